This design comes from an exercise in tuning for small area, a short achievable clock period and few clock cycles on the open sky130 flow, not from production work.
At most, simulation tests tie the RTL to the original design; equivalence was not proved.
Runs are listed by start time; runs that overlapped did not see each other's results, and the first one shown may already differ from the original design.
Some runs may be left out. An edit can pass the tests and still lose a function that they never use.
No functional check of the RTL was part of run 12.
No activity file was given, so power comes from the tool's default toggle rates.

`design/flow/run.sh`:
```
#!/bin/bash
# synth_recipe.tcl (not shown) runs the flow's synth.tcl, then flattens the netlist and writes it again
# the make line also repeats each setting of config.mk as NAME=value (left out here)
make -C /OpenROAD-flow-scripts/flow DESIGN_CONFIG=/design/flow/config.mk WORK_HOME=/design/flow/orfs CLKGATE_MAP_FILE= SYNTH_SCRIPT=/design/flow/synth_recipe.tcl finish
```
`design/flow/config.mk`:
```
export PLATFORM = sky130hd
export DESIGN_NAME = Bicubic
export DESIGN_NICKNAME = Bicubic
export VERILOG_FILES = /design/flow/design.v
export SDC_FILE = /design/flow/constraint.sdc
export NUM_CORES = 4
export LEC_CHECK = 0
export CAP_MARGIN = 20
export CORE_MARGIN = 2
export CORE_UTILIZATION = 40
export SLEW_MARGIN = 20
```
`design/flow/constraint.sdc`:
```
create_clock -name core_clock -period 55.0 [get_ports {CLK}]
set_input_delay 11.0000 -clock core_clock [delete_from_list [all_inputs] [get_ports {CLK}]]
set_output_delay 11.0000 -clock core_clock [all_outputs]
set_load 0.01 [all_outputs]
```
`design/flow/design.v`:
```
module Bicubic #(parameter fraction_bits = 15) 
(
input CLK,
input RST,
input enable,
input [7:0] input_data,
output logic [13:0] iaddr,
output logic ird,
output logic we,
output logic [13:0] waddr,
output logic [7:0] output_data,
input [6:0] V0,
input [6:0] H0,
input [4:0] SW,
input [4:0] SH,
input [5:0] TW,
input [5:0] TH,
output logic DONE
);
localparam IDLE = 4'd0;
localparam UPDATE_Y = 4'd1;
localparam UPDATE_X = 4'd2;
localparam INIT_SELECT = 4'd3;
localparam SELECT = 4'd4;
localparam READ4 = 4'd5;
localparam READ16 = 4'd6;
localparam INTERPOLATE_V = 4'd7;
localparam INTERPOLATE_V2 = 4'd8;
localparam WRITE = 4'd9;
localparam FIHISH = 4'd10;
reg [3:0] currentState, nextState;
reg [5:0] cntx, cnty;
reg [fraction_bits - 1:0] new_x, new_y;
reg [6:0] ori_x, ori_y;
reg [6:0] new_x_integer, new_y_integer, last_y_integer;
reg [7:0] p_minus1, p_0, p_1, p_2, final_p;
reg [3:0] cnt;
reg [fraction_bits:0] point;
reg [7:0] pixelvalue [0:3];
reg [7:0] additional;
reg [7:0] temp [0:2];
reg [5:0] tw_minus1, th_minus1;
reg [4:0] sw_minus1, sh_minus1;
reg [5:0] denominator;
reg [fraction_bits + 9:0] numerator_x, numerator_y, numerator;
wire [fraction_bits + 4:0] motion;
wire x_flag, y_flag, shift_flag;
reg [2:0] times;
reg [13:0] addr;
integer i;
wire [fraction_bits + 10:0] dividend = {numerator[10:0], {fraction_bits{1'b0}}};
assign motion = dividend / denominator;
assign x_flag = new_x[fraction_bits - 1 : fraction_bits - 5] > 0;
assign y_flag = new_y[fraction_bits - 1 : fraction_bits - 5] > 0;
assign shift_flag = (last_y_integer != new_y_integer);
reg inter_enable;
wire valid;
wire [7:0] p_value;
cubic_interpolation #(.fraction_bits(fraction_bits + 1)) u_cubic_interpolation(.CLK(CLK), .RST(RST), .enable(inter_enable), .p_minus1(p_minus1), .p_0(p_0), .p_1(p_1), .p_2(p_2), .point(point), .valid(valid), .p(p_value));
always @(posedge CLK or posedge RST) begin
    if (RST) begin
        currentState <= IDLE;
    end
    else begin
        currentState <= nextState;
    end
end
always @(*) begin
    case (currentState)
        IDLE: nextState = (enable)? UPDATE_Y : IDLE;
        UPDATE_Y: nextState = UPDATE_X;
        UPDATE_X: nextState = (cnty == 0)? INIT_SELECT : SELECT;
        INIT_SELECT: nextState = (x_flag)? READ16 : READ4;
        SELECT: begin
            case ({x_flag, y_flag})
                2'b00: nextState = WRITE;
                2'b01: nextState = INTERPOLATE_V;
                2'b10: nextState = WRITE;
                2'b11: nextState = INTERPOLATE_V2;
            endcase
        end
        READ4: nextState = (cnt == 5)? WRITE : READ4;
        READ16: nextState = (valid && (times == 0))? WRITE : READ16;
        INTERPOLATE_V: nextState = (valid)? WRITE : INTERPOLATE_V;
        INTERPOLATE_V2: nextState = (cnt == 7)? WRITE : INTERPOLATE_V2;
        WRITE: nextState = ((cntx == (tw_minus1)) && (cnty == (th_minus1)))? FIHISH : UPDATE_Y;
        FIHISH: nextState = FIHISH;
        default: nextState = IDLE;
    endcase
end
always @(posedge CLK or posedge RST) begin
    if (RST) begin
        iaddr <= 0;
        ird <= 0;
        we <= 0;
        waddr <= 0;
        output_data <= 0;
        DONE <= 0;
        cntx <= 0;
        cnty <= 0;
        ori_x <= 0;
        ori_y <= 0;
        new_x <= 0;
        new_y <= 0;
        p_minus1 <= 0; 
        p_0 <= 0;
        p_1 <= 0;
        p_2 <= 0;
        cnt <= 0;
        final_p <= 0;
        point <= 0;
        new_x_integer <= 0;
        new_y_integer <= 0;
        numerator_x <= 0;
        numerator_y <= 0;
        tw_minus1 <= 0;
        th_minus1 <= 0;
        sw_minus1 <= 0;
        sh_minus1 <= 0;
        last_y_integer <= 0;
        inter_enable <= 0;
        numerator <= 0;
        denominator <= 0;
        times <= 0;
        addr <= 0;
        additional <= 0;
        for (i = 0; i < 4; i = i + 1) begin
            pixelvalue[i] <= 0;
        end
        for (i = 0; i < 3; i = i + 1) begin
            temp[i] <= 0;
        end
    end
    else begin
        case (currentState)
            IDLE: begin
                ori_x <= H0;
                ori_y <= V0;
                tw_minus1 <= TW - 1;
                th_minus1 <= TH - 1;
                sw_minus1 <= SW - 1;
                sh_minus1 <= SH - 1;
                DONE <= 0;
                cntx <= 0;
                cnty <= 0;
                numerator <= 0;
                denominator <= TH - 1;
            end
            UPDATE_Y: begin
                we <= 0;
                numerator <= numerator_x;
                denominator <= tw_minus1;
                new_y <= motion[fraction_bits - 1:0];
                new_y_integer <= ori_y + motion[fraction_bits + 4:fraction_bits];
                inter_enable <= 0;
                additional <= (valid)? p_value : input_data;
            end
            UPDATE_X: begin
                new_x <= motion[fraction_bits - 1:0];
                new_x_integer <= ori_x + motion[fraction_bits + 4:fraction_bits];
                if (shift_flag) begin
                    pixelvalue[0] <= pixelvalue[1];
                    pixelvalue[1] <= pixelvalue[2];
                    pixelvalue[2] <= pixelvalue[3];
                    pixelvalue[3] <= additional;
                end
            end
            INIT_SELECT: begin
                times <= 4;
            end
            SELECT: begin
                if (y_flag) begin
                    inter_enable <= 1;
                    p_minus1 <= pixelvalue[0];
                    p_0 <= pixelvalue[1];
                    p_1 <= pixelvalue[2];
                    p_2 <= pixelvalue[3];
                    point <= {new_y[fraction_bits - 1:0], 1'b0};
                end
                else begin
                    final_p <= pixelvalue[1];
                end
                if (x_flag) begin
                    iaddr <= (new_x_integer - 1) * 100 + (new_y_integer + 3);
                end
                else begin
                    iaddr <= new_x_integer * 100 + (new_y_integer + 3);
                end
            end
            WRITE: begin
                addr <= (cnty == th_minus1)? 0 : addr + TW;
                last_y_integer <= new_y_integer;
                we <= 1;
                waddr <= cntx + addr;
                output_data <= final_p;
                cntx <= (cnty == th_minus1)? cntx + 1 : cntx;
                cnty <= (cnty == th_minus1)? 0 : cnty + 1;
                numerator_y <= (cnty == th_minus1)? 0 : numerator_y + (sh_minus1);
                numerator_x <= (cnty == th_minus1)? numerator_x + (sw_minus1) : numerator_x;
                numerator <= (cnty == th_minus1)? 0 : numerator_y + (sh_minus1);
                denominator <= th_minus1;
                cnt <= 0;
            end
            READ4: begin
                ird <= 1;
                cnt <= cnt + 1;
                case (cnt)
                    0: iaddr <= new_x_integer * 100 + (new_y_integer - 1); 
                    1: iaddr <= new_x_integer * 100 + new_y_integer;
                    2: iaddr <= new_x_integer * 100 + (new_y_integer + 1);
                    3: iaddr <= new_x_integer * 100 + (new_y_integer + 2);
                endcase
                case (cnt)
                    2: pixelvalue[0] <= input_data; 
                    3: pixelvalue[1] <= input_data;
                    4: pixelvalue[2] <= input_data;
                    5: pixelvalue[3] <= input_data;
                endcase
                final_p <= pixelvalue[1];
            end
            READ16: begin
                ird <= 1;
                point <= {new_x[fraction_bits - 1:0], 1'b0};
                cnt <= (cnt == 6)? 0 : cnt + 1;
                case (cnt)
                    0: iaddr <= (new_x_integer - 1) * 100 + ((new_y_integer + 3) - times); 
                    1: iaddr <= new_x_integer * 100 + ((new_y_integer + 3) - times);
                    2: iaddr <= (new_x_integer + 1) * 100 + ((new_y_integer + 3) - times);
                    3: iaddr <= (new_x_integer + 2) * 100 + ((new_y_integer + 3) - times);
                endcase
                case (cnt)
                    2: p_minus1 <= input_data; 
                    3: p_0 <= input_data;
                    4: p_1 <= input_data;
                    5: p_2 <= input_data;
                endcase
                if (cnt == 4) begin
                    inter_enable <= 1;
                    times <= times - 1;
                end
                if (valid) begin
                    inter_enable <= 0;
                    pixelvalue[3 - times] <= p_value;
                end
                final_p <= pixelvalue[1];
            end
            INTERPOLATE_V: begin
                inter_enable <= (valid)? 0 : 1;
                final_p <= p_value;
            end
            INTERPOLATE_V2: begin
                cnt <= cnt + 1;
                case (cnt)
                    0: iaddr <= new_x_integer * 100 + (new_y_integer + 3);
                    1: iaddr <= (new_x_integer + 1) * 100 + (new_y_integer + 3);
                    2: iaddr <= (new_x_integer + 2) * 100 + (new_y_integer + 3);
                endcase
                case (cnt)
                    1: temp[0] <= input_data;
                    2: temp[1] <= input_data;
                    3: temp[2] <= input_data;
                endcase
                if (valid) begin
                    final_p <= p_value;
                    p_minus1 <= temp[0];
                    p_0 <= temp[1];
                    p_1 <= temp[2];
                    p_2 <= input_data;
                    point <= {new_x[fraction_bits - 1:0], 1'b0};
                end
            end
            FIHISH: begin
                DONE <= 1;
            end 
        endcase
    end
end
endmodule
module cubic_interpolation #(parameter fraction_bits = 16)
(
input CLK,
input RST,
input enable,
input [7:0] p_minus1,
input [7:0] p_0,
input [7:0] p_1,
input [7:0] p_2,
input [fraction_bits - 1:0] point,
output reg valid,
output reg [7:0] p
);
localparam CAL = 2'b01;
localparam FINISH = 2'b10;
reg [1:0] currentState, nextState;
wire signed [fraction_bits + 9:0] a, b, c, d;
wire signed [fraction_bits + 27:0] constx;
reg [1:0] inter_cnt;
reg signed [fraction_bits + 27:0] temp_p;
reg signed [fraction_bits + 9:0] const_temp;
reg flag;
wire [fraction_bits - 1:0] x_temp;
multiply u_multiply(.CLK(CLK), .RST(RST), .a(x_temp), .b(point), .ans(x_temp), .flag(flag));
signed_multiply u_signed_multiply(.CLK(CLK), .RST(RST), .a(const_temp), .b({1'b0, x_temp}), .ans(constx));
assign a = ((-p_minus1 + ({p_0, 1'b0} + p_0)) + (p_2 - ({p_1, 1'b0} + p_1))) << (fraction_bits - 1);
assign b = (({p_minus1, 1'b0} - ({p_0, 2'b0} + p_0)) + ({p_1, 2'b0} - p_2)) << (fraction_bits - 1);
assign c = (-p_minus1 + p_1) << (fraction_bits - 1);
assign d = {p_0, 1'b0} << (fraction_bits - 1);
always @(posedge CLK or posedge RST) begin
    if (RST) begin
        currentState <= CAL;
    end
    else begin
        currentState <= nextState;
    end
end
always @(*) begin
    case (currentState)
        CAL: nextState = (inter_cnt == 3)? FINISH : CAL;
        FINISH: nextState = CAL;
        default: nextState = CAL;
    endcase
end
always @(*) begin
    case (inter_cnt)
        0: const_temp = c;
        1: const_temp = b;
        default: const_temp = a;
    endcase
end
always @(posedge CLK or posedge RST) begin
    if (RST) begin
        inter_cnt <= 0;
        temp_p <= 0;
        flag <= 1;
    end
    else begin
        case (currentState)
            CAL: begin
                if (enable) begin
                    inter_cnt <= inter_cnt + 1;
                    flag <= 0;
                end
                temp_p <= (inter_cnt == 0)? d : temp_p + constx;
            end
            FINISH: begin
                flag <= 1;
            end 
        endcase
    end
end
wire [8:0] rounded = temp_p[fraction_bits+7:fraction_bits] + temp_p[fraction_bits - 1];
wire overflow = (|temp_p[fraction_bits + 26:fraction_bits + 8]) | rounded[8];
always @(*) begin
    valid = (currentState == FINISH);
    p = (temp_p[fraction_bits + 27])? 0 : (overflow)? 8'd255 : rounded[7:0];
end
endmodule
module multiply #(parameter MUL_WIDTH = 16, parameter MUL_RESULT = 32)
(
input                        CLK,
input                        RST,
input  [MUL_WIDTH-1:0]         a,
input  [MUL_WIDTH-1:0]         b,
input                       flag,
output [MUL_WIDTH-1:0]       ans
);
reg [MUL_RESULT-1:0]         add;
wire [MUL_WIDTH-1:0]   mul_a_reg;
wire [MUL_WIDTH-1:0]   mul_b_reg;
wire [16:0]   stored0, stored2, stored4, stored6, stored8, stored10, stored12, stored14;
wire [16:0]   stored1, stored3, stored5, stored7, stored9, stored11, stored13, stored15;
assign mul_a_reg = a ;
assign mul_b_reg = b ;
assign stored0 = mul_b_reg[0]? mul_a_reg : 0;
assign stored1 = mul_b_reg[1]? mul_a_reg : 0;
assign stored2 = mul_b_reg[2]? mul_a_reg : 0;
assign stored3 = mul_b_reg[3]? mul_a_reg : 0;
assign stored4 = mul_b_reg[4]? mul_a_reg : 0;
assign stored5 = mul_b_reg[5]? mul_a_reg : 0;
assign stored6 = mul_b_reg[6]? mul_a_reg : 0;
assign stored7 = mul_b_reg[7]? mul_a_reg : 0;
assign stored8 = mul_b_reg[8]? mul_a_reg : 0;
assign stored9 = mul_b_reg[9]? mul_a_reg : 0;
assign stored10 = mul_b_reg[10]? mul_a_reg : 0;
assign stored11 = mul_b_reg[11]? mul_a_reg : 0;
assign stored12 = mul_b_reg[12]? mul_a_reg : 0;
assign stored13 = mul_b_reg[13]? mul_a_reg : 0;
assign stored14 = mul_b_reg[14]? mul_a_reg : 0;
assign stored15 = mul_b_reg[15]? mul_a_reg : 0;
always @(posedge CLK or posedge RST) begin
	if (RST) begin		
		add <= 0;	
	end
	else begin
        add <= (((({stored1, 1'b0} + stored0) + {({stored3, 1'b0} + stored2), 2'b0}) + 
               {(({stored5, 1'b0} + stored4) + {({stored7, 1'b0} + stored6),2'b0}), 4'b0}) +
               {((({stored9, 1'b0} + stored8) + {({stored11, 1'b0} + stored10), 2'b0}) + 
               {(({stored13, 1'b0} + stored12) + {({stored15, 1'b0} + stored14),2'b0}), 4'b0}), 8'b0});
	end
end
assign ans = (flag)? b : add[31:16];
endmodule
module signed_multiply #(parameter MUL_WIDTH = 26, parameter MUL_RESULT = 43)
(
input                    CLK,
input                    RST,
input  [MUL_WIDTH-1:0]     a,
input  [16:0]              b,
output [MUL_RESULT:0]    ans
);
reg                             msb;
reg [MUL_RESULT-1:0]            add;
wire [MUL_WIDTH-2:0]      mul_a_reg;
wire [16:0]               mul_b_reg;
wire [MUL_WIDTH-2:0]          inv_a;
wire [MUL_RESULT-1:0]       inv_add;
wire [25:0]   stored0, stored2, stored4, stored6, stored8, stored10, stored12, stored14;
wire [25:0]   stored1, stored3, stored5, stored7, stored9, stored11, stored13, stored15;
assign inv_a = ~a[24:0] + 1;
assign mul_a_reg = (a[25] == 0)? a[24:0] : inv_a;
assign mul_b_reg = b;
assign stored0 = mul_b_reg[0]? mul_a_reg : 0;
assign stored1 = mul_b_reg[1]? mul_a_reg : 0;
assign stored2 = mul_b_reg[2]? mul_a_reg : 0;
assign stored3 = mul_b_reg[3]? mul_a_reg : 0;
assign stored4 = mul_b_reg[4]? mul_a_reg : 0;
assign stored5 = mul_b_reg[5]? mul_a_reg : 0;
assign stored6 = mul_b_reg[6]? mul_a_reg : 0;
assign stored7 = mul_b_reg[7]? mul_a_reg : 0;
assign stored8 = mul_b_reg[8]? mul_a_reg : 0;
assign stored9 = mul_b_reg[9]? mul_a_reg : 0;
assign stored10 = mul_b_reg[10]? mul_a_reg : 0;
assign stored11 = mul_b_reg[11]? mul_a_reg : 0;
assign stored12 = mul_b_reg[12]? mul_a_reg : 0;
assign stored13 = mul_b_reg[13]? mul_a_reg : 0;
assign stored14 = mul_b_reg[14]? mul_a_reg : 0;
assign stored15 = mul_b_reg[15]? mul_a_reg : 0;
always @(posedge CLK or posedge RST) begin
	if (RST) begin		
		msb<=0;
		add<=0;	
	end
	else begin
		msb <= a[25];
        if (a != 0) begin
            add <= (((({stored1, 1'b0} + stored0) + {({stored3, 1'b0} + stored2), 2'b0}) + 
                    {(({stored5, 1'b0} + stored4) + {({stored7, 1'b0} + stored6),2'b0}), 4'b0}) +
                    {((({stored9, 1'b0} + stored8) + {({stored11, 1'b0} + stored10), 2'b0}) + 
                    {(({stored13, 1'b0} + stored12) + {({stored15, 1'b0} + stored14),2'b0}), 4'b0}), 8'b0}) >> 16;
        end
        else begin
            add <= 0;
        end
	end
end
assign ans = (msb)? -add : add;
endmodule
```
==> metrics.csv, run 1 <==
metric,value,unit
cpPeakStageDelay,0.59,ns
final_core_util,44.6,%
timing.critical_path.to_type,flop,
crit_slowest_cell,sky130_fd_sc_hd__or4_4,
post_synth_num_cell_types,139,
number_of_antenna_violations_at_the_first_check_in_global_routing,5,
critPathKind,reg2reg,
critical_path_peak_fanout,17,
top_level_ports,86,
final_cell_mix,"sky130_fd_sc_hd__ha_1, sky130_fd_sc_hd__a21oi_1, sky130_fd_sc_hd__nor2_1, sky130_fd_sc_hd__nand2_1, sky130_fd_sc_hd__inv_1",
clk_root_buffer_cell,sky130_fd_sc_hd__clkbuf_16,
area.growth.synth_to_final,10.5,%
worstPathRequired,55.52,ns
die_h,387,µm
gr-total-overflow,0,
finalHoldViolCount,0,
synth_top_flop_cell,sky130_fd_sc_hd__dfrtp_1,
globalRouteTotalUtil,22.6,%
tightestPinTransition,1.10,ns
ys_ff_latch,414,
port_buffers,85,
grt_start_max_net_pins,94,
arrival_time_of_the_worst_setup_path,51.92,ns
period_needed,51.39,ns
detail_route.first_pass.iterations,6,
share_of_flip_flops_with_an_asynchronous_set_or_reset_after_synthesis,100,%
setup_viol,0,
routed_via_density,5.72,
drt.antenna.violating_nets,0,
wl_per_cell,18.9,µm
floorplan.core_area,146000,µm²
drt_iter0_drc,3532,
cp_num_buf_inv,11,
achievable-frequency,19.5,MHz
synth_enable_flop_cells,0,
routed_wirelength,175000,µm
placed_wire_length_estimate,135000,µm
detailroute.via_count,52900,
holdCritPathClass,reg2reg,
startpoint_type,flop,
wire_length_of_the_first_global_routing_pass,281000,µm
status,finished clean,
floorplan.initialDensity,40.4,%
synthesis.yosys.warnings,6,
worst_clock_skew_on_the_final_layout,0.0311,ns
synth.yosys.seq_area_share,17.6,%
globalplace.congestion,0.923,
clk-insertion-delay-late,0.66,ns
power_per_cell_area,17.9,nW/µm²
maxCapViolCount,0,
final_cycle_share,93.4,%
layout.filler_cells,14500,
peakVddDrop,27.3,µV
first_global_vias,51800,
slew_headroom,26.2,%
syn_area,58800,µm²
critical-path-top-cell-by-count,sky130_fd_sc_hd__ha_1,
timing.final.max_slew_violations,0,
cts.clk_slew.worst_paths,0.06,ns
cts-buffers-inserted,51,
core.rowCount,140,
synth_area_per_cell,8.18,µm²
power_leakage,31.7,nW
fp.dieArea,150000,µm²
tritoncts_clock_tree,yes,
layout-drive-gt1-share,8.04,%
post-route-drc-count,0,
netlist_instances,7192,
layout_commonest_cell,sky130_fd_sc_hd__ha_1,
ctsLongestPathBuffers,3,
critical_path.top_delay_family,compound AO/OA/AOI/OAI gates,
clk_sink_count,414,
h-tree-depth,2,
die_width,387,µm
finalNetCount,8294,
setup_tns,0,ns
[Yosys cell counts, types with 17 or more instances]
cell type	count	area [µm²]
sky130_fd_sc_hd__a31oi_1	30	188
sky130_fd_sc_hd__xor2_1	192	1680
sky130_fd_sc_hd__nor4_1	31	194
sky130_fd_sc_hd__ha_1	736	9210
sky130_fd_sc_hd__or2_2	29	181
sky130_fd_sc_hd__nand2_1	551	2070
sky130_fd_sc_hd__o21ai_0	356	1780
sky130_fd_sc_hd__nor3_1	139	696
sky130_fd_sc_hd__mux2_2	57	642
sky130_fd_sc_hd__a22o_1	35	307
sky130_fd_sc_hd__nor2_1	608	2280
sky130_fd_sc_hd__o31ai_1	55	413
sky130_fd_sc_hd__a21oi_1	631	3160
sky130_fd_sc_hd__buf_1	20	75.1
sky130_fd_sc_hd__and4_1	17	149
sky130_fd_sc_hd__and2_1	66	413
sky130_fd_sc_hd__fa_1	221	4420
sky130_fd_sc_hd__nand4_1	53	332
sky130_fd_sc_hd__or3_1	43	269
sky130_fd_sc_hd__mux2i_1	80	801
sky130_fd_sc_hd__a211oi_1	38	285
sky130_fd_sc_hd__a221oi_1	47	412
sky130_fd_sc_hd__nand2b_1	93	582
sky130_fd_sc_hd__o21bai_1	170	1280
sky130_fd_sc_hd__o211ai_1	46	345
sky130_fd_sc_hd__nor2b_1	266	1660
sky130_fd_sc_hd__inv_1	490	1840
sky130_fd_sc_hd__o22ai_1	42	263
sky130_fd_sc_hd__buf_2	26	130
sky130_fd_sc_hd__clkbuf_1	211	792
sky130_fd_sc_hd__xnor2_1	461	4040
sky130_fd_sc_hd__a22oi_1	22	165
sky130_fd_sc_hd__o41ai_1	29	254
sky130_fd_sc_hd__o21a_1	113	848
sky130_fd_sc_hd__o21ai_1	33	165
sky130_fd_sc_hd__a21o_1	196	1470
sky130_fd_sc_hd__dfrtp_1	412	10300
sky130_fd_sc_hd__and3_1	57	357
sky130_fd_sc_hd__nand3_1	114	571
[what timing repair did]
action | CTS | global route
buffers inserted | 2 | 51
cloned | 0 | 3
pin swaps | 1 | 23
setup endpoints to repair | 2 | 6
gates resized for setup | 6 | 77
hold buffers | 0 | 0
[worst paths after layout]
kind                       depth (start not counted)  slack [ns]               to            start
max                                              257        3.61         new_y[0]   denominator[2]
min                                                1        0.47  numerator_x[10]  numerator_x[10]
max reg2reg                                      257        3.61         new_y[0]   denominator[2]
min reg2reg                                        1        0.47  numerator_x[10]  numerator_x[10]
max in group asynchronous                          4       41.84         new_x[7]              RST
min in group asynchronous                          2       10.88         iaddr[8]              RST
[layer usage]
metal / part of all wire [%] / up-vias / wire length (µm) / global-route usage (%)
li1: - / 25800 / - / -
met1: 47 / 25700 / 81800 / 31.8
met2: 46 / 1229 / 80600 / 37.3
met3: 4.9 / 232 / 8510 / 2.06
met4: 2.2 / 2 / 3860 / 5.38
met5: 0.0051 / - / 9 / 0
[flip-flops by register name, summed over array words and instances (netlist names), 15 cells and up]
signal and flops:
new_x 15, point 15, pixelvalue 32, temp 24, u_cubic_interpolation.u_signed_multiply.add 26, new_y 15, u_cubic_interpolation.temp_p 44, u_cubic_interpolation.u_multiply.add 16
[report_power, final]
group | internal (mW) | total [mW] | leakage, nW | switching, mW
registers | 0.332 | 0.359 | 4.97 | 0.0263
logic | 0.207 | 0.449 | 25.9 | 0.242
clock network | 0.203 | 0.358 | 0.845 | 0.154
[through the flow]
| step | instance area, µm² | power (mW) | instances | worst slack [ns] | hold slack [ns] |
|---|---|---|---|---|---|
| 4_1_cts | 64200 | 1.18 | 9193 | 0.0371 | 0.475 |
| 6_report | 65000 | 1.16 | 9250 | 3.61 | 0.470 |
| 3_3_place_gp | 62400 | 0.808 | 9098 | 0.439 | 0.462 |
| 5_1_grt | 64900 | 1.26 | 9247 | -0.362 | 0.502 |
| 2_1_floorplan | 58800 | 0.705 | 7192 | 0.00758 | 0.439 |
| 3_5_place_dp | 62400 | 0.816 | 9098 | -0.891 | 0.457 |
[cells by family (layout without fill, tap and decap cells)]
kind of cell,count (synthesis),after routing,synth area share (%)
buffers and inverters,762,897,5.00
DFF,414,414,17.6
muxes,142,142,2.56
xor gates and xnor gates,655,655,9.79
other,0,3,0
adders and majority gates,957,957,23.2
AOI/OAI and AO/OA,2082,2083,23.5
and+or+nand+nor,2180,2182,18.4
[cell type report]
class                   count  area [µm²]  share of cell area, %
multi-input cells        6019       46000                   70.9
flip-flops and latches    414       10400                   16.0
repair buffers            309        2540                   3.91
well taps                1917        2400                   3.69
inverters                 495        1870                   2.87
clock buffers              65        1380                   2.12
clock inverters            28         360                  0.555
diodes                      3        7.51                 0.0116
Testbench counts, summed over its fixed seeds: cycles 647,935.
==> run 2: changes to the inputs <==
==> design/flow/design.v (replaced) <==
module Bicubic #(parameter fraction_bits = 15)
(
input CLK,
input RST,
input enable,
input [7:0] input_data,
output logic [13:0] iaddr,
output logic ird,
output logic we,
output logic [13:0] waddr,
output logic [7:0] output_data,
input [6:0] V0,
input [6:0] H0,
input [4:0] SW,
input [4:0] SH,
input [5:0] TW,
input [5:0] TH,
output logic DONE
);
localparam JS_IDLE = 2'd0, JS_DIV = 2'd1, JS_RUN = 2'd2, JS_END = 2'd3;
reg [1:0] js;
reg [3:0] dcnt;
reg [5:0] rTW, rTW1, rTH1, rRows;    
reg [6:0] rH0, rV0m1;
reg [6:0] remx, remy;
reg [15:0] qx, qy;
wire eqS = qy[15];                   
wire [6:0] dvx = (dcnt == 0) ? remx : {remx[5:0], 1'b0};
wire [6:0] dvy = (dcnt == 0) ? remy : {remy[5:0], 1'b0};
wire [7:0] dsx = {1'b0, dvx} - {2'b0, rTW1};
wire [7:0] dsy = {1'b0, dvy} - {2'b0, rTH1};
wire start_run = (js == JS_DIV) && (dcnt == 4'd15);
always @(posedge CLK or posedge RST) begin
    if (RST) begin
        js <= JS_IDLE;
        dcnt <= 0;
    end else begin
        case (js)
            JS_IDLE: if (enable) begin js <= JS_DIV; dcnt <= 0; end
            JS_DIV: begin
                dcnt <= dcnt + 1'b1;
                if (dcnt == 4'd15) js <= JS_RUN;
            end
            default: ;
        endcase
    end
end
always @(posedge CLK) begin
    if (js == JS_IDLE) begin
        rTW <= TW;
        rTW1 <= TW - 1'b1;
        rTH1 <= TH - 1'b1;
        rRows <= {1'b0, SH} + 6'd2;
        rH0 <= H0;
        rV0m1 <= V0 - 1'b1;
        remx <= {2'b0, SW - 1'b1};
        remy <= {2'b0, SH - 1'b1};
    end else if (js == JS_DIV) begin
        if (!dsx[7]) begin remx <= dsx[6:0]; qx <= {qx[14:0], 1'b1}; end
        else begin remx <= dvx; qx <= {qx[14:0], 1'b0}; end
        if (!dsy[7]) begin remy <= dsy[6:0]; qy <= {qy[14:0], 1'b1}; end
        else begin remy <= dvy; qy <= {qy[14:0], 1'b0}; end
    end
end
reg tu_busy, tu_own;                 
reg [15:0] tu_tmp;
reg [14:0] tu_f;
wire pr_req, cs_req;
wire [14:0] pr_f, cs_f;
wire tu_gpr = !tu_busy && pr_req;
wire tu_gcs = !tu_busy && !pr_req && cs_req;
wire [14:0] tu_fin = tu_gpr ? pr_f : cs_f;
wire [15:0] tu_ma = tu_busy ? tu_tmp : {1'b0, tu_fin};
wire [14:0] tu_mb = tu_busy ? tu_f : tu_fin;
wire [30:0] tu_p = tu_ma * tu_mb;
wire [15:0] tu_t3 = tu_p[30:15];
always @(posedge CLK or posedge RST) begin
    if (RST) tu_busy <= 0;
    else tu_busy <= tu_gpr || tu_gcs;
end
always @(posedge CLK) begin
    if (!tu_busy) begin
        tu_tmp <= tu_p[29:14];
        tu_f <= tu_fin;
        tu_own <= tu_gcs;
    end
end
reg [6:0]  bX  [0:1][0:1];
reg        bxf [0:1][0:1];
reg        bval[0:1][0:1];
reg [14:0] bf  [0:1][0:1];
reg [15:0] bt2 [0:1][0:1];
reg [15:0] bt3 [0:1][0:1];
reg [13:0] brow[0:1];
reg [1:0]  bfull;
reg [19:0] QX; reg [5:0] RX;
wire [6:0] rxs = {1'b0, RX} + {1'b0, remx[5:0]};
wire [7:0] rxd = {1'b0, rxs} - {2'b0, rTW1};
wire       rxc = !rxd[7];
wire [19:0] QXn = QX + {4'b0, qx} + rxc;
wire [5:0] RXn = rxc ? rxd[5:0] : rxs[5:0];
localparam CS_OFF = 2'd0, CS_COL = 2'd1, CS_WT = 2'd2, CS_FIN = 2'd3;
reg [1:0] cs_st;
reg cs_b, cs_c;
reg [5:0] cs_i;
wire cs_valid = cs_i < rTW;
wire cs_xf = |QX[14:10];
assign cs_req = (cs_st == CS_COL) && !bfull[cs_b] && cs_valid && cs_xf;
assign cs_f = QX[14:0];
wire cs_colgo = (cs_st == CS_COL) && !bfull[cs_b] && (!(cs_valid && cs_xf) || tu_gcs);
wire cs_coldone = cs_colgo && !(cs_valid && cs_xf) || (cs_st == CS_WT);
wire fe_freebank;                    
wire fe_fb_cur;
always @(posedge CLK or posedge RST) begin
    if (RST) begin
        cs_st <= CS_OFF;
        bfull <= 2'b00;
    end else begin
        if (start_run) begin
            cs_st <= CS_COL;
            bfull <= 2'b00;
        end else begin
            case (cs_st)
                CS_COL: if (cs_colgo && cs_valid && cs_xf) cs_st <= CS_WT;
                        else if (cs_colgo && cs_c) cs_st <= CS_FIN;
                CS_WT:  cs_st <= cs_c ? CS_FIN : CS_COL;
                CS_FIN: cs_st <= cs_valid ? CS_COL : CS_OFF;
                default: ;
            endcase
            if (cs_st == CS_FIN) bfull[cs_b] <= 1'b1;
            if (fe_freebank) bfull[fe_fb_cur] <= 1'b0;
        end
    end
end
always @(posedge CLK) begin
    if (start_run) begin
        cs_b <= 0; cs_c <= 0; cs_i <= 0;
        QX <= 0; RX <= 0;
    end else begin
        if (cs_st == CS_COL && cs_colgo) begin
            bX[cs_b][cs_c] <= rH0 + {2'b0, QX[19:15]};
            bxf[cs_b][cs_c] <= cs_xf;
            bval[cs_b][cs_c] <= cs_valid;
            bf[cs_b][cs_c] <= cs_xf ? QX[14:0] : 15'd0;
            if (!(cs_valid && cs_xf)) begin
                bt2[cs_b][cs_c] <= 0;
                bt3[cs_b][cs_c] <= 0;
            end
        end
        if (tu_busy && tu_own) begin
            bt2[cs_b][cs_c] <= tu_tmp;
            bt3[cs_b][cs_c] <= tu_t3;
        end
        if (cs_coldone) begin
            QX <= QXn; RX <= RXn;
            cs_i <= cs_i + 1'b1;
            cs_c <= ~cs_c;
        end
        if (cs_st == CS_FIN) begin
            brow[cs_b] <= ({7'b0, bX[cs_b][0]} * 14'd100) - 14'd100 + {7'b0, rV0m1};
            cs_b <= ~cs_b;
        end
    end
end
localparam FE_OFF = 2'd0, FE_GRP = 2'd1, FE_ROW = 2'd2;
reg [1:0] fe_st;
reg fb;
reg [2:0] slot;
reg [5:0] rr;
reg [13:0] rowaddr, rdaddr;
reg [1:0] pend;
wire oe_pop;
assign fe_fb_cur = tg2_bank;
wire col1v = bval[fb][1];
wire samex = bX[fb][1] == bX[fb][0];
wire row_start = (fe_st == FE_ROW) && (slot == 0) && ((pend != 2'd2) || oe_pop);
wire slot_act = (fe_st == FE_ROW) && ((slot != 0) || row_start);
wire last_slot = slot_act && ((slot == 3'd4) || (slot == 3'd3 && !col1v));
wire s_read = slot_act && !(slot == 3'd4 && samex);
wire s_fire = slot_act && (slot == 3'd3 || slot == 3'd4);
wire lastrow = (rr == rRows);
reg tg1_sh, tg1_fire, tg1_c, tg1_alt, tg1_last, tg1_free, tg1_bank;
reg tg2_sh, tg2_fire, tg2_c, tg2_alt, tg2_last, tg2_free, tg2_bank;
always @(posedge CLK or posedge RST) begin
    if (RST) begin
        fe_st <= FE_OFF;
        pend <= 0;
        ird <= 0;
        tg1_sh <= 0; tg1_fire <= 0; tg2_sh <= 0; tg2_fire <= 0;
    end else begin
        if (start_run) begin
            fe_st <= FE_GRP;
            pend <= 0;
        end else begin
            case (fe_st)
                FE_GRP: if (bfull[fb]) fe_st <= FE_ROW;
                FE_ROW: if (last_slot && lastrow) fe_st <= FE_GRP;
                default: ;
            endcase
            pend <= pend + row_start - oe_pop;
        end
        ird <= s_read;
        tg1_sh <= s_read;
        tg1_fire <= s_fire;
        tg2_sh <= tg1_sh;
        tg2_fire <= tg1_fire;
    end
end
always @(posedge CLK) begin
    if (start_run) fb <= 0;
    if (fe_st == FE_GRP && bfull[fb]) begin
        rowaddr <= brow[fb];
        rr <= 0;
        slot <= 0;
    end
    if (slot_act) begin
        if (s_read) begin
            iaddr <= (slot == 0) ? rowaddr : rdaddr;
            rdaddr <= ((slot == 0) ? rowaddr : rdaddr) + 14'd100;
        end
        slot <= last_slot ? 3'd0 : slot + 1'b1;
        if (last_slot) begin
            rowaddr <= rowaddr + 1'b1;
            rr <= rr + 1'b1;
            if (lastrow) fb <= ~fb;
        end
    end
    tg1_c <= (slot == 3'd4);
    tg1_alt <= eqS && (rr == 6'd4);
    tg1_last <= last_slot;
    tg1_free <= last_slot && lastrow;
    tg1_bank <= fb;
    tg2_c <= tg1_c; tg2_alt <= tg1_alt; tg2_last <= tg1_last;
    tg2_free <= tg1_free; tg2_bank <= tg1_bank;
end
reg [7:0] sr [0:3];
wire [7:0] hp0 = tg2_sh ? sr[1] : sr[0];
wire [7:0] hp1 = tg2_sh ? sr[2] : sr[1];
wire [7:0] hp2 = tg2_sh ? sr[3] : sr[2];
wire [7:0] hp3 = tg2_sh ? input_data : sr[3];
always @(posedge CLK) begin
    if (tg2_sh) begin
        sr[0] <= sr[1]; sr[1] <= sr[2]; sr[2] <= sr[3]; sr[3] <= input_data;
    end
end
wire fire = tg2_fire;
assign fe_freebank = fire && tg2_free;
reg [19:0] QY; reg [5:0] RY;
reg [5:0] jp;
wire [6:0] rys = {1'b0, RY} + {1'b0, remy[5:0]};
wire [7:0] ryd = {1'b0, rys} - {2'b0, rTH1};
wire       ryc = !ryd[7];
wire [19:0] QYn = QY + {4'b0, qy} + ryc;
wire [5:0] RYn = ryc ? ryd[5:0] : rys[5:0];
reg pr_on, pr_wait, pvalid;
reg [14:0] pf; reg [15:0] pt2, pt3;
reg pstep, plast, pj0;
wire oe_load;
wire pr_free = !pvalid || oe_load;
wire pr_yf = |QY[14:10];
assign pr_req = pr_on && !pr_wait && pr_free && pr_yf;
assign pr_f = QY[14:0];
wire pr_go = pr_on && !pr_wait && pr_free && (!pr_yf || tu_gpr);
always @(posedge CLK or posedge RST) begin
    if (RST) begin
        pr_on <= 0; pr_wait <= 0; pvalid <= 0;
    end else begin
        if (start_run) begin
            pr_on <= 1; pr_wait <= 0; pvalid <= 0;
        end else begin
            if (pr_go) pr_wait <= pr_yf;
            else if (pr_wait) pr_wait <= 0;
            if (pr_go) pvalid <= !pr_yf;
            else if (pr_wait) pvalid <= 1;
            else if (oe_load) pvalid <= 0;
        end
    end
end
wire plast_n = (jp == rTH1);
always @(posedge CLK) begin
    if (start_run) begin
        QY <= 0; RY <= 0; jp <= 0;
    end else if (pr_go) begin
        pf <= pr_yf ? QY[14:0] : 15'd0;
        if (!pr_yf) begin pt2 <= 0; pt3 <= 0; end
        pstep <= !plast_n && (QYn[19:15] != QY[19:15]);
        plast <= plast_n;
        pj0 <= (jp == 0);
        if (plast_n) begin QY <= 0; RY <= 0; jp <= 0; end
        else begin QY <= QYn; RY <= RYn; jp <= jp + 1'b1; end
    end
    if (tu_busy && !tu_own) begin
        pt2 <= tu_tmp;
        pt3 <= tu_t3;
    end
end
reg [7:0] nH [0:1][0:1];             
reg [7:0] nA [0:1][0:1];
reg       nX [0:1][0:1];
reg [1:0] nvalid;
reg wptr, rptr;
reg [7:0] W [0:1][0:3];              
reg oe_on, rv, need_pop, oc;
reg [2:0] initcnt;
reg [5:0] oi0;
reg [11:0] rowbase;
reg [14:0] rf; reg [15:0] rt2, rt3;
reg rstep, rlast, rj0;
reg d1, d2;
wire olastc = ({1'b0, oi0} + 7'd1) < {1'b0, rTW};
wire issue = oe_on && rv && !fire;
wire last_issue = issue && (oc == olastc);
wire grp_end = last_issue && rlast;
wire all_end = grp_end && (({1'b0, oi0} + 7'd2) >= {1'b0, rTW});
wire head_v = nvalid[rptr];
wire step_now = last_issue && rstep;
wire pop_step = head_v && (need_pop || step_now);
wire pop_init = oe_on && head_v && (initcnt != 0) && !rv;
assign oe_pop = pop_step || pop_init;
wire need_pop_after = (need_pop || step_now) && !pop_step;
wire [2:0] initcnt_after = grp_end ? (all_end ? 3'd0 : 3'd4) : (initcnt - pop_init);
assign oe_load = oe_on && pvalid && (!rv || last_issue) && !need_pop_after &&
                 (initcnt_after == 0) && !grp_end;
wire ryf = |rf[14:10];
always @(posedge CLK or posedge RST) begin
    if (RST) begin
        oe_on <= 0; rv <= 0; need_pop <= 0; initcnt <= 0;
        nvalid <= 0; wptr <= 0; rptr <= 0;
        d1 <= 0; d2 <= 0; DONE <= 0;
    end else begin
        if (start_run) begin
            oe_on <= 1; rv <= 0; need_pop <= 0; initcnt <= 3'd4;
            nvalid <= 0; wptr <= 0; rptr <= 0;
        end else begin
            if (all_end) oe_on <= 0;
            initcnt <= initcnt_after;
            need_pop <= need_pop_after;
            if (oe_load) rv <= 1;
            else if (last_issue) rv <= 0;
            if (oe_pop) begin
                nvalid[rptr] <= 1'b0;
                rptr <= ~rptr;
            end
            if (kh && klast) begin
                nvalid[wptr] <= 1'b1;
                wptr <= ~wptr;
            end
        end
        d1 <= all_end;
        d2 <= d1;
        if (d2) DONE <= 1'b1;
    end
end
integer c;
always @(posedge CLK) begin
    if (start_run) begin
        oi0 <= 0; rowbase <= 0; oc <= 0;
    end
    if (issue) oc <= last_issue ? 1'b0 : ~oc;
    if (last_issue) begin
        if (rlast) begin
            oi0 <= oi0 + 6'd2;
            rowbase <= 0;
        end else
            rowbase <= rowbase + {6'b0, rTW};
    end
    if (oe_load) begin
        rf <= pf; rt2 <= pt2; rt3 <= pt3;
        rstep <= pstep; rlast <= plast; rj0 <= pj0;
    end
    if (oe_pop) begin
        for (c = 0; c < 2; c = c + 1) begin
            W[c][0] <= W[c][1];
            W[c][1] <= W[c][2];
            W[c][2] <= W[c][3];
            if (pop_init)
                W[c][3] <= nH[rptr][c];
            else if (nX[rptr][c])
                W[c][3] <= ryf ? nH[rptr][c] : nA[rptr][c];
            else
                W[c][3] <= rj0 ? W[c][3] : nH[rptr][c];
        end
    end
end
reg kv, kh;
reg kc, klast, kxf;
reg [7:0] kalt;
reg [11:0] kwa;
reg [7:0] kp0, kp1, kp2, kp3;
reg [14:0] kf; reg [15:0] kt2, kt3;
always @(posedge CLK or posedge RST) begin
    if (RST) begin
        kv <= 0; kh <= 0; we <= 0;
    end else begin
        kv <= issue;
        kh <= fire;
        we <= kv;
    end
end
always @(posedge CLK) begin
    if (fire) begin
        kp0 <= hp0; kp1 <= hp1; kp2 <= hp2; kp3 <= hp3;
        kf <= bf[tg2_bank][tg2_c];
        kt2 <= bt2[tg2_bank][tg2_c];
        kt3 <= bt3[tg2_bank][tg2_c];
        kc <= tg2_c;
        klast <= tg2_last;
        kxf <= bxf[tg2_bank][tg2_c];
        kalt <= tg2_alt ? hp2 : hp0;
    end else if (issue) begin
        kp0 <= W[oc][0]; kp1 <= W[oc][1]; kp2 <= W[oc][2]; kp3 <= W[oc][3];
        kf <= rf; kt2 <= rt2; kt3 <= rt3;
        kwa <= rowbase + {6'b0, oi0} + {11'b0, oc};
    end
end
wire [7:0] kres;
cubic_kernel u_kernel(.pm1(kp0), .p0(kp1), .p1(kp2), .p2(kp3), .f(kf), .t2(kt2), .t3(kt3), .q(kres));
always @(posedge CLK) begin
    if (kv) begin
        output_data <= kres;
        waddr <= {2'b0, kwa};
    end
    if (kh) begin
        nH[wptr][kc] <= kres;
        nA[wptr][kc] <= kalt;
        nX[wptr][kc] <= kxf;
    end
end
endmodule
module cubic_kernel (
input [7:0] pm1, p0, p1, p2,
input [14:0] f,
input [15:0] t2, t3,
output [7:0] q
);
wire signed [9:0] sm1 = {2'b0, pm1};
wire signed [9:0] s0 = {2'b0, p0};
wire signed [9:0] s1 = {2'b0, p1};
wire signed [9:0] s2 = {2'b0, p2};
wire signed [15:0] sf = {1'b0, f};
wire signed [16:0] st2 = {1'b0, t2};
wire signed [16:0] st3 = {1'b0, t3};
wire signed [9:0] c = s1 - sm1;
wire [10:0] kbw = {2'b0, pm1, 1'b0} - ({1'b0, p0, 2'b0} + {3'b0, p0}) + {1'b0, p1, 2'b0} - {3'b0, p2};
wire signed [10:0] kb = (kbw == 11'h400) ? 11'd0 : kbw;
wire signed [11:0] ka = s2 - sm1 + 12'sd3 * (s0 - s1);
wire signed [27:0] prb = kb * st2;
wire signed [28:0] pra = ka * st3;
wire signed [27:0] prb1 = prb + prb[27];
wire signed [28:0] pra1 = pra + pra[28];
wire signed [26:0] tb = prb1[27:1];
wire signed [27:0] ta = pra1[28:1];
wire signed [25:0] pc = c * sf;
wire signed [29:0] sp0 = {6'b0, p0, 16'b0};
wire signed [29:0] S = sp0 + pc + tb + ta;
wire [8:0] rnd = {1'b0, S[23:16]} + S[15];
assign q = S[29] ? 8'd0 : ((|S[28:24]) | rnd[8]) ? 8'd255 : rnd[7:0];
endmodule
==> metrics.csv, run 2 <==
metric,value,unit
synth_top_flop_cell,sky130_fd_sc_hd__edfxtp_1,
routed_wirelength,165000,µm
synth.area.top_cells,"sky130_fd_sc_hd__edfxtp_1, sky130_fd_sc_hd__fa_1, sky130_fd_sc_hd__ha_1",
final_cycle_share,28.7,%
floorplan.core_area,174000,µm²
achievable-frequency,63.4,MHz
setup_tns,0,ns
maxCapViolCount,0,
post-route-drc-count,0,
drt.antenna.violating_nets,0,
wire_length_of_the_first_global_routing_pass,264000,µm
cpPeakStageDelay,0.77,ns
slew_headroom,24.8,%
layout-drive-gt1-share,7.41,%
critical_path_peak_fanout,18,
core.rowCount,153,
globalRouteTotalUtil,18.7,%
tritoncts_clock_tree,yes,
tightestPinTransition,1.13,ns
setup_viol,0,
synth.yosys.seq_area_share,37.7,%
synth_enable_flop_cells,744,
arrival_time_of_the_worst_setup_path,16.11,ns
fp.dieArea,178000,µm²
multi_input_area,39100,µm²
clk-insertion-delay-late,0.73,ns
number_of_antenna_violations_at_the_first_check_in_global_routing,4,
finalHoldViolCount,0,
port_buffers,83,
grt_setup_unrepaired,no,
placed_wire_length_estimate,126000,µm
globalplace.congestion,0.883,
syn_area,69900,µm²
post_synth_num_cell_types,86,
ys_ff_latch,933,
holdCritPathClass,reg2reg,
cts_resized,0,
seq_area,26300,µm²
worst_clock_skew_on_the_final_layout,0.0743,ns
routed_via_density,5.11,
layout_commonest_cell,sky130_fd_sc_hd__inv_1,
layout.filler_cells,16200,
die_width,422,µm
yosysMostFrequentCell,sky130_fd_sc_hd__inv_1,
h-tree-depth,3,
clk_root_buffer_cell,sky130_fd_sc_hd__clkbuf_16,
post-synth-top-area-fraction,32.0,%
reg.largest.list,"W x64, bt2 x64, bt3 x64",
finalNetCount,7665,
share_of_flip_flops_with_an_asynchronous_set_or_reset_after_synthesis,4.07,%
netlist.top_cell.by_area,sky130_fd_sc_hd__edfxtp_1,
netlist_instances,6376,
grt_start_max_net_pins,79,
period_needed,15.76,ns
synth.cells.most_frequent,"sky130_fd_sc_hd__inv_1, sky130_fd_sc_hd__edfxtp_1, sky130_fd_sc_hd__fa_1, sky130_fd_sc_hd__nand2_1, sky130_fd_sc_hd__ha_1",
ctsHoldBuffers,0,
timing.final.max_slew_violations,0,
die_h,422,µm
cts-buffers-inserted,96,
final_cell_mix,"sky130_fd_sc_hd__inv_1, sky130_fd_sc_hd__edfxtp_1, sky130_fd_sc_hd__fa_1, sky130_fd_sc_hd__nand2_1, sky130_fd_sc_hd__ha_1",
first_global_vias,47100,
critPathKind,reg2reg,
floorplan.initialDensity,40.2,%
detail_route.first_pass.iterations,6,
timing.critical_path.to_type,flop,
wl_per_cell,18.6,µm
synthesis.yosys.warnings,3,
detailroute.via_count,45200,
clk_sink_count,933,
drt_iter0_drc,2825,
crit_slowest_cell,sky130_fd_sc_hd__a211oi_2,
top_level_ports,86,
startpoint_type,flop,
cts_setup_buffers,0,
worstPathRequired,55.34,ns
cts.clk_slew.worst_paths,0.07,ns
gr-total-overflow,0,
ctsLongestPathBuffers,3,
area.growth.synth_to_final,9.99,%
synth_area_per_cell,11.0,µm²
status,finished clean,
==> run 2: final timing paths <==
path | to | start | cells after the start | slack, ns
worst max-delay path | output_data[6] | kp1[0] | 61 | 39.24
worst min-delay path | tg2_bank | tg1_bank | 0 | 0.33
worst max register to register | output_data[6] | kp1[0] | 61 | 39.24
worst min register to register | tg2_bank | tg1_bank | 0 | 0.33
max in group asynchronous | js[0] | RST | 3 | 43.84
min in group asynchronous | kv | RST | 2 | 10.63
==> run 2: layout make-up <==
cell class,count,area share [%]
Timing Repair Buffer,159,1.84
Multi-Input combinational cell,4226,50.9
Clock buffer,119,3.41
Sequential cell,933,34.3
Inverter,1005,4.91
Tap cell,2325,3.79
Clock inverter,63,0.918
Antenna cell,1,0.00326
==> run 2: cell families (layout without fill, tap and decap cells) <==
group / count (synthesis) / in the layout / synth area share [%]
AND/OR/NAND/NOR: 1676 / 1676 / 11.4
buffers and inverters: 1218 / 1346 / 6.58
adder cells (fa/ha/maj): 1197 / 1197 / 28.1
flip-flops: 933 / 933 / 37.7
AO/OA/AOI/OAI: 740 / 740 / 6.74
XOR/XNOR: 350 / 350 / 4.41
multiplexers: 261 / 261 / 5.08
other: 1 / 3 / 0.00537
==> run 2: per-stage QoR <==
step                      area, µm²  setup slack, ns  std cells  util (%)  hold slack [ns]
after detailed placement      73500            38.98       8647      42.3            0.312
after global placement        73500            39.26       8646      42.3            0.311
after CTS                     76800            38.92       8829      44.2            0.327
after global routing          76900            38.27       8831      44.3            0.332
final                         76900            39.24       8831      44.3            0.326
after floorplan               69900            40.73       6377         -            0.310
==> run 2: worst max-delay path, delay by kind of cell, from the launching register on <==
kind,cells,cell delay [ns]
buffers and inverters,9,0.73
AO/OA/AOI/OAI,24,5.85
AND/OR/NAND/NOR,10,2.19
adder cells (fa/ha/maj),14,5.51
flip-flops,1,0.42
XOR/XNOR,4,0.69
==> run 2: layer usage <==
| layer | wire length, µm | up-vias | global-route usage, % |
|---|---|---|---|
| met3 | 6810 | 190 | 1.99 |
| li1 | - | 21300 | - |
| met4 | 2970 | 0 | 4.02 |
| met5 | 0 | - | 0 |
| met1 | 75300 | 22800 | 26.0 |
| met2 | 79600 | 937 | 31.4 |
Testbench counts for the RTL of run 2, summed over its fixed seeds: cycles 91,141.
Power of run 2 is not shown: default switching activity piles up to over one toggle a cycle in this logic, so the estimate is an artifact.
--- run 3: outline of the changes from run 2 ---
design/flow/design.v: 458 -> 1851 lines; modules unchanged: 0
  Bicubic: edited, 429 -> 409 lines
  cubic_kernel: edited, 29 -> 989 lines, shown in part
  tmul: new, 445 lines
  kfa: new, 4 lines
  kha: new, 4 lines
==> module Bicubic, changes in run 3 <==
@@ -74,3 +74,4 @@
 wire [14:0] tu_mb = tu_busy ? tu_f : tu_fin;
-wire [30:0] tu_p = tu_ma * tu_mb;
+wire [30:0] tu_p;
+tmul u_tmul(.a(tu_ma), .b(tu_mb), .p(tu_p));
 wire [15:0] tu_t3 = tu_p[30:15];
@@ -87,9 +88,8 @@
 end
-reg [6:0]  bX  [0:1][0:1];
-reg        bxf [0:1][0:1];
-reg        bval[0:1][0:1];
-reg [14:0] bf  [0:1][0:1];
+reg [6:0]  bX0 [0:1];                
+reg        bdx [0:1];                
+reg        bv1 [0:1];                
+reg [14:0] bf  [0:1][0:1];           
 reg [15:0] bt2 [0:1][0:1];
 reg [15:0] bt3 [0:1][0:1];
-reg [13:0] brow[0:1];
 reg [1:0]  bfull;
@@ -107,2 +107,3 @@
 wire cs_xf = |QX[14:10];
+wire [6:0] cs_X = rH0 + {2'b0, QX[19:15]};
 assign cs_req = (cs_st == CS_COL) && !bfull[cs_b] && cs_valid && cs_xf;
@@ -140,5 +141,7 @@
         if (cs_st == CS_COL && cs_colgo) begin
-            bX[cs_b][cs_c] <= rH0 + {2'b0, QX[19:15]};
-            bxf[cs_b][cs_c] <= cs_xf;
-            bval[cs_b][cs_c] <= cs_valid;
+            if (!cs_c) bX0[cs_b] <= cs_X;
+            else begin
+                bdx[cs_b] <= cs_X != bX0[cs_b];
+                bv1[cs_b] <= cs_valid;
+            end
             bf[cs_b][cs_c] <= cs_xf ? QX[14:0] : 15'd0;
@@ -158,6 +161,3 @@
         end
-        if (cs_st == CS_FIN) begin
-            brow[cs_b] <= ({7'b0, bX[cs_b][0]} * 14'd100) - 14'd100 + {7'b0, rV0m1};
-            cs_b <= ~cs_b;
-        end
+        if (cs_st == CS_FIN) cs_b <= ~cs_b;
     end
@@ -172,5 +172,6 @@
 wire oe_pop;
-assign fe_fb_cur = tg2_bank;
-wire col1v = bval[fb][1];
-wire samex = bX[fb][1] == bX[fb][0];
+assign fe_fb_cur = tg3_bank;
+wire col1v = bv1[fb];
+wire samex = !bdx[fb];
+wire [13:0] grprow = ({7'b0, bX0[fb]} * 14'd100) - 14'd100 + {7'b0, rV0m1};
 wire row_start = (fe_st == FE_ROW) && (slot == 0) && ((pend != 2'd2) || oe_pop);
@@ -183,2 +184,3 @@
 reg tg2_sh, tg2_fire, tg2_c, tg2_alt, tg2_last, tg2_free, tg2_bank;
+reg tg3_fire, tg3_c, tg3_alt, tg3_last, tg3_free, tg3_bank;
 always @(posedge CLK or posedge RST) begin
@@ -188,3 +190,3 @@
         ird <= 0;
-        tg1_sh <= 0; tg1_fire <= 0; tg2_sh <= 0; tg2_fire <= 0;
+        tg1_sh <= 0; tg1_fire <= 0; tg2_sh <= 0; tg2_fire <= 0; tg3_fire <= 0;
     end else begin
@@ -206,2 +208,3 @@
         tg2_fire <= tg1_fire;
+        tg3_fire <= tg2_fire;
     end
@@ -211,3 +214,3 @@
     if (fe_st == FE_GRP && bfull[fb]) begin
-        rowaddr <= brow[fb];
+        rowaddr <= grprow;
         rr <= 0;
@@ -234,8 +237,6 @@
     tg2_free <= tg1_free; tg2_bank <= tg1_bank;
+    tg3_c <= tg2_c; tg3_alt <= tg2_alt; tg3_last <= tg2_last;
+    tg3_free <= tg2_free; tg3_bank <= tg2_bank;
 end
 reg [7:0] sr [0:3];
-wire [7:0] hp0 = tg2_sh ? sr[1] : sr[0];
-wire [7:0] hp1 = tg2_sh ? sr[2] : sr[1];
-wire [7:0] hp2 = tg2_sh ? sr[3] : sr[2];
-wire [7:0] hp3 = tg2_sh ? input_data : sr[3];
 always @(posedge CLK) begin
@@ -245,4 +246,4 @@
 end
-wire fire = tg2_fire;
-assign fe_freebank = fire && tg2_free;
+wire fire = tg3_fire;
+assign fe_freebank = fire && tg3_free;
 reg [19:0] QY; reg [5:0] RY;
@@ -308,3 +309,3 @@
 reg rstep, rlast, rj0;
-reg d1, d2;
+reg d1;
 wire olastc = ({1'b0, oi0} + 7'd1) < {1'b0, rTW};
@@ -328,3 +329,3 @@
         nvalid <= 0; wptr <= 0; rptr <= 0;
-        d1 <= 0; d2 <= 0; DONE <= 0;
+        d1 <= 0; DONE <= 0;
     end else begin
@@ -343,3 +344,3 @@
             end
-            if (kh && klast) begin
+            if (fire && tg3_last) begin
                 nvalid[wptr] <= 1'b1;
@@ -349,4 +350,3 @@
         d1 <= all_end;
-        d2 <= d1;
-        if (d2) DONE <= 1'b1;
+        if (d1) DONE <= 1'b1;
     end
@@ -384,44 +384,24 @@
 end
-reg kv, kh;
-reg kc, klast, kxf;
-reg [7:0] kalt;
-reg [11:0] kwa;
-reg [7:0] kp0, kp1, kp2, kp3;
-reg [14:0] kf; reg [15:0] kt2, kt3;
-always @(posedge CLK or posedge RST) begin
-    if (RST) begin
-        kv <= 0; kh <= 0; we <= 0;
-    end else begin
-        kv <= issue;
-        kh <= fire;
-        we <= kv;
-    end
-end
-always @(posedge CLK) begin
-    if (fire) begin
-        kp0 <= hp0; kp1 <= hp1; kp2 <= hp2; kp3 <= hp3;
-        kf <= bf[tg2_bank][tg2_c];
-        kt2 <= bt2[tg2_bank][tg2_c];
-        kt3 <= bt3[tg2_bank][tg2_c];
-        kc <= tg2_c;
-        klast <= tg2_last;
-        kxf <= bxf[tg2_bank][tg2_c];
-        kalt <= tg2_alt ? hp2 : hp0;
-    end else if (issue) begin
-        kp0 <= W[oc][0]; kp1 <= W[oc][1]; kp2 <= W[oc][2]; kp3 <= W[oc][3];
-        kf <= rf; kt2 <= rt2; kt3 <= rt3;
-        kwa <= rowbase + {6'b0, oi0} + {11'b0, oc};
-    end
-end
+wire [7:0] kp0 = fire ? sr[0] : W[oc][0];
+wire [7:0] kp1 = fire ? sr[1] : W[oc][1];
+wire [7:0] kp2 = fire ? sr[2] : W[oc][2];
+wire [7:0] kp3 = fire ? sr[3] : W[oc][3];
+wire [14:0] kf = fire ? bf[tg3_bank][tg3_c] : rf;
+wire [15:0] kt2 = fire ? bt2[tg3_bank][tg3_c] : rt2;
+wire [15:0] kt3 = fire ? bt3[tg3_bank][tg3_c] : rt3;
 wire [7:0] kres;
 cubic_kernel u_kernel(.pm1(kp0), .p0(kp1), .p1(kp2), .p2(kp3), .f(kf), .t2(kt2), .t3(kt3), .q(kres));
+always @(posedge CLK or posedge RST) begin
+    if (RST) we <= 0;
+    else we <= issue;
+end
 always @(posedge CLK) begin
-    if (kv) begin
+    if (issue) begin
         output_data <= kres;
-        waddr <= {2'b0, kwa};
+        waddr <= {2'b0, rowbase + {6'b0, oi0} + {11'b0, oc}};
     end
-    if (kh) begin
-        nH[wptr][kc] <= kres;
-        nA[wptr][kc] <= kalt;
-        nX[wptr][kc] <= kxf;
+    if (fire) begin
+        nH[wptr][tg3_c] <= kres;
+        nA[wptr][tg3_c] <= tg3_alt ? sr[2] : sr[0];
+        nX[wptr][tg3_c] <= |kf[14:10];
     end
==> module cubic_kernel, changes in run 3, first 50 of 1006 lines <==
@@ -6,24 +6,984 @@
 );
-wire signed [9:0] sm1 = {2'b0, pm1};
-wire signed [9:0] s0 = {2'b0, p0};
-wire signed [9:0] s1 = {2'b0, p1};
-wire signed [9:0] s2 = {2'b0, p2};
-wire signed [15:0] sf = {1'b0, f};
-wire signed [16:0] st2 = {1'b0, t2};
-wire signed [16:0] st3 = {1'b0, t3};
-wire signed [9:0] c = s1 - sm1;
+wire [8:0] c = {1'b0, p1} - {1'b0, pm1};
 wire [10:0] kbw = {2'b0, pm1, 1'b0} - ({1'b0, p0, 2'b0} + {3'b0, p0}) + {1'b0, p1, 2'b0} - {3'b0, p2};
-wire signed [10:0] kb = (kbw == 11'h400) ? 11'd0 : kbw;
-wire signed [11:0] ka = s2 - sm1 + 12'sd3 * (s0 - s1);
-wire signed [27:0] prb = kb * st2;
-wire signed [28:0] pra = ka * st3;
-wire signed [27:0] prb1 = prb + prb[27];
-wire signed [28:0] pra1 = pra + pra[28];
-wire signed [26:0] tb = prb1[27:1];
-wire signed [27:0] ta = pra1[28:1];
-wire signed [25:0] pc = c * sf;
-wire signed [29:0] sp0 = {6'b0, p0, 16'b0};
-wire signed [29:0] S = sp0 + pc + tb + ta;
-wire [8:0] rnd = {1'b0, S[23:16]} + S[15];
-assign q = S[29] ? 8'd0 : ((|S[28:24]) | rnd[8]) ? 8'd255 : rnd[7:0];
+wire [10:0] kb = (kbw == 11'h400) ? 11'd0 : kbw;
+wire [10:0] ka = {3'b0, p2} - {3'b0, pm1} + {2'b0, p0, 1'b0} + {3'b0, p0} - {2'b0, p1, 1'b0} - {3'b0, p1};
+wire ob = kb[0] & t2[0];
+wire oa = ka[0] & t3[0];
+wire pp0 = c[0] & f[0];
+wire pp1 = c[0] & f[1];
+wire pp2 = c[0] & f[2];
+wire pp3 = c[0] & f[3];
+wire pp4 = c[0] & f[4];
+wire pp5 = c[0] & f[5];
+wire pp6 = c[0] & f[6];
+wire pp7 = c[0] & f[7];
+wire pp8 = c[0] & f[8];
+wire pp9 = c[0] & f[9];
+wire pp10 = c[0] & f[10];
+wire pp11 = c[0] & f[11];
+wire pp12 = c[0] & f[12];
+wire pp13 = c[0] & f[13];
+wire pp14 = c[0] & f[14];
+wire pp15 = c[1] & f[0];
+wire pp16 = c[1] & f[1];
+wire pp17 = c[1] & f[2];
+wire pp18 = c[1] & f[3];
+wire pp19 = c[1] & f[4];
+wire pp20 = c[1] & f[5];
==> module tmul as of run 3 <==
module tmul (
input [15:0] a,
input [14:0] b,
output [30:0] p
);
wire pp0 = a[0] & b[0];
wire pp1 = a[0] & b[1];
wire pp2 = a[0] & b[2];
wire pp3 = a[0] & b[3];
wire pp4 = a[0] & b[4];
wire pp5 = a[0] & b[5];
wire pp6 = a[0] & b[6];
wire pp7 = a[0] & b[7];
wire pp8 = a[0] & b[8];
wire pp9 = a[0] & b[9];
wire pp10 = a[0] & b[10];
wire pp11 = a[0] & b[11];
wire pp12 = a[0] & b[12];
wire pp13 = a[0] & b[13];
wire pp14 = a[0] & b[14];
wire pp15 = a[1] & b[0];
wire pp16 = a[1] & b[1];
wire pp17 = a[1] & b[2];
wire pp18 = a[1] & b[3];
wire pp19 = a[1] & b[4];
wire pp20 = a[1] & b[5];
wire pp21 = a[1] & b[6];
wire pp22 = a[1] & b[7];
wire pp23 = a[1] & b[8];
wire pp24 = a[1] & b[9];
wire pp25 = a[1] & b[10];
wire pp26 = a[1] & b[11];
wire pp27 = a[1] & b[12];
wire pp28 = a[1] & b[13];
wire pp29 = a[1] & b[14];
wire pp30 = a[2] & b[0];
wire pp31 = a[2] & b[1];
wire pp32 = a[2] & b[2];
wire pp33 = a[2] & b[3];
wire pp34 = a[2] & b[4];
wire pp35 = a[2] & b[5];
wire pp36 = a[2] & b[6];
wire pp37 = a[2] & b[7];
wire pp38 = a[2] & b[8];
wire pp39 = a[2] & b[9];
wire pp40 = a[2] & b[10];
wire pp41 = a[2] & b[11];
wire pp42 = a[2] & b[12];
wire pp43 = a[2] & b[13];
wire pp44 = a[2] & b[14];
wire pp45 = a[3] & b[0];
wire pp46 = a[3] & b[1];
wire pp47 = a[3] & b[2];
wire pp48 = a[3] & b[3];
wire pp49 = a[3] & b[4];
wire pp50 = a[3] & b[5];
wire pp51 = a[3] & b[6];
wire pp52 = a[3] & b[7];
wire pp53 = a[3] & b[8];
wire pp54 = a[3] & b[9];
wire pp55 = a[3] & b[10];
wire pp56 = a[3] & b[11];
wire pp57 = a[3] & b[12];
wire pp58 = a[3] & b[13];
wire pp59 = a[3] & b[14];
wire pp60 = a[4] & b[0];
wire pp61 = a[4] & b[1];
wire pp62 = a[4] & b[2];
wire pp63 = a[4] & b[3];
wire pp64 = a[4] & b[4];
wire pp65 = a[4] & b[5];
wire pp66 = a[4] & b[6];
wire pp67 = a[4] & b[7];
wire pp68 = a[4] & b[8];
wire pp69 = a[4] & b[9];
wire pp70 = a[4] & b[10];
wire pp71 = a[4] & b[11];
wire pp72 = a[4] & b[12];
wire pp73 = a[4] & b[13];
wire pp74 = a[4] & b[14];
wire pp75 = a[5] & b[0];
wire pp76 = a[5] & b[1];
wire pp77 = a[5] & b[2];
wire pp78 = a[5] & b[3];
wire pp79 = a[5] & b[4];
wire pp80 = a[5] & b[5];
wire pp81 = a[5] & b[6];
wire pp82 = a[5] & b[7];
wire pp83 = a[5] & b[8];
wire pp84 = a[5] & b[9];
wire pp85 = a[5] & b[10];
wire pp86 = a[5] & b[11];
wire pp87 = a[5] & b[12];
wire pp88 = a[5] & b[13];
wire pp89 = a[5] & b[14];
wire pp90 = a[6] & b[0];
wire pp91 = a[6] & b[1];
wire pp92 = a[6] & b[2];
wire pp93 = a[6] & b[3];
wire pp94 = a[6] & b[4];
wire pp95 = a[6] & b[5];
wire pp96 = a[6] & b[6];
wire pp97 = a[6] & b[7];
wire pp98 = a[6] & b[8];
wire pp99 = a[6] & b[9];
wire pp100 = a[6] & b[10];
wire pp101 = a[6] & b[11];
wire pp102 = a[6] & b[12];
wire pp103 = a[6] & b[13];
wire pp104 = a[6] & b[14];
wire pp105 = a[7] & b[0];
wire pp106 = a[7] & b[1];
wire pp107 = a[7] & b[2];
wire pp108 = a[7] & b[3];
wire pp109 = a[7] & b[4];
wire pp110 = a[7] & b[5];
wire pp111 = a[7] & b[6];
wire pp112 = a[7] & b[7];
wire pp113 = a[7] & b[8];
wire pp114 = a[7] & b[9];
wire pp115 = a[7] & b[10];
wire pp116 = a[7] & b[11];
wire pp117 = a[7] & b[12];
wire pp118 = a[7] & b[13];
wire pp119 = a[7] & b[14];
wire pp120 = a[8] & b[0];
wire pp121 = a[8] & b[1];
wire pp122 = a[8] & b[2];
wire pp123 = a[8] & b[3];
wire pp124 = a[8] & b[4];
wire pp125 = a[8] & b[5];
wire pp126 = a[8] & b[6];
wire pp127 = a[8] & b[7];
wire pp128 = a[8] & b[8];
wire pp129 = a[8] & b[9];
wire pp130 = a[8] & b[10];
wire pp131 = a[8] & b[11];
wire pp132 = a[8] & b[12];
wire pp133 = a[8] & b[13];
wire pp134 = a[8] & b[14];
wire pp135 = a[9] & b[0];
wire pp136 = a[9] & b[1];
wire pp137 = a[9] & b[2];
wire pp138 = a[9] & b[3];
wire pp139 = a[9] & b[4];
wire pp140 = a[9] & b[5];
wire pp141 = a[9] & b[6];
wire pp142 = a[9] & b[7];
wire pp143 = a[9] & b[8];
wire pp144 = a[9] & b[9];
wire pp145 = a[9] & b[10];
wire pp146 = a[9] & b[11];
wire pp147 = a[9] & b[12];
wire pp148 = a[9] & b[13];
wire pp149 = a[9] & b[14];
wire pp150 = a[10] & b[0];
wire pp151 = a[10] & b[1];
wire pp152 = a[10] & b[2];
wire pp153 = a[10] & b[3];
wire pp154 = a[10] & b[4];
wire pp155 = a[10] & b[5];
wire pp156 = a[10] & b[6];
wire pp157 = a[10] & b[7];
wire pp158 = a[10] & b[8];
wire pp159 = a[10] & b[9];
wire pp160 = a[10] & b[10];
wire pp161 = a[10] & b[11];
wire pp162 = a[10] & b[12];
wire pp163 = a[10] & b[13];
wire pp164 = a[10] & b[14];
wire pp165 = a[11] & b[0];
wire pp166 = a[11] & b[1];
wire pp167 = a[11] & b[2];
wire pp168 = a[11] & b[3];
wire pp169 = a[11] & b[4];
wire pp170 = a[11] & b[5];
wire pp171 = a[11] & b[6];
wire pp172 = a[11] & b[7];
wire pp173 = a[11] & b[8];
wire pp174 = a[11] & b[9];
wire pp175 = a[11] & b[10];
wire pp176 = a[11] & b[11];
wire pp177 = a[11] & b[12];
wire pp178 = a[11] & b[13];
wire pp179 = a[11] & b[14];
wire pp180 = a[12] & b[0];
wire pp181 = a[12] & b[1];
wire pp182 = a[12] & b[2];
wire pp183 = a[12] & b[3];
wire pp184 = a[12] & b[4];
wire pp185 = a[12] & b[5];
wire pp186 = a[12] & b[6];
wire pp187 = a[12] & b[7];
wire pp188 = a[12] & b[8];
wire pp189 = a[12] & b[9];
wire pp190 = a[12] & b[10];
wire pp191 = a[12] & b[11];
wire pp192 = a[12] & b[12];
wire pp193 = a[12] & b[13];
wire pp194 = a[12] & b[14];
wire pp195 = a[13] & b[0];
wire pp196 = a[13] & b[1];
wire pp197 = a[13] & b[2];
wire pp198 = a[13] & b[3];
wire pp199 = a[13] & b[4];
wire pp200 = a[13] & b[5];
wire pp201 = a[13] & b[6];
wire pp202 = a[13] & b[7];
wire pp203 = a[13] & b[8];
wire pp204 = a[13] & b[9];
wire pp205 = a[13] & b[10];
wire pp206 = a[13] & b[11];
wire pp207 = a[13] & b[12];
wire pp208 = a[13] & b[13];
wire pp209 = a[13] & b[14];
wire pp210 = a[14] & b[0];
wire pp211 = a[14] & b[1];
wire pp212 = a[14] & b[2];
wire pp213 = a[14] & b[3];
wire pp214 = a[14] & b[4];
wire pp215 = a[14] & b[5];
wire pp216 = a[14] & b[6];
wire pp217 = a[14] & b[7];
wire pp218 = a[14] & b[8];
wire pp219 = a[14] & b[9];
wire pp220 = a[14] & b[10];
wire pp221 = a[14] & b[11];
wire pp222 = a[14] & b[12];
wire pp223 = a[14] & b[13];
wire pp224 = a[14] & b[14];
wire pp225 = a[15] & b[0];
wire pp226 = a[15] & b[1];
wire pp227 = a[15] & b[2];
wire pp228 = a[15] & b[3];
wire pp229 = a[15] & b[4];
wire pp230 = a[15] & b[5];
wire pp231 = a[15] & b[6];
wire pp232 = a[15] & b[7];
wire pp233 = a[15] & b[8];
wire pp234 = a[15] & b[9];
wire pp235 = a[15] & b[10];
wire pp236 = a[15] & b[11];
wire pp237 = a[15] & b[12];
wire pp238 = a[15] & b[13];
wire pp239 = a[15] & b[14];
wire s1, k2, s3, k4, s5, k6, s7, k8, s9, k10, s11, k12, s13, k14, s15, k16, s17, k18, s19, k20, s21, k22, s23, k24, s25, k26, s27, k28, s29, k30, s31, k32, s33, k34, s35, k36, s37, k38, s39, k40, s41, k42, s43, k44, s45, k46, s47, k48, s49, k50, s51, k52, s53, k54, s55, k56, s57, k58, s59, k60, s61, k62, s63, k64, s65, k66, s67, k68, s69, k70, s71, k72, s73, k74, s75, k76, s77, k78, s79, k80, s81, k82, s83, k84, s85, k86, s87, k88, s89, k90, s91, k92, s93, k94, s95, k96, s97, k98, s99, k100, s101, k102, s103, k104, s105, k106, s107, k108, s109, k110, s111, k112, s113, k114, s115, k116, s117, k118, s119, k120, s121, k122, s123, k124, s125, k126, s127, k128, s129, k130, s131, k132, s133, k134, s135, k136, s137, k138, s139, k140, s141, k142, s143, k144, s145, k146, s147, k148, s149, k150, s151, k152, s153, k154, s155, k156, s157, k158, s159, k160, s161, k162, s163, k164, s165, k166, s167, k168, s169, k170, s171, k172, s173, k174, s175, k176, s177, k178, s179, k180, s181, k182, s183, k184, s185, k186, s187, k188, s189, k190, s191, k192, s193, k194, s195, k196, s197, k198, s199, k200, s201, k202, s203, k204, s205, k206, s207, k208, s209, k210, s211, k212, s213, k214, s215, k216, s217, k218, s219, k220, s221, k222, s223, k224, s225, k226, s227, k228, s229, k230, s231, k232, s233, k234, s235, k236, s237, k238, s239, k240, s241, k242, s243, k244, s245, k246, s247, k248, s249, k250, s251, k252, s253, k254, s255, k256, s257, k258, s259, k260, s261, k262, s263, k264, s265, k266, s267, k268, s269, k270, s271, k272, s273, k274, s275, k276, s277, k278, s279, k280, s281, k282, s283, k284, s285, k286, s287, k288, s289, k290, s291, k292, s293, k294, s295, k296, s297, k298, s299, k300, s301, k302, s303, k304, s305, k306, s307, k308, s309, k310, s311, k312, s313, k314, s315, k316, s317, k318, s319, k320, s321, k322, s323, k324, s325, k326, s327, k328, s329, k330, s331, k332, s333, k334, s335, k336, s337, k338, s339, k340, s341, k342, s343, k344, s345, k346, s347, k348, s349, k350, s351, k352, s353, k354, s355, k356, s357, k358, s359, k360, s361, k362, s363, k364, s365, k366, s367, k368, s369, k370, s371, k372, s373, k374, s375, k376, s377, k378, s379, k380, s381, k382, s383, k384, s385, k386, s387, k388, s389, k390;
kha us1(.a(pp13), .b(pp27), .s(s1), .co(k2));
kfa us3(.a(pp14), .b(pp28), .c(pp42), .s(s3), .co(k4));
kha us5(.a(pp56), .b(pp70), .s(s5), .co(k6));
kfa us7(.a(pp29), .b(pp43), .c(pp57), .s(s7), .co(k8));
kfa us9(.a(pp71), .b(pp85), .c(pp99), .s(s9), .co(k10));
kfa us11(.a(pp44), .b(pp58), .c(pp72), .s(s11), .co(k12));
kha us13(.a(pp86), .b(pp100), .s(s13), .co(k14));
kfa us15(.a(pp59), .b(pp73), .c(pp87), .s(s15), .co(k16));
kha us17(.a(pp9), .b(pp23), .s(s17), .co(k18));
kfa us19(.a(pp10), .b(pp24), .c(pp38), .s(s19), .co(k20));
kha us21(.a(pp52), .b(pp66), .s(s21), .co(k22));
kfa us23(.a(pp11), .b(pp25), .c(pp39), .s(s23), .co(k24));
kfa us25(.a(pp53), .b(pp67), .c(pp81), .s(s25), .co(k26));
kha us27(.a(pp95), .b(pp109), .s(s27), .co(k28));
kfa us29(.a(pp12), .b(pp26), .c(pp40), .s(s29), .co(k30));
kfa us31(.a(pp54), .b(pp68), .c(pp82), .s(s31), .co(k32));
kfa us33(.a(pp96), .b(pp110), .c(pp124), .s(s33), .co(k34));
kha us35(.a(pp138), .b(pp152), .s(s35), .co(k36));
kfa us37(.a(s1), .b(pp41), .c(pp55), .s(s37), .co(k38));
kfa us39(.a(pp69), .b(pp83), .c(pp97), .s(s39), .co(k40));
kfa us41(.a(pp111), .b(pp125), .c(pp139), .s(s41), .co(k42));
kfa us43(.a(pp153), .b(pp167), .c(pp181), .s(s43), .co(k44));
kfa us45(.a(k2), .b(s3), .c(s5), .s(s45), .co(k46));
kfa us47(.a(pp84), .b(pp98), .c(pp112), .s(s47), .co(k48));
kfa us49(.a(pp126), .b(pp140), .c(pp154), .s(s49), .co(k50));
kfa us51(.a(pp168), .b(pp182), .c(pp196), .s(s51), .co(k52));
kfa us53(.a(k4), .b(k6), .c(s7), .s(s53), .co(k54));
kfa us55(.a(s9), .b(pp113), .c(pp127), .s(s55), .co(k56));
kfa us57(.a(pp141), .b(pp155), .c(pp169), .s(s57), .co(k58));
kfa us59(.a(pp183), .b(pp197), .c(pp211), .s(s59), .co(k60));
kfa us61(.a(k8), .b(k10), .c(s11), .s(s61), .co(k62));
kfa us63(.a(s13), .b(pp114), .c(pp128), .s(s63), .co(k64));
kfa us65(.a(pp142), .b(pp156), .c(pp170), .s(s65), .co(k66));
kfa us67(.a(pp184), .b(pp198), .c(pp212), .s(s67), .co(k68));
kfa us69(.a(k12), .b(k14), .c(s15), .s(s69), .co(k70));
kfa us71(.a(pp101), .b(pp115), .c(pp129), .s(s71), .co(k72));
kfa us73(.a(pp143), .b(pp157), .c(pp171), .s(s73), .co(k74));
kfa us75(.a(pp185), .b(pp199), .c(pp213), .s(s75), .co(k76));
kfa us77(.a(k16), .b(pp74), .c(pp88), .s(s77), .co(k78));
kfa us79(.a(pp102), .b(pp116), .c(pp130), .s(s79), .co(k80));
kfa us81(.a(pp144), .b(pp158), .c(pp172), .s(s81), .co(k82));
kfa us83(.a(pp186), .b(pp200), .c(pp214), .s(s83), .co(k84));
kfa us85(.a(pp89), .b(pp103), .c(pp117), .s(s85), .co(k86));
kfa us87(.a(pp131), .b(pp145), .c(pp159), .s(s87), .co(k88));
kfa us89(.a(pp173), .b(pp187), .c(pp201), .s(s89), .co(k90));
kfa us91(.a(pp104), .b(pp118), .c(pp132), .s(s91), .co(k92));
kfa us93(.a(pp146), .b(pp160), .c(pp174), .s(s93), .co(k94));
kfa us95(.a(pp119), .b(pp133), .c(pp147), .s(s95), .co(k96));
kha us97(.a(pp6), .b(pp20), .s(s97), .co(k98));
kfa us99(.a(pp7), .b(pp21), .c(pp35), .s(s99), .co(k100));
kha us101(.a(pp49), .b(pp63), .s(s101), .co(k102));
kfa us103(.a(pp8), .b(pp22), .c(pp36), .s(s103), .co(k104));
kfa us105(.a(pp50), .b(pp64), .c(pp78), .s(s105), .co(k106));
kha us107(.a(pp92), .b(pp106), .s(s107), .co(k108));
kfa us109(.a(s17), .b(pp37), .c(pp51), .s(s109), .co(k110));
kfa us111(.a(pp65), .b(pp79), .c(pp93), .s(s111), .co(k112));
kfa us113(.a(pp107), .b(pp121), .c(pp135), .s(s113), .co(k114));
kfa us115(.a(k18), .b(s19), .c(s21), .s(s115), .co(k116));
kfa us117(.a(pp80), .b(pp94), .c(pp108), .s(s117), .co(k118));
kfa us119(.a(pp122), .b(pp136), .c(pp150), .s(s119), .co(k120));
kfa us121(.a(k20), .b(k22), .c(s23), .s(s121), .co(k122));
kfa us123(.a(s25), .b(s27), .c(pp123), .s(s123), .co(k124));
kfa us125(.a(pp137), .b(pp151), .c(pp165), .s(s125), .co(k126));
kfa us127(.a(k24), .b(k26), .c(k28), .s(s127), .co(k128));
kfa us129(.a(s29), .b(s31), .c(s33), .s(s129), .co(k130));
kfa us131(.a(s35), .b(pp166), .c(pp180), .s(s131), .co(k132));
kfa us133(.a(k30), .b(k32), .c(k34), .s(s133), .co(k134));
kfa us135(.a(k36), .b(s37), .c(s39), .s(s135), .co(k136));
kfa us137(.a(s41), .b(s43), .c(pp195), .s(s137), .co(k138));
kfa us139(.a(k38), .b(k40), .c(k42), .s(s139), .co(k140));
kfa us141(.a(k44), .b(s45), .c(s47), .s(s141), .co(k142));
kfa us143(.a(s49), .b(s51), .c(pp210), .s(s143), .co(k144));
kfa us145(.a(k46), .b(k48), .c(k50), .s(s145), .co(k146));
kfa us147(.a(k52), .b(s53), .c(s55), .s(s147), .co(k148));
kfa us149(.a(s57), .b(s59), .c(pp225), .s(s149), .co(k150));
kfa us151(.a(k54), .b(k56), .c(k58), .s(s151), .co(k152));
kfa us153(.a(k60), .b(s61), .c(s63), .s(s153), .co(k154));
kfa us155(.a(s65), .b(s67), .c(pp226), .s(s155), .co(k156));
kfa us157(.a(k62), .b(k64), .c(k66), .s(s157), .co(k158));
kfa us159(.a(k68), .b(s69), .c(s71), .s(s159), .co(k160));
kfa us161(.a(s73), .b(s75), .c(pp227), .s(s161), .co(k162));
kfa us163(.a(k70), .b(k72), .c(k74), .s(s163), .co(k164));
kfa us165(.a(k76), .b(s77), .c(s79), .s(s165), .co(k166));
kfa us167(.a(s81), .b(s83), .c(pp228), .s(s167), .co(k168));
kfa us169(.a(k78), .b(k80), .c(k82), .s(s169), .co(k170));
kfa us171(.a(k84), .b(s85), .c(s87), .s(s171), .co(k172));
kfa us173(.a(s89), .b(pp215), .c(pp229), .s(s173), .co(k174));
kfa us175(.a(k86), .b(k88), .c(k90), .s(s175), .co(k176));
kfa us177(.a(s91), .b(s93), .c(pp188), .s(s177), .co(k178));
kfa us179(.a(pp202), .b(pp216), .c(pp230), .s(s179), .co(k180));
kfa us181(.a(k92), .b(k94), .c(s95), .s(s181), .co(k182));
kfa us183(.a(pp161), .b(pp175), .c(pp189), .s(s183), .co(k184));
kfa us185(.a(pp203), .b(pp217), .c(pp231), .s(s185), .co(k186));
kfa us187(.a(k96), .b(pp134), .c(pp148), .s(s187), .co(k188));
kfa us189(.a(pp162), .b(pp176), .c(pp190), .s(s189), .co(k190));
kfa us191(.a(pp204), .b(pp218), .c(pp232), .s(s191), .co(k192));
kfa us193(.a(pp149), .b(pp163), .c(pp177), .s(s193), .co(k194));
kfa us195(.a(pp191), .b(pp205), .c(pp219), .s(s195), .co(k196));
kfa us197(.a(pp164), .b(pp178), .c(pp192), .s(s197), .co(k198));
kha us199(.a(pp4), .b(pp18), .s(s199), .co(k200));
kfa us201(.a(pp5), .b(pp19), .c(pp33), .s(s201), .co(k202));
kha us203(.a(pp47), .b(pp61), .s(s203), .co(k204));
kfa us205(.a(s97), .b(pp34), .c(pp48), .s(s205), .co(k206));
kfa us207(.a(pp62), .b(pp76), .c(pp90), .s(s207), .co(k208));
kfa us209(.a(k98), .b(s99), .c(s101), .s(s209), .co(k210));
kfa us211(.a(pp77), .b(pp91), .c(pp105), .s(s211), .co(k212));
kfa us213(.a(k100), .b(k102), .c(s103), .s(s213), .co(k214));
kfa us215(.a(s105), .b(s107), .c(pp120), .s(s215), .co(k216));
kfa us217(.a(k104), .b(k106), .c(k108), .s(s217), .co(k218));
kfa us219(.a(s109), .b(s111), .c(s113), .s(s219), .co(k220));
kfa us221(.a(k110), .b(k112), .c(k114), .s(s221), .co(k222));
kfa us223(.a(s115), .b(s117), .c(s119), .s(s223), .co(k224));
kfa us225(.a(k116), .b(k118), .c(k120), .s(s225), .co(k226));
kfa us227(.a(s121), .b(s123), .c(s125), .s(s227), .co(k228));
kfa us229(.a(k122), .b(k124), .c(k126), .s(s229), .co(k230));
kfa us231(.a(s127), .b(s129), .c(s131), .s(s231), .co(k232));
kfa us233(.a(k128), .b(k130), .c(k132), .s(s233), .co(k234));
kfa us235(.a(s133), .b(s135), .c(s137), .s(s235), .co(k236));
kfa us237(.a(k134), .b(k136), .c(k138), .s(s237), .co(k238));
kfa us239(.a(s139), .b(s141), .c(s143), .s(s239), .co(k240));
kfa us241(.a(k140), .b(k142), .c(k144), .s(s241), .co(k242));
kfa us243(.a(s145), .b(s147), .c(s149), .s(s243), .co(k244));
kfa us245(.a(k146), .b(k148), .c(k150), .s(s245), .co(k246));
kfa us247(.a(s151), .b(s153), .c(s155), .s(s247), .co(k248));
kfa us249(.a(k152), .b(k154), .c(k156), .s(s249), .co(k250));
kfa us251(.a(s157), .b(s159), .c(s161), .s(s251), .co(k252));
kfa us253(.a(k158), .b(k160), .c(k162), .s(s253), .co(k254));
kfa us255(.a(s163), .b(s165), .c(s167), .s(s255), .co(k256));
kfa us257(.a(k164), .b(k166), .c(k168), .s(s257), .co(k258));
kfa us259(.a(s169), .b(s171), .c(s173), .s(s259), .co(k260));
kfa us261(.a(k170), .b(k172), .c(k174), .s(s261), .co(k262));
kfa us263(.a(s175), .b(s177), .c(s179), .s(s263), .co(k264));
kfa us265(.a(k176), .b(k178), .c(k180), .s(s265), .co(k266));
kfa us267(.a(s181), .b(s183), .c(s185), .s(s267), .co(k268));
kfa us269(.a(k182), .b(k184), .c(k186), .s(s269), .co(k270));
kfa us271(.a(s187), .b(s189), .c(s191), .s(s271), .co(k272));
kfa us273(.a(k188), .b(k190), .c(k192), .s(s273), .co(k274));
kfa us275(.a(s193), .b(s195), .c(pp233), .s(s275), .co(k276));
kfa us277(.a(k194), .b(k196), .c(s197), .s(s277), .co(k278));
kfa us279(.a(pp206), .b(pp220), .c(pp234), .s(s279), .co(k280));
kfa us281(.a(k198), .b(pp179), .c(pp193), .s(s281), .co(k282));
kfa us283(.a(pp207), .b(pp221), .c(pp235), .s(s283), .co(k284));
kfa us285(.a(pp194), .b(pp208), .c(pp222), .s(s285), .co(k286));
kha us287(.a(pp3), .b(pp17), .s(s287), .co(k288));
kfa us289(.a(s199), .b(pp32), .c(pp46), .s(s289), .co(k290));
kfa us291(.a(k200), .b(s201), .c(s203), .s(s291), .co(k292));
kfa us293(.a(k202), .b(k204), .c(s205), .s(s293), .co(k294));
kfa us295(.a(k206), .b(k208), .c(s209), .s(s295), .co(k296));
kfa us297(.a(k210), .b(k212), .c(s213), .s(s297), .co(k298));
kfa us299(.a(k214), .b(k216), .c(s217), .s(s299), .co(k300));
kfa us301(.a(k218), .b(k220), .c(s221), .s(s301), .co(k302));
kfa us303(.a(k222), .b(k224), .c(s225), .s(s303), .co(k304));
kfa us305(.a(k226), .b(k228), .c(s229), .s(s305), .co(k306));
kfa us307(.a(k230), .b(k232), .c(s233), .s(s307), .co(k308));
kfa us309(.a(k234), .b(k236), .c(s237), .s(s309), .co(k310));
kfa us311(.a(k238), .b(k240), .c(s241), .s(s311), .co(k312));
kfa us313(.a(k242), .b(k244), .c(s245), .s(s313), .co(k314));
kfa us315(.a(k246), .b(k248), .c(s249), .s(s315), .co(k316));
kfa us317(.a(k250), .b(k252), .c(s253), .s(s317), .co(k318));
kfa us319(.a(k254), .b(k256), .c(s257), .s(s319), .co(k320));
kfa us321(.a(k258), .b(k260), .c(s261), .s(s321), .co(k322));
kfa us323(.a(k262), .b(k264), .c(s265), .s(s323), .co(k324));
kfa us325(.a(k266), .b(k268), .c(s269), .s(s325), .co(k326));
kfa us327(.a(k270), .b(k272), .c(s273), .s(s327), .co(k328));
kfa us329(.a(k274), .b(k276), .c(s277), .s(s329), .co(k330));
kfa us331(.a(k278), .b(k280), .c(s281), .s(s331), .co(k332));
kfa us333(.a(k282), .b(k284), .c(s285), .s(s333), .co(k334));
kfa us335(.a(k286), .b(pp209), .c(pp223), .s(s335), .co(k336));
kha us337(.a(pp2), .b(pp16), .s(s337), .co(k338));
kfa us339(.a(s287), .b(pp31), .c(pp45), .s(s339), .co(k340));
kfa us341(.a(k288), .b(s289), .c(pp60), .s(s341), .co(k342));
kfa us343(.a(k290), .b(s291), .c(pp75), .s(s343), .co(k344));
kfa us345(.a(k292), .b(s293), .c(s207), .s(s345), .co(k346));
kfa us347(.a(k294), .b(s295), .c(s211), .s(s347), .co(k348));
kfa us349(.a(k296), .b(s297), .c(s215), .s(s349), .co(k350));
kfa us351(.a(k298), .b(s299), .c(s219), .s(s351), .co(k352));
kfa us353(.a(k300), .b(s301), .c(s223), .s(s353), .co(k354));
kfa us355(.a(k302), .b(s303), .c(s227), .s(s355), .co(k356));
kfa us357(.a(k304), .b(s305), .c(s231), .s(s357), .co(k358));
kfa us359(.a(k306), .b(s307), .c(s235), .s(s359), .co(k360));
kfa us361(.a(k308), .b(s309), .c(s239), .s(s361), .co(k362));
kfa us363(.a(k310), .b(s311), .c(s243), .s(s363), .co(k364));
kfa us365(.a(k312), .b(s313), .c(s247), .s(s365), .co(k366));
kfa us367(.a(k314), .b(s315), .c(s251), .s(s367), .co(k368));
kfa us369(.a(k316), .b(s317), .c(s255), .s(s369), .co(k370));
kfa us371(.a(k318), .b(s319), .c(s259), .s(s371), .co(k372));
kfa us373(.a(k320), .b(s321), .c(s263), .s(s373), .co(k374));
kfa us375(.a(k322), .b(s323), .c(s267), .s(s375), .co(k376));
kfa us377(.a(k324), .b(s325), .c(s271), .s(s377), .co(k378));
kfa us379(.a(k326), .b(s327), .c(s275), .s(s379), .co(k380));
kfa us381(.a(k328), .b(s329), .c(s279), .s(s381), .co(k382));
kfa us383(.a(k330), .b(s331), .c(s283), .s(s383), .co(k384));
kfa us385(.a(k332), .b(s333), .c(pp236), .s(s385), .co(k386));
kfa us387(.a(k334), .b(s335), .c(pp237), .s(s387), .co(k388));
kfa us389(.a(k336), .b(pp224), .c(pp238), .s(s389), .co(k390));
wire [30:0] ra = {1'b0, k390, k388, k386, k384, k382, k380, k378, k376, k374, k372, k370, k368, k366, k364, k362, k360, k358, k356, k354, k352, k350, k348, k346, k344, k342, k340, k338, s337, pp1, pp0};
wire [30:0] rb = {1'b0, pp239, s389, s387, s385, s383, s381, s379, s377, s375, s373, s371, s369, s367, s365, s363, s361, s359, s357, s355, s353, s351, s349, s347, s345, s343, s341, s339, pp30, pp15, 1'b0};
assign p = ra + rb;
endmodule
==> module kfa as of run 3 <==
module kfa (input a, input b, input c, output s, output co);
assign s = a ^ b ^ c;
assign co = (a & b) | (c & (a ^ b));
endmodule
==> module kha as of run 3 <==
module kha (input a, input b, output s, output co);
assign s = a ^ b;
assign co = a & b;
endmodule
--- a/design/flow/config.mk
+++ b/design/flow/config.mk
@@ -11 +11,3 @@
 export SLEW_MARGIN = 20
+export SYNTH_HIERARCHICAL = 1
+export SYNTH_MINIMUM_KEEP_SIZE = 0
==> metrics.csv, run 3 <==
metric,value,unit
critical_path.cell_chain,clkdlybuf4s50_1,
h-tree-depth,3,
critPathKind,reg2out,
clk_root_buffer_cell,sky130_fd_sc_hd__clkbuf_16,
detailroute.via_count,37100,
synth_area_per_cell,12.3,µm²
maxCapViolCount,0,
holdPathStages,0,
die_width,389,µm
clk-insertion-delay-late,0.67,ns
die_h,389,µm
layout.filler_cells,13400,
final_cell_area,65500,µm²
finalHoldViolCount,0,
placedCellCount,6732,
tightestPinTransition,1.05,ns
placed_wire_length_estimate,113000,µm
worst_r2r_endpoint,nH[1][3],
reg2reg_slack,42.67,ns
final_core_util,44.4,%
setup_tns,0,ns
drt.antenna.violating_nets,0,
gr-total-overflow,0,
worstReg2RegStart,oc,
clk_sink_count,790,
post-route-drc-count,0,
layout-drive-gt1-share,9.79,%
setup_viol,0,
critical_path_peak_fanout,1,
routed_wirelength,151000,µm
number_of_antenna_violations_at_the_first_check_in_global_routing,4,
post_dp_cell_area,62700,µm²
tritoncts_clock_tree,yes,
cts_resized,0,
cpPeakStageDelay,0.59,ns
grt_setup_unrepaired,no,
port_buffers,83,
netlist_instances,4822,
status,finished clean,
finalNetCount,5934,
worst_clock_skew_on_the_final_layout,0.0334,ns
area.growth.synth_to_final,10.4,%
cp_num_buf_inv,1,
wire_length_of_the_first_global_routing_pass,235000,µm
arrival_time_of_the_worst_setup_path,1.70,ns
detail_route.first_pass.iterations,5,
setup.worst_path.start,iaddr[3],
globalRouteTotalUtil,20.2,%
holdCritPathClass,reg2reg,
final_cell_mix,"sky130_fd_sc_hd__fa_1, sky130_fd_sc_hd__and2_1, sky130_fd_sc_hd__edfxtp_1, sky130_fd_sc_hd__ha_1, sky130_fd_sc_hd__inv_1",
startpoint_type,flop,
fp.dieArea,151000,µm²
syn_area,59400,µm²
final_cycle_share,23.1,%
critical_path.top_delay_family,buffers and inverters,
slew_headroom,29.3,%
floorplan.initialDensity,40.2,%
drt_iter0_drc,2657,
reg.largest.list,"W x64, bt2 x64, bt3 x64",
floorplan.core_area,147000,µm²
cts_setup_buffers,0,
timing.final.max_slew_violations,0,
synthesis.yosys.warnings,9,
achievable-frequency,78.8,MHz
ctsHoldBuffers,0,
worst-r2r-cell-count,38,
layout_commonest_cell,sky130_fd_sc_hd__fa_1,
wl_per_cell,22.0,µm
finish.cell_count_without_fillers,6896,
first_global_vias,39500,
globalplace.congestion,0.889,
worst_hold_path.endpoint,tg2_last,
cts.clk_slew.worst_paths,0.06,ns
core.rowCount,141,
period_needed,12.70,ns
worstPathRequired,44.00,ns
grt_start_max_net_pins,74,
hp-start,tg1_last,
cts-buffers-inserted,86,
ctsLongestPathBuffers,3,
timing.critical_path.to_type,primary output,
top_level_ports,86,
crit_slowest_cell,sky130_fd_sc_hd__clkdlybuf4s50_1,
routed_via_density,5.37,
==> run 3: stage by stage <==
step,worst slack [ns],hold WS [ns]
floorplan,43.09,0.310
global route,42.05,0.335
CTS,42.21,0.326
global placement,42.45,0.311
detailed placement,42.48,0.313
finish,42.30,0.324
==> run 3: metal layers <==
metal	track usage (%)	share of wire [%]	vias to the layer above
met1	28.1	45	19100
met5	0	0	-
met2	32.8	47	960
li1	-	-	16700
met3	3.67	5.9	200
met4	4.86	2.3	0
==> run 3: final cells by class <==
class | instances | area, µm² | area share, %
clock inverters | 55 | 517 | 0.788
well taps | 1930 | 2410 | 3.68
diodes | 3 | 7.51 | 0.0115
repair buffers | 178 | 1540 | 2.36
inverters | 266 | 998 | 1.52
clock buffers | 106 | 2310 | 3.52
flip-flops and latches | 790 | 22300 | 34.0
multi-input cells | 3568 | 35400 | 54.1
==> run 3: worst max-delay path by stage <==
stage	endpoint	depth (start not counted)
floorplan	rTH1[5]	3
global placement	remy[3]	8
detailed placement	remy[3]	8
CTS	iaddr[1]	1
global route	nH[0][4]	39
finish	iaddr[3]	1
Testbench counts for the RTL of run 3, summed over its fixed seeds: cycles 90,839.
Power of run 3 is left out for the same reason.
==> run 4: changes to the inputs <==
--- a/design/flow/design.v
+++ b/design/flow/design.v
@@ -19,3 +19,3 @@
 );
-localparam JS_IDLE = 2'd0, JS_DIV = 2'd1, JS_RUN = 2'd2, JS_END = 2'd3;
+localparam JS_IDLE = 2'd0, JS_DIV = 2'd1, JS_RUN = 2'd2;
 reg [1:0] js;
@@ -64,14 +64,24 @@
 end
+reg [19:0] QX; reg [5:0] RX;
+wire [6:0] rxs = {1'b0, RX} + {1'b0, remx[5:0]};
+wire [7:0] rxd = {1'b0, rxs} - {2'b0, rTW1};
+wire       rxc = !rxd[7];
+wire [19:0] QXn = QX + {4'b0, qx} + rxc;
+wire [5:0] RXn = rxc ? rxd[5:0] : rxs[5:0];
+reg [19:0] QY; reg [5:0] RY;
+reg [5:0] jp;
+wire [6:0] rys = {1'b0, RY} + {1'b0, remy[5:0]};
+wire [7:0] ryd = {1'b0, rys} - {2'b0, rTH1};
+wire       ryc = !ryd[7];
+wire [19:0] QYn = QY + {4'b0, qy} + ryc;
+wire [5:0] RYn = ryc ? ryd[5:0] : rys[5:0];
 reg tu_busy, tu_own;                 
 reg [15:0] tu_tmp;
-reg [14:0] tu_f;
-wire pr_req, cs_req;
-wire [14:0] pr_f, cs_f;
-wire tu_gpr = !tu_busy && pr_req;
-wire tu_gcs = !tu_busy && !pr_req && cs_req;
-wire [14:0] tu_fin = tu_gpr ? pr_f : cs_f;
-wire [15:0] tu_ma = tu_busy ? tu_tmp : {1'b0, tu_fin};
-wire [14:0] tu_mb = tu_busy ? tu_f : tu_fin;
+wire cs_req, pr_req, tu_rel;
+wire tu_gcs = !tu_busy && cs_req;
+wire tu_gpr = !tu_busy && !cs_req && pr_req;
+wire [14:0] tu_fr = (tu_busy ? tu_own : tu_gcs) ? QX[14:0] : QY[14:0];
+wire [15:0] tu_ma = tu_busy ? tu_tmp : {1'b0, tu_fr};
 wire [30:0] tu_p;
-tmul u_tmul(.a(tu_ma), .b(tu_mb), .p(tu_p));
+tmul u_tmul(.a(tu_ma), .b(tu_fr), .p(tu_p));
 wire [15:0] tu_t3 = tu_p[30:15];
@@ -79,8 +89,8 @@
     if (RST) tu_busy <= 0;
-    else tu_busy <= tu_gpr || tu_gcs;
+    else if (tu_gcs || tu_gpr) tu_busy <= 1;
+    else if (tu_busy && (tu_own || tu_rel)) tu_busy <= 0;
 end
 always @(posedge CLK) begin
-    if (!tu_busy) begin
+    if (tu_gcs || tu_gpr) begin
         tu_tmp <= tu_p[29:14];
-        tu_f <= tu_fin;
         tu_own <= tu_gcs;
@@ -95,8 +105,2 @@
 reg [1:0]  bfull;
-reg [19:0] QX; reg [5:0] RX;
-wire [6:0] rxs = {1'b0, RX} + {1'b0, remx[5:0]};
-wire [7:0] rxd = {1'b0, rxs} - {2'b0, rTW1};
-wire       rxc = !rxd[7];
-wire [19:0] QXn = QX + {4'b0, qx} + rxc;
-wire [5:0] RXn = rxc ? rxd[5:0] : rxs[5:0];
 localparam CS_OFF = 2'd0, CS_COL = 2'd1, CS_WT = 2'd2, CS_FIN = 2'd3;
@@ -109,3 +113,2 @@
 assign cs_req = (cs_st == CS_COL) && !bfull[cs_b] && cs_valid && cs_xf;
-assign cs_f = QX[14:0];
 wire cs_colgo = (cs_st == CS_COL) && !bfull[cs_b] && (!(cs_valid && cs_xf) || tu_gcs);
@@ -152,3 +155,3 @@
         end
-        if (tu_busy && tu_own) begin
+        if (cs_st == CS_WT) begin
             bt2[cs_b][cs_c] <= tu_tmp;
@@ -169,4 +172,4 @@
 reg [5:0] rr;
-reg [13:0] rowaddr, rdaddr;
-reg [1:0] pend;
+reg [13:0] rowaddr;
+reg [2:0] pend;
 wire oe_pop;
@@ -176,3 +179,3 @@
 wire [13:0] grprow = ({7'b0, bX0[fb]} * 14'd100) - 14'd100 + {7'b0, rV0m1};
-wire row_start = (fe_st == FE_ROW) && (slot == 0) && ((pend != 2'd2) || oe_pop);
+wire row_start = (fe_st == FE_ROW) && (slot == 0) && (!pend[2] || oe_pop);
 wire slot_act = (fe_st == FE_ROW) && ((slot != 0) || row_start);
@@ -219,6 +222,3 @@
     if (slot_act) begin
-        if (s_read) begin
-            iaddr <= (slot == 0) ? rowaddr : rdaddr;
-            rdaddr <= ((slot == 0) ? rowaddr : rdaddr) + 14'd100;
-        end
+        if (s_read) iaddr <= ((slot == 0) ? rowaddr : iaddr + 14'd100);
         slot <= last_slot ? 3'd0 : slot + 1'b1;
@@ -248,61 +248,11 @@
 assign fe_freebank = fire && tg3_free;
-reg [19:0] QY; reg [5:0] RY;
-reg [5:0] jp;
-wire [6:0] rys = {1'b0, RY} + {1'b0, remy[5:0]};
-wire [7:0] ryd = {1'b0, rys} - {2'b0, rTH1};
-wire       ryc = !ryd[7];
-wire [19:0] QYn = QY + {4'b0, qy} + ryc;
-wire [5:0] RYn = ryc ? ryd[5:0] : rys[5:0];
-reg pr_on, pr_wait, pvalid;
-reg [14:0] pf; reg [15:0] pt2, pt3;
-reg pstep, plast, pj0;
-wire oe_load;
-wire pr_free = !pvalid || oe_load;
-wire pr_yf = |QY[14:10];
-assign pr_req = pr_on && !pr_wait && pr_free && pr_yf;
-assign pr_f = QY[14:0];
-wire pr_go = pr_on && !pr_wait && pr_free && (!pr_yf || tu_gpr);
-always @(posedge CLK or posedge RST) begin
-    if (RST) begin
-        pr_on <= 0; pr_wait <= 0; pvalid <= 0;
-    end else begin
-        if (start_run) begin
-            pr_on <= 1; pr_wait <= 0; pvalid <= 0;
-        end else begin
-            if (pr_go) pr_wait <= pr_yf;
-            else if (pr_wait) pr_wait <= 0;
-            if (pr_go) pvalid <= !pr_yf;
-            else if (pr_wait) pvalid <= 1;
-            else if (oe_load) pvalid <= 0;
-        end
-    end
-end
-wire plast_n = (jp == rTH1);
-always @(posedge CLK) begin
-    if (start_run) begin
-        QY <= 0; RY <= 0; jp <= 0;
-    end else if (pr_go) begin
-        pf <= pr_yf ? QY[14:0] : 15'd0;
-        if (!pr_yf) begin pt2 <= 0; pt3 <= 0; end
-        pstep <= !plast_n && (QYn[19:15] != QY[19:15]);
-        plast <= plast_n;
-        pj0 <= (jp == 0);
-        if (plast_n) begin QY <= 0; RY <= 0; jp <= 0; end
-        else begin QY <= QYn; RY <= RYn; jp <= jp + 1'b1; end
-    end
-    if (tu_busy && !tu_own) begin
-        pt2 <= tu_tmp;
-        pt3 <= tu_t3;
-    end
-end
-reg [7:0] nH [0:1][0:1];             
-reg [7:0] nA [0:1][0:1];
-reg       nX [0:1][0:1];
-reg [1:0] nvalid;
-reg wptr, rptr;
+reg [7:0] nH [0:3][0:1];             
+reg [7:0] nA [0:3][0:1];
+reg       nX [0:3][0:1];
+reg [3:0] nvalid;
+reg [1:0] wptr, rptr;
 reg [7:0] W [0:1][0:3];              
-reg oe_on, rv, need_pop, oc;
+reg oe_on, pr_on, rv, need_pop, oc, gfirst;
 reg [2:0] initcnt;
 reg [5:0] oi0;
-reg [11:0] rowbase;
 reg [14:0] rf; reg [15:0] rt2, rt3;
@@ -310,4 +260,13 @@
 reg d1;
+wire g_yf = |QY[14:10];
+wire g_last = (jp == rTH1);
+wire g_step = !g_last && (QYn[19:15] != QY[19:15]);
+wire g_tready = tu_busy && !tu_own;
+assign pr_req = pr_on && g_yf && !tu_busy;
+wire pvalid = pr_on && (!g_yf || g_tready);
 wire olastc = ({1'b0, oi0} + 7'd1) < {1'b0, rTW};
-wire issue = oe_on && rv && !fire;
+wire ryf = |rf[14:10];
+wire fxf = |bf[tg3_bank][tg3_c][14:10];
+wire fire_k = fire && fxf;           
+wire issue = oe_on && rv && !(fire_k && ryf);
 wire last_issue = issue && (oc == olastc);
@@ -322,8 +281,8 @@
 wire [2:0] initcnt_after = grp_end ? (all_end ? 3'd0 : 3'd4) : (initcnt - pop_init);
-assign oe_load = oe_on && pvalid && (!rv || last_issue) && !need_pop_after &&
-                 (initcnt_after == 0) && !grp_end;
-wire ryf = |rf[14:10];
+wire oe_load = oe_on && pvalid && (!rv || last_issue) && !need_pop_after &&
+               (initcnt_after == 0) && !grp_end;
+assign tu_rel = oe_load || cs_req;
 always @(posedge CLK or posedge RST) begin
     if (RST) begin
-        oe_on <= 0; rv <= 0; need_pop <= 0; initcnt <= 0;
+        oe_on <= 0; pr_on <= 0; rv <= 0; need_pop <= 0; initcnt <= 0;
         nvalid <= 0; wptr <= 0; rptr <= 0;
@@ -332,6 +291,6 @@
         if (start_run) begin
-            oe_on <= 1; rv <= 0; need_pop <= 0; initcnt <= 3'd4;
+            oe_on <= 1; pr_on <= 1; rv <= 0; need_pop <= 0; initcnt <= 3'd4;
             nvalid <= 0; wptr <= 0; rptr <= 0;
         end else begin
-            if (all_end) oe_on <= 0;
+            if (all_end) begin oe_on <= 0; pr_on <= 0; end
             initcnt <= initcnt_after;
@@ -342,3 +301,3 @@
                 nvalid[rptr] <= 1'b0;
-                rptr <= ~rptr;
+                rptr <= rptr + 1'b1;
             end
@@ -346,3 +305,3 @@
                 nvalid[wptr] <= 1'b1;
-                wptr <= ~wptr;
+                wptr <= wptr + 1'b1;
             end
@@ -356,15 +315,20 @@
     if (start_run) begin
-        oi0 <= 0; rowbase <= 0; oc <= 0;
+        oi0 <= 0; oc <= 0; gfirst <= 1;
+        QY <= 0; RY <= 0; jp <= 0;
     end
-    if (issue) oc <= last_issue ? 1'b0 : ~oc;
-    if (last_issue) begin
-        if (rlast) begin
-            oi0 <= oi0 + 6'd2;
-            rowbase <= 0;
-        end else
-            rowbase <= rowbase + {6'b0, rTW};
+    if (issue) begin
+        oc <= last_issue ? 1'b0 : ~oc;
+        gfirst <= 0;
+    end
+    if (grp_end) begin
+        oi0 <= oi0 + 6'd2;
+        gfirst <= 1;
     end
     if (oe_load) begin
-        rf <= pf; rt2 <= pt2; rt3 <= pt3;
-        rstep <= pstep; rlast <= plast; rj0 <= pj0;
+        rf <= g_yf ? QY[14:0] : 15'd0;
+        rt2 <= g_yf ? tu_tmp : 16'd0;
+        rt3 <= g_yf ? tu_t3 : 16'd0;
+        rstep <= g_step; rlast <= g_last; rj0 <= (jp == 0);
+        if (g_last) begin QY <= 0; RY <= 0; jp <= 0; end
+        else begin QY <= QYn; RY <= RYn; jp <= jp + 1'b1; end
     end
@@ -384,9 +348,9 @@
 end
-wire [7:0] kp0 = fire ? sr[0] : W[oc][0];
-wire [7:0] kp1 = fire ? sr[1] : W[oc][1];
-wire [7:0] kp2 = fire ? sr[2] : W[oc][2];
-wire [7:0] kp3 = fire ? sr[3] : W[oc][3];
-wire [14:0] kf = fire ? bf[tg3_bank][tg3_c] : rf;
-wire [15:0] kt2 = fire ? bt2[tg3_bank][tg3_c] : rt2;
-wire [15:0] kt3 = fire ? bt3[tg3_bank][tg3_c] : rt3;
+wire [7:0] kp0 = fire_k ? sr[0] : W[oc][0];
+wire [7:0] kp1 = fire_k ? sr[1] : W[oc][1];
+wire [7:0] kp2 = fire_k ? sr[2] : W[oc][2];
+wire [7:0] kp3 = fire_k ? sr[3] : W[oc][3];
+wire [14:0] kf = fire_k ? bf[tg3_bank][tg3_c] : rf;
+wire [15:0] kt2 = fire_k ? bt2[tg3_bank][tg3_c] : rt2;
+wire [15:0] kt3 = fire_k ? bt3[tg3_bank][tg3_c] : rt3;
 wire [7:0] kres;
@@ -399,9 +363,11 @@
     if (issue) begin
-        output_data <= kres;
-        waddr <= {2'b0, rowbase + {6'b0, oi0} + {11'b0, oc}};
+        output_data <= ryf ? kres : W[oc][1];
+        waddr <= gfirst ? {8'b0, oi0} :
+                 oc ? waddr + 1'b1 :
+                 waddr + {8'b0, rTW} - {13'b0, olastc};
     end
     if (fire) begin
-        nH[wptr][tg3_c] <= kres;
+        nH[wptr][tg3_c] <= fxf ? kres : sr[1];
         nA[wptr][tg3_c] <= tg3_alt ? sr[2] : sr[0];
-        nX[wptr][tg3_c] <= |kf[14:10];
+        nX[wptr][tg3_c] <= fxf;
     end
==> metrics.csv, run 4 <==
metric,value,unit
status,finished clean,
ctsLongestPathBuffers,3,
syn_area,60300,µm²
wire_length_of_the_first_global_routing_pass,239000,µm
clk_sink_count,773,
detailroute.via_count,37700,
tightestPinTransition,1.18,ns
layout_commonest_cell,sky130_fd_sc_hd__and2_1,
number_of_antenna_violations_at_the_first_check_in_global_routing,9,
met2_length,72300,µm
finalHoldViolCount,0,
die_width,392,µm
final_cell_mix,"sky130_fd_sc_hd__and2_1, sky130_fd_sc_hd__fa_1, sky130_fd_sc_hd__edfxtp_1, sky130_fd_sc_hd__ha_1, sky130_fd_sc_hd__nand2_1",
h-tree-depth,3,
startpoint_type,flop,
met3_length,8670,µm
cts-buffers-inserted,79,
post-route-drc-count,0,
highest-signal-layer,met5,
routed_via_density,5.37,
layout-drive-gt1-share,9.17,%
slew_headroom,21.0,%
setup_viol,0,
critical_path_peak_fanout,65,
synth_area_per_cell,12.3,µm²
achievable-frequency,69.0,MHz
worstPathRequired,55.37,ns
wl_per_cell,22.3,µm
critical-path-top-cell-by-count,sky130_fd_sc_hd__fa_1,
port_buffers,85,
detail_route.first_pass.iterations,5,
fp.dieArea,154000,µm²
floorplan.core_area,150000,µm²
ctsHoldBuffers,0,
cts_resized,0,
first_global_vias,39600,
clk_root_buffer_cell,sky130_fd_sc_hd__clkbuf_16,
cpPeakStageDelay,0.67,ns
grt_setup_unrepaired,no,
cts_setup_buffers,0,
holdCritPathClass,reg2reg,
layout.filler_cells,13600,
tritoncts_clock_tree,yes,
drt_iter0_drc,2651,
timing.critical_path.to_type,flop,
maxCapViolCount,0,
floorplan.initialDensity,40.3,%
final_cell_area,66200,µm²
routed_wirelength,156000,µm
critPathKind,reg2reg,
globalRouteTotalUtil,20.4,%
arrival_time_of_the_worst_setup_path,14.85,ns
period_needed,14.48,ns
gr-total-overflow,0,
worst_clock_skew_on_the_final_layout,0.0288,ns
final_cycle_share,26.3,%
globalplace.congestion,0.902,
crit_slowest_cell,sky130_fd_sc_hd__a21oi_1,
clk-insertion-delay-late,0.67,ns
grt_start_max_net_pins,66,
worst-r2r-cell-count,43,
top_level_ports,86,
placed_wire_length_estimate,117000,µm
holdPathStages,0,
core.rowCount,142,
cts.clk_slew.worst_paths,0.06,ns
area.growth.synth_to_final,9.74,%
die_h,392,µm
drt.antenna.violating_nets,0,
met1_length,71100,µm
finalNetCount,6005,
netlist_instances,4901,
post_dp_cell_area,63500,µm²
setup_tns,0,ns
synthesis.yosys.warnings,9,
final.hold.worst_slack,0.319,ns
timing.final.max_slew_violations,0,
## run 4: area by class of cell
cell class                 count  area, µm²  share of cell area, %
antenna                        3       7.51                 0.0113
clock buffer                 101       2200                   3.33
clock inverter                45        398                  0.601
inverter                     256        961                   1.45
multi-input combinational   3672      36400                   55.0
sequential                   773      22300                   33.6
tap                         2016       2520                   3.81
timing repair buffer         156       1400                   2.12
## run 4: metal layers
| layer | track usage [%] | vias to the layer above |
|---|---|---|
| met1 | 28.9 | 19500 |
| met5 | 0 | - |
| met3 | 2.96 | 220 |
| met2 | 32.7 | 969 |
| li1 | - | 17000 |
| met4 | 6.03 | 2 |
## run 4: final timing paths
kind,from,endpoint,slack [ns]
min,tg2_bank,tg3_bank,0.32
max reg2reg,tg3_c,nH[2][4],40.52
min in group asynchronous,RST,ird,10.83
max in group asynchronous,RST,rptr[0],43.70
max,tg3_c,nH[2][4],40.52
min reg2reg,tg2_bank,tg3_bank,0.32
## run 4: through the flow
step	setup slack (ns)	cells	utilization [%]
5_1_grt	39.44	7019	44.2
2_1_floorplan	42.80	4912	-
4_1_cts	40.40	7018	44.2
3_5_place_dp	40.45	6872	42.4
6_report	40.52	7022	44.2
3_3_place_gp	40.59	6872	42.4
## run 4: worst max-delay path, delay by kind of cell (launching register included)
| family | cells | cell delay (ns) |
|---|---|---|
| compound gates | 11 | 2.74 |
| xor+xnor | 3 | 0.70 |
| fa+ha+maj | 14 | 5.92 |
| buf+inv | 4 | 1.08 |
| flops | 1 | 0.60 |
| mux | 2 | 0.98 |
| simple gates | 9 | 2.01 |
Testbench counts for the RTL of run 4, summed over its fixed seeds: cycles 87,406.
Power of run 4 is left out for the same reason.
==> run 5: changes to the inputs <==
--- a/design/flow/config.mk
+++ b/design/flow/config.mk
@@ -9,3 +9,3 @@
 export CORE_MARGIN = 2
-export CORE_UTILIZATION = 40
+export CORE_UTILIZATION = 65
 export SLEW_MARGIN = 20
==> metrics.csv, run 5 <==
metric,value,unit
tritoncts_clock_tree,yes,
routed_wirelength,149000,µm
startpoint_type,flop,
final_cell_mix,"sky130_fd_sc_hd__and2_1, sky130_fd_sc_hd__fa_1, sky130_fd_sc_hd__edfxtp_1, sky130_fd_sc_hd__ha_1, sky130_fd_sc_hd__nand2_1",
detail_route.first_pass.iterations,7,
layout_commonest_cell,sky130_fd_sc_hd__and2_1,
finalHoldViolCount,0,
worstReg2RegStart,tg3_bank,
placed_wire_length_estimate,113000,µm
netlist_instances,4901,
fp.dieArea,95300,µm²
clk_root_buffer_cell,sky130_fd_sc_hd__clkbuf_16,
die_h,309,µm
critPathKind,reg2reg,
syn_area,60300,µm²
top_level_ports,86,
worstPathRequired,55.33,ns
achievable-frequency,68.6,MHz
ctsLongestPathBuffers,3,
timing.critical_path.to_type,flop,
port_buffers,85,
floorplan.core_area,91800,µm²
area.growth.synth_to_final,8.02,%
grt_setup_unrepaired,no,
critical-path-top-cell-by-count,sky130_fd_sc_hd__fa_1,
holdCritPathClass,reg2reg,
cts-buffers-inserted,80,
drt_iter0_drc,3656,
maxCapViolCount,0,
floorplan.initialDensity,65.7,%
critical_path_peak_fanout,72,
seq_area,22300,µm²
finalNetCount,6008,
clk_sink_count,773,
reg2reg_slack,40.42,ns
worst_hold_path.endpoint,tg3_free,
globalplace.congestion,0.963,
number_of_antenna_violations_at_the_first_check_in_global_routing,1,
detailroute.via_count,37900,
tightestPinTransition,1.06,ns
synth_area_per_cell,12.3,µm²
core.rowCount,111,
wl_per_cell,23.8,µm
cts_resized,0,
ctsHoldBuffers,0,
arrival_time_of_the_worst_setup_path,14.92,ns
worst_clock_skew_on_the_final_layout,0.0528,ns
post-route-drc-count,0,
grt_start_max_net_pins,73,
cts.clk_slew.worst_paths,0.06,ns
slew_headroom,29.1,%
status,finished clean,
crit_slowest_cell,sky130_fd_sc_hd__a21oi_1,
period_needed,14.58,ns
drt.antenna.violating_nets,0,
gr-total-overflow,0,
worst_r2r_endpoint,nH[6][6],
globalRouteTotalUtil,32.0,%
h-tree-depth,3,
final_cycle_share,26.5,%
layout.filler_cells,6547,
layout-drive-gt1-share,8.99,%
timing.final.max_slew_violations,0,
setup_tns,0,ns
die_width,309,µm
multi_input_area,36400,µm²
hp-start,tg2_free,
wire_length_of_the_first_global_routing_pass,230000,µm
setup_viol,0,
routed_via_density,6.07,
cpPeakStageDelay,0.84,ns
holdPathStages,0,
first_global_vias,39200,
worst-r2r-cell-count,43,
cts_setup_buffers,0,
clk-insertion-delay-late,0.67,ns
synthesis.yosys.warnings,9,
-- run 5: how the worst max path moves through the flow --
| stage | from | end | slack (ns) |
|---|---|---|---|
| after global routing | tg3_bank | nH[3][6] | 39.57 |
| after floorplan | tg3_c | nH[0][4] | 42.80 |
| after detailed placement | tg3_bank | nH[1][6] | 40.46 |
| final | tg3_bank | nH[6][6] | 40.42 |
| after global placement | tg3_bank | nH[1][6] | 40.72 |
| after CTS | tg3_bank | nH[6][6] | 40.38 |
-- run 5: cell type report --
cell class	instances	area share (%)
Tap cell	1243	2.39
Sequential cell	773	34.2
Multi-Input combinational cell	3672	55.9
Clock buffer	119	3.44
Timing Repair Buffer	158	2.15
Clock inverter	26	0.503
Inverter	256	1.47
Antenna cell	1	0.00384
-- run 5: through the flow --
step	utilization [%]	hold WS (ns)	instances	instance area [µm²]	setup slack [ns]
finish	71.0	0.328	6248	65200	40.42
global route	71.0	0.334	6247	65200	39.57
CTS	71.0	0.326	6247	65200	40.38
detailed placement	68.2	0.312	6102	62600	40.46
global placement	68.2	0.313	6102	62600	40.72
floorplan	-	0.310	4912	60400	42.80
-- run 5: per-layer routing --
| metal | vias to the layer above | wire [µm] | global-route usage [%] |
|---|---|---|---|
| li1 | 17000 | - | - |
| met1 | 19500 | 66100 | 47.9 |
| met2 | 1263 | 69000 | 50.2 |
| met3 | 181 | 10300 | 4.16 |
| met4 | 0 | 3290 | 7.92 |
| met5 | - | 0 | 0 |
-- run 5: worst max-delay path, delay by kind of cell, from the launching register on --
family | cells | cell delay (ns)
buf+inv | 5 | 1.76
compound gates | 11 | 2.96
mux | 2 | 0.83
simple gates | 9 | 1.93
flops | 1 | 0.31
xor+xnor | 3 | 0.68
fa+ha+maj | 13 | 5.72
Power of run 5 is left out for the same reason.
==> run 6: changes to the inputs <==
--- a/design/flow/design.v
+++ b/design/flow/design.v
@@ -187,3 +187,3 @@
 reg tg2_sh, tg2_fire, tg2_c, tg2_alt, tg2_last, tg2_free, tg2_bank;
-reg tg3_fire, tg3_c, tg3_alt, tg3_last, tg3_free, tg3_bank;
+reg tg3_fire, tg3_c, tg3_alt, tg3_last, tg3_free, tg3_bank, tg3_xf;
 always @(posedge CLK or posedge RST) begin
@@ -239,2 +239,3 @@
     tg3_free <= tg2_free; tg3_bank <= tg2_bank;
+    tg3_xf <= |bf[tg2_bank][tg2_c][14:10];
 end
@@ -267,4 +268,4 @@
 wire olastc = ({1'b0, oi0} + 7'd1) < {1'b0, rTW};
-wire ryf = |rf[14:10];
-wire fxf = |bf[tg3_bank][tg3_c][14:10];
+reg ryf;                             
+wire fxf = tg3_xf;
 wire fire_k = fire && fxf;           
@@ -328,2 +329,3 @@
         rf <= g_yf ? QY[14:0] : 15'd0;
+        ryf <= g_yf;
         rt2 <= g_yf ? tu_tmp : 16'd0;
--- a/design/flow/config.mk
+++ b/design/flow/config.mk
@@ -9,3 +9,3 @@
 export CORE_MARGIN = 2
-export CORE_UTILIZATION = 65
+export CORE_UTILIZATION = 40
 export SLEW_MARGIN = 20
==> metrics.csv, run 6 <==
metric,value,unit
critPathKind,reg2reg,
final_cell_mix,"sky130_fd_sc_hd__and2_1, sky130_fd_sc_hd__fa_1, sky130_fd_sc_hd__edfxtp_1, sky130_fd_sc_hd__ha_1, sky130_fd_sc_hd__inv_1",
ctsHoldBuffers,0,
layout-drive-gt1-share,10.2,%
achievable-frequency,76.1,MHz
reg2reg_slack,41.86,ns
cts_resized,0,
globalRouteTotalUtil,20.3,%
core.rowCount,142,
post-route-drc-count,0,
slew_headroom,27.2,%
ctsLongestPathBuffers,3,
floorplan.initialDensity,40.3,%
wl_per_cell,22.0,µm
timing.final.max_slew_violations,0,
holdCritPathClass,reg2reg,
finalNetCount,6013,
synthesis.yosys.warnings,9,
cts_setup_buffers,0,
area.growth.synth_to_final,9.60,%
floorplan.core_area,150000,µm²
arrival_time_of_the_worst_setup_path,13.49,ns
worstReg2RegStart,oc,
final_cycle_share,23.9,%
timing.critical_path.to_type,flop,
syn_area,60500,µm²
cpPeakStageDelay,0.71,ns
cts.clk_slew.worst_paths,0.06,ns
cp_num_buf_inv,5,
cts-buffers-inserted,78,
h-tree-depth,3,
grt_start_max_net_pins,58,
fp.dieArea,154000,µm²
grt_setup_unrepaired,no,
routed_via_density,5.39,
detail_route.first_pass.iterations,5,
placed_wire_length_estimate,116000,µm
tightestPinTransition,1.09,ns
setup_tns,0,ns
critical_path_peak_fanout,31,
finalHoldViolCount,0,
number_of_antenna_violations_at_the_first_check_in_global_routing,7,
worst_clock_skew_on_the_final_layout,0.0294,ns
drt_iter0_drc,2873,
die_h,393,µm
critical-path-top-cell-by-count,sky130_fd_sc_hd__fa_1,
tritoncts_clock_tree,yes,
drt.antenna.violating_nets,0,
period_needed,13.14,ns
startpoint_type,flop,
netlist_instances,4903,
worst_hold_path.endpoint,tg3_last,
maxCapViolCount,0,
wire_length_of_the_first_global_routing_pass,240000,µm
status,finished clean,
crit_slowest_cell,sky130_fd_sc_hd__xnor2_1,
die_width,393,µm
met2_length,73100,µm
worstPathRequired,55.35,ns
clk-insertion-delay-late,0.66,ns
clk_root_buffer_cell,sky130_fd_sc_hd__clkbuf_16,
critical_path.top_delay_family,adder cells,
layout_commonest_cell,sky130_fd_sc_hd__and2_1,
highest-signal-layer,met4,
hp-start,tg2_last,
worst-r2r-cell-count,40,
synth_area_per_cell,12.3,µm²
globalplace.congestion,0.889,
setup_viol,0,
setup.worst_path.start,oc,
routed_wirelength,154000,µm
holdPathStages,0,
top_level_ports,86,
met1_length,70000,µm
port_buffers,85,
gr-total-overflow,0,
clk_sink_count,775,
first_global_vias,40100,
detailroute.via_count,37900,
met3_length,8200,µm
worst_r2r_endpoint,nH[5][6],
[run 6: per-layer routing]
| layer | vias up | track usage, % |
|---|---|---|
| li1 | 17100 | - |
| met1 | 19700 | 28.8 |
| met2 | 947 | 33.4 |
| met3 | 183 | 2.41 |
| met4 | 0 | 4.36 |
| met5 | - | 0 |
[run 6: stage by stage]
stage / hold WS (ns) / utilization (%) / setup slack (ns) / std cells / area [µm²]
floorplan: 0.310 / - / 42.93 / 4914 / 60500
global placement: 0.313 / 42.5 / 42.14 / 6882 / 63700
detailed placement: 0.315 / 42.5 / 41.97 / 6882 / 63800
CTS: 0.329 / 44.2 / 41.92 / 7023 / 66300
global route: 0.334 / 44.2 / 41.14 / 7023 / 66300
finish: 0.326 / 44.2 / 41.86 / 7025 / 66300
[run 6: worst max path at each step]
stage	endpoint	cells past startpoint	slack, ns
global route	nH[5][6]	46	41.14
floorplan	remy[3]	7	42.93
global placement	nH[0][6]	40	42.14
detailed placement	nH[0][6]	40	41.97
CTS	nH[1][6]	40	41.92
finish	nH[5][6]	40	41.86
[run 6: final cells by class]
| cell class | instances | area [µm²] |
|---|---|---|
| antenna | 2 | 5.00 |
| fill | 13800 | 83700 |
| timing repair buffer | 161 | 1420 |
| clock buffer | 98 | 2100 |
| tap | 2016 | 2520 |
| inverter | 260 | 976 |
| sequential | 775 | 22300 |
| multi-input combinational | 3670 | 36500 |
| clock inverter | 43 | 447 |
Testbench counts for the RTL of run 6, summed over its fixed seeds: cycles 87,406.
Power of run 6 is left out for the same reason.
==> run 7: changes to the inputs <==
--- a/design/flow/design.v
+++ b/design/flow/design.v
@@ -385,3 +385,4 @@
 wire [10:0] kbw = {2'b0, pm1, 1'b0} - ({1'b0, p0, 2'b0} + {3'b0, p0}) + {1'b0, p1, 2'b0} - {3'b0, p2};
-wire [10:0] kb = (kbw == 11'h400) ? 11'd0 : kbw;
+wire [10:0] kb = kbw;
+wire kz = (kbw == 11'h400);          
 wire [10:0] ka = {3'b0, p2} - {3'b0, pm1} + {2'b0, p0, 1'b0} + {3'b0, p0} - {2'b0, p1, 1'b0} - {3'b0, p1};
@@ -876,15 +877,31 @@
 wire pp486 = ~(ka[10] & t3[15]);
-wire pp487 = p0[0];
-wire pp488 = p0[1];
-wire pp489 = p0[2];
-wire pp490 = p0[3];
-wire pp491 = p0[4];
-wire pp492 = p0[5];
-wire pp493 = p0[6];
-wire pp494 = p0[7];
-wire pp495 = ob & kb[10];
-wire pp496 = ~(ob);
-wire pp497 = oa & ka[10];
-wire pp498 = ~(oa);
-wire s1, k2, s3, k4, s5, k6, s7, k8, s9, k10, s11, k12, s13, k14, s15, k16, s17, k18, s19, k20, s21, k22, s23, k24, s25, k26, s27, k28, s29, k30, s31, k32, s33, k34, s35, k36, s37, k38, s39, k40, s41, k42, s43, k44, s45, k46, s47, k48, s49, k50, s51, k52, s53, k54, s55, k56, s57, k58, s59, k60, s61, k62, s63, k64, s65, k66, s67, k68, s69, k70, s71, k72, s73, k74, s75, k76, s77, k78, s79, k80, s81, k82, s83, k84, s85, k86, s87, k88, s89, k90, s91, k92, s93, k94, s95, k96, s97, k98, s99, k100, s101, k102, s103, k104, s105, k106, s107, k108, s109, k110, s111, k112, s113, k114, s115, k116, s117, k118, s119, k120, s121, k122, s123, k124, s125, k126, s127, k128, s129, k130, s131, k132, s133, k134, s135, k136, s137, k138, s139, k140, s141, k142, s143, k144, s145, k146, s147, k148, s149, k150, s151, k152, s153, k154, s155, k156, s157, k158, s159, k160, s161, k162, s163, k164, s165, k166, s167, k168, s169, k170, s171, k172, s173, k174, s175, k176, s177, k178, s179, k180, s181, k182, s183, k184, s185, k186, s187, k188, s189, k190, s191, k192, s193, k194, s195, k196, s197, k198, s199, k200, s201, k202, s203, k204, s205, k206, s207, k208, s209, k210, s211, k212, s213, k214, s215, k216, s217, k218, s219, k220, s221, k222, s223, k224, s225, k226, s227, k228, s229, k230, s231, k232, s233, k234, s235, k236, s237, k238, s239, k240, s241, k242, s243, k244, s245, k246, s247, k248, s249, k250, s251, k252, s253, k254, s255, k256, s257, k258, s259, k260, s261, k262, s263, k264, s265, k266, s267, k268, s269, k270, s271, k272, s273, k274, s275, k276, s277, k278, s279, k280, s281, k282, s283, k284, s285, k286, s287, k288, s289, k290, s291, k292, s293, k294, s295, k296, s297, k298, s299, k300, s301, k302, s303, k304, s305, k306, s307, k308, s309, k310, s311, k312, s313, k314, s315, k316, s317, k318, s319, k320, s321, k322, s323, k324, s325, k326, s327, k328, s329, k330, s331, k332, s333, k334, s335, k336, s337, k338, s339, k340, s341, k342, s343, k344, s345, k346, s347, k348, s349, k350, s351, k352, s353, k354, s355, k356, s357, k358, s359, k360, s361, k362, s363, k364, s365, k366, s367, k368, s369, k370, s371, k372, s373, k374, s375, k376, s377, k378, s379, k380, s381, k382, s383, k384, s385, k386, s387, k388, s389, k390, s391, k392, s393, k394, s395, k396, s397, k398, s399, k400, s401, k402, s403, k404, s405, k406, s407, k408, s409, k410, s411, k412, s413, k414, s415, k416, s417, k418, s419, k420, s421, k422, s423, k424, s425, k426, s427, k428, s429, k430, s431, k432, s433, k434, s435, k436, s437, k438, s439, k440, s441, k442, s443, k444, s445, k446, s447, k448, s449, k450, s451, k452, s453, k454, s455, k456, s457, k458, s459, k460, s461, k462, s463, k464, s465, k466, s467, k468, s469, k470, s471, k472, s473, k474, s475, k476, s477, k478, s479, k480, s481, k482, s483, k484, s485, k486, s487, k488, s489, k490, s491, k492, s493, k494, s495, k496, s497, k498, s499, k500, s501, k502, s503, k504, s505, k506, s507, k508, s509, k510, s511, k512, s513, k514, s515, k516, s517, k518, s519, k520, s521, k522, s523, k524, s525, k526, s527, k528, s529, k530, s531, k532, s533, k534, s535, k536, s537, k538, s539, k540, s541, k542, s543, k544, s545, k546, s547, k548, s549, k550, s551, k552, s553, k554, s555, k556, s557, k558, s559, k560, s561, k562, s563, k564, s565, k566, s567, k568, s569, k570, s571, k572, s573, k574, s575, k576, s577, k578, s579, k580, s581, k582, s583, k584, s585, k586, s587, k588, s589, k590, s591, k592, s593, k594, s595, k596, s597, k598, s599, k600, s601, k602, s603, k604, s605, k606, s607, k608, s609, k610, s611, k612, s613, k614, s615, k616, s617, k618, s619, k620, s621, k622, s623, k624, s625, k626, s627, k628, s629, k630, s631, k632, s633, k634, s635, k636, s637, k638, s639, k640, s641, k642, s643, k644, s645, k646, s647, k648, s649, k650, s651, k652, s653, k654, s655, k656, s657, k658, s659, k660, s661, k662, s663, k664, s665, k666, s667, k668, s669, k670, s671, k672, s673, k674, s675, k676, s677, k678, s679, k680, s681, k682, s683, k684, s685, k686, s687, k688, s689, k690, s691, k692, s693, k694, s695, k696, s697, k698, s699, k700, s701, k702, s703, k704, s705, k706, s707, k708, s709, k710, s711, k712, s713, k714, s715, k716, s717, k718, s719, k720, s721, k722, s723, k724, s725, k726, s727, k728, s729, k730, s731, k732, s733, k734, s735, k736, s737, k738, s739, k740, s741, k742, s743, k744, s745, k746, s747, k748, s749, k750, s751, k752, s753, k754, s755, k756, s757, k758, s759, k760, s761, k762, s763, k764, s765, k766, s767, k768, s769, k770, s771, k772, s773, k774, s775, k776, s777, k778, s779, k780, s781, k782, s783, k784, s785, k786, s787, k788, s789, k790, s791, k792, s793, k794, s795, k796, s797, k798, s799, k800, s801, k802, s803, k804, s805, k806, s807, k808, s809, k810, s811, k812, s813, k814, s815, k816, s817, k818, s819, k820, s821, k822, s823, k824, s825, k826, s827, k828, s829, k830, s831, k832, s833, k834, s835, k836, s837, k838, s839, k840, s841, k842, s843, k844, s845, k846, s847, k848, s849, k850, s851, k852, s853, k854, s855, k856, s857, k858, s859, k860, s861, k862, s863, k864, s865, k866, s867, k868, s869, k870, s871, k872, s873, k874, s875, k876, s877, k878, s879, k880, s881, k882, s883, k884, s885, k886, s887, k888, s889, k890, s891, k892, s893, k894, s895, k896, s897, k898, s899, k900, s901, k902, s903, k904, s905, k906, s907, k908, s909, k910, s911, k912, s913, k914, s915, k916, s917, k918, s919, k920, s921, k922, s923, k924, s925, k926, s927, k928, s929, k930, s931, k932, s933, k934, s935, k936, s937, k938, s939, k940, s941, k942;
+wire pp487 = kz & t2[0];
+wire pp488 = kz & t2[1];
+wire pp489 = kz & t2[2];
+wire pp490 = kz & t2[3];
+wire pp491 = kz & t2[4];
+wire pp492 = kz & t2[5];
+wire pp493 = kz & t2[6];
+wire pp494 = kz & t2[7];
+wire pp495 = kz & t2[8];
+wire pp496 = kz & t2[9];
+wire pp497 = kz & t2[10];
+wire pp498 = kz & t2[11];
+wire pp499 = kz & t2[12];
+wire pp500 = kz & t2[13];
+wire pp501 = kz & t2[14];
+wire pp502 = kz & t2[15];
+wire pp503 = p0[0];
+wire pp504 = p0[1];
+wire pp505 = p0[2];
+wire pp506 = p0[3];
+wire pp507 = p0[4];
+wire pp508 = p0[5];
+wire pp509 = p0[6];
+wire pp510 = p0[7];
+wire pp511 = ob & kb[10];
+wire pp512 = ~(ob);
+wire pp513 = oa & ka[10];
+wire pp514 = ~(oa);
+wire s1, k2, s3, k4, s5, k6, s7, k8, s9, k10, s11, k12, s13, k14, s15, k16, s17, k18, s19, k20, s21, k22, s23, k24, s25, k26, s27, k28, s29, k30, s31, k32, s33, k34, s35, k36, s37, k38, s39, k40, s41, k42, s43, k44, s45, k46, s47, k48, s49, k50, s51, k52, s53, k54, s55, k56, s57, k58, s59, k60, s61, k62, s63, k64, s65, k66, s67, k68, s69, k70, s71, k72, s73, k74, s75, k76, s77, k78, s79, k80, s81, k82, s83, k84, s85, k86, s87, k88, s89, k90, s91, k92, s93, k94, s95, k96, s97, k98, s99, k100, s101, k102, s103, k104, s105, k106, s107, k108, s109, k110, s111, k112, s113, k114, s115, k116, s117, k118, s119, k120, s121, k122, s123, k124, s125, k126, s127, k128, s129, k130, s131, k132, s133, k134, s135, k136, s137, k138, s139, k140, s141, k142, s143, k144, s145, k146, s147, k148, s149, k150, s151, k152, s153, k154, s155, k156, s157, k158, s159, k160, s161, k162, s163, k164, s165, k166, s167, k168, s169, k170, s171, k172, s173, k174, s175, k176, s177, k178, s179, k180, s181, k182, s183, k184, s185, k186, s187, k188, s189, k190, s191, k192, s193, k194, s195, k196, s197, k198, s199, k200, s201, k202, s203, k204, s205, k206, s207, k208, s209, k210, s211, k212, s213, k214, s215, k216, s217, k218, s219, k220, s221, k222, s223, k224, s225, k226, s227, k228, s229, k230, s231, k232, s233, k234, s235, k236, s237, k238, s239, k240, s241, k242, s243, k244, s245, k246, s247, k248, s249, k250, s251, k252, s253, k254, s255, k256, s257, k258, s259, k260, s261, k262, s263, k264, s265, k266, s267, k268, s269, k270, s271, k272, s273, k274, s275, k276, s277, k278, s279, k280, s281, k282, s283, k284, s285, k286, s287, k288, s289, k290, s291, k292, s293, k294, s295, k296, s297, k298, s299, k300, s301, k302, s303, k304, s305, k306, s307, k308, s309, k310, s311, k312, s313, k314, s315, k316, s317, k318, s319, k320, s321, k322, s323, k324, s325, k326, s327, k328, s329, k330, s331, k332, s333, k334, s335, k336, s337, k338, s339, k340, s341, k342, s343, k344, s345, k346, s347, k348, s349, k350, s351, k352, s353, k354, s355, k356, s357, k358, s359, k360, s361, k362, s363, k364, s365, k366, s367, k368, s369, k370, s371, k372, s373, k374, s375, k376, s377, k378, s379, k380, s381, k382, s383, k384, s385, k386, s387, k388, s389, k390, s391, k392, s393, k394, s395, k396, s397, k398, s399, k400, s401, k402, s403, k404, s405, k406, s407, k408, s409, k410, s411, k412, s413, k414, s415, k416, s417, k418, s419, k420, s421, k422, s423, k424, s425, k426, s427, k428, s429, k430, s431, k432, s433, k434, s435, k436, s437, k438, s439, k440, s441, k442, s443, k444, s445, k446, s447, k448, s449, k450, s451, k452, s453, k454, s455, k456, s457, k458, s459, k460, s461, k462, s463, k464, s465, k466, s467, k468, s469, k470, s471, k472, s473, k474, s475, k476, s477, k478, s479, k480, s481, k482, s483, k484, s485, k486, s487, k488, s489, k490, s491, k492, s493, k494, s495, k496, s497, k498, s499, k500, s501, k502, s503, k504, s505, k506, s507, k508, s509, k510, s511, k512, s513, k514, s515, k516, s517, k518, s519, k520, s521, k522, s523, k524, s525, k526, s527, k528, s529, k530, s531, k532, s533, k534, s535, k536, s537, k538, s539, k540, s541, k542, s543, k544, s545, k546, s547, k548, s549, k550, s551, k552, s553, k554, s555, k556, s557, k558, s559, k560, s561, k562, s563, k564, s565, k566, s567, k568, s569, k570, s571, k572, s573, k574, s575, k576, s577, k578, s579, k580, s581, k582, s583, k584, s585, k586, s587, k588, s589, k590, s591, k592, s593, k594, s595, k596, s597, k598, s599, k600, s601, k602, s603, k604, s605, k606, s607, k608, s609, k610, s611, k612, s613, k614, s615, k616, s617, k618, s619, k620, s621, k622, s623, k624, s625, k626, s627, k628, s629, k630, s631, k632, s633, k634, s635, k636, s637, k638, s639, k640, s641, k642, s643, k644, s645, k646, s647, k648, s649, k650, s651, k652, s653, k654, s655, k656, s657, k658, s659, k660, s661, k662, s663, k664, s665, k666, s667, k668, s669, k670, s671, k672, s673, k674, s675, k676, s677, k678, s679, k680, s681, k682, s683, k684, s685, k686, s687, k688, s689, k690, s691, k692, s693, k694, s695, k696, s697, k698, s699, k700, s701, k702, s703, k704, s705, k706, s707, k708, s709, k710, s711, k712, s713, k714, s715, k716, s717, k718, s719, k720, s721, k722, s723, k724, s725, k726, s727, k728, s729, k730, s731, k732, s733, k734, s735, k736, s737, k738, s739, k740, s741, k742, s743, k744, s745, k746, s747, k748, s749, k750, s751, k752, s753, k754, s755, k756, s757, k758, s759, k760, s761, k762, s763, k764, s765, k766, s767, k768, s769, k770, s771, k772, s773, k774, s775, k776, s777, k778, s779, k780, s781, k782, s783, k784, s785, k786, s787, k788, s789, k790, s791, k792, s793, k794, s795, k796, s797, k798, s799, k800, s801, k802, s803, k804, s805, k806, s807, k808, s809, k810, s811, k812, s813, k814, s815, k816, s817, k818, s819, k820, s821, k822, s823, k824, s825, k826, s827, k828, s829, k830, s831, k832, s833, k834, s835, k836, s837, k838, s839, k840, s841, k842, s843, k844, s845, k846, s847, k848, s849, k850, s851, k852, s853, k854, s855, k856, s857, k858, s859, k860, s861, k862, s863, k864, s865, k866, s867, k868, s869, k870, s871, k872, s873, k874, s875, k876, s877, k878, s879, k880, s881, k882, s883, k884, s885, k886, s887, k888, s889, k890, s891, k892, s893, k894, s895, k896, s897, k898, s899, k900, s901, k902, s903, k904, s905, k906, s907, k908, s909, k910, s911, k912, s913, k914, s915, k916, s917, k918, s919, k920, s921, k922, s923, k924, s925, k926, s927, k928, s929, k930, s931, k932, s933, k934, s935, k936, s937, k938, s939, k940, s941, k942, s943, k944, s945, k946, s947, k948, s949, k950, s951, k952, s953, k954, s955, k956, s957, k958, s959, k960, s961, k962, s963, k964, s965, k966, s967, k968, s969, k970, s971, k972, s973, k974;
 kha us1(.a(pp8), .b(pp22), .s(s1), .co(k2));
@@ -892,475 +909,490 @@
 kfa us5(.a(pp51), .b(pp65), .c(pp79), .s(s5), .co(k6));
-kfa us7(.a(pp10), .b(pp24), .c(pp38), .s(s7), .co(k8));
-kfa us9(.a(pp52), .b(pp66), .c(pp80), .s(s9), .co(k10));
-kfa us11(.a(pp94), .b(pp108), .c(pp122), .s(s11), .co(k12));
-kfa us13(.a(pp11), .b(pp25), .c(pp39), .s(s13), .co(k14));
-kfa us15(.a(pp53), .b(pp67), .c(pp81), .s(s15), .co(k16));
-kfa us17(.a(pp95), .b(pp109), .c(pp123), .s(s17), .co(k18));
-kfa us19(.a(pp12), .b(pp26), .c(pp40), .s(s19), .co(k20));
-kfa us21(.a(pp54), .b(pp68), .c(pp82), .s(s21), .co(k22));
-kfa us23(.a(pp96), .b(pp110), .c(pp124), .s(s23), .co(k24));
-kfa us25(.a(pp13), .b(pp27), .c(pp41), .s(s25), .co(k26));
-kfa us27(.a(pp55), .b(pp69), .c(pp83), .s(s27), .co(k28));
-kfa us29(.a(pp97), .b(pp111), .c(pp125), .s(s29), .co(k30));
-kfa us31(.a(pp14), .b(pp28), .c(pp42), .s(s31), .co(k32));
-kfa us33(.a(pp56), .b(pp70), .c(pp84), .s(s33), .co(k34));
-kfa us35(.a(pp98), .b(pp112), .c(pp126), .s(s35), .co(k36));
-kfa us37(.a(pp29), .b(pp43), .c(pp57), .s(s37), .co(k38));
-kha us39(.a(pp71), .b(pp85), .s(s39), .co(k40));
-kfa us41(.a(pp5), .b(pp19), .c(pp33), .s(s41), .co(k42));
-kfa us43(.a(pp6), .b(pp20), .c(pp34), .s(s43), .co(k44));
-kfa us45(.a(pp48), .b(pp62), .c(pp76), .s(s45), .co(k46));
-kfa us47(.a(pp90), .b(pp142), .c(pp157), .s(s47), .co(k48));
-kfa us49(.a(pp7), .b(pp21), .c(pp35), .s(s49), .co(k50));
-kfa us51(.a(pp49), .b(pp63), .c(pp77), .s(s51), .co(k52));
-kfa us53(.a(pp91), .b(pp105), .c(pp143), .s(s53), .co(k54));
-kfa us55(.a(pp158), .b(pp173), .c(pp188), .s(s55), .co(k56));
-kfa us57(.a(pp203), .b(pp218), .c(pp233), .s(s57), .co(k58));
-kha us59(.a(pp248), .b(pp263), .s(s59), .co(k60));
-kfa us61(.a(s1), .b(pp36), .c(pp50), .s(s61), .co(k62));
-kfa us63(.a(pp64), .b(pp78), .c(pp92), .s(s63), .co(k64));
-kfa us65(.a(pp106), .b(pp120), .c(pp144), .s(s65), .co(k66));
-kfa us67(.a(pp159), .b(pp174), .c(pp189), .s(s67), .co(k68));
-kfa us69(.a(pp204), .b(pp219), .c(pp234), .s(s69), .co(k70));
-kfa us71(.a(pp249), .b(pp264), .c(pp279), .s(s71), .co(k72));
-kfa us73(.a(pp320), .b(pp335), .c(pp350), .s(s73), .co(k74));
-kha us75(.a(pp365), .b(pp380), .s(s75), .co(k76));
-kfa us77(.a(k2), .b(s3), .c(s5), .s(s77), .co(k78));
-kfa us79(.a(pp93), .b(pp107), .c(pp121), .s(s79), .co(k80));
-kfa us81(.a(pp145), .b(pp160), .c(pp175), .s(s81), .co(k82));
-kfa us83(.a(pp190), .b(pp205), .c(pp220), .s(s83), .co(k84));
-kfa us85(.a(pp235), .b(pp250), .c(pp265), .s(s85), .co(k86));
-kfa us87(.a(pp280), .b(pp295), .c(pp321), .s(s87), .co(k88));
-kfa us89(.a(pp336), .b(pp351), .c(pp366), .s(s89), .co(k90));
-kfa us91(.a(pp381), .b(pp396), .c(pp411), .s(s91), .co(k92));
-kha us93(.a(pp426), .b(pp441), .s(s93), .co(k94));
-kfa us95(.a(k4), .b(k6), .c(s7), .s(s95), .co(k96));
-kfa us97(.a(s9), .b(s11), .c(pp146), .s(s97), .co(k98));
-kfa us99(.a(pp161), .b(pp176), .c(pp191), .s(s99), .co(k100));
-kfa us101(.a(pp206), .b(pp221), .c(pp236), .s(s101), .co(k102));
-kfa us103(.a(pp251), .b(pp266), .c(pp281), .s(s103), .co(k104));
-kfa us105(.a(pp296), .b(pp322), .c(pp337), .s(s105), .co(k106));
-kfa us107(.a(pp352), .b(pp367), .c(pp382), .s(s107), .co(k108));
-kfa us109(.a(pp397), .b(pp412), .c(pp427), .s(s109), .co(k110));
-kfa us111(.a(pp442), .b(pp457), .c(pp472), .s(s111), .co(k112));
-kfa us113(.a(k8), .b(k10), .c(k12), .s(s113), .co(k114));
-kfa us115(.a(s13), .b(s15), .c(s17), .s(s115), .co(k116));
-kfa us117(.a(pp147), .b(pp162), .c(pp177), .s(s117), .co(k118));
-kfa us119(.a(pp192), .b(pp207), .c(pp222), .s(s119), .co(k120));
-kfa us121(.a(pp237), .b(pp252), .c(pp267), .s(s121), .co(k122));
-kfa us123(.a(pp282), .b(pp297), .c(pp323), .s(s123), .co(k124));
-kfa us125(.a(pp338), .b(pp353), .c(pp368), .s(s125), .co(k126));
-kfa us127(.a(pp383), .b(pp398), .c(pp413), .s(s127), .co(k128));
-kfa us129(.a(pp428), .b(pp443), .c(pp458), .s(s129), .co(k130));
-kfa us131(.a(k14), .b(k16), .c(k18), .s(s131), .co(k132));
-kfa us133(.a(s19), .b(s21), .c(s23), .s(s133), .co(k134));
-kfa us135(.a(pp148), .b(pp163), .c(pp178), .s(s135), .co(k136));
-kfa us137(.a(pp193), .b(pp208), .c(pp223), .s(s137), .co(k138));
-kfa us139(.a(pp238), .b(pp253), .c(pp268), .s(s139), .co(k140));
-kfa us141(.a(pp283), .b(pp298), .c(pp324), .s(s141), .co(k142));
-kfa us143(.a(pp339), .b(pp354), .c(pp369), .s(s143), .co(k144));
-kfa us145(.a(pp384), .b(pp399), .c(pp414), .s(s145), .co(k146));
-kfa us147(.a(pp429), .b(pp444), .c(pp459), .s(s147), .co(k148));
-kfa us149(.a(k20), .b(k22), .c(k24), .s(s149), .co(k150));
-kfa us151(.a(s25), .b(s27), .c(s29), .s(s151), .co(k152));
-kfa us153(.a(pp149), .b(pp164), .c(pp179), .s(s153), .co(k154));
-kfa us155(.a(pp194), .b(pp209), .c(pp224), .s(s155), .co(k156));
-kfa us157(.a(pp239), .b(pp254), .c(pp269), .s(s157), .co(k158));
-kfa us159(.a(pp284), .b(pp299), .c(pp325), .s(s159), .co(k160));
-kfa us161(.a(pp340), .b(pp355), .c(pp370), .s(s161), .co(k162));
-kfa us163(.a(pp385), .b(pp400), .c(pp415), .s(s163), .co(k164));
-kfa us165(.a(pp430), .b(pp445), .c(pp460), .s(s165), .co(k166));
-kfa us167(.a(k26), .b(k28), .c(k30), .s(s167), .co(k168));
-kfa us169(.a(s31), .b(s33), .c(s35), .s(s169), .co(k170));
-kfa us171(.a(pp150), .b(pp165), .c(pp180), .s(s171), .co(k172));
-kfa us173(.a(pp195), .b(pp210), .c(pp225), .s(s173), .co(k174));
-kfa us175(.a(pp240), .b(pp255), .c(pp270), .s(s175), .co(k176));
-kfa us177(.a(pp285), .b(pp300), .c(pp326), .s(s177), .co(k178));
-kfa us179(.a(pp341), .b(pp356), .c(pp371), .s(s179), .co(k180));
-kfa us181(.a(pp386), .b(pp401), .c(pp416), .s(s181), .co(k182));
-kfa us183(.a(pp431), .b(pp446), .c(pp461), .s(s183), .co(k184));
-kfa us185(.a(k32), .b(k34), .c(k36), .s(s185), .co(k186));
-kfa us187(.a(s37), .b(s39), .c(pp99), .s(s187), .co(k188));
-kfa us189(.a(pp113), .b(pp127), .c(pp166), .s(s189), .co(k190));
-kfa us191(.a(pp181), .b(pp196), .c(pp211), .s(s191), .co(k192));
-kfa us193(.a(pp226), .b(pp241), .c(pp256), .s(s193), .co(k194));
-kfa us195(.a(pp271), .b(pp286), .c(pp301), .s(s195), .co(k196));
-kfa us197(.a(pp342), .b(pp357), .c(pp372), .s(s197), .co(k198));
-kfa us199(.a(pp387), .b(pp402), .c(pp417), .s(s199), .co(k200));
-kfa us201(.a(pp432), .b(pp447), .c(pp462), .s(s201), .co(k202));
-kfa us203(.a(k38), .b(k40), .c(pp44), .s(s203), .co(k204));
-kfa us205(.a(pp58), .b(pp72), .c(pp86), .s(s205), .co(k206));
-kfa us207(.a(pp100), .b(pp114), .c(pp128), .s(s207), .co(k208));
-kfa us209(.a(pp182), .b(pp197), .c(pp212), .s(s209), .co(k210));
-kfa us211(.a(pp227), .b(pp242), .c(pp257), .s(s211), .co(k212));
-kfa us213(.a(pp272), .b(pp287), .c(pp302), .s(s213), .co(k214));
-kfa us215(.a(pp358), .b(pp373), .c(pp388), .s(s215), .co(k216));
-kfa us217(.a(pp403), .b(pp418), .c(pp433), .s(s217), .co(k218));
-kfa us219(.a(pp448), .b(pp463), .c(pp478), .s(s219), .co(k220));
-kfa us221(.a(pp59), .b(pp73), .c(pp87), .s(s221), .co(k222));
-kfa us223(.a(pp101), .b(pp115), .c(pp129), .s(s223), .co(k224));
-kfa us225(.a(pp198), .b(pp213), .c(pp228), .s(s225), .co(k226));
-kfa us227(.a(pp243), .b(pp258), .c(pp273), .s(s227), .co(k228));
-kfa us229(.a(pp288), .b(pp303), .c(pp374), .s(s229), .co(k230));
-kfa us231(.a(pp389), .b(pp404), .c(pp419), .s(s231), .co(k232));
-kha us233(.a(pp434), .b(pp449), .s(s233), .co(k234));
-kfa us235(.a(pp74), .b(pp88), .c(pp102), .s(s235), .co(k236));
-kfa us237(.a(pp116), .b(pp130), .c(pp214), .s(s237), .co(k238));
-kfa us239(.a(pp229), .b(pp244), .c(pp259), .s(s239), .co(k240));
-kfa us241(.a(pp274), .b(pp289), .c(pp304), .s(s241), .co(k242));
-kfa us243(.a(pp89), .b(pp103), .c(pp117), .s(s243), .co(k244));
-kfa us245(.a(pp3), .b(pp17), .c(pp31), .s(s245), .co(k246));
-kfa us247(.a(pp4), .b(pp18), .c(pp32), .s(s247), .co(k248));
-kfa us249(.a(pp46), .b(pp60), .c(pp140), .s(s249), .co(k250));
-kfa us251(.a(pp155), .b(pp170), .c(pp185), .s(s251), .co(k252));
-kfa us253(.a(s41), .b(pp47), .c(pp61), .s(s253), .co(k254));
-kfa us255(.a(pp75), .b(pp141), .c(pp156), .s(s255), .co(k256));
-kfa us257(.a(pp171), .b(pp186), .c(pp201), .s(s257), .co(k258));
-kfa us259(.a(pp216), .b(pp231), .c(pp317), .s(s259), .co(k260));
-kha us261(.a(pp332), .b(pp347), .s(s261), .co(k262));
-kfa us263(.a(k42), .b(s43), .c(s45), .s(s263), .co(k264));
-kfa us265(.a(s47), .b(pp172), .c(pp187), .s(s265), .co(k266));
-kfa us267(.a(pp202), .b(pp217), .c(pp232), .s(s267), .co(k268));
-kfa us269(.a(pp247), .b(pp318), .c(pp333), .s(s269), .co(k270));
-kfa us271(.a(pp348), .b(pp363), .c(pp378), .s(s271), .co(k272));
-kha us273(.a(pp393), .b(pp408), .s(s273), .co(k274));
-kfa us275(.a(k44), .b(k46), .c(k48), .s(s275), .co(k276));
-kfa us277(.a(s49), .b(s51), .c(s53), .s(s277), .co(k278));
-kfa us279(.a(s55), .b(s57), .c(s59), .s(s279), .co(k280));
-kfa us281(.a(pp319), .b(pp334), .c(pp349), .s(s281), .co(k282));
-kfa us283(.a(pp364), .b(pp379), .c(pp394), .s(s283), .co(k284));
-kfa us285(.a(pp409), .b(pp424), .c(pp439), .s(s285), .co(k286));
-kfa us287(.a(k50), .b(k52), .c(k54), .s(s287), .co(k288));
-kfa us289(.a(k56), .b(k58), .c(k60), .s(s289), .co(k290));
-kfa us291(.a(s61), .b(s63), .c(s65), .s(s291), .co(k292));
-kfa us293(.a(s67), .b(s69), .c(s71), .s(s293), .co(k294));
-kfa us295(.a(s73), .b(s75), .c(pp395), .s(s295), .co(k296));
-kfa us297(.a(pp410), .b(pp425), .c(pp440), .s(s297), .co(k298));
-kfa us299(.a(k62), .b(k64), .c(k66), .s(s299), .co(k300));
-kfa us301(.a(k68), .b(k70), .c(k72), .s(s301), .co(k302));
-kfa us303(.a(k74), .b(k76), .c(s77), .s(s303), .co(k304));
-kfa us305(.a(s79), .b(s81), .c(s83), .s(s305), .co(k306));
-kfa us307(.a(s85), .b(s87), .c(s89), .s(s307), .co(k308));
-kfa us309(.a(s91), .b(s93), .c(pp456), .s(s309), .co(k310));
-kfa us311(.a(k78), .b(k80), .c(k82), .s(s311), .co(k312));
-kfa us313(.a(k84), .b(k86), .c(k88), .s(s313), .co(k314));
-kfa us315(.a(k90), .b(k92), .c(k94), .s(s315), .co(k316));
-kfa us317(.a(s95), .b(s97), .c(s99), .s(s317), .co(k318));
-kfa us319(.a(s101), .b(s103), .c(s105), .s(s319), .co(k320));
-kfa us321(.a(s107), .b(s109), .c(s111), .s(s321), .co(k322));
-kfa us323(.a(k96), .b(k98), .c(k100), .s(s323), .co(k324));
-kfa us325(.a(k102), .b(k104), .c(k106), .s(s325), .co(k326));
-kfa us327(.a(k108), .b(k110), .c(k112), .s(s327), .co(k328));
-kfa us329(.a(s113), .b(s115), .c(s117), .s(s329), .co(k330));
-kfa us331(.a(s119), .b(s121), .c(s123), .s(s331), .co(k332));
-kfa us333(.a(s125), .b(s127), .c(s129), .s(s333), .co(k334));
-kfa us335(.a(k114), .b(k116), .c(k118), .s(s335), .co(k336));
-kfa us337(.a(k120), .b(k122), .c(k124), .s(s337), .co(k338));
-kfa us339(.a(k126), .b(k128), .c(k130), .s(s339), .co(k340));
-kfa us341(.a(s131), .b(s133), .c(s135), .s(s341), .co(k342));
-kfa us343(.a(s137), .b(s139), .c(s141), .s(s343), .co(k344));
-kfa us345(.a(s143), .b(s145), .c(s147), .s(s345), .co(k346));
-kfa us347(.a(k132), .b(k134), .c(k136), .s(s347), .co(k348));
-kfa us349(.a(k138), .b(k140), .c(k142), .s(s349), .co(k350));
-kfa us351(.a(k144), .b(k146), .c(k148), .s(s351), .co(k352));
-kfa us353(.a(s149), .b(s151), .c(s153), .s(s353), .co(k354));
-kfa us355(.a(s155), .b(s157), .c(s159), .s(s355), .co(k356));
-kfa us357(.a(s161), .b(s163), .c(s165), .s(s357), .co(k358));
-kfa us359(.a(k150), .b(k152), .c(k154), .s(s359), .co(k360));
-kfa us361(.a(k156), .b(k158), .c(k160), .s(s361), .co(k362));
-kfa us363(.a(k162), .b(k164), .c(k166), .s(s363), .co(k364));
-kfa us365(.a(s167), .b(s169), .c(s171), .s(s365), .co(k366));
-kfa us367(.a(s173), .b(s175), .c(s177), .s(s367), .co(k368));
-kfa us369(.a(s179), .b(s181), .c(s183), .s(s369), .co(k370));
-kfa us371(.a(k168), .b(k170), .c(k172), .s(s371), .co(k372));
-kfa us373(.a(k174), .b(k176), .c(k178), .s(s373), .co(k374));
-kfa us375(.a(k180), .b(k182), .c(k184), .s(s375), .co(k376));
-kfa us377(.a(s185), .b(s187), .c(s189), .s(s377), .co(k378));
-kfa us379(.a(s191), .b(s193), .c(s195), .s(s379), .co(k380));
-kfa us381(.a(s197), .b(s199), .c(s201), .s(s381), .co(k382));
-kfa us383(.a(k186), .b(k188), .c(k190), .s(s383), .co(k384));
-kfa us385(.a(k192), .b(k194), .c(k196), .s(s385), .co(k386));
-kfa us387(.a(k198), .b(k200), .c(k202), .s(s387), .co(k388));
-kfa us389(.a(s203), .b(s205), .c(s207), .s(s389), .co(k390));
-kfa us391(.a(s209), .b(s211), .c(s213), .s(s391), .co(k392));
-kfa us393(.a(s215), .b(s217), .c(s219), .s(s393), .co(k394));
-kfa us395(.a(k204), .b(k206), .c(k208), .s(s395), .co(k396));
-kfa us397(.a(k210), .b(k212), .c(k214), .s(s397), .co(k398));
-kfa us399(.a(k216), .b(k218), .c(k220), .s(s399), .co(k400));
-kfa us401(.a(s221), .b(s223), .c(s225), .s(s401), .co(k402));
-kfa us403(.a(s227), .b(s229), .c(s231), .s(s403), .co(k404));
-kfa us405(.a(s233), .b(pp464), .c(pp479), .s(s405), .co(k406));
-kfa us407(.a(k222), .b(k224), .c(k226), .s(s407), .co(k408));
-kfa us409(.a(k228), .b(k230), .c(k232), .s(s409), .co(k410));
-kfa us411(.a(k234), .b(s235), .c(s237), .s(s411), .co(k412));
-kfa us413(.a(s239), .b(s241), .c(pp390), .s(s413), .co(k414));
-kfa us415(.a(pp405), .b(pp420), .c(pp435), .s(s415), .co(k416));
-kfa us417(.a(pp450), .b(pp465), .c(pp480), .s(s417), .co(k418));
-kfa us419(.a(k236), .b(k238), .c(k240), .s(s419), .co(k420));
-kfa us421(.a(k242), .b(s243), .c(pp131), .s(s421), .co(k422));
-kfa us423(.a(pp230), .b(pp245), .c(pp260), .s(s423), .co(k424));
-kfa us425(.a(pp275), .b(pp290), .c(pp305), .s(s425), .co(k426));
-kfa us427(.a(pp406), .b(pp421), .c(pp436), .s(s427), .co(k428));
-kfa us429(.a(pp451), .b(pp466), .c(pp481), .s(s429), .co(k430));
-kfa us431(.a(k244), .b(pp104), .c(pp118), .s(s431), .co(k432));
-kfa us433(.a(pp132), .b(pp246), .c(pp261), .s(s433), .co(k434));
-kfa us435(.a(pp276), .b(pp291), .c(pp306), .s(s435), .co(k436));
-kfa us437(.a(pp422), .b(pp437), .c(pp452), .s(s437), .co(k438));
-kfa us439(.a(pp119), .b(pp133), .c(pp262), .s(s439), .co(k440));
-kfa us441(.a(pp2), .b(pp16), .c(pp30), .s(s441), .co(k442));
-kha us443(.a(pp138), .b(pp153), .s(s443), .co(k444));
-kfa us445(.a(s245), .b(pp45), .c(pp139), .s(s445), .co(k446));
-kfa us447(.a(pp154), .b(pp169), .c(pp184), .s(s447), .co(k448));
-kfa us449(.a(pp199), .b(pp315), .c(pp330), .s(s449), .co(k450));
-kfa us451(.a(k246), .b(s247), .c(s249), .s(s451), .co(k452));
-kfa us453(.a(s251), .b(pp200), .c(pp215), .s(s453), .co(k454));
-kfa us455(.a(pp316), .b(pp331), .c(pp346), .s(s455), .co(k456));
-kha us457(.a(pp361), .b(pp376), .s(s457), .co(k458));
-kfa us459(.a(k248), .b(k250), .c(k252), .s(s459), .co(k460));
-kfa us461(.a(s253), .b(s255), .c(s257), .s(s461), .co(k462));
-kfa us463(.a(s259), .b(s261), .c(pp362), .s(s463), .co(k464));
-kfa us465(.a(pp377), .b(pp392), .c(pp407), .s(s465), .co(k466));
-kfa us467(.a(k254), .b(k256), .c(k258), .s(s467), .co(k468));
-kfa us469(.a(k260), .b(k262), .c(s263), .s(s469), .co(k470));
-kfa us471(.a(s265), .b(s267), .c(s269), .s(s471), .co(k472));
-kfa us473(.a(s271), .b(s273), .c(pp423), .s(s473), .co(k474));
-kfa us475(.a(k264), .b(k266), .c(k268), .s(s475), .co(k476));
-kfa us477(.a(k270), .b(k272), .c(k274), .s(s477), .co(k478));
-kfa us479(.a(s275), .b(s277), .c(s279), .s(s479), .co(k480));
-kfa us481(.a(s281), .b(s283), .c(s285), .s(s481), .co(k482));
-kfa us483(.a(k276), .b(k278), .c(k280), .s(s483), .co(k484));
-kfa us485(.a(k282), .b(k284), .c(k286), .s(s485), .co(k486));
-kfa us487(.a(s287), .b(s289), .c(s291), .s(s487), .co(k488));
-kfa us489(.a(s293), .b(s295), .c(s297), .s(s489), .co(k490));
-kfa us491(.a(k288), .b(k290), .c(k292), .s(s491), .co(k492));
-kfa us493(.a(k294), .b(k296), .c(k298), .s(s493), .co(k494));
-kfa us495(.a(s299), .b(s301), .c(s303), .s(s495), .co(k496));
-kfa us497(.a(s305), .b(s307), .c(s309), .s(s497), .co(k498));
-kfa us499(.a(k300), .b(k302), .c(k304), .s(s499), .co(k500));
-kfa us501(.a(k306), .b(k308), .c(k310), .s(s501), .co(k502));
-kfa us503(.a(s311), .b(s313), .c(s315), .s(s503), .co(k504));
-kfa us505(.a(s317), .b(s319), .c(s321), .s(s505), .co(k506));
-kfa us507(.a(k312), .b(k314), .c(k316), .s(s507), .co(k508));
-kfa us509(.a(k318), .b(k320), .c(k322), .s(s509), .co(k510));
-kfa us511(.a(s323), .b(s325), .c(s327), .s(s511), .co(k512));
-kfa us513(.a(s329), .b(s331), .c(s333), .s(s513), .co(k514));
-kfa us515(.a(k324), .b(k326), .c(k328), .s(s515), .co(k516));
-kfa us517(.a(k330), .b(k332), .c(k334), .s(s517), .co(k518));
-kfa us519(.a(s335), .b(s337), .c(s339), .s(s519), .co(k520));
-kfa us521(.a(s341), .b(s343), .c(s345), .s(s521), .co(k522));
-kfa us523(.a(k336), .b(k338), .c(k340), .s(s523), .co(k524));
-kfa us525(.a(k342), .b(k344), .c(k346), .s(s525), .co(k526));
-kfa us527(.a(s347), .b(s349), .c(s351), .s(s527), .co(k528));
-kfa us529(.a(s353), .b(s355), .c(s357), .s(s529), .co(k530));
-kfa us531(.a(k348), .b(k350), .c(k352), .s(s531), .co(k532));
-kfa us533(.a(k354), .b(k356), .c(k358), .s(s533), .co(k534));
-kfa us535(.a(s359), .b(s361), .c(s363), .s(s535), .co(k536));
-kfa us537(.a(s365), .b(s367), .c(s369), .s(s537), .co(k538));
-kfa us539(.a(k360), .b(k362), .c(k364), .s(s539), .co(k540));
-kfa us541(.a(k366), .b(k368), .c(k370), .s(s541), .co(k542));
-kfa us543(.a(s371), .b(s373), .c(s375), .s(s543), .co(k544));
-kfa us545(.a(s377), .b(s379), .c(s381), .s(s545), .co(k546));
-kfa us547(.a(k372), .b(k374), .c(k376), .s(s547), .co(k548));
-kfa us549(.a(k378), .b(k380), .c(k382), .s(s549), .co(k550));
-kfa us551(.a(s383), .b(s385), .c(s387), .s(s551), .co(k552));
-kfa us553(.a(s389), .b(s391), .c(s393), .s(s553), .co(k554));
-kfa us555(.a(k384), .b(k386), .c(k388), .s(s555), .co(k556));
-kfa us557(.a(k390), .b(k392), .c(k394), .s(s557), .co(k558));
-kfa us559(.a(s395), .b(s397), .c(s399), .s(s559), .co(k560));
-kfa us561(.a(s401), .b(s403), .c(s405), .s(s561), .co(k562));
-kfa us563(.a(k396), .b(k398), .c(k400), .s(s563), .co(k564));
-kfa us565(.a(k402), .b(k404), .c(k406), .s(s565), .co(k566));
-kfa us567(.a(s407), .b(s409), .c(s411), .s(s567), .co(k568));
-kfa us569(.a(s413), .b(s415), .c(s417), .s(s569), .co(k570));
-kfa us571(.a(k408), .b(k410), .c(k412), .s(s571), .co(k572));
-kfa us573(.a(k414), .b(k416), .c(k418), .s(s573), .co(k574));
-kfa us575(.a(s419), .b(s421), .c(s423), .s(s575), .co(k576));
-kfa us577(.a(s425), .b(s427), .c(s429), .s(s577), .co(k578));
-kfa us579(.a(k420), .b(k422), .c(k424), .s(s579), .co(k580));
-kfa us581(.a(k426), .b(k428), .c(k430), .s(s581), .co(k582));
-kfa us583(.a(s431), .b(s433), .c(s435), .s(s583), .co(k584));
-kfa us585(.a(s437), .b(pp467), .c(pp482), .s(s585), .co(k586));
-kfa us587(.a(k432), .b(k434), .c(k436), .s(s587), .co(k588));
-kfa us589(.a(k438), .b(s439), .c(pp277), .s(s589), .co(k590));
-kfa us591(.a(pp292), .b(pp307), .c(pp438), .s(s591), .co(k592));
-kfa us593(.a(pp453), .b(pp468), .c(pp483), .s(s593), .co(k594));
-kfa us595(.a(k440), .b(pp134), .c(pp278), .s(s595), .co(k596));
-kfa us597(.a(pp293), .b(pp308), .c(pp454), .s(s597), .co(k598));
-kfa us599(.a(pp0), .b(pp136), .c(pp151), .s(s599), .co(k600));
-kfa us601(.a(pp1), .b(pp15), .c(pp137), .s(s601), .co(k602));
-kfa us603(.a(pp152), .b(pp167), .c(pp313), .s(s603), .co(k604));
-kfa us605(.a(s441), .b(s443), .c(pp168), .s(s605), .co(k606));
-kfa us607(.a(pp183), .b(pp314), .c(pp329), .s(s607), .co(k608));
-kha us609(.a(pp344), .b(pp359), .s(s609), .co(k610));
-kfa us611(.a(k442), .b(k444), .c(s445), .s(s611), .co(k612));
-kfa us613(.a(s447), .b(s449), .c(pp345), .s(s613), .co(k614));
-kfa us615(.a(pp360), .b(pp375), .c(1'b1), .s(s615), .co(k616));
-kfa us617(.a(k446), .b(k448), .c(k450), .s(s617), .co(k618));
-kfa us619(.a(s451), .b(s453), .c(s455), .s(s619), .co(k620));
-kfa us621(.a(s457), .b(pp391), .c(1'b1), .s(s621), .co(k622));
-kfa us623(.a(k452), .b(k454), .c(k456), .s(s623), .co(k624));
-kfa us625(.a(k458), .b(s459), .c(s461), .s(s625), .co(k626));
-kfa us627(.a(s463), .b(s465), .c(1'b1), .s(s627), .co(k628));
-kfa us629(.a(k460), .b(k462), .c(k464), .s(s629), .co(k630));
-kfa us631(.a(k466), .b(s467), .c(s469), .s(s631), .co(k632));
-kfa us633(.a(s471), .b(s473), .c(1'b1), .s(s633), .co(k634));
-kfa us635(.a(k468), .b(k470), .c(k472), .s(s635), .co(k636));
-kfa us637(.a(k474), .b(s475), .c(s477), .s(s637), .co(k638));
-kfa us639(.a(s479), .b(s481), .c(1'b1), .s(s639), .co(k640));
-kfa us641(.a(k476), .b(k478), .c(k480), .s(s641), .co(k642));
-kfa us643(.a(k482), .b(s483), .c(s485), .s(s643), .co(k644));
-kfa us645(.a(s487), .b(s489), .c(pp455), .s(s645), .co(k646));
-kfa us647(.a(k484), .b(k486), .c(k488), .s(s647), .co(k648));
-kfa us649(.a(k490), .b(s491), .c(s493), .s(s649), .co(k650));
-kfa us651(.a(s495), .b(s497), .c(pp471), .s(s651), .co(k652));
-kfa us653(.a(k492), .b(k494), .c(k496), .s(s653), .co(k654));
-kfa us655(.a(k498), .b(s499), .c(s501), .s(s655), .co(k656));
-kfa us657(.a(s503), .b(s505), .c(1'b1), .s(s657), .co(k658));
-kfa us659(.a(k500), .b(k502), .c(k504), .s(s659), .co(k660));
-kfa us661(.a(k506), .b(s507), .c(s509), .s(s661), .co(k662));
-kfa us663(.a(s511), .b(s513), .c(pp473), .s(s663), .co(k664));
-kfa us665(.a(k508), .b(k510), .c(k512), .s(s665), .co(k666));
-kfa us667(.a(k514), .b(s515), .c(s517), .s(s667), .co(k668));
-kfa us669(.a(s519), .b(s521), .c(pp474), .s(s669), .co(k670));
-kfa us671(.a(k516), .b(k518), .c(k520), .s(s671), .co(k672));
-kfa us673(.a(k522), .b(s523), .c(s525), .s(s673), .co(k674));
-kfa us675(.a(s527), .b(s529), .c(pp475), .s(s675), .co(k676));
-kfa us677(.a(k524), .b(k526), .c(k528), .s(s677), .co(k678));
-kfa us679(.a(k530), .b(s531), .c(s533), .s(s679), .co(k680));
-kfa us681(.a(s535), .b(s537), .c(pp476), .s(s681), .co(k682));
-kfa us683(.a(k532), .b(k534), .c(k536), .s(s683), .co(k684));
-kfa us685(.a(k538), .b(s539), .c(s541), .s(s685), .co(k686));
-kfa us687(.a(s543), .b(s545), .c(pp477), .s(s687), .co(k688));
-kfa us689(.a(k540), .b(k542), .c(k544), .s(s689), .co(k690));
-kfa us691(.a(k546), .b(s547), .c(s549), .s(s691), .co(k692));
-kfa us693(.a(s551), .b(s553), .c(pp487), .s(s693), .co(k694));
-kfa us695(.a(k548), .b(k550), .c(k552), .s(s695), .co(k696));
-kfa us697(.a(k554), .b(s555), .c(s557), .s(s697), .co(k698));
-kfa us699(.a(s559), .b(s561), .c(pp488), .s(s699), .co(k700));
-kfa us701(.a(k556), .b(k558), .c(k560), .s(s701), .co(k702));
-kfa us703(.a(k562), .b(s563), .c(s565), .s(s703), .co(k704));
-kfa us705(.a(s567), .b(s569), .c(pp489), .s(s705), .co(k706));
-kfa us707(.a(k564), .b(k566), .c(k568), .s(s707), .co(k708));
-kfa us709(.a(k570), .b(s571), .c(s573), .s(s709), .co(k710));
-kfa us711(.a(s575), .b(s577), .c(pp490), .s(s711), .co(k712));
-kfa us713(.a(k572), .b(k574), .c(k576), .s(s713), .co(k714));
-kfa us715(.a(k578), .b(s579), .c(s581), .s(s715), .co(k716));
-kfa us717(.a(s583), .b(s585), .c(pp491), .s(s717), .co(k718));
-kfa us719(.a(k580), .b(k582), .c(k584), .s(s719), .co(k720));
-kfa us721(.a(k586), .b(s587), .c(s589), .s(s721), .co(k722));
-kfa us723(.a(s591), .b(s593), .c(pp492), .s(s723), .co(k724));
-kfa us725(.a(k588), .b(k590), .c(k592), .s(s725), .co(k726));
-kfa us727(.a(k594), .b(s595), .c(s597), .s(s727), .co(k728));
-kfa us729(.a(pp469), .b(pp484), .c(pp493), .s(s729), .co(k730));
-kfa us731(.a(k596), .b(k598), .c(pp294), .s(s731), .co(k732));
-kfa us733(.a(pp309), .b(pp470), .c(pp485), .s(s733), .co(k734));
-kha us735(.a(pp494), .b(1'b1), .s(s735), .co(k736));
-kfa us737(.a(s599), .b(pp312), .c(pp327), .s(s737), .co(k738));
-kfa us739(.a(k600), .b(s601), .c(s603), .s(s739), .co(k740));
-kha us741(.a(pp328), .b(pp343), .s(s741), .co(k742));
-kfa us743(.a(k602), .b(k604), .c(s605), .s(s743), .co(k744));
-kfa us745(.a(s607), .b(s609), .c(1'b1), .s(s745), .co(k746));
-kfa us747(.a(k606), .b(k608), .c(k610), .s(s747), .co(k748));
-kfa us749(.a(s611), .b(s613), .c(s615), .s(s749), .co(k750));
-kfa us751(.a(k612), .b(k614), .c(k616), .s(s751), .co(k752));
-kfa us753(.a(s617), .b(s619), .c(s621), .s(s753), .co(k754));
-kfa us755(.a(k618), .b(k620), .c(k622), .s(s755), .co(k756));
-kfa us757(.a(s623), .b(s625), .c(s627), .s(s757), .co(k758));
-kfa us759(.a(k624), .b(k626), .c(k628), .s(s759), .co(k760));
-kfa us761(.a(s629), .b(s631), .c(s633), .s(s761), .co(k762));
-kfa us763(.a(k630), .b(k632), .c(k634), .s(s763), .co(k764));
-kfa us765(.a(s635), .b(s637), .c(s639), .s(s765), .co(k766));
-kfa us767(.a(k636), .b(k638), .c(k640), .s(s767), .co(k768));
-kfa us769(.a(s641), .b(s643), .c(s645), .s(s769), .co(k770));
-kfa us771(.a(k642), .b(k644), .c(k646), .s(s771), .co(k772));
-kfa us773(.a(s647), .b(s649), .c(s651), .s(s773), .co(k774));
-kfa us775(.a(k648), .b(k650), .c(k652), .s(s775), .co(k776));
-kfa us777(.a(s653), .b(s655), .c(s657), .s(s777), .co(k778));
-kfa us779(.a(k654), .b(k656), .c(k658), .s(s779), .co(k780));
-kfa us781(.a(s659), .b(s661), .c(s663), .s(s781), .co(k782));
-kfa us783(.a(k660), .b(k662), .c(k664), .s(s783), .co(k784));
-kfa us785(.a(s665), .b(s667), .c(s669), .s(s785), .co(k786));
-kfa us787(.a(k666), .b(k668), .c(k670), .s(s787), .co(k788));
-kfa us789(.a(s671), .b(s673), .c(s675), .s(s789), .co(k790));
-kfa us791(.a(k672), .b(k674), .c(k676), .s(s791), .co(k792));
-kfa us793(.a(s677), .b(s679), .c(s681), .s(s793), .co(k794));
-kfa us795(.a(k678), .b(k680), .c(k682), .s(s795), .co(k796));
-kfa us797(.a(s683), .b(s685), .c(s687), .s(s797), .co(k798));
-kfa us799(.a(k684), .b(k686), .c(k688), .s(s799), .co(k800));
-kfa us801(.a(s689), .b(s691), .c(s693), .s(s801), .co(k802));
-kfa us803(.a(k690), .b(k692), .c(k694), .s(s803), .co(k804));
-kfa us805(.a(s695), .b(s697), .c(s699), .s(s805), .co(k806));
-kfa us807(.a(k696), .b(k698), .c(k700), .s(s807), .co(k808));
-kfa us809(.a(s701), .b(s703), .c(s705), .s(s809), .co(k810));
-kfa us811(.a(k702), .b(k704), .c(k706), .s(s811), .co(k812));
-kfa us813(.a(s707), .b(s709), .c(s711), .s(s813), .co(k814));
-kfa us815(.a(k708), .b(k710), .c(k712), .s(s815), .co(k816));
-kfa us817(.a(s713), .b(s715), .c(s717), .s(s817), .co(k818));
-kfa us819(.a(k714), .b(k716), .c(k718), .s(s819), .co(k820));
-kfa us821(.a(s719), .b(s721), .c(s723), .s(s821), .co(k822));
-kfa us823(.a(k720), .b(k722), .c(k724), .s(s823), .co(k824));
-kfa us825(.a(s725), .b(s727), .c(s729), .s(s825), .co(k826));
-kfa us827(.a(k726), .b(k728), .c(k730), .s(s827), .co(k828));
-kfa us829(.a(s731), .b(s733), .c(s735), .s(s829), .co(k830));
-kfa us831(.a(k732), .b(k734), .c(k736), .s(s831), .co(k832));
-kfa us833(.a(pp310), .b(pp486), .c(1'b1), .s(s833), .co(k834));
-kha us835(.a(pp135), .b(pp311), .s(s835), .co(k836));
-kfa us837(.a(s737), .b(pp495), .c(pp497), .s(s837), .co(k838));
-kfa us839(.a(k738), .b(s739), .c(s741), .s(s839), .co(k840));
-kfa us841(.a(k740), .b(k742), .c(s743), .s(s841), .co(k842));
-kfa us843(.a(k744), .b(k746), .c(s747), .s(s843), .co(k844));
-kfa us845(.a(k748), .b(k750), .c(s751), .s(s845), .co(k846));
-kfa us847(.a(k752), .b(k754), .c(s755), .s(s847), .co(k848));
-kfa us849(.a(k756), .b(k758), .c(s759), .s(s849), .co(k850));
-kfa us851(.a(k760), .b(k762), .c(s763), .s(s851), .co(k852));
-kfa us853(.a(k764), .b(k766), .c(s767), .s(s853), .co(k854));
-kfa us855(.a(k768), .b(k770), .c(s771), .s(s855), .co(k856));
-kfa us857(.a(k772), .b(k774), .c(s775), .s(s857), .co(k858));
-kfa us859(.a(k776), .b(k778), .c(s779), .s(s859), .co(k860));
-kfa us861(.a(k780), .b(k782), .c(s783), .s(s861), .co(k862));
-kfa us863(.a(k784), .b(k786), .c(s787), .s(s863), .co(k864));
-kfa us865(.a(k788), .b(k790), .c(s791), .s(s865), .co(k866));
-kfa us867(.a(k792), .b(k794), .c(s795), .s(s867), .co(k868));
-kfa us869(.a(k796), .b(k798), .c(s799), .s(s869), .co(k870));
-kfa us871(.a(k800), .b(k802), .c(s803), .s(s871), .co(k872));
-kfa us873(.a(k804), .b(k806), .c(s807), .s(s873), .co(k874));
-kfa us875(.a(k808), .b(k810), .c(s811), .s(s875), .co(k876));
-kfa us877(.a(k812), .b(k814), .c(s815), .s(s877), .co(k878));
-kfa us879(.a(k816), .b(k818), .c(s819), .s(s879), .co(k880));
-kfa us881(.a(k820), .b(k822), .c(s823), .s(s881), .co(k882));
-kfa us883(.a(k824), .b(k826), .c(s827), .s(s883), .co(k884));
-kfa us885(.a(k828), .b(k830), .c(s831), .s(s885), .co(k886));
-kha us887(.a(k832), .b(k834), .s(s887), .co(k888));
-kha us889(.a(s835), .b(pp496), .s(s889), .co(k890));
-kfa us891(.a(k836), .b(s837), .c(1'b1), .s(s891), .co(k892));
-kfa us893(.a(k838), .b(s839), .c(1'b1), .s(s893), .co(k894));
-kfa us895(.a(k840), .b(s841), .c(s745), .s(s895), .co(k896));
-kfa us897(.a(k842), .b(s843), .c(s749), .s(s897), .co(k898));
-kfa us899(.a(k844), .b(s845), .c(s753), .s(s899), .co(k900));
-kfa us901(.a(k846), .b(s847), .c(s757), .s(s901), .co(k902));
-kfa us903(.a(k848), .b(s849), .c(s761), .s(s903), .co(k904));
-kfa us905(.a(k850), .b(s851), .c(s765), .s(s905), .co(k906));
-kfa us907(.a(k852), .b(s853), .c(s769), .s(s907), .co(k908));
-kfa us909(.a(k854), .b(s855), .c(s773), .s(s909), .co(k910));
-kfa us911(.a(k856), .b(s857), .c(s777), .s(s911), .co(k912));
-kfa us913(.a(k858), .b(s859), .c(s781), .s(s913), .co(k914));
-kfa us915(.a(k860), .b(s861), .c(s785), .s(s915), .co(k916));
-kfa us917(.a(k862), .b(s863), .c(s789), .s(s917), .co(k918));
-kfa us919(.a(k864), .b(s865), .c(s793), .s(s919), .co(k920));
-kfa us921(.a(k866), .b(s867), .c(s797), .s(s921), .co(k922));
-kfa us923(.a(k868), .b(s869), .c(s801), .s(s923), .co(k924));
-kfa us925(.a(k870), .b(s871), .c(s805), .s(s925), .co(k926));
-kfa us927(.a(k872), .b(s873), .c(s809), .s(s927), .co(k928));
-kfa us929(.a(k874), .b(s875), .c(s813), .s(s929), .co(k930));
-kfa us931(.a(k876), .b(s877), .c(s817), .s(s931), .co(k932));
-kfa us933(.a(k878), .b(s879), .c(s821), .s(s933), .co(k934));
-kfa us935(.a(k880), .b(s881), .c(s825), .s(s935), .co(k936));
-kfa us937(.a(k882), .b(s883), .c(s829), .s(s937), .co(k938));
-kfa us939(.a(k884), .b(s885), .c(s833), .s(s939), .co(k940));
-kfa us941(.a(k886), .b(s887), .c(1'b1), .s(s941), .co(k942));
-wire [29:0] ra = {1'b1, 1'b1, k942, k940, k938, k936, k934, k932, k930, k928, k926, k924, k922, k920, k918, k916, k914, k912, k910, k908, k906, k904, k902, k900, k898, k896, k894, k892, k890, s889};
-wire [29:0] rb = {1'b0, 1'b0, k888, s941, s939, s937, s935, s933, s931, s929, s927, s925, s923, s921, s919, s917, s915, s913, s911, s909, s907, s905, s903, s901, s899, s897, s895, s893, s891, pp498};
+kha us7(.a(pp93), .b(pp107), .s(s7), .co(k8));
+kfa us9(.a(pp10), .b(pp24), .c(pp38), .s(s9), .co(k10));
+kfa us11(.a(pp52), .b(pp66), .c(pp80), .s(s11), .co(k12));
+kfa us13(.a(pp94), .b(pp108), .c(pp122), .s(s13), .co(k14));
+kfa us15(.a(pp146), .b(pp161), .c(pp176), .s(s15), .co(k16));
+kfa us17(.a(pp11), .b(pp25), .c(pp39), .s(s17), .co(k18));
+kfa us19(.a(pp53), .b(pp67), .c(pp81), .s(s19), .co(k20));
+kfa us21(.a(pp95), .b(pp109), .c(pp123), .s(s21), .co(k22));
+kfa us23(.a(pp147), .b(pp162), .c(pp177), .s(s23), .co(k24));
+kfa us25(.a(pp12), .b(pp26), .c(pp40), .s(s25), .co(k26));
+kfa us27(.a(pp54), .b(pp68), .c(pp82), .s(s27), .co(k28));
+kfa us29(.a(pp96), .b(pp110), .c(pp124), .s(s29), .co(k30));
+kfa us31(.a(pp148), .b(pp163), .c(pp178), .s(s31), .co(k32));
+kfa us33(.a(pp13), .b(pp27), .c(pp41), .s(s33), .co(k34));
+kfa us35(.a(pp55), .b(pp69), .c(pp83), .s(s35), .co(k36));
+kfa us37(.a(pp97), .b(pp111), .c(pp125), .s(s37), .co(k38));
+kfa us39(.a(pp149), .b(pp164), .c(pp179), .s(s39), .co(k40));
+kfa us41(.a(pp14), .b(pp28), .c(pp42), .s(s41), .co(k42));
+kfa us43(.a(pp56), .b(pp70), .c(pp84), .s(s43), .co(k44));
+kfa us45(.a(pp98), .b(pp112), .c(pp126), .s(s45), .co(k46));
+kfa us47(.a(pp150), .b(pp165), .c(pp180), .s(s47), .co(k48));
+kfa us49(.a(pp29), .b(pp43), .c(pp57), .s(s49), .co(k50));
+kfa us51(.a(pp71), .b(pp85), .c(pp99), .s(s51), .co(k52));
+kfa us53(.a(pp113), .b(pp127), .c(pp166), .s(s53), .co(k54));
+kfa us55(.a(pp44), .b(pp58), .c(pp72), .s(s55), .co(k56));
+kfa us57(.a(pp5), .b(pp19), .c(pp33), .s(s57), .co(k58));
+kfa us59(.a(pp6), .b(pp20), .c(pp34), .s(s59), .co(k60));
+kfa us61(.a(pp48), .b(pp62), .c(pp76), .s(s61), .co(k62));
+kfa us63(.a(pp90), .b(pp142), .c(pp157), .s(s63), .co(k64));
+kfa us65(.a(pp7), .b(pp21), .c(pp35), .s(s65), .co(k66));
+kfa us67(.a(pp49), .b(pp63), .c(pp77), .s(s67), .co(k68));
+kfa us69(.a(pp91), .b(pp105), .c(pp143), .s(s69), .co(k70));
+kfa us71(.a(pp158), .b(pp173), .c(pp188), .s(s71), .co(k72));
+kfa us73(.a(pp203), .b(pp218), .c(pp233), .s(s73), .co(k74));
+kha us75(.a(pp248), .b(pp263), .s(s75), .co(k76));
+kfa us77(.a(s1), .b(pp36), .c(pp50), .s(s77), .co(k78));
+kfa us79(.a(pp64), .b(pp78), .c(pp92), .s(s79), .co(k80));
+kfa us81(.a(pp106), .b(pp120), .c(pp144), .s(s81), .co(k82));
+kfa us83(.a(pp159), .b(pp174), .c(pp189), .s(s83), .co(k84));
+kfa us85(.a(pp204), .b(pp219), .c(pp234), .s(s85), .co(k86));
+kfa us87(.a(pp249), .b(pp264), .c(pp279), .s(s87), .co(k88));
+kfa us89(.a(pp320), .b(pp335), .c(pp350), .s(s89), .co(k90));
+kha us91(.a(pp365), .b(pp380), .s(s91), .co(k92));
+kfa us93(.a(k2), .b(s3), .c(s5), .s(s93), .co(k94));
+kfa us95(.a(s7), .b(pp121), .c(pp145), .s(s95), .co(k96));
+kfa us97(.a(pp160), .b(pp175), .c(pp190), .s(s97), .co(k98));
+kfa us99(.a(pp205), .b(pp220), .c(pp235), .s(s99), .co(k100));
+kfa us101(.a(pp250), .b(pp265), .c(pp280), .s(s101), .co(k102));
+kfa us103(.a(pp295), .b(pp321), .c(pp336), .s(s103), .co(k104));
+kfa us105(.a(pp351), .b(pp366), .c(pp381), .s(s105), .co(k106));
+kfa us107(.a(pp396), .b(pp411), .c(pp426), .s(s107), .co(k108));
+kha us109(.a(pp441), .b(pp456), .s(s109), .co(k110));
+kfa us111(.a(k4), .b(k6), .c(k8), .s(s111), .co(k112));
+kfa us113(.a(s9), .b(s11), .c(s13), .s(s113), .co(k114));
+kfa us115(.a(s15), .b(pp191), .c(pp206), .s(s115), .co(k116));
+kfa us117(.a(pp221), .b(pp236), .c(pp251), .s(s117), .co(k118));
+kfa us119(.a(pp266), .b(pp281), .c(pp296), .s(s119), .co(k120));
+kfa us121(.a(pp322), .b(pp337), .c(pp352), .s(s121), .co(k122));
+kfa us123(.a(pp367), .b(pp382), .c(pp397), .s(s123), .co(k124));
+kfa us125(.a(pp412), .b(pp427), .c(pp442), .s(s125), .co(k126));
+kfa us127(.a(pp457), .b(pp472), .c(pp488), .s(s127), .co(k128));
+kfa us129(.a(k10), .b(k12), .c(k14), .s(s129), .co(k130));
+kfa us131(.a(k16), .b(s17), .c(s19), .s(s131), .co(k132));
+kfa us133(.a(s21), .b(s23), .c(pp192), .s(s133), .co(k134));
+kfa us135(.a(pp207), .b(pp222), .c(pp237), .s(s135), .co(k136));
+kfa us137(.a(pp252), .b(pp267), .c(pp282), .s(s137), .co(k138));
+kfa us139(.a(pp297), .b(pp323), .c(pp338), .s(s139), .co(k140));
+kfa us141(.a(pp353), .b(pp368), .c(pp383), .s(s141), .co(k142));
+kfa us143(.a(pp398), .b(pp413), .c(pp428), .s(s143), .co(k144));
+kfa us145(.a(pp443), .b(pp458), .c(pp473), .s(s145), .co(k146));
+kfa us147(.a(k18), .b(k20), .c(k22), .s(s147), .co(k148));
+kfa us149(.a(k24), .b(s25), .c(s27), .s(s149), .co(k150));
+kfa us151(.a(s29), .b(s31), .c(pp193), .s(s151), .co(k152));
+kfa us153(.a(pp208), .b(pp223), .c(pp238), .s(s153), .co(k154));
+kfa us155(.a(pp253), .b(pp268), .c(pp283), .s(s155), .co(k156));
+kfa us157(.a(pp298), .b(pp324), .c(pp339), .s(s157), .co(k158));
+kfa us159(.a(pp354), .b(pp369), .c(pp384), .s(s159), .co(k160));
+kfa us161(.a(pp399), .b(pp414), .c(pp429), .s(s161), .co(k162));
+kfa us163(.a(pp444), .b(pp459), .c(pp474), .s(s163), .co(k164));
+kfa us165(.a(k26), .b(k28), .c(k30), .s(s165), .co(k166));
+kfa us167(.a(k32), .b(s33), .c(s35), .s(s167), .co(k168));
+kfa us169(.a(s37), .b(s39), .c(pp194), .s(s169), .co(k170));
+kfa us171(.a(pp209), .b(pp224), .c(pp239), .s(s171), .co(k172));
+kfa us173(.a(pp254), .b(pp269), .c(pp284), .s(s173), .co(k174));
+kfa us175(.a(pp299), .b(pp325), .c(pp340), .s(s175), .co(k176));
+kfa us177(.a(pp355), .b(pp370), .c(pp385), .s(s177), .co(k178));
+kfa us179(.a(pp400), .b(pp415), .c(pp430), .s(s179), .co(k180));
+kfa us181(.a(pp445), .b(pp460), .c(pp475), .s(s181), .co(k182));
+kfa us183(.a(k34), .b(k36), .c(k38), .s(s183), .co(k184));
+kfa us185(.a(k40), .b(s41), .c(s43), .s(s185), .co(k186));
+kfa us187(.a(s45), .b(s47), .c(pp195), .s(s187), .co(k188));
+kfa us189(.a(pp210), .b(pp225), .c(pp240), .s(s189), .co(k190));
+kfa us191(.a(pp255), .b(pp270), .c(pp285), .s(s191), .co(k192));
+kfa us193(.a(pp300), .b(pp326), .c(pp341), .s(s193), .co(k194));
+kfa us195(.a(pp356), .b(pp371), .c(pp386), .s(s195), .co(k196));
+kfa us197(.a(pp401), .b(pp416), .c(pp431), .s(s197), .co(k198));
+kfa us199(.a(pp446), .b(pp461), .c(pp476), .s(s199), .co(k200));
+kfa us201(.a(k42), .b(k44), .c(k46), .s(s201), .co(k202));
+kfa us203(.a(k48), .b(s49), .c(s51), .s(s203), .co(k204));
+kfa us205(.a(s53), .b(pp181), .c(pp196), .s(s205), .co(k206));
+kfa us207(.a(pp211), .b(pp226), .c(pp241), .s(s207), .co(k208));
+kfa us209(.a(pp256), .b(pp271), .c(pp286), .s(s209), .co(k210));
+kfa us211(.a(pp301), .b(pp342), .c(pp357), .s(s211), .co(k212));
+kfa us213(.a(pp372), .b(pp387), .c(pp402), .s(s213), .co(k214));
+kfa us215(.a(pp417), .b(pp432), .c(pp447), .s(s215), .co(k216));
+kfa us217(.a(pp462), .b(pp477), .c(pp493), .s(s217), .co(k218));
+kfa us219(.a(k50), .b(k52), .c(k54), .s(s219), .co(k220));
+kfa us221(.a(s55), .b(pp86), .c(pp100), .s(s221), .co(k222));
+kfa us223(.a(pp114), .b(pp128), .c(pp182), .s(s223), .co(k224));
+kfa us225(.a(pp197), .b(pp212), .c(pp227), .s(s225), .co(k226));
+kfa us227(.a(pp242), .b(pp257), .c(pp272), .s(s227), .co(k228));
+kfa us229(.a(pp287), .b(pp302), .c(pp358), .s(s229), .co(k230));
+kfa us231(.a(pp373), .b(pp388), .c(pp403), .s(s231), .co(k232));
+kfa us233(.a(pp418), .b(pp433), .c(pp448), .s(s233), .co(k234));
+kfa us235(.a(pp463), .b(pp478), .c(pp494), .s(s235), .co(k236));
+kfa us237(.a(k56), .b(pp59), .c(pp73), .s(s237), .co(k238));
+kfa us239(.a(pp87), .b(pp101), .c(pp115), .s(s239), .co(k240));
+kfa us241(.a(pp129), .b(pp198), .c(pp213), .s(s241), .co(k242));
+kfa us243(.a(pp228), .b(pp243), .c(pp258), .s(s243), .co(k244));
+kfa us245(.a(pp273), .b(pp288), .c(pp303), .s(s245), .co(k246));
+kfa us247(.a(pp374), .b(pp389), .c(pp404), .s(s247), .co(k248));
+kfa us249(.a(pp419), .b(pp434), .c(pp449), .s(s249), .co(k250));
+kha us251(.a(pp464), .b(pp479), .s(s251), .co(k252));
+kfa us253(.a(pp74), .b(pp88), .c(pp102), .s(s253), .co(k254));
+kfa us255(.a(pp116), .b(pp130), .c(pp214), .s(s255), .co(k256));
+kfa us257(.a(pp229), .b(pp244), .c(pp259), .s(s257), .co(k258));
+kfa us259(.a(pp274), .b(pp289), .c(pp304), .s(s259), .co(k260));
+kfa us261(.a(pp390), .b(pp405), .c(pp420), .s(s261), .co(k262));
+kfa us263(.a(pp89), .b(pp103), .c(pp117), .s(s263), .co(k264));
+kfa us265(.a(pp131), .b(pp230), .c(pp245), .s(s265), .co(k266));
+kfa us267(.a(pp3), .b(pp17), .c(pp31), .s(s267), .co(k268));
+kfa us269(.a(pp4), .b(pp18), .c(pp32), .s(s269), .co(k270));
+kfa us271(.a(pp46), .b(pp60), .c(pp140), .s(s271), .co(k272));
+kfa us273(.a(pp155), .b(pp170), .c(pp185), .s(s273), .co(k274));
+kfa us275(.a(s57), .b(pp47), .c(pp61), .s(s275), .co(k276));
+kfa us277(.a(pp75), .b(pp141), .c(pp156), .s(s277), .co(k278));
+kfa us279(.a(pp171), .b(pp186), .c(pp201), .s(s279), .co(k280));
+kfa us281(.a(pp216), .b(pp231), .c(pp317), .s(s281), .co(k282));
+kha us283(.a(pp332), .b(pp347), .s(s283), .co(k284));
+kfa us285(.a(k58), .b(s59), .c(s61), .s(s285), .co(k286));
+kfa us287(.a(s63), .b(pp172), .c(pp187), .s(s287), .co(k288));
+kfa us289(.a(pp202), .b(pp217), .c(pp232), .s(s289), .co(k290));
+kfa us291(.a(pp247), .b(pp318), .c(pp333), .s(s291), .co(k292));
+kfa us293(.a(pp348), .b(pp363), .c(pp378), .s(s293), .co(k294));
+kha us295(.a(pp393), .b(pp408), .s(s295), .co(k296));
+kfa us297(.a(k60), .b(k62), .c(k64), .s(s297), .co(k298));
+kfa us299(.a(s65), .b(s67), .c(s69), .s(s299), .co(k300));
+kfa us301(.a(s71), .b(s73), .c(s75), .s(s301), .co(k302));
+kfa us303(.a(pp319), .b(pp334), .c(pp349), .s(s303), .co(k304));
+kfa us305(.a(pp364), .b(pp379), .c(pp394), .s(s305), .co(k306));
+kfa us307(.a(pp409), .b(pp424), .c(pp439), .s(s307), .co(k308));
+kfa us309(.a(k66), .b(k68), .c(k70), .s(s309), .co(k310));
+kfa us311(.a(k72), .b(k74), .c(k76), .s(s311), .co(k312));
+kfa us313(.a(s77), .b(s79), .c(s81), .s(s313), .co(k314));
+kfa us315(.a(s83), .b(s85), .c(s87), .s(s315), .co(k316));
+kfa us317(.a(s89), .b(s91), .c(pp395), .s(s317), .co(k318));
+kfa us319(.a(pp410), .b(pp425), .c(pp440), .s(s319), .co(k320));
+kfa us321(.a(k78), .b(k80), .c(k82), .s(s321), .co(k322));
+kfa us323(.a(k84), .b(k86), .c(k88), .s(s323), .co(k324));
+kfa us325(.a(k90), .b(k92), .c(s93), .s(s325), .co(k326));
+kfa us327(.a(s95), .b(s97), .c(s99), .s(s327), .co(k328));
+kfa us329(.a(s101), .b(s103), .c(s105), .s(s329), .co(k330));
+kfa us331(.a(s107), .b(s109), .c(pp471), .s(s331), .co(k332));
+kfa us333(.a(k94), .b(k96), .c(k98), .s(s333), .co(k334));
+kfa us335(.a(k100), .b(k102), .c(k104), .s(s335), .co(k336));
+kfa us337(.a(k106), .b(k108), .c(k110), .s(s337), .co(k338));
+kfa us339(.a(s111), .b(s113), .c(s115), .s(s339), .co(k340));
+kfa us341(.a(s117), .b(s119), .c(s121), .s(s341), .co(k342));
+kfa us343(.a(s123), .b(s125), .c(s127), .s(s343), .co(k344));
+kfa us345(.a(k112), .b(k114), .c(k116), .s(s345), .co(k346));
+kfa us347(.a(k118), .b(k120), .c(k122), .s(s347), .co(k348));
+kfa us349(.a(k124), .b(k126), .c(k128), .s(s349), .co(k350));
+kfa us351(.a(s129), .b(s131), .c(s133), .s(s351), .co(k352));
+kfa us353(.a(s135), .b(s137), .c(s139), .s(s353), .co(k354));
+kfa us355(.a(s141), .b(s143), .c(s145), .s(s355), .co(k356));
+kfa us357(.a(k130), .b(k132), .c(k134), .s(s357), .co(k358));
+kfa us359(.a(k136), .b(k138), .c(k140), .s(s359), .co(k360));
+kfa us361(.a(k142), .b(k144), .c(k146), .s(s361), .co(k362));
+kfa us363(.a(s147), .b(s149), .c(s151), .s(s363), .co(k364));
+kfa us365(.a(s153), .b(s155), .c(s157), .s(s365), .co(k366));
+kfa us367(.a(s159), .b(s161), .c(s163), .s(s367), .co(k368));
+kfa us369(.a(k148), .b(k150), .c(k152), .s(s369), .co(k370));
+kfa us371(.a(k154), .b(k156), .c(k158), .s(s371), .co(k372));
+kfa us373(.a(k160), .b(k162), .c(k164), .s(s373), .co(k374));
+kfa us375(.a(s165), .b(s167), .c(s169), .s(s375), .co(k376));
+kfa us377(.a(s171), .b(s173), .c(s175), .s(s377), .co(k378));
+kfa us379(.a(s177), .b(s179), .c(s181), .s(s379), .co(k380));
+kfa us381(.a(k166), .b(k168), .c(k170), .s(s381), .co(k382));
+kfa us383(.a(k172), .b(k174), .c(k176), .s(s383), .co(k384));
+kfa us385(.a(k178), .b(k180), .c(k182), .s(s385), .co(k386));
+kfa us387(.a(s183), .b(s185), .c(s187), .s(s387), .co(k388));
+kfa us389(.a(s189), .b(s191), .c(s193), .s(s389), .co(k390));
+kfa us391(.a(s195), .b(s197), .c(s199), .s(s391), .co(k392));
+kfa us393(.a(k184), .b(k186), .c(k188), .s(s393), .co(k394));
+kfa us395(.a(k190), .b(k192), .c(k194), .s(s395), .co(k396));
+kfa us397(.a(k196), .b(k198), .c(k200), .s(s397), .co(k398));
+kfa us399(.a(s201), .b(s203), .c(s205), .s(s399), .co(k400));
+kfa us401(.a(s207), .b(s209), .c(s211), .s(s401), .co(k402));
+kfa us403(.a(s213), .b(s215), .c(s217), .s(s403), .co(k404));
+kfa us405(.a(k202), .b(k204), .c(k206), .s(s405), .co(k406));
+kfa us407(.a(k208), .b(k210), .c(k212), .s(s407), .co(k408));
+kfa us409(.a(k214), .b(k216), .c(k218), .s(s409), .co(k410));
+kfa us411(.a(s219), .b(s221), .c(s223), .s(s411), .co(k412));
+kfa us413(.a(s225), .b(s227), .c(s229), .s(s413), .co(k414));
+kfa us415(.a(s231), .b(s233), .c(s235), .s(s415), .co(k416));
+kfa us417(.a(k220), .b(k222), .c(k224), .s(s417), .co(k418));
+kfa us419(.a(k226), .b(k228), .c(k230), .s(s419), .co(k420));
+kfa us421(.a(k232), .b(k234), .c(k236), .s(s421), .co(k422));
+kfa us423(.a(s237), .b(s239), .c(s241), .s(s423), .co(k424));
+kfa us425(.a(s243), .b(s245), .c(s247), .s(s425), .co(k426));
+kfa us427(.a(s249), .b(s251), .c(pp495), .s(s427), .co(k428));
+kfa us429(.a(k238), .b(k240), .c(k242), .s(s429), .co(k430));
+kfa us431(.a(k244), .b(k246), .c(k248), .s(s431), .co(k432));
+kfa us433(.a(k250), .b(k252), .c(s253), .s(s433), .co(k434));
+kfa us435(.a(s255), .b(s257), .c(s259), .s(s435), .co(k436));
+kfa us437(.a(s261), .b(pp435), .c(pp450), .s(s437), .co(k438));
+kfa us439(.a(pp465), .b(pp480), .c(pp496), .s(s439), .co(k440));
+kfa us441(.a(k254), .b(k256), .c(k258), .s(s441), .co(k442));
+kfa us443(.a(k260), .b(k262), .c(s263), .s(s443), .co(k444));
+kfa us445(.a(s265), .b(pp260), .c(pp275), .s(s445), .co(k446));
+kfa us447(.a(pp290), .b(pp305), .c(pp406), .s(s447), .co(k448));
+kfa us449(.a(pp421), .b(pp436), .c(pp451), .s(s449), .co(k450));
+kfa us451(.a(pp466), .b(pp481), .c(pp497), .s(s451), .co(k452));
+kfa us453(.a(k264), .b(k266), .c(pp104), .s(s453), .co(k454));
+kfa us455(.a(pp118), .b(pp132), .c(pp246), .s(s455), .co(k456));
+kfa us457(.a(pp261), .b(pp276), .c(pp291), .s(s457), .co(k458));
+kfa us459(.a(pp306), .b(pp422), .c(pp437), .s(s459), .co(k460));
+kfa us461(.a(pp452), .b(pp467), .c(pp482), .s(s461), .co(k462));
+kfa us463(.a(pp119), .b(pp133), .c(pp262), .s(s463), .co(k464));
+kfa us465(.a(pp277), .b(pp292), .c(pp307), .s(s465), .co(k466));
+kfa us467(.a(pp2), .b(pp16), .c(pp30), .s(s467), .co(k468));
+kha us469(.a(pp138), .b(pp153), .s(s469), .co(k470));
+kfa us471(.a(s267), .b(pp45), .c(pp139), .s(s471), .co(k472));
+kfa us473(.a(pp154), .b(pp169), .c(pp184), .s(s473), .co(k474));
+kfa us475(.a(pp199), .b(pp315), .c(pp330), .s(s475), .co(k476));
+kfa us477(.a(k268), .b(s269), .c(s271), .s(s477), .co(k478));
+kfa us479(.a(s273), .b(pp200), .c(pp215), .s(s479), .co(k480));
+kfa us481(.a(pp316), .b(pp331), .c(pp346), .s(s481), .co(k482));
+kha us483(.a(pp361), .b(pp376), .s(s483), .co(k484));
+kfa us485(.a(k270), .b(k272), .c(k274), .s(s485), .co(k486));
+kfa us487(.a(s275), .b(s277), .c(s279), .s(s487), .co(k488));
+kfa us489(.a(s281), .b(s283), .c(pp362), .s(s489), .co(k490));
+kfa us491(.a(pp377), .b(pp392), .c(pp407), .s(s491), .co(k492));
+kfa us493(.a(k276), .b(k278), .c(k280), .s(s493), .co(k494));
+kfa us495(.a(k282), .b(k284), .c(s285), .s(s495), .co(k496));
+kfa us497(.a(s287), .b(s289), .c(s291), .s(s497), .co(k498));
+kfa us499(.a(s293), .b(s295), .c(pp423), .s(s499), .co(k500));
+kfa us501(.a(k286), .b(k288), .c(k290), .s(s501), .co(k502));
+kfa us503(.a(k292), .b(k294), .c(k296), .s(s503), .co(k504));
+kfa us505(.a(s297), .b(s299), .c(s301), .s(s505), .co(k506));
+kfa us507(.a(s303), .b(s305), .c(s307), .s(s507), .co(k508));
+kfa us509(.a(k298), .b(k300), .c(k302), .s(s509), .co(k510));
+kfa us511(.a(k304), .b(k306), .c(k308), .s(s511), .co(k512));
+kfa us513(.a(s309), .b(s311), .c(s313), .s(s513), .co(k514));
+kfa us515(.a(s315), .b(s317), .c(s319), .s(s515), .co(k516));
+kfa us517(.a(k310), .b(k312), .c(k314), .s(s517), .co(k518));
+kfa us519(.a(k316), .b(k318), .c(k320), .s(s519), .co(k520));
+kfa us521(.a(s321), .b(s323), .c(s325), .s(s521), .co(k522));
+kfa us523(.a(s327), .b(s329), .c(s331), .s(s523), .co(k524));
+kfa us525(.a(k322), .b(k324), .c(k326), .s(s525), .co(k526));
+kfa us527(.a(k328), .b(k330), .c(k332), .s(s527), .co(k528));
+kfa us529(.a(s333), .b(s335), .c(s337), .s(s529), .co(k530));
+kfa us531(.a(s339), .b(s341), .c(s343), .s(s531), .co(k532));
+kfa us533(.a(k334), .b(k336), .c(k338), .s(s533), .co(k534));
+kfa us535(.a(k340), .b(k342), .c(k344), .s(s535), .co(k536));
+kfa us537(.a(s345), .b(s347), .c(s349), .s(s537), .co(k538));
+kfa us539(.a(s351), .b(s353), .c(s355), .s(s539), .co(k540));
+kfa us541(.a(k346), .b(k348), .c(k350), .s(s541), .co(k542));
+kfa us543(.a(k352), .b(k354), .c(k356), .s(s543), .co(k544));
+kfa us545(.a(s357), .b(s359), .c(s361), .s(s545), .co(k546));
+kfa us547(.a(s363), .b(s365), .c(s367), .s(s547), .co(k548));
+kfa us549(.a(k358), .b(k360), .c(k362), .s(s549), .co(k550));
+kfa us551(.a(k364), .b(k366), .c(k368), .s(s551), .co(k552));
+kfa us553(.a(s369), .b(s371), .c(s373), .s(s553), .co(k554));
+kfa us555(.a(s375), .b(s377), .c(s379), .s(s555), .co(k556));
+kfa us557(.a(k370), .b(k372), .c(k374), .s(s557), .co(k558));
+kfa us559(.a(k376), .b(k378), .c(k380), .s(s559), .co(k560));
+kfa us561(.a(s381), .b(s383), .c(s385), .s(s561), .co(k562));
+kfa us563(.a(s387), .b(s389), .c(s391), .s(s563), .co(k564));
+kfa us565(.a(k382), .b(k384), .c(k386), .s(s565), .co(k566));
+kfa us567(.a(k388), .b(k390), .c(k392), .s(s567), .co(k568));
+kfa us569(.a(s393), .b(s395), .c(s397), .s(s569), .co(k570));
+kfa us571(.a(s399), .b(s401), .c(s403), .s(s571), .co(k572));
+kfa us573(.a(k394), .b(k396), .c(k398), .s(s573), .co(k574));
+kfa us575(.a(k400), .b(k402), .c(k404), .s(s575), .co(k576));
+kfa us577(.a(s405), .b(s407), .c(s409), .s(s577), .co(k578));
+kfa us579(.a(s411), .b(s413), .c(s415), .s(s579), .co(k580));
+kfa us581(.a(k406), .b(k408), .c(k410), .s(s581), .co(k582));
+kfa us583(.a(k412), .b(k414), .c(k416), .s(s583), .co(k584));
+kfa us585(.a(s417), .b(s419), .c(s421), .s(s585), .co(k586));
+kfa us587(.a(s423), .b(s425), .c(s427), .s(s587), .co(k588));
+kfa us589(.a(k418), .b(k420), .c(k422), .s(s589), .co(k590));
+kfa us591(.a(k424), .b(k426), .c(k428), .s(s591), .co(k592));
+kfa us593(.a(s429), .b(s431), .c(s433), .s(s593), .co(k594));
+kfa us595(.a(s435), .b(s437), .c(s439), .s(s595), .co(k596));
+kfa us597(.a(k430), .b(k432), .c(k434), .s(s597), .co(k598));
+kfa us599(.a(k436), .b(k438), .c(k440), .s(s599), .co(k600));
+kfa us601(.a(s441), .b(s443), .c(s445), .s(s601), .co(k602));
+kfa us603(.a(s447), .b(s449), .c(s451), .s(s603), .co(k604));
+kfa us605(.a(k442), .b(k444), .c(k446), .s(s605), .co(k606));
+kfa us607(.a(k448), .b(k450), .c(k452), .s(s607), .co(k608));
+kfa us609(.a(s453), .b(s455), .c(s457), .s(s609), .co(k610));
+kfa us611(.a(s459), .b(s461), .c(pp498), .s(s611), .co(k612));
+kfa us613(.a(k454), .b(k456), .c(k458), .s(s613), .co(k614));
+kfa us615(.a(k460), .b(k462), .c(s463), .s(s615), .co(k616));
+kfa us617(.a(s465), .b(pp438), .c(pp453), .s(s617), .co(k618));
+kfa us619(.a(pp468), .b(pp483), .c(pp499), .s(s619), .co(k620));
+kfa us621(.a(k464), .b(k466), .c(pp134), .s(s621), .co(k622));
+kfa us623(.a(pp278), .b(pp293), .c(pp308), .s(s623), .co(k624));
+kfa us625(.a(pp454), .b(pp469), .c(pp484), .s(s625), .co(k626));
+kha us627(.a(pp294), .b(pp309), .s(s627), .co(k628));
+kfa us629(.a(pp0), .b(pp136), .c(pp151), .s(s629), .co(k630));
+kfa us631(.a(pp1), .b(pp15), .c(pp137), .s(s631), .co(k632));
+kfa us633(.a(pp152), .b(pp167), .c(pp313), .s(s633), .co(k634));
+kfa us635(.a(s467), .b(s469), .c(pp168), .s(s635), .co(k636));
+kfa us637(.a(pp183), .b(pp314), .c(pp329), .s(s637), .co(k638));
+kha us639(.a(pp344), .b(pp359), .s(s639), .co(k640));
+kfa us641(.a(k468), .b(k470), .c(s471), .s(s641), .co(k642));
+kfa us643(.a(s473), .b(s475), .c(pp345), .s(s643), .co(k644));
+kfa us645(.a(pp360), .b(pp375), .c(1'b1), .s(s645), .co(k646));
+kfa us647(.a(k472), .b(k474), .c(k476), .s(s647), .co(k648));
+kfa us649(.a(s477), .b(s479), .c(s481), .s(s649), .co(k650));
+kfa us651(.a(s483), .b(pp391), .c(1'b1), .s(s651), .co(k652));
+kfa us653(.a(k478), .b(k480), .c(k482), .s(s653), .co(k654));
+kfa us655(.a(k484), .b(s485), .c(s487), .s(s655), .co(k656));
+kfa us657(.a(s489), .b(s491), .c(1'b1), .s(s657), .co(k658));
+kfa us659(.a(k486), .b(k488), .c(k490), .s(s659), .co(k660));
+kfa us661(.a(k492), .b(s493), .c(s495), .s(s661), .co(k662));
+kfa us663(.a(s497), .b(s499), .c(1'b1), .s(s663), .co(k664));
+kfa us665(.a(k494), .b(k496), .c(k498), .s(s665), .co(k666));
+kfa us667(.a(k500), .b(s501), .c(s503), .s(s667), .co(k668));
+kfa us669(.a(s505), .b(s507), .c(1'b1), .s(s669), .co(k670));
+kfa us671(.a(k502), .b(k504), .c(k506), .s(s671), .co(k672));
+kfa us673(.a(k508), .b(s509), .c(s511), .s(s673), .co(k674));
+kfa us675(.a(s513), .b(s515), .c(pp455), .s(s675), .co(k676));
+kfa us677(.a(k510), .b(k512), .c(k514), .s(s677), .co(k678));
+kfa us679(.a(k516), .b(s517), .c(s519), .s(s679), .co(k680));
+kfa us681(.a(s521), .b(s523), .c(pp487), .s(s681), .co(k682));
+kfa us683(.a(k518), .b(k520), .c(k522), .s(s683), .co(k684));
+kfa us685(.a(k524), .b(s525), .c(s527), .s(s685), .co(k686));
+kfa us687(.a(s529), .b(s531), .c(1'b1), .s(s687), .co(k688));
+kfa us689(.a(k526), .b(k528), .c(k530), .s(s689), .co(k690));
+kfa us691(.a(k532), .b(s533), .c(s535), .s(s691), .co(k692));
+kfa us693(.a(s537), .b(s539), .c(pp489), .s(s693), .co(k694));
+kfa us695(.a(k534), .b(k536), .c(k538), .s(s695), .co(k696));
+kfa us697(.a(k540), .b(s541), .c(s543), .s(s697), .co(k698));
+kfa us699(.a(s545), .b(s547), .c(pp490), .s(s699), .co(k700));
+kfa us701(.a(k542), .b(k544), .c(k546), .s(s701), .co(k702));
+kfa us703(.a(k548), .b(s549), .c(s551), .s(s703), .co(k704));
+kfa us705(.a(s553), .b(s555), .c(pp491), .s(s705), .co(k706));
+kfa us707(.a(k550), .b(k552), .c(k554), .s(s707), .co(k708));
+kfa us709(.a(k556), .b(s557), .c(s559), .s(s709), .co(k710));
+kfa us711(.a(s561), .b(s563), .c(pp492), .s(s711), .co(k712));
+kfa us713(.a(k558), .b(k560), .c(k562), .s(s713), .co(k714));
+kfa us715(.a(k564), .b(s565), .c(s567), .s(s715), .co(k716));
+kfa us717(.a(s569), .b(s571), .c(1'b1), .s(s717), .co(k718));
+kfa us719(.a(k566), .b(k568), .c(k570), .s(s719), .co(k720));
+kfa us721(.a(k572), .b(s573), .c(s575), .s(s721), .co(k722));
+kfa us723(.a(s577), .b(s579), .c(pp503), .s(s723), .co(k724));
+kfa us725(.a(k574), .b(k576), .c(k578), .s(s725), .co(k726));
+kfa us727(.a(k580), .b(s581), .c(s583), .s(s727), .co(k728));
+kfa us729(.a(s585), .b(s587), .c(pp504), .s(s729), .co(k730));
+kfa us731(.a(k582), .b(k584), .c(k586), .s(s731), .co(k732));
+kfa us733(.a(k588), .b(s589), .c(s591), .s(s733), .co(k734));
+kfa us735(.a(s593), .b(s595), .c(pp505), .s(s735), .co(k736));
+kfa us737(.a(k590), .b(k592), .c(k594), .s(s737), .co(k738));
+kfa us739(.a(k596), .b(s597), .c(s599), .s(s739), .co(k740));
+kfa us741(.a(s601), .b(s603), .c(pp506), .s(s741), .co(k742));
+kfa us743(.a(k598), .b(k600), .c(k602), .s(s743), .co(k744));
+kfa us745(.a(k604), .b(s605), .c(s607), .s(s745), .co(k746));
+kfa us747(.a(s609), .b(s611), .c(pp507), .s(s747), .co(k748));
+kfa us749(.a(k606), .b(k608), .c(k610), .s(s749), .co(k750));
+kfa us751(.a(k612), .b(s613), .c(s615), .s(s751), .co(k752));
+kfa us753(.a(s617), .b(s619), .c(pp508), .s(s753), .co(k754));
+kfa us755(.a(k614), .b(k616), .c(k618), .s(s755), .co(k756));
+kfa us757(.a(k620), .b(s621), .c(s623), .s(s757), .co(k758));
+kfa us759(.a(s625), .b(pp500), .c(pp509), .s(s759), .co(k760));
+kfa us761(.a(k622), .b(k624), .c(k626), .s(s761), .co(k762));
+kfa us763(.a(s627), .b(pp470), .c(pp485), .s(s763), .co(k764));
+kfa us765(.a(pp501), .b(pp510), .c(1'b1), .s(s765), .co(k766));
+kfa us767(.a(k628), .b(pp310), .c(pp486), .s(s767), .co(k768));
+kfa us769(.a(s629), .b(pp312), .c(pp327), .s(s769), .co(k770));
+kfa us771(.a(k630), .b(s631), .c(s633), .s(s771), .co(k772));
+kha us773(.a(pp328), .b(pp343), .s(s773), .co(k774));
+kfa us775(.a(k632), .b(k634), .c(s635), .s(s775), .co(k776));
+kfa us777(.a(s637), .b(s639), .c(1'b1), .s(s777), .co(k778));
+kfa us779(.a(k636), .b(k638), .c(k640), .s(s779), .co(k780));
+kfa us781(.a(s641), .b(s643), .c(s645), .s(s781), .co(k782));
+kfa us783(.a(k642), .b(k644), .c(k646), .s(s783), .co(k784));
+kfa us785(.a(s647), .b(s649), .c(s651), .s(s785), .co(k786));
+kfa us787(.a(k648), .b(k650), .c(k652), .s(s787), .co(k788));
+kfa us789(.a(s653), .b(s655), .c(s657), .s(s789), .co(k790));
+kfa us791(.a(k654), .b(k656), .c(k658), .s(s791), .co(k792));
+kfa us793(.a(s659), .b(s661), .c(s663), .s(s793), .co(k794));
+kfa us795(.a(k660), .b(k662), .c(k664), .s(s795), .co(k796));
+kfa us797(.a(s665), .b(s667), .c(s669), .s(s797), .co(k798));
+kfa us799(.a(k666), .b(k668), .c(k670), .s(s799), .co(k800));
+kfa us801(.a(s671), .b(s673), .c(s675), .s(s801), .co(k802));
+kfa us803(.a(k672), .b(k674), .c(k676), .s(s803), .co(k804));
+kfa us805(.a(s677), .b(s679), .c(s681), .s(s805), .co(k806));
+kfa us807(.a(k678), .b(k680), .c(k682), .s(s807), .co(k808));
+kfa us809(.a(s683), .b(s685), .c(s687), .s(s809), .co(k810));
+kfa us811(.a(k684), .b(k686), .c(k688), .s(s811), .co(k812));
+kfa us813(.a(s689), .b(s691), .c(s693), .s(s813), .co(k814));
+kfa us815(.a(k690), .b(k692), .c(k694), .s(s815), .co(k816));
+kfa us817(.a(s695), .b(s697), .c(s699), .s(s817), .co(k818));
+kfa us819(.a(k696), .b(k698), .c(k700), .s(s819), .co(k820));
+kfa us821(.a(s701), .b(s703), .c(s705), .s(s821), .co(k822));
+kfa us823(.a(k702), .b(k704), .c(k706), .s(s823), .co(k824));
+kfa us825(.a(s707), .b(s709), .c(s711), .s(s825), .co(k826));
+kfa us827(.a(k708), .b(k710), .c(k712), .s(s827), .co(k828));
+kfa us829(.a(s713), .b(s715), .c(s717), .s(s829), .co(k830));
+kfa us831(.a(k714), .b(k716), .c(k718), .s(s831), .co(k832));
+kfa us833(.a(s719), .b(s721), .c(s723), .s(s833), .co(k834));
+kfa us835(.a(k720), .b(k722), .c(k724), .s(s835), .co(k836));
+kfa us837(.a(s725), .b(s727), .c(s729), .s(s837), .co(k838));
+kfa us839(.a(k726), .b(k728), .c(k730), .s(s839), .co(k840));
+kfa us841(.a(s731), .b(s733), .c(s735), .s(s841), .co(k842));
+kfa us843(.a(k732), .b(k734), .c(k736), .s(s843), .co(k844));
+kfa us845(.a(s737), .b(s739), .c(s741), .s(s845), .co(k846));
+kfa us847(.a(k738), .b(k740), .c(k742), .s(s847), .co(k848));
+kfa us849(.a(s743), .b(s745), .c(s747), .s(s849), .co(k850));
+kfa us851(.a(k744), .b(k746), .c(k748), .s(s851), .co(k852));
+kfa us853(.a(s749), .b(s751), .c(s753), .s(s853), .co(k854));
+kfa us855(.a(k750), .b(k752), .c(k754), .s(s855), .co(k856));
+kfa us857(.a(s755), .b(s757), .c(s759), .s(s857), .co(k858));
+kfa us859(.a(k756), .b(k758), .c(k760), .s(s859), .co(k860));
+kfa us861(.a(s761), .b(s763), .c(s765), .s(s861), .co(k862));
+kfa us863(.a(k762), .b(k764), .c(k766), .s(s863), .co(k864));
+kfa us865(.a(s767), .b(pp502), .c(1'b1), .s(s865), .co(k866));
+kha us867(.a(pp135), .b(pp311), .s(s867), .co(k868));
+kfa us869(.a(s769), .b(pp511), .c(pp513), .s(s869), .co(k870));
+kfa us871(.a(k770), .b(s771), .c(s773), .s(s871), .co(k872));
+kfa us873(.a(k772), .b(k774), .c(s775), .s(s873), .co(k874));
+kfa us875(.a(k776), .b(k778), .c(s779), .s(s875), .co(k876));
+kfa us877(.a(k780), .b(k782), .c(s783), .s(s877), .co(k878));
+kfa us879(.a(k784), .b(k786), .c(s787), .s(s879), .co(k880));
+kfa us881(.a(k788), .b(k790), .c(s791), .s(s881), .co(k882));
+kfa us883(.a(k792), .b(k794), .c(s795), .s(s883), .co(k884));
+kfa us885(.a(k796), .b(k798), .c(s799), .s(s885), .co(k886));
+kfa us887(.a(k800), .b(k802), .c(s803), .s(s887), .co(k888));
+kfa us889(.a(k804), .b(k806), .c(s807), .s(s889), .co(k890));
+kfa us891(.a(k808), .b(k810), .c(s811), .s(s891), .co(k892));
+kfa us893(.a(k812), .b(k814), .c(s815), .s(s893), .co(k894));
+kfa us895(.a(k816), .b(k818), .c(s819), .s(s895), .co(k896));
+kfa us897(.a(k820), .b(k822), .c(s823), .s(s897), .co(k898));
+kfa us899(.a(k824), .b(k826), .c(s827), .s(s899), .co(k900));
+kfa us901(.a(k828), .b(k830), .c(s831), .s(s901), .co(k902));
+kfa us903(.a(k832), .b(k834), .c(s835), .s(s903), .co(k904));
+kfa us905(.a(k836), .b(k838), .c(s839), .s(s905), .co(k906));
+kfa us907(.a(k840), .b(k842), .c(s843), .s(s907), .co(k908));
+kfa us909(.a(k844), .b(k846), .c(s847), .s(s909), .co(k910));
+kfa us911(.a(k848), .b(k850), .c(s851), .s(s911), .co(k912));
+kfa us913(.a(k852), .b(k854), .c(s855), .s(s913), .co(k914));
+kfa us915(.a(k856), .b(k858), .c(s859), .s(s915), .co(k916));
+kfa us917(.a(k860), .b(k862), .c(s863), .s(s917), .co(k918));
+kfa us919(.a(k864), .b(k866), .c(k768), .s(s919), .co(k920));
+kha us921(.a(s867), .b(pp512), .s(s921), .co(k922));
+kfa us923(.a(k868), .b(s869), .c(1'b1), .s(s923), .co(k924));
+kfa us925(.a(k870), .b(s871), .c(1'b1), .s(s925), .co(k926));
+kfa us927(.a(k872), .b(s873), .c(s777), .s(s927), .co(k928));
+kfa us929(.a(k874), .b(s875), .c(s781), .s(s929), .co(k930));
+kfa us931(.a(k876), .b(s877), .c(s785), .s(s931), .co(k932));
+kfa us933(.a(k878), .b(s879), .c(s789), .s(s933), .co(k934));
+kfa us935(.a(k880), .b(s881), .c(s793), .s(s935), .co(k936));
+kfa us937(.a(k882), .b(s883), .c(s797), .s(s937), .co(k938));
+kfa us939(.a(k884), .b(s885), .c(s801), .s(s939), .co(k940));
+kfa us941(.a(k886), .b(s887), .c(s805), .s(s941), .co(k942));
+kfa us943(.a(k888), .b(s889), .c(s809), .s(s943), .co(k944));
+kfa us945(.a(k890), .b(s891), .c(s813), .s(s945), .co(k946));
+kfa us947(.a(k892), .b(s893), .c(s817), .s(s947), .co(k948));
+kfa us949(.a(k894), .b(s895), .c(s821), .s(s949), .co(k950));
+kfa us951(.a(k896), .b(s897), .c(s825), .s(s951), .co(k952));
+kfa us953(.a(k898), .b(s899), .c(s829), .s(s953), .co(k954));
+kfa us955(.a(k900), .b(s901), .c(s833), .s(s955), .co(k956));
+kfa us957(.a(k902), .b(s903), .c(s837), .s(s957), .co(k958));
+kfa us959(.a(k904), .b(s905), .c(s841), .s(s959), .co(k960));
+kfa us961(.a(k906), .b(s907), .c(s845), .s(s961), .co(k962));
+kfa us963(.a(k908), .b(s909), .c(s849), .s(s963), .co(k964));
+kfa us965(.a(k910), .b(s911), .c(s853), .s(s965), .co(k966));
+kfa us967(.a(k912), .b(s913), .c(s857), .s(s967), .co(k968));
+kfa us969(.a(k914), .b(s915), .c(s861), .s(s969), .co(k970));
+kfa us971(.a(k916), .b(s917), .c(s865), .s(s971), .co(k972));
+kfa us973(.a(k918), .b(s919), .c(1'b1), .s(s973), .co(k974));
+wire [29:0] ra = {1'b1, 1'b1, k974, k972, k970, k968, k966, k964, k962, k960, k958, k956, k954, k952, k950, k948, k946, k944, k942, k940, k938, k936, k934, k932, k930, k928, k926, k924, k922, s921};
+wire [29:0] rb = {1'b0, 1'b0, k920, s973, s971, s969, s967, s965, s963, s961, s959, s957, s955, s953, s951, s949, s947, s945, s943, s941, s939, s937, s935, s933, s931, s929, s927, s925, s923, pp514};
 wire [29:0] S2 = ra + rb;
-wire [8:0] rnd = {1'b0, S2[24:17]} + S2[16];
-assign q = S2[29] ? 8'd0 : ((|S2[28:25]) | rnd[8]) ? 8'd255 : rnd[7:0];
+assign q = S2[29] ? 8'd0 : (|S2[28:25]) ? 8'd255 : S2[24:17];
 endmodule
==> metrics.csv, run 7 <==
metric,value,unit
status,finished clean,
finalHoldViolCount,0,
grt_setup_unrepaired,no,
final_core_util,44.2,%
holdCritPathClass,reg2reg,
clk_root_buffer_cell,sky130_fd_sc_hd__clkbuf_16,
worstPathRequired,55.37,ns
finalNetCount,6050,
h-tree-depth,3,
startpoint_type,flop,
floorplan.core_area,150000,µm²
holdPathStages,0,
synthesis.yosys.warnings,9,
drt_iter0_drc,2640,
timing.final.max_slew_violations,0,
cts_resized,0,
ctsHoldBuffers,0,
floorplan.initialDensity,40.4,%
top_level_ports,86,
crit_slowest_cell,sky130_fd_sc_hd__edfxtp_1,
gr-total-overflow,0,
netlist_instances,4940,
area.growth.synth_to_final,9.51,%
number_of_antenna_violations_at_the_first_check_in_global_routing,12,
wire_length_of_the_first_global_routing_pass,250000,µm
grt_start_max_net_pins,55,
finish.cell_count_without_fillers,7052,
timing.critical_path.to_type,flop,
cts.clk_slew.worst_paths,0.06,ns
globalRouteTotalUtil,20.9,%
fp.dieArea,155000,µm²
post-route-drc-count,0,
die_h,393,µm
placed_wire_length_estimate,120000,µm
placedCellCount,6905,
layout_commonest_cell,sky130_fd_sc_hd__fa_1,
layout.filler_cells,13800,
worst-r2r-cell-count,35,
port_buffers,85,
final_cell_mix,"sky130_fd_sc_hd__fa_1, sky130_fd_sc_hd__and2_1, sky130_fd_sc_hd__edfxtp_1, sky130_fd_sc_hd__ha_1, sky130_fd_sc_hd__nand2_1",
setup_tns,0,ns
arrival_time_of_the_worst_setup_path,13.86,ns
die_width,393,µm
detailroute.via_count,38500,
slew_headroom,23.0,%
routed_wirelength,161000,µm
drt.antenna.violating_nets,0,
core.rowCount,142,
critical-path-top-cell-by-count,sky130_fd_sc_hd__fa_1,
tightestPinTransition,1.15,ns
period_needed,13.49,ns
detail_route.first_pass.iterations,5,
final_cycle_share,24.5,%
wl_per_cell,22.8,µm
cts-buffers-inserted,78,
critical_path_peak_fanout,34,
tritoncts_clock_tree,yes,
cpPeakStageDelay,0.84,ns
layout-drive-gt1-share,9.16,%
synth_area_per_cell,12.3,µm²
ctsLongestPathBuffers,3,
first_global_vias,41000,
achievable-frequency,74.1,MHz
worst_clock_skew_on_the_final_layout,0.0295,ns
clk-insertion-delay-late,0.67,ns
globalplace.congestion,0.879,
maxCapViolCount,0,
routed_via_density,5.45,
setup_viol,0,
cts_setup_buffers,0,
syn_area,60600,µm²
clk_sink_count,775,
critPathKind,reg2reg,
run 7: per-stage QoR:
| stage | hold WS [ns] | setup WS [ns] | instance area (µm²) |
|---|---|---|---|
| floorplan | 0.310 | 43.09 | 60700 |
| global placement | 0.312 | 41.87 | 63900 |
| detailed placement | 0.315 | 41.54 | 63900 |
| CTS | 0.331 | 41.48 | 66400 |
| global route | 0.334 | 40.70 | 66400 |
| finish | 0.328 | 41.51 | 66400 |
run 7: metal layers:
layer / GRT usage [%] / vias up / share of wire, %
li1: - / 17100 / -
met1: 28.2 / 19900 / 43
met2: 34.9 / 1121 / 48
met3: 2.43 / 257 / 5.3
met4: 7.58 / 4 / 3.3
met5: 0 / - / 0.014
run 7: layout make-up:
class	count	area, µm²	share of cell area, %
Antenna cell	3	7.51	0.0113
Clock inverter	42	380	0.573
Timing Repair Buffer	154	1370	2.06
Clock buffer	102	2080	3.14
Sequential cell	775	22300	33.6
Multi-Input combinational cell	3702	36800	55.3
Inverter	258	970	1.46
Tap cell	2016	2520	3.80
run 7: critical path: cells and delay by family, from the launching register on:
kind | cells | cell delay, ns
flip-flops | 1 | 0.84
AND/OR/NAND/NOR | 4 | 1.85
multiplexers | 2 | 0.59
AO/OA/AOI/OAI | 13 | 3.57
adder cells (fa/ha/maj) | 12 | 5.40
buffers and inverters | 4 | 0.86
run 7: worst paths after layout:
check                         start        to  slack (ns)
setup / recovery                 oc  nH[0][5]       41.51
hold reg to reg            tg1_last  tg2_last        0.33
min in group asynchronous       RST  fe_st[1]       10.87
hold / removal             tg1_last  tg2_last        0.33
max in group asynchronous       RST   dcnt[0]       43.58
setup reg to reg                 oc  nH[0][5]       41.51
Testbench counts for the RTL of run 7, summed over its fixed seeds: cycles 87,406.
Power of run 7 is left out for the same reason.
==> run 8: changes to the inputs <==
==> design/flow/flow/run.sh (new file) <==
#!/bin/bash
# The standard layout (standard.sh), except that the ports are buffered with a
# plain buffer cell instead of the default delay cell.  The make output goes
# to standard.log; each ORFS step also keeps its own log under orfs/logs/.
set -euo pipefail
export BUFFER_PORTS_ARGS="-buffer_cell sky130_fd_sc_hd__buf_2"
bash standard.sh > standard.log 2>&1
==> design/flow/standard.sh (new file) <==
#!/bin/bash
# synth_recipe.tcl (not shown) runs the flow's synth.tcl, then flattens the netlist and writes it again
# the make line also repeats each setting of config.mk as NAME=value (left out here)
make -C /OpenROAD-flow-scripts/flow DESIGN_CONFIG=/design/flow/config.mk WORK_HOME=/design/flow/orfs CLKGATE_MAP_FILE= SYNTH_SCRIPT=/design/flow/synth_recipe.tcl "${@:-finish}"
removed: design/flow/run.sh
==> metrics.csv, run 8 <==
metric,value,unit
status,finished clean,
worst_clock_skew_on_the_final_layout,0.0264,ns
cpPeakStageDelay,0.72,ns
multi_input_area,36700,µm²
finalWorstSetupSlack,41.80,ns
cts_setup_buffers,0,
routed_via_density,5.45,
port_buffers,85,
placement.setup.worst_slack,41.92,ns
globalRouteTotalUtil,21.2,%
clk_root_buffer_cell,sky130_fd_sc_hd__clkbuf_16,
holdPathStages,0,
arrival_time_of_the_worst_setup_path,13.56,ns
floorplan.core_area,150000,µm²
detailroute.via_count,38400,
first_global_vias,41100,
startpoint_type,flop,
floorplan.initialDensity,40.4,%
post-route-drc-count,0,
synthesis.yosys.warnings,9,
layout.filler_cells,13800,
crit_slowest_cell,sky130_fd_sc_hd__buf_4,
drt_iter0_drc,3056,
clk-insertion-delay-late,0.66,ns
clk_sink_count,775,
timing.final.max_slew_violations,0,
critPathKind,reg2reg,
worstPathRequired,55.35,ns
cts-buffers-inserted,79,
globalplace.congestion,0.910,
finalNetCount,6051,
h-tree-depth,3,
slew_headroom,22.5,%
cp_num_buf_inv,3,
achievable-frequency,75.7,MHz
core.rowCount,142,
setup_viol,0,
placed_wire_length_estimate,121000,µm
ctsHoldBuffers,0,
cts.clk_slew.worst_paths,0.06,ns
layout_commonest_cell,sky130_fd_sc_hd__fa_1,
synth_area_per_cell,12.3,µm²
critical-path-top-cell-by-count,sky130_fd_sc_hd__fa_1,
critical_path_depth,39,
grt_setup_unrepaired,no,
wl_per_cell,23.2,µm
setup_tns,0,ns
final_cycle_share,24.0,%
area.growth.synth_to_final,8.90,%
die_h,393,µm
critical_path_peak_fanout,55,
final_cell_mix,"sky130_fd_sc_hd__fa_1, sky130_fd_sc_hd__and2_1, sky130_fd_sc_hd__edfxtp_1, sky130_fd_sc_hd__ha_1, sky130_fd_sc_hd__nand2_1",
grt_start_max_net_pins,56,
period_needed,13.20,ns
syn_area,60600,µm²
layout-drive-gt1-share,11.0,%
finalHoldViolCount,0,
holdCritPathClass,reg2reg,
fp.dieArea,155000,µm²
worst-r2r-cell-count,39,
gr-total-overflow,0,
detail_route.first_pass.iterations,8,
ctsLongestPathBuffers,3,
drt.antenna.violating_nets,0,
maxCapViolCount,0,
top_level_ports,86,
seq_area,22300,µm²
number_of_antenna_violations_at_the_first_check_in_global_routing,6,
timing.critical_path.to_type,flop,
cts_resized,0,
die_width,393,µm
critical_path.top_delay_family,adder cells,
tightestPinTransition,1.16,ns
tritoncts_clock_tree,yes,
netlist_instances,4940,
wire_length_of_the_first_global_routing_pass,252000,µm
routed_wirelength,164000,µm
-- run 8: cell type report --
type                            instances  area share, %
Multi-Input combinational cell       3702           55.6
Sequential cell                       775           33.8
Tap cell                             2016           3.82
Clock buffer                          100           3.24
Timing Repair Buffer                  154           1.48
Inverter                              258           1.47
Clock inverter                         42          0.595
Antenna cell                            1        0.00379
-- run 8: worst register-to-register path, delay by kind of cell, from the launching register on --
kind | cells | cell delay (ns)
adders and majority gates | 11 | 4.89
AOI/OAI and AO/OA | 13 | 3.05
and+or+nand+nor | 10 | 2.85
buffers and inverters | 3 | 0.93
DFF | 1 | 0.60
muxes | 1 | 0.44
xor gates and xnor gates | 1 | 0.12
-- run 8: path summary, 6_finish.rpt --
path                          start  endpoint  slack [ns]
max                          tg3_xf  nH[0][6]       41.80
min                        tg2_last  tg3_last        0.33
max reg2reg                  tg3_xf  nH[0][6]       41.80
min reg2reg                tg2_last  tg3_last        0.33
max in group asynchronous       RST   dcnt[0]       44.01
min in group asynchronous       RST  fe_st[0]       10.50
-- run 8: per-stage QoR --
stage	area, µm²	utilization [%]	instances	hold slack [ns]
floorplan	60700	-	4952	0.310
global placement	63400	42.3	6902	0.311
detailed placement	63400	42.3	6902	0.313
CTS	66000	43.9	7044	0.328
global route	66000	44.0	7047	0.337
finish	66000	44.0	7048	0.327
-- run 8: routing by layer --
metal	global-route usage, %	part of all wire [%]	up-vias
met3	2.57	5.2	265
met5	0	0	-
li1	-	-	17100
met4	7.77	3.7	0
met2	34.8	48	1059
met1	28.8	44	20000
Power of run 8 is left out for the same reason.
==> run 9: changes to the inputs <==
--- a/design/flow/design.v
+++ b/design/flow/design.v
@@ -98,12 +98,11 @@
 end
-reg [6:0]  bX0 [0:1];                
-reg        bdx [0:1];                
-reg        bv1 [0:1];                
-reg [14:0] bf  [0:1][0:1];           
-reg [15:0] bt2 [0:1][0:1];
-reg [15:0] bt3 [0:1][0:1];
-reg [1:0]  bfull;
-localparam CS_OFF = 2'd0, CS_COL = 2'd1, CS_WT = 2'd2, CS_FIN = 2'd3;
+reg [14:0] bf  [0:1];                
+reg [15:0] bt2 [0:1];
+reg [15:0] bt3 [0:1];
+reg [1:0]  cf;                       
+reg [1:0]  bw;                       
+reg        fe_lat;                   
+localparam CS_OFF = 2'd0, CS_COL = 2'd1, CS_WT = 2'd2;
 reg [1:0] cs_st;
-reg cs_b, cs_c;
+reg cs_c;
 reg [5:0] cs_i;
@@ -112,7 +111,9 @@
 wire [6:0] cs_X = rH0 + {2'b0, QX[19:15]};
-assign cs_req = (cs_st == CS_COL) && !bfull[cs_b] && cs_valid && cs_xf;
-wire cs_colgo = (cs_st == CS_COL) && !bfull[cs_b] && (!(cs_valid && cs_xf) || tu_gcs);
+wire [6:0] cs_Xn = rH0 + {2'b0, QXn[19:15]};
+wire cs_ok = (cs_st == CS_COL) && fe_lat && cf[cs_c];
+assign cs_req = cs_ok && cs_valid && cs_xf;
+wire cs_colgo = cs_ok && (!(cs_valid && cs_xf) || tu_gcs);
 wire cs_coldone = cs_colgo && !(cs_valid && cs_xf) || (cs_st == CS_WT);
-wire fe_freebank;                    
-wire fe_fb_cur;
+wire fe_take;                        
+wire col_free;                       
 always @(posedge CLK or posedge RST) begin
@@ -120,3 +121,5 @@
         cs_st <= CS_OFF;
-        bfull <= 2'b00;
+        cf <= 2'b00;
+        bw <= 2'b00;
+        fe_lat <= 0;
     end else begin
@@ -124,3 +127,5 @@
             cs_st <= CS_COL;
-            bfull <= 2'b00;
+            cf <= 2'b11;
+            bw <= 2'b00;
+            fe_lat <= 0;
         end else begin
@@ -128,9 +133,14 @@
                 CS_COL: if (cs_colgo && cs_valid && cs_xf) cs_st <= CS_WT;
-                        else if (cs_colgo && cs_c) cs_st <= CS_FIN;
-                CS_WT:  cs_st <= cs_c ? CS_FIN : CS_COL;
-                CS_FIN: cs_st <= cs_valid ? CS_COL : CS_OFF;
+                CS_WT:  cs_st <= CS_COL;
                 default: ;
             endcase
-            if (cs_st == CS_FIN) bfull[cs_b] <= 1'b1;
-            if (fe_freebank) bfull[fe_fb_cur] <= 1'b0;
+            if (fe_take) begin
+                fe_lat <= 1'b1;
+                bw <= 2'b00;
+            end else if (cs_coldone) begin
+                bw[cs_c] <= 1'b1;
+                if (cs_c) fe_lat <= 1'b0;
+            end
+            if (cs_coldone) cf[cs_c] <= 1'b0;
+            if (col_free) cf[tg3_c] <= 1'b1;
         end
@@ -140,3 +150,3 @@
     if (start_run) begin
-        cs_b <= 0; cs_c <= 0; cs_i <= 0;
+        cs_c <= 0; cs_i <= 0;
         QX <= 0; RX <= 0;
@@ -144,11 +154,6 @@
         if (cs_st == CS_COL && cs_colgo) begin
-            if (!cs_c) bX0[cs_b] <= cs_X;
-            else begin
-                bdx[cs_b] <= cs_X != bX0[cs_b];
-                bv1[cs_b] <= cs_valid;
-            end
-            bf[cs_b][cs_c] <= cs_xf ? QX[14:0] : 15'd0;
+            bf[cs_c] <= cs_xf ? QX[14:0] : 15'd0;
             if (!(cs_valid && cs_xf)) begin
-                bt2[cs_b][cs_c] <= 0;
-                bt3[cs_b][cs_c] <= 0;
+                bt2[cs_c] <= 0;
+                bt3[cs_c] <= 0;
             end
@@ -156,4 +161,4 @@
         if (cs_st == CS_WT) begin
-            bt2[cs_b][cs_c] <= tu_tmp;
-            bt3[cs_b][cs_c] <= tu_t3;
+            bt2[cs_c] <= tu_tmp;
+            bt3[cs_c] <= tu_t3;
         end
@@ -164,3 +169,2 @@
         end
-        if (cs_st == CS_FIN) cs_b <= ~cs_b;
     end
@@ -169,3 +173,2 @@
 reg [1:0] fe_st;
-reg fb;
 reg [2:0] slot;
@@ -174,9 +177,9 @@
 reg [2:0] pend;
+reg col1v, samex;
 wire oe_pop;
-assign fe_fb_cur = tg3_bank;
-wire col1v = bv1[fb];
-wire samex = !bdx[fb];
-wire [13:0] grprow = ({7'b0, bX0[fb]} * 14'd100) - 14'd100 + {7'b0, rV0m1};
+assign fe_take = (fe_st == FE_GRP) && (cs_st == CS_COL) && !cs_c && !fe_lat && cs_valid;
+wire [13:0] grprow = ({7'b0, cs_X} * 14'd100) - 14'd100 + {7'b0, rV0m1};
 wire row_start = (fe_st == FE_ROW) && (slot == 0) && (!pend[2] || oe_pop);
-wire slot_act = (fe_st == FE_ROW) && ((slot != 0) || row_start);
+wire slot_act = (fe_st == FE_ROW) && ((slot != 0) || row_start) &&
+                !(slot == 3'd3 && !bw[0]) && !(slot == 3'd4 && !bw[1]);
 wire last_slot = slot_act && ((slot == 3'd4) || (slot == 3'd3 && !col1v));
@@ -185,5 +188,5 @@
 wire lastrow = (rr == rRows);
-reg tg1_sh, tg1_fire, tg1_c, tg1_alt, tg1_last, tg1_free, tg1_bank;
-reg tg2_sh, tg2_fire, tg2_c, tg2_alt, tg2_last, tg2_free, tg2_bank;
-reg tg3_fire, tg3_c, tg3_alt, tg3_last, tg3_free, tg3_bank, tg3_xf;
+reg tg1_sh, tg1_fire, tg1_c, tg1_alt, tg1_last, tg1_free;
+reg tg2_sh, tg2_fire, tg2_c, tg2_alt, tg2_last, tg2_free;
+reg tg3_fire, tg3_c, tg3_alt, tg3_last, tg3_free, tg3_xf;
 always @(posedge CLK or posedge RST) begin
@@ -200,3 +203,3 @@
             case (fe_st)
-                FE_GRP: if (bfull[fb]) fe_st <= FE_ROW;
+                FE_GRP: if (fe_take) fe_st <= FE_ROW;
                 FE_ROW: if (last_slot && lastrow) fe_st <= FE_GRP;
@@ -215,5 +218,6 @@
 always @(posedge CLK) begin
-    if (start_run) fb <= 0;
-    if (fe_st == FE_GRP && bfull[fb]) begin
+    if (fe_take) begin
         rowaddr <= grprow;
+        samex <= cs_Xn == cs_X;
+        col1v <= (cs_i + 1'b1) < rTW;
         rr <= 0;
@@ -227,3 +231,2 @@
             rr <= rr + 1'b1;
-            if (lastrow) fb <= ~fb;
         end
@@ -233,9 +236,8 @@
     tg1_last <= last_slot;
-    tg1_free <= last_slot && lastrow;
-    tg1_bank <= fb;
+    tg1_free <= lastrow;
     tg2_c <= tg1_c; tg2_alt <= tg1_alt; tg2_last <= tg1_last;
-    tg2_free <= tg1_free; tg2_bank <= tg1_bank;
+    tg2_free <= tg1_free;
     tg3_c <= tg2_c; tg3_alt <= tg2_alt; tg3_last <= tg2_last;
-    tg3_free <= tg2_free; tg3_bank <= tg2_bank;
-    tg3_xf <= |bf[tg2_bank][tg2_c][14:10];
+    tg3_free <= tg2_free;
+    tg3_xf <= |bf[tg2_c][14:10];
 end
@@ -248,3 +250,3 @@
 wire fire = tg3_fire;
-assign fe_freebank = fire && tg3_free;
+assign col_free = fire && tg3_free;
 reg [7:0] nH [0:3][0:1];             
@@ -354,5 +356,5 @@
 wire [7:0] kp3 = fire_k ? sr[3] : W[oc][3];
-wire [14:0] kf = fire_k ? bf[tg3_bank][tg3_c] : rf;
-wire [15:0] kt2 = fire_k ? bt2[tg3_bank][tg3_c] : rt2;
-wire [15:0] kt3 = fire_k ? bt3[tg3_bank][tg3_c] : rt3;
+wire [14:0] kf = fire_k ? bf[tg3_c] : rf;
+wire [15:0] kt2 = fire_k ? bt2[tg3_c] : rt2;
+wire [15:0] kt3 = fire_k ? bt3[tg3_c] : rt3;
 wire [7:0] kres;
==> design/flow/run.sh (new file) <==
#!/bin/bash
# synth_recipe.tcl (not shown) runs the flow's synth.tcl, then flattens the netlist and writes it again
# the make line also repeats each setting of config.mk as NAME=value (left out here)
make -C /OpenROAD-flow-scripts/flow DESIGN_CONFIG=/design/flow/config.mk WORK_HOME=/design/flow/orfs CLKGATE_MAP_FILE= SYNTH_SCRIPT=/design/flow/synth_recipe.tcl finish
removed: design/flow/flow/run.sh
removed: design/flow/standard.sh
==> metrics.csv, run 9 <==
metric,value,unit
ctsHoldBuffers,0,
final_cycle_share,24.5,%
area.growth.synth_to_final,10.4,%
synth_area_per_cell,11.7,µm²
globalplace.congestion,0.877,
layout-drive-gt1-share,8.17,%
port_buffers,85,
status,finished clean,
clk_root_buffer_cell,sky130_fd_sc_hd__clkbuf_16,
synthesis.yosys.warnings,9,
final_cell_mix,"sky130_fd_sc_hd__fa_1, sky130_fd_sc_hd__and2_1, sky130_fd_sc_hd__edfxtp_1, sky130_fd_sc_hd__nand2_1, sky130_fd_sc_hd__ha_1",
startpoint_type,flop,
h-tree-depth,3,
first_global_vias,39100,
worst_clock_skew_on_the_final_layout,0.0324,ns
routed_wirelength,152000,µm
clk_sink_count,662,
floorplan.core_area,140000,µm²
worstPathRequired,55.35,ns
netlist_instances,4852,
die_width,380,µm
fp.dieArea,144000,µm²
arrival_time_of_the_worst_setup_path,13.82,ns
core.rowCount,137,
cts-buffers-inserted,72,
timing.final.max_slew_violations,0,
syn_area,56600,µm²
clk-insertion-delay-late,0.65,ns
cpPeakStageDelay,0.84,ns
wl_per_cell,22.1,µm
ctsLongestPathBuffers,3,
grt_setup_unrepaired,no,
number_of_antenna_violations_at_the_first_check_in_global_routing,7,
globalRouteTotalUtil,21.2,%
drt.antenna.violating_nets,0,
top_level_ports,86,
critical_path_peak_fanout,29,
wire_length_of_the_first_global_routing_pass,236000,µm
post-route-drc-count,0,
setup_viol,0,
drt_iter0_drc,2536,
detail_route.first_pass.iterations,5,
tightestPinTransition,1.27,ns
finalNetCount,6026,
detailroute.via_count,36800,
timing.critical_path.to_type,flop,
critPathKind,reg2reg,
die_h,380,µm
placedCellCount,6736,
maxCapViolCount,0,
holdCritPathClass,reg2reg,
floorplan.initialDensity,40.4,%
cts_resized,0,
critical-path-top-cell-by-count,sky130_fd_sc_hd__fa_1,
placed_wire_length_estimate,113000,µm
routed_via_density,5.35,
finalHoldViolCount,0,
period_needed,13.47,ns
crit_slowest_cell,sky130_fd_sc_hd__edfxtp_1,
layout_commonest_cell,sky130_fd_sc_hd__fa_1,
grt_start_max_net_pins,82,
cts_setup_buffers,0,
setup_tns,0,ns
achievable-frequency,74.2,MHz
reg.largest.list,"W x64, nA x64, nH x64",
gr-total-overflow,0,
slew_headroom,14.3,%
tritoncts_clock_tree,yes,
cts.clk_slew.worst_paths,0.06,ns
finish.cell_count_without_fillers,6870,
==> run 9: metal layers <==
layer	vias to the layer above	global-route usage (%)	routed length, µm
met3	230	2.19	6680
met1	19000	29.2	68000
met2	925	34.8	71600
met5	-	0	0
met4	0	7.50	5310
li1	16600	-	-
==> run 9: worst paths after layout <==
| kind | startpoint | end | slack (ns) | depth (start not counted) |
|---|---|---|---|---|
| max in group asynchronous | RST | tg2_sh | 43.60 | 3 |
| worst min register to register | tg2_free | tg3_free | 0.33 | 0 |
| worst max-delay path | oc | nH[1][1] | 41.53 | 35 |
| worst min-delay path | tg2_free | tg3_free | 0.33 | 0 |
| min in group asynchronous | RST | js[1] | 10.90 | 3 |
| worst max register to register | oc | nH[1][1] | 41.53 | 35 |
==> run 9: area by class of cell <==
class | count | area, µm²
diodes | 1 | 2.50
repair buffers | 206 | 1760
multi-input cells | 3730 | 36000
clock buffers | 92 | 2000
well taps | 1876 | 2350
inverters | 262 | 983
fillers | 13100 | 77400
clock inverters | 41 | 418
flip-flops and latches | 662 | 19000
==> run 9: metrics by stage <==
step	instance area [µm²]	worst slack, ns	hold WS [ns]	utilization [%]
2_1_floorplan	56600	43.05	0.310	-
3_3_place_gp	60000	41.91	0.315	42.9
3_5_place_dp	60000	41.70	0.315	42.9
4_1_cts	62400	41.62	0.326	44.6
5_1_grt	62400	40.80	0.329	44.6
6_report	62400	41.53	0.326	44.6
==> run 9: worst max-delay path, delay by kind of cell, from the launching register on <==
family | cells | cell delay, ns
muxes | 2 | 0.68
DFF | 1 | 0.84
and+or+nand+nor | 6 | 2.26
adders and majority gates | 12 | 5.45
xor gates and xnor gates | 1 | 0.08
buffers and inverters | 4 | 1.19
AOI/OAI and AO/OA | 10 | 2.57
Testbench counts for the RTL of run 9, summed over its fixed seeds: cycles 87,930.
Power of run 9 is left out for the same reason.
==> run 10: changes to the inputs <==
--- a/design/flow/config.mk
+++ b/design/flow/config.mk
@@ -7,2 +7,3 @@
 export LEC_CHECK = 0
+export ABC_CLOCK_PERIOD_IN_PS = 8000
 export CAP_MARGIN = 20
==> metrics.csv, run 10 <==
metric,value,unit
placed_wire_length_estimate,113000,µm
slew_headroom,14.3,%
worstReg2RegStart,oc,
crit_slowest_cell,sky130_fd_sc_hd__edfxtp_1,
worstPathRequired,55.35,ns
globalplace.congestion,0.877,
fp.dieArea,144000,µm²
worst_r2r_endpoint,nH[1][1],
status,finished clean,
detail_route.first_pass.iterations,5,
clk-insertion-delay-late,0.65,ns
critical_path_depth,35,
floorplan.core_area,140000,µm²
tritoncts_clock_tree,yes,
final_cell_mix,"sky130_fd_sc_hd__fa_1, sky130_fd_sc_hd__and2_1, sky130_fd_sc_hd__edfxtp_1, sky130_fd_sc_hd__nand2_1, sky130_fd_sc_hd__ha_1",
tightestPinTransition,1.27,ns
critPathKind,reg2reg,
layout_commonest_cell,sky130_fd_sc_hd__fa_1,
reg2reg_slack,41.53,ns
multi_input_area,36000,µm²
h-tree-depth,3,
period_needed,13.47,ns
die_h,380,µm
layout.filler_cells,13100,
floorplan.initialDensity,40.4,%
critical-path-top-cell-by-count,sky130_fd_sc_hd__fa_1,
top_level_ports,86,
arrival_time_of_the_worst_setup_path,13.82,ns
wire_length_of_the_first_global_routing_pass,236000,µm
drt_iter0_drc,2536,
setup_tns,0,ns
synth_area_per_cell,11.7,µm²
cp_num_buf_inv,4,
critical_path_peak_fanout,29,
timing.final.max_slew_violations,0,
ctsLongestPathBuffers,3,
cts_resized,0,
reg.largest.list,"W x64, nA x64, nH x64",
cts_setup_buffers,0,
grt_start_max_net_pins,82,
finalNetCount,6026,
clk_root_buffer_cell,sky130_fd_sc_hd__clkbuf_16,
netlist_instances,4852,
drt.antenna.violating_nets,0,
worst_hold_path.endpoint,tg3_free,
syn_area,56600,µm²
ctsHoldBuffers,0,
achievable-frequency,74.2,MHz
worst-r2r-cell-count,35,
maxCapViolCount,0,
detailroute.via_count,36800,
post-route-drc-count,0,
worst_clock_skew_on_the_final_layout,0.0324,ns
holdPathStages,0,
seq_area,19000,µm²
first_global_vias,39100,
routed_via_density,5.35,
routed_wirelength,152000,µm
final_cycle_share,24.5,%
holdCritPathClass,reg2reg,
clk_sink_count,662,
globalRouteTotalUtil,21.2,%
cpPeakStageDelay,0.84,ns
hp-start,tg2_free,
number_of_antenna_violations_at_the_first_check_in_global_routing,7,
wl_per_cell,22.1,µm
port_buffers,85,
area.growth.synth_to_final,10.4,%
core.rowCount,137,
cts-buffers-inserted,72,
grt_setup_unrepaired,no,
die_width,380,µm
timing.critical_path.to_type,flop,
gr-total-overflow,0,
setup_viol,0,
layout-drive-gt1-share,8.17,%
cts.clk_slew.worst_paths,0.06,ns
startpoint_type,flop,
finalHoldViolCount,0,
synthesis.yosys.warnings,9,
critical_path.top_delay_family,adder cells,
## run 10: worst max path at each step
stage,start,end
after global placement,oc,nH[0][1]
after detailed placement,oc,nH[0][1]
final,oc,nH[1][1]
after CTS,oc,nH[1][1]
after floorplan,RST,DONE
after global routing,oc,nH[1][1]
## run 10: metal layers
layer	share of wire, %	vias up	wire [µm]	track usage, %
met2	47	925	71600	34.8
met5	0	-	0	0
met4	3.5	0	5310	7.50
met3	4.4	230	6680	2.19
met1	45	19000	68000	29.2
li1	-	16600	-	-
## run 10: final cells by class
cell class	count	share of cell area [%]
diodes	1	0.00401
flip-flops and latches	662	30.4
multi-input cells	3730	57.6
repair buffers	206	2.82
well taps	1876	3.76
inverters	262	1.58
clock buffers	92	3.21
clock inverters	41	0.669
## run 10: stage by stage
| step | setup WS [ns] | instance area (µm²) | utilization, % | hold WS, ns | std cells |
|---|---|---|---|---|---|
| 2_1_floorplan | 43.05 | 56600 | - | 0.310 | 4864 |
| 3_3_place_gp | 41.91 | 60000 | 42.9 | 0.315 | 6736 |
| 3_5_place_dp | 41.70 | 60000 | 42.9 | 0.315 | 6736 |
| 4_1_cts | 41.62 | 62400 | 44.6 | 0.326 | 6869 |
| 5_1_grt | 40.80 | 62400 | 44.6 | 0.329 | 6869 |
| 6_report | 41.53 | 62400 | 44.6 | 0.326 | 6870 |
Power of run 10 is left out for the same reason.
==> run 11: changes to the inputs <==
--- a/design/flow/design.v
+++ b/design/flow/design.v
@@ -271,5 +271,3 @@
 reg ryf;                             
-wire fxf = tg3_xf;
-wire fire_k = fire && fxf;           
-wire issue = oe_on && rv && !(fire_k && ryf);
+wire issue = oe_on && rv && !fire;
 wire last_issue = issue && (oc == olastc);
@@ -352,9 +350,9 @@
 end
-wire [7:0] kp0 = fire_k ? sr[0] : W[oc][0];
-wire [7:0] kp1 = fire_k ? sr[1] : W[oc][1];
-wire [7:0] kp2 = fire_k ? sr[2] : W[oc][2];
-wire [7:0] kp3 = fire_k ? sr[3] : W[oc][3];
-wire [14:0] kf = fire_k ? bf[tg3_c] : rf;
-wire [15:0] kt2 = fire_k ? bt2[tg3_c] : rt2;
-wire [15:0] kt3 = fire_k ? bt3[tg3_c] : rt3;
+wire [7:0] kp0 = fire ? sr[0] : W[oc][0];
+wire [7:0] kp1 = fire ? sr[1] : W[oc][1];
+wire [7:0] kp2 = fire ? sr[2] : W[oc][2];
+wire [7:0] kp3 = fire ? sr[3] : W[oc][3];
+wire [14:0] kf = fire ? bf[tg3_c] : rf;
+wire [15:0] kt2 = fire ? bt2[tg3_c] : rt2;
+wire [15:0] kt3 = fire ? bt3[tg3_c] : rt3;
 wire [7:0] kres;
@@ -367,3 +365,3 @@
     if (issue) begin
-        output_data <= ryf ? kres : W[oc][1];
+        output_data <= kres;
         waddr <= gfirst ? {8'b0, oi0} :
@@ -373,5 +371,5 @@
     if (fire) begin
-        nH[wptr][tg3_c] <= fxf ? kres : sr[1];
+        nH[wptr][tg3_c] <= kres;
         nA[wptr][tg3_c] <= tg3_alt ? sr[2] : sr[0];
-        nX[wptr][tg3_c] <= fxf;
+        nX[wptr][tg3_c] <= tg3_xf;
     end
--- a/design/flow/config.mk
+++ b/design/flow/config.mk
@@ -7,3 +7,2 @@
 export LEC_CHECK = 0
-export ABC_CLOCK_PERIOD_IN_PS = 8000
 export CAP_MARGIN = 20
==> metrics.csv, run 11 <==
metric,value,unit
status,finished clean,
h-tree-depth,3,
placedCellCount,6726,
peakVddDrop,113,µV
wl_per_cell,21.9,µm
cts.clk_slew.worst_paths,0.06,ns
period_needed,13.73,ns
final_cycle_share,25.0,%
synth_area_per_cell,11.6,µm²
achievable-frequency,72.8,MHz
multi_input_area,35900,µm²
worstPathRequired,55.33,ns
finalNetCount,6022,
finalHoldViolCount,0,
wire_length_of_the_first_global_routing_pass,234000,µm
floorplan.core_area,140000,µm²
synthesis.yosys.warnings,9,
seq_area,19000,µm²
clk_sink_count,662,
fp.dieArea,144000,µm²
layout-drive-gt1-share,7.67,%
finish.cell_count_without_fillers,6870,
setup_viol,0,
critPathKind,reg2reg,
reg.largest.list,"W x64, nA x64, nH x64",
routed_via_density,5.38,
tritoncts_clock_tree,yes,
post_dp_cell_area,59900,µm²
ctsLongestPathBuffers,3,
detailroute.via_count,36900,
gr-total-overflow,0,
startpoint_type,flop,
grt_start_max_net_pins,73,
die_width,380,µm
critical-path-top-cell-by-count,sky130_fd_sc_hd__fa_1,
globalRouteTotalUtil,21.0,%
syn_area,56500,µm²
placed_wire_length_estimate,112000,µm
timing.final.max_slew_violations,0,
worst_clock_skew_on_the_final_layout,0.0447,ns
tightestPinTransition,1.18,ns
netlist_instances,4857,
layout.filler_cells,13000,
top_level_ports,86,
cts_setup_buffers,0,
floorplan.initialDensity,40.4,%
cpPeakStageDelay,0.78,ns
power_per_cell_area,38.2,nW/µm²
area.growth.synth_to_final,10.5,%
port_buffers,85,
drt.antenna.violating_nets,0,
timing.critical_path.to_type,flop,
power_leakage,25.5,nW
cts_resized,0,
clk-insertion-delay-late,0.67,ns
fin_total_pwr,2.38,mW
post-route-drc-count,0,
holdCritPathClass,reg2reg,
first_global_vias,38800,
clk_root_buffer_cell,sky130_fd_sc_hd__clkbuf_16,
setup_tns,0,ns
ctsHoldBuffers,0,
grt_setup_unrepaired,no,
final_cell_area,62500,µm²
critical_path_peak_fanout,36,
number_of_antenna_violations_at_the_first_check_in_global_routing,5,
crit_slowest_cell,sky130_fd_sc_hd__nor4_2,
final_cell_mix,"sky130_fd_sc_hd__and2_1, sky130_fd_sc_hd__fa_1, sky130_fd_sc_hd__edfxtp_1, sky130_fd_sc_hd__ha_1, sky130_fd_sc_hd__nand2_1",
detail_route.first_pass.iterations,5,
layout_commonest_cell,sky130_fd_sc_hd__and2_1,
final.hold.worst_slack,0.334,ns
globalplace.congestion,0.892,
slew_headroom,21.1,%
routed_wirelength,151000,µm
core.rowCount,137,
cts-buffers-inserted,75,
drt_iter0_drc,2783,
arrival_time_of_the_worst_setup_path,14.06,ns
die_h,380,µm
maxCapViolCount,0,
[run 11: through the flow]
stage          util [%]  setup slack, ns
2_1_floorplan         -            42.93
3_3_place_gp       42.8            41.63
3_5_place_dp       42.8            41.36
4_1_cts            44.6            41.30
5_1_grt            44.6            40.51
6_report           44.6            41.27
[run 11: final timing paths]
kind,start,endpoint,slack (ns),cells after the start
worst min-delay path,tg1_c,tg2_c,0.33,0
min in group asynchronous,RST,dcnt[0],10.83,3
worst max register to register,oc,nH[0][6],41.27,34
max in group asynchronous,RST,tg3_fire,43.59,3
worst min register to register,tg1_c,tg2_c,0.33,0
worst max-delay path,oc,nH[0][6],41.27,34
[run 11: layout make-up]
type,count,share of cell area [%]
multi-input combinational,3726,57.5
tap,1876,3.76
antenna,1,0.00401
clock buffer,112,3.37
sequential,662,30.4
inverter,270,1.63
timing repair buffer,195,2.77
clock inverter,28,0.597
[run 11: critical path, delay by kind of cell, from the launching register on]
family,cells,cell delay (ns)
compound gates,11,3.70
fa+ha+maj,12,5.55
buf+inv,4,0.88
flops,1,0.76
mux,1,0.14
simple gates,6,2.21
[run 11: report_power, final]
part | internal (mW) | total [mW] | switching [mW]
clock | 0.293 | 0.502 | 0.209
combinational | 0.526 | 1.28 | 0.754
sequential | 0.599 | 0.601 | 0.00283
[run 11: routing by layer]
layer	track usage (%)	vias to the layer above	wire length, µm
li1	-	16700	-
met1	29.4	19100	68000
met2	34.5	958	71800
met3	2.65	191	7460
met4	5.67	0	3530
met5	0	-	0
Testbench counts for the RTL of run 11, summed over its fixed seeds: cycles 89,565.
==> run 12: changes to the inputs <==
--- a/design/flow/design.v
+++ b/design/flow/design.v
@@ -384,6 +384,163 @@
 wire [8:0] c = {1'b0, p1} - {1'b0, pm1};
-wire [10:0] kbw = {2'b0, pm1, 1'b0} - ({1'b0, p0, 2'b0} + {3'b0, p0}) + {1'b0, p1, 2'b0} - {3'b0, p2};
+wire kbw_pp0 = pm1[0];
+wire kbw_pp1 = pm1[1];
+wire kbw_pp2 = pm1[2];
+wire kbw_pp3 = pm1[3];
+wire kbw_pp4 = pm1[4];
+wire kbw_pp5 = pm1[5];
+wire kbw_pp6 = pm1[6];
+wire kbw_pp7 = pm1[7];
+wire kbw_pp8 = ~(p0[0]);
+wire kbw_pp9 = ~(p0[1]);
+wire kbw_pp10 = ~(p0[2]);
+wire kbw_pp11 = ~(p0[3]);
+wire kbw_pp12 = ~(p0[4]);
+wire kbw_pp13 = ~(p0[5]);
+wire kbw_pp14 = ~(p0[6]);
+wire kbw_pp15 = ~(p0[7]);
+wire kbw_pp16 = ~(p0[0]);
+wire kbw_pp17 = ~(p0[1]);
+wire kbw_pp18 = ~(p0[2]);
+wire kbw_pp19 = ~(p0[3]);
+wire kbw_pp20 = ~(p0[4]);
+wire kbw_pp21 = ~(p0[5]);
+wire kbw_pp22 = ~(p0[6]);
+wire kbw_pp23 = ~(p0[7]);
+wire kbw_pp24 = p1[0];
+wire kbw_pp25 = p1[1];
+wire kbw_pp26 = p1[2];
+wire kbw_pp27 = p1[3];
+wire kbw_pp28 = p1[4];
+wire kbw_pp29 = p1[5];
+wire kbw_pp30 = p1[6];
+wire kbw_pp31 = p1[7];
+wire kbw_pp32 = ~(p2[0]);
+wire kbw_pp33 = ~(p2[1]);
+wire kbw_pp34 = ~(p2[2]);
+wire kbw_pp35 = ~(p2[3]);
+wire kbw_pp36 = ~(p2[4]);
+wire kbw_pp37 = ~(p2[5]);
+wire kbw_pp38 = ~(p2[6]);
+wire kbw_pp39 = ~(p2[7]);
+wire kbw_s1, kbw_k2, kbw_s3, kbw_k4, kbw_s5, kbw_k6, kbw_s7, kbw_k8, kbw_s9, kbw_k10, kbw_s11, kbw_k12, kbw_s13, kbw_k14, kbw_s15, kbw_k16, kbw_s17, kbw_k18, kbw_s19, kbw_k20, kbw_s21, kbw_k22, kbw_s23, kbw_k24, kbw_s25, kbw_k26, kbw_s27, kbw_k28, kbw_s29, kbw_k30, kbw_s31, kbw_k32, kbw_s33, kbw_k34, kbw_s35, kbw_k36, kbw_s37, kbw_k38, kbw_s39, kbw_k40, kbw_s41, kbw_k42, kbw_s43, kbw_k44, kbw_s45, kbw_k46, kbw_s47, kbw_k48;
+kfa ukbw_s1(.a(kbw_pp1), .b(kbw_pp8), .c(kbw_pp18), .s(kbw_s1), .co(kbw_k2));
+kfa ukbw_s3(.a(kbw_pp2), .b(kbw_pp9), .c(kbw_pp19), .s(kbw_s3), .co(kbw_k4));
+kfa ukbw_s5(.a(kbw_pp3), .b(kbw_pp10), .c(kbw_pp20), .s(kbw_s5), .co(kbw_k6));
+kfa ukbw_s7(.a(kbw_pp4), .b(kbw_pp11), .c(kbw_pp21), .s(kbw_s7), .co(kbw_k8));
+kfa ukbw_s9(.a(kbw_pp5), .b(kbw_pp12), .c(kbw_pp22), .s(kbw_s9), .co(kbw_k10));
+kfa ukbw_s11(.a(kbw_pp6), .b(kbw_pp13), .c(kbw_pp23), .s(kbw_s11), .co(kbw_k12));
+kha ukbw_s13(.a(kbw_pp0), .b(kbw_pp17), .s(kbw_s13), .co(kbw_k14));
+kfa ukbw_s15(.a(kbw_s1), .b(kbw_pp24), .c(kbw_pp34), .s(kbw_s15), .co(kbw_k16));
+kfa ukbw_s17(.a(kbw_k2), .b(kbw_s3), .c(kbw_pp25), .s(kbw_s17), .co(kbw_k18));
+kfa ukbw_s19(.a(kbw_k4), .b(kbw_s5), .c(kbw_pp26), .s(kbw_s19), .co(kbw_k20));
+kfa ukbw_s21(.a(kbw_k6), .b(kbw_s7), .c(kbw_pp27), .s(kbw_s21), .co(kbw_k22));
+kfa ukbw_s23(.a(kbw_k8), .b(kbw_s9), .c(kbw_pp28), .s(kbw_s23), .co(kbw_k24));
+kfa ukbw_s25(.a(kbw_k10), .b(kbw_s11), .c(kbw_pp29), .s(kbw_s25), .co(kbw_k26));
+kfa ukbw_s27(.a(kbw_k12), .b(kbw_pp7), .c(kbw_pp14), .s(kbw_s27), .co(kbw_k28));
+kha ukbw_s29(.a(kbw_pp15), .b(kbw_pp31), .s(kbw_s29), .co(kbw_k30));
+kha ukbw_s31(.a(kbw_s13), .b(kbw_pp33), .s(kbw_s31), .co(kbw_k32));
+kfa ukbw_s33(.a(kbw_k14), .b(kbw_s15), .c(1'b1), .s(kbw_s33), .co(kbw_k34));
+kfa ukbw_s35(.a(kbw_k16), .b(kbw_s17), .c(kbw_pp35), .s(kbw_s35), .co(kbw_k36));
+kfa ukbw_s37(.a(kbw_k18), .b(kbw_s19), .c(kbw_pp36), .s(kbw_s37), .co(kbw_k38));
+kfa ukbw_s39(.a(kbw_k20), .b(kbw_s21), .c(kbw_pp37), .s(kbw_s39), .co(kbw_k40));
+kfa ukbw_s41(.a(kbw_k22), .b(kbw_s23), .c(kbw_pp38), .s(kbw_s41), .co(kbw_k42));
+kfa ukbw_s43(.a(kbw_k24), .b(kbw_s25), .c(kbw_pp39), .s(kbw_s43), .co(kbw_k44));
+kfa ukbw_s45(.a(kbw_k26), .b(kbw_s27), .c(kbw_pp30), .s(kbw_s45), .co(kbw_k46));
+kfa ukbw_s47(.a(kbw_k28), .b(kbw_s29), .c(1'b1), .s(kbw_s47), .co(kbw_k48));
+wire [10:0] kbw_ra = {kbw_k48, kbw_k46, kbw_k44, kbw_k42, kbw_k40, kbw_k38, kbw_k36, kbw_k34, kbw_k32, kbw_s31, kbw_pp16};
+wire [10:0] kbw_rb = {kbw_k30, kbw_s47, kbw_s45, kbw_s43, kbw_s41, kbw_s39, kbw_s37, kbw_s35, kbw_s33, 1'b1, kbw_pp32};
+wire [10:0] kbw = kbw_ra + kbw_rb;
+wire ka_pp0 = p2[0];
+wire ka_pp1 = p2[1];
+wire ka_pp2 = p2[2];
+wire ka_pp3 = p2[3];
+wire ka_pp4 = p2[4];
+wire ka_pp5 = p2[5];
+wire ka_pp6 = p2[6];
+wire ka_pp7 = p2[7];
+wire ka_pp8 = ~(pm1[0]);
+wire ka_pp9 = ~(pm1[1]);
+wire ka_pp10 = ~(pm1[2]);
+wire ka_pp11 = ~(pm1[3]);
+wire ka_pp12 = ~(pm1[4]);
+wire ka_pp13 = ~(pm1[5]);
+wire ka_pp14 = ~(pm1[6]);
+wire ka_pp15 = ~(pm1[7]);
+wire ka_pp16 = p0[0];
+wire ka_pp17 = p0[1];
+wire ka_pp18 = p0[2];
+wire ka_pp19 = p0[3];
+wire ka_pp20 = p0[4];
+wire ka_pp21 = p0[5];
+wire ka_pp22 = p0[6];
+wire ka_pp23 = p0[7];
+wire ka_pp24 = p0[0];
+wire ka_pp25 = p0[1];
+wire ka_pp26 = p0[2];
+wire ka_pp27 = p0[3];
+wire ka_pp28 = p0[4];
+wire ka_pp29 = p0[5];
+wire ka_pp30 = p0[6];
+wire ka_pp31 = p0[7];
+wire ka_pp32 = ~(p1[0]);
+wire ka_pp33 = ~(p1[1]);
+wire ka_pp34 = ~(p1[2]);
+wire ka_pp35 = ~(p1[3]);
+wire ka_pp36 = ~(p1[4]);
+wire ka_pp37 = ~(p1[5]);
+wire ka_pp38 = ~(p1[6]);
+wire ka_pp39 = ~(p1[7]);
+wire ka_pp40 = ~(p1[0]);
+wire ka_pp41 = ~(p1[1]);
+wire ka_pp42 = ~(p1[2]);
+wire ka_pp43 = ~(p1[3]);
+wire ka_pp44 = ~(p1[4]);
+wire ka_pp45 = ~(p1[5]);
+wire ka_pp46 = ~(p1[6]);
+wire ka_pp47 = ~(p1[7]);
+wire ka_s1, ka_k2, ka_s3, ka_k4, ka_s5, ka_k6, ka_s7, ka_k8, ka_s9, ka_k10, ka_s11, ka_k12, ka_s13, ka_k14, ka_s15, ka_k16, ka_s17, ka_k18, ka_s19, ka_k20, ka_s21, ka_k22, ka_s23, ka_k24, ka_s25, ka_k26, ka_s27, ka_k28, ka_s29, ka_k30, ka_s31, ka_k32, ka_s33, ka_k34, ka_s35, ka_k36, ka_s37, ka_k38, ka_s39, ka_k40, ka_s41, ka_k42, ka_s43, ka_k44, ka_s45, ka_k46, ka_s47, ka_k48, ka_s49, ka_k50, ka_s51, ka_k52, ka_s53, ka_k54, ka_s55, ka_k56, ka_s57, ka_k58, ka_s59, ka_k60, ka_s61, ka_k62, ka_s63, ka_k64, ka_s65, ka_k66, ka_s67, ka_k68, ka_s69, ka_k70, ka_s71, ka_k72, ka_s73, ka_k74, ka_s75, ka_k76, ka_s77, ka_k78;
+kha uka_s1(.a(ka_pp2), .b(ka_pp10), .s(ka_s1), .co(ka_k2));
+kha uka_s3(.a(ka_pp3), .b(ka_pp11), .s(ka_s3), .co(ka_k4));
+kha uka_s5(.a(ka_pp4), .b(ka_pp12), .s(ka_s5), .co(ka_k6));
+kha uka_s7(.a(ka_pp5), .b(ka_pp13), .s(ka_s7), .co(ka_k8));
+kha uka_s9(.a(ka_pp6), .b(ka_pp14), .s(ka_s9), .co(ka_k10));
+kha uka_s11(.a(ka_pp7), .b(ka_pp15), .s(ka_s11), .co(ka_k12));
+kfa uka_s13(.a(ka_pp1), .b(ka_pp9), .c(ka_pp16), .s(ka_s13), .co(ka_k14));
+kfa uka_s15(.a(ka_s1), .b(ka_pp17), .c(ka_pp26), .s(ka_s15), .co(ka_k16));
+kha uka_s17(.a(ka_pp33), .b(ka_pp42), .s(ka_s17), .co(ka_k18));
+kfa uka_s19(.a(ka_k2), .b(ka_s3), .c(ka_pp18), .s(ka_s19), .co(ka_k20));
+kfa uka_s21(.a(ka_pp27), .b(ka_pp34), .c(ka_pp43), .s(ka_s21), .co(ka_k22));
+kfa uka_s23(.a(ka_k4), .b(ka_s5), .c(ka_pp19), .s(ka_s23), .co(ka_k24));
+kfa uka_s25(.a(ka_pp28), .b(ka_pp35), .c(ka_pp44), .s(ka_s25), .co(ka_k26));
+kfa uka_s27(.a(ka_k6), .b(ka_s7), .c(ka_pp20), .s(ka_s27), .co(ka_k28));
+kfa uka_s29(.a(ka_pp29), .b(ka_pp36), .c(ka_pp45), .s(ka_s29), .co(ka_k30));
+kfa uka_s31(.a(ka_k8), .b(ka_s9), .c(ka_pp21), .s(ka_s31), .co(ka_k32));
+kfa uka_s33(.a(ka_pp30), .b(ka_pp37), .c(ka_pp46), .s(ka_s33), .co(ka_k34));
+kfa uka_s35(.a(ka_k10), .b(ka_s11), .c(ka_pp22), .s(ka_s35), .co(ka_k36));
+kfa uka_s37(.a(ka_pp31), .b(ka_pp38), .c(ka_pp47), .s(ka_s37), .co(ka_k38));
+kha uka_s39(.a(ka_k12), .b(ka_pp23), .s(ka_s39), .co(ka_k40));
+kha uka_s41(.a(ka_pp0), .b(ka_pp8), .s(ka_s41), .co(ka_k42));
+kfa uka_s43(.a(ka_s13), .b(ka_pp25), .c(ka_pp32), .s(ka_s43), .co(ka_k44));
+kfa uka_s45(.a(ka_k14), .b(ka_s15), .c(ka_s17), .s(ka_s45), .co(ka_k46));
+kfa uka_s47(.a(ka_k16), .b(ka_k18), .c(ka_s19), .s(ka_s47), .co(ka_k48));
+kfa uka_s49(.a(ka_k20), .b(ka_k22), .c(ka_s23), .s(ka_s49), .co(ka_k50));
+kfa uka_s51(.a(ka_k24), .b(ka_k26), .c(ka_s27), .s(ka_s51), .co(ka_k52));
+kfa uka_s53(.a(ka_k28), .b(ka_k30), .c(ka_s31), .s(ka_s53), .co(ka_k54));
+kfa uka_s55(.a(ka_k32), .b(ka_k34), .c(ka_s35), .s(ka_s55), .co(ka_k56));
+kfa uka_s57(.a(ka_k36), .b(ka_k38), .c(ka_s39), .s(ka_s57), .co(ka_k58));
+kha uka_s59(.a(ka_s41), .b(ka_pp24), .s(ka_s59), .co(ka_k60));
+kfa uka_s61(.a(ka_k42), .b(ka_s43), .c(ka_pp41), .s(ka_s61), .co(ka_k62));
+kfa uka_s63(.a(ka_k44), .b(ka_s45), .c(1'b1), .s(ka_s63), .co(ka_k64));
+kfa uka_s65(.a(ka_k46), .b(ka_s47), .c(ka_s21), .s(ka_s65), .co(ka_k66));
+kfa uka_s67(.a(ka_k48), .b(ka_s49), .c(ka_s25), .s(ka_s67), .co(ka_k68));
+kfa uka_s69(.a(ka_k50), .b(ka_s51), .c(ka_s29), .s(ka_s69), .co(ka_k70));
+kfa uka_s71(.a(ka_k52), .b(ka_s53), .c(ka_s33), .s(ka_s71), .co(ka_k72));
+kfa uka_s73(.a(ka_k54), .b(ka_s55), .c(ka_s37), .s(ka_s73), .co(ka_k74));
+kfa uka_s75(.a(ka_k56), .b(ka_s57), .c(ka_pp39), .s(ka_s75), .co(ka_k76));
+kha uka_s77(.a(ka_k58), .b(ka_k40), .s(ka_s77), .co(ka_k78));
+wire [10:0] ka_ra = {ka_k78, ka_k76, ka_k74, ka_k72, ka_k70, ka_k68, ka_k66, ka_k64, ka_k62, ka_k60, ka_s59};
+wire [10:0] ka_rb = {1'b1, ka_s77, ka_s75, ka_s73, ka_s71, ka_s69, ka_s67, ka_s65, ka_s63, ka_s61, ka_pp40};
+wire [10:0] ka = ka_ra + ka_rb;
 wire [10:0] kb = kbw;
 wire kz = (kbw == 11'h400);          
-wire [10:0] ka = {3'b0, p2} - {3'b0, pm1} + {2'b0, p0, 1'b0} + {3'b0, p0} - {2'b0, p1, 1'b0} - {3'b0, p1};
 wire ob = kb[0] & t2[0];
==> design/flow/flow/run.sh (new file) <==
#!/bin/bash
# The standard layout (standard.sh), except that the ports are buffered with a
# plain buffer cell instead of the default delay cell.  The make output goes
# to standard.log; each ORFS step also keeps its own log under orfs/logs/.
set -euo pipefail
export BUFFER_PORTS_ARGS="-buffer_cell sky130_fd_sc_hd__buf_2"
bash standard.sh > standard.log 2>&1
==> design/flow/standard.sh (new file) <==
#!/bin/bash
# synth_recipe.tcl (not shown) runs the flow's synth.tcl, then flattens the netlist and writes it again
# the make line also repeats each setting of config.mk as NAME=value (left out here)
make -C /OpenROAD-flow-scripts/flow DESIGN_CONFIG=/design/flow/config.mk WORK_HOME=/design/flow/orfs CLKGATE_MAP_FILE= SYNTH_SCRIPT=/design/flow/synth_recipe.tcl "${@:-finish}"
removed: design/flow/run.sh
==> metrics.csv, run 12 <==
metric,value,unit
gr-total-overflow,0,
reg2reg_slack,42.01,ns
worstReg2RegStart,tg3_fire,
synthesis.yosys.warnings,9,
setup.worst_path.start,tg3_fire,
routed_wirelength,142000,µm
drt_iter0_drc,2362,
holdPathStages,0,
layout-drive-gt1-share,9.41,%
clk_root_buffer_cell,sky130_fd_sc_hd__clkbuf_16,
clk_sink_count,662,
netlist_instances,4739,
core.rowCount,137,
final_core_util,43.9,%
worst_hold_path.endpoint,tg3_alt,
synth_area_per_cell,11.8,µm²
port_buffers,85,
setup_viol,0,
slew_headroom,20.6,%
worst_clock_skew_on_the_final_layout,0.0371,ns
die_h,378,µm
crit_slowest_cell,sky130_fd_sc_hd__o21ai_0,
cts.clk_slew.worst_paths,0.06,ns
grt_start_max_net_pins,85,
ctsLongestPathBuffers,3,
tritoncts_clock_tree,yes,
top_level_ports,86,
wire_length_of_the_first_global_routing_pass,222000,µm
routed_via_density,5.29,
floorplan.initialDensity,40.2,%
finalNetCount,5903,
timing.critical_path.to_type,flop,
detail_route.first_pass.iterations,5,
grt_setup_unrepaired,no,
final_cycle_share,23.6,%
hp-start,tg2_alt,
ctsHoldBuffers,0,
critical-path-top-cell-by-count,sky130_fd_sc_hd__fa_1,
placement.setup.worst_slack,42.01,ns
fp.dieArea,143000,µm²
period_needed,12.99,ns
startpoint_type,flop,
critical_path_peak_fanout,64,
setup_tns,0,ns
globalplace.congestion,0.900,
worst-r2r-cell-count,31,
tightestPinTransition,1.18,ns
maxCapViolCount,0,
arrival_time_of_the_worst_setup_path,13.41,ns
drt.antenna.violating_nets,0,
status,finished clean,
detailroute.via_count,35700,
finalHoldViolCount,0,
area.growth.synth_to_final,9.29,%
timing.final.max_slew_violations,0,
clk-insertion-delay-late,0.66,ns
floorplan.core_area,139000,µm²
placed_wire_length_estimate,106000,µm
h-tree-depth,3,
number_of_antenna_violations_at_the_first_check_in_global_routing,6,
cts_setup_buffers,0,
syn_area,55900,µm²
final_cell_mix,"sky130_fd_sc_hd__fa_1, sky130_fd_sc_hd__and2_1, sky130_fd_sc_hd__edfxtp_1, sky130_fd_sc_hd__ha_1, sky130_fd_sc_hd__nand2_1",
globalRouteTotalUtil,20.1,%
final.hold.worst_slack,0.326,ns
die_width,378,µm
layout_commonest_cell,sky130_fd_sc_hd__fa_1,
worst_r2r_endpoint,nH[0][3],
holdCritPathClass,reg2reg,
cts-buffers-inserted,72,
cts_resized,0,
post-route-drc-count,0,
finalWorstSetupSlack,42.01,ns
achievable-frequency,77.0,MHz
wl_per_cell,21.0,µm
worstPathRequired,55.42,ns
cpPeakStageDelay,0.82,ns
reg.largest.list,"W x64, nA x64, nH x64",
first_global_vias,37500,
critPathKind,reg2reg,
## run 12: how the worst max path moves through the flow
stage                     endpoint  slack [ns]  cells past startpoint
after floorplan               DONE       43.05                      1
after global routing      nH[1][6]       41.38                     31
after global placement    nH[0][6]       42.36                     31
after CTS                 nH[2][6]       41.95                     31
final                     nH[0][3]       42.01                     31
after detailed placement  nH[1][6]       42.01                     31
## run 12: layout make-up
cell class	count	area, µm²
fill	13000	78100
multi-input combinational	3663	35500
sequential	662	19000
tap	1876	2350
clock buffer	107	2070
timing repair buffer	190	1230
inverter	219	822
clock inverter	26	204
antenna	1	2.50
## run 12: stage by stage
| stage | std cells | cell area, µm² |
|---|---|---|
| after floorplan | 4754 | 56000 |
| after global placement | 6609 | 58800 |
| after detailed placement | 6609 | 58800 |
| after CTS | 6742 | 61100 |
| after global routing | 6743 | 61100 |
| final | 6744 | 61100 |
## run 12: metal layers
metal	up-vias	global-route usage, %	routed length, µm	share of wire (%)
li1	16300	-	-	-
met1	18300	28.4	65300	46
met2	944	32.2	65300	46
met3	183	4.10	8520	6.0
met4	2	4.28	2650	1.9
met5	-	0	13	0.0092
## run 12: critical path: cells and delay by family, from the launching register on
kind / cells / cell delay [ns]
AOI/OAI and AO/OA: 8 / 2.45
and+or+nand+nor: 7 / 2.77
adders and majority gates: 12 / 5.51
muxes: 1 / 0.57
DFF: 1 / 0.61
buffers and inverters: 3 / 0.77
Power of run 12 is left out: the tool's default activity adds up to more than one toggle a clock period on the data nets, which glitch-free logic cannot reach.
==> run 13: changes to the inputs <==
--- a/design/flow/design.v
+++ b/design/flow/design.v
@@ -543,4 +543,26 @@
 wire [10:0] ka = ka_ra + ka_rb;
+wire kzr0 = kbw_ra[0] ^ kbw_rb[0];
+wire kzc0 = (kbw_ra[0] & kbw_rb[0]) | ((kbw_ra[0] ^ kbw_rb[0]));
+wire kzr1 = kbw_ra[1] ^ kbw_rb[1];
+wire kzc1 = (kbw_ra[1] & kbw_rb[1]) | ((kbw_ra[1] ^ kbw_rb[1]));
+wire kzr2 = kbw_ra[2] ^ kbw_rb[2];
+wire kzc2 = (kbw_ra[2] & kbw_rb[2]) | ((kbw_ra[2] ^ kbw_rb[2]));
+wire kzr3 = kbw_ra[3] ^ kbw_rb[3];
+wire kzc3 = (kbw_ra[3] & kbw_rb[3]) | ((kbw_ra[3] ^ kbw_rb[3]));
+wire kzr4 = kbw_ra[4] ^ kbw_rb[4];
+wire kzc4 = (kbw_ra[4] & kbw_rb[4]) | ((kbw_ra[4] ^ kbw_rb[4]));
+wire kzr5 = kbw_ra[5] ^ kbw_rb[5];
+wire kzc5 = (kbw_ra[5] & kbw_rb[5]) | ((kbw_ra[5] ^ kbw_rb[5]));
+wire kzr6 = kbw_ra[6] ^ kbw_rb[6];
+wire kzc6 = (kbw_ra[6] & kbw_rb[6]) | ((kbw_ra[6] ^ kbw_rb[6]));
+wire kzr7 = kbw_ra[7] ^ kbw_rb[7];
+wire kzc7 = (kbw_ra[7] & kbw_rb[7]) | ((kbw_ra[7] ^ kbw_rb[7]));
+wire kzr8 = kbw_ra[8] ^ kbw_rb[8];
+wire kzc8 = (kbw_ra[8] & kbw_rb[8]) | ((kbw_ra[8] ^ kbw_rb[8]));
+wire kzr9 = kbw_ra[9] ^ kbw_rb[9];
+wire kzc9 = (kbw_ra[9] & kbw_rb[9]) | ((kbw_ra[9] ^ kbw_rb[9]));
+wire kzr10 = kbw_ra[10] ^ kbw_rb[10] ^ 1'b1;
+wire kzc10 = (kbw_ra[10] & kbw_rb[10]) | ((kbw_ra[10] ^ kbw_rb[10]) & 1'b0);
+wire kz = ~kzr0 & (kzr1 ~^ kzc0) & (kzr2 ~^ kzc1) & (kzr3 ~^ kzc2) & (kzr4 ~^ kzc3) & (kzr5 ~^ kzc4) & (kzr6 ~^ kzc5) & (kzr7 ~^ kzc6) & (kzr8 ~^ kzc7) & (kzr9 ~^ kzc8) & (kzr10 ~^ kzc9);    
 wire [10:0] kb = kbw;
-wire kz = (kbw == 11'h400);          
 wire ob = kb[0] & t2[0];
==> metrics.csv, run 13 <==
metric,value,unit
status,finished clean,
highest-signal-layer,met4,
ctsHoldBuffers,0,
critical_path_peak_fanout,63,
routed_wirelength,144000,µm
met2_length,66900,µm
worst_clock_skew_on_the_final_layout,0.0333,ns
core.rowCount,137,
grt_setup_unrepaired,no,
met3_length,9040,µm
gr-total-overflow,0,
drt.antenna.violating_nets,0,
critical-path-top-cell-by-count,sky130_fd_sc_hd__fa_1,
final_core_util,44.2,%
seq_area,19000,µm²
syn_area,56400,µm²
fp.dieArea,144000,µm²
routed_via_density,5.32,
met1_length,65700,µm
synth_area_per_cell,11.7,µm²
reg.largest.list,"W x64, nA x64, nH x64",
floorplan.initialDensity,40.4,%
clk-insertion-delay-late,0.65,ns
detail_route.first_pass.iterations,8,
finish.cell_count_without_fillers,6826,
globalplace.congestion,0.918,
placedCellCount,6686,
layout.filler_cells,12900,
layout-drive-gt1-share,9.30,%
area.growth.synth_to_final,9.49,%
die_width,379,µm
timing.critical_path.to_type,flop,
layout_commonest_cell,sky130_fd_sc_hd__and2_1,
setup_tns,0,ns
wl_per_cell,21.1,µm
netlist_instances,4816,
clk_root_buffer_cell,sky130_fd_sc_hd__clkbuf_16,
drt_iter0_drc,2484,
grt_start_max_net_pins,76,
startpoint_type,flop,
port_buffers,85,
achievable-frequency,78.1,MHz
setup_viol,0,
floorplan.core_area,140000,µm²
maxCapViolCount,0,
cts.clk_slew.worst_paths,0.06,ns
critical_path.top_delay_family,adder cells,
cpPeakStageDelay,0.86,ns
period_needed,12.81,ns
cts-buffers-inserted,73,
holdCritPathClass,reg2reg,
first_global_vias,38300,
h-tree-depth,3,
final_cell_mix,"sky130_fd_sc_hd__and2_1, sky130_fd_sc_hd__fa_1, sky130_fd_sc_hd__edfxtp_1, sky130_fd_sc_hd__ha_1, sky130_fd_sc_hd__nand2_1",
number_of_antenna_violations_at_the_first_check_in_global_routing,3,
tightestPinTransition,1.14,ns
top_level_ports,86,
placed_wire_length_estimate,107000,µm
finalNetCount,5993,
final_cycle_share,23.3,%
clk_sink_count,662,
tritoncts_clock_tree,yes,
wire_length_of_the_first_global_routing_pass,226000,µm
critPathKind,reg2reg,
cts_resized,0,
die_h,379,µm
globalRouteTotalUtil,20.5,%
timing.final.max_slew_violations,0,
ctsLongestPathBuffers,3,
crit_slowest_cell,sky130_fd_sc_hd__o21ai_0,
detailroute.via_count,36300,
cts_setup_buffers,0,
multi_input_area,36000,µm²
slew_headroom,23.9,%
finalHoldViolCount,0,
synthesis.yosys.warnings,9,
cp_num_buf_inv,3,
arrival_time_of_the_worst_setup_path,13.24,ns
worstPathRequired,55.44,ns
post-route-drc-count,0,
## run 13: metrics by stage
stage	worst slack [ns]	hold WS, ns	cell area (µm²)
final	42.19	0.326	61700
after global routing	41.63	0.336	61700
after CTS	42.14	0.326	61700
after detailed placement	42.17	0.312	59400
after global placement	42.41	0.313	59300
after floorplan	43.05	0.310	56400
## run 13: worst paths after layout
kind	from	endpoint	slack, ns	cells after the start
setup / recovery	oc	nH[5][3]	42.19	33
hold / removal	tg1_free	tg2_free	0.33	0
setup reg to reg	oc	nH[5][3]	42.19	33
hold reg to reg	tg1_free	tg2_free	0.33	0
max in group asynchronous	RST	tg3_fire	43.63	2
min in group asynchronous	RST	nvalid[1]	10.66	2
## run 13: final cells by class
cell class / count / area share [%]
repair buffers: 189 / 2.03
inverters: 237 / 1.44
multi-input cells: 3726 / 58.3
flip-flops and latches: 662 / 30.7
clock inverters: 40 / 0.539
diodes: 2 / 0.00811
clock buffers: 94 / 3.17
well taps: 1876 / 3.80
## run 13: worst reg2reg max path: cells and delay by family (launching register included)
family	cells	cell delay, ns
adders and majority gates	12	5.65
and+or+nand+nor	3	0.69
buffers and inverters	3	1.07
xor gates and xnor gates	2	1.17
AOI/OAI and AO/OA	12	3.38
muxes	1	0.19
DFF	1	0.44
## run 13: routing by layer
layer	global-route usage (%)	up-vias
met5	0	-
met4	4.35	0
met3	3.81	162
met2	33.0	968
met1	28.8	18600
li1	-	16600
Testbench counts for the RTL of run 13, summed over its fixed seeds: cycles 89,565.
Power of run 13 is left out for the same reason.
==> run 14: changes to the inputs <==
==> design/flow/run.sh (new file) <==
#!/bin/bash
# synth_recipe.tcl (not shown) runs the flow's synth.tcl, then flattens the netlist and writes it again
# the make line also repeats each setting of config.mk as NAME=value (left out here)
make -C /OpenROAD-flow-scripts/flow DESIGN_CONFIG=/design/flow/config.mk WORK_HOME=/design/flow/orfs CLKGATE_MAP_FILE= SYNTH_SCRIPT=/design/flow/synth_recipe.tcl finish
removed: design/flow/flow/run.sh
removed: design/flow/standard.sh
==> metrics.csv, run 14 <==
metric,value,unit
status,finished clean,
routed_wirelength,143000,µm
startpoint_type,flop,
critical_path_peak_fanout,6,
post-route-drc-count,0,
worst-r2r-cell-count,33,
timing.critical_path.to_type,primary output,
arrival_time_of_the_worst_setup_path,1.74,ns
floorplan.initialDensity,40.4,%
slew_headroom,23.0,%
timing.final.max_slew_violations,0,
floorplan.core_area,140000,µm²
clk_sink_count,662,
reg2reg_slack,42.52,ns
globalplace.congestion,0.878,
worstPathRequired,44.00,ns
cts_resized,0,
netlist_instances,4816,
number_of_antenna_violations_at_the_first_check_in_global_routing,9,
finalNetCount,5989,
cts_setup_buffers,0,
final_cycle_share,23.2,%
drt_iter0_drc,2490,
grt_start_max_net_pins,74,
cts.clk_slew.worst_paths,0.06,ns
area.growth.synth_to_final,10.5,%
clk_root_buffer_cell,sky130_fd_sc_hd__clkbuf_16,
cp_num_buf_inv,1,
maxCapViolCount,0,
setup_viol,0,
drt.antenna.violating_nets,0,
reg.largest.list,"W x64, nA x64, nH x64",
tightestPinTransition,1.15,ns
critPathCapture,waddr[12],
critPathKind,reg2out,
routed_via_density,5.29,
die_h,379,µm
holdCritPathClass,reg2reg,
period_needed,12.74,ns
placed_wire_length_estimate,106000,µm
critical_path.top_delay_family,buffers and inverters,
critical_path.cell_chain,clkdlybuf4s50_1,
tritoncts_clock_tree,yes,
final_cell_mix,"sky130_fd_sc_hd__and2_1, sky130_fd_sc_hd__fa_1, sky130_fd_sc_hd__edfxtp_1, sky130_fd_sc_hd__ha_1, sky130_fd_sc_hd__nand2_1",
die_width,379,µm
synthesis.yosys.warnings,9,
cpPeakStageDelay,0.60,ns
layout-drive-gt1-share,7.95,%
worstReg2RegStart,oc,
ctsLongestPathBuffers,3,
worst_clock_skew_on_the_final_layout,0.0341,ns
achievable-frequency,78.5,MHz
globalRouteTotalUtil,20.2,%
wire_length_of_the_first_global_routing_pass,225000,µm
syn_area,56400,µm²
detailroute.via_count,36100,
setup.worst_path.start,waddr[12],
finalHoldViolCount,0,
core.rowCount,137,
fp.dieArea,144000,µm²
gr-total-overflow,0,
layout_commonest_cell,sky130_fd_sc_hd__and2_1,
worst_r2r_endpoint,nH[0][3],
ctsHoldBuffers,0,
critical_path_depth,1,
synth_area_per_cell,11.7,µm²
wl_per_cell,21.0,µm
first_global_vias,38200,
top_level_ports,86,
setup_tns,0,ns
crit_slowest_cell,sky130_fd_sc_hd__clkdlybuf4s50_1,
port_buffers,85,
grt_setup_unrepaired,no,
cts-buffers-inserted,73,
h-tree-depth,3,
detail_route.first_pass.iterations,5,
clk-insertion-delay-late,0.65,ns
[run 14: cell count changes in the layout (fill, tap and decap cells not counted), sizes merged]
cell,change
buf,-89
clkbuf,+3
clkdlybuf4s50,+85
clkinv,+1
inv,-2
[run 14: how the worst min path moves through the flow]
stage / start / endpoint / depth (start not counted)
2_1_floorplan: tg1_alt / tg2_alt / 0
3_3_place_gp: tg2_last / tg3_last / 0
3_5_place_dp: tg1_last / tg2_last / 0
4_1_cts: tg2_free / tg3_free / 0
5_1_grt: tg2_last / tg3_last / 0
6_report: tg2_free / tg3_free / 0
[run 14: final cells by class]
| cell class | instances | area, µm² |
|---|---|---|
| Clock inverter | 39 | 383 |
| Fill cell | 12900 | 77400 |
| Clock buffer | 97 | 2040 |
| Sequential cell | 662 | 19000 |
| Timing Repair Buffer | 185 | 1660 |
| Multi-Input combinational cell | 3726 | 36000 |
| Antenna cell | 2 | 5.00 |
| Inverter | 237 | 892 |
| Tap cell | 1876 | 2350 |
[run 14: stage by stage]
step | area, µm² | instances | setup slack, ns | utilization [%] | hold WS, ns
global route | 62300 | 6822 | 41.91 | 44.6 | 0.333
CTS | 62200 | 6816 | 42.21 | 44.5 | 0.325
floorplan | 56400 | 4831 | 43.05 | - | 0.310
finish | 62300 | 6824 | 42.26 | 44.6 | 0.325
detailed placement | 59700 | 6680 | 42.33 | 42.8 | 0.312
global placement | 59700 | 6680 | 42.36 | 42.8 | 0.314
[run 14: layer usage]
| metal | vias to the layer above | global-route usage, % | wire (µm) | part of all wire, % |
|---|---|---|---|---|
| li1 | 16500 | - | - | - |
| met1 | 18500 | 28.3 | 65200 | 46 |
| met2 | 871 | 33.2 | 67300 | 47 |
| met3 | 189 | 3.31 | 7880 | 5.5 |
| met4 | 8 | 4.04 | 2560 | 1.8 |
| met5 | - | 0 | 49 | 0.034 |
Power of run 14 is left out for the same reason.
==> run 15: changes to the inputs <==
--- a/design/flow/design.v
+++ b/design/flow/design.v
@@ -262,3 +262,4 @@
 reg rstep, rlast, rj0;
-reg d1;
+reg d1, d2;
+reg k_iss, k_fire;                   
 wire g_yf = |QY[14:10];
@@ -289,3 +290,3 @@
         nvalid <= 0; wptr <= 0; rptr <= 0;
-        d1 <= 0; DONE <= 0;
+        d1 <= 0; d2 <= 0; DONE <= 0;
     end else begin
@@ -304,3 +305,3 @@
             end
-            if (fire && tg3_last) begin
+            if (k_fire && k_last) begin
                 nvalid[wptr] <= 1'b1;
@@ -310,3 +311,4 @@
         d1 <= all_end;
-        if (d1) DONE <= 1'b1;
+        d2 <= d1;
+        if (d2) DONE <= 1'b1;
     end
@@ -357,19 +359,36 @@
 wire [15:0] kt3 = fire ? bt3[tg3_c] : rt3;
+wire [12:0] kha, khb;
+wire kc17;
+cubic_kernel u_kernel(.pm1(kp0), .p0(kp1), .p1(kp2), .p2(kp3), .f(kf), .t2(kt2), .t3(kt3),
+                      .ha(kha), .hb(khb), .c17(kc17));
+reg [12:0] kha_r, khb_r;
+reg kc17_r;
+reg k_c, k_last, k_xf, k_oc, k_gf, k_olc;
+reg [7:0] k_alt;
 wire [7:0] kres;
-cubic_kernel u_kernel(.pm1(kp0), .p0(kp1), .p1(kp2), .p2(kp3), .f(kf), .t2(kt2), .t3(kt3), .q(kres));
+kernel_round u_round(.ha(kha_r), .hb(khb_r), .c17(kc17_r), .q(kres));
 always @(posedge CLK or posedge RST) begin
-    if (RST) we <= 0;
-    else we <= issue;
+    if (RST) begin
+        k_iss <= 0; k_fire <= 0; we <= 0;
+    end else begin
+        k_iss <= issue;
+        k_fire <= fire;
+        we <= k_iss;
+    end
 end
 always @(posedge CLK) begin
-    if (issue) begin
+    kha_r <= kha; khb_r <= khb; kc17_r <= kc17;
+    k_c <= tg3_c; k_last <= tg3_last; k_xf <= tg3_xf;
+    k_alt <= tg3_alt ? sr[2] : sr[0];
+    k_oc <= oc; k_gf <= gfirst; k_olc <= olastc;
+    if (k_iss) begin
         output_data <= kres;
-        waddr <= gfirst ? {8'b0, oi0} :
-                 oc ? waddr + 1'b1 :
-                 waddr + {8'b0, rTW} - {13'b0, olastc};
+        waddr <= k_gf ? {8'b0, oi0} :
+                 k_oc ? waddr + 1'b1 :
+                 waddr + {8'b0, rTW} - {13'b0, k_olc};
     end
-    if (fire) begin
-        nH[wptr][tg3_c] <= kres;
-        nA[wptr][tg3_c] <= tg3_alt ? sr[2] : sr[0];
-        nX[wptr][tg3_c] <= tg3_xf;
+    if (k_fire) begin
+        nH[wptr][k_c] <= kres;
+        nA[wptr][k_c] <= k_alt;
+        nX[wptr][k_c] <= k_xf;
     end
@@ -381,3 +400,4 @@
 input [15:0] t2, t3,
-output [7:0] q
+output [12:0] ha, hb,
+output c17
 );
@@ -1574,4 +1594,14 @@
 wire [29:0] rb = {1'b0, 1'b0, k920, s973, s971, s969, s967, s965, s963, s961, s959, s957, s955, s953, s951, s949, s947, s945, s943, s941, s939, s937, s935, s933, s931, s929, s927, s925, s923, pp514};
-wire [29:0] S2 = ra + rb;
-assign q = S2[29] ? 8'd0 : (|S2[28:25]) ? 8'd255 : S2[24:17];
+wire [17:0] lo = {1'b0, ra[16:0]} + {1'b0, rb[16:0]};
+assign c17 = lo[17];
+assign ha = ra[29:17];
+assign hb = rb[29:17];
+endmodule
+module kernel_round (
+input [12:0] ha, hb,
+input c17,
+output [7:0] q
+);
+wire [12:0] S = ha + hb + {12'b0, c17};
+assign q = S[12] ? 8'd0 : (|S[11:8]) ? 8'd255 : S[7:0];
 endmodule
==> design/flow/flow/run.sh (new file) <==
#!/bin/bash
# The standard layout (standard.sh), except that the ports are buffered with a
# plain buffer cell instead of the default delay cell.  The make output goes
# to standard.log; each ORFS step also keeps its own log under orfs/logs/.
set -euo pipefail
export BUFFER_PORTS_ARGS="-buffer_cell sky130_fd_sc_hd__buf_2"
bash standard.sh > standard.log 2>&1
==> design/flow/standard.sh (new file) <==
#!/bin/bash
# synth_recipe.tcl (not shown) runs the flow's synth.tcl, then flattens the netlist and writes it again
# the make line also repeats each setting of config.mk as NAME=value (left out here)
make -C /OpenROAD-flow-scripts/flow DESIGN_CONFIG=/design/flow/config.mk WORK_HOME=/design/flow/orfs CLKGATE_MAP_FILE= SYNTH_SCRIPT=/design/flow/synth_recipe.tcl "${@:-finish}"
removed: design/flow/run.sh
==> metrics.csv, run 15 <==
metric,value,unit
status,finished clean,
layout_commonest_cell,sky130_fd_sc_hd__fa_1,
top_level_ports,86,
reg2reg_slack,44.97,ns
maxCapViolCount,0,
grt_setup_unrepaired,no,
netlist_instances,4946,
cts-buffers-inserted,77,
worstPathRequired,44.00,ns
first_global_vias,39700,
port_buffers,85,
wl_per_cell,20.9,µm
slew_headroom,22.8,%
layout.filler_cells,13400,
critical_path.top_delay_family,flip-flops,
gr-total-overflow,0,
grt_start_max_net_pins,89,
clk_root_buffer_cell,sky130_fd_sc_hd__clkbuf_16,
clk_sink_count,706,
area.growth.synth_to_final,9.13,%
worstReg2RegStart,oc,
ctsLongestPathBuffers,3,
setup_viol,0,
critPathCapture,waddr[0],
period_needed,12.34,ns
critical_path_depth,1,
layout-drive-gt1-share,9.38,%
startpoint_type,flop,
crit_slowest_cell,sky130_fd_sc_hd__edfxtp_1,
clk-insertion-delay-late,0.67,ns
timing.final.max_slew_violations,0,
floorplan.initialDensity,40.3,%
wire_length_of_the_first_global_routing_pass,229000,µm
cts_resized,0,
setup.worst_path.start,waddr[0],
tritoncts_clock_tree,yes,
core.rowCount,139,
arrival_time_of_the_worst_setup_path,1.34,ns
synthesis.yosys.warnings,9,
critPathKind,reg2out,
globalRouteTotalUtil,20.0,%
finalNetCount,6109,
ctsHoldBuffers,0,
number_of_antenna_violations_at_the_first_check_in_global_routing,5,
die_h,385,µm
detailroute.via_count,37100,
finalHoldViolCount,0,
globalplace.congestion,0.871,
worst_clock_skew_on_the_final_layout,0.0327,ns
achievable-frequency,81.0,MHz
holdCritPathClass,reg2reg,
routed_wirelength,146000,µm
syn_area,57900,µm²
cpPeakStageDelay,0.50,ns
h-tree-depth,3,
floorplan.core_area,144000,µm²
tightestPinTransition,1.16,ns
timing.critical_path.to_type,primary output,
drt.antenna.violating_nets,0,
worst_r2r_endpoint,kc17_r,
critical_path_peak_fanout,7,
final_cycle_share,22.4,%
cts.clk_slew.worst_paths,0.06,ns
drt_iter0_drc,2437,
fp.dieArea,148000,µm²
critical_path.cell_chain,buf_2,
reg.largest.list,"W x64, nA x64, nH x64",
die_width,385,µm
cts_setup_buffers,0,
setup_tns,0,ns
placed_wire_length_estimate,107000,µm
routed_via_density,5.32,
cp_num_buf_inv,1,
post-route-drc-count,0,
detail_route.first_pass.iterations,16,
final_cell_mix,"sky130_fd_sc_hd__fa_1, sky130_fd_sc_hd__and2_1, sky130_fd_sc_hd__edfxtp_1, sky130_fd_sc_hd__nand2_1, sky130_fd_sc_hd__ha_1",
worst-r2r-cell-count,28,
synth_area_per_cell,11.7,µm²
==> run 15: through the flow <==
| step | hold WS, ns | instance area, µm² | worst slack (ns) | utilization, % | instances |
|---|---|---|---|---|---|
| floorplan | 0.310 | 58000 | 42.97 | - | 4964 |
| global placement | 0.312 | 60800 | 42.94 | 42.3 | 6827 |
| detailed placement | 0.312 | 60800 | 42.90 | 42.3 | 6827 |
| CTS | 0.327 | 63200 | 42.60 | 44.0 | 6967 |
| global route | 0.331 | 63200 | 42.59 | 44.0 | 6968 |
| finish | 0.327 | 63200 | 42.66 | 44.0 | 6971 |
==> run 15: final cells by class <==
type	count	area [µm²]	area share (%)
inverters	232	871	1.38
clock buffers	105	2140	3.38
flip-flops and latches	706	19900	31.4
repair buffers	201	1300	2.05
diodes	4	10.0	0.0158
well taps	1903	2380	3.77
clock inverters	35	314	0.497
multi-input cells	3785	36400	57.5
==> run 15: how the worst min path moves through the flow <==
stage	from	endpoint	slack, ns	cells after the start
after global placement	tg1_c	tg2_c	0.31	0
final	tg1_c	tg2_c	0.33	0
after global routing	tg2_free	tg3_free	0.33	0
after detailed placement	tg2_free	tg3_free	0.31	0
after CTS	tg2_free	tg3_free	0.33	0
after floorplan	tg3_last	k_last	0.31	0
==> run 15: routing by layer <==
layer | vias up | GRT usage, % | wire length, µm
li1 | 16900 | - | -
met2 | 875 | 32.3 | 67800
met5 | - | 0 | 0
met4 | 0 | 5.72 | 3830
met1 | 19100 | 27.8 | 66400
met3 | 202 | 3.42 | 7460
Testbench counts for the RTL of run 15, summed over its fixed seeds: cycles 90,277.
Power of run 15 is left out for the same reason.
==> run 16: changes to the inputs <==
--- a/design/flow/config.mk
+++ b/design/flow/config.mk
@@ -10,2 +10,4 @@
 export CORE_UTILIZATION = 40
+export CTS_CLUSTER_DIAMETER = 80
+export CTS_CLUSTER_SIZE = 30
 export SLEW_MARGIN = 20
==> metrics.csv, run 16 <==
metric,value,unit
port_buffers,85,
die_h,385,µm
drt_iter0_drc,2491,
netlist_instances,4946,
die_width,385,µm
cts-buffers-inserted,38,
worstPathRequired,44.00,ns
critical_path.top_delay_family,flip-flops,
number_of_antenna_violations_at_the_first_check_in_global_routing,4,
cpPeakStageDelay,0.52,ns
finalNetCount,6070,
cts.clk_slew.worst_paths,0.12,ns
critical_path.cell_chain,buf_2,
globalRouteTotalUtil,19.8,%
clk_root_buffer_cell,sky130_fd_sc_hd__clkbuf_16,
slew_headroom,24.1,%
holdCritPathClass,reg2reg,
arrival_time_of_the_worst_setup_path,1.35,ns
grt_start_max_net_pins,89,
layout-drive-gt1-share,8.53,%
top_level_ports,86,
fp.dieArea,148000,µm²
detail_route.first_pass.iterations,18,
maxCapViolCount,0,
tritoncts_clock_tree,yes,
clk-insertion-delay-late,0.65,ns
critical_path_peak_fanout,7,
timing.final.max_slew_violations,0,
detailroute.via_count,36700,
h-tree-depth,2,
startpoint_type,flop,
floorplan.initialDensity,40.3,%
final_core_util,43.3,%
cp_num_buf_inv,1,
drt.antenna.violating_nets,0,
final_cell_mix,"sky130_fd_sc_hd__fa_1, sky130_fd_sc_hd__and2_1, sky130_fd_sc_hd__edfxtp_1, sky130_fd_sc_hd__nand2_1, sky130_fd_sc_hd__ha_1",
reg.largest.list,"W x64, nA x64, nH x64",
routed_wirelength,144000,µm
timing.critical_path.to_type,primary output,
finalHoldViolCount,0,
globalplace.congestion,0.871,
floorplan.core_area,144000,µm²
ctsHoldBuffers,0,
reg2reg_slack,44.88,ns
routed_via_density,5.32,
syn_area,57900,µm²
wl_per_cell,20.9,µm
setup_tns,0,ns
area.growth.synth_to_final,7.34,%
clk_sink_count,706,
grt_setup_unrepaired,no,
critPathKind,reg2out,
gr-total-overflow,0,
status,finished clean,
placement.setup.worst_slack,42.90,ns
post-route-drc-count,0,
ctsLongestPathBuffers,3,
wire_length_of_the_first_global_routing_pass,228000,µm
crit_slowest_cell,sky130_fd_sc_hd__edfxtp_1,
synthesis.yosys.warnings,9,
cts_resized,0,
layout_commonest_cell,sky130_fd_sc_hd__fa_1,
placed_wire_length_estimate,107000,µm
cts_setup_buffers,0,
first_global_vias,39200,
worst_clock_skew_on_the_final_layout,0.0654,ns
finalWorstSetupSlack,42.65,ns
tightestPinTransition,1.14,ns
final_cycle_share,22.5,%
synth_area_per_cell,11.7,µm²
core.rowCount,139,
achievable-frequency,81.0,MHz
period_needed,12.35,ns
setup_viol,0,
run 16: worst paths after layout:
path,startpoint,to,cells after the start
setup / recovery,waddr[0],waddr[0],1
hold / removal,tg3_xf,k_xf,0
setup reg to reg,oc,kc17_r,28
hold reg to reg,tg3_xf,k_xf,0
max in group asynchronous,RST,tg3_fire,3
min in group asynchronous,RST,DONE,3
run 16: metal layers:
metal	GRT usage [%]	share of wire [%]	wire [µm]
met2	32.2	47	67200
met3	3.12	5.4	7820
met4	4.83	2.4	3500
met1	27.7	46	65800
met5	0	0	0
run 16: stage by stage:
step                cell area [µm²]  hold slack (ns)  std cells
floorplan                     58000            0.310       4964
finish                        62200            0.338       6900
global route                  62200            0.344       6898
global placement              60800            0.312       6827
CTS                           62200            0.339       6897
detailed placement            60800            0.312       6827
run 16: area by class of cell:
| cell class | count | area, µm² |
|---|---|---|
| fillers | 13500 | 81500 |
| multi-input cells | 3785 | 36400 |
| flip-flops and latches | 706 | 19900 |
| well taps | 1903 | 2380 |
| repair buffers | 201 | 1300 |
| clock buffers | 50 | 1050 |
| inverters | 232 | 871 |
| clock inverters | 20 | 364 |
| diodes | 3 | 7.51 |
Power of run 16 is left out for the same reason.
==> run 17: changes to the inputs <==
--- a/design/flow/config.mk
+++ b/design/flow/config.mk
@@ -10,4 +10,3 @@
 export CORE_UTILIZATION = 40
-export CTS_CLUSTER_DIAMETER = 80
-export CTS_CLUSTER_SIZE = 30
+export CTS_BUF_LIST = sky130_fd_sc_hd__clkbuf_8
 export SLEW_MARGIN = 20
==> metrics.csv, run 17 <==
metric,value,unit
arrival_time_of_the_worst_setup_path,1.48,ns
seq_area,19900,µm²
worst_clock_skew_on_the_final_layout,0.0380,ns
placement.setup.worst_slack,42.90,ns
worstPathRequired,44.00,ns
clk-insertion-delay-late,0.82,ns
h-tree-depth,3,
setup_tns,0,ns
globalplace.congestion,0.871,
ctsHoldBuffers,0,
port_buffers,85,
tightestPinTransition,1.14,ns
cp_num_buf_inv,1,
wl_per_cell,20.7,µm
clk_sink_count,706,
post-route-drc-count,0,
grt_start_max_net_pins,89,
tritoncts_clock_tree,yes,
reg2reg_slack,44.94,ns
final_cell_area,63100,µm²
critical_path.top_delay_family,flip-flops,
startpoint_type,flop,
gr-total-overflow,0,
finalHoldViolCount,0,
setup_viol,0,
cts.clk_slew.worst_paths,0.07,ns
final_cycle_share,22.7,%
synthesis.yosys.warnings,9,
clk_root_buffer_cell,sky130_fd_sc_hd__clkbuf_8,
critical_path_peak_fanout,7,
cts_setup_buffers,0,
routed_wirelength,146000,µm
achievable-frequency,80.1,MHz
core.rowCount,139,
drt.antenna.violating_nets,0,
layout_commonest_cell,sky130_fd_sc_hd__fa_1,
die_h,385,µm
timing.final.max_slew_violations,0,
drt_iter0_drc,2465,
holdCritPathClass,reg2reg,
syn_area,57900,µm²
critPathKind,reg2out,
crit_slowest_cell,sky130_fd_sc_hd__edfxtp_1,
floorplan.initialDensity,40.3,%
area.growth.synth_to_final,8.89,%
first_global_vias,40000,
cts_resized,0,
placed_wire_length_estimate,107000,µm
netlist_instances,4946,
critical_path.cell_chain,buf_2,
detail_route.first_pass.iterations,18,
multi_input_area,36400,µm²
finalNetCount,6148,
globalRouteTotalUtil,20.1,%
routed_via_density,5.30,
die_width,385,µm
fp.dieArea,148000,µm²
wire_length_of_the_first_global_routing_pass,230000,µm
ctsLongestPathBuffers,3,
layout.filler_cells,13500,
cts-buffers-inserted,116,
synth_area_per_cell,11.7,µm²
final_cell_mix,"sky130_fd_sc_hd__fa_1, sky130_fd_sc_hd__and2_1, sky130_fd_sc_hd__edfxtp_1, sky130_fd_sc_hd__nand2_1, sky130_fd_sc_hd__ha_1",
maxCapViolCount,0,
number_of_antenna_violations_at_the_first_check_in_global_routing,5,
top_level_ports,86,
detailroute.via_count,37400,
reg.largest.list,"W x64, nA x64, nH x64",
grt_setup_unrepaired,no,
post_dp_cell_area,60800,µm²
finalWorstSetupSlack,42.52,ns
timing.critical_path.to_type,primary output,
cpPeakStageDelay,0.50,ns
slew_headroom,24.1,%
layout-drive-gt1-share,10.2,%
floorplan.core_area,144000,µm²
period_needed,12.48,ns
status,finished clean,
final_core_util,43.9,%
-- run 17: final cells by class --
class / instances / share of cell area (%)
antenna: 5 / 0.0198
sequential: 706 / 31.5
clock inverter: 91 / 0.823
tap: 1903 / 3.77
timing repair buffer: 201 / 2.05
clock buffer: 130 / 2.84
inverter: 232 / 1.38
multi-input combinational: 3785 / 57.6
-- run 17: path summary, 6_finish.rpt --
check / from / to / depth (start not counted)
setup / recovery: waddr[0] / waddr[0] / 1
hold / removal: tg1_c / tg2_c / 0
setup reg to reg: oc / kc17_r / 28
hold reg to reg: tg1_c / tg2_c / 0
max in group asynchronous: RST / tg3_fire / 3
min in group asynchronous: RST / DONE / 3
-- run 17: per-stage QoR --
step / hold WS, ns / cells
after floorplan: 0.310 / 4964
after global placement: 0.312 / 6827
after detailed placement: 0.312 / 6827
after CTS: 0.329 / 7048
after global routing: 0.336 / 7050
final: 0.331 / 7053
-- run 17: per-layer routing --
metal	part of all wire, %	GRT usage (%)	wire length, µm	up-vias
met5	0	0	0	-
met4	2.7	6.19	4020	0
met3	5.8	3.67	8510	226
met2	46	32.1	67400	978
met1	45	27.8	66200	19200
li1	-	-	-	17000
Power of run 17 is left out for the same reason.
==> run 18: changes to the inputs <==
--- a/design/flow/design.v
+++ b/design/flow/design.v
@@ -111,3 +111,2 @@
 wire [6:0] cs_X = rH0 + {2'b0, QX[19:15]};
-wire [6:0] cs_Xn = rH0 + {2'b0, QXn[19:15]};
 wire cs_ok = (cs_st == CS_COL) && fe_lat && cf[cs_c];
@@ -220,3 +219,3 @@
         rowaddr <= grprow;
-        samex <= cs_Xn == cs_X;
+        samex <= QXn[19:15] == QX[19:15];
         col1v <= (cs_i + 1'b1) < rTW;
@@ -365,4 +364,3 @@
 reg kc17_r;
-reg k_c, k_last, k_xf, k_oc, k_gf, k_olc;
-reg [7:0] k_alt;
+reg k_c, k_last, k_oc, k_gf, k_olc;
 wire [7:0] kres;
@@ -380,4 +378,3 @@
     kha_r <= kha; khb_r <= khb; kc17_r <= kc17;
-    k_c <= tg3_c; k_last <= tg3_last; k_xf <= tg3_xf;
-    k_alt <= tg3_alt ? sr[2] : sr[0];
+    k_c <= tg3_c; k_last <= tg3_last;
     k_oc <= oc; k_gf <= gfirst; k_olc <= olastc;
@@ -386,10 +383,9 @@
         waddr <= k_gf ? {8'b0, oi0} :
-                 k_oc ? waddr + 1'b1 :
-                 waddr + {8'b0, rTW} - {13'b0, k_olc};
+                 waddr + (k_oc ? 14'd1 : {8'b0, rTW} - {13'b0, k_olc});
     end
-    if (k_fire) begin
-        nH[wptr][k_c] <= kres;
-        nA[wptr][k_c] <= k_alt;
-        nX[wptr][k_c] <= k_xf;
+    if (fire) begin
+        nA[wptr][tg3_c] <= tg3_alt ? sr[2] : sr[0];
+        nX[wptr][tg3_c] <= tg3_xf;
     end
+    if (k_fire) nH[wptr][k_c] <= kres;
 end
--- a/design/flow/config.mk
+++ b/design/flow/config.mk
@@ -10,3 +10,4 @@
 export CORE_UTILIZATION = 40
-export CTS_BUF_LIST = sky130_fd_sc_hd__clkbuf_8
+export CTS_CLUSTER_DIAMETER = 80
+export CTS_CLUSTER_SIZE = 30
 export SLEW_MARGIN = 20
==> metrics.csv, run 18 <==
metric,value,unit
status,finished clean,
routed_via_density,5.30,
highest-signal-layer,met5,
cts_resized,0,
post-route-drc-count,0,
netlist_instances,4869,
globalplace.congestion,0.877,
h-tree-depth,2,
clk-insertion-delay-late,0.65,ns
top_level_ports,86,
setup_tns,0,ns
worst_clock_skew_on_the_final_layout,0.0491,ns
finalHoldViolCount,0,
synthesis.yosys.warnings,9,
syn_area,57400,µm²
grt_start_max_net_pins,69,
final_cell_mix,"sky130_fd_sc_hd__fa_1, sky130_fd_sc_hd__and2_1, sky130_fd_sc_hd__edfxtp_1, sky130_fd_sc_hd__nand2_1, sky130_fd_sc_hd__ha_1",
layout_commonest_cell,sky130_fd_sc_hd__fa_1,
worstReg2RegStart,oc,
detailroute.via_count,36100,
die_width,383,µm
ctsHoldBuffers,0,
globalRouteTotalUtil,19.5,%
holdCritPathClass,reg2reg,
finalNetCount,5972,
final_cycle_share,22.4,%
met3_length,7370,µm
number_of_antenna_violations_at_the_first_check_in_global_routing,6,
timing.critical_path.to_type,primary output,
cpPeakStageDelay,0.48,ns
wl_per_cell,20.9,µm
crit_slowest_cell,sky130_fd_sc_hd__edfxtp_1,
met2_length,66500,µm
tritoncts_clock_tree,yes,
reg.largest.list,"W x64, nA x64, nH x64",
tightestPinTransition,1.16,ns
detail_route.first_pass.iterations,5,
maxCapViolCount,0,
port_buffers,85,
timing.final.max_slew_violations,0,
met1_length,65800,µm
routed_wirelength,142000,µm
critical_path.cell_chain,buf_2,
critical_path.top_delay_family,flip-flops,
gr-total-overflow,0,
critPathKind,reg2out,
grt_setup_unrepaired,no,
hp-start,tg1_last,
die_h,383,µm
area.growth.synth_to_final,7.62,%
synth_area_per_cell,11.8,µm²
drt_iter0_drc,2516,
slew_headroom,22.4,%
cts_setup_buffers,0,
clk_sink_count,697,
drt.antenna.violating_nets,0,
worstPathRequired,44.00,ns
setup.worst_path.start,iaddr[5],
layout-drive-gt1-share,8.88,%
ctsLongestPathBuffers,3,
cts-buffers-inserted,41,
cp_num_buf_inv,1,
fp.dieArea,146000,µm²
arrival_time_of_the_worst_setup_path,1.29,ns
placed_wire_length_estimate,106000,µm
startpoint_type,flop,
floorplan.initialDensity,40.4,%
floorplan.core_area,142000,µm²
first_global_vias,38400,
wire_length_of_the_first_global_routing_pass,223000,µm
period_needed,12.29,ns
achievable-frequency,81.3,MHz
critical_path_peak_fanout,4,
core.rowCount,138,
clk_root_buffer_cell,sky130_fd_sc_hd__clkbuf_16,
cts.clk_slew.worst_paths,0.11,ns
setup_viol,0,
## run 18: cell types whose count changed in the layout (fill, tap and decap cells not counted), moves of 11 or more
cell / before / now
sky130_fd_sc_hd__ha_1: 335 / 319
sky130_fd_sc_hd__and3_1: 59 / 29
sky130_fd_sc_hd__nor3_1: 48 / 34
sky130_fd_sc_hd__clkinv_1: 13 / 1
sky130_fd_sc_hd__clkinv_2: 14 / 3
sky130_fd_sc_hd__clkbuf_8: 130 / 0
sky130_fd_sc_hd__xor2_1: 82 / 67
sky130_fd_sc_hd__buf_4: 116 / 105
sky130_fd_sc_hd__clkbuf_16: 0 / 42
sky130_fd_sc_hd__nor2b_1: 138 / 95
sky130_fd_sc_hd__and2_1: 585 / 665
sky130_fd_sc_hd__inv_1: 276 / 193
## run 18: layout make-up
cell class | count | area (µm²)
timing repair buffer | 195 | 1290
sequential | 697 | 19700
antenna | 2 | 5.00
clock inverter | 27 | 509
inverter | 202 | 761
multi-input combinational | 3746 | 36100
tap | 1890 | 2360
fill | 13300 | 80200
clock buffer | 43 | 1050
## run 18: per-stage QoR
step | hold WS [ns] | instances | utilization (%) | cell area, µm² | setup WS [ns]
3_5_place_dp | 0.314 | 6725 | 42.3 | 60100 | 42.76
3_3_place_gp | 0.311 | 6725 | 42.3 | 60100 | 42.77
5_1_grt | 0.340 | 6800 | 43.5 | 61700 | 42.64
2_1_floorplan | 0.310 | 4887 | - | 57400 | 42.97
4_1_cts | 0.330 | 6795 | 43.4 | 61700 | 42.66
6_report | 0.331 | 6802 | 43.5 | 61800 | 42.71
## run 18: worst register-to-register path: stages, from the launching register on
cell and delay, ns:
sky130_fd_sc_hd__edfxtp_1 0.44, sky130_fd_sc_hd__buf_4 0.52, sky130_fd_sc_hd__mux2i_1 0.21, sky130_fd_sc_hd__o21ai_0 0.59, sky130_fd_sc_hd__inv_1 0.16, sky130_fd_sc_hd__ha_1 0.34
sky130_fd_sc_hd__fa_1 0.57, sky130_fd_sc_hd__fa_1 0.45, sky130_fd_sc_hd__fa_1 0.47, sky130_fd_sc_hd__ha_1 0.38, sky130_fd_sc_hd__nor2b_4 0.17, sky130_fd_sc_hd__o31a_1 0.30
sky130_fd_sc_hd__o41ai_2 0.39, sky130_fd_sc_hd__xor2_2 0.20, sky130_fd_sc_hd__buf_4 0.35, sky130_fd_sc_hd__nor2b_1 0.13, sky130_fd_sc_hd__fa_1 0.58, sky130_fd_sc_hd__fa_1 0.47
sky130_fd_sc_hd__fa_1 0.43, sky130_fd_sc_hd__fa_1 0.51, sky130_fd_sc_hd__fa_1 0.44, sky130_fd_sc_hd__fa_1 0.55, sky130_fd_sc_hd__fa_1 0.44, sky130_fd_sc_hd__ha_1 0.31
sky130_fd_sc_hd__a21o_1 0.16, sky130_fd_sc_hd__a21o_1 0.17, sky130_fd_sc_hd__a211oi_1 0.25, sky130_fd_sc_hd__o31ai_1 0.10
## run 18: worst paths after layout
check	end	slack [ns]	cells after the start
max in group asynchronous	tg3_fire	43.83	2
min in group asynchronous	tu_busy	10.57	2
max	iaddr[5]	42.71	1
min	tg2_last	0.33	0
min reg2reg	tg2_last	0.33	0
max reg2reg	kc17_r	44.78	27
## run 18: per-layer routing
layer	global-route usage [%]	up-vias
li1	-	16600
met1	27.8	18500
met2	32.0	832
met3	2.73	128
met4	3.59	2
met5	0	-
Testbench counts for the RTL of run 18, summed over its fixed seeds: cycles 90,277.
Power of run 18 is left out for the same reason.
==> run 19: changes to the inputs <==
--- a/design/flow/config.mk
+++ b/design/flow/config.mk
@@ -10,4 +10,4 @@
 export CORE_UTILIZATION = 40
-export CTS_CLUSTER_DIAMETER = 80
-export CTS_CLUSTER_SIZE = 30
+export CTS_CLUSTER_DIAMETER = 70
+export CTS_CLUSTER_SIZE = 25
 export SLEW_MARGIN = 20
==> metrics.csv, run 19 <==
metric,value,unit
status,finished clean,
gr-total-overflow,0,
critical_path.top_delay_family,flip-flops,
port_buffers,85,
timing.critical_path.to_type,primary output,
hp-start,tg2_last,
holdCritPathClass,reg2reg,
worst_hold_path.endpoint,tg3_last,
maxCapViolCount,0,
first_global_vias,38400,
top_level_ports,86,
finalNetCount,5978,
finalHoldViolCount,0,
drt_iter0_drc,2592,
wl_per_cell,20.9,µm
final_cycle_share,22.4,%
worstReg2RegStart,oc,
grt_start_max_net_pins,69,
startpoint_type,flop,
floorplan.core_area,142000,µm²
arrival_time_of_the_worst_setup_path,1.32,ns
detailroute.via_count,36100,
setup_tns,0,ns
globalRouteTotalUtil,19.5,%
cpPeakStageDelay,0.48,ns
critical_path.cell_chain,buf_2,
grt_setup_unrepaired,no,
clk-insertion-delay-late,0.68,ns
holdPathStages,0,
final_cell_mix,"sky130_fd_sc_hd__fa_1, sky130_fd_sc_hd__and2_1, sky130_fd_sc_hd__edfxtp_1, sky130_fd_sc_hd__nand2_1, sky130_fd_sc_hd__ha_1",
worst-r2r-cell-count,27,
routed_wirelength,142000,µm
setup_viol,0,
drt.antenna.violating_nets,0,
post-route-drc-count,0,
cp_num_buf_inv,1,
reg.largest.list,"W x64, nA x64, nH x64",
routed_via_density,5.30,
detail_route.first_pass.iterations,5,
clk_sink_count,697,
timing.final.max_slew_violations,0,
number_of_antenna_violations_at_the_first_check_in_global_routing,6,
core.rowCount,138,
reg2reg_slack,44.80,ns
achievable-frequency,81.2,MHz
layout-drive-gt1-share,9.01,%
worstPathRequired,44.00,ns
cts.clk_slew.worst_paths,0.10,ns
tritoncts_clock_tree,yes,
wire_length_of_the_first_global_routing_pass,223000,µm
seq_area,19700,µm²
cts_setup_buffers,0,
placed_wire_length_estimate,106000,µm
worst_clock_skew_on_the_final_layout,0.0553,ns
cts-buffers-inserted,47,
period_needed,12.32,ns
ctsHoldBuffers,0,
netlist_instances,4869,
synth_area_per_cell,11.8,µm²
multi_input_area,36100,µm²
fp.dieArea,146000,µm²
ctsLongestPathBuffers,3,
clk_root_buffer_cell,sky130_fd_sc_hd__clkbuf_16,
worst_r2r_endpoint,kc17_r,
cts_resized,0,
syn_area,57400,µm²
layout.filler_cells,13300,
die_h,383,µm
critical_path_peak_fanout,4,
h-tree-depth,2,
die_width,383,µm
layout_commonest_cell,sky130_fd_sc_hd__fa_1,
globalplace.congestion,0.877,
tightestPinTransition,1.21,ns
critPathKind,reg2out,
floorplan.initialDensity,40.4,%
area.growth.synth_to_final,7.89,%
slew_headroom,19.2,%
synthesis.yosys.warnings,9,
crit_slowest_cell,sky130_fd_sc_hd__edfxtp_1,
==> run 19: cell count changes in the layout (fill, tap and decap cells not counted), sizes merged <==
cell,previous run,this run
clkinv,16,15
clkbuf,44,51
diode,2,3
bufinv,1,2
inv,211,212
clkinvlp,1,2
==> run 19: worst max path at each step <==
stage / from / end / slack (ns) / cells after the start
final: iaddr[5] / iaddr[5] / 42.68 / 1
after global routing: iaddr[5] / iaddr[5] / 42.61 / 1
after CTS: iaddr[5] / iaddr[5] / 42.63 / 1
after detailed placement: RST / tg3_fire / 42.76 / 2
after global placement: RST / tg3_fire / 42.77 / 2
after floorplan: RST / DONE / 42.97 / 1
==> run 19: layout make-up <==
class	count	share of cell area (%)
inverters	202	1.23
repair buffers	195	2.08
flip-flops and latches	697	31.8
multi-input cells	3746	58.3
clock buffers	50	1.99
diodes	3	0.0121
well taps	1890	3.82
clock inverters	29	0.792
==> run 19: per-stage QoR <==
stage               worst slack, ns  utilization (%)  hold WS, ns  cells  area, µm²
floorplan                     42.97                -        0.310   4887      57400
global placement              42.77             42.3        0.311   6725      60100
detailed placement            42.76             42.3        0.314   6725      60100
CTS                           42.63             43.6        0.336   6804      61800
global route                  42.61             43.6        0.342   6809      61900
finish                        42.68             43.6        0.334   6812      61900
==> run 19: layer usage <==
metal | vias to the layer above | part of all wire [%] | track usage, %
met5 | - | 0.0077 | 0
met4 | 2 | 1.7 | 3.79
met3 | 138 | 5.4 | 2.88
met2 | 834 | 47 | 31.9
met1 | 18600 | 46 | 27.8
li1 | 16600 | - | -
Power of run 19 is left out for the same reason.
==> run 20: changes to the inputs <==
--- a/design/flow/config.mk
+++ b/design/flow/config.mk
@@ -7,3 +7,3 @@
 export LEC_CHECK = 0
-export CAP_MARGIN = 20
+export CAP_MARGIN = 5
 export CORE_MARGIN = 2
@@ -12,3 +12,3 @@
 export CTS_CLUSTER_SIZE = 25
-export SLEW_MARGIN = 20
+export SLEW_MARGIN = 5
 export SYNTH_HIERARCHICAL = 1
==> metrics.csv, run 20 <==
metric,value,unit
holdCritPathClass,reg2reg,
crit_slowest_cell,sky130_fd_sc_hd__edfxtp_1,
die_width,383,µm
wl_per_cell,20.9,µm
clk-insertion-delay-late,0.68,ns
ctsLongestPathBuffers,3,
finalNetCount,5973,
status,finished clean,
core.rowCount,138,
floorplan.initialDensity,40.4,%
critPathKind,reg2out,
netlist_instances,4869,
clk_sink_count,697,
critical_path.cell_chain,buf_2,
routed_via_density,5.30,
grt_start_max_net_pins,69,
detail_route.first_pass.iterations,5,
wire_length_of_the_first_global_routing_pass,223000,µm
critical_path_peak_fanout,4,
tritoncts_clock_tree,yes,
grt_setup_unrepaired,no,
area.growth.synth_to_final,7.74,%
setup_tns,0,ns
die_h,383,µm
number_of_antenna_violations_at_the_first_check_in_global_routing,6,
worstPathRequired,44.00,ns
syn_area,57400,µm²
globalRouteTotalUtil,19.5,%
globalplace.congestion,0.877,
timing.final.max_slew_violations,0,
synthesis.yosys.warnings,9,
cts-buffers-inserted,47,
cts_resized,0,
finalHoldViolCount,0,
fp.dieArea,146000,µm²
synth_area_per_cell,11.8,µm²
arrival_time_of_the_worst_setup_path,1.32,ns
timing.critical_path.to_type,primary output,
post-route-drc-count,0,
finish.cell_count_without_fillers,6806,
cts_setup_buffers,0,
top_level_ports,86,
worst_clock_skew_on_the_final_layout,0.0549,ns
detailroute.via_count,36000,
routed_wirelength,142000,µm
reg.largest.list,"W x64, nA x64, nH x64",
cts.clk_slew.worst_paths,0.10,ns
final_core_util,43.6,%
h-tree-depth,2,
slew_headroom,17.2,%
ctsHoldBuffers,0,
placed_wire_length_estimate,106000,µm
tightestPinTransition,1.24,ns
cpPeakStageDelay,0.48,ns
drt_iter0_drc,2574,
layout-drive-gt1-share,8.89,%
clk_root_buffer_cell,sky130_fd_sc_hd__clkbuf_16,
setup_viol,0,
drt.antenna.violating_nets,0,
placedCellCount,6725,
layout_commonest_cell,sky130_fd_sc_hd__fa_1,
port_buffers,85,
cp_num_buf_inv,1,
final_cell_mix,"sky130_fd_sc_hd__fa_1, sky130_fd_sc_hd__and2_1, sky130_fd_sc_hd__edfxtp_1, sky130_fd_sc_hd__nand2_1, sky130_fd_sc_hd__ha_1",
critical_path.top_delay_family,flip-flops,
period_needed,12.32,ns
gr-total-overflow,0,
achievable-frequency,81.2,MHz
floorplan.core_area,142000,µm²
first_global_vias,38400,
startpoint_type,flop,
final_cycle_share,22.4,%
maxCapViolCount,0,
==> run 20: path summary, 6_finish.rpt <==
kind,start,slack [ns],depth (start not counted),end
setup / recovery,iaddr[5],42.68,1,iaddr[5]
hold / removal,tg2_free,0.33,0,tg3_free
setup reg to reg,oc,44.79,27,kc17_r
hold reg to reg,tg2_free,0.33,0,tg3_free
max in group asynchronous,RST,43.55,2,tg3_fire
min in group asynchronous,RST,10.68,2,tu_busy
==> run 20: cell type report <==
type / count / area [µm²]
inverters: 202 / 759
fillers: 13300 / 80100
diodes: 2 / 5.00
repair buffers: 190 / 1210
clock buffers: 50 / 1230
well taps: 1890 / 2360
clock inverters: 29 / 490
flip-flops and latches: 697 / 19700
multi-input cells: 3746 / 36100
==> run 20: through the flow <==
step                setup WS, ns  hold WS (ns)  area [µm²]
CTS                        42.63         0.336       61800
global route               42.61         0.342       61800
floorplan                  42.97         0.310       57400
detailed placement         42.76         0.314       60100
finish                     42.68         0.333       61800
global placement           42.77         0.311       60100
==> run 20: metal layers <==
metal | global-route usage, % | part of all wire [%]
met5 | 0 | 0.0049
met3 | 2.88 | 5.4
met1 | 27.8 | 46
met4 | 3.79 | 1.7
met2 | 31.9 | 47
Power of run 20 is left out for the same reason.
==> run 21: changes to the inputs <==
--- a/design/flow/config.mk
+++ b/design/flow/config.mk
@@ -7,8 +7,8 @@
 export LEC_CHECK = 0
-export CAP_MARGIN = 5
+export CAP_MARGIN = 20
 export CORE_MARGIN = 2
-export CORE_UTILIZATION = 40
-export CTS_CLUSTER_DIAMETER = 70
-export CTS_CLUSTER_SIZE = 25
-export SLEW_MARGIN = 5
+export CORE_UTILIZATION = 55
+export CTS_CLUSTER_DIAMETER = 80
+export CTS_CLUSTER_SIZE = 30
+export SLEW_MARGIN = 20
 export SYNTH_HIERARCHICAL = 1
==> metrics.csv, run 21 <==
metric,value,unit
reg2reg_slack,44.72,ns
ctsHoldBuffers,0,
reg.largest.list,"W x64, nA x64, nH x64",
crit_slowest_cell,sky130_fd_sc_hd__edfxtp_1,
setup_tns,0,ns
critPathKind,reg2out,
cts-buffers-inserted,38,
floorplan.initialDensity,55.4,%
critical_path.top_delay_family,flip-flops,
layout_commonest_cell,sky130_fd_sc_hd__fa_1,
detailroute.via_count,36100,
first_global_vias,38200,
worst_clock_skew_on_the_final_layout,0.0391,ns
finalNetCount,5964,
final.hold.worst_slack,0.334,ns
clk_sink_count,697,
worstReg2RegStart,oc,
gr-total-overflow,0,
placed_wire_length_estimate,106000,µm
synth_area_per_cell,11.8,µm²
period_needed,12.32,ns
floorplan.core_area,103000,µm²
worstPathRequired,44.00,ns
grt_setup_unrepaired,no,
cts_resized,0,
setup_viol,0,
ctsLongestPathBuffers,3,
fp.dieArea,107000,µm²
worst-r2r-cell-count,26,
cts.clk_slew.worst_paths,0.10,ns
wire_length_of_the_first_global_routing_pass,225000,µm
post-route-drc-count,0,
worst_r2r_endpoint,kc17_r,
netlist_instances,4869,
grt_start_max_net_pins,78,
syn_area,57400,µm²
clk_root_buffer_cell,sky130_fd_sc_hd__clkbuf_16,
clk-insertion-delay-late,0.63,ns
detail_route.first_pass.iterations,5,
number_of_antenna_violations_at_the_first_check_in_global_routing,6,
globalRouteTotalUtil,27.3,%
slew_headroom,20.1,%
cts_setup_buffers,0,
holdPathStages,0,
timing.critical_path.to_type,primary output,
cpPeakStageDelay,0.49,ns
critical_path.cell_chain,buf_2,
tightestPinTransition,1.19,ns
die_h,327,µm
finalHoldViolCount,0,
die_width,327,µm
setup.worst_path.start,iaddr[9],
globalplace.congestion,0.865,
layout-drive-gt1-share,8.73,%
synthesis.yosys.warnings,9,
status,finished clean,
critical_path_depth,1,
final_cell_mix,"sky130_fd_sc_hd__fa_1, sky130_fd_sc_hd__and2_1, sky130_fd_sc_hd__edfxtp_1, sky130_fd_sc_hd__nand2_1, sky130_fd_sc_hd__ha_1",
timing.final.max_slew_violations,0,
maxCapViolCount,0,
critical_path_peak_fanout,5,
routed_wirelength,143000,µm
core.rowCount,118,
drt.antenna.violating_nets,0,
final_cycle_share,22.4,%
cp_num_buf_inv,1,
port_buffers,85,
top_level_ports,86,
achievable-frequency,81.2,MHz
routed_via_density,5.75,
h-tree-depth,2,
wl_per_cell,22.7,µm
area.growth.synth_to_final,5.99,%
tritoncts_clock_tree,yes,
critPathCapture,iaddr[9],
holdCritPathClass,reg2reg,
drt_iter0_drc,2477,
startpoint_type,flop,
arrival_time_of_the_worst_setup_path,1.32,ns
==> run 21: how the worst min path moves through the flow <==
stage,startpoint,end,slack [ns]
2_1_floorplan,tg3_last,k_last,0.31
3_3_place_gp,tg3_last,k_last,0.31
3_5_place_dp,tg3_last,k_last,0.31
4_1_cts,tg3_last,k_last,0.34
5_1_grt,tg1_alt,tg2_alt,0.34
6_report,tg3_last,k_last,0.33
==> run 21: layer usage <==
| metal | global-route usage [%] | part of all wire [%] |
|---|---|---|
| met1 | 40.2 | 47 |
| met4 | 5.48 | 1.8 |
| met3 | 3.29 | 4.9 |
| met5 | 0 | 0.0091 |
| met2 | 43.9 | 47 |
==> run 21: cell type report <==
class                           instances  area (µm²)
Fill cell                            8714       42700
Multi-Input combinational cell       3746       36100
Sequential cell                       697       19700
Tap cell                             1380        1730
Timing Repair Buffer                  190        1250
Clock buffer                           46         991
Inverter                              202         761
Clock inverter                         23         312
Antenna cell                            3        7.51
==> run 21: per-stage QoR <==
step	utilization [%]	area, µm²	worst slack (ns)	instances
after detailed placement	57.4	59400	42.89	6211
after global placement	57.4	59400	42.92	6211
after global routing	58.8	60800	42.63	6284
after floorplan	-	57400	42.97	4887
final	58.8	60800	42.68	6287
after CTS	58.7	60700	42.64	6280
==> run 21: worst reg2reg max path, cell delays in order, from the launching register on <==
cell and delay (ns):
sky130_fd_sc_hd__edfxtp_1 0.45, sky130_fd_sc_hd__buf_4 0.52, sky130_fd_sc_hd__mux2i_1 0.20, sky130_fd_sc_hd__o21ai_0 0.54, sky130_fd_sc_hd__inv_1 0.21, sky130_fd_sc_hd__fa_1 0.57
sky130_fd_sc_hd__fa_1 0.45, sky130_fd_sc_hd__fa_1 0.56, sky130_fd_sc_hd__inv_1 0.05, sky130_fd_sc_hd__ha_1 0.26, sky130_fd_sc_hd__buf_4 0.36, sky130_fd_sc_hd__nand2_1 0.13
sky130_fd_sc_hd__o31ai_1 0.38, sky130_fd_sc_hd__xor2_2 0.88, sky130_fd_sc_hd__and2_1 0.26, sky130_fd_sc_hd__fa_1 0.44, sky130_fd_sc_hd__fa_1 0.52, sky130_fd_sc_hd__fa_1 0.45
sky130_fd_sc_hd__fa_1 0.53, sky130_fd_sc_hd__fa_1 0.43, sky130_fd_sc_hd__fa_1 0.54, sky130_fd_sc_hd__fa_1 0.42, sky130_fd_sc_hd__ha_1 0.33, sky130_fd_sc_hd__a41oi_1 0.22
sky130_fd_sc_hd__a21oi_1 0.09, sky130_fd_sc_hd__a211oi_1 0.23, sky130_fd_sc_hd__o31ai_1 0.10
Power of run 21 is left out for the same reason.
==> run 22: changes to the inputs <==
--- a/design/flow/config.mk
+++ b/design/flow/config.mk
@@ -9,5 +9,6 @@
 export CORE_MARGIN = 2
-export CORE_UTILIZATION = 55
+export CORE_UTILIZATION = 40
 export CTS_CLUSTER_DIAMETER = 80
 export CTS_CLUSTER_SIZE = 30
+export GPL_TIMING_DRIVEN = 0
 export SLEW_MARGIN = 20
==> metrics.csv, run 22 <==
metric,value,unit
setup.worst_path.start,iaddr[9],
critical_path_depth,1,
wl_per_cell,21.1,µm
globalRouteTotalUtil,20.2,%
timing.final.max_slew_violations,0,
cts.clk_slew.worst_paths,0.11,ns
number_of_antenna_violations_at_the_first_check_in_global_routing,4,
placement.setup.worst_slack,42.86,ns
wire_length_of_the_first_global_routing_pass,230000,µm
final_cell_mix,"sky130_fd_sc_hd__fa_1, sky130_fd_sc_hd__and2_1, sky130_fd_sc_hd__edfxtp_1, sky130_fd_sc_hd__nand2_1, sky130_fd_sc_hd__ha_1",
drt_iter0_drc,2836,
layout-drive-gt1-share,7.33,%
timing.critical_path.to_type,primary output,
clk_sink_count,697,
critPathCapture,iaddr[9],
first_global_vias,38900,
clk_root_buffer_cell,sky130_fd_sc_hd__clkbuf_16,
die_width,383,µm
final_cell_area,61800,µm²
status,finished clean,
worst_clock_skew_on_the_final_layout,0.0387,ns
cts_setup_buffers,0,
holdCritPathClass,reg2reg,
port_buffers,85,
netlist_instances,4869,
synth_area_per_cell,11.8,µm²
startpoint_type,flop,
finalNetCount,6114,
worstPathRequired,44.00,ns
die_h,383,µm
reg2reg_slack,42.94,ns
post_dp_cell_area,60500,µm²
critPathKind,reg2out,
worst_r2r_endpoint,kc17_r,
final_cycle_share,22.3,%
grt_start_max_net_pins,53,
floorplan.core_area,142000,µm²
tritoncts_clock_tree,yes,
worstReg2RegStart,tg3_fire,
core.rowCount,138,
finalWorstSetupSlack,42.73,ns
drt.antenna.violating_nets,0,
ctsLongestPathBuffers,3,
cts_resized,0,
layout_commonest_cell,sky130_fd_sc_hd__fa_1,
worst-r2r-cell-count,27,
critical_path_peak_fanout,5,
crit_slowest_cell,sky130_fd_sc_hd__edfxtp_1,
cpPeakStageDelay,0.48,ns
h-tree-depth,2,
ctsHoldBuffers,0,
finalHoldViolCount,0,
final.hold.worst_slack,0.338,ns
detail_route.first_pass.iterations,7,
clk-insertion-delay-late,0.61,ns
grt_setup_unrepaired,no,
setup_viol,0,
syn_area,57400,µm²
fp.dieArea,146000,µm²
post-route-drc-count,0,
gr-total-overflow,0,
setup_tns,0,ns
slew_headroom,21.8,%
routed_wirelength,146000,µm
maxCapViolCount,0,
area.growth.synth_to_final,7.64,%
globalplace.congestion,0.885,
critical_path.top_delay_family,flip-flops,
placed_wire_length_estimate,119000,µm
arrival_time_of_the_worst_setup_path,1.27,ns
cts-buffers-inserted,36,
reg.largest.list,"W x64, nA x64, nH x64",
routed_via_density,5.28,
critical_path.cell_chain,buf_2,
achievable-frequency,81.5,MHz
period_needed,12.27,ns
synthesis.yosys.warnings,9,
cp_num_buf_inv,1,
hp-start,tg1_c,
top_level_ports,86,
tightestPinTransition,1.17,ns
detailroute.via_count,36600,
floorplan.initialDensity,40.4,%
run 22: changes by cell type in the layout (fill, tap and decap cells not counted), moves of 4 or more:
cell	delta
sky130_fd_sc_hd__clkbuf_1	+173
sky130_fd_sc_hd__buf_1	+6
sky130_fd_sc_hd__xnor2_2	-5
sky130_fd_sc_hd__a21oi_1	+10
sky130_fd_sc_hd__xnor2_1	+5
sky130_fd_sc_hd__o21ai_1	+5
sky130_fd_sc_hd__buf_4	-67
sky130_fd_sc_hd__buf_12	+4
sky130_fd_sc_hd__clkbuf_2	+4
sky130_fd_sc_hd__buf_2	+24
sky130_fd_sc_hd__o21ai_0	-5
sky130_fd_sc_hd__buf_6	+5
sky130_fd_sc_hd__a21oi_2	-10
run 22: worst min path at each step:
stage | endpoint | depth (start not counted)
after floorplan | k_last | 0
after global placement | tg2_last | 0
after detailed placement | tg2_c | 0
after CTS | tg2_c | 0
after global routing | tg3_free | 0
final | tg2_c | 0
run 22: layout make-up:
class                      count  area (µm²)
fill                       13200       80200
multi-input combinational   3746       36000
sequential                   697       19700
tap                         1890        2360
buffer                       242        1090
clock buffer                  41         941
inverter                     202         762
timing repair buffer         100         634
clock inverter                20         312
antenna                        3        7.51
run 22: per-layer routing:
| metal | global-route usage, % | vias up | wire, µm |
|---|---|---|---|
| li1 | - | 16900 | - |
| met1 | 28.8 | 18900 | 67000 |
| met2 | 33.8 | 787 | 70300 |
| met3 | 2.12 | 130 | 7090 |
| met4 | 3.15 | 0 | 2010 |
| met5 | 0 | - | 0 |
run 22: metrics by stage:
stage / cells / utilization, %
floorplan: 4887 / -
global placement: 6862 / 42.4
detailed placement: 6875 / 42.6
CTS: 6936 / 43.5
global route: 6940 / 43.5
finish: 6941 / 43.5
Power of run 22 is left out for the same reason.
==> run 23: changes to the inputs <==
--- a/design/flow/design.v
+++ b/design/flow/design.v
@@ -143,3 +143,3 @@
             if (cs_coldone) cf[cs_c] <= 1'b0;
-            if (col_free) cf[tg3_c] <= 1'b1;
+            if (col_free) cf[fcol] <= 1'b1;
         end
@@ -181,5 +181,6 @@
 wire row_start = (fe_st == FE_ROW) && (slot == 0) && (!pend[2] || oe_pop);
+wire dbl = col1v && samex;
 wire slot_act = (fe_st == FE_ROW) && ((slot != 0) || row_start) &&
-                !(slot == 3'd3 && !bw[0]) && !(slot == 3'd4 && !bw[1]);
-wire last_slot = slot_act && ((slot == 3'd4) || (slot == 3'd3 && !col1v));
+                !(slot == 3'd3 && (!bw[0] || (dbl && !bw[1]))) && !(slot == 3'd4 && !bw[1]);
+wire last_slot = slot_act && ((slot == 3'd4) || (slot == 3'd3 && (!col1v || samex)));
 wire s_read = slot_act && !(slot == 3'd4 && samex);
@@ -187,5 +188,6 @@
 wire lastrow = (rr == rRows);
-reg tg1_sh, tg1_fire, tg1_c, tg1_alt, tg1_last, tg1_free;
-reg tg2_sh, tg2_fire, tg2_c, tg2_alt, tg2_last, tg2_free;
-reg tg3_fire, tg3_c, tg3_alt, tg3_last, tg3_free, tg3_xf;
+reg tg1_sh, tg1_fire, tg1_c, tg1_alt, tg1_last, tg1_free, tg1_dbl;
+reg tg2_sh, tg2_fire, tg2_c, tg2_alt, tg2_last, tg2_free, tg2_dbl;
+reg tg3_fire, tg3_c, tg3_alt, tg3_last, tg3_free, tg3_xf, tg3_dbl;
+reg fd, fd_alt, fd_free, sh_d;          
 always @(posedge CLK or posedge RST) begin
@@ -196,2 +198,3 @@
         tg1_sh <= 0; tg1_fire <= 0; tg2_sh <= 0; tg2_fire <= 0; tg3_fire <= 0;
+        fd <= 0;
     end else begin
@@ -214,2 +217,3 @@
         tg3_fire <= tg2_fire;
+        fd <= tg3_fire && tg3_dbl;
     end
@@ -234,3 +238,4 @@
     tg1_alt <= eqS && (rr == 6'd4);
-    tg1_last <= last_slot;
+    tg1_last <= last_slot && !(slot == 3'd3 && dbl);
+    tg1_dbl <= (slot == 3'd3) && dbl;
     tg1_free <= lastrow;
@@ -240,2 +245,4 @@
     tg3_free <= tg2_free;
+    tg2_dbl <= tg1_dbl; tg3_dbl <= tg2_dbl;
+    fd_alt <= tg3_alt; fd_free <= tg3_free; sh_d <= tg2_sh;
     tg3_xf <= |bf[tg2_c][14:10];
@@ -243,4 +250,6 @@
 reg [7:0] sr [0:3];
+reg [7:0] srx;                       
 always @(posedge CLK) begin
     if (tg2_sh) begin
+        srx <= sr[0];
         sr[0] <= sr[1]; sr[1] <= sr[2]; sr[2] <= sr[3]; sr[3] <= input_data;
@@ -248,4 +257,13 @@
 end
-wire fire = tg3_fire;
-assign col_free = fire && tg3_free;
+wire fire = tg3_fire || fd;
+wire fcol = fd || tg3_c;
+wire flast = fd || tg3_last;
+wire falt = fd ? fd_alt : tg3_alt;
+wire fxf = fd ? |bf[1][14:10] : tg3_xf;
+wire fwin = fd && sh_d;              
+wire [7:0] fp0 = fwin ? srx : sr[0];
+wire [7:0] fp1 = fwin ? sr[0] : sr[1];
+wire [7:0] fp2 = fwin ? sr[1] : sr[2];
+wire [7:0] fp3 = fwin ? sr[2] : sr[3];
+assign col_free = fire && (fd ? fd_free : tg3_free);
 reg [7:0] nH [0:3][0:1];             
@@ -351,9 +369,9 @@
 end
-wire [7:0] kp0 = fire ? sr[0] : W[oc][0];
-wire [7:0] kp1 = fire ? sr[1] : W[oc][1];
-wire [7:0] kp2 = fire ? sr[2] : W[oc][2];
-wire [7:0] kp3 = fire ? sr[3] : W[oc][3];
-wire [14:0] kf = fire ? bf[tg3_c] : rf;
-wire [15:0] kt2 = fire ? bt2[tg3_c] : rt2;
-wire [15:0] kt3 = fire ? bt3[tg3_c] : rt3;
+wire [7:0] kp0 = fire ? fp0 : W[oc][0];
+wire [7:0] kp1 = fire ? fp1 : W[oc][1];
+wire [7:0] kp2 = fire ? fp2 : W[oc][2];
+wire [7:0] kp3 = fire ? fp3 : W[oc][3];
+wire [14:0] kf = fire ? bf[fcol] : rf;
+wire [15:0] kt2 = fire ? bt2[fcol] : rt2;
+wire [15:0] kt3 = fire ? bt3[fcol] : rt3;
 wire [12:0] kha, khb;
@@ -378,3 +396,3 @@
     kha_r <= kha; khb_r <= khb; kc17_r <= kc17;
-    k_c <= tg3_c; k_last <= tg3_last;
+    k_c <= fcol; k_last <= flast;
     k_oc <= oc; k_gf <= gfirst; k_olc <= olastc;
@@ -386,4 +404,4 @@
     if (fire) begin
-        nA[wptr][tg3_c] <= tg3_alt ? sr[2] : sr[0];
-        nX[wptr][tg3_c] <= tg3_xf;
+        nA[wptr][fcol] <= falt ? fp2 : fp0;
+        nX[wptr][fcol] <= fxf;
     end
--- a/design/flow/config.mk
+++ b/design/flow/config.mk
@@ -12,3 +12,2 @@
 export CTS_CLUSTER_SIZE = 30
-export GPL_TIMING_DRIVEN = 0
 export SLEW_MARGIN = 20
==> metrics.csv, run 23 <==
metric,value,unit
status,finished clean,
finalNetCount,6126,
crit_slowest_cell,sky130_fd_sc_hd__edfxtp_1,
post-route-drc-count,0,
finalHoldViolCount,0,
critical_path.top_delay_family,flip-flops,
floorplan.core_area,146000,µm²
setup_viol,0,
ctsLongestPathBuffers,3,
final_core_util,43.3,%
routed_via_density,5.43,
synth_area_per_cell,11.6,µm²
cp_num_buf_inv,1,
holdCritPathClass,reg2reg,
routed_wirelength,149000,µm
first_global_vias,39800,
wl_per_cell,21.4,µm
cts_resized,0,
wire_length_of_the_first_global_routing_pass,235000,µm
port_buffers,85,
met1_length,69900,µm
reg.largest.list,"W x64, nA x64, nH x64",
cts.clk_slew.worst_paths,0.12,ns
die_h,388,µm
slew_headroom,21.3,%
synthesis.yosys.warnings,9,
met3_length,6960,µm
setup_tns,0,ns
clk-insertion-delay-late,0.67,ns
detailroute.via_count,38000,
worstPathRequired,44.00,ns
tightestPinTransition,1.18,ns
cts-buffers-inserted,39,
post_dp_cell_area,61700,µm²
timing.critical_path.to_type,primary output,
detail_route.first_pass.iterations,5,
achievable-frequency,81.0,MHz
grt_setup_unrepaired,no,
drt.antenna.violating_nets,0,
final.hold.worst_slack,0.338,ns
globalRouteTotalUtil,19.9,%
final_cycle_share,22.5,%
top_level_ports,86,
worst_clock_skew_on_the_final_layout,0.0542,ns
number_of_antenna_violations_at_the_first_check_in_global_routing,3,
clk_root_buffer_cell,sky130_fd_sc_hd__clkbuf_16,
arrival_time_of_the_worst_setup_path,1.35,ns
area.growth.synth_to_final,7.38,%
syn_area,58800,µm²
drt_iter0_drc,2596,
floorplan.initialDensity,40.3,%
tritoncts_clock_tree,yes,
final_cell_area,63200,µm²
layout_commonest_cell,sky130_fd_sc_hd__fa_1,
highest-signal-layer,met4,
cpPeakStageDelay,0.49,ns
die_width,388,µm
layout.filler_cells,13600,
cts_setup_buffers,0,
maxCapViolCount,0,
layout-drive-gt1-share,9.63,%
globalplace.congestion,0.881,
gr-total-overflow,0,
fp.dieArea,150000,µm²
critical_path.cell_chain,buf_2,
clk_sink_count,712,
period_needed,12.35,ns
grt_start_max_net_pins,79,
core.rowCount,140,
final_cell_mix,"sky130_fd_sc_hd__fa_1, sky130_fd_sc_hd__and2_1, sky130_fd_sc_hd__edfxtp_1, sky130_fd_sc_hd__nand2_1, sky130_fd_sc_hd__ha_1",
timing.final.max_slew_violations,0,
placed_wire_length_estimate,111000,µm
met2_length,69800,µm
netlist_instances,5052,
h-tree-depth,2,
startpoint_type,flop,
critical_path_peak_fanout,5,
critPathKind,reg2out,
ctsHoldBuffers,0,
[run 23: through the flow]
step	cells	setup WS, ns
finish	6988	42.65
global route	6985	42.58
CTS	6982	42.61
detailed placement	6911	42.67
global placement	6911	42.68
floorplan	5070	42.93
[run 23: area by class of cell]
type	instances	area (µm²)	share of cell area (%)
Antenna cell	4	10.0	0.0158
Clock inverter	23	383	0.606
Sequential cell	712	20100	31.8
Multi-Input combinational cell	3883	37200	58.9
Inverter	200	756	1.20
Timing Repair Buffer	201	1320	2.09
Tap cell	1917	2400	3.80
Clock buffer	48	1030	1.63
[run 23: worst paths after layout]
kind	start	depth (start not counted)	slack [ns]	endpoint
min in group asynchronous	RST	3	10.51	DONE
worst min register to register	tg2_dbl	0	0.34	tg3_dbl
worst min-delay path	tg2_dbl	0	0.34	tg3_dbl
worst max register to register	fd	30	44.01	kc17_r
max in group asynchronous	RST	3	43.84	tg2_sh
worst max-delay path	iaddr[9]	1	42.65	iaddr[9]
[run 23: routing by layer]
metal	global-route usage, %	vias to the layer above
li1	-	17300
met1	28.9	19600
met2	32.2	865
met3	2.26	146
met4	3.95	0
met5	0	-
Testbench counts for the RTL of run 23, summed over its fixed seeds: cycles 88,947.
Power of run 23 is left out for the same reason.
==> run 24: changes to the inputs <==
--- a/design/flow/design.v
+++ b/design/flow/design.v
@@ -289,3 +289,4 @@
 reg ryf;                             
-wire issue = oe_on && rv && !fire;
+wire fire_k = fire && fxf;           
+wire issue = oe_on && rv && !(fire_k && ryf);
 wire last_issue = issue && (oc == olastc);
@@ -369,9 +370,9 @@
 end
-wire [7:0] kp0 = fire ? fp0 : W[oc][0];
-wire [7:0] kp1 = fire ? fp1 : W[oc][1];
-wire [7:0] kp2 = fire ? fp2 : W[oc][2];
-wire [7:0] kp3 = fire ? fp3 : W[oc][3];
-wire [14:0] kf = fire ? bf[fcol] : rf;
-wire [15:0] kt2 = fire ? bt2[fcol] : rt2;
-wire [15:0] kt3 = fire ? bt3[fcol] : rt3;
+wire [7:0] kp0 = fire_k ? fp0 : W[oc][0];
+wire [7:0] kp1 = fire_k ? fp1 : W[oc][1];
+wire [7:0] kp2 = fire_k ? fp2 : W[oc][2];
+wire [7:0] kp3 = fire_k ? fp3 : W[oc][3];
+wire [14:0] kf = fire_k ? bf[fcol] : rf;
+wire [15:0] kt2 = fire_k ? bt2[fcol] : rt2;
+wire [15:0] kt3 = fire_k ? bt3[fcol] : rt3;
 wire [12:0] kha, khb;
@@ -382,3 +383,4 @@
 reg kc17_r;
-reg k_c, k_last, k_oc, k_gf, k_olc;
+reg k_c, k_last, k_oc, k_gf, k_olc, k_kf, k_ik;
+reg [7:0] k_bv;
 wire [7:0] kres;
@@ -397,5 +399,6 @@
     k_c <= fcol; k_last <= flast;
+    k_kf <= fxf; k_ik <= ryf; k_bv <= W[oc][1];
     k_oc <= oc; k_gf <= gfirst; k_olc <= olastc;
     if (k_iss) begin
-        output_data <= kres;
+        output_data <= k_ik ? kres : k_bv;
         waddr <= k_gf ? {8'b0, oi0} :
@@ -406,4 +409,5 @@
         nX[wptr][fcol] <= fxf;
+        if (!fxf) nH[wptr][fcol] <= fp1;
     end
-    if (k_fire) nH[wptr][k_c] <= kres;
+    if (k_fire && k_kf) nH[wptr][k_c] <= kres;
 end
==> metrics.csv, run 24 <==
metric,value,unit
holdPathStages,0,
worst-r2r-cell-count,26,
final_core_util,43.2,%
wire_length_of_the_first_global_routing_pass,243000,µm
synth_area_per_cell,11.5,µm²
hp-start,tg2_last,
port_buffers,85,
critPathKind,reg2out,
core.rowCount,142,
tritoncts_clock_tree,yes,
cts-buffers-inserted,40,
status,finished clean,
use_met3,2.32,%
arrival_time_of_the_worst_setup_path,1.32,ns
netlist_instances,5262,
holdCritPathClass,reg2reg,
routed_via_density,5.39,
global_route.usage.met1,28.8,%
crit_slowest_cell,sky130_fd_sc_hd__edfxtp_1,
worst_hold_path.endpoint,tg3_last,
ctsHoldBuffers,0,
h-tree-depth,2,
reg2reg_slack,43.13,ns
drt_iter0_drc,2914,
ctsLongestPathBuffers,3,
worstReg2RegStart,fd,
finalHoldViolCount,0,
layout-drive-gt1-share,9.70,%
placement.setup.worst_slack,42.69,ns
timing.final.max_slew_violations,0,
drt.antenna.violating_nets,0,
setup.worst_path.start,iaddr[2],
setup_tns,0,ns
syn_area,60300,µm²
period_needed,12.32,ns
clk-insertion-delay-late,0.67,ns
grt_start_max_net_pins,73,
cts_setup_buffers,0,
first_global_vias,40900,
wl_per_cell,21.4,µm
routed_wirelength,156000,µm
top_level_ports,86,
die_h,392,µm
layout.filler_cells,14000,
critical_path_peak_fanout,4,
achievable-frequency,81.1,MHz
post-route-drc-count,0,
worstPathRequired,44.00,ns
final_cell_mix,"sky130_fd_sc_hd__fa_1, sky130_fd_sc_hd__and2_1, sky130_fd_sc_hd__edfxtp_1, sky130_fd_sc_hd__nand2_1, sky130_fd_sc_hd__ha_1",
startpoint_type,flop,
timing.critical_path.to_type,primary output,
tightestPinTransition,1.14,ns
cts_resized,0,
die_width,392,µm
grt_setup_unrepaired,no,
detail_route.first_pass.iterations,5,
layout_commonest_cell,sky130_fd_sc_hd__fa_1,
globalplace.congestion,0.890,
final_cycle_share,22.4,%
detailroute.via_count,39300,
slew_headroom,23.8,%
clk_sink_count,722,
cpPeakStageDelay,0.48,ns
globalRouteTotalUtil,20.4,%
clk_root_buffer_cell,sky130_fd_sc_hd__clkbuf_16,
synthesis.yosys.warnings,9,
fp.dieArea,154000,µm²
maxCapViolCount,0,
cts.clk_slew.worst_paths,0.11,ns
critical_path.cell_chain,buf_2,
floorplan.core_area,150000,µm²
cp_num_buf_inv,1,
floorplan.initialDensity,40.3,%
number_of_antenna_violations_at_the_first_check_in_global_routing,0,
finalWorstSetupSlack,42.68,ns
critical_path.top_delay_family,flip-flops,
setup_viol,0,
top_usage_layer,met2,
area.growth.synth_to_final,7.30,%
finalNetCount,6327,
groute.layer.met2.usage,33.8,%
gr-total-overflow,0,
reg.largest.list,"W x64, nA x64, nH x64",
placed_wire_length_estimate,117000,µm
worst_clock_skew_on_the_final_layout,0.0562,ns
worst_r2r_endpoint,kc17_r,
==> run 24: how the worst max path moves through the flow <==
stage	end	slack (ns)	cells past startpoint
floorplan	remy[3]	42.93	7
global placement	remy[3]	42.69	8
detailed placement	remy[3]	42.69	8
CTS	iaddr[2]	42.61	1
global route	kc17_r	42.53	28
finish	iaddr[2]	42.68	1
==> run 24: worst register-to-register path, cell delays in order, from the launching register on <==
cell	delay (ns)
sky130_fd_sc_hd__dfrtp_1	0.64
sky130_fd_sc_hd__a21oi_1	0.14
sky130_fd_sc_hd__a31oi_4	0.78
sky130_fd_sc_hd__buf_4	0.73
sky130_fd_sc_hd__nor2_1	0.16
sky130_fd_sc_hd__a21oi_1	0.60
sky130_fd_sc_hd__inv_1	0.21
sky130_fd_sc_hd__fa_1	0.54
sky130_fd_sc_hd__fa_1	0.55
sky130_fd_sc_hd__fa_1	0.56
sky130_fd_sc_hd__inv_1	0.05
sky130_fd_sc_hd__ha_1	0.34
sky130_fd_sc_hd__xnor2_2	0.91
sky130_fd_sc_hd__and2_1	0.27
sky130_fd_sc_hd__fa_1	0.45
sky130_fd_sc_hd__fa_1	0.55
sky130_fd_sc_hd__fa_1	0.49
sky130_fd_sc_hd__fa_1	0.49
sky130_fd_sc_hd__fa_1	0.47
sky130_fd_sc_hd__fa_1	0.45
sky130_fd_sc_hd__fa_1	0.61
sky130_fd_sc_hd__fa_1	0.44
sky130_fd_sc_hd__ha_1	0.32
sky130_fd_sc_hd__and4_1	0.24
sky130_fd_sc_hd__and3_1	0.19
sky130_fd_sc_hd__a221o_1	0.34
sky130_fd_sc_hd__a41o_1	0.20
==> run 24: cell type report <==
cell class / instances / area [µm²] / share of cell area [%]
multi-input combinational: 4073 / 38300 / 59.2
sequential: 722 / 20300 / 31.3
tap: 2016 / 2520 / 3.90
timing repair buffer: 207 / 1340 / 2.07
clock buffer: 48 / 1050 / 1.63
inverter: 194 / 728 / 1.13
clock inverter: 25 / 449 / 0.694
antenna: 2 / 5.00 / 0.00774
==> run 24: layer usage <==
layer	wire length [µm]	vias up
li1	-	18000
met1	71300	20200
met2	73800	975
met3	8080	162
met4	2800	0
met5	0	-
==> run 24: per-stage QoR <==
stage	instances	hold WS, ns	area (µm²)
after floorplan	5280	0.310	60400
after global placement	7211	0.311	63200
after detailed placement	7212	0.313	63200
after CTS	7285	0.340	64700
after global routing	7285	0.345	64700
final	7287	0.340	64700
Testbench counts for the RTL of run 24, summed over its fixed seeds: cycles 85,609.
Power of run 24 is left out for the same reason.
==> run 25: changes to the inputs <==
--- a/design/flow/design.v
+++ b/design/flow/design.v
@@ -143,3 +143,3 @@
             if (cs_coldone) cf[cs_c] <= 1'b0;
-            if (col_free) cf[fcol] <= 1'b1;
+            if (col_free) cf[tg3_c] <= 1'b1;
         end
@@ -181,6 +181,5 @@
 wire row_start = (fe_st == FE_ROW) && (slot == 0) && (!pend[2] || oe_pop);
-wire dbl = col1v && samex;
 wire slot_act = (fe_st == FE_ROW) && ((slot != 0) || row_start) &&
-                !(slot == 3'd3 && (!bw[0] || (dbl && !bw[1]))) && !(slot == 3'd4 && !bw[1]);
-wire last_slot = slot_act && ((slot == 3'd4) || (slot == 3'd3 && (!col1v || samex)));
+                !(slot == 3'd3 && !bw[0]) && !(slot == 3'd4 && !bw[1]);
+wire last_slot = slot_act && ((slot == 3'd4) || (slot == 3'd3 && !col1v));
 wire s_read = slot_act && !(slot == 3'd4 && samex);
@@ -188,6 +187,5 @@
 wire lastrow = (rr == rRows);
-reg tg1_sh, tg1_fire, tg1_c, tg1_alt, tg1_last, tg1_free, tg1_dbl;
-reg tg2_sh, tg2_fire, tg2_c, tg2_alt, tg2_last, tg2_free, tg2_dbl;
-reg tg3_fire, tg3_c, tg3_alt, tg3_last, tg3_free, tg3_xf, tg3_dbl;
-reg fd, fd_alt, fd_free, sh_d;          
+reg tg1_sh, tg1_fire, tg1_c, tg1_alt, tg1_last, tg1_free;
+reg tg2_sh, tg2_fire, tg2_c, tg2_alt, tg2_last, tg2_free;
+reg tg3_fire, tg3_c, tg3_alt, tg3_last, tg3_free, tg3_xf;
 always @(posedge CLK or posedge RST) begin
@@ -198,3 +196,2 @@
         tg1_sh <= 0; tg1_fire <= 0; tg2_sh <= 0; tg2_fire <= 0; tg3_fire <= 0;
-        fd <= 0;
     end else begin
@@ -217,3 +214,2 @@
         tg3_fire <= tg2_fire;
-        fd <= tg3_fire && tg3_dbl;
     end
@@ -238,4 +234,3 @@
     tg1_alt <= eqS && (rr == 6'd4);
-    tg1_last <= last_slot && !(slot == 3'd3 && dbl);
-    tg1_dbl <= (slot == 3'd3) && dbl;
+    tg1_last <= last_slot;
     tg1_free <= lastrow;
@@ -245,4 +240,2 @@
     tg3_free <= tg2_free;
-    tg2_dbl <= tg1_dbl; tg3_dbl <= tg2_dbl;
-    fd_alt <= tg3_alt; fd_free <= tg3_free; sh_d <= tg2_sh;
     tg3_xf <= |bf[tg2_c][14:10];
@@ -250,6 +243,4 @@
 reg [7:0] sr [0:3];
-reg [7:0] srx;                       
 always @(posedge CLK) begin
     if (tg2_sh) begin
-        srx <= sr[0];
         sr[0] <= sr[1]; sr[1] <= sr[2]; sr[2] <= sr[3]; sr[3] <= input_data;
@@ -257,13 +248,4 @@
 end
-wire fire = tg3_fire || fd;
-wire fcol = fd || tg3_c;
-wire flast = fd || tg3_last;
-wire falt = fd ? fd_alt : tg3_alt;
-wire fxf = fd ? |bf[1][14:10] : tg3_xf;
-wire fwin = fd && sh_d;              
-wire [7:0] fp0 = fwin ? srx : sr[0];
-wire [7:0] fp1 = fwin ? sr[0] : sr[1];
-wire [7:0] fp2 = fwin ? sr[1] : sr[2];
-wire [7:0] fp3 = fwin ? sr[2] : sr[3];
-assign col_free = fire && (fd ? fd_free : tg3_free);
+wire fire = tg3_fire;
+assign col_free = fire && tg3_free;
 reg [7:0] nH [0:3][0:1];             
@@ -289,2 +271,3 @@
 reg ryf;                             
+wire fxf = tg3_xf;
 wire fire_k = fire && fxf;           
@@ -370,9 +353,9 @@
 end
-wire [7:0] kp0 = fire_k ? fp0 : W[oc][0];
-wire [7:0] kp1 = fire_k ? fp1 : W[oc][1];
-wire [7:0] kp2 = fire_k ? fp2 : W[oc][2];
-wire [7:0] kp3 = fire_k ? fp3 : W[oc][3];
-wire [14:0] kf = fire_k ? bf[fcol] : rf;
-wire [15:0] kt2 = fire_k ? bt2[fcol] : rt2;
-wire [15:0] kt3 = fire_k ? bt3[fcol] : rt3;
+wire [7:0] kp0 = fire_k ? sr[0] : W[oc][0];
+wire [7:0] kp1 = fire_k ? sr[1] : W[oc][1];
+wire [7:0] kp2 = fire_k ? sr[2] : W[oc][2];
+wire [7:0] kp3 = fire_k ? sr[3] : W[oc][3];
+wire [14:0] kf = fire_k ? bf[tg3_c] : rf;
+wire [15:0] kt2 = fire_k ? bt2[tg3_c] : rt2;
+wire [15:0] kt3 = fire_k ? bt3[tg3_c] : rt3;
 wire [12:0] kha, khb;
@@ -398,3 +381,3 @@
     kha_r <= kha; khb_r <= khb; kc17_r <= kc17;
-    k_c <= fcol; k_last <= flast;
+    k_c <= tg3_c; k_last <= tg3_last;
     k_kf <= fxf; k_ik <= ryf; k_bv <= W[oc][1];
@@ -407,5 +390,5 @@
     if (fire) begin
-        nA[wptr][fcol] <= falt ? fp2 : fp0;
-        nX[wptr][fcol] <= fxf;
-        if (!fxf) nH[wptr][fcol] <= fp1;
+        nA[wptr][tg3_c] <= tg3_alt ? sr[2] : sr[0];
+        nX[wptr][tg3_c] <= tg3_xf;
+        if (!fxf) nH[wptr][tg3_c] <= sr[1];
     end
==> metrics.csv, run 25 <==
metric,value,unit
status,finished clean,
maxCapViolCount,0,
worstPathRequired,44.00,ns
worst_hold_path.endpoint,k_last,
gr-total-overflow,0,
floorplan.initialDensity,40.2,%
routed_via_density,5.36,
globalRouteTotalUtil,20.0,%
ctsHoldBuffers,0,
port_buffers,85,
worst_r2r_endpoint,kc17_r,
critical_path.top_delay_family,flip-flops,
worst-r2r-cell-count,27,
drt_iter0_drc,2402,
layout-drive-gt1-share,10.6,%
cts.clk_slew.worst_paths,0.10,ns
detail_route.first_pass.iterations,5,
grt_start_max_net_pins,96,
layout_commonest_cell,sky130_fd_sc_hd__fa_1,
layout.filler_cells,13500,
cts_setup_buffers,0,
cpPeakStageDelay,0.49,ns
critical_path.cell_chain,buf_2,
placed_wire_length_estimate,109000,µm
floorplan.core_area,145000,µm²
worst_clock_skew_on_the_final_layout,0.0559,ns
synth_area_per_cell,11.8,µm²
h-tree-depth,2,
synthesis.yosys.warnings,9,
ctsLongestPathBuffers,3,
timing.final.max_slew_violations,0,
routed_wirelength,147000,µm
cp_num_buf_inv,1,
cts-buffers-inserted,40,
grt_setup_unrepaired,no,
reg.largest.list,"W x64, nA x64, nH x64",
die_width,386,µm
cts_resized,0,
crit_slowest_cell,sky130_fd_sc_hd__edfxtp_1,
setup_tns,0,ns
detailroute.via_count,36900,
clk-insertion-delay-late,0.67,ns
worstReg2RegStart,tg3_fire,
core.rowCount,140,
top_level_ports,86,
post-route-drc-count,0,
slew_headroom,20.5,%
hp-start,tg3_last,
reg2reg_slack,44.33,ns
arrival_time_of_the_worst_setup_path,1.34,ns
area.growth.synth_to_final,7.28,%
finalNetCount,6027,
clk_sink_count,707,
finalHoldViolCount,0,
fp.dieArea,149000,µm²
clk_root_buffer_cell,sky130_fd_sc_hd__clkbuf_16,
setup_viol,0,
drt.antenna.violating_nets,0,
achievable-frequency,81.0,MHz
final_cell_mix,"sky130_fd_sc_hd__fa_1, sky130_fd_sc_hd__and2_1, sky130_fd_sc_hd__edfxtp_1, sky130_fd_sc_hd__nand2_1, sky130_fd_sc_hd__ha_1",
critPathKind,reg2out,
first_global_vias,39200,
critical_path_peak_fanout,5,
holdPathStages,0,
syn_area,58400,µm²
holdCritPathClass,reg2reg,
seq_area,19900,µm²
netlist_instances,4933,
tightestPinTransition,1.19,ns
multi_input_area,36900,µm²
globalplace.congestion,0.857,
wire_length_of_the_first_global_routing_pass,231000,µm
die_h,386,µm
startpoint_type,flop,
number_of_antenna_violations_at_the_first_check_in_global_routing,3,
timing.critical_path.to_type,primary output,
period_needed,12.34,ns
final_cycle_share,22.4,%
tritoncts_clock_tree,yes,
wl_per_cell,21.3,µm
-- run 25: per-layer routing --
metal / track usage, % / routed length [µm] / up-vias
met5: 0 / 0 / -
met4: 3.66 / 2390 / 0
met3: 2.38 / 7490 / 132
met2: 33.3 / 70000 / 872
met1: 28.3 / 66900 / 19100
li1: - / - / 16800
-- run 25: worst max-delay path by stage --
stage                   from  endpoint  cells after the start
floorplan                RST      DONE                      1
global placement       TH[1]   rTH1[5]                      4
detailed placement     SH[1]   remy[3]                      8
CTS                 iaddr[9]  iaddr[9]                      1
global route        iaddr[9]  iaddr[9]                      1
finish              iaddr[9]  iaddr[9]                      1
-- run 25: layout make-up --
cell class	instances	area share [%]
antenna	2	0.00798
clock buffer	47	1.67
clock inverter	27	0.711
inverter	212	1.27
multi-input combinational	3792	58.9
sequential	707	31.7
tap	1917	3.83
timing repair buffer	185	1.93
-- run 25: through the flow --
| stage | area (µm²) | hold slack (ns) | utilization, % | std cells | setup slack (ns) |
|---|---|---|---|---|---|
| after floorplan | 58500 | 0.310 | - | 4951 | 42.97 |
| final | 62700 | 0.336 | 43.1 | 6889 | 42.66 |
| after global placement | 61100 | 0.310 | 42.0 | 6808 | 42.94 |
| after CTS | 62600 | 0.337 | 43.1 | 6885 | 42.64 |
| after global routing | 62700 | 0.343 | 43.1 | 6887 | 42.62 |
| after detailed placement | 61200 | 0.312 | 42.1 | 6811 | 42.93 |
Testbench counts for the RTL of run 25, summed over its fixed seeds: cycles 87,983.
Power of run 25 is left out for the same reason.
==> run 26: changes to the inputs <==
--- a/design/flow/design.v
+++ b/design/flow/design.v
@@ -143,3 +143,3 @@
             if (cs_coldone) cf[cs_c] <= 1'b0;
-            if (col_free) cf[tg3_c] <= 1'b1;
+            if (col_free) cf[fcol] <= 1'b1;
         end
@@ -181,5 +181,6 @@
 wire row_start = (fe_st == FE_ROW) && (slot == 0) && (!pend[2] || oe_pop);
+wire dbl = col1v && samex;
 wire slot_act = (fe_st == FE_ROW) && ((slot != 0) || row_start) &&
-                !(slot == 3'd3 && !bw[0]) && !(slot == 3'd4 && !bw[1]);
-wire last_slot = slot_act && ((slot == 3'd4) || (slot == 3'd3 && !col1v));
+                !(slot == 3'd3 && (!bw[0] || (dbl && !bw[1]))) && !(slot == 3'd4 && !bw[1]);
+wire last_slot = slot_act && ((slot == 3'd4) || (slot == 3'd3 && (!col1v || samex)));
 wire s_read = slot_act && !(slot == 3'd4 && samex);
@@ -187,5 +188,6 @@
 wire lastrow = (rr == rRows);
-reg tg1_sh, tg1_fire, tg1_c, tg1_alt, tg1_last, tg1_free;
-reg tg2_sh, tg2_fire, tg2_c, tg2_alt, tg2_last, tg2_free;
-reg tg3_fire, tg3_c, tg3_alt, tg3_last, tg3_free, tg3_xf;
+reg tg1_sh, tg1_fire, tg1_c, tg1_alt, tg1_last, tg1_free, tg1_dbl;
+reg tg2_sh, tg2_fire, tg2_c, tg2_alt, tg2_last, tg2_free, tg2_dbl;
+reg tg3_fire, tg3_c, tg3_alt, tg3_last, tg3_free, tg3_xf, tg3_dbl;
+reg fd, fd_alt, fd_free, sh_d;          
 always @(posedge CLK or posedge RST) begin
@@ -196,2 +198,3 @@
         tg1_sh <= 0; tg1_fire <= 0; tg2_sh <= 0; tg2_fire <= 0; tg3_fire <= 0;
+        fd <= 0;
     end else begin
@@ -214,2 +217,3 @@
         tg3_fire <= tg2_fire;
+        fd <= tg3_fire && tg3_dbl;
     end
@@ -234,3 +238,4 @@
     tg1_alt <= eqS && (rr == 6'd4);
-    tg1_last <= last_slot;
+    tg1_last <= last_slot && !(slot == 3'd3 && dbl);
+    tg1_dbl <= (slot == 3'd3) && dbl;
     tg1_free <= lastrow;
@@ -240,2 +245,4 @@
     tg3_free <= tg2_free;
+    tg2_dbl <= tg1_dbl; tg3_dbl <= tg2_dbl;
+    fd_alt <= tg3_alt; fd_free <= tg3_free; sh_d <= tg2_sh;
     tg3_xf <= |bf[tg2_c][14:10];
@@ -243,4 +250,6 @@
 reg [7:0] sr [0:3];
+reg [7:0] srx;                       
 always @(posedge CLK) begin
     if (tg2_sh) begin
+        srx <= sr[0];
         sr[0] <= sr[1]; sr[1] <= sr[2]; sr[2] <= sr[3]; sr[3] <= input_data;
@@ -248,4 +257,13 @@
 end
-wire fire = tg3_fire;
-assign col_free = fire && tg3_free;
+wire fire = tg3_fire || fd;
+wire fcol = fd || tg3_c;
+wire flast = fd || tg3_last;
+wire falt = fd ? fd_alt : tg3_alt;
+wire fxf = fd ? |bf[1][14:10] : tg3_xf;
+wire fwin = fd && sh_d;              
+wire [7:0] fp0 = fwin ? srx : sr[0];
+wire [7:0] fp1 = fwin ? sr[0] : sr[1];
+wire [7:0] fp2 = fwin ? sr[1] : sr[2];
+wire [7:0] fp3 = fwin ? sr[2] : sr[3];
+assign col_free = fire && (fd ? fd_free : tg3_free);
 reg [7:0] nH [0:3][0:1];             
@@ -271,3 +289,2 @@
 reg ryf;                             
-wire fxf = tg3_xf;
 wire fire_k = fire && fxf;           
@@ -353,9 +370,9 @@
 end
-wire [7:0] kp0 = fire_k ? sr[0] : W[oc][0];
-wire [7:0] kp1 = fire_k ? sr[1] : W[oc][1];
-wire [7:0] kp2 = fire_k ? sr[2] : W[oc][2];
-wire [7:0] kp3 = fire_k ? sr[3] : W[oc][3];
-wire [14:0] kf = fire_k ? bf[tg3_c] : rf;
-wire [15:0] kt2 = fire_k ? bt2[tg3_c] : rt2;
-wire [15:0] kt3 = fire_k ? bt3[tg3_c] : rt3;
+wire [7:0] kp0 = fire_k ? fp0 : W[oc][0];
+wire [7:0] kp1 = fire_k ? fp1 : W[oc][1];
+wire [7:0] kp2 = fire_k ? fp2 : W[oc][2];
+wire [7:0] kp3 = fire_k ? fp3 : W[oc][3];
+wire [14:0] kf = fire_k ? bf[fcol] : rf;
+wire [15:0] kt2 = fire_k ? bt2[fcol] : rt2;
+wire [15:0] kt3 = fire_k ? bt3[fcol] : rt3;
 wire [12:0] kha, khb;
@@ -367,3 +384,3 @@
 reg k_c, k_last, k_oc, k_gf, k_olc, k_kf, k_ik;
-reg [7:0] k_bv;
+reg [7:0] k_bv, k_fv;
 wire [7:0] kres;
@@ -381,4 +398,4 @@
     kha_r <= kha; khb_r <= khb; kc17_r <= kc17;
-    k_c <= tg3_c; k_last <= tg3_last;
-    k_kf <= fxf; k_ik <= ryf; k_bv <= W[oc][1];
+    k_c <= fcol; k_last <= flast;
+    k_kf <= fxf; k_ik <= ryf; k_bv <= W[oc][1]; k_fv <= fp1;
     k_oc <= oc; k_gf <= gfirst; k_olc <= olastc;
@@ -390,7 +407,6 @@
     if (fire) begin
-        nA[wptr][tg3_c] <= tg3_alt ? sr[2] : sr[0];
-        nX[wptr][tg3_c] <= tg3_xf;
-        if (!fxf) nH[wptr][tg3_c] <= sr[1];
+        nA[wptr][fcol] <= falt ? fp2 : fp0;
+        nX[wptr][fcol] <= fxf;
     end
-    if (k_fire && k_kf) nH[wptr][k_c] <= kres;
+    if (k_fire) nH[wptr][k_c] <= k_kf ? kres : k_fv;
 end
==> metrics.csv, run 26 <==
metric,value,unit
maxCapViolCount,0,
achievable-frequency,81.2,MHz
syn_area,59400,µm²
synthesis.yosys.warnings,9,
post-route-drc-count,0,
placed_wire_length_estimate,111000,µm
fp.dieArea,152000,µm²
startpoint_type,flop,
globalplace.congestion,0.871,
gr-total-overflow,0,
tightestPinTransition,1.21,ns
clk_root_buffer_cell,sky130_fd_sc_hd__clkbuf_16,
cts_resized,0,
clk_sink_count,730,
core.rowCount,141,
slew_headroom,19.6,%
cts_setup_buffers,0,
floorplan.initialDensity,40.2,%
layout_commonest_cell,sky130_fd_sc_hd__fa_1,
cp_num_buf_inv,1,
crit_slowest_cell,sky130_fd_sc_hd__edfxtp_1,
wl_per_cell,20.9,µm
clk-insertion-delay-late,0.67,ns
critical_path.top_delay_family,flip-flops,
area.growth.synth_to_final,6.97,%
synth_area_per_cell,11.7,µm²
finalNetCount,6123,
worst_clock_skew_on_the_final_layout,0.0494,ns
floorplan.core_area,148000,µm²
drt_iter0_drc,2632,
arrival_time_of_the_worst_setup_path,1.32,ns
status,finished clean,
worstPathRequired,44.00,ns
netlist_instances,5068,
antenna-diode-count,0,
ctsHoldBuffers,0,
reg.largest.list,"W x64, nA x64, nH x64",
setup_tns,0,ns
layout-drive-gt1-share,9.62,%
port_buffers,85,
die_h,389,µm
final_cycle_share,22.4,%
ctsLongestPathBuffers,3,
grt_start_max_net_pins,59,
critical_path_peak_fanout,5,
period_needed,12.32,ns
routed_via_density,5.38,
cts-buffers-inserted,40,
layout.filler_cells,13700,
grt_setup_unrepaired,no,
finalHoldViolCount,0,
critPathKind,reg2out,
routed_wirelength,146000,µm
drt.antenna.violating_nets,0,
detailroute.via_count,37700,
globalRouteTotalUtil,19.3,%
detail_route.first_pass.iterations,8,
final_cell_mix,"sky130_fd_sc_hd__fa_1, sky130_fd_sc_hd__and2_1, sky130_fd_sc_hd__edfxtp_1, sky130_fd_sc_hd__nand2_1, sky130_fd_sc_hd__ha_1",
setup_viol,0,
timing.critical_path.to_type,primary output,
timing.final.max_slew_violations,0,
number_of_antenna_violations_at_the_first_check_in_global_routing,4,
top_level_ports,86,
tritoncts_clock_tree,yes,
die_width,389,µm
holdCritPathClass,reg2reg,
h-tree-depth,2,
wire_length_of_the_first_global_routing_pass,230000,µm
first_global_vias,39400,
critical_path.cell_chain,buf_2,
cpPeakStageDelay,0.47,ns
cts.clk_slew.worst_paths,0.11,ns
run 26: metal layers:
metal  wire (µm)  track usage (%)  vias up
li1            -                -    17200
met1       67100             27.0    19400
met2       68900             31.8      852
met3        7410             3.03      153
met4        2890             4.09        0
met5           0                0        -
run 26: worst paths after layout:
kind / from / end / slack, ns / cells past startpoint
hold reg to reg: tg1_free / tg2_free / 0.34 / 0
hold / removal: tg1_free / tg2_free / 0.34 / 0
setup reg to reg: bf[1][11] / kc17_r / 43.78 / 30
min in group asynchronous: RST / fd / 10.62 / 3
setup / recovery: iaddr[9] / iaddr[9] / 42.68 / 1
max in group asynchronous: RST / tg2_sh / 43.90 / 3
run 26: final cells by class:
cell class / count / area [µm²] / area share (%)
multi-input combinational: 3875 / 37300 / 58.7
sequential: 730 / 20400 / 32.1
tap: 1930 / 2410 / 3.80
timing repair buffer: 183 / 1190 / 1.87
clock buffer: 47 / 1050 / 1.65
inverter: 204 / 767 / 1.21
clock inverter: 26 / 424 / 0.667
run 26: worst register-to-register path: cells and delay by family, from the launching register on:
kind,cells,cell delay [ns]
AOI/OAI and AO/OA,11,3.20
buffers and inverters,3,0.71
and+or+nand+nor,2,0.75
muxes,1,0.39
DFF,1,0.41
adders and majority gates,13,5.64
run 26: metrics by stage:
step | hold slack, ns | cells | instance area (µm²) | worst slack [ns] | utilization, %
after floorplan | 0.310 | 5086 | 59500 | 42.94 | -
after global placement | 0.313 | 6920 | 62000 | 42.94 | 42.0
after detailed placement | 0.313 | 6920 | 62000 | 42.94 | 42.0
after CTS | 0.338 | 6993 | 63500 | 42.63 | 43.0
after global routing | 0.344 | 6995 | 63600 | 42.61 | 43.0
final | 0.339 | 6995 | 63600 | 42.68 | 43.0
Testbench counts for the RTL of run 26, summed over its fixed seeds: cycles 85,609.
Power of run 26 is left out for the same reason.
==> run 27: changes to the inputs <==
--- a/design/flow/design.v
+++ b/design/flow/design.v
@@ -143,3 +143,3 @@
             if (cs_coldone) cf[cs_c] <= 1'b0;
-            if (col_free) cf[fcol] <= 1'b1;
+            if (col_free) cf[tg3_c] <= 1'b1;
         end
@@ -181,6 +181,5 @@
 wire row_start = (fe_st == FE_ROW) && (slot == 0) && (!pend[2] || oe_pop);
-wire dbl = col1v && samex;
 wire slot_act = (fe_st == FE_ROW) && ((slot != 0) || row_start) &&
-                !(slot == 3'd3 && (!bw[0] || (dbl && !bw[1]))) && !(slot == 3'd4 && !bw[1]);
-wire last_slot = slot_act && ((slot == 3'd4) || (slot == 3'd3 && (!col1v || samex)));
+                !(slot == 3'd3 && !bw[0]) && !(slot == 3'd4 && !bw[1]);
+wire last_slot = slot_act && ((slot == 3'd4) || (slot == 3'd3 && !col1v));
 wire s_read = slot_act && !(slot == 3'd4 && samex);
@@ -188,6 +187,5 @@
 wire lastrow = (rr == rRows);
-reg tg1_sh, tg1_fire, tg1_c, tg1_alt, tg1_last, tg1_free, tg1_dbl;
-reg tg2_sh, tg2_fire, tg2_c, tg2_alt, tg2_last, tg2_free, tg2_dbl;
-reg tg3_fire, tg3_c, tg3_alt, tg3_last, tg3_free, tg3_xf, tg3_dbl;
-reg fd, fd_alt, fd_free, sh_d;          
+reg tg1_sh, tg1_fire, tg1_c, tg1_alt, tg1_last, tg1_free;
+reg tg2_sh, tg2_fire, tg2_c, tg2_alt, tg2_last, tg2_free;
+reg tg3_fire, tg3_c, tg3_alt, tg3_last, tg3_free, tg3_xf;
 always @(posedge CLK or posedge RST) begin
@@ -198,3 +196,2 @@
         tg1_sh <= 0; tg1_fire <= 0; tg2_sh <= 0; tg2_fire <= 0; tg3_fire <= 0;
-        fd <= 0;
     end else begin
@@ -217,3 +214,2 @@
         tg3_fire <= tg2_fire;
-        fd <= tg3_fire && tg3_dbl;
     end
@@ -238,4 +234,3 @@
     tg1_alt <= eqS && (rr == 6'd4);
-    tg1_last <= last_slot && !(slot == 3'd3 && dbl);
-    tg1_dbl <= (slot == 3'd3) && dbl;
+    tg1_last <= last_slot;
     tg1_free <= lastrow;
@@ -245,4 +240,2 @@
     tg3_free <= tg2_free;
-    tg2_dbl <= tg1_dbl; tg3_dbl <= tg2_dbl;
-    fd_alt <= tg3_alt; fd_free <= tg3_free; sh_d <= tg2_sh;
     tg3_xf <= |bf[tg2_c][14:10];
@@ -250,6 +243,4 @@
 reg [7:0] sr [0:3];
-reg [7:0] srx;                       
 always @(posedge CLK) begin
     if (tg2_sh) begin
-        srx <= sr[0];
         sr[0] <= sr[1]; sr[1] <= sr[2]; sr[2] <= sr[3]; sr[3] <= input_data;
@@ -257,13 +248,4 @@
 end
-wire fire = tg3_fire || fd;
-wire fcol = fd || tg3_c;
-wire flast = fd || tg3_last;
-wire falt = fd ? fd_alt : tg3_alt;
-wire fxf = fd ? |bf[1][14:10] : tg3_xf;
-wire fwin = fd && sh_d;              
-wire [7:0] fp0 = fwin ? srx : sr[0];
-wire [7:0] fp1 = fwin ? sr[0] : sr[1];
-wire [7:0] fp2 = fwin ? sr[1] : sr[2];
-wire [7:0] fp3 = fwin ? sr[2] : sr[3];
-assign col_free = fire && (fd ? fd_free : tg3_free);
+wire fire = tg3_fire;
+assign col_free = fire && tg3_free;
 reg [7:0] nH [0:3][0:1];             
@@ -289,2 +271,3 @@
 reg ryf;                             
+wire fxf = tg3_xf;
 wire fire_k = fire && fxf;           
@@ -370,9 +353,9 @@
 end
-wire [7:0] kp0 = fire_k ? fp0 : W[oc][0];
-wire [7:0] kp1 = fire_k ? fp1 : W[oc][1];
-wire [7:0] kp2 = fire_k ? fp2 : W[oc][2];
-wire [7:0] kp3 = fire_k ? fp3 : W[oc][3];
-wire [14:0] kf = fire_k ? bf[fcol] : rf;
-wire [15:0] kt2 = fire_k ? bt2[fcol] : rt2;
-wire [15:0] kt3 = fire_k ? bt3[fcol] : rt3;
+wire [7:0] kp0 = fire_k ? sr[0] : W[oc][0];
+wire [7:0] kp1 = fire_k ? sr[1] : W[oc][1];
+wire [7:0] kp2 = fire_k ? sr[2] : W[oc][2];
+wire [7:0] kp3 = fire_k ? sr[3] : W[oc][3];
+wire [14:0] kf = fire_k ? bf[tg3_c] : rf;
+wire [15:0] kt2 = fire_k ? bt2[tg3_c] : rt2;
+wire [15:0] kt3 = fire_k ? bt3[tg3_c] : rt3;
 wire [12:0] kha, khb;
@@ -398,4 +381,4 @@
     kha_r <= kha; khb_r <= khb; kc17_r <= kc17;
-    k_c <= fcol; k_last <= flast;
-    k_kf <= fxf; k_ik <= ryf; k_bv <= W[oc][1]; k_fv <= fp1;
+    k_c <= tg3_c; k_last <= tg3_last;
+    k_kf <= fxf; k_ik <= ryf; k_bv <= W[oc][1]; k_fv <= sr[1];
     k_oc <= oc; k_gf <= gfirst; k_olc <= olastc;
@@ -407,4 +390,4 @@
     if (fire) begin
-        nA[wptr][fcol] <= falt ? fp2 : fp0;
-        nX[wptr][fcol] <= fxf;
+        nA[wptr][tg3_c] <= tg3_alt ? sr[2] : sr[0];
+        nX[wptr][tg3_c] <= tg3_xf;
     end
==> metrics.csv, run 27 <==
metric,value,unit
crit_slowest_cell,sky130_fd_sc_hd__edfxtp_1,
holdCritPathClass,reg2reg,
worst_hold_path.endpoint,tg3_free,
grt_start_max_net_pins,95,
cts-buffers-inserted,38,
die_h,385,µm
globalplace.congestion,0.879,
critical_path_peak_fanout,5,
detail_route.first_pass.iterations,16,
achievable-frequency,81.2,MHz
drt.antenna.violating_nets,0,
setup_tns,0,ns
period_needed,12.31,ns
wl_per_cell,21.2,µm
clk_sink_count,715,
cts_resized,0,
timing.final.max_slew_violations,0,
global_route.usage.met1,28.3,%
top_level_ports,86,
slew_headroom,25.2,%
layout_commonest_cell,sky130_fd_sc_hd__fa_1,
drt_iter0_drc,2417,
clk_root_buffer_cell,sky130_fd_sc_hd__clkbuf_16,
area.growth.synth_to_final,7.22,%
netlist_instances,4859,
h-tree-depth,2,
port_buffers,85,
floorplan.core_area,144000,µm²
fp.dieArea,148000,µm²
worst-r2r-cell-count,25,
worstPathRequired,44.00,ns
worst_r2r_endpoint,kc17_r,
first_global_vias,38200,
gr-total-overflow,0,
detailroute.via_count,36200,
globalRouteTotalUtil,19.7,%
tightestPinTransition,1.11,ns
startpoint_type,flop,
arrival_time_of_the_worst_setup_path,1.31,ns
core.rowCount,139,
reg.largest.list,"W x64, nA x64, nH x64",
post-route-drc-count,0,
die_width,385,µm
worstReg2RegStart,oc,
status,finished clean,
final_cell_mix,"sky130_fd_sc_hd__fa_1, sky130_fd_sc_hd__and2_1, sky130_fd_sc_hd__edfxtp_1, sky130_fd_sc_hd__nand2_1, sky130_fd_sc_hd__ha_1",
placed_wire_length_estimate,109000,µm
routed_wirelength,144000,µm
hp-start,tg2_free,
wire_length_of_the_first_global_routing_pass,226000,µm
reg2reg_slack,44.61,ns
critical_path.top_delay_family,flip-flops,
holdPathStages,0,
ctsLongestPathBuffers,3,
top_usage_layer,met2,
cts.clk_slew.worst_paths,0.11,ns
finalNetCount,5962,
timing.critical_path.to_type,primary output,
worst_clock_skew_on_the_final_layout,0.0506,ns
use_met3,2.12,%
cts_setup_buffers,0,
layout-drive-gt1-share,9.42,%
ctsHoldBuffers,0,
tritoncts_clock_tree,yes,
critical_path.cell_chain,buf_2,
synthesis.yosys.warnings,9,
final_cycle_share,22.4,%
critPathKind,reg2out,
grt_setup_unrepaired,no,
groute.layer.met2.usage,32.2,%
cpPeakStageDelay,0.48,ns
setup_viol,0,
clk-insertion-delay-late,0.67,ns
synth_area_per_cell,11.9,µm²
routed_via_density,5.32,
maxCapViolCount,0,
finalHoldViolCount,0,
floorplan.initialDensity,40.3,%
syn_area,57900,µm²
cp_num_buf_inv,1,
number_of_antenna_violations_at_the_first_check_in_global_routing,6,
==> run 27: cell types whose count changed in the layout (fill, tap and decap cells not counted), moves of 20 or more <==
cell | before | now
sky130_fd_sc_hd__nor2_1 | 227 | 207
sky130_fd_sc_hd__nor3b_1 | 5 | 38
sky130_fd_sc_hd__o21ai_0 | 86 | 160
sky130_fd_sc_hd__mux2i_1 | 112 | 151
sky130_fd_sc_hd__and2_1 | 649 | 592
sky130_fd_sc_hd__a21oi_1 | 216 | 157
sky130_fd_sc_hd__o211ai_1 | 29 | 8
sky130_fd_sc_hd__mux2_2 | 100 | 80
sky130_fd_sc_hd__a211oi_1 | 45 | 19
==> run 27: worst reg2reg max path: cells and delay by family (launching register included) <==
family	cells	cell delay [ns]
xor gates and xnor gates	1	0.87
and+or+nand+nor	3	0.87
muxes	1	0.35
buffers and inverters	3	0.78
DFF	1	0.49
AOI/OAI and AO/OA	4	0.68
adders and majority gates	13	6.21
==> run 27: metal layers <==
metal,up-vias,wire length (µm)
li1,16600,-
met1,18600,66800
met2,860,68100
met3,136,6900
met4,2,2350
met5,-,11
==> run 27: cell type report <==
type                       count  area [µm²]
fill                       13500       81500
timing repair buffer         200        1290
antenna                        2        5.00
clock buffer                  49        1030
clock inverter                20         367
tap                         1903        2380
sequential                   715       20000
inverter                     198         743
multi-input combinational   3720       36200
==> run 27: through the flow <==
| step | cell area, µm² | hold slack, ns | util, % | worst slack (ns) | std cells |
|---|---|---|---|---|---|
| final | 62100 | 0.339 | 43.2 | 42.69 | 6807 |
| after global routing | 62100 | 0.343 | 43.2 | 42.63 | 6805 |
| after CTS | 62100 | 0.340 | 43.2 | 42.64 | 6805 |
| after detailed placement | 60700 | 0.313 | 42.3 | 42.94 | 6736 |
| after global placement | 60700 | 0.315 | 42.2 | 42.95 | 6736 |
| after floorplan | 58000 | 0.310 | - | 42.97 | 4877 |
==> run 27: how the worst max path moves through the flow <==
stage | slack (ns) | from | end | depth (start not counted)
floorplan | 42.97 | RST | DONE | 1
global placement | 42.95 | TH[1] | rTH1[5] | 4
detailed placement | 42.94 | SH[1] | remy[3] | 8
CTS | 42.64 | iaddr[8] | iaddr[8] | 1
global route | 42.63 | iaddr[8] | iaddr[8] | 1
finish | 42.69 | iaddr[8] | iaddr[8] | 1
Testbench counts for the RTL of run 27, summed over its fixed seeds: cycles 87,983.
Power of run 27 is left out for the same reason.
==> run 28: changes to the inputs <==
--- a/design/flow/design.v
+++ b/design/flow/design.v
@@ -143,3 +143,3 @@
             if (cs_coldone) cf[cs_c] <= 1'b0;
-            if (col_free) cf[tg3_c] <= 1'b1;
+            if (col_free) cf[fcol] <= 1'b1;
         end
@@ -181,5 +181,6 @@
 wire row_start = (fe_st == FE_ROW) && (slot == 0) && (!pend[2] || oe_pop);
+wire dbl = col1v && samex;
 wire slot_act = (fe_st == FE_ROW) && ((slot != 0) || row_start) &&
-                !(slot == 3'd3 && !bw[0]) && !(slot == 3'd4 && !bw[1]);
-wire last_slot = slot_act && ((slot == 3'd4) || (slot == 3'd3 && !col1v));
+                !(slot == 3'd3 && (!bw[0] || (dbl && !bw[1]))) && !(slot == 3'd4 && !bw[1]);
+wire last_slot = slot_act && ((slot == 3'd4) || (slot == 3'd3 && (!col1v || samex)));
 wire s_read = slot_act && !(slot == 3'd4 && samex);
@@ -187,5 +188,6 @@
 wire lastrow = (rr == rRows);
-reg tg1_sh, tg1_fire, tg1_c, tg1_alt, tg1_last, tg1_free;
-reg tg2_sh, tg2_fire, tg2_c, tg2_alt, tg2_last, tg2_free;
-reg tg3_fire, tg3_c, tg3_alt, tg3_last, tg3_free, tg3_xf;
+reg tg1_sh, tg1_fire, tg1_c, tg1_alt, tg1_last, tg1_free, tg1_dbl;
+reg tg2_sh, tg2_fire, tg2_c, tg2_alt, tg2_last, tg2_free, tg2_dbl;
+reg tg3_fire, tg3_c, tg3_alt, tg3_last, tg3_free, tg3_xf, tg3_dbl;
+reg fd, fd_alt, fd_free, sh_d;          
 always @(posedge CLK or posedge RST) begin
@@ -196,2 +198,3 @@
         tg1_sh <= 0; tg1_fire <= 0; tg2_sh <= 0; tg2_fire <= 0; tg3_fire <= 0;
+        fd <= 0;
     end else begin
@@ -214,2 +217,3 @@
         tg3_fire <= tg2_fire;
+        fd <= tg3_fire && tg3_dbl;
     end
@@ -234,3 +238,4 @@
     tg1_alt <= eqS && (rr == 6'd4);
-    tg1_last <= last_slot;
+    tg1_last <= last_slot && !(slot == 3'd3 && dbl);
+    tg1_dbl <= (slot == 3'd3) && dbl;
     tg1_free <= lastrow;
@@ -240,2 +245,4 @@
     tg3_free <= tg2_free;
+    tg2_dbl <= tg1_dbl; tg3_dbl <= tg2_dbl;
+    fd_alt <= tg3_alt; fd_free <= tg3_free; sh_d <= tg2_sh;
     tg3_xf <= |bf[tg2_c][14:10];
@@ -243,4 +250,6 @@
 reg [7:0] sr [0:3];
+reg [7:0] srx;                       
 always @(posedge CLK) begin
     if (tg2_sh) begin
+        srx <= sr[0];
         sr[0] <= sr[1]; sr[1] <= sr[2]; sr[2] <= sr[3]; sr[3] <= input_data;
@@ -248,4 +257,13 @@
 end
-wire fire = tg3_fire;
-assign col_free = fire && tg3_free;
+wire fire = tg3_fire || fd;
+wire fcol = fd || tg3_c;
+wire flast = fd || tg3_last;
+wire falt = fd ? fd_alt : tg3_alt;
+wire fxf = fd ? |bf[1][14:10] : tg3_xf;
+wire fwin = fd && sh_d;              
+wire [7:0] fp0 = fwin ? srx : sr[0];
+wire [7:0] fp1 = fwin ? sr[0] : sr[1];
+wire [7:0] fp2 = fwin ? sr[1] : sr[2];
+wire [7:0] fp3 = fwin ? sr[2] : sr[3];
+assign col_free = fire && (fd ? fd_free : tg3_free);
 reg [7:0] nH [0:3][0:1];             
@@ -271,3 +289,2 @@
 reg ryf;                             
-wire fxf = tg3_xf;
 wire fire_k = fire && fxf;           
@@ -286,3 +303,4 @@
                (initcnt_after == 0) && !grp_end;
-assign tu_rel = oe_load || cs_req;
+wire fe_near = (fe_st == FE_ROW) && ((slot == 3'd2) || (slot == 3'd3) || (slot == 3'd4));
+assign tu_rel = oe_load || (cs_req && fe_near);
 always @(posedge CLK or posedge RST) begin
@@ -353,9 +371,9 @@
 end
-wire [7:0] kp0 = fire_k ? sr[0] : W[oc][0];
-wire [7:0] kp1 = fire_k ? sr[1] : W[oc][1];
-wire [7:0] kp2 = fire_k ? sr[2] : W[oc][2];
-wire [7:0] kp3 = fire_k ? sr[3] : W[oc][3];
-wire [14:0] kf = fire_k ? bf[tg3_c] : rf;
-wire [15:0] kt2 = fire_k ? bt2[tg3_c] : rt2;
-wire [15:0] kt3 = fire_k ? bt3[tg3_c] : rt3;
+wire [7:0] kp0 = fire_k ? fp0 : W[oc][0];
+wire [7:0] kp1 = fire_k ? fp1 : W[oc][1];
+wire [7:0] kp2 = fire_k ? fp2 : W[oc][2];
+wire [7:0] kp3 = fire_k ? fp3 : W[oc][3];
+wire [14:0] kf = fire_k ? bf[fcol] : rf;
+wire [15:0] kt2 = fire_k ? bt2[fcol] : rt2;
+wire [15:0] kt3 = fire_k ? bt3[fcol] : rt3;
 wire [12:0] kha, khb;
@@ -381,7 +399,7 @@
     kha_r <= kha; khb_r <= khb; kc17_r <= kc17;
-    k_c <= tg3_c; k_last <= tg3_last;
-    k_kf <= fxf; k_ik <= ryf; k_bv <= W[oc][1]; k_fv <= sr[1];
+    k_c <= fcol; k_last <= flast;
+    k_kf <= fxf; k_ik <= ryf; k_bv <= W[oc][1]; k_fv <= fp1;
     k_oc <= oc; k_gf <= gfirst; k_olc <= olastc;
+    output_data <= k_ik ? kres : k_bv;       
     if (k_iss) begin
-        output_data <= k_ik ? kres : k_bv;
         waddr <= k_gf ? {8'b0, oi0} :
@@ -390,4 +408,4 @@
     if (fire) begin
-        nA[wptr][tg3_c] <= tg3_alt ? sr[2] : sr[0];
-        nX[wptr][tg3_c] <= tg3_xf;
+        nA[wptr][fcol] <= falt ? fp2 : fp0;
+        nX[wptr][fcol] <= fxf;
     end
==> metrics.csv, run 28 <==
metric,value,unit
ctsLongestPathBuffers,3,
layout-drive-gt1-share,9.79,%
final_cell_mix,"sky130_fd_sc_hd__fa_1, sky130_fd_sc_hd__and2_1, sky130_fd_sc_hd__edfxtp_1, sky130_fd_sc_hd__ha_1, sky130_fd_sc_hd__nand2_1",
placed_wire_length_estimate,112000,µm
die_h,390,µm
detail_route.first_pass.iterations,7,
setup_viol,0,
die_width,390,µm
finalHoldViolCount,0,
crit_slowest_cell,sky130_fd_sc_hd__edfxtp_1,
post-route-drc-count,0,
fp.dieArea,152000,µm²
netlist_instances,5071,
layout.filler_cells,13600,
clk-insertion-delay-late,0.65,ns
gr-total-overflow,0,
clk_sink_count,730,
wl_per_cell,21.3,µm
floorplan.initialDensity,40.3,%
port_buffers,85,
final_cycle_share,22.4,%
synthesis.yosys.warnings,9,
reg.largest.list,"W x64, nA x64, nH x64",
tritoncts_clock_tree,yes,
syn_area,59500,µm²
finalNetCount,6146,
timing.critical_path.to_type,primary output,
critical_path.cell_chain,buf_2,
top_level_ports,86,
startpoint_type,flop,
grt_start_max_net_pins,58,
cts-buffers-inserted,37,
achievable-frequency,81.1,MHz
clk_root_buffer_cell,sky130_fd_sc_hd__clkbuf_16,
cts_resized,0,
multi_input_area,37500,µm²
tightestPinTransition,1.12,ns
h-tree-depth,2,
area.growth.synth_to_final,6.87,%
routed_wirelength,149000,µm
grt_setup_unrepaired,no,
status,finished clean,
core.rowCount,141,
drt_iter0_drc,2536,
first_global_vias,39500,
critPathKind,reg2out,
highest-signal-layer,met4,
cpPeakStageDelay,0.49,ns
timing.final.max_slew_violations,0,
seq_area,20300,µm²
final.hold.worst_slack,0.337,ns
maxCapViolCount,0,
globalRouteTotalUtil,19.8,%
ctsHoldBuffers,0,
arrival_time_of_the_worst_setup_path,1.33,ns
met1_length,69100,µm
synth_area_per_cell,11.7,µm²
floorplan.core_area,148000,µm²
cp_num_buf_inv,1,
drt.antenna.violating_nets,0,
globalplace.congestion,0.865,
met2_length,70400,µm
worst_clock_skew_on_the_final_layout,0.0473,ns
critical_path_peak_fanout,5,
wire_length_of_the_first_global_routing_pass,234000,µm
slew_headroom,25.2,%
met3_length,6780,µm
layout_commonest_cell,sky130_fd_sc_hd__fa_1,
cts_setup_buffers,0,
period_needed,12.33,ns
worstPathRequired,44.00,ns
cts.clk_slew.worst_paths,0.11,ns
setup_tns,0,ns
routed_via_density,5.36,
holdCritPathClass,reg2reg,
critical_path.top_delay_family,flip-flops,
detailroute.via_count,37600,
number_of_antenna_violations_at_the_first_check_in_global_routing,1,
run 28: changes by cell type in the layout (fill, tap and decap cells not counted), moves of 25 or more:
cell | before | now
sky130_fd_sc_hd__o21ai_0 | 160 | 110
sky130_fd_sc_hd__nor2_1 | 207 | 247
sky130_fd_sc_hd__a21oi_1 | 157 | 237
sky130_fd_sc_hd__nor3b_1 | 38 | 12
sky130_fd_sc_hd__nor2b_1 | 147 | 209
sky130_fd_sc_hd__nand2_1 | 325 | 289
sky130_fd_sc_hd__a211oi_1 | 19 | 44
run 28: worst reg2reg max path, delay by kind of cell (launching register included):
kind	cells	cell delay, ns
fa+ha+maj	13	5.74
compound gates	11	2.95
buf+inv	3	0.89
flops	1	0.68
mux	1	0.39
simple gates	1	0.18
run 28: metrics by stage:
step	setup WS, ns	area [µm²]	instances	utilization [%]
finish	42.67	63600	7016	43.1
global placement	42.96	62300	6947	42.2
floorplan	42.94	59600	5089	-
global route	42.60	63600	7015	43.1
CTS	42.61	63600	7015	43.1
detailed placement	42.93	62300	6947	42.2
run 28: layer usage:
| metal | track usage [%] | up-vias |
|---|---|---|
| met1 | 28.2 | 19300 |
| li1 | - | 17300 |
| met3 | 2.13 | 158 |
| met2 | 32.5 | 873 |
| met5 | 0 | - |
| met4 | 4.22 | 0 |
run 28: worst paths after layout:
path | from | endpoint | slack, ns | cells past startpoint
min in group asynchronous | RST | js[0] | 10.51 | 3
hold reg to reg | tg1_free | tg2_free | 0.34 | 0
setup / recovery | iaddr[8] | iaddr[8] | 42.67 | 1
hold / removal | tg1_free | tg2_free | 0.34 | 0
setup reg to reg | fd | kc17_r | 44.02 | 29
max in group asynchronous | RST | tg2_sh | 43.97 | 3
run 28: layout make-up:
type	instances	share of cell area, %
well taps	1930	3.80
flip-flops and latches	730	32.0
clock buffers	49	1.56
inverters	196	1.16
clock inverters	19	0.468
diodes	1	0.00393
repair buffers	206	2.10
multi-input cells	3885	58.9
Testbench counts for the RTL of run 28, summed over its fixed seeds: cycles 85,340.
Power of run 28 is left out for the same reason.

## what the ideal ports hide
Ports are ideal in the flow. The routed layouts listed here were re-timed in OpenROAD.
Step 1: set_driving_cell puts a clkbuf_16 on CLK and a buf_2 on each other input, an assumption about the parent block.
Step 2 also shifts input and output timing later by t, the mid clock arrival at the registers, as if the neighbouring blocks saw the same clock.
Three values: ideal ports, drivers, drivers and shift; two values: the first two.
run | shift t [ns] | slack for setup (ns) | hold WS [ns] | cell pins on the clock port's net
run 1 | 0.723 | 3.606 / 3.606 / 3.606 | 0.470 / 0.470 / 0.470 | 1
run 2 | 0.772 | 39.236 / 39.236 / 39.236 | 0.326 / 0.326 / 0.326 | 1
run 3 | 0.724 | 42.302 / 42.237 / 42.474 | 0.324 / 0.324 / 0.324 | 1
run 4 | 0.714 | 40.517 / 40.517 / 40.517 | 0.319 / 0.319 / 0.319 | 1
run 5 | 0.719 | 40.419 / 40.419 / 40.419 | 0.328 / 0.328 / 0.328 | 1
run 6 | 0.716 | 41.862 / 41.862 / 41.862 | 0.326 / 0.326 / 0.326 | 1
run 7 | 0.718 | 41.511 / 41.511 / 41.511 | 0.328 / 0.328 / 0.328 | 1
run 8 | 0.710 | 41.797 / 41.797 / 41.797 | 0.327 / 0.327 / 0.327 | 1
run 9 | 0.701 | 41.526 / 41.526 / 41.526 | 0.326 / 0.326 / 0.326 | 1
run 10 | 0.701 | 41.526 / 41.526 / 41.526 | 0.326 / 0.326 / 0.326 | 1
run 11 | 0.722 | 41.267 / 41.267 / 41.267 | 0.334 / 0.334 / 0.334 | 1
run 12 | 0.708 | 42.010 / 42.010 / 42.010 | 0.326 / 0.326 / 0.326 | 1
run 13 | 0.702 | 42.195 / 42.195 / 42.195 | 0.326 / 0.326 / 0.326 | 1
run 14 | 0.708 | 42.264 / 42.192 / 42.495 | 0.325 / 0.325 / 0.325 | 1
run 15 | 0.727 | 42.660 / 42.588 / 42.902 | 0.327 / 0.327 / 0.327 | 1
run 16 | 0.689 | 42.651 / 42.575 / 42.945 | 0.338 / 0.338 / 0.338 | 1
run 17 | 0.867 | 42.520 / 42.449 / 42.906 | 0.331 / 0.331 / 0.331 | 1
run 18 | 0.691 | 42.707 / 42.644 / 42.927 | 0.331 / 0.331 / 0.331 | 1
run 19 | 0.719 | 42.679 / 42.611 / 42.917 | 0.334 / 0.334 / 0.334 | 1
run 20 | 0.720 | 42.679 / 42.612 / 42.874 | 0.333 / 0.333 / 0.333 | 1
run 21 | 0.685 | 42.683 / 42.614 / 42.902 | 0.334 / 0.334 / 0.334 | 1
run 22 | 0.662 | 42.726 / 42.660 / 42.916 | 0.338 / 0.338 / 0.338 | 1
run 23 | 0.708 | 42.650 / 42.583 / 42.677 | 0.338 / 0.338 / 0.338 | 1
run 24 | 0.716 | 42.676 / 42.606 / 42.708 | 0.340 / 0.340 / 0.340 | 1
run 25 | 0.720 | 42.660 / 42.583 / 42.932 | 0.336 / 0.336 / 0.336 | 1
run 26 | 0.713 | 42.683 / 42.614 / 42.977 | 0.339 / 0.339 / 0.339 | 1
run 27 | 0.720 | 42.688 / 42.612 / 42.929 | 0.339 / 0.339 / 0.339 | 1
run 28 | 0.699 | 42.668 / 42.599 / 42.937 | 0.337 / 0.337 / 0.337 | 1
After both steps every run listed still meets setup and hold. The worst setup slack also covers recovery checks on asynchronous resets.
